Context: an optimization exercise on an open-source flow, tuned for small area, a short achievable clock period and few clock cycles per item. The choices shown serve that exercise and are no tape-out recipe.
Where RTL was checked, it was by simulation tests only, not by an equivalence proof against the original.
Order is by start time. A run may have started before the one above it ended, and the first run may already hold edits.
The series may have gaps, and a smaller design here may also do less where the tests do not look.
For runs 3, 6 to 9, 13, 14, 19 to 22, 25 to 29 and 34 to 36, only the layout was checked, not whether the RTL still works.
Power and IR drop assume default switching activity.

[design/flow/run.sh]
#!/bin/bash
# synth_recipe.tcl (not shown) runs the flow's synth.tcl, then flattens the netlist and writes it again
# the make line also repeats each setting of config.mk as NAME=value (left out here)
make -C /OpenROAD-flow-scripts/flow DESIGN_CONFIG=/design/flow/config.mk WORK_HOME=/design/flow/orfs CLKGATE_MAP_FILE= SYNTH_SCRIPT=/design/flow/synth_recipe.tcl finish
[design/flow/config.mk]
export PLATFORM = sky130hd
export DESIGN_NAME = LASER
export DESIGN_NICKNAME = LASER
export VERILOG_FILES = /design/flow/design.v
export SDC_FILE = /design/flow/constraint.sdc
export NUM_CORES = 4
export LEC_CHECK = 0
export CAP_MARGIN = 20
export CORE_MARGIN = 2
export CORE_UTILIZATION = 40
export SLEW_MARGIN = 20
[design/flow/constraint.sdc]
create_clock -name core_clock -period 6.0 [get_ports {CLK}]
set_input_delay 1.2000 -clock core_clock [delete_from_list [all_inputs] [get_ports {CLK}]]
set_output_delay 1.2000 -clock core_clock [all_outputs]
set_load 0.01 [all_outputs]
[design/flow/design.v]
module LASER (
input CLK,
input RST,
input [3:0] X,
input [3:0] Y,
output reg [3:0] C1X,
output reg [3:0] C1Y,
output reg [3:0] C2X,
output reg [3:0] C2Y,
output reg DONE);
parameter LFSR_WIDTH = 10;
parameter [LFSR_WIDTH-1:0] threshold = 10'd150;
reg [LFSR_WIDTH-1:0] q;  
wire feedback;  
assign feedback = q[9] ^ q[6];
always @(posedge CLK) begin
    if (RST)
        q <= 10'h1;  
    else
        q <= {q[LFSR_WIDTH-2:0], feedback};  
end
wire [3:0] step;
assign step = (q[5])? 4'b0001: 4'b0010;   
reg [1:0] current_state;
reg [1:0] next_state;
parameter  INIT = 0;
parameter READ = 1;
parameter WALK = 2;
parameter OUTPUT = 3;
reg [5:0] cover_prev;  
reg [5:0] cover_current;  
reg [5:0] cover_max;  
reg [5:0] cnt;  
reg [3:0] corX [39:0];  
reg [3:0] corY [39:0];
reg [3:0] x1, y1, x2, y2;  
reg [3:0] tmpX1, tmpY1, tmpX2, tmpY2; 
reg [3:0] dx1, dy1, dx2, dy2;
reg [19:0] round;  
parameter MAX_ROUND = 20'd2000;
parameter [5:0] LAST = 6'd41;  
always @(posedge CLK) begin
  if (current_state == INIT) begin
    corX[cnt] <= X;
    corY[cnt] <= Y;
  end
  if (current_state == READ || next_state == READ) begin
    corX[cnt] <= X;
    corY[cnt] <= Y;
  end
end
always @(*) begin
  if (cnt == 6'd0 || cnt == LAST || next_state == READ || RST) begin
    dx1 = 4'd0; dy1 = 4'd0;
    dx2 = 4'd0; dy2 = 4'd0;
  end
  else if (next_state == WALK) begin
    dx1 = (tmpX1 > corX[cnt-6'd1])? tmpX1 - corX[cnt-6'd1] : corX[cnt-6'd1] - tmpX1;
    dy1 = (tmpY1 > corY[cnt-6'd1])? tmpY1 - corY[cnt-6'd1] : corY[cnt-6'd1] - tmpY1;
    dx2 = (tmpX2 > corX[cnt-6'd1])? tmpX2 - corX[cnt-6'd1] : corX[cnt-6'd1] - tmpX2;
    dy2 = (tmpY2 > corY[cnt-6'd1])? tmpY2 - corY[cnt-6'd1] : corY[cnt-6'd1] - tmpY2;
  end
  else begin
    dx1 = 4'd0; dy1 = 4'd0;
    dx2 = 4'd0; dy2 = 4'd0;
  end
end
always @(posedge CLK) begin
  if (RST)
    current_state <= INIT;
  else
    current_state <= next_state;
end
always @(*) begin
  case (current_state)
    INIT:
      next_state = (RST)? INIT: READ;
    READ:
      next_state = (cnt == 6'd39)? WALK: READ;
    WALK:  
      next_state = (round == MAX_ROUND)? OUTPUT: WALK;
    OUTPUT:
      next_state = INIT;
    default:
      next_state = INIT;
  endcase
end
always @(posedge CLK) begin
  if (RST)
    round <= 0;
  else if (current_state == OUTPUT)
    round <= 0;
  else if (current_state == WALK) begin
    if (cnt == LAST)
      round <= round + 1;
  end
end
always @(posedge CLK) begin
  if (RST) begin
    tmpX2 <= 4'd7; 
  end
  else if (current_state == OUTPUT) begin
    tmpX2 <= 4'd7;
  end
  else if (current_state == WALK && cnt == 6'd0) begin  
    if (q[5]) tmpX2 <= (x2+step < 16)? x2+step : 15; 
    else      tmpX2 <= (x2 > step) ? x2-step : 0;  
  end
end
always @(posedge CLK) begin
  if (RST) begin
    tmpY2 <= 4'd7;
  end
  else if (current_state == OUTPUT) begin
    tmpY2 <= 4'd7;
  end
  else if (current_state == WALK && cnt == 6'd0) begin  
    if (q[9]) tmpY2 <= (y2+step < 16)? y2+step : 15;
    else      tmpY2 <= (y2 > step)? y2-step : 0;  
  end
end
always @(posedge CLK) begin
  if (RST) begin
    tmpX1 <= 4'd7;
  end
  else if (current_state == OUTPUT) begin
    tmpX1 <= 4'd7;
  end
  else if (current_state == WALK && cnt == 6'd0) begin  
    if (q[0]) tmpX1 <= (x1+step < 16)? x1+step : 15;  
    else      tmpX1 <= (x1 > step)? x1-step : 0; 
  end
end
always @(posedge CLK) begin
  if (RST) begin
    tmpY1 <= 4'd7;
  end
  else if (current_state == OUTPUT) begin
    tmpY1 <= 4'd7;
  end
  else if (current_state == WALK && cnt == 6'd0) begin  
    if (q[3]) tmpY1 <= (y1+step < 16)? y1+step : 15; 
    else      tmpY1 <= (y1 > step)? y1-step : 0;  
  end
end
always @(posedge CLK) begin
  if (RST) begin
    x1 <= 4'd0; y1 <= 4'd0;
    x2 <= 4'd8; y2 <= 4'd8;
  end
  else if (current_state == OUTPUT) begin
    x1 <= 4'd0; y1 <= 4'd0;
    x2 <= 4'd8; y2 <= 4'd8;
  end
  else if (current_state == WALK) begin
    if (cnt == LAST) begin
      if(cover_current > cover_prev) begin
        x1 <= tmpX1; y1 <= tmpY1;
        x2 <= tmpX2; y2 <= tmpY2;
      end
      else begin  
        if (q < threshold) begin  
          x1 <= tmpX1; y1 <= tmpY1;
          x2 <= tmpX2; y2 <= tmpY2;
        end
      end
    end
  end
end
always @(posedge CLK) begin
  if (RST)
    cover_prev <= 6'd0;
  else if (current_state == OUTPUT)
    cover_prev <= 6'd0;
  else if (current_state == WALK) begin
    if(cnt == LAST) begin  
      if(cover_current > cover_prev)
        cover_prev <= cover_current;
      else begin  
        if (q < threshold)   
          cover_prev <= cover_current;
      end
    end
  end
end
always @(posedge CLK) begin
  if(RST)
    cover_current <= 6'd0;
  else if(next_state == OUTPUT)   
    cover_current <= 6'd0;
  else if(current_state == WALK) begin
    if(cnt > 0) begin
      if (cnt == LAST)
        cover_current <= 6'd0;
      else begin
        cover_current <= cover_current +
        ((dx1 + dy1 <= 4) || (dx1 == 3 && dy1 == 2) || (dx1 == 2 && dy1 == 3) ||
         (dx2 + dy2 <= 4) || (dx2 == 3 && dy2 == 2) || (dx2 == 2 && dy2 == 3));        
      end
    end
    else 
      cover_current <= 6'd0;
  end
  else
    cover_current <= 6'd0;
end
always @(posedge CLK) begin
  if(RST)
    cover_max <= 6'd0;
  else if(current_state == WALK) begin
    if(cnt == LAST) begin  
      if(cover_current > cover_max)
        cover_max <= cover_current;
    end
  end
  else if(current_state == OUTPUT)
    cover_max <= 0;
  else
    cover_max <= 0;
end
always @(posedge CLK) begin
  if (RST)
    cnt <= 0;
  else if (current_state == OUTPUT || next_state == OUTPUT)
    cnt <= 0;
  else if (next_state == READ)  
    cnt <= cnt + 1;
  else if (current_state == WALK) begin
      cnt <= (cnt == LAST)? 0: cnt+1;
  end
  else
    cnt <= 0;
end
always @(posedge CLK) begin
  if (RST) begin
    C1X <= 4'd7; C1Y <= 4'd7;
    C2X <= 4'd7; C2Y <= 4'd7;
  end
  else if (current_state == WALK) begin
    if(cnt == LAST) begin
      if(cover_current > cover_max) begin
        C1X <= tmpX1; C1Y <= tmpY1;
        C2X <= tmpX2; C2Y <= tmpY2;
      end
    end
  end
end
always @(posedge CLK) begin
  if(RST)
    DONE <= 1'b0;
  else if (next_state == OUTPUT)
    DONE <= 1'b1;
  else
    DONE <= 1'b0;
end
endmodule
==> results.sh, run 1 <==
export IMPL_status="timing/DRC/antenna clean"
export IMPL_worst_pin_slew_ps=1070
export IMPL_yosys_warnings=1
export IMPL_grt_pass1_wl_um=66300
export IMPL_synth_seq_cells=425
export IMPL_slowest_delay_ps=500
export IMPL_core_rowCount=80
export IMPL_power_mw=7.24
export IMPL_fin_crit_sh_pct=97.5
export IMPL_synthFlopType="edfxtp_1"
export IMPL_synth_edff_count=320
export IMPL_worstSkewPairLatency_ps=580
export IMPL_cts_root_buf="clkbuf_16"
export IMPL_hpwl_um=28200
export IMPL_worstPathArrival_ps=6310
export IMPL_seq_area_frac_synth_pct=60.6
export IMPL_reg2reg_setup_slack_ps=150
export IMPL_max_slew_margin_pct=28.4
export IMPL_crit_family="multiplexers"
export IMPL_cts_tree="built"
export IMPL_syn_area_sq_um=19300
export IMPL_grt_max_degree=49
export IMPL_core_area_sq_um=47700
export IMPL_layout_nets=1539
export IMPL_min_path_type="flip-flop to flip-flop"
export IMPL_path_buf_inv=5
export IMPL_design_die_area_sq_um=50100
export IMPL_finalSetupViolCount=0
export IMPL_maxSlewViolCount=0
export IMPL_most_common_layout_cells="edfxtp_1, nor2_1, dfxtp_1, mux4_2, nand2_1"
export IMPL_syn_num_nets=1463
export IMPL_clock_sinks=425
export IMPL_viasPerCell=5.45
export IMPL_rsz0062_at_grt="true"
export IMPL_first_iter_violations=932
export IMPL_crit_path_end_kind="flip-flop"
export IMPL_crit_type="flip-flop to flip-flop"
export IMPL_avgSynthCellArea_sq_um=14.2
export IMPL_grt_pass1_vias=11400
export IMPL_htreeDepth=2
export IMPL_die_height_um=224
export IMPL_crit_path_frequent_cell="mux2i_2"
export IMPL_grt_usage_pct=17.1
export IMPL_ir_drop_v=0.000246
export IMPL_max_cap_viol_count=0
export IMPL_wl_um=43200
export IMPL_seqCellArea_sq_um=11700
export IMPL_drc=0
export IMPL_numCtsBuffers=45
export IMPL_synth_distinct_cells=57
export IMPL_stdcell_area_sq_um=22500
export IMPL_cts_hold_buf=0
export IMPL_final_fill_count=4106
export IMPL_worstPathMaxFanout=7
export IMPL_gp_congestion=0.879
export IMPL_route_vias_total=11400
export IMPL_finClkSkew_ps=20.5
export IMPL_total_leakage_power_nw=7.87
export IMPL_slowest_stage="mux4_2"
export IMPL_grt_overflow=0
export IMPL_final_antenna_net_count=0
export IMPL_die_width_um=224
export IMPL_drive_gt1_share_pct=20.2
export IMPL_area_growth_pct=16.6
export IMPL_worst_ep_required_time_ps=6460
export IMPL_antenna_found_initial=0
export IMPL_finalHoldViolations=0
export IMPL_design_portCount=27
export IMPL_final_common_cell="edfxtp_1"
export IMPL_clock_fmax_ghz=0.171
export IMPL_wl_per_cell_um=20.7
export IMPL_portBuffers=26
export IMPL_async_flop_share_pct=0
export IMPL_post_route_min_period_ps=5850
export IMPL_start_util_pct=40.5
export IMPL_dr_pass1_iters=5
export IMPL_powerDensity_nw_per_um2=321
export IMPL_synth_cells=1363
export IMPL_critPathLaunchType="flip-flop"
export IMPL_clk_pin_slew_ps=60
export IMPL_clockBufferDepth=3
export IMPL_multi_input_area_sq_um=7400
export IMPL_placed_area_sq_um=20500
## repair_timing
action / 4_1_cts / 5_1_grt
endpoints found under the setup margin: 0 / 6
gates resized for setup: 0 / 64
setup buffers: 0 / 29
endpoints found under the hold margin: 0 / 0
## area by class of cell
type,count,share of cell area [%]
inverters,65,1.09
well taps,615,3.42
multi-input cells,810,32.9
clock buffers,54,5.24
repair buffers,92,4.08
clock inverters,28,1.32
flip-flops and latches,425,52.0
diodes,1,0.0111
## where the power goes
part / total [mW] / switching [mW] / internal (mW)
registers: 3.19 / 0.00967 / 3.18
logic: 1.25 / 0.636 / 0.612
clock network: 2.80 / 1.17 / 1.63
total: 7.24 / 1.81 / 5.43
## flip-flops by register name (all words and copies together) (netlist names), 6 cells and up
register	flops
q	10
corY	160
cnt	6
cover_current	6
cover_prev	6
corX	160
cover_max	6
round	20
## final timing paths
kind	end	depth (start not counted)	start
hold reg to reg	C1X[3]$_SDFFE_PP0P_	2	C1X[3]$_SDFFE_PP0P_
setup reg to reg	cover_current[5]$_SDFF_PP0_	27	cnt[0]$_SDFF_PP0_
hold / removal	C1X[3]$_SDFFE_PP0P_	2	C1X[3]$_SDFFE_PP0P_
setup / recovery	cover_current[5]$_SDFF_PP0_	27	cnt[0]$_SDFF_PP0_
## layer usage
metal / global-route usage [%] / vias to the layer above / share of wire (%)
met4: 5.16 / 0 / 2.2
li1: - / 5297 / -
met3: 2.77 / 61 / 4.8
met1: 23.8 / 5760 / 45
met2: 27.9 / 279 / 48
met5: 0 / - / 0
## tightest hold or removal path: cells and delay by family (launching register included)
| kind | cells | cell delay [ps] |
|---|---|---|
| AOI/OAI and AO/OA | 1 | 50 |
| DFF | 1 | 310 |
| and+or+nand+nor | 1 | 50 |
## cells in the mapped netlist (7+ instances only)
cell type | n | area [sq um]
edfxtp_1 | 320 | 9610
nor2_1 | 127 | 477
dfxtp_1 | 105 | 2100
mux4_2 | 96 | 2160
a21oi_1 | 72 | 360
ha_1 | 72 | 901
nand2_1 | 71 | 267
inv_1 | 65 | 244
o21ai_0 | 53 | 265
nand3_1 | 45 | 225
mux2i_1 | 40 | 400
clkbuf_1 | 39 | 146
nor2b_1 | 24 | 150
fa_1 | 18 | 360
xor2_1 | 17 | 149
o211ai_1 | 16 | 120
buf_2 | 15 | 75.1
a211o_1 | 13 | 114
nand2b_1 | 13 | 81.3
xnor2_1 | 13 | 114
mux2_2 | 11 | 124
and3_1 | 10 | 62.6
a21o_1 | 9 | 67.6
nand4_1 | 8 | 50.1
nor3_1 | 8 | 40.0
nand3b_1 | 7 | 52.6
or3_1 | 7 | 43.8
## kinds of logic (layout without fill, tap and decap cells)
kind of cell | after synthesis | in the layout | share of synthesized area [%]
other | 0 | 1 | 0
buffers and inverters | 128 | 239 | 2.74
flip-flops | 425 | 425 | 60.6
AND/OR/NAND/NOR | 345 | 345 | 8.61
AO/OA/AOI/OAI | 197 | 197 | 6.15
multiplexers | 147 | 147 | 13.9
XOR/XNOR | 31 | 31 | 1.44
adder cells (fa/ha/maj) | 90 | 90 | 6.53
## through the flow
step                hold WS (ps)  utilization, %  std cells  setup WS [ps]  TNS [ps]
floorplan                    430               -       1363           3.92         0
global placement             437            42.8       1975            102         0
detailed placement           450            42.8       1975           43.0         0
CTS                          461            45.9       2057           28.6         0
global route                 482            47.2       2089          -89.7      -152
finish                       457            47.2       2090            153         0
Testbench counts, summed over its fixed seeds: cycles 5,378,688, items 64.
==> run 2: changes to the inputs <==
==> design/flow/design.v (replaced) <==
module LASER (
input CLK,
input RST,
input [3:0] X,
input [3:0] Y,
output reg [3:0] C1X,
output reg [3:0] C1Y,
output reg [3:0] C2X,
output reg [3:0] C2Y,
output reg DONE);
localparam [10:0] NREAD  = 11'd40;
localparam [10:0] LASTC  = 11'd2040;    
function [9:0] lfsr_step;
  input [9:0] v;
  input integer n;
  integer k;
  begin
    lfsr_step = v;
    for (k = 0; k < n; k = k + 1)
      lfsr_step = {lfsr_step[8:0], lfsr_step[9] ^ lfsr_step[6]};
  end
endfunction
reg  [9:0]  V;
reg  [10:0] cnt;
wire        rd    = (cnt < NREAD);
wire        last  = (cnt == LASTC);
wire [9:0]  V1    = lfsr_step(V, 1);
wire [9:0]  V2    = lfsr_step(V, 2);
wire [9:0]  V42   = lfsr_step(V, 42);
wire [9:0]  VD    = lfsr_step(V, 41);      
wire [9:0]  Vn    = rd ? V1 : last ? V2 : V42;
wire        rnd_acc = (VD < 10'd150);
always @(posedge CLK) begin
  if (RST) begin
    V   <= 10'h1;
    cnt <= 11'd0;
  end else begin
    V   <= Vn;
    cnt <= last ? 11'd0 : cnt + 11'd1;
  end
end
always @(posedge CLK) begin
  if (RST) DONE <= 1'b0;
  else     DONE <= (cnt == LASTC - 11'd1);
end
reg [7:0] P [0:39];
integer i;
always @(posedge CLK) begin
  P[0] <= rd ? {X, Y} : P[39];
  for (i = 1; i < 40; i = i + 1)
    P[i] <= P[i-1];
end
reg [3:0] x1, y1, x2, y2;          
reg [3:0] t1x, t1y, t2x, t2y;      
reg [5:0] prev, best;
function [3:0] mv;
  input [3:0] b;
  input       up;
  input       s1;                  
  reg   [4:0] sum;
  begin
    if (up) begin
      sum = {1'b0, b} + (s1 ? 5'd1 : 5'd2);
      mv  = sum[4] ? 4'd15 : sum[3:0];
    end else begin
      sum = {1'b0, b} - (s1 ? 5'd1 : 5'd2);
      mv  = sum[4] ? 4'd0 : sum[3:0];
    end
  end
endfunction
function cov1;
  input [3:0] px, py, cx, cy;
  reg   [3:0] dx, dy;
  begin
    dx = (px > cx) ? px - cx : cx - px;
    dy = (py > cy) ? py - cy : cy - py;
    cov1 = ({1'b0, dx} + {1'b0, dy} <= 5'd4) || (dx == 4'd3 && dy == 4'd2) || (dx == 4'd2 && dy == 4'd3);
  end
endfunction
reg [5:0] cov;
integer j;
always @(*) begin
  cov = 6'd0;
  for (j = 0; j < 40; j = j + 1)
    cov = cov + (cov1(P[j][7:4], P[j][3:0], t1x, t1y) | cov1(P[j][7:4], P[j][3:0], t2x, t2y));
end
wire accept = (cov > prev) | rnd_acc;
wire better = (cov > best);
wire [3:0] bx1 = rd ? 4'd0 : accept ? t1x : x1;
wire [3:0] by1 = rd ? 4'd0 : accept ? t1y : y1;
wire [3:0] bx2 = rd ? 4'd8 : accept ? t2x : x2;
wire [3:0] by2 = rd ? 4'd8 : accept ? t2y : y2;
always @(posedge CLK) begin
  x1 <= bx1; y1 <= by1; x2 <= bx2; y2 <= by2;
  t1x <= mv(bx1, Vn[0], Vn[5]);
  t1y <= mv(by1, Vn[3], Vn[5]);
  t2x <= mv(bx2, Vn[5], Vn[5]);
  t2y <= mv(by2, Vn[9], Vn[5]);
  if (rd) begin
    prev <= 6'd0;
    best <= 6'd0;
  end else begin
    if (accept) prev <= cov;
    if (better) best <= cov;
  end
end
always @(posedge CLK) begin
  if (RST) begin
    C1X <= 4'd7; C1Y <= 4'd7;
    C2X <= 4'd7; C2Y <= 4'd7;
  end else if (!rd && !last && better) begin
    C1X <= t1x; C1Y <= t1y;
    C2X <= t2x; C2Y <= t2y;
  end
end
endmodule
==> results.sh, run 2 <==
export IMPL_die_height_um=400
export IMPL_slowest_stage="fa_2"
export IMPL_final_antenna_net_count=0
export IMPL_max_cap_viol_count=0
export IMPL_finalSetupTns_ps=-260970
export IMPL_clk_pin_slew_ps=70
export IMPL_syn_area_sq_um=62800
export IMPL_dr_pass1_iters=5
export IMPL_status="failed layout checks"
export IMPL_drive_gt1_share_pct=29.0
export IMPL_grt_overflow=0
export IMPL_finClkSkew_ps=40.7
export IMPL_critPathLaunchType="flip-flop"
export IMPL_cts_hold_buf=0
export IMPL_top_regs="P (320), cnt (11), V (10)"
export IMPL_finalSetupViolCount=60
export IMPL_syn_num_nets=8545
export IMPL_path_buf_inv=12
export IMPL_synth_distinct_cells=68
export IMPL_worstPathArrival_ps=11690
export IMPL_clock_sinks=402
export IMPL_grt_pass1_wl_um=321000
export IMPL_yosysMostFrequentCell="ha_1"
export IMPL_drc=0
export IMPL_synth_top_area_cell="ha_1"
export IMPL_clock_fmax_ghz=0.0902
export IMPL_numCtsBuffers=55
export IMPL_grt_max_degree=45
export IMPL_route_vias_total=56500
export IMPL_portBuffers=26
export IMPL_cts_root_buf="clkbuf_16"
export IMPL_crit_family="adder cells"
export IMPL_antenna_found_initial=5
export IMPL_yosys_warnings=2
export IMPL_wl_per_cell_um=18.5
export IMPL_worstSkewPairLatency_ps=710
export IMPL_design_portCount=27
export IMPL_avgSynthCellArea_sq_um=9.48
export IMPL_async_flop_share_pct=0
export IMPL_maxSlewViolCount=0
export IMPL_grt_pass1_vias=59900
export IMPL_synthTopCellsByArea="ha_1, fa_1, dfxtp_1"
export IMPL_core_rowCount=145
export IMPL_yosysTopAreaCellShare_pct=29.5
export IMPL_clockBufferDepth=3
export IMPL_start_util_pct=40.2
export IMPL_worstPathMaxFanout=5
export IMPL_viasPerCell=5.13
export IMPL_rsz0062_at_grt="true"
export IMPL_pre_cts_ws_ps=-5060
export IMPL_slowest_delay_ps=560
export IMPL_worst_ep_required_time_ps=6600
export IMPL_hpwl_um=165000
export IMPL_reg2reg_setup_slack_ps=-5090
export IMPL_post_route_min_period_ps=11090
export IMPL_die_width_um=400
export IMPL_synth_edff_count=0
export IMPL_ys_top_cells_by_count="ha_1, inv_1, a21oi_1, a21o_1, mux2i_1"
export IMPL_wl_um=203000
export IMPL_n_antenna_cell=0
export IMPL_final_common_cell="buf_4"
export IMPL_gp_congestion=0.927
export IMPL_area_growth_pct=37.7
export IMPL_worst_slack_ps=-5090
export IMPL_fin_crit_sh_pct=185
export IMPL_stdcell_area_sq_um=86400
export IMPL_synthFlopType="dfxtp_1"
export IMPL_crit_path_end_kind="flip-flop"
export IMPL_first_iter_violations=2645
export IMPL_worst_pin_slew_ps=1080
export IMPL_synth_cells=6624
export IMPL_finalHoldViolations=0
export IMPL_min_path_type="flip-flop to flip-flop"
export IMPL_cts_tree="built"
export IMPL_top_register="P"
export IMPL_layout_nets=10800
export IMPL_seq_area_frac_synth_pct=12.8
export IMPL_htreeDepth=2
export IMPL_most_common_layout_cells="buf_4, ha_1, inv_1, a21oi_1, a21o_1"
export IMPL_grt_usage_pct=25.3
export IMPL_largest_reg_flops=320
export IMPL_crit_type="flip-flop to flip-flop"
export IMPL_core_area_sq_um=156000
export IMPL_synth_seq_cells=402
export IMPL_max_slew_margin_pct=28.3
export IMPL_hold_slack_ps=397
export IMPL_design_die_area_sq_um=160000
export IMPL_check_faults="setup timing"
export IMPL_placed_area_sq_um=82900
## run 2: worst reg2reg max path, delay by kind of cell (launching register included)
kind / cells / cell delay (ps)
AND/OR/NAND/NOR: 5 / 840
flip-flops: 1 / 450
buffers and inverters: 12 / 1260
XOR/XNOR: 3 / 710
AO/OA/AOI/OAI: 15 / 2260
multiplexers: 2 / 410
adder cells (fa/ha/maj): 14 / 5060
## run 2: final cells by class
class	count	area (sq um)
Timing Repair Buffer	2248	18000
Tap cell	2058	2570
Inverter	1110	4220
Fill cell	13800	69600
Clock inverter	32	430
Multi-Input combinational cell	5083	51600
Sequential cell	402	8090
Clock buffer	72	1540
## run 2: stage by stage
step                      util (%)  cells
after floorplan                  -   6624
after global placement        53.2  10800
after detailed placement      53.2  10800
after CTS                     55.1  11000
after global routing          55.4  11000
final                         55.4  11000
## run 2: cells by family (layout without fill, tap and decap cells)
group,Yosys count,after routing,synth area share (%)
flip-flops,402,402,12.8
AND/OR/NAND/NOR,537,537,4.64
XOR/XNOR,526,526,7.46
adder cells (fa/ha/maj),1912,1912,43.3
buffers and inverters,1139,3462,6.91
AO/OA/AOI/OAI,1588,1588,16.6
multiplexers,520,520,8.36
## run 2: final timing paths
check                                       from                to  cells past startpoint
worst max-delay path              t1x[0]$_DFF_P_    t1y[2]$_DFF_P_                     51
worst min-delay path            P[33][6]$_DFF_P_  P[34][6]$_DFF_P_                      0
worst max register to register    t1x[0]$_DFF_P_    t1y[2]$_DFF_P_                     51
worst min register to register  P[33][6]$_DFF_P_  P[34][6]$_DFF_P_                      0
## run 2: repair_timing
action	4_1_cts	5_1_grt
setup buffers	48	22
pin swaps	61	45
setup endpoints to repair	60	60
gates resized for setup	143	80
gates cloned	2	2
endpoints found under the hold margin	0	0
## run 2: metal layers
| metal | part of all wire (%) | vias up | GRT usage [%] |
|---|---|---|---|
| li1 | - | 27700 | - |
| met3 | 4.9 | 358 | 3.39 |
| met5 | 0.0064 | - | 0 |
| met4 | 3.7 | 2 | 8.59 |
| met2 | 46 | 1068 | 42.8 |
| met1 | 45 | 27400 | 33.1 |
Testbench counts for the RTL of run 2, summed over its fixed seeds: cycles 130,624, items 64.
Power of run 2 is not shown: the default activity estimate is doubtful for this run.
==> run 3: changes to the inputs <==
==> design/flow/design.v (replaced) <==
module LASER (
input CLK,
input RST,
input [3:0] X,
input [3:0] Y,
output reg [3:0] C1X,
output reg [3:0] C1Y,
output reg [3:0] C2X,
output reg [3:0] C2Y,
output reg DONE);
localparam [12:0] NREAD  = 13'd40;
localparam [12:0] LASTC  = 13'd4040;    
function [9:0] lfsr_step;
  input [9:0] v;
  input integer n;
  integer k;
  begin
    lfsr_step = v;
    for (k = 0; k < n; k = k + 1)
      lfsr_step = {lfsr_step[8:0], lfsr_step[9] ^ lfsr_step[6]};
  end
endfunction
reg  [9:0]  V;
reg  [12:0] cnt;
wire        ph1   = cnt[0];              
wire        rd    = (cnt < NREAD);
wire        last  = (cnt == LASTC);
wire [9:0]  V1    = lfsr_step(V, 1);
wire [9:0]  V2    = lfsr_step(V, 2);
wire [9:0]  V42   = lfsr_step(V, 42);
wire [9:0]  VD    = lfsr_step(V, 41);      
wire [9:0]  Vn    = rd ? V1 : last ? V2 : ph1 ? V42 : V;
wire        rnd_acc = (VD < 10'd150);
always @(posedge CLK) begin
  if (RST) begin
    V   <= 10'h1;
    cnt <= 13'd0;
  end else begin
    V   <= Vn;
    cnt <= last ? 13'd0 : cnt + 13'd1;
  end
end
always @(posedge CLK) begin
  if (RST) DONE <= 1'b0;
  else     DONE <= (cnt == LASTC - 13'd1);
end
reg [7:0] P [0:39];
integer i;
always @(posedge CLK) begin
  P[0] <= rd ? {X, Y} : P[39];
  for (i = 1; i < 40; i = i + 1)
    P[i] <= P[i-1];
end
reg [3:0] x1, y1, x2, y2;          
reg [3:0] t1x, t1y, t2x, t2y;      
reg [5:0] prev, best;
function [3:0] mv;
  input [3:0] b;
  input       up;
  input       s1;                  
  reg   [4:0] sum;
  begin
    if (up) begin
      sum = {1'b0, b} + (s1 ? 5'd1 : 5'd2);
      mv  = sum[4] ? 4'd15 : sum[3:0];
    end else begin
      sum = {1'b0, b} - (s1 ? 5'd1 : 5'd2);
      mv  = sum[4] ? 4'd0 : sum[3:0];
    end
  end
endfunction
function [3:0] cls;
  input [3:0] p, c;
  reg [4:0] d, k;
  integer b;
  begin
    k[0] = 1'b1;
    for (b = 0; b < 4; b = b + 1) begin
      d[b]   = p[b] ^ ~c[b] ^ k[b];
      k[b+1] = (p[b] & ~c[b]) | (p[b] & k[b]) | (~c[b] & k[b]);
    end
    d[4] = ~k[4];
    cls[0] = ~|d;
    cls[1] = (~d[4] & ~d[3] & ~d[2] & ~(d[1] & d[0])) | (d[4] & d[3] & d[2] & d[1]);
    cls[2] = (~d[4] & ~d[3] & ~d[2]) | (d[4] & d[3] & d[2] & (d[1] | d[0]));
    cls[3] = (~d[4] & ~d[3] & (~d[2] | ~(d[1] | d[0]))) | (d[4] & d[3] & d[2]);
  end
endfunction
function cov1;
  input [3:0] px, py, cx, cy;
  reg [3:0] a, b;
  begin
    a = cls(px, cx);
    b = cls(py, cy);
    cov1 = (a[3] & b[0]) | (a[2] & b[1]) | (a[1] & b[2]) | (a[0] & b[3]);
  end
endfunction
reg [39:0] hit;
integer j;
always @(*)
  for (j = 0; j < 40; j = j + 1)
    hit[j] = cov1(P[j][7:4], P[j][3:0], t1x, t1y) | cov1(P[j][7:4], P[j][3:0], t2x, t2y);
wire [5:0] ca, cb;
wire cs1 = hit[0] ^ hit[1] ^ hit[2];
wire cs2 = (hit[0] & hit[1]) | (hit[0] & hit[2]) | (hit[1] & hit[2]);
wire cs3 = hit[3] ^ hit[4] ^ hit[5];
wire cs4 = (hit[3] & hit[4]) | (hit[3] & hit[5]) | (hit[4] & hit[5]);
wire cs5 = hit[6] ^ hit[7] ^ hit[8];
wire cs6 = (hit[6] & hit[7]) | (hit[6] & hit[8]) | (hit[7] & hit[8]);
wire cs7 = hit[9] ^ hit[10] ^ hit[11];
wire cs8 = (hit[9] & hit[10]) | (hit[9] & hit[11]) | (hit[10] & hit[11]);
wire cs9 = hit[12] ^ hit[13] ^ hit[14];
wire cs10 = (hit[12] & hit[13]) | (hit[12] & hit[14]) | (hit[13] & hit[14]);
wire cs11 = hit[15] ^ hit[16] ^ hit[17];
wire cs12 = (hit[15] & hit[16]) | (hit[15] & hit[17]) | (hit[16] & hit[17]);
wire cs13 = hit[18] ^ hit[19] ^ hit[20];
wire cs14 = (hit[18] & hit[19]) | (hit[18] & hit[20]) | (hit[19] & hit[20]);
wire cs15 = hit[21] ^ hit[22] ^ hit[23];
wire cs16 = (hit[21] & hit[22]) | (hit[21] & hit[23]) | (hit[22] & hit[23]);
wire cs17 = hit[24] ^ hit[25] ^ hit[26];
wire cs18 = (hit[24] & hit[25]) | (hit[24] & hit[26]) | (hit[25] & hit[26]);
wire cs19 = hit[27] ^ hit[28] ^ hit[29];
wire cs20 = (hit[27] & hit[28]) | (hit[27] & hit[29]) | (hit[28] & hit[29]);
wire cs21 = hit[30] ^ hit[31] ^ hit[32];
wire cs22 = (hit[30] & hit[31]) | (hit[30] & hit[32]) | (hit[31] & hit[32]);
wire cs23 = hit[33] ^ hit[34] ^ hit[35];
wire cs24 = (hit[33] & hit[34]) | (hit[33] & hit[35]) | (hit[34] & hit[35]);
wire cs25 = hit[36] ^ hit[37] ^ hit[38];
wire cs26 = (hit[36] & hit[37]) | (hit[36] & hit[38]) | (hit[37] & hit[38]);
wire cs27 = cs1 ^ cs3 ^ cs5;
wire cs28 = (cs1 & cs3) | (cs1 & cs5) | (cs3 & cs5);
wire cs29 = cs7 ^ cs9 ^ cs11;
wire cs30 = (cs7 & cs9) | (cs7 & cs11) | (cs9 & cs11);
wire cs31 = cs13 ^ cs15 ^ cs17;
wire cs32 = (cs13 & cs15) | (cs13 & cs17) | (cs15 & cs17);
wire cs33 = cs19 ^ cs21 ^ cs23;
wire cs34 = (cs19 & cs21) | (cs19 & cs23) | (cs21 & cs23);
wire cs35 = cs2 ^ cs4 ^ cs6;
wire cs36 = (cs2 & cs4) | (cs2 & cs6) | (cs4 & cs6);
wire cs37 = cs8 ^ cs10 ^ cs12;
wire cs38 = (cs8 & cs10) | (cs8 & cs12) | (cs10 & cs12);
wire cs39 = cs14 ^ cs16 ^ cs18;
wire cs40 = (cs14 & cs16) | (cs14 & cs18) | (cs16 & cs18);
wire cs41 = cs20 ^ cs22 ^ cs24;
wire cs42 = (cs20 & cs22) | (cs20 & cs24) | (cs22 & cs24);
wire cs43 = pr0 ^ pr1 ^ pr2;
wire cs44 = (pr0 & pr1) | (pr0 & pr2) | (pr1 & pr2);
wire cs45 = pr3 ^ pr4 ^ pr5;
wire cs46 = (pr3 & pr4) | (pr3 & pr5) | (pr4 & pr5);
wire cs47 = pr6 ^ pr7 ^ pr8;
wire cs48 = (pr6 & pr7) | (pr6 & pr8) | (pr7 & pr8);
wire cs49 = pr9 ^ pr10 ^ pr11;
wire cs50 = (pr9 & pr10) | (pr9 & pr11) | (pr10 & pr11);
wire cs51 = pr12 ^ pr13 ^ pr14;
wire cs52 = (pr12 & pr13) | (pr12 & pr14) | (pr13 & pr14);
wire cs53 = pr15 ^ pr16 ^ pr17;
wire cs54 = (pr15 & pr16) | (pr15 & pr17) | (pr16 & pr17);
wire cs55 = cs44 ^ cs46 ^ cs47;
wire cs56 = (cs44 & cs46) | (cs44 & cs47) | (cs46 & cs47);
wire cs57 = cs48 ^ cs50 ^ cs52;
wire cs58 = (cs48 & cs50) | (cs48 & cs52) | (cs50 & cs52);
wire cs59 = cs55 ^ cs49 ^ cs51;
wire cs60 = (cs55 & cs49) | (cs55 & cs51) | (cs49 & cs51);
wire cs61 = cs56 ^ cs57 ^ cs53;
wire cs62 = (cs56 & cs57) | (cs56 & cs53) | (cs57 & cs53);
wire cs63 = cs60 ^ cs61 ^ pr18;
wire cs64 = (cs60 & cs61) | (cs60 & pr18) | (cs61 & pr18);
wire cs65 = cs62 ^ cs58 ^ cs54;
wire cs66 = (cs62 & cs58) | (cs62 & cs54) | (cs58 & cs54);
reg pr0;
reg pr1;
reg pr2;
reg pr3;
reg pr4;
reg pr5;
reg pr6;
reg pr7;
reg pr8;
reg pr9;
reg pr10;
reg pr11;
reg pr12;
reg pr13;
reg pr14;
reg pr15;
reg pr16;
reg pr17;
reg pr18;
always @(posedge CLK) begin
  pr0 <= cs27;
  pr1 <= cs29;
  pr2 <= cs31;
  pr3 <= cs33;
  pr4 <= cs25;
  pr5 <= hit[39];
  pr6 <= cs28;
  pr7 <= cs30;
  pr8 <= cs32;
  pr9 <= cs34;
  pr10 <= cs35;
  pr11 <= cs37;
  pr12 <= cs39;
  pr13 <= cs41;
  pr14 <= cs26;
  pr15 <= cs36;
  pr16 <= cs38;
  pr17 <= cs40;
  pr18 <= cs42;
end
assign ca = {1'b0, cs66, cs64, cs63, cs59, cs43};
assign cb = {1'b0, 1'b0, cs65, 1'b0, 1'b0, cs45};
wire [5:0] cov = ca + cb;
function gt3;
  input [5:0] a, b, r;
  reg [5:0] s, k;
  reg [6:0] t;
  begin
    s = a ^ b ^ ~r;
    k = (a & b) | (a & ~r) | (b & ~r);
    t = {1'b0, s} + {k, 1'b0};
    gt3 = t[6];
  end
endfunction
wire accept = gt3(ca, cb, prev) | rnd_acc;
wire better = gt3(ca, cb, best);
wire [3:0] ix1 = rd ? 4'd0 : x1;
wire [3:0] iy1 = rd ? 4'd0 : y1;
wire [3:0] ix2 = rd ? 4'd8 : x2;
wire [3:0] iy2 = rd ? 4'd8 : y2;
wire [15:0] cand_x = {mv(ix1, Vn[0], Vn[5]), mv(iy1, Vn[3], Vn[5]), mv(ix2, Vn[5], Vn[5]), mv(iy2, Vn[9], Vn[5])};
wire [15:0] cand_t = {mv(t1x, Vn[0], Vn[5]), mv(t1y, Vn[3], Vn[5]), mv(t2x, Vn[5], Vn[5]), mv(t2y, Vn[9], Vn[5])};
wire        dec    = ph1 & ~rd & accept;
always @(posedge CLK) begin
  if (rd) begin
    x1 <= 4'd0; y1 <= 4'd0; x2 <= 4'd8; y2 <= 4'd8;
  end else if (dec) begin
    x1 <= t1x; y1 <= t1y; x2 <= t2x; y2 <= t2y;
  end
  if (rd || ph1)
    {t1x, t1y, t2x, t2y} <= dec ? cand_t : cand_x;
  if (rd) begin
    prev <= 6'd0;
    best <= 6'd0;
  end else if (ph1) begin
    if (accept) prev <= cov;
    if (better) best <= cov;
  end
end
always @(posedge CLK) begin
  if (RST) begin
    C1X <= 4'd7; C1Y <= 4'd7;
    C2X <= 4'd7; C2Y <= 4'd7;
  end else if (!rd && !last && ph1 && better) begin
    C1X <= t1x; C1Y <= t1y;
    C2X <= t2x; C2Y <= t2y;
  end
end
endmodule
==> results.sh, run 3 <==
export IMPL_synth_xor_area_share_pct=0.991
export IMPL_cts_hold_buf=0
export IMPL_top_regs="P (320), cnt (13), V (10)"
export IMPL_pwr_share_comb_pct=34.9
export IMPL_cp_cell_sequence="fa_1 > fa_1 > inv_1 > fa_1 > inv_1 > fa_1 > fa_1 > ha_1 > and3_1 > a221oi_1 > o21ai_0 > a22oi_2 > buf_4 > nor2_2 > o211ai_1 > a31o_1"
export IMPL_synth_top_family_by_area="adder cells"
export IMPL_total_leakage_power_nw=17.8
export IMPL_syn_area_sq_um=36900
export IMPL_final_common_cell="inv_1"
export IMPL_worstPathMaxFanout=29
export IMPL_seq_area_frac_synth_pct=23.4
export IMPL_muxShareOfSynthArea_pct=2.87
export IMPL_grt_pass1_vias=26900
export IMPL_cts_root_buf="clkbuf_16"
export IMPL_viasPerCell=5.08
export IMPL_drc=0
export IMPL_gp_congestion=0.847
export IMPL_worst_pin_slew_ps=1060
export IMPL_synthAdderAreaFrac_pct=36.2
export IMPL_pre_cts_ws_ps=749
export IMPL_finClkSkew_ps=27.8
export IMPL_max_slew_margin_pct=29.1
export IMPL_final_fill_count=8674
export IMPL_grt_overflow=0
export IMPL_portBuffers=26
export IMPL_worst_slack_ps=780
export IMPL_finalSetupTns_ps=0
export IMPL_gr_usage_met3_pct=2.13
export IMPL_hpwl_um=68100
export IMPL_status="timing/DRC/antenna clean"
export IMPL_yosysTopAreaCellShare_pct=28.8
export IMPL_crit_path_end_kind="flip-flop"
export IMPL_core_area_sq_um=91500
export IMPL_synth_cells=3988
export IMPL_syn_num_nets=4747
export IMPL_p_seq_share_pct=31.2
export IMPL_p_int_mw=6.54
export IMPL_core_rowCount=111
export IMPL_postCtsResizedCells=0
export IMPL_synth_compound_area_share_pct=11.9
export IMPL_largest_reg_flops=320
export IMPL_slowest_delay_ps=520
export IMPL_htreeDepth=2
export IMPL_synth_top_area_cell="fa_1"
export IMPL_crit_type="flip-flop to flip-flop"
export IMPL_die_width_um=308
export IMPL_clk_pin_slew_ps=60
export IMPL_slowest_stage="fa_1"
export IMPL_reg2reg_depth=16
export IMPL_yosys_warnings=2
export IMPL_sw_frac_of_total_pct=35.2
export IMPL_synth_seq_cells=423
export IMPL_die_height_um=308
export IMPL_p_switching_mw=3.56
export IMPL_grt_met1_usage_pct=27.6
export IMPL_wl_per_cell_um=17.3
export IMPL_crit_path_frequent_cell="fa_1"
export IMPL_busiest_layer="met2"
export IMPL_antenna_found_initial=0
export IMPL_synth_edff_count=16
export IMPL_synthTopCellsByArea="fa_1, dfxtp_1, inv_1"
export IMPL_most_common_layout_cells="inv_1, fa_1, dfxtp_1, o21ai_0, nor2_1"
export IMPL_max_cap_viol_count=0
export IMPL_yosysMostFrequentCell="inv_1"
export IMPL_synthFlopType="dfxtp_1"
export IMPL_powerDensity_nw_per_um2=248
export IMPL_worst_ep_required_time_ps=6380
export IMPL_clock_sinks=423
export IMPL_maxSlewViolCount=0
export IMPL_worstPathArrival_ps=5600
export IMPL_critPathLaunchType="flip-flop"
export IMPL_drive_gt1_share_pct=4.88
export IMPL_post_route_min_period_ps=5220
export IMPL_yosys_area_share_simple_pct=15.8
export IMPL_fin_crit_sh_pct=87.0
export IMPL_met2_usage_pct=34.2
export IMPL_route_vias_total=26900
export IMPL_top_register="P"
export IMPL_synth_distinct_cells=90
export IMPL_numCtsBuffers=51
export IMPL_post_cts_setup_buffers=0
export IMPL_clock_fmax_ghz=0.192
export IMPL_ir_drop_v=0.000368
export IMPL_wl_um=91700
export IMPL_start_util_pct=40.3
export IMPL_final_antenna_net_count=0
export IMPL_cts_tree="built"
export IMPL_design_portCount=27
export IMPL_area_growth_pct=10.3
export IMPL_avgSynthCellArea_sq_um=9.24
export IMPL_clockBufferDepth=3
export IMPL_first_iter_violations=1336
export IMPL_ys_top_cells_by_count="inv_1, fa_1, dfxtp_1, o21ai_0, nor2_1"
export IMPL_async_flop_share_pct=0
export IMPL_grt_usage_pct=20.0
export IMPL_dr_pass1_iters=5
export IMPL_finalSetupViolCount=0
export IMPL_rsz0062_at_grt="false"
export IMPL_whs_path_depth=0
export IMPL_design_die_area_sq_um=94600
export IMPL_clkPwrFrac_pct=33.9
export IMPL_grt_pass1_wl_um=149000
export IMPL_min_path_type="flip-flop to flip-flop"
export IMPL_grt_max_degree=49
export IMPL_finalHoldViolations=0
export IMPL_worstSkewPairLatency_ps=630
export IMPL_layout_nets=4821
-- run 3: cell count changes after synthesis, sizes merged, moves of 233 or more --
cell	delta
mux2i	-442
a21oi	-465
xor2	-233
xnor2	-251
ha	-1262
inv	-328
a21o	-558
-- run 3: worst paths after layout --
kind | end | from | slack [ps]
setup / recovery | t2y[3]$_DFFE_PP_ | pr9$_DFF_P_ | 780
hold / removal | P[18][0]$_DFF_P_ | P[17][0]$_DFF_P_ | 350
setup reg to reg | t2y[3]$_DFFE_PP_ | pr9$_DFF_P_ | 780
hold reg to reg | P[18][0]$_DFF_P_ | P[17][0]$_DFF_P_ | 350
-- run 3: worst max-delay path, delay by kind of cell (launching register included) --
kind / cells / cell delay, ps
AO/OA/AOI/OAI: 5 / 950
adder cells (fa/ha/maj): 6 / 2650
buffers and inverters: 3 / 390
flip-flops: 1 / 320
AND/OR/NAND/NOR: 2 / 670
-- run 3: cell type report --
cell class / count / area [sq um] / share of cell area [%]
clock inverters: 26 / 382 / 0.938
flip-flops and latches: 423 / 8630 / 21.2
clock buffers: 66 / 1440 / 3.53
diodes: 1 / 2.50 / 0.00615
multi-input cells: 2724 / 25000 / 61.5
inverters: 783 / 2960 / 7.28
repair buffers: 79 / 771 / 1.90
well taps: 1186 / 1480 / 3.65
-- run 3: per-layer routing --
| layer | part of all wire (%) | wire length, um |
|---|---|---|
| met5 | 0 | 0 |
| met4 | 1.7 | 1580 |
| met3 | 3.4 | 3090 |
| met2 | 48 | 43900 |
| met1 | 47 | 43200 |
-- run 3: cells by family (layout without fill, tap and decap cells) --
family | Yosys count | in the layout
XOR/XNOR | 37 | 37
buffers and inverters | 841 | 954
multiplexers | 99 | 99
other | 0 | 1
AND/OR/NAND/NOR | 1102 | 1102
adder cells (fa/ha/maj) | 749 | 749
flip-flops | 423 | 423
AO/OA/AOI/OAI | 737 | 737
-- run 3: power by group through the flow --
stage / Sequential, mW / Combinational (mW) / Clock (mW)
5_1_grt: 3.18 / 4.07 / 3.59
4_1_cts: 3.16 / 3.57 / 3.50
2_1_floorplan: 3.16 / 2.71 / 0
6_report: 3.15 / 3.53 / 3.42
3_3_place_gp: 3.22 / 3.49 / 0
3_5_place_dp: 3.22 / 3.54 / 0
-- run 3: through the flow --
step                      total power, mW  area (sq um)  hold WS (ps)  cells  util [%]
after CTS                            10.2         40700           349   5287      44.4
after global routing                 10.8         40700           354   5287      44.4
after global placement               6.71         38800           335   5195      42.4
after floorplan                      5.87         36900           331   3988         -
after detailed placement             6.76         38800           335   5195      42.4
final                                10.1         40700           348   5288      44.4
==> run 4: changes to the inputs <==
--- a/design/flow/design.v
+++ b/design/flow/design.v
@@ -143,30 +143,30 @@
 wire cs40 = (cs14 & cs16) | (cs14 & cs18) | (cs16 & cs18);
 wire cs41 = cs20 ^ cs22 ^ cs24;
 wire cs42 = (cs20 & cs22) | (cs20 & cs24) | (cs22 & cs24);
-wire cs43 = pr0 ^ pr1 ^ pr2;
-wire cs44 = (pr0 & pr1) | (pr0 & pr2) | (pr1 & pr2);
-wire cs45 = pr3 ^ pr4 ^ pr5;
-wire cs46 = (pr3 & pr4) | (pr3 & pr5) | (pr4 & pr5);
-wire cs47 = pr6 ^ pr7 ^ pr8;
-wire cs48 = (pr6 & pr7) | (pr6 & pr8) | (pr7 & pr8);
-wire cs49 = pr9 ^ pr10 ^ pr11;
-wire cs50 = (pr9 & pr10) | (pr9 & pr11) | (pr10 & pr11);
-wire cs51 = pr12 ^ pr13 ^ pr14;
-wire cs52 = (pr12 & pr13) | (pr12 & pr14) | (pr13 & pr14);
-wire cs53 = pr15 ^ pr16 ^ pr17;
-wire cs54 = (pr15 & pr16) | (pr15 & pr17) | (pr16 & pr17);
-wire cs55 = cs44 ^ cs46 ^ cs47;
-wire cs56 = (cs44 & cs46) | (cs44 & cs47) | (cs46 & cs47);
-wire cs57 = cs48 ^ cs50 ^ cs52;
-wire cs58 = (cs48 & cs50) | (cs48 & cs52) | (cs50 & cs52);
-wire cs59 = cs55 ^ cs49 ^ cs51;
-wire cs60 = (cs55 & cs49) | (cs55 & cs51) | (cs49 & cs51);
-wire cs61 = cs56 ^ cs57 ^ cs53;
-wire cs62 = (cs56 & cs57) | (cs56 & cs53) | (cs57 & cs53);
-wire cs63 = cs60 ^ cs61 ^ pr18;
-wire cs64 = (cs60 & cs61) | (cs60 & pr18) | (cs61 & pr18);
-wire cs65 = cs62 ^ cs58 ^ cs54;
-wire cs66 = (cs62 & cs58) | (cs62 & cs54) | (cs58 & cs54);
+wire cs43 = cs27 ^ cs29 ^ cs31;
+wire cs44 = (cs27 & cs29) | (cs27 & cs31) | (cs29 & cs31);
+wire cs45 = cs33 ^ cs25 ^ hit[39];
+wire cs46 = (cs33 & cs25) | (cs33 & hit[39]) | (cs25 & hit[39]);
+wire cs47 = cs28 ^ cs30 ^ cs32;
+wire cs48 = (cs28 & cs30) | (cs28 & cs32) | (cs30 & cs32);
+wire cs49 = cs34 ^ cs35 ^ cs37;
+wire cs50 = (cs34 & cs35) | (cs34 & cs37) | (cs35 & cs37);
+wire cs51 = cs39 ^ cs41 ^ cs26;
+wire cs52 = (cs39 & cs41) | (cs39 & cs26) | (cs41 & cs26);
+wire cs53 = cs36 ^ cs38 ^ cs40;
+wire cs54 = (cs36 & cs38) | (cs36 & cs40) | (cs38 & cs40);
+wire cs55 = pr2 ^ pr3 ^ pr4;
+wire cs56 = (pr2 & pr3) | (pr2 & pr4) | (pr3 & pr4);
+wire cs57 = pr7 ^ pr8 ^ pr9;
+wire cs58 = (pr7 & pr8) | (pr7 & pr9) | (pr8 & pr9);
+wire cs59 = cs55 ^ pr5 ^ pr6;
+wire cs60 = (cs55 & pr5) | (cs55 & pr6) | (pr5 & pr6);
+wire cs61 = cs56 ^ cs57 ^ pr10;
+wire cs62 = (cs56 & cs57) | (cs56 & pr10) | (cs57 & pr10);
+wire cs63 = cs60 ^ cs61 ^ pr11;
+wire cs64 = (cs60 & cs61) | (cs60 & pr11) | (cs61 & pr11);
+wire cs65 = cs62 ^ cs58 ^ pr12;
+wire cs66 = (cs62 & cs58) | (cs62 & pr12) | (cs58 & pr12);
 reg pr0;
 reg pr1;
 reg pr2;
@@ -180,35 +180,23 @@
 reg pr10;
 reg pr11;
 reg pr12;
-reg pr13;
-reg pr14;
-reg pr15;
-reg pr16;
-reg pr17;
-reg pr18;
-always @(posedge CLK) begin
-  pr0 <= cs27;
-  pr1 <= cs29;
-  pr2 <= cs31;
-  pr3 <= cs33;
-  pr4 <= cs25;
-  pr5 <= hit[39];
-  pr6 <= cs28;
-  pr7 <= cs30;
-  pr8 <= cs32;
-  pr9 <= cs34;
-  pr10 <= cs35;
-  pr11 <= cs37;
-  pr12 <= cs39;
-  pr13 <= cs41;
-  pr14 <= cs26;
-  pr15 <= cs36;
-  pr16 <= cs38;
-  pr17 <= cs40;
-  pr18 <= cs42;
-end
-assign ca = {1'b0, cs66, cs64, cs63, cs59, cs43};
-assign cb = {1'b0, 1'b0, cs65, 1'b0, 1'b0, cs45};
+always @(posedge CLK) begin
+  pr0 <= cs43;
+  pr1 <= cs45;
+  pr2 <= cs44;
+  pr3 <= cs46;
+  pr4 <= cs47;
+  pr5 <= cs49;
+  pr6 <= cs51;
+  pr7 <= cs48;
+  pr8 <= cs50;
+  pr9 <= cs52;
+  pr10 <= cs53;
+  pr11 <= cs42;
+  pr12 <= cs54;
+end
+assign ca = {1'b0, cs66, cs64, cs63, cs59, pr0};
+assign cb = {1'b0, 1'b0, cs65, 1'b0, 1'b0, pr1};
 wire [5:0] cov = ca + cb;
 function gt3;
   input [5:0] a, b, r;
==> results.sh, run 4 <==
export IMPL_synth_top_area_cell="fa_1"
export IMPL_top_regs="P (320), cnt (13), V (10)"
export IMPL_largest_reg_flops=320
export IMPL_wl_per_cell_um=17.3
export IMPL_first_iter_violations=1491
export IMPL_core_area_sq_um=91200
export IMPL_startpoint="t1x[1]$_DFFE_PP_"
export IMPL_hpwl_um=67700
export IMPL_max_slew_margin_pct=33.7
export IMPL_clock_sinks=417
export IMPL_grt_max_degree=48
export IMPL_worst_ep_required_time_ps=6490
export IMPL_avgSynthCellArea_sq_um=9.21
export IMPL_die_height_um=307
export IMPL_post_route_min_period_ps=5030
export IMPL_post_cts_setup_buffers=0
export IMPL_powerDensity_nw_per_um2=231
export IMPL_ir_drop_v=0.000215
export IMPL_clockBufferDepth=3
export IMPL_dr_pass1_iters=6
export IMPL_design_portCount=27
export IMPL_grt_usage_pct=20.0
export IMPL_synthFlopType="dfxtp_1"
export IMPL_cp_cell_sequence="inv_4 > buf_12 > fa_1 > inv_1 > fa_1 > nor4bb_1 > o21ai_0 > nand2_1 > nand2_1 > o21ai_0 > nand2_1 > o21ai_0 > fa_1 > fa_1 > fa_1"
export IMPL_crit_family="adder cells"
export IMPL_core_rowCount=111
export IMPL_r2r_start="t1x[1]$_DFFE_PP_"
export IMPL_route_vias_total=26800
export IMPL_finalSetupTns_ps=0
export IMPL_max_cap_viol_count=0
export IMPL_final_fill_count=8741
export IMPL_viasPerCell=5.07
export IMPL_synth_distinct_cells=83
export IMPL_min_path_type="flip-flop to flip-flop"
export IMPL_grt_pass1_wl_um=148000
export IMPL_worstPathArrival_ps=5520
export IMPL_fin_crit_sh_pct=83.9
export IMPL_syn_num_nets=4741
export IMPL_finClkSkew_ps=38.9
export IMPL_synth_seq_cells=417
export IMPL_r2r_end="pr0$_DFF_P_"
export IMPL_grt_pass1_vias=26900
export IMPL_synth_cells=3982
export IMPL_total_leakage_power_nw=17.8
export IMPL_worst_pin_slew_ps=984
export IMPL_clock_fmax_ghz=0.199
export IMPL_yosysMostFrequentCell="inv_1"
export IMPL_antenna_found_initial=1
export IMPL_n_antenna_cell=0
export IMPL_drc=0
export IMPL_ys_top_cells_by_count="inv_1, fa_1, dfxtp_1, nor2_1"
export IMPL_numCtsBuffers=54
export IMPL_final_common_cell="inv_1"
export IMPL_cts_root_buf="clkbuf_16"
export IMPL_reg2reg_depth=15
export IMPL_crit_path_end="pr0$_DFF_P_"
export IMPL_most_common_layout_cells="inv_1, fa_1, dfxtp_1, nor2_1"
export IMPL_critPathLaunchType="flip-flop"
export IMPL_gp_congestion=0.836
export IMPL_crit_path_end_kind="flip-flop"
export IMPL_async_flop_share_pct=0
export IMPL_grt_overflow=0
export IMPL_area_growth_pct=10.7
export IMPL_clk_pin_slew_ps=60
export IMPL_finalHoldViolations=0
export IMPL_syn_area_sq_um=36700
export IMPL_path_buf_inv=3
export IMPL_seqCellArea_sq_um=8510
export IMPL_yosysTopAreaCellShare_pct=29.0
export IMPL_synthTopCellsByArea="fa_1, dfxtp_1, inv_1"
export IMPL_synth_edff_count=16
export IMPL_wl_um=91600
export IMPL_stdcell_area_sq_um=40600
export IMPL_status="timing/DRC/antenna clean"
export IMPL_rsz0062_at_grt="false"
export IMPL_layout_nets=4824
export IMPL_worstSkewPairLatency_ps=640
export IMPL_drive_gt1_share_pct=4.94
export IMPL_worstPathMaxFanout=19
export IMPL_portBuffers=26
export IMPL_die_width_um=307
export IMPL_reg2reg_setup_slack_ps=970
export IMPL_crit_type="flip-flop to flip-flop"
export IMPL_placed_area_sq_um=38800
export IMPL_slowest_delay_ps=610
export IMPL_cts_tree="built"
export IMPL_finalSetupViolCount=0
export IMPL_design_die_area_sq_um=94100
export IMPL_yosys_warnings=2
export IMPL_multi_input_area_sq_um=24900
export IMPL_crit_path_frequent_cell="fa_1"
export IMPL_critical_path_depth=15
export IMPL_maxSlewViolCount=0
export IMPL_postCtsResizedCells=0
export IMPL_final_antenna_net_count=0
export IMPL_top_register="P"
export IMPL_slowest_stage="fa_1"
export IMPL_seq_area_frac_synth_pct=23.2
export IMPL_start_util_pct=40.2
export IMPL_cts_hold_buf=0
export IMPL_htreeDepth=2
run 4: layout make-up:
type | count | share of cell area [%]
sequential | 417 | 20.9
tap | 1186 | 3.65
clock inverter | 27 | 0.798
clock buffer | 73 | 3.73
multi-input combinational | 2702 | 61.3
inverter | 810 | 7.53
timing repair buffer | 80 | 2.09
run 4: stage by stage:
step	utilization, %	cells	worst slack [ps]	hold slack (ps)	total power, mW
final	44.5	5295	969	348	9.40
after global routing	44.5	5295	691	353	10.0
after CTS	44.5	5295	970	344	9.50
after detailed placement	42.5	5195	989	336	6.04
after global placement	42.5	5194	1070	334	5.98
after floorplan	-	3982	412	331	5.23
run 4: routing by layer:
layer	vias to the layer above	GRT usage, %	part of all wire [%]
met5	-	0	0
met4	0	5.52	2.7
met3	140	2.47	3.9
met2	486	32.7	46
met1	13000	27.9	47
li1	13200	-	-
run 4: cell families (layout without fill, tap and decap cells):
group / Yosys count / count (layout) / synth area share, %
adder cells (fa/ha/maj): 749 / 749 / 36.4
XOR/XNOR: 45 / 45 / 1.07
AO/OA/AOI/OAI: 720 / 720 / 12.0
flip-flops: 417 / 417 / 23.2
AND/OR/NAND/NOR: 1075 / 1075 / 15.1
buffers and inverters: 863 / 990 / 8.99
multiplexers: 113 / 113 / 3.21
run 4: how the worst min path moves through the flow:
| stage | cells after the start | from | endpoint | slack, ps |
|---|---|---|---|---|
| after floorplan | 0 | P[9][0]$_DFF_P_ | P[10][0]$_DFF_P_ | 330 |
| after global placement | 0 | P[30][3]$_DFF_P_ | P[31][3]$_DFF_P_ | 330 |
| after detailed placement | 0 | P[29][6]$_DFF_P_ | P[30][6]$_DFF_P_ | 340 |
| after CTS | 0 | P[38][0]$_DFF_P_ | P[39][0]$_DFF_P_ | 340 |
| after global routing | 0 | P[26][4]$_DFF_P_ | P[27][4]$_DFF_P_ | 350 |
| final | 0 | P[31][4]$_DFF_P_ | P[32][4]$_DFF_P_ | 350 |
run 4: power by group:
part           internal, mW  total (mW)  switching (mW)
Combinational          1.22        2.87            1.66
Clock                  2.03        3.40            1.37
Sequential             2.94        3.12           0.174
Total                  6.19        9.40            3.20
Testbench counts for the RTL of run 4, summed over its fixed seeds: cycles 258,624, items 64.
==> run 5: changes to the inputs <==
--- a/design/flow/config.mk
+++ b/design/flow/config.mk
@@ -8,4 +8,5 @@
 export CAP_MARGIN = 20
 export CORE_MARGIN = 2
 export CORE_UTILIZATION = 40
+export SETUP_SLACK_MARGIN = 1.5
 export SLEW_MARGIN = 20
==> results.sh, run 5 <==
export IMPL_status="timing/DRC/antenna clean"
export IMPL_finalSetupViolCount=0
export IMPL_avgSynthCellArea_sq_um=9.21
export IMPL_slowest_delay_ps=640
export IMPL_gp_congestion=0.837
export IMPL_design_die_area_sq_um=94100
export IMPL_p_switching_mw=3.21
export IMPL_worstPathMaxFanout=41
export IMPL_hpwl_um=65800
export IMPL_top_register="P"
export IMPL_core_area_sq_um=91200
export IMPL_cp_cell_sequence="clkinvlp_4 > buf_12 > fa_1 > fa_1 > inv_1 > fa_1 > inv_1 > nand3_1 > o21ai_0 > o221ai_1 > o22ai_2 > fa_1 > fa_2 > fa_2"
export IMPL_die_width_um=307
export IMPL_synthTopCellsByArea="fa_1, dfxtp_1, inv_1"
export IMPL_crit_path_end_kind="flip-flop"
export IMPL_final_common_cell="inv_1"
export IMPL_synthFlopType="dfxtp_1"
export IMPL_first_iter_violations=1703
export IMPL_hold_slack_ps=323
export IMPL_design_portCount=27
export IMPL_drive_gt1_share_pct=10.7
export IMPL_viasPerCell=5.16
export IMPL_maxSlewViolCount=0
export IMPL_clock_sinks=417
export IMPL_crit_family="adder cells"
export IMPL_htreeDepth=2
export IMPL_wl_per_cell_um=18.8
export IMPL_route_vias_total=27700
export IMPL_fin_crit_sh_pct=77.4
export IMPL_drc=0
export IMPL_layout_nets=4899
export IMPL_finalSetupTns_ps=0
export IMPL_sw_frac_of_total_pct=33.2
export IMPL_powerDensity_nw_per_um2=228
export IMPL_worst_ep_required_time_ps=6510
export IMPL_area_growth_pct=16.1
export IMPL_yosysTopAreaCellShare_pct=29.0
export IMPL_synth_seq_cells=417
export IMPL_clockBufferDepth=3
export IMPL_grt_pass1_vias=27300
export IMPL_synth_top_area_cell="fa_1"
export IMPL_die_height_um=307
export IMPL_grt_max_degree=52
export IMPL_most_common_layout_cells="inv_1, fa_1, dfxtp_1, nor2_1, ha_1"
export IMPL_min_path_type="flip-flop to flip-flop"
export IMPL_final_antenna_net_count=0
export IMPL_max_slew_margin_pct=36.2
export IMPL_grt_usage_pct=21.2
export IMPL_p_seq_share_pct=32.0
export IMPL_syn_num_nets=4741
export IMPL_seq_area_frac_synth_pct=23.2
export IMPL_grt_pass1_wl_um=155000
export IMPL_worst_pin_slew_ps=955
export IMPL_grt_overflow=0
export IMPL_core_rowCount=111
export IMPL_post_route_util_pct=46.7
export IMPL_pwr_share_comb_pct=30.9
export IMPL_path_buf_inv=4
export IMPL_slowest_stage="fa_2"
export IMPL_worstPathArrival_ps=5150
export IMPL_top_regs="P (320), cnt (13), V (10)"
export IMPL_ir_drop_v=0.000221
export IMPL_synth_cells=3982
export IMPL_largest_reg_flops=320
export IMPL_crit_path_frequent_cell="fa_1"
export IMPL_critPathLaunchType="flip-flop"
export IMPL_synth_edff_count=16
export IMPL_numCtsBuffers=53
export IMPL_clock_fmax_ghz=0.215
export IMPL_crit_type="flip-flop to flip-flop"
export IMPL_finClkSkew_ps=31.4
export IMPL_yosysMostFrequentCell="inv_1"
export IMPL_synth_distinct_cells=83
export IMPL_yosys_warnings=2
export IMPL_clk_pin_slew_ps=60
export IMPL_rsz0062_at_grt="true"
export IMPL_place_inst=5188
export IMPL_total_leakage_power_nw=18.5
export IMPL_clkPwrFrac_pct=37.1
export IMPL_syn_area_sq_um=36700
export IMPL_post_route_min_period_ps=4640
export IMPL_async_flop_share_pct=0
export IMPL_fin_cells=5371
export IMPL_worstSkewPairLatency_ps=640
export IMPL_p_int_mw=6.48
export IMPL_cts_root_buf="clkbuf_16"
export IMPL_wl_um=101000
export IMPL_dr_pass1_iters=6
export IMPL_finalHoldViolations=0
export IMPL_max_cap_viol_count=0
export IMPL_antenna_found_initial=2
export IMPL_ys_top_cells_by_count="inv_1, fa_1, dfxtp_1, nor2_1"
export IMPL_portBuffers=26
export IMPL_cts_tree="built"
export IMPL_start_util_pct=40.2
[run 5: through the flow]
step	worst slack [ps]	instance area [sq um]	power, mW
after floorplan	686	36900	5.25
after global placement	936	38900	5.92
after detailed placement	836	38900	5.97
after CTS	1360	41900	9.68
after global routing	1190	42600	10.3
final	1360	42600	9.69
[run 5: cell type report]
cell class              count  area, sq um
clock buffers              77         1570
flip-flops and latches    417         8510
well taps                1186         1480
clock inverters            21          393
diodes                      2         5.00
repair buffers            156         2030
fillers                  8592        48700
inverters                 810         3070
multi-input cells        2702        25500
[run 5: power groups by stage]
stage | logic [mW] | registers (mW) | clock network (mW)
2_1_floorplan | 2.14 | 3.11 | 0
3_3_place_gp | 2.75 | 3.17 | 0
3_5_place_dp | 2.80 | 3.17 | 0
4_1_cts | 2.91 | 3.11 | 3.66
5_1_grt | 3.36 | 3.13 | 3.77
6_report | 2.99 | 3.10 | 3.60
[run 5: metal layers]
metal | wire length [um] | up-vias | track usage [%]
li1 | - | 13400 | -
met1 | 45700 | 13700 | 29.4
met2 | 48000 | 515 | 35.9
met3 | 4520 | 131 | 2.38
met4 | 2690 | 2 | 4.58
met5 | 13 | - | 0
[run 5: cell families after synthesis]
| logic type | Yosys count | synth area share [%] |
|---|---|---|
| XOR/XNOR | 45 | 1.07 |
| multiplexers | 113 | 3.21 |
| AND/OR/NAND/NOR | 1075 | 15.1 |
| adder cells (fa/ha/maj) | 749 | 36.4 |
| flip-flops | 417 | 23.2 |
| buffers and inverters | 863 | 8.99 |
| AO/OA/AOI/OAI | 720 | 12.0 |
[run 5: repair_timing]
item	CTS	global route
endpoints found under the setup margin	15	27
resized for setup	70	83
hold buffers	0	0
pin swaps	32	42
gates cloned	11	8
buffers inserted	40	24
[run 5: worst paths after layout]
kind | start | end | slack [ps] | depth (start not counted)
worst max-delay path | t2y[1]$_DFFE_PP_ | pr0$_DFF_P_ | 1360 | 14
worst max register to register | t2y[1]$_DFFE_PP_ | pr0$_DFF_P_ | 1360 | 14
worst min-delay path | P[31][4]$_DFF_P_ | P[32][4]$_DFF_P_ | 320 | 0
worst min register to register | P[31][4]$_DFF_P_ | P[32][4]$_DFF_P_ | 320 | 0
==> run 6: changes to the inputs <==
==> design/flow/design.v (replaced) <==
module LASER (
input CLK,
input RST,
input [3:0] X,
input [3:0] Y,
output reg [3:0] C1X,
output reg [3:0] C1Y,
output reg [3:0] C2X,
output reg [3:0] C2Y,
output reg DONE);
localparam [10:0] NREAD  = 11'd40;      
localparam [10:0] LAST1  = 11'd2039;    
localparam [10:0] LASTC  = 11'd2041;    
function [9:0] lfsr_step;
  input [9:0] v;
  input integer n;
  integer k;
  begin
    lfsr_step = v;
    for (k = 0; k < n; k = k + 1)
      lfsr_step = {lfsr_step[8:0], lfsr_step[9] ^ lfsr_step[6]};
  end
endfunction
reg  [9:0]  V;
reg  [10:0] cnt;
wire        rd    = (cnt < NREAD);
wire        s1    = ~rd & (cnt <= LAST1);               
wire        s2    = (cnt > NREAD) & (cnt <= LAST1 + 11'd1);  
wire        last  = (cnt == LASTC);
wire [9:0]  V1    = lfsr_step(V, 1);
wire [9:0]  V42   = lfsr_step(V, 42);
wire [9:0]  VD    = lfsr_step(V, 41);      
always @(posedge CLK) begin
  if (RST) begin
    V   <= 10'h1;
    cnt <= 11'd0;
  end else begin
    V   <= s1 ? V42 : V1;
    cnt <= last ? 11'd0 : cnt + 11'd1;
  end
end
always @(posedge CLK) begin
  if (RST) DONE <= 1'b0;
  else     DONE <= (cnt == LASTC - 11'd1);
end
reg [7:0] P [0:39];
integer i;
always @(posedge CLK) begin
  P[0] <= rd ? {X, Y} : P[39];
  for (i = 1; i < 40; i = i + 1)
    P[i] <= P[i-1];
end
function [3:0] mv;
  input [3:0] b;
  input       up;
  input       st1;                 
  reg   [4:0] sum;
  begin
    if (up) begin
      sum = {1'b0, b} + (st1 ? 5'd1 : 5'd2);
      mv  = sum[4] ? 4'd15 : sum[3:0];
    end else begin
      sum = {1'b0, b} - (st1 ? 5'd1 : 5'd2);
      mv  = sum[4] ? 4'd0 : sum[3:0];
    end
  end
endfunction
function [15:0] mv4;
  input [15:0] b;
  input [9:0]  q;
  begin
    mv4 = {mv(b[15:12], q[0], q[5]), mv(b[11:8], q[3], q[5]),
           mv(b[7:4],   q[5], q[5]), mv(b[3:0],  q[9], q[5])};
  end
endfunction
function [3:0] cls;
  input [3:0] p, c;
  reg [4:0] d, k;
  integer b;
  begin
    k[0] = 1'b1;
    for (b = 0; b < 4; b = b + 1) begin
      d[b]   = p[b] ^ ~c[b] ^ k[b];
      k[b+1] = (p[b] & ~c[b]) | (p[b] & k[b]) | (~c[b] & k[b]);
    end
    d[4] = ~k[4];
    cls[0] = ~|d;
    cls[1] = (~d[4] & ~d[3] & ~d[2] & ~(d[1] & d[0])) | (d[4] & d[3] & d[2] & d[1]);
    cls[2] = (~d[4] & ~d[3] & ~d[2]) | (d[4] & d[3] & d[2] & (d[1] | d[0]));
    cls[3] = (~d[4] & ~d[3] & (~d[2] | ~(d[1] | d[0]))) | (d[4] & d[3] & d[2]);
  end
endfunction
function cov1;
  input [3:0] px, py, cx, cy;
  reg [3:0] a, b;
  begin
    a = cls(px, cx);
    b = cls(py, cy);
    cov1 = (a[3] & b[0]) | (a[2] & b[1]) | (a[1] & b[2]) | (a[0] & b[3]);
  end
endfunction
function cov2;
  input [7:0]  p;
  input [15:0] t;
  begin
    cov2 = cov1(p[7:4], p[3:0], t[15:12], t[11:8]) | cov1(p[7:4], p[3:0], t[7:4], t[3:0]);
  end
endfunction
localparam [15:0] INIT = {4'd0, 4'd0, 4'd8, 4'd8};
reg        dec;                
reg [15:0] Ar, Br;             
reg [15:0] T2, X2;             
reg [5:0]  prev, best;
reg        rndr;               
wire [15:0] tp  = dec ? Ar : Br;           
wire [15:0] xp  = dec ? T2 : X2;           
wire [15:0] mA1 = mv4(Ar, V);
wire [15:0] mA2 = mv4(Br, V);
wire [15:0] mB1 = mv4(T2, V);
wire [15:0] mB2 = mv4(X2, V);
wire [15:0] A   = dec ? mA1 : mA2;         
wire [15:0] B   = dec ? mB1 : mB2;         
always @(posedge CLK) begin
  if (rd) begin
    Ar <= INIT; Br <= INIT; T2 <= INIT; X2 <= INIT;
  end else begin
    Ar <= A; Br <= B; T2 <= tp; X2 <= xp;
  end
  rndr <= (VD < 10'd150);
end
reg [39:0] hitA, hitB;
integer j;
always @(*)
  for (j = 0; j < 40; j = j + 1) begin
    hitA[j] = cov2(P[j], A);
    hitB[j] = cov2(P[j], B);
  end
wire [5:0] caA, cbA, caB, cbB;
wire A_s1 = hitA[0] ^ hitA[1] ^ hitA[2];
wire A_s2 = (hitA[0] & hitA[1]) | (hitA[0] & hitA[2]) | (hitA[1] & hitA[2]);
wire A_s3 = hitA[3] ^ hitA[4] ^ hitA[5];
wire A_s4 = (hitA[3] & hitA[4]) | (hitA[3] & hitA[5]) | (hitA[4] & hitA[5]);
wire A_s5 = hitA[6] ^ hitA[7] ^ hitA[8];
wire A_s6 = (hitA[6] & hitA[7]) | (hitA[6] & hitA[8]) | (hitA[7] & hitA[8]);
wire A_s7 = hitA[9] ^ hitA[10] ^ hitA[11];
wire A_s8 = (hitA[9] & hitA[10]) | (hitA[9] & hitA[11]) | (hitA[10] & hitA[11]);
wire A_s9 = hitA[12] ^ hitA[13] ^ hitA[14];
wire A_s10 = (hitA[12] & hitA[13]) | (hitA[12] & hitA[14]) | (hitA[13] & hitA[14]);
wire A_s11 = hitA[15] ^ hitA[16] ^ hitA[17];
wire A_s12 = (hitA[15] & hitA[16]) | (hitA[15] & hitA[17]) | (hitA[16] & hitA[17]);
wire A_s13 = hitA[18] ^ hitA[19] ^ hitA[20];
wire A_s14 = (hitA[18] & hitA[19]) | (hitA[18] & hitA[20]) | (hitA[19] & hitA[20]);
wire A_s15 = hitA[21] ^ hitA[22] ^ hitA[23];
wire A_s16 = (hitA[21] & hitA[22]) | (hitA[21] & hitA[23]) | (hitA[22] & hitA[23]);
wire A_s17 = hitA[24] ^ hitA[25] ^ hitA[26];
wire A_s18 = (hitA[24] & hitA[25]) | (hitA[24] & hitA[26]) | (hitA[25] & hitA[26]);
wire A_s19 = hitA[27] ^ hitA[28] ^ hitA[29];
wire A_s20 = (hitA[27] & hitA[28]) | (hitA[27] & hitA[29]) | (hitA[28] & hitA[29]);
wire A_s21 = hitA[30] ^ hitA[31] ^ hitA[32];
wire A_s22 = (hitA[30] & hitA[31]) | (hitA[30] & hitA[32]) | (hitA[31] & hitA[32]);
wire A_s23 = hitA[33] ^ hitA[34] ^ hitA[35];
wire A_s24 = (hitA[33] & hitA[34]) | (hitA[33] & hitA[35]) | (hitA[34] & hitA[35]);
wire A_s25 = hitA[36] ^ hitA[37] ^ hitA[38];
wire A_s26 = (hitA[36] & hitA[37]) | (hitA[36] & hitA[38]) | (hitA[37] & hitA[38]);
wire A_s27 = A_s1 ^ A_s3 ^ A_s5;
wire A_s28 = (A_s1 & A_s3) | (A_s1 & A_s5) | (A_s3 & A_s5);
wire A_s29 = A_s7 ^ A_s9 ^ A_s11;
wire A_s30 = (A_s7 & A_s9) | (A_s7 & A_s11) | (A_s9 & A_s11);
wire A_s31 = A_s13 ^ A_s15 ^ A_s17;
wire A_s32 = (A_s13 & A_s15) | (A_s13 & A_s17) | (A_s15 & A_s17);
wire A_s33 = A_s19 ^ A_s21 ^ A_s23;
wire A_s34 = (A_s19 & A_s21) | (A_s19 & A_s23) | (A_s21 & A_s23);
wire A_s35 = A_s2 ^ A_s4 ^ A_s6;
wire A_s36 = (A_s2 & A_s4) | (A_s2 & A_s6) | (A_s4 & A_s6);
wire A_s37 = A_s8 ^ A_s10 ^ A_s12;
wire A_s38 = (A_s8 & A_s10) | (A_s8 & A_s12) | (A_s10 & A_s12);
wire A_s39 = A_s14 ^ A_s16 ^ A_s18;
wire A_s40 = (A_s14 & A_s16) | (A_s14 & A_s18) | (A_s16 & A_s18);
wire A_s41 = A_s20 ^ A_s22 ^ A_s24;
wire A_s42 = (A_s20 & A_s22) | (A_s20 & A_s24) | (A_s22 & A_s24);
wire A_s43 = A_s27 ^ A_s29 ^ A_s31;
wire A_s44 = (A_s27 & A_s29) | (A_s27 & A_s31) | (A_s29 & A_s31);
wire A_s45 = A_s33 ^ A_s25 ^ hitA[39];
wire A_s46 = (A_s33 & A_s25) | (A_s33 & hitA[39]) | (A_s25 & hitA[39]);
wire A_s47 = A_s28 ^ A_s30 ^ A_s32;
wire A_s48 = (A_s28 & A_s30) | (A_s28 & A_s32) | (A_s30 & A_s32);
wire A_s49 = A_s34 ^ A_s35 ^ A_s37;
wire A_s50 = (A_s34 & A_s35) | (A_s34 & A_s37) | (A_s35 & A_s37);
wire A_s51 = A_s39 ^ A_s41 ^ A_s26;
wire A_s52 = (A_s39 & A_s41) | (A_s39 & A_s26) | (A_s41 & A_s26);
wire A_s53 = A_s36 ^ A_s38 ^ A_s40;
wire A_s54 = (A_s36 & A_s38) | (A_s36 & A_s40) | (A_s38 & A_s40);
wire A_s55 = prA2 ^ prA3 ^ prA4;
wire A_s56 = (prA2 & prA3) | (prA2 & prA4) | (prA3 & prA4);
wire A_s57 = prA7 ^ prA8 ^ prA9;
wire A_s58 = (prA7 & prA8) | (prA7 & prA9) | (prA8 & prA9);
wire A_s59 = A_s55 ^ prA5 ^ prA6;
wire A_s60 = (A_s55 & prA5) | (A_s55 & prA6) | (prA5 & prA6);
wire A_s61 = A_s56 ^ A_s57 ^ prA10;
wire A_s62 = (A_s56 & A_s57) | (A_s56 & prA10) | (A_s57 & prA10);
wire A_s63 = A_s60 ^ A_s61 ^ prA11;
wire A_s64 = (A_s60 & A_s61) | (A_s60 & prA11) | (A_s61 & prA11);
wire A_s65 = A_s62 ^ A_s58 ^ prA12;
wire A_s66 = (A_s62 & A_s58) | (A_s62 & prA12) | (A_s58 & prA12);
reg prA0;
reg prA1;
reg prA2;
reg prA3;
reg prA4;
reg prA5;
reg prA6;
reg prA7;
reg prA8;
reg prA9;
reg prA10;
reg prA11;
reg prA12;
always @(posedge CLK) begin
  prA0 <= A_s43;
  prA1 <= A_s45;
  prA2 <= A_s44;
  prA3 <= A_s46;
  prA4 <= A_s47;
  prA5 <= A_s49;
  prA6 <= A_s51;
  prA7 <= A_s48;
  prA8 <= A_s50;
  prA9 <= A_s52;
  prA10 <= A_s53;
  prA11 <= A_s42;
  prA12 <= A_s54;
end
assign caA = {1'b0, A_s66, A_s64, A_s63, A_s59, prA0};
assign cbA = {1'b0, 1'b0, A_s65, 1'b0, 1'b0, prA1};
wire B_s1 = hitB[0] ^ hitB[1] ^ hitB[2];
wire B_s2 = (hitB[0] & hitB[1]) | (hitB[0] & hitB[2]) | (hitB[1] & hitB[2]);
wire B_s3 = hitB[3] ^ hitB[4] ^ hitB[5];
wire B_s4 = (hitB[3] & hitB[4]) | (hitB[3] & hitB[5]) | (hitB[4] & hitB[5]);
wire B_s5 = hitB[6] ^ hitB[7] ^ hitB[8];
wire B_s6 = (hitB[6] & hitB[7]) | (hitB[6] & hitB[8]) | (hitB[7] & hitB[8]);
wire B_s7 = hitB[9] ^ hitB[10] ^ hitB[11];
wire B_s8 = (hitB[9] & hitB[10]) | (hitB[9] & hitB[11]) | (hitB[10] & hitB[11]);
wire B_s9 = hitB[12] ^ hitB[13] ^ hitB[14];
wire B_s10 = (hitB[12] & hitB[13]) | (hitB[12] & hitB[14]) | (hitB[13] & hitB[14]);
wire B_s11 = hitB[15] ^ hitB[16] ^ hitB[17];
wire B_s12 = (hitB[15] & hitB[16]) | (hitB[15] & hitB[17]) | (hitB[16] & hitB[17]);
wire B_s13 = hitB[18] ^ hitB[19] ^ hitB[20];
wire B_s14 = (hitB[18] & hitB[19]) | (hitB[18] & hitB[20]) | (hitB[19] & hitB[20]);
wire B_s15 = hitB[21] ^ hitB[22] ^ hitB[23];
wire B_s16 = (hitB[21] & hitB[22]) | (hitB[21] & hitB[23]) | (hitB[22] & hitB[23]);
wire B_s17 = hitB[24] ^ hitB[25] ^ hitB[26];
wire B_s18 = (hitB[24] & hitB[25]) | (hitB[24] & hitB[26]) | (hitB[25] & hitB[26]);
wire B_s19 = hitB[27] ^ hitB[28] ^ hitB[29];
wire B_s20 = (hitB[27] & hitB[28]) | (hitB[27] & hitB[29]) | (hitB[28] & hitB[29]);
wire B_s21 = hitB[30] ^ hitB[31] ^ hitB[32];
wire B_s22 = (hitB[30] & hitB[31]) | (hitB[30] & hitB[32]) | (hitB[31] & hitB[32]);
wire B_s23 = hitB[33] ^ hitB[34] ^ hitB[35];
wire B_s24 = (hitB[33] & hitB[34]) | (hitB[33] & hitB[35]) | (hitB[34] & hitB[35]);
wire B_s25 = hitB[36] ^ hitB[37] ^ hitB[38];
wire B_s26 = (hitB[36] & hitB[37]) | (hitB[36] & hitB[38]) | (hitB[37] & hitB[38]);
wire B_s27 = B_s1 ^ B_s3 ^ B_s5;
wire B_s28 = (B_s1 & B_s3) | (B_s1 & B_s5) | (B_s3 & B_s5);
wire B_s29 = B_s7 ^ B_s9 ^ B_s11;
wire B_s30 = (B_s7 & B_s9) | (B_s7 & B_s11) | (B_s9 & B_s11);
wire B_s31 = B_s13 ^ B_s15 ^ B_s17;
wire B_s32 = (B_s13 & B_s15) | (B_s13 & B_s17) | (B_s15 & B_s17);
wire B_s33 = B_s19 ^ B_s21 ^ B_s23;
wire B_s34 = (B_s19 & B_s21) | (B_s19 & B_s23) | (B_s21 & B_s23);
wire B_s35 = B_s2 ^ B_s4 ^ B_s6;
wire B_s36 = (B_s2 & B_s4) | (B_s2 & B_s6) | (B_s4 & B_s6);
wire B_s37 = B_s8 ^ B_s10 ^ B_s12;
wire B_s38 = (B_s8 & B_s10) | (B_s8 & B_s12) | (B_s10 & B_s12);
wire B_s39 = B_s14 ^ B_s16 ^ B_s18;
wire B_s40 = (B_s14 & B_s16) | (B_s14 & B_s18) | (B_s16 & B_s18);
wire B_s41 = B_s20 ^ B_s22 ^ B_s24;
wire B_s42 = (B_s20 & B_s22) | (B_s20 & B_s24) | (B_s22 & B_s24);
wire B_s43 = B_s27 ^ B_s29 ^ B_s31;
wire B_s44 = (B_s27 & B_s29) | (B_s27 & B_s31) | (B_s29 & B_s31);
wire B_s45 = B_s33 ^ B_s25 ^ hitB[39];
wire B_s46 = (B_s33 & B_s25) | (B_s33 & hitB[39]) | (B_s25 & hitB[39]);
wire B_s47 = B_s28 ^ B_s30 ^ B_s32;
wire B_s48 = (B_s28 & B_s30) | (B_s28 & B_s32) | (B_s30 & B_s32);
wire B_s49 = B_s34 ^ B_s35 ^ B_s37;
wire B_s50 = (B_s34 & B_s35) | (B_s34 & B_s37) | (B_s35 & B_s37);
wire B_s51 = B_s39 ^ B_s41 ^ B_s26;
wire B_s52 = (B_s39 & B_s41) | (B_s39 & B_s26) | (B_s41 & B_s26);
wire B_s53 = B_s36 ^ B_s38 ^ B_s40;
wire B_s54 = (B_s36 & B_s38) | (B_s36 & B_s40) | (B_s38 & B_s40);
wire B_s55 = prB2 ^ prB3 ^ prB4;
wire B_s56 = (prB2 & prB3) | (prB2 & prB4) | (prB3 & prB4);
wire B_s57 = prB7 ^ prB8 ^ prB9;
wire B_s58 = (prB7 & prB8) | (prB7 & prB9) | (prB8 & prB9);
wire B_s59 = B_s55 ^ prB5 ^ prB6;
wire B_s60 = (B_s55 & prB5) | (B_s55 & prB6) | (prB5 & prB6);
wire B_s61 = B_s56 ^ B_s57 ^ prB10;
wire B_s62 = (B_s56 & B_s57) | (B_s56 & prB10) | (B_s57 & prB10);
wire B_s63 = B_s60 ^ B_s61 ^ prB11;
wire B_s64 = (B_s60 & B_s61) | (B_s60 & prB11) | (B_s61 & prB11);
wire B_s65 = B_s62 ^ B_s58 ^ prB12;
wire B_s66 = (B_s62 & B_s58) | (B_s62 & prB12) | (B_s58 & prB12);
reg prB0;
reg prB1;
reg prB2;
reg prB3;
reg prB4;
reg prB5;
reg prB6;
reg prB7;
reg prB8;
reg prB9;
reg prB10;
reg prB11;
reg prB12;
always @(posedge CLK) begin
  prB0 <= B_s43;
  prB1 <= B_s45;
  prB2 <= B_s44;
  prB3 <= B_s46;
  prB4 <= B_s47;
  prB5 <= B_s49;
  prB6 <= B_s51;
  prB7 <= B_s48;
  prB8 <= B_s50;
  prB9 <= B_s52;
  prB10 <= B_s53;
  prB11 <= B_s42;
  prB12 <= B_s54;
end
assign caB = {1'b0, B_s66, B_s64, B_s63, B_s59, prB0};
assign cbB = {1'b0, 1'b0, B_s65, 1'b0, 1'b0, prB1};
function gt3;
  input [5:0] a, b, r;
  reg [5:0] s, k;
  reg [6:0] t;
  begin
    s = a ^ b ^ ~r;
    k = (a & b) | (a & ~r) | (b & ~r);
    t = {1'b0, s} + {k, 1'b0};
    gt3 = t[6];
  end
endfunction
wire [5:0] cntA = caA + cbA;
wire [5:0] cntB = caB + cbB;
wire [5:0] cov  = dec ? cntA : cntB;
wire       acc  = (dec ? gt3(caA, cbA, prev) : gt3(caB, cbB, prev)) | rndr;
wire       bet  = dec ? gt3(caA, cbA, best) : gt3(caB, cbB, best);
wire [15:0] tr  = dec ? Ar : Br;           
always @(posedge CLK) begin
  dec <= s2 & acc;
  if (!s2) begin
    prev <= 6'd0;
    best <= 6'd0;
  end else begin
    if (acc) prev <= cov;
    if (bet) best <= cov;
  end
end
always @(posedge CLK) begin
  if (RST) begin
    C1X <= 4'd7; C1Y <= 4'd7;
    C2X <= 4'd7; C2Y <= 4'd7;
  end else if (s2 && bet) begin
    {C1X, C1Y, C2X, C2Y} <= tr;
  end
end
endmodule
--- a/design/flow/config.mk
+++ b/design/flow/config.mk
@@ -8,5 +8,4 @@
 export CAP_MARGIN = 20
 export CORE_MARGIN = 2
 export CORE_UTILIZATION = 40
-export SETUP_SLACK_MARGIN = 1.5
 export SLEW_MARGIN = 20
==> results.sh, run 6 <==
export IMPL_finalHoldViolations=0
export IMPL_worst_slack_ps=-112
export IMPL_critPathLaunchType="flip-flop"
export IMPL_portBuffers=26
export IMPL_synth_seq_cells=462
export IMPL_first_iter_violations=3587
export IMPL_numCtsBuffers=59
export IMPL_multi_input_area_sq_um=48900
export IMPL_avgSynthCellArea_sq_um=9.62
export IMPL_final_fill_count=13900
export IMPL_cts_hold_buf=0
export IMPL_clockBufferDepth=3
export IMPL_grt_pass1_vias=49500
export IMPL_clock_fmax_ghz=0.164
export IMPL_die_height_um=393
export IMPL_synth_xor_area_share_pct=0.522
export IMPL_largest_reg_flops=320
export IMPL_core_rowCount=142
export IMPL_worst_pin_slew_ps=887
export IMPL_synth_cells=6280
export IMPL_synth_top_area_cell="fa_1"
export IMPL_muxShareOfSynthArea_pct=5.70
export IMPL_core_area_sq_um=150000
export IMPL_ys_top_cells_by_count="fa_1, inv_1, dfxtp_1, nor2_1, ha_1"
export IMPL_final_common_cell="fa_1"
export IMPL_dr_pass1_iters=8
export IMPL_syn_num_nets=7773
export IMPL_wl_per_cell_um=22.3
export IMPL_grt_pass1_wl_um=297000
export IMPL_wl_um=197000
export IMPL_top_register="P"
export IMPL_synth_top_family_by_area="adder cells"
export IMPL_most_common_layout_cells="fa_1, inv_1, dfxtp_1, nor2_1, ha_1"
export IMPL_area_growth_pct=19.1
export IMPL_drc=0
export IMPL_cts_root_buf="clkbuf_16"
export IMPL_min_path_type="flip-flop to flip-flop"
export IMPL_layout_nets=8261
export IMPL_htreeDepth=2
export IMPL_hpwl_um=148000
export IMPL_synthTopCellsByArea="fa_1, dfxtp_1, ha_1"
export IMPL_post_route_min_period_ps=6110
export IMPL_crit_path_end_kind="flip-flop"
export IMPL_fin_crit_sh_pct=102
export IMPL_finClkSkew_ps=38.7
export IMPL_worstPathMaxFanout=7
export IMPL_stdcell_area_sq_um=71900
export IMPL_crit_type="flip-flop to flip-flop"
export IMPL_reg2reg_setup_slack_ps=-110
export IMPL_worst_ep_required_time_ps=6560
export IMPL_yosysMostFrequentCell="fa_1"
export IMPL_grt_overflow=0
export IMPL_synth_distinct_cells=72
export IMPL_clock_sinks=462
export IMPL_status="failed layout checks"
export IMPL_syn_area_sq_um=60400
export IMPL_viasPerCell=5.56
export IMPL_maxSlewViolCount=0
export IMPL_check_faults="setup timing"
export IMPL_max_cap_viol_count=0
export IMPL_worstSkewPairLatency_ps=710
export IMPL_grt_max_degree=55
export IMPL_design_portCount=27
export IMPL_synthAdderAreaFrac_pct=43.9
export IMPL_start_util_pct=40.3
export IMPL_async_flop_share_pct=0
export IMPL_worstPathArrival_ps=6670
export IMPL_seq_area_frac_synth_pct=15.3
export IMPL_grt_usage_pct=25.5
export IMPL_yosysTopAreaCellShare_pct=35.2
export IMPL_yosys_area_share_simple_pct=15.2
export IMPL_pre_cts_ws_ps=-320
export IMPL_clk_pin_slew_ps=60
export IMPL_final_antenna_net_count=0
export IMPL_drive_gt1_share_pct=15.8
export IMPL_finalSetupViolCount=6
export IMPL_gp_congestion=0.933
export IMPL_route_vias_total=49100
export IMPL_antenna_found_initial=3
export IMPL_max_slew_margin_pct=40.8
export IMPL_synth_edff_count=0
export IMPL_seqCellArea_sq_um=9260
export IMPL_yosys_warnings=2
export IMPL_die_width_um=393
export IMPL_rsz0062_at_grt="true"
export IMPL_placed_area_sq_um=67200
export IMPL_synth_compound_area_share_pct=12.9
export IMPL_design_die_area_sq_um=154000
export IMPL_cts_tree="built"
export IMPL_synthFlopType="dfxtp_1"
-- run 6: area by class of cell --
type,count,area share [%]
diodes,1,0.00348
clock buffers,76,2.27
clock inverters,34,0.604
inverters,964,5.05
multi-input cells,4786,68.0
flip-flops and latches,462,12.9
well taps,2016,3.51
repair buffers,495,7.67
-- run 6: cell families after synthesis --
| family | count (synthesis) |
|---|---|
| xor+xnor | 36 |
| simple gates | 1700 |
| compound gates | 1248 |
| mux | 319 |
| flops | 462 |
| fa+ha+maj | 1483 |
| buf+inv | 1032 |
-- run 6: through the flow --
stage	setup TNS, ps	utilization [%]	hold slack, ps	instances
after floorplan	-7620	-	331	6280
after global placement	-2060	44.8	333	8632
after detailed placement	-3180	44.8	336	8632
after CTS	-174	47.2	350	8803
after global routing	-2280	48.0	353	8833
final	-279	48.0	348	8834
-- run 6: critical path, cell delays in order (launching register included) --
cell      delay [ps]
dfxtp_4          350
buf_12           160
ha_4             170
fa_1             450
a31o_2           230
mux4_4           680
buf_12           200
buf_12           150
fa_1             410
fa_1             370
inv_1             80
fa_1             440
o22ai_1          220
a211oi_2         110
a22oi_1          340
fa_2             540
fa_2             540
inv_1             70
fa_1             430
-- run 6: routing by layer --
| layer | global-route usage (%) | wire length, um | share of wire (%) |
|---|---|---|---|
| met1 | 34.8 | 84200 | 43 |
| met2 | 41.2 | 89700 | 46 |
| met3 | 3.40 | 13400 | 6.8 |
| met4 | 9.90 | 9360 | 4.8 |
| met5 | 0 | 0 | 0 |
-- run 6: path summary, 6_finish.rpt --
kind | startpoint | endpoint | depth (start not counted)
setup / recovery | V[5]$_SDFF_PP0_ | prA0$_DFF_P_ | 18
hold / removal | P[25][2]$_DFF_P_ | P[26][2]$_DFF_P_ | 0
setup reg to reg | V[5]$_SDFF_PP0_ | prA0$_DFF_P_ | 18
hold reg to reg | P[25][2]$_DFF_P_ | P[26][2]$_DFF_P_ | 0
-- run 6: repair_timing --
item                       4_1_cts  5_1_grt
resized for setup              212      225
pin swaps                      101       78
setup endpoints to repair       22       22
gates cloned                     7        5
buffers inserted                57       27
Power of run 6 is not shown: the default activity estimate is doubtful for this run.
==> run 7: changes to the inputs <==
--- a/design/flow/design.v
+++ b/design/flow/design.v
@@ -178,30 +178,30 @@
 wire A_s40 = (A_s14 & A_s16) | (A_s14 & A_s18) | (A_s16 & A_s18);
 wire A_s41 = A_s20 ^ A_s22 ^ A_s24;
 wire A_s42 = (A_s20 & A_s22) | (A_s20 & A_s24) | (A_s22 & A_s24);
-wire A_s43 = A_s27 ^ A_s29 ^ A_s31;
-wire A_s44 = (A_s27 & A_s29) | (A_s27 & A_s31) | (A_s29 & A_s31);
-wire A_s45 = A_s33 ^ A_s25 ^ hitA[39];
-wire A_s46 = (A_s33 & A_s25) | (A_s33 & hitA[39]) | (A_s25 & hitA[39]);
-wire A_s47 = A_s28 ^ A_s30 ^ A_s32;
-wire A_s48 = (A_s28 & A_s30) | (A_s28 & A_s32) | (A_s30 & A_s32);
-wire A_s49 = A_s34 ^ A_s35 ^ A_s37;
-wire A_s50 = (A_s34 & A_s35) | (A_s34 & A_s37) | (A_s35 & A_s37);
-wire A_s51 = A_s39 ^ A_s41 ^ A_s26;
-wire A_s52 = (A_s39 & A_s41) | (A_s39 & A_s26) | (A_s41 & A_s26);
-wire A_s53 = A_s36 ^ A_s38 ^ A_s40;
-wire A_s54 = (A_s36 & A_s38) | (A_s36 & A_s40) | (A_s38 & A_s40);
-wire A_s55 = prA2 ^ prA3 ^ prA4;
-wire A_s56 = (prA2 & prA3) | (prA2 & prA4) | (prA3 & prA4);
-wire A_s57 = prA7 ^ prA8 ^ prA9;
-wire A_s58 = (prA7 & prA8) | (prA7 & prA9) | (prA8 & prA9);
-wire A_s59 = A_s55 ^ prA5 ^ prA6;
-wire A_s60 = (A_s55 & prA5) | (A_s55 & prA6) | (prA5 & prA6);
-wire A_s61 = A_s56 ^ A_s57 ^ prA10;
-wire A_s62 = (A_s56 & A_s57) | (A_s56 & prA10) | (A_s57 & prA10);
-wire A_s63 = A_s60 ^ A_s61 ^ prA11;
-wire A_s64 = (A_s60 & A_s61) | (A_s60 & prA11) | (A_s61 & prA11);
-wire A_s65 = A_s62 ^ A_s58 ^ prA12;
-wire A_s66 = (A_s62 & A_s58) | (A_s62 & prA12) | (A_s58 & prA12);
+wire A_s43 = prA0 ^ prA1 ^ prA2;
+wire A_s44 = (prA0 & prA1) | (prA0 & prA2) | (prA1 & prA2);
+wire A_s45 = prA3 ^ prA4 ^ prA5;
+wire A_s46 = (prA3 & prA4) | (prA3 & prA5) | (prA4 & prA5);
+wire A_s47 = prA6 ^ prA7 ^ prA8;
+wire A_s48 = (prA6 & prA7) | (prA6 & prA8) | (prA7 & prA8);
+wire A_s49 = prA9 ^ prA10 ^ prA11;
+wire A_s50 = (prA9 & prA10) | (prA9 & prA11) | (prA10 & prA11);
+wire A_s51 = prA12 ^ prA13 ^ prA14;
+wire A_s52 = (prA12 & prA13) | (prA12 & prA14) | (prA13 & prA14);
+wire A_s53 = prA15 ^ prA16 ^ prA17;
+wire A_s54 = (prA15 & prA16) | (prA15 & prA17) | (prA16 & prA17);
+wire A_s55 = A_s44 ^ A_s46 ^ A_s47;
+wire A_s56 = (A_s44 & A_s46) | (A_s44 & A_s47) | (A_s46 & A_s47);
+wire A_s57 = A_s48 ^ A_s50 ^ A_s52;
+wire A_s58 = (A_s48 & A_s50) | (A_s48 & A_s52) | (A_s50 & A_s52);
+wire A_s59 = A_s55 ^ A_s49 ^ A_s51;
+wire A_s60 = (A_s55 & A_s49) | (A_s55 & A_s51) | (A_s49 & A_s51);
+wire A_s61 = A_s56 ^ A_s57 ^ A_s53;
+wire A_s62 = (A_s56 & A_s57) | (A_s56 & A_s53) | (A_s57 & A_s53);
+wire A_s63 = A_s60 ^ A_s61 ^ prA18;
+wire A_s64 = (A_s60 & A_s61) | (A_s60 & prA18) | (A_s61 & prA18);
+wire A_s65 = A_s62 ^ A_s58 ^ A_s54;
+wire A_s66 = (A_s62 & A_s58) | (A_s62 & A_s54) | (A_s58 & A_s54);
 reg prA0;
 reg prA1;
 reg prA2;
@@ -215,23 +215,35 @@
 reg prA10;
 reg prA11;
 reg prA12;
+reg prA13;
+reg prA14;
+reg prA15;
+reg prA16;
+reg prA17;
+reg prA18;
 always @(posedge CLK) begin
-  prA0 <= A_s43;
-  prA1 <= A_s45;
-  prA2 <= A_s44;
-  prA3 <= A_s46;
-  prA4 <= A_s47;
-  prA5 <= A_s49;
-  prA6 <= A_s51;
-  prA7 <= A_s48;
-  prA8 <= A_s50;
-  prA9 <= A_s52;
-  prA10 <= A_s53;
-  prA11 <= A_s42;
-  prA12 <= A_s54;
+  prA0 <= A_s27;
+  prA1 <= A_s29;
+  prA2 <= A_s31;
+  prA3 <= A_s33;
+  prA4 <= A_s25;
+  prA5 <= hitA[39];
+  prA6 <= A_s28;
+  prA7 <= A_s30;
+  prA8 <= A_s32;
+  prA9 <= A_s34;
+  prA10 <= A_s35;
+  prA11 <= A_s37;
+  prA12 <= A_s39;
+  prA13 <= A_s41;
+  prA14 <= A_s26;
+  prA15 <= A_s36;
+  prA16 <= A_s38;
+  prA17 <= A_s40;
+  prA18 <= A_s42;
 end
-assign caA = {1'b0, A_s66, A_s64, A_s63, A_s59, prA0};
-assign cbA = {1'b0, 1'b0, A_s65, 1'b0, 1'b0, prA1};
+assign caA = {1'b0, A_s66, A_s64, A_s63, A_s59, A_s43};
+assign cbA = {1'b0, 1'b0, A_s65, 1'b0, 1'b0, A_s45};
 wire B_s1 = hitB[0] ^ hitB[1] ^ hitB[2];
 wire B_s2 = (hitB[0] & hitB[1]) | (hitB[0] & hitB[2]) | (hitB[1] & hitB[2]);
 wire B_s3 = hitB[3] ^ hitB[4] ^ hitB[5];
@@ -274,30 +286,30 @@
 wire B_s40 = (B_s14 & B_s16) | (B_s14 & B_s18) | (B_s16 & B_s18);
 wire B_s41 = B_s20 ^ B_s22 ^ B_s24;
 wire B_s42 = (B_s20 & B_s22) | (B_s20 & B_s24) | (B_s22 & B_s24);
-wire B_s43 = B_s27 ^ B_s29 ^ B_s31;
-wire B_s44 = (B_s27 & B_s29) | (B_s27 & B_s31) | (B_s29 & B_s31);
-wire B_s45 = B_s33 ^ B_s25 ^ hitB[39];
-wire B_s46 = (B_s33 & B_s25) | (B_s33 & hitB[39]) | (B_s25 & hitB[39]);
-wire B_s47 = B_s28 ^ B_s30 ^ B_s32;
-wire B_s48 = (B_s28 & B_s30) | (B_s28 & B_s32) | (B_s30 & B_s32);
-wire B_s49 = B_s34 ^ B_s35 ^ B_s37;
-wire B_s50 = (B_s34 & B_s35) | (B_s34 & B_s37) | (B_s35 & B_s37);
-wire B_s51 = B_s39 ^ B_s41 ^ B_s26;
-wire B_s52 = (B_s39 & B_s41) | (B_s39 & B_s26) | (B_s41 & B_s26);
-wire B_s53 = B_s36 ^ B_s38 ^ B_s40;
-wire B_s54 = (B_s36 & B_s38) | (B_s36 & B_s40) | (B_s38 & B_s40);
-wire B_s55 = prB2 ^ prB3 ^ prB4;
-wire B_s56 = (prB2 & prB3) | (prB2 & prB4) | (prB3 & prB4);
-wire B_s57 = prB7 ^ prB8 ^ prB9;
-wire B_s58 = (prB7 & prB8) | (prB7 & prB9) | (prB8 & prB9);
-wire B_s59 = B_s55 ^ prB5 ^ prB6;
-wire B_s60 = (B_s55 & prB5) | (B_s55 & prB6) | (prB5 & prB6);
-wire B_s61 = B_s56 ^ B_s57 ^ prB10;
-wire B_s62 = (B_s56 & B_s57) | (B_s56 & prB10) | (B_s57 & prB10);
-wire B_s63 = B_s60 ^ B_s61 ^ prB11;
-wire B_s64 = (B_s60 & B_s61) | (B_s60 & prB11) | (B_s61 & prB11);
-wire B_s65 = B_s62 ^ B_s58 ^ prB12;
-wire B_s66 = (B_s62 & B_s58) | (B_s62 & prB12) | (B_s58 & prB12);
+wire B_s43 = prB0 ^ prB1 ^ prB2;
+wire B_s44 = (prB0 & prB1) | (prB0 & prB2) | (prB1 & prB2);
+wire B_s45 = prB3 ^ prB4 ^ prB5;
+wire B_s46 = (prB3 & prB4) | (prB3 & prB5) | (prB4 & prB5);
+wire B_s47 = prB6 ^ prB7 ^ prB8;
+wire B_s48 = (prB6 & prB7) | (prB6 & prB8) | (prB7 & prB8);
+wire B_s49 = prB9 ^ prB10 ^ prB11;
+wire B_s50 = (prB9 & prB10) | (prB9 & prB11) | (prB10 & prB11);
+wire B_s51 = prB12 ^ prB13 ^ prB14;
+wire B_s52 = (prB12 & prB13) | (prB12 & prB14) | (prB13 & prB14);
+wire B_s53 = prB15 ^ prB16 ^ prB17;
+wire B_s54 = (prB15 & prB16) | (prB15 & prB17) | (prB16 & prB17);
+wire B_s55 = B_s44 ^ B_s46 ^ B_s47;
+wire B_s56 = (B_s44 & B_s46) | (B_s44 & B_s47) | (B_s46 & B_s47);
+wire B_s57 = B_s48 ^ B_s50 ^ B_s52;
+wire B_s58 = (B_s48 & B_s50) | (B_s48 & B_s52) | (B_s50 & B_s52);
+wire B_s59 = B_s55 ^ B_s49 ^ B_s51;
+wire B_s60 = (B_s55 & B_s49) | (B_s55 & B_s51) | (B_s49 & B_s51);
+wire B_s61 = B_s56 ^ B_s57 ^ B_s53;
+wire B_s62 = (B_s56 & B_s57) | (B_s56 & B_s53) | (B_s57 & B_s53);
+wire B_s63 = B_s60 ^ B_s61 ^ prB18;
+wire B_s64 = (B_s60 & B_s61) | (B_s60 & prB18) | (B_s61 & prB18);
+wire B_s65 = B_s62 ^ B_s58 ^ B_s54;
+wire B_s66 = (B_s62 & B_s58) | (B_s62 & B_s54) | (B_s58 & B_s54);
 reg prB0;
 reg prB1;
 reg prB2;
@@ -311,23 +323,35 @@
 reg prB10;
 reg prB11;
 reg prB12;
+reg prB13;
+reg prB14;
+reg prB15;
+reg prB16;
+reg prB17;
+reg prB18;
 always @(posedge CLK) begin
-  prB0 <= B_s43;
-  prB1 <= B_s45;
-  prB2 <= B_s44;
-  prB3 <= B_s46;
-  prB4 <= B_s47;
-  prB5 <= B_s49;
-  prB6 <= B_s51;
-  prB7 <= B_s48;
-  prB8 <= B_s50;
-  prB9 <= B_s52;
-  prB10 <= B_s53;
-  prB11 <= B_s42;
-  prB12 <= B_s54;
+  prB0 <= B_s27;
+  prB1 <= B_s29;
+  prB2 <= B_s31;
+  prB3 <= B_s33;
+  prB4 <= B_s25;
+  prB5 <= hitB[39];
+  prB6 <= B_s28;
+  prB7 <= B_s30;
+  prB8 <= B_s32;
+  prB9 <= B_s34;
+  prB10 <= B_s35;
+  prB11 <= B_s37;
+  prB12 <= B_s39;
+  prB13 <= B_s41;
+  prB14 <= B_s26;
+  prB15 <= B_s36;
+  prB16 <= B_s38;
+  prB17 <= B_s40;
+  prB18 <= B_s42;
 end
-assign caB = {1'b0, B_s66, B_s64, B_s63, B_s59, prB0};
-assign cbB = {1'b0, 1'b0, B_s65, 1'b0, 1'b0, prB1};
+assign caB = {1'b0, B_s66, B_s64, B_s63, B_s59, B_s43};
+assign cbB = {1'b0, 1'b0, B_s65, 1'b0, 1'b0, B_s45};
 function gt3;
   input [5:0] a, b, r;
   reg [5:0] s, k;
==> results.sh, run 7 <==
export IMPL_status="timing/DRC/antenna clean"
export IMPL_final_common_cell="fa_1"
export IMPL_grt_pass1_wl_um=283000
export IMPL_finalSetupTns_ps=0
export IMPL_finalSetupViolCount=0
export IMPL_die_height_um=393
export IMPL_most_common_layout_cells="fa_1, inv_1, dfxtp_1, nor2_1, ha_1"
export IMPL_drc=0
export IMPL_placed_area_sq_um=65000
export IMPL_crit_type="flip-flop to flip-flop"
export IMPL_max_slew_margin_pct=35.2
export IMPL_start_util_pct=40.4
export IMPL_hpwl_um=138000
export IMPL_syn_area_sq_um=60600
export IMPL_clock_sinks=474
export IMPL_place_inst=8432
export IMPL_critPathLaunchType="flip-flop"
export IMPL_cts_root_buf="clkbuf_16"
export IMPL_total_leakage_power_nw=29.1
export IMPL_htreeDepth=3
export IMPL_die_width_um=393
export IMPL_worst_pin_slew_ps=972
export IMPL_yosys_warnings=2
export IMPL_post_route_min_period_ps=5720
export IMPL_crit_family="adder cells"
export IMPL_dr_pass1_iters=6
export IMPL_route_vias_total=47200
export IMPL_slowest_stage="fa_1"
export IMPL_stdcell_area_sq_um=67300
export IMPL_first_iter_violations=3514
export IMPL_top_register="P"
export IMPL_area_growth_pct=11.2
export IMPL_path_buf_inv=5
export IMPL_async_flop_share_pct=0
export IMPL_numCtsBuffers=66
export IMPL_final_antenna_net_count=0
export IMPL_worstSkewPairLatency_ps=650
export IMPL_worstPathArrival_ps=6230
export IMPL_fin_crit_sh_pct=95.3
export IMPL_hold_start="P[4][1]$_DFF_P_"
export IMPL_portBuffers=26
export IMPL_synth_edff_count=0
export IMPL_clockBufferDepth=3
export IMPL_finClkSkew_ps=33.6
export IMPL_synthTopCellsByArea="fa_1, dfxtp_1, ha_1"
export IMPL_antenna_found_initial=3
export IMPL_design_die_area_sq_um=155000
export IMPL_crit_path_frequent_cell="fa_1"
export IMPL_clock_fmax_ghz=0.175
export IMPL_slowest_delay_ps=540
export IMPL_wl_um=186000
export IMPL_ys_top_cells_by_count="fa_1, inv_1, dfxtp_1, nor2_1, ha_1"
export IMPL_grt_pass1_vias=46900
export IMPL_worst_ep_required_time_ps=6510
export IMPL_yosysTopAreaCellShare_pct=35.1
export IMPL_cts_tree="built"
export IMPL_r2r_start="V[5]$_SDFF_PP0_"
export IMPL_post_route_util_pct=44.9
export IMPL_gp_congestion=0.925
export IMPL_cts_hold_buf=0
export IMPL_maxSlewViolCount=0
export IMPL_design_portCount=27
export IMPL_ir_drop_v=0.000819
export IMPL_avgSynthCellArea_sq_um=9.59
export IMPL_largest_reg_flops=320
export IMPL_wl_per_cell_um=21.7
export IMPL_finalHoldViolations=0
export IMPL_core_area_sq_um=150000
export IMPL_seq_area_frac_synth_pct=15.7
export IMPL_grt_usage_pct=24.3
export IMPL_rsz0062_at_grt="false"
export IMPL_grt_overflow=0
export IMPL_layout_nets=7994
export IMPL_startpoint="V[5]$_SDFF_PP0_"
export IMPL_power_mw=15.4
export IMPL_max_cap_viol_count=0
export IMPL_crit_path_end_kind="flip-flop"
export IMPL_pre_cts_ws_ps=194
export IMPL_worst_slack_ps=279
export IMPL_core_rowCount=142
export IMPL_clk_pin_slew_ps=60
export IMPL_min_path_type="flip-flop to flip-flop"
export IMPL_final_fill_count=14200
export IMPL_cp_cell_sequence="buf_4 > ha_1 > fa_1 > and3_1 > o211ai_1 > nand2_4 > buf_12 > buf_4 > ha_1 > inv_1 > fa_1 > inv_1 > fa_1 > fa_1 > nor3_1 > a21oi_1 > a211oi_1 > a22o_1 > fa_1 > fa_1"
export IMPL_synth_top_area_cell="fa_1"
export IMPL_hold_slack_ps=337
export IMPL_synthFlopType="dfxtp_1"
export IMPL_synth_distinct_cells=74
export IMPL_yosysMostFrequentCell="fa_1"
export IMPL_fin_cells=8571
export IMPL_grt_max_degree=45
export IMPL_synth_cells=6317
export IMPL_worstPathMaxFanout=16
export IMPL_drive_gt1_share_pct=6.68
export IMPL_viasPerCell=5.51
export IMPL_synth_seq_cells=474
export IMPL_powerDensity_nw_per_um2=228
export IMPL_syn_num_nets=7810
-- run 7: changes by cell type after synthesis, sizes merged, moves of 9 or more --
cell	delta
nand2	+32
o21ai	+22
a21oi	-20
nand3b	-14
dfxtp	+12
nand2b	-12
inv	+11
nand4	+11
a221oi	-10
nand3	+10
a22o	+9
mux2i	-9
o31ai	+9
-- run 7: layout make-up --
| cell class | count | area [sq um] | share of cell area [%] |
|---|---|---|---|
| Antenna cell | 2 | 5.00 | 0.00743 |
| Clock buffer | 89 | 1850 | 2.75 |
| Clock inverter | 31 | 345 | 0.513 |
| Inverter | 975 | 3660 | 5.44 |
| Multi-Input combinational cell | 4805 | 47600 | 70.6 |
| Sequential cell | 474 | 9500 | 14.1 |
| Tap cell | 2016 | 2520 | 3.75 |
| Timing Repair Buffer | 179 | 1900 | 2.81 |
-- run 7: power by group --
group,internal (mW),switching [mW],leakage (nW)
Clock,2.40,1.72,1.07
Combinational,3.35,4.28,24.1
Sequential,3.36,0.278,3.95
Total,9.11,6.28,29.1
-- run 7: path summary, 6_finish.rpt --
check / end / slack, ps / cells past startpoint
max: prA2$_DFF_P_ / 280 / 20
min: P[5][1]$_DFF_P_ / 340 / 0
max reg2reg: prA2$_DFF_P_ / 280 / 20
min reg2reg: P[5][1]$_DFF_P_ / 340 / 0
-- run 7: cells by family (layout without fill, tap and decap cells) --
family	count (synthesis)	count (layout)	share of synthesized area (%)
AO/OA/AOI/OAI	1238	1238	12.7
XOR/XNOR	36	36	0.520
adder cells (fa/ha/maj)	1483	1483	43.8
buffers and inverters	1039	1274	6.49
flip-flops	474	474	15.7
multiplexers	302	302	5.38
other	0	2	0
AND/OR/NAND/NOR	1745	1746	15.5
-- run 7: what timing repair did --
| item | in CTS | in global routing |
|---|---|---|
| gates resized for setup | 0 | 8 |
| endpoints found under the setup margin | 0 | 16 |
| setup buffers | 0 | 16 |
-- run 7: layer usage --
metal / global-route usage (%) / routed length, um
met1: 33.8 / 83100
met2: 39.4 / 85700
met3: 2.82 / 11100
met4: 7.91 / 6390
met5: 0 / 13
==> run 8: changes to the inputs <==
--- a/design/flow/design.v
+++ b/design/flow/design.v
@@ -10,7 +10,7 @@
 output reg DONE);
 localparam [10:0] NREAD  = 11'd40;      
 localparam [10:0] LAST1  = 11'd2039;    
-localparam [10:0] LASTC  = 11'd2041;    
+localparam [10:0] LASTC  = 11'd2042;    
 function [9:0] lfsr_step;
   input [9:0] v;
   input integer n;
@@ -30,12 +30,13 @@
 wire [9:0]  V1    = lfsr_step(V, 1);
 wire [9:0]  V42   = lfsr_step(V, 42);
 wire [9:0]  VD    = lfsr_step(V, 41);      
+wire [9:0]  Vn    = s1 ? V42 : last ? V : V1;    
 always @(posedge CLK) begin
   if (RST) begin
     V   <= 10'h1;
     cnt <= 11'd0;
   end else begin
-    V   <= s1 ? V42 : V1;
+    V   <= Vn;
     cnt <= last ? 11'd0 : cnt + 11'd1;
   end
 end
@@ -110,22 +111,24 @@
 reg        dec;                
 reg [15:0] Ar, Br;             
 reg [15:0] T2, X2;             
+reg [15:0] MA1, MA2, MB1, MB2;  
 reg [5:0]  prev, best;
 reg        rndr;               
 wire [15:0] tp  = dec ? Ar : Br;           
 wire [15:0] xp  = dec ? T2 : X2;           
-wire [15:0] mA1 = mv4(Ar, V);
-wire [15:0] mA2 = mv4(Br, V);
-wire [15:0] mB1 = mv4(T2, V);
-wire [15:0] mB2 = mv4(X2, V);
-wire [15:0] A   = dec ? mA1 : mA2;         
-wire [15:0] B   = dec ? mB1 : mB2;         
+wire [15:0] A   = dec ? MA1 : MA2;         
+wire [15:0] B   = dec ? MB1 : MB2;         
 always @(posedge CLK) begin
   if (rd) begin
     Ar <= INIT; Br <= INIT; T2 <= INIT; X2 <= INIT;
   end else begin
     Ar <= A; Br <= B; T2 <= tp; X2 <= xp;
   end
+  if (rd) begin
+    MA1 <= mv4(INIT, Vn); MA2 <= mv4(INIT, Vn); MB1 <= mv4(INIT, Vn); MB2 <= mv4(INIT, Vn);
+  end else begin
+    MA1 <= mv4(A, Vn); MA2 <= mv4(B, Vn); MB1 <= mv4(tp, Vn); MB2 <= mv4(xp, Vn);
+  end
   rndr <= (VD < 10'd150);
 end
 reg [39:0] hitA, hitB;
@@ -367,24 +370,31 @@
 wire [5:0] cntB = caB + cbB;
 wire [5:0] cov  = dec ? cntA : cntB;
 wire       acc  = (dec ? gt3(caA, cbA, prev) : gt3(caB, cbB, prev)) | rndr;
-wire       bet  = dec ? gt3(caA, cbA, best) : gt3(caB, cbB, best);
-wire [15:0] tr  = dec ? Ar : Br;           
+reg [5:0]  cov3;               
+reg [15:0] t3;
+reg        s3;
 always @(posedge CLK) begin
   dec <= s2 & acc;
-  if (!s2) begin
+  if (!s2)
     prev <= 6'd0;
+  else if (acc)
+    prev <= cov;
+  cov3 <= cov;
+  t3   <= dec ? Ar : Br;
+  s3   <= s2;
+end
+always @(posedge CLK) begin
+  if (rd)
     best <= 6'd0;
-  end else begin
-    if (acc) prev <= cov;
-    if (bet) best <= cov;
-  end
+  else if (s3 && cov3 > best)
+    best <= cov3;
 end
 always @(posedge CLK) begin
   if (RST) begin
     C1X <= 4'd7; C1Y <= 4'd7;
     C2X <= 4'd7; C2Y <= 4'd7;
-  end else if (s2 && bet) begin
-    {C1X, C1Y, C2X, C2Y} <= tr;
+  end else if (s3 && cov3 > best) begin
+    {C1X, C1Y, C2X, C2Y} <= t3;
   end
 end
 endmodule
==> results.sh, run 8 <==
export IMPL_status="timing/DRC/antenna clean"
export IMPL_placed_area_sq_um=68900
export IMPL_design_die_area_sq_um=165000
export IMPL_first_iter_violations=3788
export IMPL_clock_fmax_ghz=0.185
export IMPL_crit_family="adder cells"
export IMPL_grt_usage_pct=24.1
export IMPL_drive_gt1_share_pct=5.02
export IMPL_path_buf_inv=6
export IMPL_fin_cells=9494
export IMPL_stdcell_area_sq_um=71600
export IMPL_post_route_util_pct=44.6
export IMPL_grt_pass1_wl_um=301000
export IMPL_antenna_found_initial=2
export IMPL_most_common_layout_cells="inv_1, fa_1, dfxtp_1, o21ai_0, nor2_1"
export IMPL_top_register="P"
export IMPL_wl_um=195000
export IMPL_postCtsResizedCells=0
export IMPL_clk_pin_slew_ps=60
export IMPL_worstPathMaxFanout=53
export IMPL_synthFlopType="dfxtp_1"
export IMPL_async_flop_share_pct=0
export IMPL_slowest_stage="dfxtp_4"
export IMPL_slowest_delay_ps=710
export IMPL_grt_pass1_vias=50100
export IMPL_syn_num_nets=8580
export IMPL_worstSkewPairLatency_ps=710
export IMPL_synthTopCellsByArea="fa_1, dfxtp_1, inv_1"
export IMPL_worst_slack_ps=588
export IMPL_hold_slack_ps=310
export IMPL_gp_congestion=0.940
export IMPL_synth_seq_cells=561
export IMPL_worstPathArrival_ps=6010
export IMPL_cp_cell_sequence="buf_12 > mux2i_1 > clkinv_2 > buf_12 > ha_1 > inv_1 > fa_1 > fa_1 > inv_1 > fa_1 > mux2_2 > nor3_1 > a31oi_1 > fa_1 > inv_1 > fa_1"
export IMPL_crit_path_frequent_cell="fa_1"
export IMPL_yosysMostFrequentCell="inv_1"
export IMPL_fin_crit_sh_pct=90.2
export IMPL_worst_pin_slew_ps=1040
export IMPL_design_portCount=27
export IMPL_crit_path_end_kind="flip-flop"
export IMPL_final_antenna_net_count=0
export IMPL_viasPerCell=5.35
export IMPL_worst_ep_required_time_ps=6590
export IMPL_grt_max_degree=82
export IMPL_route_vias_total=50800
export IMPL_ys_top_cells_by_count="inv_1, fa_1, dfxtp_1, o21ai_0, nor2_1"
export IMPL_finalHoldViolations=0
export IMPL_htreeDepth=3
export IMPL_n_antenna_cell=0
export IMPL_synth_top_area_cell="fa_1"
export IMPL_total_leakage_power_nw=31.3
export IMPL_layout_nets=8755
export IMPL_yosys_warnings=2
export IMPL_clock_sinks=561
export IMPL_maxSlewViolCount=0
export IMPL_dr_pass1_iters=6
export IMPL_whs_path_depth=0
export IMPL_post_cts_setup_buffers=0
export IMPL_largest_reg_flops=320
export IMPL_place_inst=9353
export IMPL_finalSetupViolCount=0
export IMPL_die_width_um=406
export IMPL_finalSetupTns_ps=0
export IMPL_start_util_pct=40.2
export IMPL_critPathLaunchType="flip-flop"
export IMPL_max_cap_viol_count=0
export IMPL_cts_tree="built"
export IMPL_area_growth_pct=11.0
export IMPL_synth_cells=7096
export IMPL_cts_root_buf="clkbuf_16"
export IMPL_pre_cts_ws_ps=644
export IMPL_crit_type="flip-flop to flip-flop"
export IMPL_core_rowCount=147
export IMPL_die_height_um=406
export IMPL_finClkSkew_ps=66.4
export IMPL_clockBufferDepth=3
export IMPL_wl_per_cell_um=20.6
export IMPL_hpwl_um=144000
export IMPL_final_common_cell="inv_1"
export IMPL_powerDensity_nw_per_um2=199
export IMPL_numCtsBuffers=76
export IMPL_cts_hold_buf=0
export IMPL_grt_overflow=0
export IMPL_synth_edff_count=0
export IMPL_drc=0
export IMPL_min_path_type="flip-flop to flip-flop"
export IMPL_avgSynthCellArea_sq_um=9.09
export IMPL_post_route_min_period_ps=5410
export IMPL_ir_drop_v=0.000376
export IMPL_critical_path_depth=16
export IMPL_syn_area_sq_um=64500
export IMPL_core_area_sq_um=160000
export IMPL_power_mw=14.2
export IMPL_synth_distinct_cells=76
export IMPL_yosysTopAreaCellShare_pct=32.9
export IMPL_seq_area_frac_synth_pct=17.4
export IMPL_max_slew_margin_pct=30.2
export IMPL_rsz0062_at_grt="false"
export IMPL_final_fill_count=15300
export IMPL_portBuffers=26
export IMPL_reg2reg_depth=16
export IMPL_reg2reg_setup_slack_ps=590
## run 8: cell count changes after synthesis, moves of 104 or more
| cell | previous run | this run |
|---|---|---|
| nand2b_1 | 251 | 94 |
| nor2b_1 | 187 | 347 |
| nor3b_1 | 188 | 84 |
| inv_1 | 974 | 1417 |
| o22ai_1 | 281 | 115 |
| o21ai_0 | 302 | 503 |
## run 8: cell type report
type | instances | area (sq um) | share of cell area [%]
Multi-Input combinational cell | 5059 | 47900 | 66.9
Timing Repair Buffer | 155 | 1680 | 2.35
Tap cell | 2160 | 2700 | 3.77
Inverter | 1418 | 5360 | 7.49
Clock buffer | 94 | 2080 | 2.90
Sequential cell | 561 | 11200 | 15.7
Clock inverter | 47 | 644 | 0.900
## run 8: final timing paths
check	to	startpoint
worst min-delay path	P[38][0]$_DFF_P_	P[37][0]$_DFF_P_
worst max register to register	prB2$_DFF_P_	dec$_DFF_P_
worst min register to register	P[38][0]$_DFF_P_	P[37][0]$_DFF_P_
worst max-delay path	prB2$_DFF_P_	dec$_DFF_P_
## run 8: routing by layer
| layer | global-route usage (%) | up-vias | wire (um) |
|---|---|---|---|
| li1 | - | 23700 | - |
| met1 | 33.5 | 25200 | 86500 |
| met2 | 39.0 | 1575 | 89500 |
| met3 | 3.08 | 341 | 12200 |
| met4 | 7.77 | 4 | 7050 |
| met5 | 0 | - | 23 |
## run 8: cells by family after synthesis
group                      after synthesis  share of synthesized area [%]
AOI/OAI and AO/OA                     1327                           12.3
DFF                                    561                           17.4
xor gates and xnor gates                44                          0.597
buffers and inverters                 1476                           8.64
adders and majority gates             1474                           40.9
and+or+nand+nor                       1930                           15.6
muxes                                  284                           4.58
## run 8: where the power goes
group / internal, mW / switching (mW) / leakage (nW)
sequential: 3.96 / 0.346 / 4.66
clock: 2.84 / 2.11 / 1.30
combinational: 2.12 / 2.84 / 25.3
==> run 9: changes to the inputs <==
--- a/design/flow/design.v
+++ b/design/flow/design.v
@@ -181,30 +181,30 @@
 wire A_s40 = (A_s14 & A_s16) | (A_s14 & A_s18) | (A_s16 & A_s18);
 wire A_s41 = A_s20 ^ A_s22 ^ A_s24;
 wire A_s42 = (A_s20 & A_s22) | (A_s20 & A_s24) | (A_s22 & A_s24);
-wire A_s43 = prA0 ^ prA1 ^ prA2;
-wire A_s44 = (prA0 & prA1) | (prA0 & prA2) | (prA1 & prA2);
-wire A_s45 = prA3 ^ prA4 ^ prA5;
-wire A_s46 = (prA3 & prA4) | (prA3 & prA5) | (prA4 & prA5);
-wire A_s47 = prA6 ^ prA7 ^ prA8;
-wire A_s48 = (prA6 & prA7) | (prA6 & prA8) | (prA7 & prA8);
-wire A_s49 = prA9 ^ prA10 ^ prA11;
-wire A_s50 = (prA9 & prA10) | (prA9 & prA11) | (prA10 & prA11);
-wire A_s51 = prA12 ^ prA13 ^ prA14;
-wire A_s52 = (prA12 & prA13) | (prA12 & prA14) | (prA13 & prA14);
-wire A_s53 = prA15 ^ prA16 ^ prA17;
-wire A_s54 = (prA15 & prA16) | (prA15 & prA17) | (prA16 & prA17);
-wire A_s55 = A_s44 ^ A_s46 ^ A_s47;
-wire A_s56 = (A_s44 & A_s46) | (A_s44 & A_s47) | (A_s46 & A_s47);
-wire A_s57 = A_s48 ^ A_s50 ^ A_s52;
-wire A_s58 = (A_s48 & A_s50) | (A_s48 & A_s52) | (A_s50 & A_s52);
-wire A_s59 = A_s55 ^ A_s49 ^ A_s51;
-wire A_s60 = (A_s55 & A_s49) | (A_s55 & A_s51) | (A_s49 & A_s51);
-wire A_s61 = A_s56 ^ A_s57 ^ A_s53;
-wire A_s62 = (A_s56 & A_s57) | (A_s56 & A_s53) | (A_s57 & A_s53);
-wire A_s63 = A_s60 ^ A_s61 ^ prA18;
-wire A_s64 = (A_s60 & A_s61) | (A_s60 & prA18) | (A_s61 & prA18);
-wire A_s65 = A_s62 ^ A_s58 ^ A_s54;
-wire A_s66 = (A_s62 & A_s58) | (A_s62 & A_s54) | (A_s58 & A_s54);
+wire A_s43 = A_s27 ^ A_s29 ^ A_s31;
+wire A_s44 = (A_s27 & A_s29) | (A_s27 & A_s31) | (A_s29 & A_s31);
+wire A_s45 = A_s33 ^ A_s25 ^ hitA[39];
+wire A_s46 = (A_s33 & A_s25) | (A_s33 & hitA[39]) | (A_s25 & hitA[39]);
+wire A_s47 = A_s28 ^ A_s30 ^ A_s32;
+wire A_s48 = (A_s28 & A_s30) | (A_s28 & A_s32) | (A_s30 & A_s32);
+wire A_s49 = A_s34 ^ A_s35 ^ A_s37;
+wire A_s50 = (A_s34 & A_s35) | (A_s34 & A_s37) | (A_s35 & A_s37);
+wire A_s51 = A_s39 ^ A_s41 ^ A_s26;
+wire A_s52 = (A_s39 & A_s41) | (A_s39 & A_s26) | (A_s41 & A_s26);
+wire A_s53 = A_s36 ^ A_s38 ^ A_s40;
+wire A_s54 = (A_s36 & A_s38) | (A_s36 & A_s40) | (A_s38 & A_s40);
+wire A_s55 = prA2 ^ prA3 ^ prA4;
+wire A_s56 = (prA2 & prA3) | (prA2 & prA4) | (prA3 & prA4);
+wire A_s57 = prA7 ^ prA8 ^ prA9;
+wire A_s58 = (prA7 & prA8) | (prA7 & prA9) | (prA8 & prA9);
+wire A_s59 = A_s55 ^ prA5 ^ prA6;
+wire A_s60 = (A_s55 & prA5) | (A_s55 & prA6) | (prA5 & prA6);
+wire A_s61 = A_s56 ^ A_s57 ^ prA10;
+wire A_s62 = (A_s56 & A_s57) | (A_s56 & prA10) | (A_s57 & prA10);
+wire A_s63 = A_s60 ^ A_s61 ^ prA11;
+wire A_s64 = (A_s60 & A_s61) | (A_s60 & prA11) | (A_s61 & prA11);
+wire A_s65 = A_s62 ^ A_s58 ^ prA12;
+wire A_s66 = (A_s62 & A_s58) | (A_s62 & prA12) | (A_s58 & prA12);
 reg prA0;
 reg prA1;
 reg prA2;
@@ -218,35 +218,23 @@
 reg prA10;
 reg prA11;
 reg prA12;
-reg prA13;
-reg prA14;
-reg prA15;
-reg prA16;
-reg prA17;
-reg prA18;
 always @(posedge CLK) begin
-  prA0 <= A_s27;
-  prA1 <= A_s29;
-  prA2 <= A_s31;
-  prA3 <= A_s33;
-  prA4 <= A_s25;
-  prA5 <= hitA[39];
-  prA6 <= A_s28;
-  prA7 <= A_s30;
-  prA8 <= A_s32;
-  prA9 <= A_s34;
-  prA10 <= A_s35;
-  prA11 <= A_s37;
-  prA12 <= A_s39;
-  prA13 <= A_s41;
-  prA14 <= A_s26;
-  prA15 <= A_s36;
-  prA16 <= A_s38;
-  prA17 <= A_s40;
-  prA18 <= A_s42;
+  prA0 <= A_s43;
+  prA1 <= A_s45;
+  prA2 <= A_s44;
+  prA3 <= A_s46;
+  prA4 <= A_s47;
+  prA5 <= A_s49;
+  prA6 <= A_s51;
+  prA7 <= A_s48;
+  prA8 <= A_s50;
+  prA9 <= A_s52;
+  prA10 <= A_s53;
+  prA11 <= A_s42;
+  prA12 <= A_s54;
 end
-assign caA = {1'b0, A_s66, A_s64, A_s63, A_s59, A_s43};
-assign cbA = {1'b0, 1'b0, A_s65, 1'b0, 1'b0, A_s45};
+assign caA = {1'b0, A_s66, A_s64, A_s63, A_s59, prA0};
+assign cbA = {1'b0, 1'b0, A_s65, 1'b0, 1'b0, prA1};
 wire B_s1 = hitB[0] ^ hitB[1] ^ hitB[2];
 wire B_s2 = (hitB[0] & hitB[1]) | (hitB[0] & hitB[2]) | (hitB[1] & hitB[2]);
 wire B_s3 = hitB[3] ^ hitB[4] ^ hitB[5];
@@ -289,30 +277,30 @@
 wire B_s40 = (B_s14 & B_s16) | (B_s14 & B_s18) | (B_s16 & B_s18);
 wire B_s41 = B_s20 ^ B_s22 ^ B_s24;
 wire B_s42 = (B_s20 & B_s22) | (B_s20 & B_s24) | (B_s22 & B_s24);
-wire B_s43 = prB0 ^ prB1 ^ prB2;
-wire B_s44 = (prB0 & prB1) | (prB0 & prB2) | (prB1 & prB2);
-wire B_s45 = prB3 ^ prB4 ^ prB5;
-wire B_s46 = (prB3 & prB4) | (prB3 & prB5) | (prB4 & prB5);
-wire B_s47 = prB6 ^ prB7 ^ prB8;
-wire B_s48 = (prB6 & prB7) | (prB6 & prB8) | (prB7 & prB8);
-wire B_s49 = prB9 ^ prB10 ^ prB11;
-wire B_s50 = (prB9 & prB10) | (prB9 & prB11) | (prB10 & prB11);
-wire B_s51 = prB12 ^ prB13 ^ prB14;
-wire B_s52 = (prB12 & prB13) | (prB12 & prB14) | (prB13 & prB14);
-wire B_s53 = prB15 ^ prB16 ^ prB17;
-wire B_s54 = (prB15 & prB16) | (prB15 & prB17) | (prB16 & prB17);
-wire B_s55 = B_s44 ^ B_s46 ^ B_s47;
-wire B_s56 = (B_s44 & B_s46) | (B_s44 & B_s47) | (B_s46 & B_s47);
-wire B_s57 = B_s48 ^ B_s50 ^ B_s52;
-wire B_s58 = (B_s48 & B_s50) | (B_s48 & B_s52) | (B_s50 & B_s52);
-wire B_s59 = B_s55 ^ B_s49 ^ B_s51;
-wire B_s60 = (B_s55 & B_s49) | (B_s55 & B_s51) | (B_s49 & B_s51);
-wire B_s61 = B_s56 ^ B_s57 ^ B_s53;
-wire B_s62 = (B_s56 & B_s57) | (B_s56 & B_s53) | (B_s57 & B_s53);
-wire B_s63 = B_s60 ^ B_s61 ^ prB18;
-wire B_s64 = (B_s60 & B_s61) | (B_s60 & prB18) | (B_s61 & prB18);
-wire B_s65 = B_s62 ^ B_s58 ^ B_s54;
-wire B_s66 = (B_s62 & B_s58) | (B_s62 & B_s54) | (B_s58 & B_s54);
+wire B_s43 = B_s27 ^ B_s29 ^ B_s31;
+wire B_s44 = (B_s27 & B_s29) | (B_s27 & B_s31) | (B_s29 & B_s31);
+wire B_s45 = B_s33 ^ B_s25 ^ hitB[39];
+wire B_s46 = (B_s33 & B_s25) | (B_s33 & hitB[39]) | (B_s25 & hitB[39]);
+wire B_s47 = B_s28 ^ B_s30 ^ B_s32;
+wire B_s48 = (B_s28 & B_s30) | (B_s28 & B_s32) | (B_s30 & B_s32);
+wire B_s49 = B_s34 ^ B_s35 ^ B_s37;
+wire B_s50 = (B_s34 & B_s35) | (B_s34 & B_s37) | (B_s35 & B_s37);
+wire B_s51 = B_s39 ^ B_s41 ^ B_s26;
+wire B_s52 = (B_s39 & B_s41) | (B_s39 & B_s26) | (B_s41 & B_s26);
+wire B_s53 = B_s36 ^ B_s38 ^ B_s40;
+wire B_s54 = (B_s36 & B_s38) | (B_s36 & B_s40) | (B_s38 & B_s40);
+wire B_s55 = prB2 ^ prB3 ^ prB4;
+wire B_s56 = (prB2 & prB3) | (prB2 & prB4) | (prB3 & prB4);
+wire B_s57 = prB7 ^ prB8 ^ prB9;
+wire B_s58 = (prB7 & prB8) | (prB7 & prB9) | (prB8 & prB9);
+wire B_s59 = B_s55 ^ prB5 ^ prB6;
+wire B_s60 = (B_s55 & prB5) | (B_s55 & prB6) | (prB5 & prB6);
+wire B_s61 = B_s56 ^ B_s57 ^ prB10;
+wire B_s62 = (B_s56 & B_s57) | (B_s56 & prB10) | (B_s57 & prB10);
+wire B_s63 = B_s60 ^ B_s61 ^ prB11;
+wire B_s64 = (B_s60 & B_s61) | (B_s60 & prB11) | (B_s61 & prB11);
+wire B_s65 = B_s62 ^ B_s58 ^ prB12;
+wire B_s66 = (B_s62 & B_s58) | (B_s62 & prB12) | (B_s58 & prB12);
 reg prB0;
 reg prB1;
 reg prB2;
@@ -326,35 +314,23 @@
 reg prB10;
 reg prB11;
 reg prB12;
-reg prB13;
-reg prB14;
-reg prB15;
-reg prB16;
-reg prB17;
-reg prB18;
 always @(posedge CLK) begin
-  prB0 <= B_s27;
-  prB1 <= B_s29;
-  prB2 <= B_s31;
-  prB3 <= B_s33;
-  prB4 <= B_s25;
-  prB5 <= hitB[39];
-  prB6 <= B_s28;
-  prB7 <= B_s30;
-  prB8 <= B_s32;
-  prB9 <= B_s34;
-  prB10 <= B_s35;
-  prB11 <= B_s37;
-  prB12 <= B_s39;
-  prB13 <= B_s41;
-  prB14 <= B_s26;
-  prB15 <= B_s36;
-  prB16 <= B_s38;
-  prB17 <= B_s40;
-  prB18 <= B_s42;
+  prB0 <= B_s43;
+  prB1 <= B_s45;
+  prB2 <= B_s44;
+  prB3 <= B_s46;
+  prB4 <= B_s47;
+  prB5 <= B_s49;
+  prB6 <= B_s51;
+  prB7 <= B_s48;
+  prB8 <= B_s50;
+  prB9 <= B_s52;
+  prB10 <= B_s53;
+  prB11 <= B_s42;
+  prB12 <= B_s54;
 end
-assign caB = {1'b0, B_s66, B_s64, B_s63, B_s59, B_s43};
-assign cbB = {1'b0, 1'b0, B_s65, 1'b0, 1'b0, B_s45};
+assign caB = {1'b0, B_s66, B_s64, B_s63, B_s59, prB0};
+assign cbB = {1'b0, 1'b0, B_s65, 1'b0, 1'b0, prB1};
 function gt3;
   input [5:0] a, b, r;
   reg [5:0] s, k;
==> results.sh, run 9 <==
export IMPL_synth_distinct_cells=84
export IMPL_post_route_min_period_ps=5670
export IMPL_total_leakage_power_nw=30.9
export IMPL_grt_max_degree=57
export IMPL_final_common_cell="inv_1"
export IMPL_core_rowCount=147
export IMPL_design_portCount=27
export IMPL_hpwl_um=140000
export IMPL_top_layer_used="met4"
export IMPL_min_path_type="flip-flop to flip-flop"
export IMPL_wl_per_cell_um=20.2
export IMPL_worst_pin_slew_ps=1040
export IMPL_clock_fmax_ghz=0.176
export IMPL_most_common_layout_cells="inv_1, fa_1, dfxtp_1, nor2_1, o21ai_0"
export IMPL_synth_compound_area_share_pct=12.1
export IMPL_synth_edff_count=0
export IMPL_wl_um=189000
export IMPL_first_iter_violations=3904
export IMPL_synthTopCellsByArea="fa_1, dfxtp_1, inv_1"
export IMPL_clk_pin_slew_ps=60
export IMPL_die_width_um=405
export IMPL_largest_reg_flops=320
export IMPL_layout_nets=8710
export IMPL_top_register="P"
export IMPL_synthFlopType="dfxtp_1"
export IMPL_worstPathMaxFanout=20
export IMPL_crit_type="flip-flop to flip-flop"
export IMPL_maxSlewViolCount=0
export IMPL_max_cap_viol_count=0
export IMPL_drive_gt1_share_pct=5.60
export IMPL_muxShareOfSynthArea_pct=5.06
export IMPL_grt_pass1_vias=49700
export IMPL_grt_pass1_wl_um=293000
export IMPL_worstSkewPairLatency_ps=690
export IMPL_synth_top_family_by_area="adder cells"
export IMPL_grt_overflow=0
export IMPL_grt_usage_pct=23.4
export IMPL_dr_pass1_iters=6
export IMPL_synth_cells=7051
export IMPL_yosys_warnings=2
export IMPL_rsz0062_at_grt="false"
export IMPL_yosys_area_share_simple_pct=15.1
export IMPL_cts_tree="built"
export IMPL_viasPerCell=5.35
export IMPL_htreeDepth=3
export IMPL_start_util_pct=40.2
export IMPL_status="timing/DRC/antenna clean"
export IMPL_area_growth_pct=10.7
export IMPL_powerDensity_nw_per_um2=186
export IMPL_worstPathArrival_ps=6230
export IMPL_design_die_area_sq_um=164000
export IMPL_synth_xor_area_share_pct=0.640
export IMPL_postCtsResizedCells=0
export IMPL_stdcell_area_sq_um=71200
export IMPL_critPathLaunchType="flip-flop"
export IMPL_route_vias_total=50100
export IMPL_ir_drop_v=0.000209
export IMPL_n_antenna_cell=0
export IMPL_portBuffers=26
export IMPL_synth_top_area_cell="fa_1"
export IMPL_async_flop_share_pct=0
export IMPL_pre_cts_ws_ps=353
export IMPL_final_antenna_net_count=0
export IMPL_wl_met3_um=11000
export IMPL_gp_congestion=0.893
export IMPL_power_mw=13.2
export IMPL_seq_area_frac_synth_pct=17.1
export IMPL_placed_area_sq_um=68700
export IMPL_fin_crit_sh_pct=94.5
export IMPL_cts_root_buf="clkbuf_16"
export IMPL_die_height_um=405
export IMPL_hold_slack_ps=316
export IMPL_worst_slack_ps=331
export IMPL_clock_sinks=549
export IMPL_antenna_found_initial=2
export IMPL_post_cts_setup_buffers=0
export IMPL_syn_area_sq_um=64300
export IMPL_yosysMostFrequentCell="inv_1"
export IMPL_max_slew_margin_pct=29.2
export IMPL_synthAdderAreaFrac_pct=41.1
export IMPL_yosysTopAreaCellShare_pct=33.0
export IMPL_ys_top_cells_by_count="inv_1, fa_1, dfxtp_1, nor2_1, o21ai_0"
export IMPL_numCtsBuffers=69
export IMPL_avgSynthCellArea_sq_um=9.12
export IMPL_clockBufferDepth=3
export IMPL_finalHoldViolations=0
export IMPL_wl_met1_um=84400
export IMPL_synth_seq_cells=549
export IMPL_syn_num_nets=8535
export IMPL_crit_path_end_kind="flip-flop"
export IMPL_finalSetupTns_ps=0
export IMPL_core_area_sq_um=160000
export IMPL_worst_ep_required_time_ps=6570
export IMPL_finalSetupViolCount=0
export IMPL_dr_wl_met2_um=88200
export IMPL_cts_hold_buf=0
export IMPL_finClkSkew_ps=46.2
export IMPL_drc=0
run 9: changes by cell type after synthesis, moves of 15 or more:
cell and delta:
mux2_2 +33, a21oi_1 +43, nand3b_1 -15, nor3_1 +15, o21ai_0 -56, nor4_1 +17, inv_1 +29, nand2_1 -46
run 9: worst paths after layout:
check | startpoint | to | slack [ps] | cells past startpoint
min reg2reg | P[26][6]$_DFF_P_ | P[27][6]$_DFF_P_ | 320 | 0
max | dec$_DFF_P_ | prB0$_DFF_P_ | 330 | 15
max reg2reg | dec$_DFF_P_ | prB0$_DFF_P_ | 330 | 15
min | P[26][6]$_DFF_P_ | P[27][6]$_DFF_P_ | 320 | 0
run 9: area by class of cell:
cell class	count	area, sq um
fill	15400	88800
multi-input combinational	4995	47800
sequential	549	11000
inverter	1447	5470
tap	2086	2610
clock buffer	92	1960
timing repair buffer	164	1900
clock inverter	35	480
run 9: cell families after synthesis:
| logic type | after synthesis |
|---|---|
| AOI/OAI and AO/OA | 1296 |
| adders and majority gates | 1474 |
| and+or+nand+nor | 1866 |
| buffers and inverters | 1507 |
| xor gates and xnor gates | 47 |
| DFF | 549 |
| muxes | 312 |
run 9: worst max-delay path, cell delays in order (launching register included):
cell	delay [ps]
dfxtp_4	570
buf_4	400
mux2i_4	680
buf_12	310
fa_1	220
inv_1	50
fa_1	350
inv_1	80
fa_1	430
mux2i_1	180
nor3_1	60
a31oi_1	350
fa_1	620
fa_1	640
inv_1	100
fa_1	460
run 9: power by group:
part           total, mW  switching, mW  leakage [nW]  internal (mW)
combinational       4.51           2.58          25.2           1.92
clock               4.54           1.92          1.19           2.61
sequential          4.17          0.306          4.56           3.86
total               13.2           4.81          30.9           8.40
run 9: stage by stage:
stage / util (%) / cells
floorplan: - / 7051
global placement: 43.0 / 9241
detailed placement: 43.0 / 9241
CTS: 44.5 / 9368
global route: 44.5 / 9368
finish: 44.5 / 9368
run 9: routing by layer:
metal  global-route usage, %  vias to the layer above
met4                    6.57                        0
met1                    32.3                    24900
met3                    2.70                      281
li1                        -                    23500
met5                       0                        -
met2                    38.8                     1399
==> run 10: changes to the inputs <==
--- a/design/flow/design.v
+++ b/design/flow/design.v
@@ -108,16 +108,19 @@
   end
 endfunction
 localparam [15:0] INIT = {4'd0, 4'd0, 4'd8, 4'd8};
+localparam NG = 5;             
 reg        dec;                
+reg [NG-1:0] decg;
+reg        decm;
 reg [15:0] Ar, Br;             
 reg [15:0] T2, X2;             
 reg [15:0] MA1, MA2, MB1, MB2;  
 reg [5:0]  prev, best;
 reg        rndr;               
-wire [15:0] tp  = dec ? Ar : Br;           
-wire [15:0] xp  = dec ? T2 : X2;           
-wire [15:0] A   = dec ? MA1 : MA2;         
-wire [15:0] B   = dec ? MB1 : MB2;         
+wire [15:0] tp  = decm ? Ar : Br;          
+wire [15:0] xp  = decm ? T2 : X2;          
+wire [15:0] A   = decm ? MA1 : MA2;        
+wire [15:0] B   = decm ? MB1 : MB2;        
 always @(posedge CLK) begin
   if (rd) begin
     Ar <= INIT; Br <= INIT; T2 <= INIT; X2 <= INIT;
@@ -132,11 +135,14 @@
   rndr <= (VD < 10'd150);
 end
 reg [39:0] hitA, hitB;
+reg [15:0] Ag, Bg;
 integer j;
 always @(*)
   for (j = 0; j < 40; j = j + 1) begin
-    hitA[j] = cov2(P[j], A);
-    hitB[j] = cov2(P[j], B);
+    Ag = decg[j / 8] ? MA1 : MA2;
+    Bg = decg[j / 8] ? MB1 : MB2;
+    hitA[j] = cov2(P[j], Ag);
+    hitB[j] = cov2(P[j], Bg);
   end
 wire [5:0] caA, cbA, caB, cbB;
 wire A_s1 = hitA[0] ^ hitA[1] ^ hitA[2];
@@ -181,30 +187,30 @@
 wire A_s40 = (A_s14 & A_s16) | (A_s14 & A_s18) | (A_s16 & A_s18);
 wire A_s41 = A_s20 ^ A_s22 ^ A_s24;
 wire A_s42 = (A_s20 & A_s22) | (A_s20 & A_s24) | (A_s22 & A_s24);
-wire A_s43 = A_s27 ^ A_s29 ^ A_s31;
-wire A_s44 = (A_s27 & A_s29) | (A_s27 & A_s31) | (A_s29 & A_s31);
-wire A_s45 = A_s33 ^ A_s25 ^ hitA[39];
-wire A_s46 = (A_s33 & A_s25) | (A_s33 & hitA[39]) | (A_s25 & hitA[39]);
-wire A_s47 = A_s28 ^ A_s30 ^ A_s32;
-wire A_s48 = (A_s28 & A_s30) | (A_s28 & A_s32) | (A_s30 & A_s32);
-wire A_s49 = A_s34 ^ A_s35 ^ A_s37;
-wire A_s50 = (A_s34 & A_s35) | (A_s34 & A_s37) | (A_s35 & A_s37);
-wire A_s51 = A_s39 ^ A_s41 ^ A_s26;
-wire A_s52 = (A_s39 & A_s41) | (A_s39 & A_s26) | (A_s41 & A_s26);
-wire A_s53 = A_s36 ^ A_s38 ^ A_s40;
-wire A_s54 = (A_s36 & A_s38) | (A_s36 & A_s40) | (A_s38 & A_s40);
-wire A_s55 = prA2 ^ prA3 ^ prA4;
-wire A_s56 = (prA2 & prA3) | (prA2 & prA4) | (prA3 & prA4);
-wire A_s57 = prA7 ^ prA8 ^ prA9;
-wire A_s58 = (prA7 & prA8) | (prA7 & prA9) | (prA8 & prA9);
-wire A_s59 = A_s55 ^ prA5 ^ prA6;
-wire A_s60 = (A_s55 & prA5) | (A_s55 & prA6) | (prA5 & prA6);
-wire A_s61 = A_s56 ^ A_s57 ^ prA10;
-wire A_s62 = (A_s56 & A_s57) | (A_s56 & prA10) | (A_s57 & prA10);
-wire A_s63 = A_s60 ^ A_s61 ^ prA11;
-wire A_s64 = (A_s60 & A_s61) | (A_s60 & prA11) | (A_s61 & prA11);
-wire A_s65 = A_s62 ^ A_s58 ^ prA12;
-wire A_s66 = (A_s62 & A_s58) | (A_s62 & prA12) | (A_s58 & prA12);
+wire A_s43 = prA0 ^ prA1 ^ prA2;
+wire A_s44 = (prA0 & prA1) | (prA0 & prA2) | (prA1 & prA2);
+wire A_s45 = prA3 ^ prA4 ^ prA5;
+wire A_s46 = (prA3 & prA4) | (prA3 & prA5) | (prA4 & prA5);
+wire A_s47 = prA6 ^ prA7 ^ prA8;
+wire A_s48 = (prA6 & prA7) | (prA6 & prA8) | (prA7 & prA8);
+wire A_s49 = prA9 ^ prA10 ^ prA11;
+wire A_s50 = (prA9 & prA10) | (prA9 & prA11) | (prA10 & prA11);
+wire A_s51 = prA12 ^ prA13 ^ prA14;
+wire A_s52 = (prA12 & prA13) | (prA12 & prA14) | (prA13 & prA14);
+wire A_s53 = prA15 ^ prA16 ^ prA17;
+wire A_s54 = (prA15 & prA16) | (prA15 & prA17) | (prA16 & prA17);
+wire A_s55 = A_s44 ^ A_s46 ^ A_s47;
+wire A_s56 = (A_s44 & A_s46) | (A_s44 & A_s47) | (A_s46 & A_s47);
+wire A_s57 = A_s48 ^ A_s50 ^ A_s52;
+wire A_s58 = (A_s48 & A_s50) | (A_s48 & A_s52) | (A_s50 & A_s52);
+wire A_s59 = A_s55 ^ A_s49 ^ A_s51;
+wire A_s60 = (A_s55 & A_s49) | (A_s55 & A_s51) | (A_s49 & A_s51);
+wire A_s61 = A_s56 ^ A_s57 ^ A_s53;
+wire A_s62 = (A_s56 & A_s57) | (A_s56 & A_s53) | (A_s57 & A_s53);
+wire A_s63 = A_s60 ^ A_s61 ^ prA18;
+wire A_s64 = (A_s60 & A_s61) | (A_s60 & prA18) | (A_s61 & prA18);
+wire A_s65 = A_s62 ^ A_s58 ^ A_s54;
+wire A_s66 = (A_s62 & A_s58) | (A_s62 & A_s54) | (A_s58 & A_s54);
 reg prA0;
 reg prA1;
 reg prA2;
@@ -218,23 +224,35 @@
 reg prA10;
 reg prA11;
 reg prA12;
+reg prA13;
+reg prA14;
+reg prA15;
+reg prA16;
+reg prA17;
+reg prA18;
 always @(posedge CLK) begin
-  prA0 <= A_s43;
-  prA1 <= A_s45;
-  prA2 <= A_s44;
-  prA3 <= A_s46;
-  prA4 <= A_s47;
-  prA5 <= A_s49;
-  prA6 <= A_s51;
-  prA7 <= A_s48;
-  prA8 <= A_s50;
-  prA9 <= A_s52;
-  prA10 <= A_s53;
-  prA11 <= A_s42;
-  prA12 <= A_s54;
+  prA0 <= A_s27;
+  prA1 <= A_s29;
+  prA2 <= A_s31;
+  prA3 <= A_s33;
+  prA4 <= A_s25;
+  prA5 <= hitA[39];
+  prA6 <= A_s28;
+  prA7 <= A_s30;
+  prA8 <= A_s32;
+  prA9 <= A_s34;
+  prA10 <= A_s35;
+  prA11 <= A_s37;
+  prA12 <= A_s39;
+  prA13 <= A_s41;
+  prA14 <= A_s26;
+  prA15 <= A_s36;
+  prA16 <= A_s38;
+  prA17 <= A_s40;
+  prA18 <= A_s42;
 end
-assign caA = {1'b0, A_s66, A_s64, A_s63, A_s59, prA0};
-assign cbA = {1'b0, 1'b0, A_s65, 1'b0, 1'b0, prA1};
+assign caA = {1'b0, A_s66, A_s64, A_s63, A_s59, A_s43};
+assign cbA = {1'b0, 1'b0, A_s65, 1'b0, 1'b0, A_s45};
 wire B_s1 = hitB[0] ^ hitB[1] ^ hitB[2];
 wire B_s2 = (hitB[0] & hitB[1]) | (hitB[0] & hitB[2]) | (hitB[1] & hitB[2]);
 wire B_s3 = hitB[3] ^ hitB[4] ^ hitB[5];
@@ -277,30 +295,30 @@
 wire B_s40 = (B_s14 & B_s16) | (B_s14 & B_s18) | (B_s16 & B_s18);
 wire B_s41 = B_s20 ^ B_s22 ^ B_s24;
 wire B_s42 = (B_s20 & B_s22) | (B_s20 & B_s24) | (B_s22 & B_s24);
-wire B_s43 = B_s27 ^ B_s29 ^ B_s31;
-wire B_s44 = (B_s27 & B_s29) | (B_s27 & B_s31) | (B_s29 & B_s31);
-wire B_s45 = B_s33 ^ B_s25 ^ hitB[39];
-wire B_s46 = (B_s33 & B_s25) | (B_s33 & hitB[39]) | (B_s25 & hitB[39]);
-wire B_s47 = B_s28 ^ B_s30 ^ B_s32;
-wire B_s48 = (B_s28 & B_s30) | (B_s28 & B_s32) | (B_s30 & B_s32);
-wire B_s49 = B_s34 ^ B_s35 ^ B_s37;
-wire B_s50 = (B_s34 & B_s35) | (B_s34 & B_s37) | (B_s35 & B_s37);
-wire B_s51 = B_s39 ^ B_s41 ^ B_s26;
-wire B_s52 = (B_s39 & B_s41) | (B_s39 & B_s26) | (B_s41 & B_s26);
-wire B_s53 = B_s36 ^ B_s38 ^ B_s40;
-wire B_s54 = (B_s36 & B_s38) | (B_s36 & B_s40) | (B_s38 & B_s40);
-wire B_s55 = prB2 ^ prB3 ^ prB4;
-wire B_s56 = (prB2 & prB3) | (prB2 & prB4) | (prB3 & prB4);
-wire B_s57 = prB7 ^ prB8 ^ prB9;
-wire B_s58 = (prB7 & prB8) | (prB7 & prB9) | (prB8 & prB9);
-wire B_s59 = B_s55 ^ prB5 ^ prB6;
-wire B_s60 = (B_s55 & prB5) | (B_s55 & prB6) | (prB5 & prB6);
-wire B_s61 = B_s56 ^ B_s57 ^ prB10;
-wire B_s62 = (B_s56 & B_s57) | (B_s56 & prB10) | (B_s57 & prB10);
-wire B_s63 = B_s60 ^ B_s61 ^ prB11;
-wire B_s64 = (B_s60 & B_s61) | (B_s60 & prB11) | (B_s61 & prB11);
-wire B_s65 = B_s62 ^ B_s58 ^ prB12;
-wire B_s66 = (B_s62 & B_s58) | (B_s62 & prB12) | (B_s58 & prB12);
+wire B_s43 = prB0 ^ prB1 ^ prB2;
+wire B_s44 = (prB0 & prB1) | (prB0 & prB2) | (prB1 & prB2);
+wire B_s45 = prB3 ^ prB4 ^ prB5;
+wire B_s46 = (prB3 & prB4) | (prB3 & prB5) | (prB4 & prB5);
+wire B_s47 = prB6 ^ prB7 ^ prB8;
+wire B_s48 = (prB6 & prB7) | (prB6 & prB8) | (prB7 & prB8);
+wire B_s49 = prB9 ^ prB10 ^ prB11;
+wire B_s50 = (prB9 & prB10) | (prB9 & prB11) | (prB10 & prB11);
+wire B_s51 = prB12 ^ prB13 ^ prB14;
+wire B_s52 = (prB12 & prB13) | (prB12 & prB14) | (prB13 & prB14);
+wire B_s53 = prB15 ^ prB16 ^ prB17;
+wire B_s54 = (prB15 & prB16) | (prB15 & prB17) | (prB16 & prB17);
+wire B_s55 = B_s44 ^ B_s46 ^ B_s47;
+wire B_s56 = (B_s44 & B_s46) | (B_s44 & B_s47) | (B_s46 & B_s47);
+wire B_s57 = B_s48 ^ B_s50 ^ B_s52;
+wire B_s58 = (B_s48 & B_s50) | (B_s48 & B_s52) | (B_s50 & B_s52);
+wire B_s59 = B_s55 ^ B_s49 ^ B_s51;
+wire B_s60 = (B_s55 & B_s49) | (B_s55 & B_s51) | (B_s49 & B_s51);
+wire B_s61 = B_s56 ^ B_s57 ^ B_s53;
+wire B_s62 = (B_s56 & B_s57) | (B_s56 & B_s53) | (B_s57 & B_s53);
+wire B_s63 = B_s60 ^ B_s61 ^ prB18;
+wire B_s64 = (B_s60 & B_s61) | (B_s60 & prB18) | (B_s61 & prB18);
+wire B_s65 = B_s62 ^ B_s58 ^ B_s54;
+wire B_s66 = (B_s62 & B_s58) | (B_s62 & B_s54) | (B_s58 & B_s54);
 reg prB0;
 reg prB1;
 reg prB2;
@@ -314,23 +332,35 @@
 reg prB10;
 reg prB11;
 reg prB12;
+reg prB13;
+reg prB14;
+reg prB15;
+reg prB16;
+reg prB17;
+reg prB18;
 always @(posedge CLK) begin
-  prB0 <= B_s43;
-  prB1 <= B_s45;
-  prB2 <= B_s44;
-  prB3 <= B_s46;
-  prB4 <= B_s47;
-  prB5 <= B_s49;
-  prB6 <= B_s51;
-  prB7 <= B_s48;
-  prB8 <= B_s50;
-  prB9 <= B_s52;
-  prB10 <= B_s53;
-  prB11 <= B_s42;
-  prB12 <= B_s54;
+  prB0 <= B_s27;
+  prB1 <= B_s29;
+  prB2 <= B_s31;
+  prB3 <= B_s33;
+  prB4 <= B_s25;
+  prB5 <= hitB[39];
+  prB6 <= B_s28;
+  prB7 <= B_s30;
+  prB8 <= B_s32;
+  prB9 <= B_s34;
+  prB10 <= B_s35;
+  prB11 <= B_s37;
+  prB12 <= B_s39;
+  prB13 <= B_s41;
+  prB14 <= B_s26;
+  prB15 <= B_s36;
+  prB16 <= B_s38;
+  prB17 <= B_s40;
+  prB18 <= B_s42;
 end
-assign caB = {1'b0, B_s66, B_s64, B_s63, B_s59, prB0};
-assign cbB = {1'b0, 1'b0, B_s65, 1'b0, 1'b0, prB1};
+assign caB = {1'b0, B_s66, B_s64, B_s63, B_s59, B_s43};
+assign cbB = {1'b0, 1'b0, B_s65, 1'b0, 1'b0, B_s45};
 function gt3;
   input [5:0] a, b, r;
   reg [5:0] s, k;
@@ -345,12 +375,18 @@
 wire [5:0] cntA = caA + cbA;
 wire [5:0] cntB = caB + cbB;
 wire [5:0] cov  = dec ? cntA : cntB;
-wire       acc  = (dec ? gt3(caA, cbA, prev) : gt3(caB, cbB, prev)) | rndr;
+wire       gtA  = gt3(caA, cbA, prev);
+wire       gtB  = gt3(caB, cbB, prev);
+wire       acc  = (dec ? gtA : gtB) | rndr;
+integer g;
 reg [5:0]  cov3;               
 reg [15:0] t3;
 reg        s3;
 always @(posedge CLK) begin
-  dec <= s2 & acc;
+  dec  <= s2 & acc;
+  decm <= s2 & ((decm ? gtA : gtB) | rndr);
+  for (g = 0; g < NG; g = g + 1)
+    decg[g] <= s2 & ((decg[g] ? gtA : gtB) | rndr);
   if (!s2)
     prev <= 6'd0;
   else if (acc)
==> results.sh, run 10 <==
export IMPL_gp_congestion=0.934
export IMPL_finalSetupTns_ps=0
export IMPL_r2r_end="prA1$_DFF_P_"
export IMPL_start_util_pct=40.1
export IMPL_wl_per_cell_um=22.0
export IMPL_final_antenna_net_count=0
export IMPL_cts_tree="built"
export IMPL_async_flop_share_pct=0
export IMPL_ys_top_cells_by_count="inv_1, fa_1, dfxtp_1, o21ai_0, nor2_1"
export IMPL_die_width_um=410
export IMPL_syn_area_sq_um=65900
export IMPL_clockBufferDepth=3
export IMPL_powerDensity_nw_per_um2=216
export IMPL_viasPerCell=5.50
export IMPL_synth_cells=7090
export IMPL_first_iter_violations=3986
export IMPL_wl_um=209000
export IMPL_clk_pin_slew_ps=70
export IMPL_largest_reg_flops=320
export IMPL_max_slew_margin_pct=19.1
export IMPL_status="timing/DRC/antenna clean"
export IMPL_multi_input_area_sq_um=50000
export IMPL_synthTopCellsByArea="fa_1, dfxtp_1, ha_1"
export IMPL_yosysMostFrequentCell="inv_1"
export IMPL_postCtsResizedCells=0
export IMPL_seq_area_frac_synth_pct=17.2
export IMPL_yosys_warnings=2
export IMPL_grt_pass1_wl_um=314000
export IMPL_hpwl_um=154000
export IMPL_synth_edff_count=0
export IMPL_grt_pass1_vias=51600
export IMPL_worst_ep_required_time_ps=6570
export IMPL_clock_fmax_ghz=0.198
export IMPL_min_path_type="flip-flop to flip-flop"
export IMPL_antenna_found_initial=2
export IMPL_drc=0
export IMPL_post_route_util_pct=44.2
export IMPL_reg2reg_depth=15
export IMPL_area_growth_pct=10.2
export IMPL_avgSynthCellArea_sq_um=9.30
export IMPL_fin_cells=9494
export IMPL_route_vias_total=52200
export IMPL_synth_seq_cells=567
export IMPL_post_cts_setup_buffers=0
export IMPL_pre_cts_ws_ps=983
export IMPL_worst_pin_slew_ps=1190
export IMPL_seqCellArea_sq_um=11400
export IMPL_startpoint="decg[1]$_DFF_P_"
export IMPL_dr_pass1_iters=6
export IMPL_finalSetupViolCount=0
export IMPL_rsz0062_at_grt="false"
export IMPL_finalHoldViolations=0
export IMPL_worstPathArrival_ps=5620
export IMPL_fin_crit_sh_pct=84.2
export IMPL_place_inst=9357
export IMPL_portBuffers=26
export IMPL_max_cap_viol_count=0
export IMPL_numCtsBuffers=74
export IMPL_most_common_layout_cells="inv_1, fa_1, dfxtp_1, o21ai_0, nor2_1"
export IMPL_core_rowCount=149
export IMPL_total_leakage_power_nw=30.4
export IMPL_ir_drop_v=0.000560
export IMPL_worstPathMaxFanout=20
export IMPL_final_fill_count=15800
export IMPL_synth_top_area_cell="fa_1"
export IMPL_design_die_area_sq_um=168000
export IMPL_top_register="P"
export IMPL_stdcell_area_sq_um=72700
export IMPL_final_common_cell="inv_1"
export IMPL_whs_endpoint="P[16][0]$_DFF_P_"
export IMPL_r2r_start="decg[1]$_DFF_P_"
export IMPL_reg2reg_setup_slack_ps=950
export IMPL_grt_overflow=0
export IMPL_die_height_um=410
export IMPL_worstSkewPairLatency_ps=700
export IMPL_crit_type="flip-flop to flip-flop"
export IMPL_yosysTopAreaCellShare_pct=32.2
export IMPL_hold_start="P[15][0]$_DFF_P_"
export IMPL_cts_hold_buf=0
export IMPL_placed_area_sq_um=70000
export IMPL_design_portCount=27
export IMPL_layout_nets=8729
export IMPL_clock_sinks=567
export IMPL_maxSlewViolCount=0
export IMPL_crit_path_end_kind="flip-flop"
export IMPL_worst_slack_ps=947
export IMPL_synth_distinct_cells=78
export IMPL_finClkSkew_ps=31.0
export IMPL_core_area_sq_um=164000
export IMPL_whs_path_depth=0
export IMPL_synthFlopType="dfxtp_1"
export IMPL_drive_gt1_share_pct=7.50
export IMPL_critPathLaunchType="flip-flop"
export IMPL_syn_num_nets=8575
export IMPL_grt_max_degree=68
export IMPL_cts_root_buf="clkbuf_16"
export IMPL_grt_usage_pct=24.8
export IMPL_post_route_min_period_ps=5050
export IMPL_htreeDepth=3
run 10: changes by cell type after synthesis, moves of 14 or more:
cell      change
o21ai_0      +58
a211oi_1     +25
a31oi_1      -14
nand3b_1     +17
mux2i_1      +75
and2_1       +16
inv_1       -202
nor3_1       -18
nor2_1       -19
dfxtp_1      +18
nand3_1      +29
mux2_2       +84
a21oi_1      -31
run 10: report_power, final:
group	leakage (nW)	internal [mW]	total, mW	switching [mW]
clock network	1.28	2.96	4.93	1.97
registers	4.71	4.01	4.44	0.430
logic	24.4	2.68	6.32	3.63
total	30.4	9.65	15.7	6.04
run 10: worst max-delay path by stage:
stage                         endpoint  slack (ps)  cells after the start
after floorplan           prB3$_DFF_P_        1030                     15
after global placement    prA3$_DFF_P_        1070                     13
after detailed placement  prA3$_DFF_P_         980                     13
after CTS                 prA3$_DFF_P_         970                     13
after global routing      prA2$_DFF_P_         760                     15
final                     prA1$_DFF_P_         950                     15
run 10: through the flow:
stage,hold slack (ps),power (mW)
2_1_floorplan,331,8.88
3_3_place_gp,333,10.5
3_5_place_dp,335,10.6
4_1_cts,336,15.6
5_1_grt,348,16.6
6_report,337,15.7
run 10: cell type report:
type	count	area share [%]
multi-input cells	5201	68.8
flip-flops and latches	567	15.6
clock buffers	97	2.89
inverters	1245	6.43
clock inverters	38	0.757
well taps	2189	3.77
diodes	2	0.00689
repair buffers	155	1.71
run 10: logic make-up (layout without fill, tap and decap cells):
| logic type | Yosys count | in the layout | synth area share [%] |
|---|---|---|---|
| flops | 567 | 567 | 17.2 |
| fa+ha+maj | 1475 | 1475 | 40.1 |
| compound gates | 1326 | 1326 | 12.0 |
| simple gates | 1882 | 1882 | 15.0 |
| xor+xnor | 45 | 45 | 0.598 |
| other cells | 0 | 2 | 0 |
| mux | 473 | 473 | 7.52 |
| buf+inv | 1322 | 1535 | 7.61 |
run 10: critical path: stages (launching register included):
cell and delay [ps]:
dfxtp_2 570, buf_4 430, mux2_2 500, ha_1 230, inv_1 50, fa_1 370
fa_1 390, fa_1 510, inv_1 60, nor3b_1 200, o21ai_0 160, a21oi_1 150
a31oi_1 70, o32ai_1 220, fa_1 500, fa_1 490
run 10: routing by layer:
layer	vias to the layer above	global-route usage, %	wire length, um
met5	-	0	163
met4	2	10.3	9870
met3	495	5.26	16200
met2	1962	39.1	93400
met1	25800	33.1	89000
li1	24000	-	-
Testbench counts for the RTL of run 10, summed over its fixed seeds: cycles 130,752, items 64.
==> run 11: changes to the inputs <==
--- a/design/flow/config.mk
+++ b/design/flow/config.mk
@@ -8,4 +8,5 @@
 export CAP_MARGIN = 20
 export CORE_MARGIN = 2
 export CORE_UTILIZATION = 40
+export SETUP_SLACK_MARGIN = 1.5
 export SLEW_MARGIN = 20
==> results.sh, run 11 <==
export IMPL_largest_reg_flops=320
export IMPL_syn_num_nets=8575
export IMPL_startpoint="decg[2]$_DFF_P_"
export IMPL_drive_gt1_share_pct=8.59
export IMPL_avgSynthCellArea_sq_um=9.30
export IMPL_crit_path_end_kind="flip-flop"
export IMPL_grt_max_degree=82
export IMPL_post_route_util_pct=44.5
export IMPL_hold_start="P[14][0]$_DFF_P_"
export IMPL_design_portCount=27
export IMPL_synth_xor_area_share_pct=0.598
export IMPL_clockBufferDepth=3
export IMPL_finalHoldViolations=0
export IMPL_worstSkewPairLatency_ps=690
export IMPL_pre_cts_ws_ps=982
export IMPL_seq_area_frac_synth_pct=17.2
export IMPL_most_common_layout_cells="inv_1, fa_1, dfxtp_1, o21ai_0, nor2_1"
export IMPL_grt_pass1_wl_um=311000
export IMPL_yosysMostFrequentCell="inv_1"
export IMPL_worst_ep_required_time_ps=6540
export IMPL_hold_slack_ps=341
export IMPL_htreeDepth=3
export IMPL_first_iter_violations=4499
export IMPL_finalSetupTns_ps=0
export IMPL_ys_top_cells_by_count="inv_1, fa_1, dfxtp_1, o21ai_0, nor2_1"
export IMPL_synthFlopType="dfxtp_1"
export IMPL_wl_per_cell_um=21.7
export IMPL_top_layer_used="met5"
export IMPL_antenna_found_initial=3
export IMPL_gp_congestion=0.944
export IMPL_powerDensity_nw_per_um2=213
export IMPL_grt_pass1_vias=51000
export IMPL_dr_pass1_iters=6
export IMPL_async_flop_share_pct=0
export IMPL_drc=0
export IMPL_route_vias_total=51800
export IMPL_yosys_warnings=2
export IMPL_design_die_area_sq_um=168000
export IMPL_syn_area_sq_um=65900
export IMPL_numCtsBuffers=72
export IMPL_slowest_stage="fa_1"
export IMPL_synth_compound_area_share_pct=12.0
export IMPL_start_util_pct=40.1
export IMPL_area_growth_pct=11.1
export IMPL_clock_fmax_ghz=0.226
export IMPL_dr_wl_met2_um=93800
export IMPL_worstPathMaxFanout=13
export IMPL_synth_distinct_cells=78
export IMPL_portBuffers=26
export IMPL_wl_met3_um=14400
export IMPL_final_common_cell="inv_1"
export IMPL_top_register="P"
export IMPL_max_cap_viol_count=0
export IMPL_total_leakage_power_nw=30.6
export IMPL_grt_usage_pct=24.6
export IMPL_synth_top_area_cell="fa_1"
export IMPL_reg2reg_setup_slack_ps=1570
export IMPL_worst_slack_ps=1570
export IMPL_synth_seq_cells=567
export IMPL_hpwl_um=153000
export IMPL_core_area_sq_um=164000
export IMPL_synthAdderAreaFrac_pct=40.1
export IMPL_synth_top_family_by_area="adder cells"
export IMPL_clk_pin_slew_ps=60
export IMPL_critPathLaunchType="flip-flop"
export IMPL_die_width_um=410
export IMPL_core_rowCount=149
export IMPL_grt_overflow=0
export IMPL_max_slew_margin_pct=24.1
export IMPL_finClkSkew_ps=26.4
export IMPL_wl_um=207000
export IMPL_maxSlewViolCount=0
export IMPL_ir_drop_v=0.000504
export IMPL_synth_cells=7090
export IMPL_synthTopCellsByArea="fa_1, dfxtp_1, ha_1"
export IMPL_post_route_min_period_ps=4430
export IMPL_die_height_um=410
export IMPL_synth_edff_count=0
export IMPL_r2r_start="decg[2]$_DFF_P_"
export IMPL_layout_nets=8771
export IMPL_cts_hold_buf=0
export IMPL_yosysTopAreaCellShare_pct=32.2
export IMPL_cts_root_buf="clkbuf_16"
export IMPL_cts_tree="built"
export IMPL_fin_crit_sh_pct=73.8
export IMPL_muxShareOfSynthArea_pct=7.52
export IMPL_viasPerCell=5.44
export IMPL_min_path_type="flip-flop to flip-flop"
export IMPL_crit_path_frequent_cell="fa_1"
export IMPL_worst_pin_slew_ps=1120
export IMPL_clock_sinks=567
export IMPL_crit_type="flip-flop to flip-flop"
export IMPL_worstPathArrival_ps=4970
export IMPL_rsz0062_at_grt="true"
export IMPL_cp_cell_sequence="buf_4 > mux2i_2 > buf_4 > fa_1 > fa_1 > fa_1 > inv_1 > a22oi_1 > a21oi_1 > nor4_1 > a31oi_1 > fa_1 > inv_1 > fa_1"
export IMPL_status="timing/DRC/antenna clean"
export IMPL_yosys_area_share_simple_pct=15.0
export IMPL_finalSetupViolCount=0
export IMPL_slowest_delay_ps=630
export IMPL_final_antenna_net_count=0
export IMPL_wl_met1_um=90100
## run 11: cell counts after synthesis
No cell type changed its count.
## run 11: cells by family after synthesis
kind of cell,Yosys count
AO/OA/AOI/OAI,1326
XOR/XNOR,45
adder cells (fa/ha/maj),1475
buffers and inverters,1322
flip-flops,567
multiplexers,473
AND/OR/NAND/NOR,1882
## run 11: area by class of cell
| class | count | area [sq um] |
|---|---|---|
| antenna | 3 | 7.51 |
| clock inverter | 33 | 370 |
| sequential | 567 | 11400 |
| tap | 2189 | 2740 |
| clock buffer | 98 | 2010 |
| fill | 15800 | 91200 |
| timing repair buffer | 199 | 1700 |
| inverter | 1245 | 4680 |
| multi-input combinational | 5201 | 50300 |
## run 11: timing repair
item                       4_1_cts  5_1_grt
pin swaps                        1        2
gates resized for setup         63       43
setup endpoints to repair       46       35
setup buffers                    9       38
## run 11: report_power, final
part	internal (mW)	switching, mW
clock	2.62	1.91
combinational	2.82	3.79
sequential	4.01	0.428
total	9.45	6.13
## run 11: critical path: cells and delay by family (launching register included)
family,cells,cell delay [ps]
mux,1,80
compound gates,3,400
fa+ha+maj,5,2390
flops,1,460
buf+inv,4,640
simple gates,1,340
## run 11: layer usage
| metal | vias to the layer above | global-route usage, % |
|---|---|---|
| li1 | 24100 | - |
| met1 | 25600 | 33.4 |
| met2 | 1661 | 39.0 |
| met3 | 425 | 4.54 |
| met4 | 4 | 9.60 |
| met5 | - | 0 |
## run 11: path summary, 6_finish.rpt
kind	end	depth (start not counted)
max reg2reg	prA1$_DFF_P_	14
max	prA1$_DFF_P_	14
min reg2reg	P[15][0]$_DFF_P_	0
min	P[15][0]$_DFF_P_	0
## run 11: through the flow
step / instance area (sq um) / power, mW / std cells
2_1_floorplan: 66000 / 8.88 / 7090
3_3_place_gp: 69900 / 10.5 / 9352
3_5_place_dp: 70000 / 10.7 / 9354
4_1_cts: 72700 / 15.3 / 9494
5_1_grt: 73200 / 16.5 / 9532
6_report: 73200 / 15.6 / 9535
==> run 12: changes to the inputs <==
--- a/design/flow/config.mk
+++ b/design/flow/config.mk
@@ -8,5 +8,5 @@
 export CAP_MARGIN = 20
 export CORE_MARGIN = 2
 export CORE_UTILIZATION = 40
-export SETUP_SLACK_MARGIN = 1.5
+export SETUP_SLACK_MARGIN = 2.5
 export SLEW_MARGIN = 20
==> results.sh, run 12 <==
export IMPL_status="timing/DRC/antenna clean"
export IMPL_clock_fmax_ghz=0.233
export IMPL_die_height_um=410
export IMPL_whs_path_depth=0
export IMPL_most_common_layout_cells="inv_1, fa_1, dfxtp_1, o21ai_0, nor2_1"
export IMPL_max_cap_viol_count=0
export IMPL_numCtsBuffers=76
export IMPL_finalSetupTns_ps=0
export IMPL_synth_cells=7090
export IMPL_grt_usage_pct=25.8
export IMPL_worstSkewPairLatency_ps=710
export IMPL_grt_pass1_wl_um=327000
export IMPL_p_seq_share_pct=24.1
export IMPL_stdcell_area_sq_um=79600
export IMPL_design_die_area_sq_um=168000
export IMPL_core_rowCount=149
export IMPL_gp_congestion=0.952
export IMPL_htreeDepth=3
export IMPL_async_flop_share_pct=0
export IMPL_max_slew_margin_pct=25.5
export IMPL_post_route_util_pct=48.4
export IMPL_reg2reg_setup_slack_ps=1710
export IMPL_top_register="P"
export IMPL_design_portCount=27
export IMPL_rsz0062_at_grt="true"
export IMPL_area_growth_pct=20.8
export IMPL_first_iter_violations=4443
export IMPL_worstPathArrival_ps=4870
export IMPL_yosysTopAreaCellShare_pct=32.2
export IMPL_sw_frac_of_total_pct=40.0
export IMPL_maxSlewViolCount=0
export IMPL_synth_seq_cells=567
export IMPL_crit_path_end_kind="flip-flop"
export IMPL_route_vias_total=54000
export IMPL_start_util_pct=40.1
export IMPL_pwr_share_comb_pct=48.3
export IMPL_grt_pass1_vias=53400
export IMPL_clk_pin_slew_ps=60
export IMPL_clock_sinks=567
export IMPL_syn_num_nets=8575
export IMPL_wl_per_cell_um=22.5
export IMPL_grt_max_degree=80
export IMPL_place_inst=9328
export IMPL_crit_type="flip-flop to flip-flop"
export IMPL_worst_pin_slew_ps=1100
export IMPL_powerDensity_nw_per_um2=231
export IMPL_clkPwrFrac_pct=27.6
export IMPL_min_path_type="flip-flop to flip-flop"
export IMPL_clockBufferDepth=3
export IMPL_worst_ep_required_time_ps=6590
export IMPL_synth_edff_count=0
export IMPL_die_width_um=410
export IMPL_portBuffers=26
export IMPL_final_common_cell="inv_1"
export IMPL_antenna_found_initial=4
export IMPL_reg2reg_depth=13
export IMPL_synthFlopType="dfxtp_1"
export IMPL_ys_top_cells_by_count="inv_1, fa_1, dfxtp_1, o21ai_0, nor2_1"
export IMPL_ir_drop_v=0.000856
export IMPL_largest_reg_flops=320
export IMPL_yosys_warnings=2
export IMPL_finalSetupViolCount=0
export IMPL_final_fill_count=15100
export IMPL_viasPerCell=5.52
export IMPL_fin_cells=9788
export IMPL_seq_area_frac_synth_pct=17.2
export IMPL_p_int_mw=11.0
export IMPL_post_route_min_period_ps=4290
export IMPL_cts_root_buf="clkbuf_16"
export IMPL_wl_um=220000
export IMPL_fin_crit_sh_pct=71.4
export IMPL_finClkSkew_ps=28.5
export IMPL_final_antenna_net_count=0
export IMPL_worstPathMaxFanout=8
export IMPL_critPathLaunchType="flip-flop"
export IMPL_avgSynthCellArea_sq_um=9.30
export IMPL_hold_slack_ps=330
export IMPL_placed_area_sq_um=70700
export IMPL_synth_top_area_cell="fa_1"
export IMPL_p_switching_mw=7.36
export IMPL_drc=0
export IMPL_cts_tree="built"
export IMPL_grt_overflow=0
export IMPL_hpwl_um=155000
export IMPL_layout_nets=9018
export IMPL_synthTopCellsByArea="fa_1, dfxtp_1, ha_1"
export IMPL_core_area_sq_um=164000
export IMPL_yosysMostFrequentCell="inv_1"
export IMPL_total_leakage_power_nw=32.4
export IMPL_cts_hold_buf=0
export IMPL_syn_area_sq_um=65900
export IMPL_finalHoldViolations=0
export IMPL_dr_pass1_iters=6
export IMPL_drive_gt1_share_pct=19.7
export IMPL_synth_distinct_cells=78
==> run 12: cell counts after synthesis <==
No cell type changed its count.
==> run 12: area by class of cell <==
cell class / instances / area, sq um / area share (%)
Multi-Input combinational cell: 5203 / 53100 / 66.7
Sequential cell: 567 / 11500 / 14.5
Timing Repair Buffer: 439 / 4780 / 6.00
Inverter: 1245 / 4680 / 5.88
Tap cell: 2189 / 2740 / 3.44
Clock buffer: 99 / 2130 / 2.67
Clock inverter: 42 / 644 / 0.809
Timing Repair inverter: 1 / 7.51 / 0.00943
Antenna cell: 3 / 7.51 / 0.00943
==> run 12: metal layers <==
metal / vias up / GRT usage (%) / wire length (um)
met5: - / 0 / 0
met4: 0 / 11.4 / 11900
met3: 557 / 4.82 / 16400
met2: 1987 / 40.5 / 99100
met1: 26900 / 34.8 / 92700
li1: 24600 / - / -
==> run 12: worst paths after layout <==
path                                  startpoint                to
worst min register to register  P[14][4]$_DFF_P_  P[15][4]$_DFF_P_
worst max-delay path             decg[1]$_DFF_P_      prA1$_DFF_P_
worst min-delay path            P[14][4]$_DFF_P_  P[15][4]$_DFF_P_
worst max register to register   decg[1]$_DFF_P_      prA1$_DFF_P_
==> run 12: cell families (layout without fill, tap and decap cells) <==
group | after synthesis | in the layout | share of synthesized area (%)
buffers and inverters | 1322 | 1826 | 7.61
muxes | 473 | 473 | 7.52
xor gates and xnor gates | 45 | 45 | 0.598
adders and majority gates | 1475 | 1475 | 40.1
other | 0 | 3 | 0
AOI/OAI and AO/OA | 1326 | 1326 | 12.0
DFF | 567 | 567 | 17.2
and+or+nand+nor | 1882 | 1884 | 15.0
==> run 12: critical path, cell delays in order, from the launching register on <==
cell      delay (ps)
dfxtp_4          370
buf_6            130
buf_4            140
mux2i_4          180
buf_6            190
fa_2             380
fa_2             420
fa_1             540
nand2b_1         170
a21oi_1          140
o21ai_1          120
o32ai_4          310
fa_2             560
fa_1             490
==> run 12: power groups by stage <==
| stage | clock network (mW) | registers, mW | logic [mW] |
|---|---|---|---|
| after CTS | 5.12 | 4.42 | 7.95 |
| after global routing | 5.28 | 4.47 | 9.55 |
| final | 5.06 | 4.43 | 8.87 |
| after detailed placement | 0 | 4.50 | 6.86 |
| after global placement | 0 | 4.50 | 6.73 |
| after floorplan | 0 | 4.30 | 5.28 |
==> run 12: through the flow <==
step / setup slack [ps] / total power [mW]
CTS: 1760 / 17.5
finish: 1710 / 18.4
global route: 1590 / 19.3
global placement: 1050 / 11.2
detailed placement: 1000 / 11.4
floorplan: 2080 / 9.58
==> run 12: repair_timing <==
| action | in CTS | in global routing |
|---|---|---|
| pin swaps | 132 | 212 |
| setup buffers | 225 | 83 |
| gates cloned | 6 | 2 |
| endpoints found under the setup margin | 115 | 71 |
| gates resized for setup | 422 | 372 |
| endpoints found under the hold margin | 0 | 0 |
==> run 13: changes to the inputs <==
--- a/design/flow/design.v
+++ b/design/flow/design.v
@@ -75,20 +75,23 @@
   end
 endfunction
 function [3:0] cls;
-  input [3:0] p, c;
+  input [3:0] p, cb;
   reg [4:0] d, k;
+  reg z, o;
   integer b;
   begin
     k[0] = 1'b1;
     for (b = 0; b < 4; b = b + 1) begin
-      d[b]   = p[b] ^ ~c[b] ^ k[b];
-      k[b+1] = (p[b] & ~c[b]) | (p[b] & k[b]) | (~c[b] & k[b]);
+      d[b]   = p[b] ^ cb[b] ^ k[b];
+      k[b+1] = (p[b] & cb[b]) | (p[b] & k[b]) | (cb[b] & k[b]);
     end
     d[4] = ~k[4];
-    cls[0] = ~|d;
-    cls[1] = (~d[4] & ~d[3] & ~d[2] & ~(d[1] & d[0])) | (d[4] & d[3] & d[2] & d[1]);
-    cls[2] = (~d[4] & ~d[3] & ~d[2]) | (d[4] & d[3] & d[2] & (d[1] | d[0]));
-    cls[3] = (~d[4] & ~d[3] & (~d[2] | ~(d[1] | d[0]))) | (d[4] & d[3] & d[2]);
+    z = ~(d[4] | d[3] | d[2]);             
+    o = d[4] & d[3] & d[2];                
+    cls[0] = z & ~(d[1] | d[0]);
+    cls[1] = (z & ~(d[1] & d[0])) | (o & d[1]);
+    cls[2] = z | (o & (d[1] | d[0]));
+    cls[3] = z | o | (d[2] & ~(d[4] | d[3] | d[1] | d[0]));
   end
 endfunction
 function cov1;
@@ -102,7 +105,7 @@
 endfunction
 function cov2;
   input [7:0]  p;
-  input [15:0] t;
+  input [15:0] t;                  
   begin
     cov2 = cov1(p[7:4], p[3:0], t[15:12], t[11:8]) | cov1(p[7:4], p[3:0], t[7:4], t[3:0]);
   end
@@ -119,8 +122,8 @@
 reg        rndr;               
 wire [15:0] tp  = decm ? Ar : Br;          
 wire [15:0] xp  = decm ? T2 : X2;          
-wire [15:0] A   = decm ? MA1 : MA2;        
-wire [15:0] B   = decm ? MB1 : MB2;        
+wire [15:0] A   = ~(decm ? MA1 : MA2);     
+wire [15:0] B   = ~(decm ? MB1 : MB2);     
 always @(posedge CLK) begin
   if (rd) begin
     Ar <= INIT; Br <= INIT; T2 <= INIT; X2 <= INIT;
@@ -128,9 +131,9 @@
     Ar <= A; Br <= B; T2 <= tp; X2 <= xp;
   end
   if (rd) begin
-    MA1 <= mv4(INIT, Vn); MA2 <= mv4(INIT, Vn); MB1 <= mv4(INIT, Vn); MB2 <= mv4(INIT, Vn);
+    MA1 <= ~mv4(INIT, Vn); MA2 <= ~mv4(INIT, Vn); MB1 <= ~mv4(INIT, Vn); MB2 <= ~mv4(INIT, Vn);
   end else begin
-    MA1 <= mv4(A, Vn); MA2 <= mv4(B, Vn); MB1 <= mv4(tp, Vn); MB2 <= mv4(xp, Vn);
+    MA1 <= ~mv4(A, Vn); MA2 <= ~mv4(B, Vn); MB1 <= ~mv4(tp, Vn); MB2 <= ~mv4(xp, Vn);
   end
   rndr <= (VD < 10'd150);
 end
--- a/design/flow/config.mk
+++ b/design/flow/config.mk
@@ -8,5 +8,5 @@
 export CAP_MARGIN = 20
 export CORE_MARGIN = 2
 export CORE_UTILIZATION = 40
-export SETUP_SLACK_MARGIN = 2.5
+export SETUP_SLACK_MARGIN = 1.0
 export SLEW_MARGIN = 20
==> results.sh, run 13 <==
export IMPL_status="timing/DRC/antenna clean"
export IMPL_grt_pass1_wl_um=323000
export IMPL_dr_pass1_iters=8
export IMPL_placed_area_sq_um=69400
export IMPL_avgSynthCellArea_sq_um=9.36
export IMPL_wl_per_cell_um=23.1
export IMPL_synthTopCellsByArea="fa_1, dfxtp_1, ha_1"
export IMPL_yosysTopAreaCellShare_pct=32.4
export IMPL_syn_num_nets=8492
export IMPL_core_rowCount=148
export IMPL_hpwl_um=164000
export IMPL_synth_distinct_cells=60
export IMPL_ys_top_cells_by_count="inv_1, fa_1, nor2_1, dfxtp_1, nand2_1"
export IMPL_worst_ep_required_time_ps=6570
export IMPL_rsz0062_at_grt="true"
export IMPL_yosysMostFrequentCell="inv_1"
export IMPL_yosys_warnings=2
export IMPL_crit_type="flip-flop to flip-flop"
export IMPL_finalHoldViolations=0
export IMPL_final_fill_count=15800
export IMPL_design_die_area_sq_um=167000
export IMPL_worstPathArrival_ps=5530
export IMPL_max_slew_margin_pct=26.7
export IMPL_final_common_cell="inv_1"
export IMPL_synth_cells=6995
export IMPL_finalSetupViolCount=0
export IMPL_htreeDepth=3
export IMPL_post_route_min_period_ps=4960
export IMPL_cts_root_buf="clkbuf_16"
export IMPL_max_cap_viol_count=0
export IMPL_gp_congestion=0.969
export IMPL_synth_top_area_cell="fa_1"
export IMPL_grt_pass1_vias=51400
export IMPL_viasPerCell=5.58
export IMPL_start_util_pct=40.3
export IMPL_clock_sinks=567
export IMPL_crit_path_end_kind="flip-flop"
export IMPL_die_height_um=409
export IMPL_finalSetupTns_ps=0
export IMPL_area_growth_pct=9.99
export IMPL_drc=0
export IMPL_syn_area_sq_um=65400
export IMPL_worstSkewPairLatency_ps=720
export IMPL_worst_pin_slew_ps=1080
export IMPL_fin_crit_sh_pct=82.7
export IMPL_ir_drop_v=0.000442
export IMPL_clk_pin_slew_ps=70
export IMPL_async_flop_share_pct=0
export IMPL_p_seq_share_pct=28.7
export IMPL_worstPathMaxFanout=17
export IMPL_route_vias_total=52500
export IMPL_hold_slack_ps=346
export IMPL_power_mw=15.3
export IMPL_clock_fmax_ghz=0.201
export IMPL_min_path_type="flip-flop to flip-flop"
export IMPL_seq_area_frac_synth_pct=17.3
export IMPL_numCtsBuffers=72
export IMPL_grt_max_degree=97
export IMPL_p_switching_mw=6.03
export IMPL_die_width_um=409
export IMPL_design_portCount=27
export IMPL_portBuffers=26
export IMPL_maxSlewViolCount=0
export IMPL_sw_frac_of_total_pct=39.4
export IMPL_final_antenna_net_count=0
export IMPL_clkPwrFrac_pct=30.6
export IMPL_powerDensity_nw_per_um2=213
export IMPL_core_area_sq_um=163000
export IMPL_pwr_share_comb_pct=40.7
export IMPL_largest_reg_flops=320
export IMPL_antenna_found_initial=15
export IMPL_p_int_mw=9.28
export IMPL_cts_tree="built"
export IMPL_first_iter_violations=4223
export IMPL_synth_edff_count=0
export IMPL_top_register="P"
export IMPL_stdcell_area_sq_um=72000
export IMPL_most_common_layout_cells="inv_1, fa_1, nor2_1, dfxtp_1, nand2_1"
export IMPL_synth_seq_cells=567
export IMPL_synthFlopType="dfxtp_1"
export IMPL_wl_um=217000
export IMPL_finClkSkew_ps=40.0
export IMPL_clockBufferDepth=3
export IMPL_critPathLaunchType="flip-flop"
export IMPL_layout_nets=8649
export IMPL_grt_overflow=0
export IMPL_total_leakage_power_nw=31.4
export IMPL_grt_usage_pct=25.9
export IMPL_drive_gt1_share_pct=7.53
[run 13: kinds of logic after synthesis]
family	synth area share [%]
AO/OA/AOI/OAI	11.8
XOR/XNOR	0.482
adder cells (fa/ha/maj)	40.6
buffers and inverters	7.04
flip-flops	17.3
multiplexers	9.06
AND/OR/NAND/NOR	13.7
[run 13: routing by layer]
metal	share of wire (%)	vias to the layer above	track usage, %
li1	-	23900	-
met1	42	26000	34.0
met2	45	2048	40.2
met3	8.4	544	6.33
met4	5.1	4	12.2
met5	0.0097	-	0
[run 13: final timing paths]
check	startpoint	to	slack, ps	depth (start not counted)
worst max register to register	decg[4]$_DFF_P_	prB4$_DFF_P_	1040	9
worst min-delay path	P[23][2]$_DFF_P_	P[24][2]$_DFF_P_	350	0
worst max-delay path	decg[4]$_DFF_P_	prB4$_DFF_P_	1040	9
worst min register to register	P[23][2]$_DFF_P_	P[24][2]$_DFF_P_	350	0
[run 13: critical path, cell delays in order, from the launching register on]
cell and delay (ps):
dfxtp_4 530, buf_4 390, mux2i_1 770, inv_1 550, fa_1 650, nand2_1 60, mux2_2 260, or3_1 350
o21ai_0 690, fa_1 540
[run 13: layout make-up]
| cell class | instances | area [sq um] | area share [%] |
|---|---|---|---|
| Clock inverter | 40 | 541 | 0.751 |
| Inverter | 1140 | 4280 | 5.94 |
| Sequential cell | 567 | 11400 | 15.8 |
| Tap cell | 2175 | 2720 | 3.78 |
| Multi-Input combinational cell | 5207 | 49700 | 69.1 |
| Antenna cell | 9 | 22.5 | 0.0313 |
| Timing Repair Buffer | 164 | 1350 | 1.88 |
| Clock buffer | 93 | 1970 | 2.74 |
[run 13: power groups by stage]
| stage | Sequential, mW | Combinational (mW) | Clock [mW] |
|---|---|---|---|
| 3_5_place_dp | 4.47 | 6.07 | 0 |
| 5_1_grt | 4.41 | 6.94 | 4.90 |
| 3_3_place_gp | 4.47 | 5.93 | 0 |
| 6_report | 4.39 | 6.23 | 4.69 |
| 2_1_floorplan | 4.26 | 4.52 | 0 |
| 4_1_cts | 4.39 | 6.10 | 4.76 |
[run 13: repair_timing]
item / 4_1_cts / 5_1_grt
hold buffers: 0 / 0
hold endpoints to repair: 0 / 0
endpoints found under the setup margin: 9 / 17
gates resized for setup: 6 / 10
buffers inserted: 0 / 0
pin swaps: 0 / 0
[run 13: metrics by stage]
stage | cells | setup slack, ps | util [%]
floorplan | 6995 | 1000 | -
global placement | 9252 | 832 | 42.7
detailed placement | 9252 | 756 | 42.7
CTS | 9385 | 957 | 44.2
global route | 9386 | 944 | 44.3
finish | 9395 | 1040 | 44.3
==> run 14: changes to the inputs <==
--- a/design/flow/config.mk
+++ b/design/flow/config.mk
@@ -8,5 +8,5 @@
 export CAP_MARGIN = 20
 export CORE_MARGIN = 2
 export CORE_UTILIZATION = 40
-export SETUP_SLACK_MARGIN = 1.0
+export SETUP_SLACK_MARGIN = 1.5
 export SLEW_MARGIN = 20
==> results.sh, run 14 <==
export IMPL_yosysTopAreaCellShare_pct=32.4
export IMPL_grt_pass1_wl_um=323000
export IMPL_ir_drop_v=0.000553
export IMPL_p_seq_share_pct=26.8
export IMPL_core_rowCount=148
export IMPL_die_height_um=409
export IMPL_synth_edff_count=0
export IMPL_layout_nets=8750
export IMPL_first_iter_violations=4550
export IMPL_finalSetupTns_ps=0
export IMPL_crit_path_end_kind="flip-flop"
export IMPL_core_area_sq_um=163000
export IMPL_synth_distinct_cells=60
export IMPL_cts_root_buf="clkbuf_16"
export IMPL_post_route_min_period_ps=4550
export IMPL_muxShareOfSynthArea_pct=9.06
export IMPL_start_util_pct=40.3
export IMPL_design_die_area_sq_um=167000
export IMPL_worst_ep_required_time_ps=6570
export IMPL_async_flop_share_pct=0
export IMPL_drc=0
export IMPL_clockBufferDepth=3
export IMPL_crit_type="flip-flop to flip-flop"
export IMPL_startpoint="MA1[10]$_SDFF_PP1_"
export IMPL_drive_gt1_share_pct=10.4
export IMPL_viasPerCell=5.55
export IMPL_hpwl_um=159000
export IMPL_most_common_layout_cells="inv_1, fa_1, nor2_1, dfxtp_1, nand2_1"
export IMPL_worst_pin_slew_ps=1040
export IMPL_grt_pass1_vias=52200
export IMPL_power_mw=16.3
export IMPL_area_growth_pct=13.3
export IMPL_hold_slack_ps=307
export IMPL_clock_sinks=567
export IMPL_dr_pass1_iters=8
export IMPL_finalHoldViolations=0
export IMPL_synthTopCellsByArea="fa_1, dfxtp_1, ha_1"
export IMPL_largest_reg_flops=320
export IMPL_r2r_end="prA0$_DFF_P_"
export IMPL_wl_um=217000
export IMPL_grt_max_degree=63
export IMPL_reg2reg_setup_slack_ps=1450
export IMPL_yosys_warnings=2
export IMPL_wl_per_cell_um=22.8
export IMPL_critPathLaunchType="flip-flop"
export IMPL_synth_compound_area_share_pct=11.8
export IMPL_synth_top_area_cell="fa_1"
export IMPL_reg2reg_depth=10
export IMPL_gp_congestion=0.941
export IMPL_powerDensity_nw_per_um2=220
export IMPL_antenna_found_initial=7
export IMPL_yosysMostFrequentCell="inv_1"
export IMPL_worstPathArrival_ps=5110
export IMPL_syn_area_sq_um=65400
export IMPL_ys_top_cells_by_count="inv_1, fa_1, nor2_1, dfxtp_1, nand2_1"
export IMPL_seq_area_frac_synth_pct=17.3
export IMPL_final_common_cell="inv_1"
export IMPL_synth_top_family_by_area="adder cells"
export IMPL_placed_area_sq_um=69300
export IMPL_final_antenna_net_count=0
export IMPL_die_width_um=409
export IMPL_syn_num_nets=8492
export IMPL_p_switching_mw=6.40
export IMPL_max_slew_margin_pct=30.8
export IMPL_clock_fmax_ghz=0.220
export IMPL_numCtsBuffers=77
export IMPL_status="timing/DRC/antenna clean"
export IMPL_avgSynthCellArea_sq_um=9.36
export IMPL_sw_frac_of_total_pct=39.2
export IMPL_hold_start="P[12][5]$_DFF_P_"
export IMPL_worstSkewPairLatency_ps=740
export IMPL_synthFlopType="dfxtp_1"
export IMPL_grt_usage_pct=25.8
export IMPL_crit_path_end="prA0$_DFF_P_"
export IMPL_worstPathMaxFanout=7
export IMPL_design_portCount=27
export IMPL_rsz0062_at_grt="true"
export IMPL_yosys_area_share_simple_pct=13.7
export IMPL_top_register="P"
export IMPL_clkPwrFrac_pct=30.6
export IMPL_htreeDepth=3
export IMPL_finClkSkew_ps=58.5
export IMPL_route_vias_total=52700
export IMPL_pwr_share_comb_pct=42.6
export IMPL_synthAdderAreaFrac_pct=40.6
export IMPL_stdcell_area_sq_um=74200
export IMPL_synth_cells=6995
export IMPL_cts_tree="built"
export IMPL_finalSetupViolCount=0
export IMPL_maxSlewViolCount=0
export IMPL_fin_crit_sh_pct=75.8
export IMPL_synth_seq_cells=567
export IMPL_r2r_start="MA1[10]$_SDFF_PP1_"
export IMPL_synth_xor_area_share_pct=0.482
export IMPL_grt_overflow=0
export IMPL_cts_hold_buf=0
export IMPL_total_leakage_power_nw=32.3
export IMPL_final_fill_count=15600
export IMPL_clk_pin_slew_ps=60
export IMPL_min_path_type="flip-flop to flip-flop"
export IMPL_portBuffers=26
export IMPL_max_cap_viol_count=0
export IMPL_p_int_mw=9.92
## run 14: cell types whose count changed in the layout (fill, tap and decap cells not counted), sizes merged
| cell | delta |
|---|---|
| clkbuf | +13 |
| clkinv | -2 |
| inv | -4 |
| clkinvlp | +1 |
| bufinv | +1 |
| buf | +95 |
| and3 | +1 |
| diode | -1 |
## run 14: area by class of cell
cell class                 instances  area, sq um  share of cell area (%)
antenna                            8         20.0                  0.0270
timing repair buffer             259         2490                    3.36
inverter                        1140         4280                    5.77
sequential                       567        11400                    15.4
clock inverter                    36          543                   0.732
clock buffer                     106         2210                    2.97
tap                             2175         2720                    3.67
multi-input combinational       5208        50500                    68.1
## run 14: worst min path at each step
stage | slack, ps | cells after the start | end
after floorplan | 330 | 0 | P[10][0]$_DFF_P_
after global placement | 340 | 0 | P[14][2]$_DFF_P_
after detailed placement | 330 | 0 | P[26][5]$_DFF_P_
after CTS | 310 | 0 | P[13][5]$_DFF_P_
after global routing | 330 | 0 | P[12][4]$_DFF_P_
final | 310 | 0 | P[13][5]$_DFF_P_
## run 14: logic make-up (layout without fill, tap and decap cells)
kind of cell	count (synthesis)	count (layout)
simple gates	1899	1900
fa+ha+maj	1487	1487
buf+inv	1221	1541
compound gates	1220	1220
flops	567	567
mux	565	565
xor+xnor	36	36
other cells	0	8
## run 14: metal layers
metal	global-route usage, %	wire, um
met3	5.45	17100
met2	40.0	96700
met4	13.0	11800
met1	34.2	91300
met5	0	14
## run 14: power groups by stage
stage	logic [mW]	registers (mW)	clock network [mW]
finish	6.94	4.38	5.00
global route	7.59	4.41	5.20
CTS	6.30	4.37	5.07
detailed placement	6.03	4.45	0
global placement	5.87	4.46	0
floorplan	4.52	4.26	0
## run 14: stage by stage
| stage | cells | util, % | setup slack (ps) |
|---|---|---|---|
| floorplan | 6995 | - | 1460 |
| global placement | 9220 | 42.6 | 800 |
| detailed placement | 9222 | 42.6 | 733 |
| CTS | 9432 | 45.0 | 1460 |
| global route | 9491 | 45.6 | 1450 |
| finish | 9499 | 45.6 | 1450 |
## run 14: what timing repair did
action,CTS,global route
setup endpoints to repair,47,45
endpoints found under the hold margin,0,0
gates cloned,1,0
pin swaps,2,23
setup buffers,67,59
resized for setup,104,121
## run 14: critical path: stages, from the launching register on
cell and delay [ps]:
dfxtp_1 1000, mux2i_2 480, buf_4 340, fa_1 380
inv_1 80, fa_1 430, mux2i_1 140, a221oi_1 220
a22o_1 250, fa_1 550, fa_1 480
==> run 15: changes to the inputs <==
--- a/design/flow/design.v
+++ b/design/flow/design.v
@@ -75,23 +75,20 @@
   end
 endfunction
 function [3:0] cls;
-  input [3:0] p, cb;
+  input [3:0] p, c;
   reg [4:0] d, k;
-  reg z, o;
   integer b;
   begin
     k[0] = 1'b1;
     for (b = 0; b < 4; b = b + 1) begin
-      d[b]   = p[b] ^ cb[b] ^ k[b];
-      k[b+1] = (p[b] & cb[b]) | (p[b] & k[b]) | (cb[b] & k[b]);
+      d[b]   = p[b] ^ ~c[b] ^ k[b];
+      k[b+1] = (p[b] & ~c[b]) | (p[b] & k[b]) | (~c[b] & k[b]);
     end
     d[4] = ~k[4];
-    z = ~(d[4] | d[3] | d[2]);             
-    o = d[4] & d[3] & d[2];                
-    cls[0] = z & ~(d[1] | d[0]);
-    cls[1] = (z & ~(d[1] & d[0])) | (o & d[1]);
-    cls[2] = z | (o & (d[1] | d[0]));
-    cls[3] = z | o | (d[2] & ~(d[4] | d[3] | d[1] | d[0]));
+    cls[0] = ~|d;
+    cls[1] = (~d[4] & ~d[3] & ~d[2] & ~(d[1] & d[0])) | (d[4] & d[3] & d[2] & d[1]);
+    cls[2] = (~d[4] & ~d[3] & ~d[2]) | (d[4] & d[3] & d[2] & (d[1] | d[0]));
+    cls[3] = (~d[4] & ~d[3] & (~d[2] | ~(d[1] | d[0]))) | (d[4] & d[3] & d[2]);
   end
 endfunction
 function cov1;
@@ -105,7 +102,7 @@
 endfunction
 function cov2;
   input [7:0]  p;
-  input [15:0] t;                  
+  input [15:0] t;
   begin
     cov2 = cov1(p[7:4], p[3:0], t[15:12], t[11:8]) | cov1(p[7:4], p[3:0], t[7:4], t[3:0]);
   end
@@ -122,8 +119,8 @@
 reg        rndr;               
 wire [15:0] tp  = decm ? Ar : Br;          
 wire [15:0] xp  = decm ? T2 : X2;          
-wire [15:0] A   = ~(decm ? MA1 : MA2);     
-wire [15:0] B   = ~(decm ? MB1 : MB2);     
+wire [15:0] A   = decm ? MA1 : MA2;        
+wire [15:0] B   = decm ? MB1 : MB2;        
 always @(posedge CLK) begin
   if (rd) begin
     Ar <= INIT; Br <= INIT; T2 <= INIT; X2 <= INIT;
@@ -131,9 +128,9 @@
     Ar <= A; Br <= B; T2 <= tp; X2 <= xp;
   end
   if (rd) begin
-    MA1 <= ~mv4(INIT, Vn); MA2 <= ~mv4(INIT, Vn); MB1 <= ~mv4(INIT, Vn); MB2 <= ~mv4(INIT, Vn);
+    MA1 <= mv4(INIT, Vn); MA2 <= mv4(INIT, Vn); MB1 <= mv4(INIT, Vn); MB2 <= mv4(INIT, Vn);
   end else begin
-    MA1 <= ~mv4(A, Vn); MA2 <= ~mv4(B, Vn); MB1 <= ~mv4(tp, Vn); MB2 <= ~mv4(xp, Vn);
+    MA1 <= mv4(A, Vn); MA2 <= mv4(B, Vn); MB1 <= mv4(tp, Vn); MB2 <= mv4(xp, Vn);
   end
   rndr <= (VD < 10'd150);
 end
--- a/design/flow/config.mk
+++ b/design/flow/config.mk
@@ -7,6 +7,7 @@
 export LEC_CHECK = 0
 export CAP_MARGIN = 20
 export CORE_MARGIN = 2
-export CORE_UTILIZATION = 40
+export CORE_UTILIZATION = 60
+export PLACE_DENSITY = 0.75
 export SETUP_SLACK_MARGIN = 1.5
 export SLEW_MARGIN = 20
==> results.sh, run 15 <==
export IMPL_design_die_area_sq_um=113000
export IMPL_r2r_end="prB1$_DFF_P_"
export IMPL_synth_xor_area_share_pct=0.598
export IMPL_synthAdderAreaFrac_pct=40.1
export IMPL_cts_hold_buf=0
export IMPL_synth_edff_count=0
export IMPL_finalSetupViolCount=0
export IMPL_design_portCount=27
export IMPL_place_inst=8572
export IMPL_synth_top_family_by_area="adder cells"
export IMPL_total_leakage_power_nw=30.7
export IMPL_most_common_layout_cells="inv_1, fa_1, dfxtp_1, o21ai_0, nor2_1"
export IMPL_multi_input_area_sq_um=50400
export IMPL_core_area_sq_um=109000
export IMPL_whs_path_depth=0
export IMPL_die_width_um=336
export IMPL_avgSynthCellArea_sq_um=9.30
export IMPL_hpwl_um=155000
export IMPL_crit_path_end_kind="flip-flop"
export IMPL_seqCellArea_sq_um=11400
export IMPL_slowest_delay_ps=610
export IMPL_crit_path_frequent_cell="fa_1"
export IMPL_syn_num_nets=8575
export IMPL_worst_pin_slew_ps=1170
export IMPL_clockBufferDepth=3
export IMPL_final_common_cell="inv_1"
export IMPL_synth_compound_area_share_pct=12.0
export IMPL_rsz0062_at_grt="true"
export IMPL_hold_start="P[20][0]$_DFF_P_"
export IMPL_synthTopCellsByArea="fa_1, dfxtp_1, ha_1"
export IMPL_yosys_area_share_simple_pct=15.0
export IMPL_largest_reg_flops=320
export IMPL_grt_usage_pct=37.4
export IMPL_dr_pass1_iters=6
export IMPL_synth_distinct_cells=78
export IMPL_fin_crit_sh_pct=74.1
export IMPL_grt_pass1_wl_um=316000
export IMPL_critPathLaunchType="flip-flop"
export IMPL_pre_cts_ws_ps=902
export IMPL_r2r_start="MB2[9]$_DFF_P_"
export IMPL_status="timing/DRC/antenna clean"
export IMPL_htreeDepth=3
export IMPL_max_slew_margin_pct=20.5
export IMPL_powerDensity_nw_per_um2=219
export IMPL_crit_type="flip-flop to flip-flop"
export IMPL_worst_ep_required_time_ps=6540
export IMPL_grt_overflow=0
export IMPL_fin_cells=8762
export IMPL_muxShareOfSynthArea_pct=7.52
export IMPL_area_growth_pct=10.0
export IMPL_async_flop_share_pct=0
export IMPL_synthFlopType="dfxtp_1"
export IMPL_reg2reg_setup_slack_ps=1550
export IMPL_wl_per_cell_um=23.8
export IMPL_drive_gt1_share_pct=8.93
export IMPL_syn_area_sq_um=65900
export IMPL_worstPathMaxFanout=8
export IMPL_min_path_type="flip-flop to flip-flop"
export IMPL_grt_max_degree=87
export IMPL_finClkSkew_ps=50.0
export IMPL_grt_pass1_vias=53900
export IMPL_post_route_min_period_ps=4450
export IMPL_clock_sinks=567
export IMPL_ir_drop_v=0.000413
export IMPL_drc=0
export IMPL_route_vias_total=54100
export IMPL_viasPerCell=6.17
export IMPL_yosysTopAreaCellShare_pct=32.2
export IMPL_core_rowCount=121
export IMPL_worst_slack_ps=1550
export IMPL_worstSkewPairLatency_ps=690
export IMPL_die_height_um=336
export IMPL_portBuffers=26
export IMPL_clock_fmax_ghz=0.225
export IMPL_synth_seq_cells=567
export IMPL_final_fill_count=8603
export IMPL_layout_nets=8773
export IMPL_gp_congestion=1.00
export IMPL_cts_root_buf="clkbuf_16"
export IMPL_worstPathArrival_ps=4990
export IMPL_yosysMostFrequentCell="inv_1"
export IMPL_hold_slack_ps=346
export IMPL_antenna_found_initial=3
export IMPL_start_util_pct=60.5
export IMPL_yosys_warnings=2
export IMPL_max_cap_viol_count=0
export IMPL_first_iter_violations=5524
export IMPL_final_antenna_net_count=0
export IMPL_finalHoldViolations=0
export IMPL_finalSetupTns_ps=0
export IMPL_synth_top_area_cell="fa_1"
export IMPL_whs_endpoint="P[21][0]$_DFF_P_"
export IMPL_cp_cell_sequence="buf_4 > mux2i_2 > fa_1 > fa_1 > fa_1 > nand2_1 > mux2_2 > nor4_2 > a31oi_1 > fa_1 > inv_1 > fa_1"
export IMPL_reg2reg_depth=12
export IMPL_cts_tree="built"
export IMPL_seq_area_frac_synth_pct=17.2
export IMPL_numCtsBuffers=72
export IMPL_clk_pin_slew_ps=70
export IMPL_top_register="P"
export IMPL_slowest_stage="fa_1"
export IMPL_maxSlewViolCount=0
export IMPL_ys_top_cells_by_count="inv_1, fa_1, dfxtp_1, o21ai_0, nor2_1"
export IMPL_wl_um=208000
export IMPL_synth_cells=7090
## run 15: changes by cell type in the layout (fill, tap and decap cells not counted), moves of 57 or more
| cell | previous run | this run |
|---|---|---|
| o21ai_0 | 302 | 495 |
| nor2b_1 | 136 | 326 |
| nor2_1 | 599 | 441 |
| nand2_1 | 478 | 340 |
| inv_1 | 1136 | 1243 |
| nor3b_1 | 1 | 94 |
| a32oi_1 | 87 | 9 |
| mux2i_1 | 283 | 208 |
| mux2_2 | 201 | 129 |
| a21o_1 | 82 | 11 |
| a22oi_1 | 150 | 83 |
| nor3_1 | 190 | 133 |
## run 15: cell families after synthesis
family,count (synthesis)
compound gates,1326
xor+xnor,45
fa+ha+maj,1475
buf+inv,1322
flops,567
mux,473
simple gates,1882
## run 15: stage by stage
step                      utilization [%]  cell area [sq um]  total power [mW]
after floorplan                         -              66000              8.88
after global placement               63.3              68900              10.5
after detailed placement             63.3              69000              10.6
after CTS                            66.0              71900              15.4
after global routing                 66.5              72500              16.8
final                                66.5              72500              15.9
## run 15: how the worst max path moves through the flow
stage / start / to / slack (ps) / cells after the start
after floorplan: decg[4]$_DFF_P_ / prB3$_DFF_P_ / 1430 / 15
after global placement: decg[0]$_DFF_P_ / prA0$_DFF_P_ / 1000 / 12
after detailed placement: decg[0]$_DFF_P_ / prA0$_DFF_P_ / 900 / 12
after CTS: decg[0]$_DFF_P_ / prA0$_DFF_P_ / 1480 / 12
after global routing: MB1[1]$_DFF_P_ / prB1$_DFF_P_ / 1460 / 12
final: MB2[9]$_DFF_P_ / prB1$_DFF_P_ / 1550 / 12
## run 15: worst max-delay path: cells and delay by family (launching register included)
family,cells,cell delay (ps)
flip-flops,1,540
adder cells (fa/ha/maj),5,2450
multiplexers,2,550
AND/OR/NAND/NOR,2,380
AO/OA/AOI/OAI,1,120
buffers and inverters,2,270
## run 15: layout make-up
| type | instances | share of cell area [%] |
|---|---|---|
| repair buffers | 201 | 2.40 |
| inverters | 1245 | 6.44 |
| flip-flops and latches | 567 | 15.8 |
| clock inverters | 41 | 0.702 |
| well taps | 1414 | 2.44 |
| diodes | 2 | 0.00690 |
| clock buffers | 91 | 2.82 |
| multi-input cells | 5201 | 69.4 |
## run 15: report_power, final
part | leakage [nW] | switching [mW] | internal, mW
Combinational | 24.7 | 3.84 | 2.88
Sequential | 4.72 | 0.402 | 4.00
Clock | 1.23 | 1.98 | 2.75
Total | 30.7 | 6.22 | 9.64
## run 15: metal layers
layer / vias to the layer above / GRT usage [%] / part of all wire (%)
li1: 24100 / - / -
met1: 26500 / 48.8 / 39
met2: 2709 / 57.2 / 44
met3: 742 / 9.09 / 10
met4: 4 / 21.4 / 6.4
met5: - / 0 / 0.031
## run 15: repair_timing
| action | CTS | global route |
|---|---|---|
| gates resized for setup | 73 | 61 |
| setup endpoints to repair | 40 | 40 |
| hold endpoints to repair | 0 | 0 |
| pin swaps | 1 | 6 |
| setup buffers | 10 | 46 |
Testbench counts for the RTL of run 15, summed over its fixed seeds: cycles 130,752, items 64.
==> run 16: changes to the inputs <==
--- a/design/flow/config.mk
+++ b/design/flow/config.mk
@@ -9,5 +9,5 @@
 export CORE_MARGIN = 2
 export CORE_UTILIZATION = 60
 export PLACE_DENSITY = 0.75
-export SETUP_SLACK_MARGIN = 1.5
+export SETUP_SLACK_MARGIN = 2.0
 export SLEW_MARGIN = 20
==> results.sh, run 16 <==
export IMPL_die_height_um=336
export IMPL_critPathLaunchType="flip-flop"
export IMPL_gp_congestion=1.00
export IMPL_place_inst=8564
export IMPL_viasPerCell=6.24
export IMPL_largest_reg_flops=320
export IMPL_antenna_found_initial=6
export IMPL_ir_drop_v=0.000636
export IMPL_yosys_warnings=2
export IMPL_reg2reg_setup_slack_ps=1650
export IMPL_avgSynthCellArea_sq_um=9.30
export IMPL_htreeDepth=3
export IMPL_worstPathMaxFanout=8
export IMPL_synth_top_area_cell="fa_1"
export IMPL_synthTopCellsByArea="fa_1, dfxtp_1, ha_1"
export IMPL_grt_max_degree=82
export IMPL_yosysTopAreaCellShare_pct=32.2
export IMPL_clk_pin_slew_ps=70
export IMPL_finalSetupViolCount=0
export IMPL_placed_area_sq_um=69200
export IMPL_finClkSkew_ps=40.5
export IMPL_async_flop_share_pct=0
export IMPL_grt_pass1_vias=55600
export IMPL_powerDensity_nw_per_um2=232
export IMPL_crit_type="flip-flop to flip-flop"
export IMPL_worst_pin_slew_ps=1060
export IMPL_rsz0062_at_grt="true"
export IMPL_multi_input_area_sq_um=52800
export IMPL_total_leakage_power_nw=31.9
export IMPL_clock_sinks=567
export IMPL_grt_usage_pct=37.6
export IMPL_maxSlewViolCount=0
export IMPL_most_common_layout_cells="inv_1, fa_1, dfxtp_1, o21ai_0, nor2_1"
export IMPL_max_cap_viol_count=0
export IMPL_layout_nets=8975
export IMPL_drc=0
export IMPL_fin_crit_sh_pct=72.5
export IMPL_whs_endpoint="P[5][0]$_DFF_P_"
export IMPL_core_area_sq_um=109000
export IMPL_worstPathArrival_ps=4880
export IMPL_worstSkewPairLatency_ps=680
export IMPL_final_fill_count=7866
export IMPL_area_growth_pct=17.1
export IMPL_core_rowCount=121
export IMPL_hpwl_um=149000
export IMPL_grt_pass1_wl_um=320000
export IMPL_r2r_end="prA0$_DFF_P_"
export IMPL_syn_num_nets=8575
export IMPL_r2r_start="MA1[12]$_DFF_P_"
export IMPL_start_util_pct=60.5
export IMPL_seq_area_frac_synth_pct=17.2
export IMPL_max_slew_margin_pct=27.7
export IMPL_synth_edff_count=0
export IMPL_power_mw=17.9
export IMPL_finalSetupTns_ps=0
export IMPL_seqCellArea_sq_um=11500
export IMPL_worst_slack_ps=1650
export IMPL_grt_overflow=0
export IMPL_whs_path_depth=0
export IMPL_die_width_um=336
export IMPL_status="timing/DRC/antenna clean"
export IMPL_post_route_min_period_ps=4350
export IMPL_drive_gt1_share_pct=18.2
export IMPL_synthFlopType="dfxtp_1"
export IMPL_cts_tree="built"
export IMPL_finalHoldViolations=0
export IMPL_portBuffers=26
export IMPL_worst_ep_required_time_ps=6530
export IMPL_first_iter_violations=5660
export IMPL_syn_area_sq_um=65900
export IMPL_synth_distinct_cells=78
export IMPL_stdcell_area_sq_um=77200
export IMPL_synth_cells=7090
export IMPL_clock_fmax_ghz=0.230
export IMPL_final_antenna_net_count=0
export IMPL_design_die_area_sq_um=113000
export IMPL_route_vias_total=56000
export IMPL_post_route_util_pct=70.8
export IMPL_reg2reg_depth=16
export IMPL_wl_per_cell_um=24.1
export IMPL_cts_root_buf="clkbuf_16"
export IMPL_wl_um=216000
export IMPL_hold_start="P[4][0]$_DFF_P_"
export IMPL_numCtsBuffers=69
export IMPL_synth_seq_cells=567
export IMPL_pre_cts_ws_ps=1060
export IMPL_min_path_type="flip-flop to flip-flop"
export IMPL_top_register="P"
export IMPL_fin_cells=8962
export IMPL_design_portCount=27
export IMPL_final_common_cell="inv_1"
export IMPL_crit_path_end_kind="flip-flop"
export IMPL_yosysMostFrequentCell="inv_1"
export IMPL_dr_pass1_iters=7
export IMPL_clockBufferDepth=3
export IMPL_hold_slack_ps=340
export IMPL_ys_top_cells_by_count="inv_1, fa_1, dfxtp_1, o21ai_0, nor2_1"
## run 16: repair_timing
item | in CTS | in global routing
setup endpoints to repair | 65 | 65
buffers inserted | 196 | 68
resized for setup | 464 | 390
pin swaps | 128 | 242
gates cloned | 3 | 1
hold buffers | 0 | 0
## run 16: logic make-up (layout without fill, tap and decap cells)
family / after synthesis / after routing / synth area share [%]
other: 0 / 4 / 0
buffers and inverters: 1322 / 1775 / 7.61
DFF: 567 / 567 / 17.2
and+or+nand+nor: 1882 / 1883 / 15.0
adders and majority gates: 1475 / 1475 / 40.1
muxes: 473 / 473 / 7.52
xor gates and xnor gates: 45 / 45 / 0.598
AOI/OAI and AO/OA: 1326 / 1326 / 12.0
## run 16: how the worst max path moves through the flow
| stage | startpoint | endpoint | slack (ps) |
|---|---|---|---|
| 2_1_floorplan | decg[4]$_DFF_P_ | prB3$_DFF_P_ | 1960 |
| 3_3_place_gp | decg[3]$_DFF_P_ | prA3$_DFF_P_ | 1140 |
| 3_5_place_dp | decg[3]$_DFF_P_ | prA3$_DFF_P_ | 1060 |
| 4_1_cts | decg[3]$_DFF_P_ | prB3$_DFF_P_ | 1800 |
| 5_1_grt | MA1[12]$_DFF_P_ | prA0$_DFF_P_ | 1590 |
| 6_report | MA1[12]$_DFF_P_ | prA0$_DFF_P_ | 1650 |
## run 16: final cells by class
class / instances / area share [%]
Antenna cell: 4 / 0.0130
Clock buffer: 85 / 2.46
Clock inverter: 40 / 0.626
Inverter: 1245 / 6.05
Multi-Input combinational cell: 5202 / 68.4
Sequential cell: 567 / 14.9
Tap cell: 1414 / 2.29
Timing Repair Buffer: 405 / 5.28
## run 16: layer usage
metal / global-route usage, % / up-vias / part of all wire [%]
li1: - / 24500 / -
met1: 47.3 / 27400 / 37
met2: 59.0 / 3052 / 45
met3: 9.00 / 948 / 10
met4: 22.5 / 2 / 7.3
met5: 0 / - / 0.0046
## run 16: worst max-delay path, cell delays in order (launching register included)
cell     delay (ps)
dfxtp_1         540
mux2_4          430
buf_6           150
ha_4            110
inv_1            40
fa_1            350
inv_1            80
fa_1            160
inv_1            50
fa_1            470
inv_1            60
nor3_2          160
a21oi_1          70
or3_1           320
o22ai_2         210
fa_2            540
fa_1            480
## run 16: power by group
part,leakage [nW],internal (mW),switching (mW)
Combinational,26.0,4.16,4.75
Clock,1.16,2.65,1.92
Sequential,4.72,4.02,0.439
Total,31.9,10.8,7.11
==> run 17: changes to the inputs <==
==> design/flow/design.v (replaced) <==
module LASER (
input CLK,
input RST,
input [3:0] X,
input [3:0] Y,
output reg [3:0] C1X,
output reg [3:0] C1Y,
output reg [3:0] C2X,
output reg [3:0] C2Y,
output reg DONE);
localparam [5:0]  NREAD  = 6'd40;       
localparam [10:0] NROUND = 11'd2000;
localparam [15:0] INIT   = {4'd0, 4'd0, 4'd8, 4'd8};
localparam NG = 5;                      
function [9:0] lfsr_step;
  input [9:0] v;
  input integer n;
  integer k;
  begin
    lfsr_step = v;
    for (k = 0; k < n; k = k + 1)
      lfsr_step = {lfsr_step[8:0], lfsr_step[9] ^ lfsr_step[6]};
  end
endfunction
function [3:0] mv;
  input [3:0] b;
  input       up;
  input       st1;                 
  reg   [4:0] sum;
  begin
    if (up) begin
      sum = {1'b0, b} + (st1 ? 5'd1 : 5'd2);
      mv  = sum[4] ? 4'd15 : sum[3:0];
    end else begin
      sum = {1'b0, b} - (st1 ? 5'd1 : 5'd2);
      mv  = sum[4] ? 4'd0 : sum[3:0];
    end
  end
endfunction
function [15:0] mv4;
  input [15:0] b;
  input [9:0]  q;
  begin
    mv4 = {mv(b[15:12], q[0], q[5]), mv(b[11:8], q[3], q[5]),
           mv(b[7:4],   q[5], q[5]), mv(b[3:0],  q[9], q[5])};
  end
endfunction
function [3:0] cls;
  input [3:0] p, c;
  reg [4:0] d, k;
  integer b;
  begin
    k[0] = 1'b1;
    for (b = 0; b < 4; b = b + 1) begin
      d[b]   = p[b] ^ ~c[b] ^ k[b];
      k[b+1] = (p[b] & ~c[b]) | (p[b] & k[b]) | (~c[b] & k[b]);
    end
    d[4] = ~k[4];
    cls[0] = ~|d;
    cls[1] = (~d[4] & ~d[3] & ~d[2] & ~(d[1] & d[0])) | (d[4] & d[3] & d[2] & d[1]);
    cls[2] = (~d[4] & ~d[3] & ~d[2]) | (d[4] & d[3] & d[2] & (d[1] | d[0]));
    cls[3] = (~d[4] & ~d[3] & (~d[2] | ~(d[1] | d[0]))) | (d[4] & d[3] & d[2]);
  end
endfunction
function cov1;
  input [3:0] px, py, cx, cy;
  reg [3:0] a, b;
  begin
    a = cls(px, cx);
    b = cls(py, cy);
    cov1 = (a[3] & b[0]) | (a[2] & b[1]) | (a[1] & b[2]) | (a[0] & b[3]);
  end
endfunction
function cov2;
  input [7:0]  p;
  input [15:0] t;
  begin
    cov2 = cov1(p[7:4], p[3:0], t[15:12], t[11:8]) | cov1(p[7:4], p[3:0], t[7:4], t[3:0]);
  end
endfunction
function gt3;
  input [5:0] a, b, r;
  reg [5:0] s, k;
  reg [6:0] t;
  begin
    s = a ^ b ^ ~r;
    k = (a & b) | (a & ~r) | (b & ~r);
    t = {1'b0, s} + {k, 1'b0};
    gt3 = t[6];
  end
endfunction
reg  [5:0]  cnt;                        
reg  [10:0] rc;                         
reg  [9:0]  V;
reg         s1d;                        
reg         fin2, fin3;                 
wire        rd    = (cnt < NREAD);
wire        s1    = ~rd & ~DONE & (rc < NROUND);    
wire [9:0]  V1    = lfsr_step(V, 1);
wire [9:0]  V42   = lfsr_step(V, 42);
wire        rndS  = (lfsr_step(V, 41) < 10'd150);  
reg [NG-1:0] redo;
reg          redom;
reg          rnd2;                      
wire         s2v = s1d & ~redom;        
wire         gt;                        
wire         mp  = s2v & ~rnd2 & gt & s1;
always @(posedge CLK) begin
  if (RST) begin
    cnt  <= 6'd0;
    s1d  <= 1'b0;
    fin2 <= 1'b0;
    fin3 <= 1'b0;
    DONE <= 1'b0;
  end else begin
    cnt  <= DONE ? 6'd0 : rd ? cnt + 6'd1 : cnt;
    s1d  <= s1;
    fin2 <= s1 & ~mp & (rc == NROUND - 11'd1);
    fin3 <= fin2;
    DONE <= fin3;
  end
end
integer g;
always @(posedge CLK) begin
  if (RST | rd) begin
    redom <= 1'b0;
    redo  <= {NG{1'b0}};
  end else begin
    redom <= s1d & ~redom & ~rnd2 & gt & s1;
    for (g = 0; g < NG; g = g + 1)
      redo[g] <= s1d & ~redo[g] & ~rnd2 & gt & s1;
  end
  rnd2 <= rndS;
end
always @(posedge CLK) begin
  if (RST)
    V <= 10'h1;
  else if (rd | fin2 | fin3)
    V <= V1;
  else if (s1 & ~mp)
    V <= V42;
end
always @(posedge CLK) begin
  if (rd)
    rc <= 11'd0;
  else if (s1 & ~mp)
    rc <= rc + 11'd1;
end
reg [7:0] P [0:39];
integer i;
always @(posedge CLK) begin
  P[0] <= rd ? {X, Y} : P[39];
  for (i = 1; i < 40; i = i + 1)
    P[i] <= P[i-1];
end
reg  [15:0] PA;                         
reg  [15:0] PQ;                         
reg  [15:0] T1;                         
reg  [15:0] Xc;                         
wire [15:0] K = redom ? PA : PQ;        
always @(posedge CLK) begin
  PA <= mv4(T1, V);
  if (rd)
    PQ <= mv4(INIT, V1);
  else if (rndS)
    PQ <= mv4(K, V42);
  else if (s2v & rnd2)
    PQ <= mv4(T1, V42);
  else
    PQ <= mv4(Xc, V42);
  if (s1 & ~mp)
    T1 <= K;
  if (rd)
    Xc <= INIT;
  else if (s1 & (mp | (s2v & rnd2)))
    Xc <= T1;
end
reg [39:0] hit;
reg [15:0] Kg;
integer j;
always @(*)
  for (j = 0; j < 40; j = j + 1) begin
    Kg = redo[j / 8] ? PA : PQ;
    hit[j] = cov2(P[j], Kg);
  end
wire [5:0] ca, cb;
wire cs1 = hit[0] ^ hit[1] ^ hit[2];
wire cs2 = (hit[0] & hit[1]) | (hit[0] & hit[2]) | (hit[1] & hit[2]);
wire cs3 = hit[3] ^ hit[4] ^ hit[5];
wire cs4 = (hit[3] & hit[4]) | (hit[3] & hit[5]) | (hit[4] & hit[5]);
wire cs5 = hit[6] ^ hit[7] ^ hit[8];
wire cs6 = (hit[6] & hit[7]) | (hit[6] & hit[8]) | (hit[7] & hit[8]);
wire cs7 = hit[9] ^ hit[10] ^ hit[11];
wire cs8 = (hit[9] & hit[10]) | (hit[9] & hit[11]) | (hit[10] & hit[11]);
wire cs9 = hit[12] ^ hit[13] ^ hit[14];
wire cs10 = (hit[12] & hit[13]) | (hit[12] & hit[14]) | (hit[13] & hit[14]);
wire cs11 = hit[15] ^ hit[16] ^ hit[17];
wire cs12 = (hit[15] & hit[16]) | (hit[15] & hit[17]) | (hit[16] & hit[17]);
wire cs13 = hit[18] ^ hit[19] ^ hit[20];
wire cs14 = (hit[18] & hit[19]) | (hit[18] & hit[20]) | (hit[19] & hit[20]);
wire cs15 = hit[21] ^ hit[22] ^ hit[23];
wire cs16 = (hit[21] & hit[22]) | (hit[21] & hit[23]) | (hit[22] & hit[23]);
wire cs17 = hit[24] ^ hit[25] ^ hit[26];
wire cs18 = (hit[24] & hit[25]) | (hit[24] & hit[26]) | (hit[25] & hit[26]);
wire cs19 = hit[27] ^ hit[28] ^ hit[29];
wire cs20 = (hit[27] & hit[28]) | (hit[27] & hit[29]) | (hit[28] & hit[29]);
wire cs21 = hit[30] ^ hit[31] ^ hit[32];
wire cs22 = (hit[30] & hit[31]) | (hit[30] & hit[32]) | (hit[31] & hit[32]);
wire cs23 = hit[33] ^ hit[34] ^ hit[35];
wire cs24 = (hit[33] & hit[34]) | (hit[33] & hit[35]) | (hit[34] & hit[35]);
wire cs25 = hit[36] ^ hit[37] ^ hit[38];
wire cs26 = (hit[36] & hit[37]) | (hit[36] & hit[38]) | (hit[37] & hit[38]);
wire cs27 = cs1 ^ cs3 ^ cs5;
wire cs28 = (cs1 & cs3) | (cs1 & cs5) | (cs3 & cs5);
wire cs29 = cs7 ^ cs9 ^ cs11;
wire cs30 = (cs7 & cs9) | (cs7 & cs11) | (cs9 & cs11);
wire cs31 = cs13 ^ cs15 ^ cs17;
wire cs32 = (cs13 & cs15) | (cs13 & cs17) | (cs15 & cs17);
wire cs33 = cs19 ^ cs21 ^ cs23;
wire cs34 = (cs19 & cs21) | (cs19 & cs23) | (cs21 & cs23);
wire cs35 = cs2 ^ cs4 ^ cs6;
wire cs36 = (cs2 & cs4) | (cs2 & cs6) | (cs4 & cs6);
wire cs37 = cs8 ^ cs10 ^ cs12;
wire cs38 = (cs8 & cs10) | (cs8 & cs12) | (cs10 & cs12);
wire cs39 = cs14 ^ cs16 ^ cs18;
wire cs40 = (cs14 & cs16) | (cs14 & cs18) | (cs16 & cs18);
wire cs41 = cs20 ^ cs22 ^ cs24;
wire cs42 = (cs20 & cs22) | (cs20 & cs24) | (cs22 & cs24);
wire cs43 = pr0 ^ pr1 ^ pr2;
wire cs44 = (pr0 & pr1) | (pr0 & pr2) | (pr1 & pr2);
wire cs45 = pr3 ^ pr4 ^ pr5;
wire cs46 = (pr3 & pr4) | (pr3 & pr5) | (pr4 & pr5);
wire cs47 = pr6 ^ pr7 ^ pr8;
wire cs48 = (pr6 & pr7) | (pr6 & pr8) | (pr7 & pr8);
wire cs49 = pr9 ^ pr10 ^ pr11;
wire cs50 = (pr9 & pr10) | (pr9 & pr11) | (pr10 & pr11);
wire cs51 = pr12 ^ pr13 ^ pr14;
wire cs52 = (pr12 & pr13) | (pr12 & pr14) | (pr13 & pr14);
wire cs53 = pr15 ^ pr16 ^ pr17;
wire cs54 = (pr15 & pr16) | (pr15 & pr17) | (pr16 & pr17);
wire cs55 = cs44 ^ cs46 ^ cs47;
wire cs56 = (cs44 & cs46) | (cs44 & cs47) | (cs46 & cs47);
wire cs57 = cs48 ^ cs50 ^ cs52;
wire cs58 = (cs48 & cs50) | (cs48 & cs52) | (cs50 & cs52);
wire cs59 = cs55 ^ cs49 ^ cs51;
wire cs60 = (cs55 & cs49) | (cs55 & cs51) | (cs49 & cs51);
wire cs61 = cs56 ^ cs57 ^ cs53;
wire cs62 = (cs56 & cs57) | (cs56 & cs53) | (cs57 & cs53);
wire cs63 = cs60 ^ cs61 ^ pr18;
wire cs64 = (cs60 & cs61) | (cs60 & pr18) | (cs61 & pr18);
wire cs65 = cs62 ^ cs58 ^ cs54;
wire cs66 = (cs62 & cs58) | (cs62 & cs54) | (cs58 & cs54);
reg pr0;
reg pr1;
reg pr2;
reg pr3;
reg pr4;
reg pr5;
reg pr6;
reg pr7;
reg pr8;
reg pr9;
reg pr10;
reg pr11;
reg pr12;
reg pr13;
reg pr14;
reg pr15;
reg pr16;
reg pr17;
reg pr18;
always @(posedge CLK) begin
  pr0 <= cs27;
  pr1 <= cs29;
  pr2 <= cs31;
  pr3 <= cs33;
  pr4 <= cs25;
  pr5 <= hit[39];
  pr6 <= cs28;
  pr7 <= cs30;
  pr8 <= cs32;
  pr9 <= cs34;
  pr10 <= cs35;
  pr11 <= cs37;
  pr12 <= cs39;
  pr13 <= cs41;
  pr14 <= cs26;
  pr15 <= cs36;
  pr16 <= cs38;
  pr17 <= cs40;
  pr18 <= cs42;
end
assign ca = {1'b0, cs66, cs64, cs63, cs59, cs43};
assign cb = {1'b0, 1'b0, cs65, 1'b0, 1'b0, cs45};
reg  [5:0] prev, best;
wire [5:0] cov = ca + cb;
assign     gt  = gt3(ca, cb, prev);
wire       dec = rnd2 | gt;
reg  [5:0]  cov3;                       
reg  [15:0] t3;
reg         s3;
always @(posedge CLK) begin
  if (rd)
    prev <= 6'd0;
  else if (s2v & dec)
    prev <= cov;
  cov3 <= cov;
  t3   <= T1;
  s3   <= s2v & ~rd;
end
always @(posedge CLK) begin
  if (rd)
    best <= 6'd0;
  else if (s3 && cov3 > best)
    best <= cov3;
end
always @(posedge CLK) begin
  if (RST) begin
    C1X <= 4'd7; C1Y <= 4'd7;
    C2X <= 4'd7; C2Y <= 4'd7;
  end else if (s3 && cov3 > best) begin
    {C1X, C1Y, C2X, C2Y} <= t3;
  end
end
endmodule
--- a/design/flow/config.mk
+++ b/design/flow/config.mk
@@ -7,7 +7,6 @@
 export LEC_CHECK = 0
 export CAP_MARGIN = 20
 export CORE_MARGIN = 2
-export CORE_UTILIZATION = 60
-export PLACE_DENSITY = 0.75
+export CORE_UTILIZATION = 40
 export SETUP_SLACK_MARGIN = 2.0
 export SLEW_MARGIN = 20
==> results.sh, run 17 <==
export IMPL_final_fill_count=9232
export IMPL_dr_pass1_iters=6
export IMPL_path_buf_inv=3
export IMPL_gr_usage_met3_pct=2.75
export IMPL_avgSynthCellArea_sq_um=9.48
export IMPL_crit_path_frequent_cell="fa_1"
export IMPL_critical_path_depth=15
export IMPL_viasPerCell=5.23
export IMPL_drc=0
export IMPL_ir_drop_v=0.000676
export IMPL_yosysMostFrequentCell="inv_1"
export IMPL_powerDensity_nw_per_um2=255
export IMPL_synth_edff_count=16
export IMPL_die_width_um=322
export IMPL_hold_start="P[22][6]$_DFF_P_"
export IMPL_grt_overflow=0
export IMPL_async_flop_share_pct=0
export IMPL_finalSetupTns_ps=0
export IMPL_seq_area_frac_synth_pct=24.8
export IMPL_core_rowCount=116
export IMPL_fin_cells=5828
export IMPL_crit_type="flip-flop to flip-flop"
export IMPL_synthFlopType="dfxtp_1"
export IMPL_grt_pass1_vias=30000
export IMPL_hpwl_um=79200
export IMPL_reg2reg_depth=15
export IMPL_reg2reg_setup_slack_ps=1640
export IMPL_worst_ep_required_time_ps=6620
export IMPL_clock_fmax_ghz=0.230
export IMPL_clock_sinks=492
export IMPL_final_antenna_net_count=0
export IMPL_min_path_type="flip-flop to flip-flop"
export IMPL_slowest_stage="fa_1"
export IMPL_grt_usage_pct=21.3
export IMPL_drive_gt1_share_pct=15.9
export IMPL_layout_nets=5279
export IMPL_final_common_cell="inv_1"
export IMPL_grt_met1_usage_pct=29.6
export IMPL_synth_seq_cells=492
export IMPL_worst_pin_slew_ps=1140
export IMPL_clockBufferDepth=3
export IMPL_grt_max_degree=45
export IMPL_synth_top_area_cell="fa_1"
export IMPL_max_slew_margin_pct=23.8
export IMPL_syn_area_sq_um=40400
export IMPL_clk_pin_slew_ps=60
export IMPL_wl_per_cell_um=18.8
export IMPL_ys_top_cells_by_count="inv_1, fa_1, dfxtp_1, o21ai_0, nor2_1"
export IMPL_finalHoldViolations=0
export IMPL_worstPathArrival_ps=4980
export IMPL_yosysTopAreaCellShare_pct=27.0
export IMPL_syn_num_nets=5058
export IMPL_route_vias_total=30500
export IMPL_total_leakage_power_nw=19.8
export IMPL_design_portCount=27
export IMPL_most_common_layout_cells="inv_1, fa_1, dfxtp_1, nor2_1, o21ai_0"
export IMPL_place_inst=5566
export IMPL_finClkSkew_ps=38.8
export IMPL_gp_congestion=0.881
export IMPL_design_die_area_sq_um=104000
export IMPL_wl_um=109000
export IMPL_r2r_start="pr6$_DFF_P_"
export IMPL_synth_cells=4261
export IMPL_status="timing/DRC/antenna clean"
export IMPL_htreeDepth=2
export IMPL_whs_path_depth=0
export IMPL_portBuffers=26
export IMPL_top_register="P"
export IMPL_numCtsBuffers=60
export IMPL_worstSkewPairLatency_ps=700
export IMPL_maxSlewViolCount=0
export IMPL_startpoint="pr6$_DFF_P_"
export IMPL_post_route_min_period_ps=4360
export IMPL_n_antenna_cell=0
export IMPL_core_area_sq_um=100000
export IMPL_first_iter_violations=2103
export IMPL_met2_usage_pct=34.4
export IMPL_synthTopCellsByArea="fa_1, dfxtp_1, ha_1"
export IMPL_synth_distinct_cells=73
export IMPL_crit_path_end_kind="flip-flop"
export IMPL_rsz0062_at_grt="true"
export IMPL_die_height_um=322
export IMPL_area_growth_pct=19.3
export IMPL_cts_root_buf="clkbuf_16"
export IMPL_worstPathMaxFanout=6
export IMPL_max_cap_viol_count=0
export IMPL_critPathLaunchType="flip-flop"
export IMPL_start_util_pct=40.3
export IMPL_yosys_warnings=2
export IMPL_busiest_layer="met2"
export IMPL_fin_crit_sh_pct=72.6
export IMPL_largest_reg_flops=320
export IMPL_slowest_delay_ps=530
export IMPL_crit_family="adder cells"
export IMPL_finalSetupViolCount=0
export IMPL_antenna_found_initial=0
export IMPL_grt_pass1_wl_um=172000
export IMPL_cts_tree="built"
export IMPL_cp_cell_sequence="inv_2 > fa_1 > inv_1 > fa_1 > fa_2 > fa_2 > fa_1 > ha_1 > o21a_1 > o21a_1 > a21oi_4 > o21ai_4 > buf_6 > or4_1 > a21oi_1"
-- run 17: per-stage QoR --
stage                     area [sq um]  hold slack [ps]  worst slack, ps  power [mW]  utilization [%]
after floorplan                  41100              331             1780        6.30                -
after global placement           43000              336             1260        6.90             42.9
after detailed placement         43000              338             1240        6.95             42.9
after CTS                        47300              346             1640        12.0             47.3
after global routing             48200              353             1470        13.0             48.1
final                            48200              346             1640        12.3             48.1
-- run 17: what timing repair did --
action	in CTS	in global routing
pin swaps	88	74
setup endpoints to repair	98	86
gates cloned	2	1
hold buffers	0	0
gates resized for setup	250	140
setup buffers	114	34
-- run 17: worst reg2reg max path, cell delays in order, from the launching register on --
cell and delay [ps]:
dfxtp_2 320, inv_2 30, fa_1 530, inv_1 50, fa_1 450, fa_2 390, fa_2 390, fa_1 460
ha_1 280, o21a_1 170, o21a_1 210, a21oi_4 180, o21ai_4 120, buf_6 170, or4_1 400, a21oi_1 130
-- run 17: worst paths after layout --
| path | endpoint |
|---|---|
| worst max register to register | rc[6]$_SDFFE_PP0P_ |
| worst min register to register | P[23][6]$_DFF_P_ |
| worst max-delay path | rc[6]$_SDFFE_PP0P_ |
| worst min-delay path | P[23][6]$_DFF_P_ |
-- run 17: kinds of logic (layout without fill, tap and decap cells) --
logic type / after synthesis / count (layout) / synth area share [%]
muxes: 212 / 212 / 5.49
buffers and inverters: 795 / 1064 / 7.47
DFF: 492 / 492 / 24.8
xor gates and xnor gates: 52 / 52 / 1.21
adders and majority gates: 787 / 787 / 34.5
AOI/OAI and AO/OA: 809 / 809 / 12.2
and+or+nand+nor: 1114 / 1114 / 14.4
-- run 17: layout make-up --
cell class	instances	area, sq um	share of cell area, %
multi-input cells	2974	29100	60.4
flip-flops and latches	492	10100	20.9
clock inverters	36	638	1.32
repair buffers	236	2350	4.87
repair inverters	1	7.51	0.0156
inverters	717	2700	5.60
clock buffers	74	1670	3.46
well taps	1298	1620	3.37
-- run 17: report_power, final --
part | internal, mW | total, mW | switching [mW] | leakage [nW]
Sequential | 3.47 | 3.68 | 0.208 | 4.13
Combinational | 2.06 | 4.40 | 2.34 | 14.6
Clock | 2.59 | 4.21 | 1.62 | 1.11
-- run 17: per-layer routing --
metal  vias to the layer above  wire length (um)
li1                      14700                 -
met5                         -                 0
met1                     14900             50100
met3                       198              4800
met4                         0              3360
met2                       675             51200
Testbench counts for the RTL of run 17, summed over its fixed seeds: cycles 151,005, items 64.
==> run 18: changes to the inputs <==
--- a/design/flow/config.mk
+++ b/design/flow/config.mk
@@ -8,5 +8,5 @@
 export CAP_MARGIN = 20
 export CORE_MARGIN = 2
 export CORE_UTILIZATION = 40
-export SETUP_SLACK_MARGIN = 2.0
+export SETUP_SLACK_MARGIN = 1.5
 export SLEW_MARGIN = 20
==> results.sh, run 18 <==
export IMPL_largest_reg_flops=320
export IMPL_ys_top_cells_by_count="inv_1, fa_1, dfxtp_1, o21ai_0, nor2_1"
export IMPL_min_path_type="flip-flop to flip-flop"
export IMPL_reg2reg_setup_slack_ps=1570
export IMPL_design_die_area_sq_um=104000
export IMPL_grt_max_degree=42
export IMPL_pre_cts_ws_ps=1190
export IMPL_yosys_warnings=2
export IMPL_worstPathArrival_ps=5040
export IMPL_worst_ep_required_time_ps=6610
export IMPL_clock_sinks=492
export IMPL_max_slew_margin_pct=26.7
export IMPL_drc=0
export IMPL_portBuffers=26
export IMPL_viasPerCell=5.23
export IMPL_worst_pin_slew_ps=1080
export IMPL_yosysTopAreaCellShare_pct=27.0
export IMPL_area_growth_pct=12.4
export IMPL_wl_um=106000
export IMPL_yosysMostFrequentCell="inv_1"
export IMPL_grt_overflow=0
export IMPL_r2r_start="pr9$_DFF_P_"
export IMPL_synth_top_area_cell="fa_1"
export IMPL_synth_distinct_cells=73
export IMPL_cts_tree="built"
export IMPL_max_cap_viol_count=0
export IMPL_crit_type="flip-flop to flip-flop"
export IMPL_syn_num_nets=5058
export IMPL_layout_nets=5150
export IMPL_numCtsBuffers=58
export IMPL_clockBufferDepth=3
export IMPL_wl_met1_um=49700
export IMPL_seq_area_frac_synth_pct=24.8
export IMPL_clock_fmax_ghz=0.226
export IMPL_worst_slack_ps=1570
export IMPL_die_width_um=322
export IMPL_r2r_end="rc[6]$_SDFFE_PP0P_"
export IMPL_cts_root_buf="clkbuf_16"
export IMPL_cts_hold_buf=0
export IMPL_seqCellArea_sq_um=10000
export IMPL_final_common_cell="inv_1"
export IMPL_total_leakage_power_nw=18.9
export IMPL_whs_endpoint="P[38][4]$_DFF_P_"
export IMPL_crit_path_end_kind="flip-flop"
export IMPL_worstPathMaxFanout=5
export IMPL_start_util_pct=40.3
export IMPL_synth_edff_count=16
export IMPL_clk_pin_slew_ps=70
export IMPL_status="timing/DRC/antenna clean"
export IMPL_core_rowCount=116
export IMPL_critPathLaunchType="flip-flop"
export IMPL_fin_crit_sh_pct=73.9
export IMPL_first_iter_violations=2018
export IMPL_hpwl_um=80300
export IMPL_top_layer_used="met5"
export IMPL_ir_drop_v=0.000426
export IMPL_htreeDepth=2
export IMPL_synth_seq_cells=492
export IMPL_synth_cells=4261
export IMPL_final_fill_count=9505
export IMPL_hold_start="P[37][4]$_DFF_P_"
export IMPL_route_vias_total=29800
export IMPL_reg2reg_depth=15
export IMPL_top_register="P"
export IMPL_n_antenna_cell=0
export IMPL_async_flop_share_pct=0
export IMPL_whs_path_depth=0
export IMPL_syn_area_sq_um=40400
export IMPL_final_antenna_net_count=0
export IMPL_finalSetupTns_ps=0
export IMPL_powerDensity_nw_per_um2=250
export IMPL_finClkSkew_ps=47.4
export IMPL_finalSetupViolCount=0
export IMPL_grt_pass1_wl_um=167000
export IMPL_core_area_sq_um=100000
export IMPL_drive_gt1_share_pct=8.29
export IMPL_synthTopCellsByArea="fa_1, dfxtp_1, ha_1"
export IMPL_grt_usage_pct=20.8
export IMPL_dr_wl_met2_um=48400
export IMPL_synthFlopType="dfxtp_1"
export IMPL_worstSkewPairLatency_ps=680
export IMPL_dr_pass1_iters=6
export IMPL_multi_input_area_sq_um=27800
export IMPL_gp_congestion=0.850
export IMPL_die_height_um=322
export IMPL_post_route_min_period_ps=4430
export IMPL_grt_pass1_vias=29400
export IMPL_maxSlewViolCount=0
export IMPL_design_portCount=27
export IMPL_antenna_found_initial=1
export IMPL_avgSynthCellArea_sq_um=9.48
export IMPL_finalHoldViolations=0
export IMPL_wl_met3_um=5120
export IMPL_rsz0062_at_grt="true"
export IMPL_most_common_layout_cells="inv_1, fa_1, dfxtp_1, nor2_1, o21ai_0"
export IMPL_wl_per_cell_um=18.6
==> run 18: timing repair <==
item,CTS,global route
setup buffers,4,4
endpoints found under the setup margin,63,62
pin swaps,2,10
resized for setup,27,53
gates cloned,0,2
==> run 18: routing by layer <==
layer,GRT usage (%),vias up
li1,-,14400
met1,29.5,14500
met2,33.2,727
met3,2.70,169
met4,6.14,2
met5,0,-
==> run 18: per-stage QoR <==
| step | cells | instance area [sq um] | power (mW) | util [%] | hold WS (ps) |
|---|---|---|---|---|---|
| 3_5_place_dp | 5579 | 42800 | 6.92 | 42.7 | 336 |
| 2_1_floorplan | 4261 | 40500 | 5.97 | - | 331 |
| 6_report | 5701 | 45400 | 11.3 | 45.3 | 335 |
| 5_1_grt | 5701 | 45400 | 12.0 | 45.3 | 341 |
| 4_1_cts | 5693 | 45200 | 11.3 | 45.1 | 326 |
| 3_3_place_gp | 5578 | 42700 | 6.87 | 42.7 | 335 |
==> run 18: logic make-up after synthesis <==
group,count (synthesis),share of synthesized area (%)
AOI/OAI and AO/OA,809,12.2
xor gates and xnor gates,52,1.21
adders and majority gates,787,34.5
buffers and inverters,795,7.47
DFF,492,24.8
muxes,212,5.49
and+or+nand+nor,1114,14.4
==> run 18: how the worst max path moves through the flow <==
stage | start | endpoint | cells past startpoint
6_report | pr9$_DFF_P_ | rc[6]$_SDFFE_PP0P_ | 15
5_1_grt | pr11$_DFF_P_ | rc[6]$_SDFFE_PP0P_ | 15
2_1_floorplan | V[5]$_SDFFE_PP0P_ | PQ[15]$_SDFF_PP0_ | 12
3_5_place_dp | pr6$_DFF_P_ | rc[9]$_SDFFE_PP0P_ | 15
3_3_place_gp | pr9$_DFF_P_ | rc[9]$_SDFFE_PP0P_ | 15
4_1_cts | PQ[12]$_DFF_P_ | pr6$_DFF_P_ | 13
==> run 18: cell type report <==
cell class	count	share of cell area (%)
clock buffer	71	3.63
clock inverter	39	1.34
inverter	717	5.94
multi-input combinational	2974	61.3
sequential	492	22.1
tap	1298	3.58
timing repair buffer	109	2.04
timing repair inverter	1	0.0110
==> run 18: critical path: stages, from the launching register on <==
cell	delay [ps]
dfxtp_1	320
fa_2	400
fa_1	530
inv_2	40
fa_1	370
inv_1	70
fa_1	450
fa_1	470
ha_1	280
o21a_1	170
o21a_1	220
a21oi_4	190
o21ai_4	100
buf_6	150
or4_4	500
a21oi_2	120
==> run 18: report_power, final <==
group / switching (mW) / leakage (nW) / total (mW) / internal (mW)
registers: 0.202 / 4.12 / 3.68 / 3.48
clock network: 1.60 / 1.07 / 4.13 / 2.53
logic: 2.04 / 13.7 / 3.54 / 1.49
==> run 19: changes to the inputs <==
--- a/design/flow/design.v
+++ b/design/flow/design.v
@@ -91,60 +91,59 @@
 endfunction
 reg  [5:0]  cnt;                        
 reg  [10:0] rc;                         
-reg  [9:0]  V;
-reg         s1d;                        
-reg         fin2, fin3;                 
+reg  [10:0] cr;                         
+reg  [9:0]  V;                          
+reg         fin4;                       
 wire        rd    = (cnt < NREAD);
 wire        s1    = ~rd & ~DONE & (rc < NROUND);    
 wire [9:0]  V1    = lfsr_step(V, 1);
 wire [9:0]  V42   = lfsr_step(V, 42);
 wire        rndS  = (lfsr_step(V, 41) < 10'd150);  
-reg [NG-1:0] redo;
-reg          redom;
-reg          rnd2;                      
-wire         s2v = s1d & ~redom;        
-wire         gt;                        
-wire         mp  = s2v & ~rnd2 & gt & s1;
+reg  [15:0] T2, T3;
+reg         r2, r3, v2, v3;
+reg  [9:0]  V2;
+wire        gt;                         
+wire        fin3 = v3 & (cr == NROUND - 11'd1);     
+wire        mp   = v3 & ~r3 & gt & ~fin3;           
 always @(posedge CLK) begin
   if (RST) begin
     cnt  <= 6'd0;
-    s1d  <= 1'b0;
-    fin2 <= 1'b0;
-    fin3 <= 1'b0;
+    fin4 <= 1'b0;
     DONE <= 1'b0;
   end else begin
     cnt  <= DONE ? 6'd0 : rd ? cnt + 6'd1 : cnt;
-    s1d  <= s1;
-    fin2 <= s1 & ~mp & (rc == NROUND - 11'd1);
-    fin3 <= fin2;
-    DONE <= fin3;
+    fin4 <= fin3;
+    DONE <= fin4;
   end
 end
-integer g;
-always @(posedge CLK) begin
-  if (RST | rd) begin
-    redom <= 1'b0;
-    redo  <= {NG{1'b0}};
-  end else begin
-    redom <= s1d & ~redom & ~rnd2 & gt & s1;
-    for (g = 0; g < NG; g = g + 1)
-      redo[g] <= s1d & ~redo[g] & ~rnd2 & gt & s1;
-  end
-  rnd2 <= rndS;
-end
 always @(posedge CLK) begin
   if (RST)
     V <= 10'h1;
-  else if (rd | fin2 | fin3)
+  else if (rd | fin3 | fin4)
     V <= V1;
-  else if (s1 & ~mp)
+  else if (mp)
+    V <= V2;
+  else if (s1)
     V <= V42;
 end
 always @(posedge CLK) begin
-  if (rd)
+  if (rd) begin
     rc <= 11'd0;
-  else if (s1 & ~mp)
-    rc <= rc + 11'd1;
+    cr <= 11'd0;
+    v2 <= 1'b0;
+    v3 <= 1'b0;
+  end else begin
+    if (mp)
+      rc <= cr + 11'd1;
+    else if (s1)
+      rc <= rc + 11'd1;
+    if (v3)
+      cr <= cr + 11'd1;
+    v2 <= s1 & ~mp;
+    v3 <= v2 & ~mp;
+  end
+  T2 <= Km; r2 <= rndS; V2 <= V;
+  T3 <= T2; r3 <= r2;
 end
 reg [7:0] P [0:39];
 integer i;
@@ -153,36 +152,33 @@
   for (i = 1; i < 40; i = i + 1)
     P[i] <= P[i-1];
 end
-reg  [15:0] PA;                         
-reg  [15:0] PQ;                         
-reg  [15:0] T1;                         
-reg  [15:0] Xc;                         
-wire [15:0] K = redom ? PA : PQ;        
+reg  [15:0] Km;
+reg  [15:0] Kg [0:NG-1];
+reg  [15:0] XP;                         
+wire [15:0] Kfl = mv4(T3, V2);          
+wire [15:0] Kxp = mv4(XP, V42);         
+wire [15:0] Ki  = mv4(INIT, V1);
+integer g;
 always @(posedge CLK) begin
-  PA <= mv4(T1, V);
-  if (rd)
-    PQ <= mv4(INIT, V1);
-  else if (rndS)
-    PQ <= mv4(K, V42);
-  else if (s2v & rnd2)
-    PQ <= mv4(T1, V42);
-  else
-    PQ <= mv4(Xc, V42);
-  if (s1 & ~mp)
-    T1 <= K;
-  if (rd)
-    Xc <= INIT;
-  else if (s1 & (mp | (s2v & rnd2)))
-    Xc <= T1;
+  if (rd) begin
+    Km <= Ki;
+    for (g = 0; g < NG; g = g + 1) Kg[g] <= Ki;
+    XP <= INIT;
+  end else if (mp) begin
+    Km <= Kfl;
+    for (g = 0; g < NG; g = g + 1) Kg[g] <= Kfl;
+    XP <= T3;
+  end else if (s1) begin
+    Km <= rndS ? mv4(Km, V42) : Kxp;
+    for (g = 0; g < NG; g = g + 1) Kg[g] <= rndS ? mv4(Kg[g], V42) : Kxp;
+    if (rndS) XP <= Km;
+  end
 end
 reg [39:0] hit;
-reg [15:0] Kg;
 integer j;
-always @(*)
-  for (j = 0; j < 40; j = j + 1) begin
-    Kg = redo[j / 8] ? PA : PQ;
-    hit[j] = cov2(P[j], Kg);
-  end
+always @(posedge CLK)
+  for (j = 0; j < 40; j = j + 1)
+    hit[j] <= cov2(P[j], Kg[j / 8]);
 wire [5:0] ca, cb;
 wire cs1 = hit[0] ^ hit[1] ^ hit[2];
 wire cs2 = (hit[0] & hit[1]) | (hit[0] & hit[2]) | (hit[1] & hit[2]);
@@ -226,30 +222,30 @@
 wire cs40 = (cs14 & cs16) | (cs14 & cs18) | (cs16 & cs18);
 wire cs41 = cs20 ^ cs22 ^ cs24;
 wire cs42 = (cs20 & cs22) | (cs20 & cs24) | (cs22 & cs24);
-wire cs43 = pr0 ^ pr1 ^ pr2;
-wire cs44 = (pr0 & pr1) | (pr0 & pr2) | (pr1 & pr2);
-wire cs45 = pr3 ^ pr4 ^ pr5;
-wire cs46 = (pr3 & pr4) | (pr3 & pr5) | (pr4 & pr5);
-wire cs47 = pr6 ^ pr7 ^ pr8;
-wire cs48 = (pr6 & pr7) | (pr6 & pr8) | (pr7 & pr8);
-wire cs49 = pr9 ^ pr10 ^ pr11;
-wire cs50 = (pr9 & pr10) | (pr9 & pr11) | (pr10 & pr11);
-wire cs51 = pr12 ^ pr13 ^ pr14;
-wire cs52 = (pr12 & pr13) | (pr12 & pr14) | (pr13 & pr14);
-wire cs53 = pr15 ^ pr16 ^ pr17;
-wire cs54 = (pr15 & pr16) | (pr15 & pr17) | (pr16 & pr17);
+wire cs43 = cs27 ^ cs29 ^ cs31;
+wire cs44 = (cs27 & cs29) | (cs27 & cs31) | (cs29 & cs31);
+wire cs45 = cs33 ^ cs25 ^ hit[39];
+wire cs46 = (cs33 & cs25) | (cs33 & hit[39]) | (cs25 & hit[39]);
+wire cs47 = cs28 ^ cs30 ^ cs32;
+wire cs48 = (cs28 & cs30) | (cs28 & cs32) | (cs30 & cs32);
+wire cs49 = cs34 ^ cs35 ^ cs37;
+wire cs50 = (cs34 & cs35) | (cs34 & cs37) | (cs35 & cs37);
+wire cs51 = cs39 ^ cs41 ^ cs26;
+wire cs52 = (cs39 & cs41) | (cs39 & cs26) | (cs41 & cs26);
+wire cs53 = cs36 ^ cs38 ^ cs40;
+wire cs54 = (cs36 & cs38) | (cs36 & cs40) | (cs38 & cs40);
 wire cs55 = cs44 ^ cs46 ^ cs47;
 wire cs56 = (cs44 & cs46) | (cs44 & cs47) | (cs46 & cs47);
 wire cs57 = cs48 ^ cs50 ^ cs52;
 wire cs58 = (cs48 & cs50) | (cs48 & cs52) | (cs50 & cs52);
-wire cs59 = cs55 ^ cs49 ^ cs51;
-wire cs60 = (cs55 & cs49) | (cs55 & cs51) | (cs49 & cs51);
-wire cs61 = cs56 ^ cs57 ^ cs53;
-wire cs62 = (cs56 & cs57) | (cs56 & cs53) | (cs57 & cs53);
-wire cs63 = cs60 ^ cs61 ^ pr18;
-wire cs64 = (cs60 & cs61) | (cs60 & pr18) | (cs61 & pr18);
-wire cs65 = cs62 ^ cs58 ^ cs54;
-wire cs66 = (cs62 & cs58) | (cs62 & cs54) | (cs58 & cs54);
+wire cs59 = pr2 ^ pr3 ^ pr4;
+wire cs60 = (pr2 & pr3) | (pr2 & pr4) | (pr3 & pr4);
+wire cs61 = pr5 ^ pr6 ^ pr7;
+wire cs62 = (pr5 & pr6) | (pr5 & pr7) | (pr6 & pr7);
+wire cs63 = cs60 ^ cs61 ^ pr8;
+wire cs64 = (cs60 & cs61) | (cs60 & pr8) | (cs61 & pr8);
+wire cs65 = cs62 ^ pr9 ^ pr10;
+wire cs66 = (cs62 & pr9) | (cs62 & pr10) | (pr9 & pr10);
 reg pr0;
 reg pr1;
 reg pr2;
@@ -261,65 +257,49 @@
 reg pr8;
 reg pr9;
 reg pr10;
-reg pr11;
-reg pr12;
-reg pr13;
-reg pr14;
-reg pr15;
-reg pr16;
-reg pr17;
-reg pr18;
-always @(posedge CLK) begin
-  pr0 <= cs27;
-  pr1 <= cs29;
-  pr2 <= cs31;
-  pr3 <= cs33;
-  pr4 <= cs25;
-  pr5 <= hit[39];
-  pr6 <= cs28;
-  pr7 <= cs30;
-  pr8 <= cs32;
-  pr9 <= cs34;
-  pr10 <= cs35;
-  pr11 <= cs37;
-  pr12 <= cs39;
-  pr13 <= cs41;
-  pr14 <= cs26;
-  pr15 <= cs36;
-  pr16 <= cs38;
-  pr17 <= cs40;
-  pr18 <= cs42;
+always @(posedge CLK) begin
+  pr0 <= cs43;
+  pr1 <= cs45;
+  pr2 <= cs55;
+  pr3 <= cs49;
+  pr4 <= cs51;
+  pr5 <= cs56;
+  pr6 <= cs57;
+  pr7 <= cs53;
+  pr8 <= cs42;
+  pr9 <= cs58;
+  pr10 <= cs54;
 end
-assign ca = {1'b0, cs66, cs64, cs63, cs59, cs43};
-assign cb = {1'b0, 1'b0, cs65, 1'b0, 1'b0, cs45};
+assign ca = {1'b0, cs66, cs64, cs63, cs59, pr0};
+assign cb = {1'b0, 1'b0, cs65, 1'b0, 1'b0, pr1};
 reg  [5:0] prev, best;
 wire [5:0] cov = ca + cb;
 assign     gt  = gt3(ca, cb, prev);
-wire       dec = rnd2 | gt;
-reg  [5:0]  cov3;                       
-reg  [15:0] t3;
-reg         s3;
+wire       dec = r3 | gt;
+reg  [5:0]  cov4;                       
+reg  [15:0] t4;
+reg         v4;
 always @(posedge CLK) begin
   if (rd)
     prev <= 6'd0;
-  else if (s2v & dec)
+  else if (v3 & dec)
     prev <= cov;
-  cov3 <= cov;
-  t3   <= T1;
-  s3   <= s2v & ~rd;
+  cov4 <= cov;
+  t4   <= T3;
+  v4   <= v3 & ~rd;
 end
 always @(posedge CLK) begin
   if (rd)
     best <= 6'd0;
-  else if (s3 && cov3 > best)
-    best <= cov3;
+  else if (v4 && cov4 > best)
+    best <= cov4;
 end
 always @(posedge CLK) begin
   if (RST) begin
     C1X <= 4'd7; C1Y <= 4'd7;
     C2X <= 4'd7; C2Y <= 4'd7;
-  end else if (s3 && cov3 > best) begin
-    {C1X, C1Y, C2X, C2Y} <= t3;
+  end else if (v4 && cov4 > best) begin
+    {C1X, C1Y, C2X, C2Y} <= t4;
   end
 end
 endmodule
--- a/design/flow/config.mk
+++ b/design/flow/config.mk
@@ -8,5 +8,5 @@
 export CAP_MARGIN = 20
 export CORE_MARGIN = 2
 export CORE_UTILIZATION = 40
-export SETUP_SLACK_MARGIN = 1.5
+export SETUP_SLACK_MARGIN = 2.5
 export SLEW_MARGIN = 20
==> results.sh, run 19 <==
export IMPL_synth_distinct_cells=78
export IMPL_powerDensity_nw_per_um2=233
export IMPL_syn_area_sq_um=47800
export IMPL_cts_root_buf="clkbuf_16"
export IMPL_finalSetupTns_ps=0
export IMPL_grt_max_degree=65
export IMPL_worstSkewPairLatency_ps=660
export IMPL_most_common_layout_cells="inv_1, fa_1, dfxtp_1, o21ai_0, nor2_1"
export IMPL_drive_gt1_share_pct=7.17
export IMPL_design_portCount=27
export IMPL_design_die_area_sq_um=122000
export IMPL_syn_num_nets=5951
export IMPL_yosys_warnings=3
export IMPL_post_route_min_period_ps=3800
export IMPL_clk_pin_slew_ps=60
export IMPL_yosysTopAreaCellShare_pct=24.0
export IMPL_max_cap_viol_count=0
export IMPL_grt_usage_pct=21.8
export IMPL_worstPathArrival_ps=4210
export IMPL_fin_crit_sh_pct=63.4
export IMPL_grt_overflow=0
export IMPL_numCtsBuffers=77
export IMPL_maxSlewViolCount=0
export IMPL_reg2reg_setup_slack_ps=2200
export IMPL_crit_type="flip-flop to flip-flop"
export IMPL_core_rowCount=126
export IMPL_cts_tree="built"
export IMPL_worst_slack_ps=2200
export IMPL_multi_input_area_sq_um=31500
export IMPL_final_common_cell="inv_1"
export IMPL_synth_seq_cells=620
export IMPL_area_growth_pct=14.2
export IMPL_worst_ep_required_time_ps=6410
export IMPL_drc=0
export IMPL_cts_hold_buf=0
export IMPL_largest_reg_flops=320
export IMPL_die_width_um=350
export IMPL_synth_cells=5072
export IMPL_antenna_found_initial=3
export IMPL_synthTopCellsByArea="fa_1, dfxtp_1, ha_1"
export IMPL_hpwl_um=92500
export IMPL_ir_drop_v=0.000323
export IMPL_layout_nets=6088
export IMPL_core_area_sq_um=118000
export IMPL_synth_edff_count=96
export IMPL_die_height_um=350
export IMPL_critPathLaunchType="flip-flop"
export IMPL_max_slew_margin_pct=22.4
export IMPL_first_iter_violations=2671
export IMPL_reg2reg_depth=15
export IMPL_startpoint="pr7$_DFF_P_"
export IMPL_dr_pass1_iters=5
export IMPL_avgSynthCellArea_sq_um=9.42
export IMPL_finalSetupViolCount=0
export IMPL_final_antenna_net_count=0
export IMPL_top_regs="P (320), Kg (80), hit (40)"
export IMPL_grt_pass1_vias=35600
export IMPL_clock_fmax_ghz=0.263
export IMPL_clock_sinks=620
export IMPL_min_path_type="flip-flop to flip-flop"
export IMPL_crit_path_end="Kg[2][12]$_DFFE_PP_"
export IMPL_worst_pin_slew_ps=1160
export IMPL_async_flop_share_pct=0
export IMPL_power_mw=12.7
export IMPL_r2r_end="Kg[2][12]$_DFFE_PP_"
export IMPL_final_fill_count=11100
export IMPL_crit_path_end_kind="flip-flop"
export IMPL_hold_slack_ps=323
export IMPL_finalHoldViolations=0
export IMPL_gp_congestion=0.858
export IMPL_portBuffers=26
export IMPL_r2r_start="pr7$_DFF_P_"
export IMPL_top_register="P"
export IMPL_pre_cts_ws_ps=1360
export IMPL_wl_per_cell_um=19.5
export IMPL_grt_pass1_wl_um=206000
export IMPL_wl_um=133000
export IMPL_yosysMostFrequentCell="inv_1"
export IMPL_route_vias_total=36200
export IMPL_total_leakage_power_nw=23.2
export IMPL_worstPathMaxFanout=24
export IMPL_clockBufferDepth=3
export IMPL_status="timing/DRC/antenna clean"
export IMPL_synthFlopType="dfxtp_1"
export IMPL_seqCellArea_sq_um=13400
export IMPL_viasPerCell=5.32
export IMPL_finClkSkew_ps=27.6
export IMPL_synth_top_area_cell="fa_1"
export IMPL_seq_area_frac_synth_pct=28.0
export IMPL_rsz0062_at_grt="true"
export IMPL_htreeDepth=3
export IMPL_ys_top_cells_by_count="inv_1, fa_1, dfxtp_1, o21ai_0, nor2_1"
export IMPL_start_util_pct=40.4
export IMPL_n_antenna_cell=0
==> run 19: cell families after synthesis <==
logic type | count (synthesis) | share of synthesized area, %
buf+inv | 1004 | 8.03
mux | 117 | 2.57
simple gates | 1331 | 14.4
compound gates | 1061 | 13.7
fa+ha+maj | 869 | 31.8
flops | 620 | 28.0
xor+xnor | 70 | 1.52
==> run 19: area by class of cell <==
type / instances / share of cell area [%]
clock buffer: 107 / 4.27
clock inverter: 33 / 0.879
inverter: 918 / 6.36
multi-input combinational: 3463 / 57.7
sequential: 620 / 24.5
tap: 1536 / 3.52
timing repair buffer: 129 / 2.74
==> run 19: through the flow <==
stage	util, %	instances	instance area, sq um
6_report	46.1	6806	54500
3_5_place_dp	42.3	6582	50000
3_3_place_gp	42.3	6582	50000
2_1_floorplan	-	5072	47900
5_1_grt	46.1	6806	54500
4_1_cts	45.4	6766	53700
==> run 19: worst min-delay path by stage <==
stage                         from              to  slack [ps]  cells past startpoint
global placement     T2[7]$_DFF_P_   T3[7]$_DFF_P_         310                      0
global route         T2[4]$_DFF_P_   T3[4]$_DFF_P_         320                      0
CTS                  T2[4]$_DFF_P_   T3[4]$_DFF_P_         320                      0
detailed placement  T2[12]$_DFF_P_  T3[12]$_DFF_P_         310                      0
finish               T2[0]$_DFF_P_   T3[0]$_DFF_P_         320                      0
floorplan            T2[0]$_DFF_P_   T3[0]$_DFF_P_         310                      0
==> run 19: metal layers <==
| layer | vias up | part of all wire [%] | track usage [%] |
|---|---|---|---|
| met3 | 183 | 5.6 | 2.96 |
| met2 | 956 | 47 | 35.8 |
| met1 | 17800 | 45 | 30.1 |
| met4 | 0 | 2.4 | 5.96 |
| met5 | - | 0 | 0 |
| li1 | 17300 | - | - |
==> run 19: worst max-delay path: stages, from the launching register on <==
cell	delay (ps)
dfxtp_2	330
fa_2	380
inv_2	60
fa_1	410
inv_2	80
fa_1	410
ha_1	290
nor2_1	40
o21a_1	220
a31oi_4	250
buf_6	140
nand2b_4	100
buf_12	170
nand2_4	280
a21oi_1	60
or2_2	310
==> run 19: what timing repair did <==
action / CTS / global route
setup buffers: 32 / 29
resized for setup: 102 / 91
gates cloned: 12 / 9
endpoints found under the setup margin: 231 / 234
pin swaps: 25 / 25
==> run 19: power breakdown <==
part / switching [mW] / internal, mW
combinational: 1.70 / 1.25
clock: 2.01 / 3.12
sequential: 0.220 / 4.44
==> run 20: changes to the inputs <==
--- a/design/flow/config.mk
+++ b/design/flow/config.mk
@@ -8,5 +8,5 @@
 export CAP_MARGIN = 20
 export CORE_MARGIN = 2
 export CORE_UTILIZATION = 40
-export SETUP_SLACK_MARGIN = 2.5
+export SETUP_SLACK_MARGIN = 3.0
 export SLEW_MARGIN = 20
==> results.sh, run 20 <==
export IMPL_crit_path_end_kind="flip-flop"
export IMPL_maxSlewViolCount=0
export IMPL_synthTopCellsByArea="fa_1, dfxtp_1, ha_1"
export IMPL_largest_reg_flops=320
export IMPL_sw_frac_of_total_pct=31.3
export IMPL_htreeDepth=3
export IMPL_top_register="P"
export IMPL_rsz0062_at_grt="true"
export IMPL_final_fill_count=10900
export IMPL_r2r_start="pr5$_DFF_P_"
export IMPL_yosysMostFrequentCell="inv_1"
export IMPL_wl_met3_um=8430
export IMPL_p_switching_mw=4.08
export IMPL_cp_cell_sequence="fa_2 > inv_2 > fa_1 > inv_2 > fa_1 > ha_1 > nor2_1 > o21a_1 > a31oi_4 > nor2b_4 > buf_12 > buf_12 > buf_6 > o211ai_1 > o21ai_1 > a21oi_1"
export IMPL_first_iter_violations=2666
export IMPL_die_height_um=350
export IMPL_post_route_min_period_ps=3800
export IMPL_total_leakage_power_nw=24.0
export IMPL_finalSetupTns_ps=0
export IMPL_grt_pass1_vias=36600
export IMPL_worstPathMaxFanout=6
export IMPL_die_width_um=350
export IMPL_grt_overflow=0
export IMPL_design_portCount=27
export IMPL_numCtsBuffers=77
export IMPL_startpoint="pr5$_DFF_P_"
export IMPL_worstPathArrival_ps=4210
export IMPL_powerDensity_nw_per_um2=230
export IMPL_hold_slack_ps=311
export IMPL_clkPwrFrac_pct=39.3
export IMPL_clock_sinks=620
export IMPL_dr_pass1_iters=7
export IMPL_r2r_end="Kg[2][2]$_DFFE_PP_"
export IMPL_reg2reg_setup_slack_ps=2200
export IMPL_worst_ep_required_time_ps=6410
export IMPL_slowest_stage="fa_1"
export IMPL_status="timing/DRC/antenna clean"
export IMPL_worstSkewPairLatency_ps=680
export IMPL_final_common_cell="inv_1"
export IMPL_portBuffers=26
export IMPL_cts_tree="built"
export IMPL_max_slew_margin_pct=27.3
export IMPL_grt_usage_pct=22.3
export IMPL_finalHoldViolations=0
export IMPL_min_path_type="flip-flop to flip-flop"
export IMPL_ys_top_cells_by_count="inv_1, fa_1, dfxtp_1, o21ai_0, nor2_1"
export IMPL_avgSynthCellArea_sq_um=9.42
export IMPL_crit_path_end="Kg[2][2]$_DFFE_PP_"
export IMPL_async_flop_share_pct=0
export IMPL_wl_met1_um=58800
export IMPL_grt_max_degree=65
export IMPL_cts_root_buf="clkbuf_16"
export IMPL_clk_pin_slew_ps=70
export IMPL_finClkSkew_ps=46.7
export IMPL_synth_cells=5072
export IMPL_clock_fmax_ghz=0.263
export IMPL_critPathLaunchType="flip-flop"
export IMPL_worst_pin_slew_ps=1090
export IMPL_layout_nets=6215
export IMPL_crit_type="flip-flop to flip-flop"
export IMPL_drive_gt1_share_pct=10.6
export IMPL_most_common_layout_cells="inv_1, fa_1, dfxtp_1, o21ai_0, nor2_1"
export IMPL_top_regs="P (320), Kg (80), hit (40)"
export IMPL_synth_top_area_cell="fa_1"
export IMPL_slowest_delay_ps=410
export IMPL_ir_drop_v=0.000226
export IMPL_synth_distinct_cells=78
export IMPL_max_cap_viol_count=0
export IMPL_cts_hold_buf=0
export IMPL_wl_um=136000
export IMPL_synthFlopType="dfxtp_1"
export IMPL_finalSetupViolCount=0
export IMPL_viasPerCell=5.36
export IMPL_yosys_warnings=3
export IMPL_core_rowCount=126
export IMPL_dr_wl_met2_um=63900
export IMPL_clockBufferDepth=3
export IMPL_grt_pass1_wl_um=210000
export IMPL_gp_congestion=0.877
export IMPL_reg2reg_depth=16
export IMPL_start_util_pct=40.4
export IMPL_yosysTopAreaCellShare_pct=24.0
export IMPL_design_die_area_sq_um=122000
export IMPL_area_growth_pct=18.4
export IMPL_route_vias_total=37200
export IMPL_p_int_mw=8.94
export IMPL_syn_num_nets=5951
export IMPL_wl_per_cell_um=19.7
export IMPL_core_area_sq_um=118000
export IMPL_antenna_found_initial=5
export IMPL_top_layer_used="met4"
export IMPL_seq_area_frac_synth_pct=28.0
export IMPL_synth_edff_count=96
export IMPL_fin_crit_sh_pct=63.3
export IMPL_hpwl_um=93500
export IMPL_final_antenna_net_count=0
export IMPL_drc=0
export IMPL_synth_seq_cells=620
export IMPL_pwr_share_comb_pct=25.0
export IMPL_p_seq_share_pct=35.7
export IMPL_syn_area_sq_um=47800
## run 20: power groups by stage
stage	logic (mW)	clock network [mW]	registers [mW]
finish	3.26	5.11	4.65
global placement	2.57	0	4.75
global route	3.62	5.36	4.68
floorplan	1.94	0	4.66
detailed placement	2.61	0	4.75
CTS	3.08	5.20	4.66
## run 20: layout make-up
class / count / area, sq um / share of cell area [%]
Clock buffer: 99 / 2140 / 3.79
Sequential cell: 620 / 13400 / 23.7
Timing Repair Buffer: 250 / 3110 / 5.50
Multi-Input combinational cell: 3469 / 31800 / 56.3
Antenna cell: 1 / 2.50 / 0.00443
Tap cell: 1536 / 1920 / 3.40
Clock inverter: 44 / 627 / 1.11
Inverter: 918 / 3540 / 6.26
## run 20: worst min path at each step
| stage | from | to | slack, ps | cells after the start |
|---|---|---|---|---|
| finish | T2[9]$_DFF_P_ | T3[9]$_DFF_P_ | 310 | 0 |
| CTS | T2[9]$_DFF_P_ | T3[9]$_DFF_P_ | 320 | 0 |
| floorplan | T2[0]$_DFF_P_ | T3[0]$_DFF_P_ | 310 | 0 |
| global route | T2[9]$_DFF_P_ | T3[9]$_DFF_P_ | 330 | 0 |
| global placement | T2[14]$_DFF_P_ | T3[14]$_DFF_P_ | 310 | 0 |
| detailed placement | T2[13]$_DFF_P_ | T3[13]$_DFF_P_ | 310 | 0 |
## run 20: stage by stage
step / utilization (%) / area (sq um) / setup WS [ps] / instances / power (mW)
global route: 47.8 / 56500 / 2100 / 6936 / 13.7
finish: 47.8 / 56500 / 2200 / 6937 / 13.0
detailed placement: 42.4 / 50100 / 1660 / 6581 / 7.36
CTS: 46.8 / 55400 / 2320 / 6879 / 12.9
global placement: 42.4 / 50100 / 1710 / 6581 / 7.31
floorplan: - / 48100 / 2500 / 5072 / 6.60
## run 20: timing repair
| item | CTS | global route |
|---|---|---|
| pin swaps | 29 | 32 |
| resized for setup | 168 | 101 |
| setup endpoints to repair | 269 | 256 |
| buffers inserted | 132 | 46 |
| cloned | 23 | 7 |
## run 20: cell families (layout without fill, tap and decap cells)
logic type	Yosys count	in the layout	synth area share [%]
buffers and inverters	1004	1311	8.03
and+or+nand+nor	1331	1349	14.4
DFF	620	620	28.0
adders and majority gates	869	869	31.8
xor gates and xnor gates	70	72	1.52
AOI/OAI and AO/OA	1061	1062	13.7
muxes	117	117	2.57
other	0	1	0
## run 20: critical path, delay by kind of cell (launching register included)
family / cells / cell delay, ps
compound gates: 5 / 940
fa+ha+maj: 4 / 1480
buf+inv: 5 / 510
flops: 1 / 330
simple gates: 2 / 280
## run 20: metal layers
metal  vias to the layer above  GRT usage (%)
li1                      17600              -
met1                     18200           29.9
met2                      1134           36.8
met3                       272           2.92
met4                         0           8.15
met5                         -              0
==> run 21: changes to the inputs <==
--- a/design/flow/design.v
+++ b/design/flow/design.v
@@ -90,21 +90,29 @@
   end
 endfunction
 reg  [5:0]  cnt;                        
-reg  [10:0] rc;                         
+reg  [10:0] rcQ;                        
 reg  [10:0] cr;                         
-reg  [9:0]  V;                          
+reg  [9:0]  VQ, VF;                     
 reg         fin4;                       
+reg  [NG-1:0] flq;                      
+reg         flqm;                       
+wire [10:0] rc    = flqm ? cr : rcQ;
+wire [9:0]  V     = flqm ? VF : VQ;
 wire        rd    = (cnt < NREAD);
 wire        s1    = ~rd & ~DONE & (rc < NROUND);    
 wire [9:0]  V1    = lfsr_step(V, 1);
 wire [9:0]  V42   = lfsr_step(V, 42);
 wire        rndS  = (lfsr_step(V, 41) < 10'd150);  
 reg  [15:0] T2, T3;
-reg         r2, r3, v2, v3;
+reg         r2, r3, v2d, v3d;
 reg  [9:0]  V2;
+wire        v2   = v2d & ~flqm;
+wire        v3   = v3d & ~flqm;
 wire        gt;                         
-wire        fin3 = v3 & (cr == NROUND - 11'd1);     
-wire        mp   = v3 & ~r3 & gt & ~fin3;           
+wire        last = (cr == NROUND - 11'd1);
+wire        fin3 = v3 & last;           
+wire        mp   = v3 & ~r3 & gt & ~last;   
+integer g;
 always @(posedge CLK) begin
   if (RST) begin
     cnt  <= 6'd0;
@@ -115,32 +123,38 @@
     fin4 <= fin3;
     DONE <= fin4;
   end
+  if (RST | rd) begin
+    flqm <= 1'b0;
+    flq  <= {NG{1'b0}};
+  end else begin
+    flqm <= v3d & ~flqm & ~r3 & gt & ~last;
+    for (g = 0; g < NG; g = g + 1)
+      flq[g] <= v3d & ~flq[g] & ~r3 & gt & ~last;
+  end
 end
 always @(posedge CLK) begin
   if (RST)
-    V <= 10'h1;
+    VQ <= 10'h1;
   else if (rd | fin3 | fin4)
-    V <= V1;
-  else if (mp)
-    V <= V2;
+    VQ <= V1;
   else if (s1)
-    V <= V42;
+    VQ <= V42;
+  else
+    VQ <= V;
+  VF <= V2;
 end
 always @(posedge CLK) begin
   if (rd) begin
-    rc <= 11'd0;
-    cr <= 11'd0;
-    v2 <= 1'b0;
-    v3 <= 1'b0;
+    rcQ <= 11'd0;
+    cr  <= 11'd0;
+    v2d <= 1'b0;
+    v3d <= 1'b0;
   end else begin
-    if (mp)
-      rc <= cr + 11'd1;
-    else if (s1)
-      rc <= rc + 11'd1;
+    rcQ <= s1 ? rc + 11'd1 : rc;
     if (v3)
       cr <= cr + 11'd1;
-    v2 <= s1 & ~mp;
-    v3 <= v2 & ~mp;
+    v2d <= s1;
+    v3d <= v2;
   end
   T2 <= Km; r2 <= rndS; V2 <= V;
   T3 <= T2; r3 <= r2;
@@ -152,26 +166,33 @@
   for (i = 1; i < 40; i = i + 1)
     P[i] <= P[i-1];
 end
-reg  [15:0] Km;
-reg  [15:0] Kg [0:NG-1];
-reg  [15:0] XP;                         
-wire [15:0] Kfl = mv4(T3, V2);          
+reg  [15:0] KQm, KF;
+reg  [15:0] KQg [0:NG-1];
+reg  [15:0] XQ, XF;                     
+wire [15:0] Km  = flqm ? KF : KQm;
+wire [15:0] XP  = flqm ? XF : XQ;
 wire [15:0] Kxp = mv4(XP, V42);         
 wire [15:0] Ki  = mv4(INIT, V1);
-integer g;
+reg  [15:0] Kg [0:NG-1];
+integer h;
+always @(*)
+  for (h = 0; h < NG; h = h + 1)
+    Kg[h] = flq[h] ? KF : KQg[h];
 always @(posedge CLK) begin
+  KF <= mv4(T3, V2);                    
+  XF <= T3;
   if (rd) begin
-    Km <= Ki;
-    for (g = 0; g < NG; g = g + 1) Kg[g] <= Ki;
-    XP <= INIT;
-  end else if (mp) begin
-    Km <= Kfl;
-    for (g = 0; g < NG; g = g + 1) Kg[g] <= Kfl;
-    XP <= T3;
+    KQm <= Ki;
+    for (g = 0; g < NG; g = g + 1) KQg[g] <= Ki;
+    XQ <= INIT;
   end else if (s1) begin
-    Km <= rndS ? mv4(Km, V42) : Kxp;
-    for (g = 0; g < NG; g = g + 1) Kg[g] <= rndS ? mv4(Kg[g], V42) : Kxp;
-    if (rndS) XP <= Km;
+    KQm <= rndS ? mv4(Km, V42) : Kxp;
+    for (g = 0; g < NG; g = g + 1) KQg[g] <= rndS ? mv4(Kg[g], V42) : Kxp;
+    XQ <= rndS ? Km : XP;
+  end else begin
+    KQm <= Km;
+    for (g = 0; g < NG; g = g + 1) KQg[g] <= Kg[g];
+    XQ <= XP;
   end
 end
 reg [39:0] hit;
--- a/design/flow/config.mk
+++ b/design/flow/config.mk
@@ -8,5 +8,5 @@
 export CAP_MARGIN = 20
 export CORE_MARGIN = 2
 export CORE_UTILIZATION = 40
-export SETUP_SLACK_MARGIN = 3.0
+export SETUP_SLACK_MARGIN = 2.5
 export SLEW_MARGIN = 20
==> results.sh, run 21 <==
export IMPL_core_area_sq_um=122000
export IMPL_placed_area_sq_um=51500
export IMPL_max_cap_viol_count=0
export IMPL_htreeDepth=3
export IMPL_synth_top_area_cell="dfxtp_1"
export IMPL_min_path_type="flip-flop to flip-flop"
export IMPL_synth_seq_cells=652
export IMPL_design_portCount=27
export IMPL_hpwl_um=96900
export IMPL_worstPathArrival_ps=3970
export IMPL_core_rowCount=128
export IMPL_fin_cells=7170
export IMPL_async_flop_share_pct=0
export IMPL_grt_pass1_wl_um=212000
export IMPL_drc=0
export IMPL_viasPerCell=5.26
export IMPL_antenna_found_initial=1
export IMPL_final_common_cell="inv_1"
export IMPL_max_slew_margin_pct=32.1
export IMPL_portBuffers=26
export IMPL_grt_overflow=0
export IMPL_cts_tree="built"
export IMPL_crit_type="flip-flop to flip-flop"
export IMPL_numCtsBuffers=82
export IMPL_cts_root_buf="clkbuf_16"
export IMPL_rsz0062_at_grt="true"
export IMPL_crit_path_end_kind="flip-flop"
export IMPL_yosys_warnings=4
export IMPL_clockBufferDepth=3
export IMPL_clk_pin_slew_ps=60
export IMPL_grt_max_degree=58
export IMPL_final_antenna_net_count=0
export IMPL_cts_hold_buf=0
export IMPL_first_iter_violations=2635
export IMPL_finalHoldViolations=0
export IMPL_area_growth_pct=14.8
export IMPL_ir_drop_v=0.000224
export IMPL_synth_edff_count=0
export IMPL_synth_cells=5306
export IMPL_synthTopCellsByArea="dfxtp_1, fa_1, ha_1"
export IMPL_status="timing/DRC/antenna clean"
export IMPL_design_die_area_sq_um=125000
export IMPL_synthFlopType="dfxtp_1"
export IMPL_dr_pass1_iters=5
export IMPL_finClkSkew_ps=45.0
export IMPL_syn_area_sq_um=49000
export IMPL_worst_pin_slew_ps=998
export IMPL_drive_gt1_share_pct=9.45
export IMPL_wl_per_cell_um=18.6
export IMPL_worstSkewPairLatency_ps=670
export IMPL_power_mw=12.7
export IMPL_top_register="P"
export IMPL_largest_reg_flops=320
export IMPL_layout_nets=6354
export IMPL_reg2reg_depth=14
export IMPL_syn_num_nets=6185
export IMPL_grt_usage_pct=21.5
export IMPL_finalSetupViolCount=0
export IMPL_die_width_um=354
export IMPL_critPathLaunchType="flip-flop"
export IMPL_slowest_delay_ps=420
export IMPL_ys_top_cells_by_count="inv_1, dfxtp_1, fa_1, nor2_1, o21ai_0"
export IMPL_slowest_stage="fa_1"
export IMPL_grt_pass1_vias=37300
export IMPL_r2r_end="KQg[4][4]$_DFF_P_"
export IMPL_crit_path_frequent_cell="o21ai_0"
export IMPL_yosysTopAreaCellShare_pct=26.6
export IMPL_wl_um=134000
export IMPL_hold_start="T2[3]$_DFF_P_"
export IMPL_whs_endpoint="T3[3]$_DFF_P_"
export IMPL_post_route_min_period_ps=3390
export IMPL_start_util_pct=40.3
export IMPL_yosysMostFrequentCell="inv_1"
export IMPL_fin_crit_sh_pct=56.5
export IMPL_r2r_start="VF[3]$_DFF_P_"
export IMPL_place_inst=6894
export IMPL_worstPathMaxFanout=26
export IMPL_maxSlewViolCount=0
export IMPL_die_height_um=354
export IMPL_avgSynthCellArea_sq_um=9.24
export IMPL_stdcell_area_sq_um=56300
export IMPL_worst_ep_required_time_ps=6590
export IMPL_cp_cell_sequence="xnor2_1 > mux2i_4 > xnor2_4 > buf_4 > buf_12 > ha_1 > inv_1 > fa_1 > or3_1 > nand2_1 > o21ai_0 > o21ai_0 > nand3_2 > o211ai_1"
export IMPL_most_common_layout_cells="inv_1, dfxtp_1, fa_1, nor2_1, o21ai_0"
export IMPL_seq_area_frac_synth_pct=26.6
export IMPL_finalSetupTns_ps=0
export IMPL_reg2reg_setup_slack_ps=2610
export IMPL_top_regs="P (320), KQg (80), hit (40)"
export IMPL_hold_slack_ps=322
export IMPL_route_vias_total=37700
export IMPL_clock_fmax_ghz=0.295
export IMPL_whs_path_depth=0
export IMPL_powerDensity_nw_per_um2=225
export IMPL_gp_congestion=0.877
export IMPL_clock_sinks=652
export IMPL_total_leakage_power_nw=23.6
export IMPL_synth_distinct_cells=82
## run 21: changes by cell type after synthesis, moves of 19 or more
cell,delta
a21o_1,-19
a21oi_1,+53
clkbuf_1,+27
dfxtp_1,+128
edfxtp_1,-96
inv_1,+22
mux2_2,+39
mux2i_1,+69
nand2_1,-37
nand3_1,+42
nor2_1,+27
o21ai_0,-73
o311ai_1,+22
or3_1,+21
## run 21: how the worst max path moves through the flow
stage | start | end | slack [ps]
floorplan | flqm$_SDFF_PP0_ | KQg[4][15]$_SDFF_PP0_ | 2440
finish | VF[3]$_DFF_P_ | KQg[4][4]$_DFF_P_ | 2610
global route | flq[4]$_SDFF_PP0_ | hit[32]$_DFF_P_ | 2450
global placement | flqm$_SDFF_PP0_ | KQg[4][5]$_DFF_P_ | 1450
CTS | flq[4]$_SDFF_PP0_ | hit[32]$_DFF_P_ | 2500
detailed placement | flqm$_SDFF_PP0_ | KQg[2][5]$_DFF_P_ | 1390
## run 21: per-stage QoR
step	setup WS, ps	util (%)
6_report	2610	46.2
4_1_cts	2500	45.6
3_3_place_gp	1450	42.3
3_5_place_dp	1390	42.3
5_1_grt	2450	46.2
2_1_floorplan	2440	-
## run 21: routing by layer
| metal | global-route usage (%) | vias up | part of all wire, % | wire [um] |
|---|---|---|---|---|
| met5 | 0 | - | 0 | 0 |
| met4 | 7.02 | 0 | 3.0 | 4070 |
| met3 | 2.56 | 216 | 5.0 | 6640 |
| met2 | 35.2 | 858 | 47 | 62200 |
| met1 | 29.6 | 18400 | 45 | 60800 |
| li1 | - | 18200 | - | - |
## run 21: layout make-up
| class | count | area (sq um) |
|---|---|---|
| Fill cell | 11500 | 65400 |
| Multi-Input combinational cell | 3590 | 32600 |
| Sequential cell | 652 | 13100 |
| Inverter | 947 | 3660 |
| Clock buffer | 107 | 2310 |
| Tap cell | 1625 | 2030 |
| Timing Repair Buffer | 201 | 2000 |
| Clock inverter | 46 | 616 |
| Timing Repair inverter | 1 | 7.51 |
| Antenna cell | 1 | 2.50 |
## run 21: kinds of logic (layout without fill, tap and decap cells)
group,count (synthesis),in the layout,share of synthesized area (%)
buffers and inverters,1065,1302,8.28
AND/OR/NAND/NOR,1332,1332,13.9
AO/OA/AOI/OAI,1101,1101,14.2
multiplexers,228,228,4.87
XOR/XNOR,59,60,1.16
other,0,1,0
adder cells (fa/ha/maj),869,869,31.0
flip-flops,652,652,26.6
## run 21: worst max-delay path, delay by kind of cell, from the launching register on
family	cells	cell delay [ps]
muxes	1	150
DFF	1	410
xor gates and xnor gates	2	540
and+or+nand+nor	3	710
adders and majority gates	2	620
AOI/OAI and AO/OA	3	430
buffers and inverters	3	440
## run 21: report_power, final
group	switching [mW]	internal [mW]
combinational	1.50	1.08
sequential	0.211	4.55
clock	2.08	3.25
## run 21: repair_timing
item,in CTS,in global routing
setup buffers,67,51
gates resized for setup,92,71
cloned,3,1
pin swaps,4,5
endpoints found under the setup margin,160,149
==> run 22: changes to the inputs <==
--- a/design/flow/config.mk
+++ b/design/flow/config.mk
@@ -8,5 +8,5 @@
 export CAP_MARGIN = 20
 export CORE_MARGIN = 2
 export CORE_UTILIZATION = 40
-export SETUP_SLACK_MARGIN = 2.5
+export SETUP_SLACK_MARGIN = 3.0
 export SLEW_MARGIN = 20
==> results.sh, run 22 <==
export IMPL_yosysMostFrequentCell="inv_1"
export IMPL_pwr_share_comb_pct=24.7
export IMPL_wl_per_cell_um=20.4
export IMPL_syn_area_sq_um=49000
export IMPL_clk_pin_slew_ps=60
export IMPL_cp_cell_sequence="buf_6 > mux2i_4 > xnor2_4 > buf_6 > buf_6 > buf_8 > ha_4 > inv_2 > fa_2 > or3_4 > nand2_2 > o21ai_2 > o21ai_2 > nand3_4 > o211ai_1"
export IMPL_synthTopCellsByArea="dfxtp_1, fa_1, ha_1"
export IMPL_powerDensity_nw_per_um2=204
export IMPL_seq_area_frac_synth_pct=26.6
export IMPL_yosys_warnings=4
export IMPL_sw_frac_of_total_pct=31.9
export IMPL_most_common_layout_cells="inv_1, dfxtp_1, fa_1, nor2_1, buf_4"
export IMPL_hpwl_um=97500
export IMPL_fin_crit_sh_pct=53.5
export IMPL_clkPwrFrac_pct=38.3
export IMPL_crit_path_frequent_cell="buf_6"
export IMPL_crit_path_end_kind="flip-flop"
export IMPL_cts_tree="built"
export IMPL_start_util_pct=40.3
export IMPL_core_rowCount=128
export IMPL_finalSetupViolCount=0
export IMPL_synth_distinct_cells=82
export IMPL_critPathLaunchType="flip-flop"
export IMPL_worstPathArrival_ps=3780
export IMPL_rsz0062_at_grt="true"
export IMPL_crit_type="flip-flop to flip-flop"
export IMPL_maxSlewViolCount=0
export IMPL_core_area_sq_um=122000
export IMPL_worst_pin_slew_ps=1400
export IMPL_area_growth_pct=28.9
export IMPL_worstSkewPairLatency_ps=680
export IMPL_slowest_stage="dfxtp_4"
export IMPL_total_leakage_power_nw=25.6
export IMPL_clockBufferDepth=3
export IMPL_finalHoldViolations=0
export IMPL_first_iter_violations=3264
export IMPL_drc=0
export IMPL_async_flop_share_pct=0
export IMPL_power_mw=12.9
export IMPL_layout_nets=6675
export IMPL_path_buf_inv=5
export IMPL_yosysTopAreaCellShare_pct=26.6
export IMPL_slowest_delay_ps=400
export IMPL_clock_sinks=652
export IMPL_largest_reg_flops=320
export IMPL_antenna_found_initial=8
export IMPL_htreeDepth=3
export IMPL_syn_num_nets=6185
export IMPL_route_vias_total=40400
export IMPL_synthFlopType="dfxtp_1"
export IMPL_ir_drop_v=0.000217
export IMPL_grt_usage_pct=23.1
export IMPL_top_regs="P (320), KQg (80), hit (40)"
export IMPL_viasPerCell=5.40
export IMPL_avgSynthCellArea_sq_um=9.24
export IMPL_max_slew_margin_pct=6.85
export IMPL_grt_max_degree=78
export IMPL_synth_edff_count=0
export IMPL_status="timing/DRC/antenna clean"
export IMPL_wl_um=153000
export IMPL_ys_top_cells_by_count="inv_1, dfxtp_1, fa_1, nor2_1, o21ai_0"
export IMPL_max_cap_viol_count=0
export IMPL_p_int_mw=8.79
export IMPL_worstPathMaxFanout=6
export IMPL_final_antenna_net_count=0
export IMPL_gp_congestion=0.892
export IMPL_worst_ep_required_time_ps=6570
export IMPL_synth_cells=5306
export IMPL_hold_slack_ps=316
export IMPL_design_portCount=27
export IMPL_die_height_um=354
export IMPL_cts_root_buf="clkbuf_16"
export IMPL_grt_pass1_wl_um=225000
export IMPL_grt_overflow=0
export IMPL_grt_pass1_vias=38800
export IMPL_finClkSkew_ps=44.2
export IMPL_post_route_min_period_ps=3210
export IMPL_min_path_type="flip-flop to flip-flop"
export IMPL_dr_pass1_iters=8
export IMPL_portBuffers=26
export IMPL_numCtsBuffers=79
export IMPL_design_die_area_sq_um=125000
export IMPL_p_seq_share_pct=37.0
export IMPL_synth_top_area_cell="dfxtp_1"
export IMPL_drive_gt1_share_pct=27.3
export IMPL_final_fill_count=10600
export IMPL_crit_family="simple AND/OR/NAND/NOR gates"
export IMPL_p_switching_mw=4.11
export IMPL_clock_fmax_ghz=0.312
export IMPL_top_register="P"
export IMPL_finalSetupTns_ps=0
export IMPL_die_width_um=354
export IMPL_final_common_cell="inv_1"
export IMPL_synth_seq_cells=652
[run 22: kinds of logic after synthesis]
group	synth area share [%]
flops	26.6
mux	4.87
simple gates	13.9
buf+inv	8.28
compound gates	14.2
xor+xnor	1.16
fa+ha+maj	31.0
[run 22: power groups by stage]
stage / clock network, mW / registers [mW] / logic (mW)
floorplan: 0 / 4.78 / 1.86
global placement: 0 / 4.87 / 2.45
detailed placement: 0 / 4.87 / 2.51
CTS: 5.02 / 4.78 / 2.88
global route: 5.19 / 4.81 / 3.51
finish: 4.94 / 4.78 / 3.18
[run 22: what timing repair did]
| action | in CTS | in global routing |
|---|---|---|
| endpoints found under the hold margin | 0 | 0 |
| pin swaps | 183 | 341 |
| resized for setup | 522 | 731 |
| endpoints found under the setup margin | 184 | 165 |
| hold buffers | 0 | 0 |
| cloned | 14 | 10 |
| setup buffers | 263 | 163 |
[run 22: through the flow]
step	util (%)	setup WS, ps	std cells	area (sq um)
after global routing	51.9	2680	7482	63200
after detailed placement	42.6	1720	6889	51800
final	51.9	2790	7483	63200
after CTS	48.7	2880	7308	59300
after global placement	42.6	1790	6888	51800
after floorplan	-	2440	5306	49800
[run 22: per-layer routing]
layer	GRT usage, %	part of all wire, %	vias up	wire length [um]
li1	-	-	18800	-
met1	31.1	43	19700	65200
met2	37.0	46	1392	69700
met3	4.27	7.3	418	11200
met4	8.45	4.5	12	6810
met5	0	0.059	-	90
[run 22: final timing paths]
check | cells after the start | from | slack (ps) | endpoint
hold reg to reg | 0 | V2[6]$_DFF_P_ | 320 | VF[6]$_DFF_P_
setup reg to reg | 15 | flqm$_SDFF_PP0_ | 2790 | KQg[1][4]$_DFF_P_
setup / recovery | 15 | flqm$_SDFF_PP0_ | 2790 | KQg[1][4]$_DFF_P_
hold / removal | 0 | V2[6]$_DFF_P_ | 320 | VF[6]$_DFF_P_
[run 22: final cells by class]
| cell class | count | area (sq um) | share of cell area, % |
|---|---|---|---|
| multi-input combinational | 3591 | 35800 | 56.7 |
| clock inverter | 45 | 514 | 0.814 |
| sequential | 652 | 13100 | 20.8 |
| antenna | 1 | 2.50 | 0.00396 |
| inverter | 947 | 3740 | 5.92 |
| timing repair buffer | 522 | 5750 | 9.10 |
| tap | 1625 | 2030 | 3.22 |
| timing repair inverter | 3 | 31.3 | 0.0495 |
| clock buffer | 97 | 2160 | 3.41 |
==> run 23: changes to the inputs <==
==> design/flow/design.v: back to that of run 17 <==
--- a/design/flow/config.mk
+++ b/design/flow/config.mk
@@ -5,8 +5,9 @@
 export SDC_FILE = /design/flow/constraint.sdc
 export NUM_CORES = 4
 export LEC_CHECK = 0
+export ABC_AREA = 1
 export CAP_MARGIN = 20
 export CORE_MARGIN = 2
 export CORE_UTILIZATION = 40
-export SETUP_SLACK_MARGIN = 3.0
+export SETUP_SLACK_MARGIN = 1.5
 export SLEW_MARGIN = 20
==> results.sh, run 23 <==
export IMPL_status="timing/DRC/antenna clean"
export IMPL_max_cap_viol_count=0
export IMPL_yosys_warnings=2
export IMPL_worstPathArrival_ps=5070
export IMPL_total_leakage_power_nw=21.0
export IMPL_crit_path_end_kind="flip-flop"
export IMPL_slowest_delay_ps=570
export IMPL_max_slew_margin_pct=32.3
export IMPL_critPathLaunchType="flip-flop"
export IMPL_worstSkewPairLatency_ps=660
export IMPL_synth_top_area_cell="fa_1"
export IMPL_fin_cells=6319
export IMPL_finClkSkew_ps=18.1
export IMPL_start_util_pct=40.3
export IMPL_drive_gt1_share_pct=9.38
export IMPL_yosysMostFrequentCell="inv_1"
export IMPL_htreeDepth=2
export IMPL_placed_area_sq_um=42700
export IMPL_crit_type="flip-flop to flip-flop"
export IMPL_grt_pass1_wl_um=172000
export IMPL_fin_crit_sh_pct=74.7
export IMPL_area_growth_pct=13.7
export IMPL_clock_fmax_ghz=0.223
export IMPL_gp_congestion=0.898
export IMPL_cts_tree="built"
export IMPL_ir_drop_v=0.000423
export IMPL_worst_pin_slew_ps=1010
export IMPL_grt_overflow=0
export IMPL_syn_area_sq_um=40300
export IMPL_cts_hold_buf=0
export IMPL_reg2reg_setup_slack_ps=1520
export IMPL_antenna_found_initial=1
export IMPL_hold_start="P[6][6]$_DFF_P_"
export IMPL_grt_max_degree=56
export IMPL_largest_reg_flops=320
export IMPL_design_die_area_sq_um=103000
export IMPL_clock_sinks=492
export IMPL_powerDensity_nw_per_um2=234
export IMPL_yosysTopAreaCellShare_pct=27.1
export IMPL_finalSetupViolCount=0
export IMPL_slowest_stage="fa_2"
export IMPL_synth_edff_count=16
export IMPL_min_path_type="flip-flop to flip-flop"
export IMPL_finalHoldViolations=0
export IMPL_die_height_um=321
export IMPL_power_mw=10.7
export IMPL_avgSynthCellArea_sq_um=8.38
export IMPL_r2r_start="PQ[0]$_DFF_P_"
export IMPL_pre_cts_ws_ps=880
export IMPL_synth_seq_cells=492
export IMPL_layout_nets=5770
export IMPL_clk_pin_slew_ps=60
export IMPL_ys_top_cells_by_count="inv_1, nand2_1, fa_1, o21ai_0, dfxtp_1"
export IMPL_cp_cell_sequence="clkinvlp_4 > buf_4 > buf_4 > o21ai_2 > buf_6 > ha_1 > inv_1 > fa_2 > fa_2 > fa_1 > a21oi_1 > a221o_1 > nor2_1 > nand2_1 > o31ai_4 > fa_2 > fa_2"
export IMPL_worst_slack_ps=1520
export IMPL_die_width_um=321
export IMPL_dr_pass1_iters=7
export IMPL_design_portCount=27
export IMPL_r2r_end="pr3$_DFF_P_"
export IMPL_numCtsBuffers=58
export IMPL_wl_um=109000
export IMPL_synthFlopType="dfxtp_1"
export IMPL_route_vias_total=31900
export IMPL_async_flop_share_pct=0
export IMPL_core_rowCount=116
export IMPL_core_area_sq_um=100000
export IMPL_worst_ep_required_time_ps=6590
export IMPL_clockBufferDepth=3
export IMPL_viasPerCell=5.05
export IMPL_final_antenna_net_count=0
export IMPL_stdcell_area_sq_um=45800
export IMPL_grt_pass1_vias=31800
export IMPL_grt_usage_pct=21.3
export IMPL_wl_per_cell_um=17.2
export IMPL_crit_path_frequent_cell="fa_2"
export IMPL_rsz0062_at_grt="true"
export IMPL_whs_endpoint="P[7][6]$_DFF_P_"
export IMPL_cts_root_buf="clkbuf_16"
export IMPL_first_iter_violations=2157
export IMPL_synth_distinct_cells=63
export IMPL_portBuffers=26
export IMPL_n_antenna_cell=0
export IMPL_worstPathMaxFanout=8
export IMPL_syn_num_nets=5607
export IMPL_post_route_min_period_ps=4480
export IMPL_finalSetupTns_ps=0
export IMPL_hpwl_um=82700
export IMPL_synthTopCellsByArea="fa_1, dfxtp_1, inv_1"
export IMPL_synth_cells=4809
export IMPL_final_common_cell="inv_1"
export IMPL_seq_area_frac_synth_pct=24.8
export IMPL_drc=0
export IMPL_place_inst=6168
export IMPL_most_common_layout_cells="inv_1, nand2_1, fa_1, dfxtp_1, o21ai_0"
export IMPL_maxSlewViolCount=0
export IMPL_whs_path_depth=0
export IMPL_reg2reg_depth=17
export IMPL_top_register="P"
## run 23: cell types whose count changed after synthesis, sizes merged, moves of 54 or more
| cell | previous run | this run |
|---|---|---|
| nor2b | 212 | 0 |
| nand3b | 78 | 8 |
| o21ai | 349 | 523 |
| nor2 | 341 | 215 |
| mux2 | 63 | 0 |
| or2 | 0 | 86 |
| a31oi | 71 | 14 |
| dfxtp | 652 | 476 |
| inv | 942 | 1051 |
| mux2i | 165 | 3 |
| ha | 296 | 242 |
| nand2 | 252 | 734 |
| nand3 | 143 | 199 |
## run 23: cells by family (layout without fill, tap and decap cells)
group | Yosys count | count (layout) | synth area share (%)
simple gates | 1342 | 1342 | 14.3
buf+inv | 1120 | 1332 | 10.6
compound gates | 1034 | 1034 | 14.9
fa+ha+maj | 788 | 788 | 34.6
flops | 492 | 492 | 24.8
xor+xnor | 30 | 30 | 0.723
mux | 3 | 3 | 0.0745
## run 23: worst max-delay path by stage
stage / startpoint / endpoint / slack, ps / depth (start not counted)
after floorplan: redo[1]$_SDFF_PP0_ / pr1$_DFF_P_ / 1480 / 12
after global placement: redo[1]$_SDFF_PP0_ / pr1$_DFF_P_ / 900 / 14
after detailed placement: redo[0]$_SDFF_PP0_ / pr0$_DFF_P_ / 880 / 15
after CTS: PQ[0]$_DFF_P_ / pr9$_DFF_P_ / 1480 / 16
after global routing: PQ[0]$_DFF_P_ / pr1$_DFF_P_ / 1380 / 15
final: PQ[0]$_DFF_P_ / pr3$_DFF_P_ / 1520 / 17
## run 23: area by class of cell
| cell class | count | area, sq um |
|---|---|---|
| repair buffers | 168 | 1500 |
| clock buffers | 77 | 1690 |
| fillers | 9583 | 54200 |
| repair inverters | 1 | 7.51 |
| well taps | 1298 | 1620 |
| clock inverters | 32 | 434 |
| multi-input cells | 3197 | 26600 |
| flip-flops and latches | 492 | 10000 |
| inverters | 1054 | 3970 |
## run 23: metrics by stage
step	hold WS, ps	util, %
3_3_place_gp	336	42.7
6_report	343	45.8
5_1_grt	349	45.8
3_5_place_dp	336	42.7
2_1_floorplan	331	-
4_1_cts	345	45.0
## run 23: repair_timing
item	in CTS	in global routing
cloned	1	1
gates resized for setup	44	133
setup endpoints to repair	72	66
setup buffers	8	32
endpoints found under the hold margin	0	0
pin swaps	5	43
## run 23: critical path: cells and delay by family, from the launching register on
| family | cells | cell delay, ps |
|---|---|---|
| and+or+nand+nor | 2 | 190 |
| DFF | 1 | 350 |
| buffers and inverters | 5 | 620 |
| AOI/OAI and AO/OA | 4 | 780 |
| adders and majority gates | 6 | 2460 |
## run 23: power by group
part	switching [mW]	internal (mW)	total (mW)
sequential	0.206	3.49	3.70
combinational	1.79	1.33	3.12
clock	1.54	2.36	3.91
total	3.53	7.19	10.7
## run 23: layer usage
metal	GRT usage, %	share of wire [%]	vias to the layer above
met5	0	0	-
met4	7.62	3.4	0
met3	2.68	5.2	195
met2	35.2	47	796
met1	28.6	45	15100
li1	-	-	15800
Testbench counts for the RTL of run 23, summed over its fixed seeds: cycles 151,005, items 64.
==> run 24: changes to the inputs <==
==> design/flow/config.mk (replaced) <==
export PLATFORM = sky130hd
export DESIGN_NAME = LASER
export DESIGN_NICKNAME = LASER
export VERILOG_FILES = /design/flow/design.v
export SDC_FILE = /design/flow/constraint.sdc
export NUM_CORES = 4
export LEC_CHECK = 0
export CAP_MARGIN = 20
export CORE_MARGIN = 2
export CORE_UTILIZATION = 40
export SETUP_SLACK_MARGIN = 1.0
export SLEW_MARGIN = 20
==> results.sh, run 24 <==
export IMPL_layout_nets=5138
export IMPL_finClkSkew_ps=30.7
export IMPL_route_vias_total=29500
export IMPL_min_path_type="flip-flop to flip-flop"
export IMPL_core_area_sq_um=100000
export IMPL_status="timing/DRC/antenna clean"
export IMPL_synthTopCellsByArea="fa_1, dfxtp_1, ha_1"
export IMPL_portBuffers=26
export IMPL_synth_distinct_cells=73
export IMPL_worstPathArrival_ps=5320
export IMPL_clockBufferDepth=3
export IMPL_cts_tree="built"
export IMPL_first_iter_violations=1873
export IMPL_design_die_area_sq_um=104000
export IMPL_clock_fmax_ghz=0.208
export IMPL_worstPathMaxFanout=6
export IMPL_grt_usage_pct=20.8
export IMPL_hold_slack_ps=345
export IMPL_synth_edff_count=16
export IMPL_crit_path_end_kind="flip-flop"
export IMPL_postCtsResizedCells=1
export IMPL_max_cap_viol_count=0
export IMPL_worst_ep_required_time_ps=6510
export IMPL_synth_top_area_cell="fa_1"
export IMPL_start_util_pct=40.3
export IMPL_design_portCount=27
export IMPL_async_flop_share_pct=0
export IMPL_cts_hold_buf=0
export IMPL_largest_reg_flops=320
export IMPL_total_leakage_power_nw=18.7
export IMPL_n_antenna_cell=0
export IMPL_post_route_min_period_ps=4810
export IMPL_avgSynthCellArea_sq_um=9.48
export IMPL_grt_pass1_vias=29500
export IMPL_clock_sinks=492
export IMPL_gp_congestion=0.874
export IMPL_clk_pin_slew_ps=60
export IMPL_core_rowCount=116
export IMPL_grt_pass1_wl_um=167000
export IMPL_max_slew_margin_pct=27.5
export IMPL_ys_top_cells_by_count="inv_1, fa_1, dfxtp_1, o21ai_0, nor2_1"
export IMPL_finalSetupTns_ps=0
export IMPL_wl_um=106000
export IMPL_yosys_warnings=2
export IMPL_top_register="P"
export IMPL_drive_gt1_share_pct=6.68
export IMPL_antenna_found_initial=1
export IMPL_grt_max_degree=74
export IMPL_most_common_layout_cells="inv_1, fa_1, dfxtp_1, o21ai_0, nor2_1"
export IMPL_pre_cts_ws_ps=953
export IMPL_finalSetupViolCount=0
export IMPL_synth_cells=4261
export IMPL_synthFlopType="dfxtp_1"
export IMPL_wl_per_cell_um=18.6
export IMPL_post_route_util_pct=44.7
export IMPL_powerDensity_nw_per_um2=231
export IMPL_seq_area_frac_synth_pct=24.8
export IMPL_numCtsBuffers=59
export IMPL_synth_seq_cells=492
export IMPL_grt_overflow=0
export IMPL_viasPerCell=5.20
export IMPL_hpwl_um=79000
export IMPL_syn_area_sq_um=40400
export IMPL_area_growth_pct=10.7
export IMPL_htreeDepth=2
export IMPL_finalHoldViolations=0
export IMPL_worstSkewPairLatency_ps=660
export IMPL_syn_num_nets=5058
export IMPL_maxSlewViolCount=0
export IMPL_die_height_um=322
export IMPL_cts_root_buf="clkbuf_16"
export IMPL_crit_type="flip-flop to flip-flop"
export IMPL_critPathLaunchType="flip-flop"
export IMPL_dr_pass1_iters=6
export IMPL_post_cts_setup_buffers=0
export IMPL_worst_slack_ps=1190
export IMPL_fin_crit_sh_pct=80.2
export IMPL_final_common_cell="inv_1"
export IMPL_drc=0
export IMPL_worst_pin_slew_ps=1060
export IMPL_ir_drop_v=0.000554
export IMPL_final_antenna_net_count=0
export IMPL_yosysMostFrequentCell="inv_1"
export IMPL_yosysTopAreaCellShare_pct=27.0
export IMPL_die_width_um=322
export IMPL_rsz0062_at_grt="false"
run 24: per-layer routing:
metal	up-vias	global-route usage (%)	wire [um]
met5	-	0	0
met4	0	5.96	3000
met3	158	2.85	4710
met2	566	34.2	48900
met1	14400	28.7	49000
li1	14400	-	-
run 24: through the flow:
step / std cells / instance area [sq um] / total power [mW]
finish: 5684 / 44700 / 10.4
detailed placement: 5578 / 42700 / 6.72
CTS: 5684 / 44700 / 10.4
global route: 5684 / 44700 / 11.0
floorplan: 4261 / 40400 / 5.96
global placement: 5578 / 42700 / 6.71
run 24: layout make-up:
type	instances	area (sq um)
clock buffer	82	1700
sequential	492	10000
tap	1298	1620
clock inverter	24	273
timing repair buffer	97	793
multi-input combinational	2974	27600
inverter	717	2700
fill	9599	55400
run 24: final timing paths:
| check | end | from | cells past startpoint | slack (ps) |
|---|---|---|---|---|
| setup / recovery | pr2$_DFF_P_ | PQ[1]$_DFF_P_ | 11 | 1190 |
| hold / removal | P[27][0]$_DFF_P_ | P[26][0]$_DFF_P_ | 0 | 350 |
| setup reg to reg | pr2$_DFF_P_ | PQ[1]$_DFF_P_ | 11 | 1190 |
| hold reg to reg | P[27][0]$_DFF_P_ | P[26][0]$_DFF_P_ | 0 | 350 |
run 24: power by group:
group / switching [mW] / total, mW / internal, mW
Clock: 1.54 / 3.65 / 2.11
Combinational: 1.76 / 3.02 / 1.27
Sequential: 0.196 / 3.68 / 3.48
Total: 3.50 / 10.4 / 6.85
run 24: logic make-up after synthesis:
| family | count (synthesis) | synth area share (%) |
|---|---|---|
| mux | 212 | 5.49 |
| fa+ha+maj | 787 | 34.5 |
| buf+inv | 795 | 7.47 |
| xor+xnor | 52 | 1.21 |
| simple gates | 1114 | 14.4 |
| compound gates | 809 | 12.2 |
| flops | 492 | 24.8 |
run 24: critical path, cell delays in order, from the launching register on:
cell      delay, ps
dfxtp_1         790
mux2i_1         550
buf_4           350
fa_1            410
fa_1            390
fa_1            490
nand2b_1        170
a221oi_1        280
nand3_1         110
nand2_1         110
fa_1            490
fa_1            520
==> run 25: changes to the inputs <==
--- a/design/flow/design.v
+++ b/design/flow/design.v
@@ -90,34 +90,36 @@
   end
 endfunction
 reg  [5:0]  cnt;                        
-reg  [10:0] rc;                         
-reg  [9:0]  V;
+reg  [10:0] rcQ, rcO;                   
+reg  [9:0]  VQ, VO;                     
 reg         s1d;                        
-reg         fin2, fin3;                 
+reg         fin2q, fin3;                
 wire        rd    = (cnt < NREAD);
+reg [NG-1:0] redo;
+reg          redom;
+reg          rnd2;                      
+wire [10:0] rc    = redom ? rcO : rcQ;
+wire [9:0]  V     = redom ? VO : VQ;
+wire        fin2  = fin2q & ~redom;
 wire        s1    = ~rd & ~DONE & (rc < NROUND);    
 wire [9:0]  V1    = lfsr_step(V, 1);
 wire [9:0]  V42   = lfsr_step(V, 42);
 wire        rndS  = (lfsr_step(V, 41) < 10'd150);  
-reg [NG-1:0] redo;
-reg          redom;
-reg          rnd2;                      
 wire         s2v = s1d & ~redom;        
 wire         gt;                        
-wire         mp  = s2v & ~rnd2 & gt & s1;
 always @(posedge CLK) begin
   if (RST) begin
-    cnt  <= 6'd0;
-    s1d  <= 1'b0;
-    fin2 <= 1'b0;
-    fin3 <= 1'b0;
-    DONE <= 1'b0;
+    cnt   <= 6'd0;
+    s1d   <= 1'b0;
+    fin2q <= 1'b0;
+    fin3  <= 1'b0;
+    DONE  <= 1'b0;
   end else begin
-    cnt  <= DONE ? 6'd0 : rd ? cnt + 6'd1 : cnt;
-    s1d  <= s1;
-    fin2 <= s1 & ~mp & (rc == NROUND - 11'd1);
-    fin3 <= fin2;
-    DONE <= fin3;
+    cnt   <= DONE ? 6'd0 : rd ? cnt + 6'd1 : cnt;
+    s1d   <= s1;
+    fin2q <= s1 & (rc == NROUND - 11'd1);
+    fin3  <= fin2;
+    DONE  <= fin3;
   end
 end
 integer g;
@@ -134,17 +136,23 @@
 end
 always @(posedge CLK) begin
   if (RST)
-    V <= 10'h1;
+    VQ <= 10'h1;
   else if (rd | fin2 | fin3)
-    V <= V1;
-  else if (s1 & ~mp)
-    V <= V42;
+    VQ <= V1;
+  else if (s1)
+    VQ <= V42;
+  else
+    VQ <= V;
+  VO <= V;
 end
 always @(posedge CLK) begin
   if (rd)
-    rc <= 11'd0;
-  else if (s1 & ~mp)
-    rc <= rc + 11'd1;
+    rcQ <= 11'd0;
+  else if (s1)
+    rcQ <= rc + 11'd1;
+  else
+    rcQ <= rc;
+  rcO <= rc;
 end
 reg [7:0] P [0:39];
 integer i;
@@ -155,25 +163,22 @@
 end
 reg  [15:0] PA;                         
 reg  [15:0] PQ;                         
-reg  [15:0] T1;                         
-reg  [15:0] Xc;                         
-wire [15:0] K = redom ? PA : PQ;        
+reg  [15:0] T1Q, XQ, TO;
+wire [15:0] T1 = redom ? TO : T1Q;      
+wire [15:0] Xc = redom ? TO : XQ;       
+wire [15:0] K  = redom ? PA : PQ;       
+wire [15:0] Pb = rd ? INIT : rndS ? K : (s2v & rnd2) ? T1 : Xc;
 always @(posedge CLK) begin
   PA <= mv4(T1, V);
+  PQ <= mv4(Pb, rd ? V1 : V42);
+  T1Q <= s1 ? K : T1;
+  TO  <= T1;
   if (rd)
-    PQ <= mv4(INIT, V1);
-  else if (rndS)
-    PQ <= mv4(K, V42);
-  else if (s2v & rnd2)
-    PQ <= mv4(T1, V42);
+    XQ <= INIT;
+  else if (s1 & s2v & rnd2)
+    XQ <= T1;
   else
-    PQ <= mv4(Xc, V42);
-  if (s1 & ~mp)
-    T1 <= K;
-  if (rd)
-    Xc <= INIT;
-  else if (s1 & (mp | (s2v & rnd2)))
-    Xc <= T1;
+    XQ <= Xc;
 end
 reg [39:0] hit;
 reg [15:0] Kg;
--- a/design/flow/config.mk
+++ b/design/flow/config.mk
@@ -8,5 +8,5 @@
 export CAP_MARGIN = 20
 export CORE_MARGIN = 2
 export CORE_UTILIZATION = 40
-export SETUP_SLACK_MARGIN = 1.0
+export SETUP_SLACK_MARGIN = 1.5
 export SLEW_MARGIN = 20
==> results.sh, run 25 <==
export IMPL_p_int_mw=7.43
export IMPL_synthTopCellsByArea="fa_1, dfxtp_1, inv_1"
export IMPL_sw_frac_of_total_pct=33.1
export IMPL_numCtsBuffers=59
export IMPL_maxSlewViolCount=0
export IMPL_worst_ep_required_time_ps=6510
export IMPL_worst_pin_slew_ps=1100
export IMPL_final_antenna_net_count=0
export IMPL_design_portCount=27
export IMPL_start_util_pct=40.2
export IMPL_min_path_type="flip-flop to flip-flop"
export IMPL_top_register="P"
export IMPL_crit_path_end_kind="flip-flop"
export IMPL_placed_area_sq_um=42500
export IMPL_core_rowCount=116
export IMPL_reg2reg_depth=14
export IMPL_seq_area_frac_synth_pct=25.6
export IMPL_p_seq_share_pct=36.0
export IMPL_most_common_layout_cells="inv_1, fa_1, dfxtp_1, nor2_1, o21ai_0"
export IMPL_largest_reg_flops=320
export IMPL_first_iter_violations=1991
export IMPL_grt_pass1_wl_um=168000
export IMPL_crit_type="flip-flop to flip-flop"
export IMPL_finalSetupViolCount=0
export IMPL_portBuffers=26
export IMPL_n_antenna_cell=0
export IMPL_htreeDepth=2
export IMPL_hold_slack_ps=337
export IMPL_syn_area_sq_um=40100
export IMPL_wl_um=106000
export IMPL_syn_num_nets=4979
export IMPL_async_flop_share_pct=0
export IMPL_final_common_cell="inv_1"
export IMPL_synthFlopType="dfxtp_1"
export IMPL_grt_max_degree=58
export IMPL_core_area_sq_um=99700
export IMPL_synth_seq_cells=513
export IMPL_clock_fmax_ghz=0.225
export IMPL_finalSetupTns_ps=0
export IMPL_final_fill_count=9432
export IMPL_total_leakage_power_nw=19.1
export IMPL_layout_nets=5107
export IMPL_yosys_warnings=2
export IMPL_seqCellArea_sq_um=10300
export IMPL_drc=0
export IMPL_fin_crit_sh_pct=74.0
export IMPL_pwr_share_comb_pct=29.4
export IMPL_reg2reg_setup_slack_ps=1560
export IMPL_worstSkewPairLatency_ps=660
export IMPL_whs_path_depth=0
export IMPL_hpwl_um=79900
export IMPL_die_height_um=320
export IMPL_wl_per_cell_um=18.6
export IMPL_grt_usage_pct=21.0
export IMPL_grt_overflow=0
export IMPL_clk_pin_slew_ps=60
export IMPL_post_route_min_period_ps=4440
export IMPL_yosysMostFrequentCell="inv_1"
export IMPL_cts_root_buf="clkbuf_16"
export IMPL_worstPathMaxFanout=6
export IMPL_die_width_um=320
export IMPL_rsz0062_at_grt="true"
export IMPL_status="timing/DRC/antenna clean"
export IMPL_clock_sinks=513
export IMPL_cts_hold_buf=0
export IMPL_synth_edff_count=0
export IMPL_max_slew_margin_pct=25.3
export IMPL_worstPathArrival_ps=4950
export IMPL_drive_gt1_share_pct=8.22
export IMPL_finalHoldViolations=0
export IMPL_clkPwrFrac_pct=34.6
export IMPL_dr_pass1_iters=5
export IMPL_max_cap_viol_count=0
export IMPL_gp_congestion=0.874
export IMPL_p_switching_mw=3.67
export IMPL_area_growth_pct=12.2
export IMPL_finClkSkew_ps=32.1
export IMPL_design_die_area_sq_um=103000
export IMPL_powerDensity_nw_per_um2=247
export IMPL_route_vias_total=29400
export IMPL_avgSynthCellArea_sq_um=9.47
export IMPL_yosysTopAreaCellShare_pct=26.5
export IMPL_ys_top_cells_by_count="inv_1, fa_1, dfxtp_1, nor2_1, o21ai_0"
export IMPL_viasPerCell=5.17
export IMPL_antenna_found_initial=0
export IMPL_stdcell_area_sq_um=45000
export IMPL_grt_pass1_vias=29500
export IMPL_ir_drop_v=0.000375
export IMPL_synth_distinct_cells=78
export IMPL_multi_input_area_sq_um=27200
export IMPL_cts_tree="built"
export IMPL_synth_cells=4229
export IMPL_clockBufferDepth=3
export IMPL_synth_top_area_cell="fa_1"
export IMPL_critPathLaunchType="flip-flop"
==> run 25: timing repair <==
item                       in CTS  in global routing
setup endpoints to repair      23                 31
pin swaps                       1                  5
setup buffers                   2                 26
gates cloned                    0                  0
resized for setup              22                 40
==> run 25: metal layers <==
layer,vias up,track usage (%),routed length (um)
met1,14400,28.6,48400
li1,14300,-,-
met5,-,0,0
met2,612,34.8,49800
met3,155,3.25,5040
met4,0,5.43,2880
==> run 25: worst max-delay path, stage by stage, from the launching register on <==
cell	delay, ps
dfxtp_2	500
mux2_4	280
ha_1	160
inv_1	50
fa_1	370
fa_1	390
fa_1	490
and3b_1	200
o21ai_0	240
o211ai_1	140
nand4b_1	110
o21ai_0	100
a32o_1	270
fa_1	500
fa_1	470
==> run 25: stage by stage <==
stage	std cells	worst slack (ps)	utilization [%]	power (mW)
2_1_floorplan	4229	1430	-	6.20
3_3_place_gp	5565	1140	42.6	6.99
3_5_place_dp	5566	1030	42.6	7.05
4_1_cts	5674	1450	44.8	11.0
5_1_grt	5700	1410	45.1	11.8
6_report	5700	1560	45.1	11.1
==> run 25: power by group through the flow <==
stage	logic (mW)	registers, mW	clock network [mW]
after global placement	2.92	4.07	0
after floorplan	2.31	3.89	0
final	3.26	4.00	3.84
after global routing	3.74	4.03	4.04
after CTS	3.04	3.99	3.92
after detailed placement	2.98	4.06	0
==> run 25: cell families after synthesis <==
kind of cell,count (synthesis),share of synthesized area [%]
xor+xnor,54,1.37
fa+ha+maj,740,33.0
flops,513,25.6
mux,221,5.90
simple gates,1137,14.8
compound gates,769,11.7
buf+inv,795,7.53
==> run 25: path summary, 6_finish.rpt <==
check,start,end
worst max register to register,PQ[8]$_DFF_P_,pr0$_DFF_P_
worst max-delay path,PQ[8]$_DFF_P_,pr0$_DFF_P_
worst min-delay path,P[26][4]$_DFF_P_,P[27][4]$_DFF_P_
worst min register to register,P[26][4]$_DFF_P_,P[27][4]$_DFF_P_
==> run 25: cell type report <==
class | instances | area share, %
multi-input cells | 2921 | 60.4
clock inverters | 28 | 0.862
flip-flops and latches | 513 | 22.9
inverters | 733 | 6.12
clock buffers | 78 | 3.69
repair buffers | 129 | 2.39
well taps | 1298 | 3.61
==> run 26: changes to the inputs <==
--- a/design/flow/design.v
+++ b/design/flow/design.v
@@ -215,34 +215,34 @@
 wire cs24 = (hit[33] & hit[34]) | (hit[33] & hit[35]) | (hit[34] & hit[35]);
 wire cs25 = hit[36] ^ hit[37] ^ hit[38];
 wire cs26 = (hit[36] & hit[37]) | (hit[36] & hit[38]) | (hit[37] & hit[38]);
-wire cs27 = cs1 ^ cs3 ^ cs5;
-wire cs28 = (cs1 & cs3) | (cs1 & cs5) | (cs3 & cs5);
-wire cs29 = cs7 ^ cs9 ^ cs11;
-wire cs30 = (cs7 & cs9) | (cs7 & cs11) | (cs9 & cs11);
-wire cs31 = cs13 ^ cs15 ^ cs17;
-wire cs32 = (cs13 & cs15) | (cs13 & cs17) | (cs15 & cs17);
-wire cs33 = cs19 ^ cs21 ^ cs23;
-wire cs34 = (cs19 & cs21) | (cs19 & cs23) | (cs21 & cs23);
-wire cs35 = cs2 ^ cs4 ^ cs6;
-wire cs36 = (cs2 & cs4) | (cs2 & cs6) | (cs4 & cs6);
-wire cs37 = cs8 ^ cs10 ^ cs12;
-wire cs38 = (cs8 & cs10) | (cs8 & cs12) | (cs10 & cs12);
-wire cs39 = cs14 ^ cs16 ^ cs18;
-wire cs40 = (cs14 & cs16) | (cs14 & cs18) | (cs16 & cs18);
-wire cs41 = cs20 ^ cs22 ^ cs24;
-wire cs42 = (cs20 & cs22) | (cs20 & cs24) | (cs22 & cs24);
-wire cs43 = pr0 ^ pr1 ^ pr2;
-wire cs44 = (pr0 & pr1) | (pr0 & pr2) | (pr1 & pr2);
-wire cs45 = pr3 ^ pr4 ^ pr5;
-wire cs46 = (pr3 & pr4) | (pr3 & pr5) | (pr4 & pr5);
-wire cs47 = pr6 ^ pr7 ^ pr8;
-wire cs48 = (pr6 & pr7) | (pr6 & pr8) | (pr7 & pr8);
-wire cs49 = pr9 ^ pr10 ^ pr11;
-wire cs50 = (pr9 & pr10) | (pr9 & pr11) | (pr10 & pr11);
-wire cs51 = pr12 ^ pr13 ^ pr14;
-wire cs52 = (pr12 & pr13) | (pr12 & pr14) | (pr13 & pr14);
-wire cs53 = pr15 ^ pr16 ^ pr17;
-wire cs54 = (pr15 & pr16) | (pr15 & pr17) | (pr16 & pr17);
+wire cs27 = pr0 ^ pr1 ^ pr2;
+wire cs28 = (pr0 & pr1) | (pr0 & pr2) | (pr1 & pr2);
+wire cs29 = pr3 ^ pr4 ^ pr5;
+wire cs30 = (pr3 & pr4) | (pr3 & pr5) | (pr4 & pr5);
+wire cs31 = pr6 ^ pr7 ^ pr8;
+wire cs32 = (pr6 & pr7) | (pr6 & pr8) | (pr7 & pr8);
+wire cs33 = pr9 ^ pr10 ^ pr11;
+wire cs34 = (pr9 & pr10) | (pr9 & pr11) | (pr10 & pr11);
+wire cs35 = pr14 ^ pr15 ^ pr16;
+wire cs36 = (pr14 & pr15) | (pr14 & pr16) | (pr15 & pr16);
+wire cs37 = pr17 ^ pr18 ^ pr19;
+wire cs38 = (pr17 & pr18) | (pr17 & pr19) | (pr18 & pr19);
+wire cs39 = pr20 ^ pr21 ^ pr22;
+wire cs40 = (pr20 & pr21) | (pr20 & pr22) | (pr21 & pr22);
+wire cs41 = pr23 ^ pr24 ^ pr25;
+wire cs42 = (pr23 & pr24) | (pr23 & pr25) | (pr24 & pr25);
+wire cs43 = cs27 ^ cs29 ^ cs31;
+wire cs44 = (cs27 & cs29) | (cs27 & cs31) | (cs29 & cs31);
+wire cs45 = cs33 ^ pr12 ^ pr13;
+wire cs46 = (cs33 & pr12) | (cs33 & pr13) | (pr12 & pr13);
+wire cs47 = cs28 ^ cs30 ^ cs32;
+wire cs48 = (cs28 & cs30) | (cs28 & cs32) | (cs30 & cs32);
+wire cs49 = cs34 ^ cs35 ^ cs37;
+wire cs50 = (cs34 & cs35) | (cs34 & cs37) | (cs35 & cs37);
+wire cs51 = cs39 ^ cs41 ^ pr26;
+wire cs52 = (cs39 & cs41) | (cs39 & pr26) | (cs41 & pr26);
+wire cs53 = cs36 ^ cs38 ^ cs40;
+wire cs54 = (cs36 & cs38) | (cs36 & cs40) | (cs38 & cs40);
 wire cs55 = cs44 ^ cs46 ^ cs47;
 wire cs56 = (cs44 & cs46) | (cs44 & cs47) | (cs46 & cs47);
 wire cs57 = cs48 ^ cs50 ^ cs52;
@@ -251,8 +251,8 @@
 wire cs60 = (cs55 & cs49) | (cs55 & cs51) | (cs49 & cs51);
 wire cs61 = cs56 ^ cs57 ^ cs53;
 wire cs62 = (cs56 & cs57) | (cs56 & cs53) | (cs57 & cs53);
-wire cs63 = cs60 ^ cs61 ^ pr18;
-wire cs64 = (cs60 & cs61) | (cs60 & pr18) | (cs61 & pr18);
+wire cs63 = cs60 ^ cs61 ^ cs42;
+wire cs64 = (cs60 & cs61) | (cs60 & cs42) | (cs61 & cs42);
 wire cs65 = cs62 ^ cs58 ^ cs54;
 wire cs66 = (cs62 & cs58) | (cs62 & cs54) | (cs58 & cs54);
 reg pr0;
@@ -274,26 +274,42 @@
 reg pr16;
 reg pr17;
 reg pr18;
+reg pr19;
+reg pr20;
+reg pr21;
+reg pr22;
+reg pr23;
+reg pr24;
+reg pr25;
+reg pr26;
 always @(posedge CLK) begin
-  pr0 <= cs27;
-  pr1 <= cs29;
-  pr2 <= cs31;
-  pr3 <= cs33;
-  pr4 <= cs25;
-  pr5 <= hit[39];
-  pr6 <= cs28;
-  pr7 <= cs30;
-  pr8 <= cs32;
-  pr9 <= cs34;
-  pr10 <= cs35;
-  pr11 <= cs37;
-  pr12 <= cs39;
-  pr13 <= cs41;
-  pr14 <= cs26;
-  pr15 <= cs36;
-  pr16 <= cs38;
-  pr17 <= cs40;
-  pr18 <= cs42;
+  pr0 <= cs1;
+  pr1 <= cs3;
+  pr2 <= cs5;
+  pr3 <= cs7;
+  pr4 <= cs9;
+  pr5 <= cs11;
+  pr6 <= cs13;
+  pr7 <= cs15;
+  pr8 <= cs17;
+  pr9 <= cs19;
+  pr10 <= cs21;
+  pr11 <= cs23;
+  pr12 <= cs25;
+  pr13 <= hit[39];
+  pr14 <= cs2;
+  pr15 <= cs4;
+  pr16 <= cs6;
+  pr17 <= cs8;
+  pr18 <= cs10;
+  pr19 <= cs12;
+  pr20 <= cs14;
+  pr21 <= cs16;
+  pr22 <= cs18;
+  pr23 <= cs20;
+  pr24 <= cs22;
+  pr25 <= cs24;
+  pr26 <= cs26;
 end
 assign ca = {1'b0, cs66, cs64, cs63, cs59, cs43};
 assign cb = {1'b0, 1'b0, cs65, 1'b0, 1'b0, cs45};
==> results.sh, run 26 <==
export IMPL_status="timing/DRC/antenna clean"
export IMPL_r2r_start="pr19$_DFF_P_"
export IMPL_die_height_um=321
export IMPL_synthTopCellsByArea="fa_1, dfxtp_1, inv_1"
export IMPL_synth_top_area_cell="fa_1"
export IMPL_drc=0
export IMPL_synth_distinct_cells=74
export IMPL_finalHoldViolations=0
export IMPL_crit_path_end_kind="flip-flop"
export IMPL_first_iter_violations=1974
export IMPL_stdcell_area_sq_um=44900
export IMPL_min_path_type="flip-flop to flip-flop"
export IMPL_worstPathMaxFanout=7
export IMPL_synth_seq_cells=521
export IMPL_placed_area_sq_um=42500
export IMPL_final_fill_count=9354
export IMPL_powerDensity_nw_per_um2=287
export IMPL_portBuffers=26
export IMPL_grt_max_degree=69
export IMPL_die_width_um=321
export IMPL_wl_um=103000
export IMPL_dr_pass1_iters=6
export IMPL_slowest_stage="fa_1"
export IMPL_hold_start="P[36][4]$_DFF_P_"
export IMPL_finalSetupViolCount=0
export IMPL_ir_drop_v=0.000729
export IMPL_worstPathArrival_ps=5130
export IMPL_grt_pass1_vias=29200
export IMPL_yosys_warnings=2
export IMPL_maxSlewViolCount=0
export IMPL_gp_congestion=0.874
export IMPL_whs_endpoint="P[37][4]$_DFF_P_"
export IMPL_cp_cell_sequence="fa_1 > fa_2 > fa_1 > inv_2 > fa_2 > fa_1 > inv_2 > ha_4 > ha_4 > o211a_1 > o21a_1 > o21a_1 > o21a_1 > o31ai_4 > buf_12 > mux2i_1 > nor2_1"
export IMPL_top_register="P"
export IMPL_slowest_delay_ps=530
export IMPL_hpwl_um=77800
export IMPL_fin_cells=5691
export IMPL_final_antenna_net_count=0
export IMPL_syn_area_sq_um=40100
export IMPL_cts_hold_buf=0
export IMPL_final_common_cell="inv_1"
export IMPL_async_flop_share_pct=0
export IMPL_worstSkewPairLatency_ps=640
export IMPL_core_rowCount=116
export IMPL_critPathLaunchType="flip-flop"
export IMPL_place_inst=5562
export IMPL_htreeDepth=3
export IMPL_hold_slack_ps=345
export IMPL_synth_cells=4229
export IMPL_cts_root_buf="clkbuf_16"
export IMPL_clockBufferDepth=3
export IMPL_worst_pin_slew_ps=1160
export IMPL_drive_gt1_share_pct=7.76
export IMPL_ys_top_cells_by_count="inv_1, fa_1, dfxtp_1, nor2_1, o21ai_0"
export IMPL_clock_sinks=521
export IMPL_route_vias_total=29300
export IMPL_wl_per_cell_um=18.2
export IMPL_rsz0062_at_grt="true"
export IMPL_synthFlopType="dfxtp_1"
export IMPL_crit_type="flip-flop to flip-flop"
export IMPL_max_cap_viol_count=0
export IMPL_reg2reg_depth=17
export IMPL_viasPerCell=5.15
export IMPL_max_slew_margin_pct=21.3
export IMPL_n_antenna_cell=0
export IMPL_area_growth_pct=12.1
export IMPL_grt_usage_pct=20.5
export IMPL_finalSetupTns_ps=0
export IMPL_reg2reg_setup_slack_ps=1340
export IMPL_total_leakage_power_nw=19.1
export IMPL_whs_path_depth=0
export IMPL_seq_area_frac_synth_pct=26.0
export IMPL_start_util_pct=40.2
export IMPL_post_route_min_period_ps=4660
export IMPL_worst_ep_required_time_ps=6470
export IMPL_seqCellArea_sq_um=10400
export IMPL_finClkSkew_ps=32.9
export IMPL_cts_tree="built"
export IMPL_yosysTopAreaCellShare_pct=26.5
export IMPL_core_area_sq_um=99700
export IMPL_syn_num_nets=4979
export IMPL_fin_crit_sh_pct=77.7
export IMPL_largest_reg_flops=320
export IMPL_synth_edff_count=0
export IMPL_avgSynthCellArea_sq_um=9.48
export IMPL_clk_pin_slew_ps=60
export IMPL_multi_input_area_sq_um=27000
export IMPL_antenna_found_initial=0
export IMPL_yosysMostFrequentCell="inv_1"
export IMPL_numCtsBuffers=66
export IMPL_layout_nets=5090
export IMPL_grt_overflow=0
export IMPL_design_die_area_sq_um=103000
export IMPL_grt_pass1_wl_um=164000
export IMPL_design_portCount=27
export IMPL_r2r_end="prev[0]$_SDFFE_PP0P_"
export IMPL_most_common_layout_cells="inv_1, fa_1, dfxtp_1, nor2_1, o21ai_0"
export IMPL_clock_fmax_ghz=0.215
export IMPL_power_mw=12.9
==> run 26: critical path: cells and delay by family (launching register included) <==
kind,cells,cell delay (ps)
buf+inv,3,300
compound gates,5,860
mux,1,180
flops,1,320
fa+ha+maj,7,2790
simple gates,1,60
==> run 26: cell families (layout without fill, tap and decap cells) <==
| group | Yosys count | in the layout | share of synthesized area (%) |
|---|---|---|---|
| adders and majority gates | 740 | 740 | 33.0 |
| xor gates and xnor gates | 54 | 54 | 1.35 |
| DFF | 521 | 521 | 26.0 |
| buffers and inverters | 775 | 939 | 7.31 |
| and+or+nand+nor | 1127 | 1127 | 14.6 |
| AOI/OAI and AO/OA | 773 | 773 | 11.5 |
| muxes | 239 | 239 | 6.24 |
==> run 26: routing by layer <==
layer	vias up	global-route usage, %	wire (um)
met5	-	0	0
met4	0	6.92	3270
met3	170	2.88	5250
met2	679	33.1	47400
met1	14200	28.3	47500
li1	14300	-	-
==> run 26: metrics by stage <==
step                      utilization, %  worst slack [ps]
final                               45.1              1340
after global routing                45.1              1180
after CTS                           45.0              1330
after detailed placement            42.6              1140
after global placement              42.6              1200
after floorplan                        -              1400
==> run 26: power breakdown <==
part | leakage [nW] | internal, mW | switching [mW]
logic | 13.7 | 2.12 | 2.50
registers | 4.35 | 3.74 | 0.312
clock network | 1.13 | 2.51 | 1.71
total | 19.1 | 8.37 | 4.52
==> run 26: cell type report <==
| type | count | share of cell area [%] |
|---|---|---|
| Inverter | 716 | 5.99 |
| Tap cell | 1298 | 3.61 |
| Sequential cell | 521 | 23.2 |
| Timing Repair Buffer | 102 | 1.93 |
| Multi-Input combinational cell | 2933 | 60.1 |
| Clock buffer | 78 | 3.89 |
| Clock inverter | 43 | 1.23 |
==> run 26: what timing repair did <==
action	4_1_cts	5_1_grt
setup buffers	5	2
cloned	0	0
pin swaps	6	1
setup endpoints to repair	14	28
resized for setup	0	18
==> run 26: worst max path at each step <==
| stage | from | cells past startpoint | endpoint |
|---|---|---|---|
| CTS | pr25$_DFF_P_ | 17 | prev[0]$_SDFFE_PP0P_ |
| floorplan | pr25$_DFF_P_ | 16 | prev[0]$_SDFFE_PP0P_ |
| detailed placement | pr3$_DFF_P_ | 18 | prev[0]$_SDFFE_PP0P_ |
| finish | pr19$_DFF_P_ | 17 | prev[0]$_SDFFE_PP0P_ |
| global placement | pr3$_DFF_P_ | 18 | prev[0]$_SDFFE_PP0P_ |
| global route | pr25$_DFF_P_ | 17 | prev[4]$_SDFFE_PP0P_ |
==> run 27: changes to the inputs <==
==> design/flow/design.v: back to that of run 25 <==
--- a/design/flow/config.mk
+++ b/design/flow/config.mk
@@ -5,6 +5,7 @@
 export SDC_FILE = /design/flow/constraint.sdc
 export NUM_CORES = 4
 export LEC_CHECK = 0
+export ABC_CLOCK_PERIOD_IN_PS = 3500
 export CAP_MARGIN = 20
 export CORE_MARGIN = 2
 export CORE_UTILIZATION = 40
==> results.sh, run 27 <==
export IMPL_antenna_found_initial=0
export IMPL_drive_gt1_share_pct=8.22
export IMPL_max_slew_margin_pct=25.3
export IMPL_slowest_stage="dfxtp_2"
export IMPL_finalSetupViolCount=0
export IMPL_yosys_warnings=2
export IMPL_start_util_pct=40.2
export IMPL_grt_max_degree=58
export IMPL_wl_um=106000
export IMPL_cts_tree="built"
export IMPL_whs_path_depth=0
export IMPL_maxSlewViolCount=0
export IMPL_hold_slack_ps=337
export IMPL_grt_pass1_vias=29500
export IMPL_grt_overflow=0
export IMPL_largest_reg_flops=320
export IMPL_synth_top_area_cell="fa_1"
export IMPL_first_iter_violations=1991
export IMPL_reg2reg_setup_slack_ps=1560
export IMPL_crit_path_frequent_cell="fa_1"
export IMPL_worst_ep_required_time_ps=6510
export IMPL_design_portCount=27
export IMPL_finClkSkew_ps=32.1
export IMPL_yosysMostFrequentCell="inv_1"
export IMPL_final_fill_count=9432
export IMPL_clock_sinks=513
export IMPL_crit_path_end_kind="flip-flop"
export IMPL_synth_cells=4229
export IMPL_fin_crit_sh_pct=74.0
export IMPL_crit_path_end="pr0$_DFF_P_"
export IMPL_synth_edff_count=0
export IMPL_worstSkewPairLatency_ps=660
export IMPL_startpoint="PQ[8]$_DFF_P_"
export IMPL_viasPerCell=5.17
export IMPL_slowest_delay_ps=500
export IMPL_cts_root_buf="clkbuf_16"
export IMPL_design_die_area_sq_um=103000
export IMPL_min_path_type="flip-flop to flip-flop"
export IMPL_seqCellArea_sq_um=10300
export IMPL_most_common_layout_cells="inv_1, fa_1, dfxtp_1, nor2_1, o21ai_0"
export IMPL_numCtsBuffers=59
export IMPL_wl_per_cell_um=18.6
export IMPL_post_route_min_period_ps=4440
export IMPL_layout_nets=5107
export IMPL_r2r_end="pr0$_DFF_P_"
export IMPL_top_register="P"
export IMPL_hpwl_um=79900
export IMPL_ir_drop_v=0.000375
export IMPL_syn_area_sq_um=40100
export IMPL_synthFlopType="dfxtp_1"
export IMPL_finalSetupTns_ps=0
export IMPL_die_width_um=320
export IMPL_grt_usage_pct=21.0
export IMPL_worst_pin_slew_ps=1100
export IMPL_core_rowCount=116
export IMPL_r2r_start="PQ[8]$_DFF_P_"
export IMPL_async_flop_share_pct=0
export IMPL_finalHoldViolations=0
export IMPL_seq_area_frac_synth_pct=25.6
export IMPL_drc=0
export IMPL_core_area_sq_um=99700
export IMPL_powerDensity_nw_per_um2=247
export IMPL_synth_seq_cells=513
export IMPL_gp_congestion=0.874
export IMPL_area_growth_pct=12.2
export IMPL_crit_type="flip-flop to flip-flop"
export IMPL_synth_distinct_cells=78
export IMPL_cts_hold_buf=0
export IMPL_syn_num_nets=4979
export IMPL_worstPathArrival_ps=4950
export IMPL_reg2reg_depth=14
export IMPL_clk_pin_slew_ps=60
export IMPL_final_antenna_net_count=0
export IMPL_ys_top_cells_by_count="inv_1, fa_1, dfxtp_1, nor2_1, o21ai_0"
export IMPL_rsz0062_at_grt="true"
export IMPL_status="timing/DRC/antenna clean"
export IMPL_die_height_um=320
export IMPL_synthTopCellsByArea="fa_1, dfxtp_1, inv_1"
export IMPL_max_cap_viol_count=0
export IMPL_total_leakage_power_nw=19.1
export IMPL_critPathLaunchType="flip-flop"
export IMPL_route_vias_total=29400
export IMPL_htreeDepth=2
export IMPL_clockBufferDepth=3
export IMPL_grt_pass1_wl_um=168000
export IMPL_avgSynthCellArea_sq_um=9.47
export IMPL_clock_fmax_ghz=0.225
export IMPL_portBuffers=26
export IMPL_cp_cell_sequence="mux2_4 > ha_1 > inv_1 > fa_1 > fa_1 > fa_1 > and3b_1 > o21ai_0 > o211ai_1 > nand4b_1 > o21ai_0 > a32o_1 > fa_1 > fa_1"
export IMPL_final_common_cell="inv_1"
export IMPL_dr_pass1_iters=5
export IMPL_n_antenna_cell=0
export IMPL_yosysTopAreaCellShare_pct=26.5
export IMPL_worstPathMaxFanout=6
export IMPL_multi_input_area_sq_um=27200
## run 27: critical path: cells and delay by family (launching register included)
kind	cells	cell delay [ps]
buffers and inverters	1	50
AND/OR/NAND/NOR	2	310
multiplexers	1	280
AO/OA/AOI/OAI	4	750
flip-flops	1	500
adder cells (fa/ha/maj)	6	2380
## run 27: stage by stage
step                setup WS, ps  total power, mW  utilization, %  cell area, sq um  instances
finish                      1560             11.1            45.1             45000       5700
detailed placement          1030             7.05            42.6             42500       5566
CTS                         1450             11.0            44.8             44600       5674
floorplan                   1430             6.20               -             40100       4229
global placement            1140             6.99            42.6             42500       5565
global route                1410             11.8            45.1             45000       5700
## run 27: worst min-delay path by stage
stage                                 from               end
after floorplan            P[9][0]$_DFF_P_  P[10][0]$_DFF_P_
after global placement     P[5][4]$_DFF_P_   P[6][4]$_DFF_P_
after detailed placement  P[20][6]$_DFF_P_  P[21][6]$_DFF_P_
after CTS                 P[20][6]$_DFF_P_  P[21][6]$_DFF_P_
after global routing      P[20][6]$_DFF_P_  P[21][6]$_DFF_P_
final                     P[26][4]$_DFF_P_  P[27][4]$_DFF_P_
## run 27: cell type report
type	count	share of cell area [%]
clock buffers	78	3.69
clock inverters	28	0.862
inverters	733	6.12
multi-input cells	2921	60.4
flip-flops and latches	513	22.9
well taps	1298	3.61
repair buffers	129	2.39
## run 27: per-layer routing
| metal | routed length, um | vias up | part of all wire (%) | track usage, % |
|---|---|---|---|---|
| met5 | 0 | - | 0 | 0 |
| met4 | 2880 | 0 | 2.7 | 5.43 |
| met3 | 5040 | 155 | 4.7 | 3.25 |
| met2 | 49800 | 612 | 47 | 34.8 |
| met1 | 48400 | 14400 | 46 | 28.6 |
| li1 | - | 14300 | - | - |
## run 27: cells by family after synthesis
| logic type | after synthesis | share of synthesized area [%] |
|---|---|---|
| simple gates | 1137 | 14.8 |
| buf+inv | 795 | 7.53 |
| compound gates | 769 | 11.7 |
| fa+ha+maj | 740 | 33.0 |
| flops | 513 | 25.6 |
| mux | 221 | 5.90 |
| xor+xnor | 54 | 1.37 |
## run 27: what timing repair did
item / in CTS / in global routing
gates resized for setup: 22 / 40
pin swaps: 1 / 5
endpoints found under the setup margin: 23 / 31
buffers inserted: 2 / 26
## run 27: where the power goes
part	leakage [nW]	internal, mW	switching [mW]
Combinational	13.8	1.49	1.77
Sequential	4.29	3.66	0.338
Clock	1.00	2.28	1.56
Total	19.1	7.43	3.67
==> run 28: changes to the inputs <==
--- a/design/flow/config.mk
+++ b/design/flow/config.mk
@@ -5,7 +5,7 @@
 export SDC_FILE = /design/flow/constraint.sdc
 export NUM_CORES = 4
 export LEC_CHECK = 0
-export ABC_CLOCK_PERIOD_IN_PS = 3500
+export ABC_CLOCK_PERIOD_IN_PS = 2500
 export CAP_MARGIN = 20
 export CORE_MARGIN = 2
 export CORE_UTILIZATION = 40
==> results.sh, run 28 <==
export IMPL_crit_family="adder cells"
export IMPL_portBuffers=26
export IMPL_final_fill_count=9432
export IMPL_synth_top_area_cell="fa_1"
export IMPL_n_antenna_cell=0
export IMPL_crit_path_end_kind="flip-flop"
export IMPL_syn_area_sq_um=40100
export IMPL_design_die_area_sq_um=103000
export IMPL_wl_um=106000
export IMPL_clockBufferDepth=3
export IMPL_max_cap_viol_count=0
export IMPL_synth_edff_count=0
export IMPL_max_slew_margin_pct=25.3
export IMPL_synth_cells=4229
export IMPL_yosysTopAreaCellShare_pct=26.5
export IMPL_yosysMostFrequentCell="inv_1"
export IMPL_maxSlewViolCount=0
export IMPL_post_route_min_period_ps=4440
export IMPL_crit_path_frequent_cell="fa_1"
export IMPL_synthFlopType="dfxtp_1"
export IMPL_avgSynthCellArea_sq_um=9.47
export IMPL_powerDensity_nw_per_um2=247
export IMPL_total_leakage_power_nw=19.1
export IMPL_top_register="P"
export IMPL_layout_nets=5107
export IMPL_core_rowCount=116
export IMPL_worst_ep_required_time_ps=6510
export IMPL_route_vias_total=29400
export IMPL_area_growth_pct=12.2
export IMPL_critPathLaunchType="flip-flop"
export IMPL_finalSetupViolCount=0
export IMPL_clk_pin_slew_ps=60
export IMPL_seq_area_frac_synth_pct=25.6
export IMPL_placed_area_sq_um=42500
export IMPL_cp_cell_sequence="mux2_4 > ha_1 > inv_1 > fa_1 > fa_1 > fa_1 > and3b_1 > o21ai_0 > o211ai_1 > nand4b_1 > o21ai_0 > a32o_1 > fa_1 > fa_1"
export IMPL_grt_overflow=0
export IMPL_slowest_stage="dfxtp_2"
export IMPL_crit_type="flip-flop to flip-flop"
export IMPL_hpwl_um=79900
export IMPL_grt_pass1_wl_um=168000
export IMPL_gp_congestion=0.874
export IMPL_clock_fmax_ghz=0.225
export IMPL_viasPerCell=5.17
export IMPL_ys_top_cells_by_count="inv_1, fa_1, dfxtp_1, nor2_1, o21ai_0"
export IMPL_worstPathArrival_ps=4950
export IMPL_drive_gt1_share_pct=8.22
export IMPL_async_flop_share_pct=0
export IMPL_worst_pin_slew_ps=1100
export IMPL_finalHoldViolations=0
export IMPL_syn_num_nets=4979
export IMPL_finalSetupTns_ps=0
export IMPL_pre_cts_ws_ps=1030
export IMPL_numCtsBuffers=59
export IMPL_start_util_pct=40.2
export IMPL_final_common_cell="inv_1"
export IMPL_antenna_found_initial=0
export IMPL_first_iter_violations=1991
export IMPL_yosys_warnings=2
export IMPL_worst_slack_ps=1560
export IMPL_dr_pass1_iters=5
export IMPL_cts_tree="built"
export IMPL_grt_pass1_vias=29500
export IMPL_synth_seq_cells=513
export IMPL_cts_hold_buf=0
export IMPL_fin_crit_sh_pct=74.0
export IMPL_die_width_um=320
export IMPL_hold_slack_ps=337
export IMPL_final_antenna_net_count=0
export IMPL_core_area_sq_um=99700
export IMPL_drc=0
export IMPL_largest_reg_flops=320
export IMPL_ir_drop_v=0.000375
export IMPL_stdcell_area_sq_um=45000
export IMPL_most_common_layout_cells="inv_1, fa_1, dfxtp_1, nor2_1, o21ai_0"
export IMPL_synth_distinct_cells=78
export IMPL_htreeDepth=2
export IMPL_cts_root_buf="clkbuf_16"
export IMPL_grt_usage_pct=21.0
export IMPL_clock_sinks=513
export IMPL_finClkSkew_ps=32.1
export IMPL_min_path_type="flip-flop to flip-flop"
export IMPL_synthTopCellsByArea="fa_1, dfxtp_1, inv_1"
export IMPL_grt_max_degree=58
export IMPL_design_portCount=27
export IMPL_status="timing/DRC/antenna clean"
export IMPL_rsz0062_at_grt="true"
export IMPL_wl_per_cell_um=18.6
export IMPL_worstSkewPairLatency_ps=660
export IMPL_worstPathMaxFanout=6
export IMPL_slowest_delay_ps=500
export IMPL_path_buf_inv=1
export IMPL_die_height_um=320
## run 28: cell counts in the layout (fill, tap and decap cells not counted)
Identical to the previous run, type by type.
## run 28: metrics by stage
| step | total power, mW | cells | utilization [%] |
|---|---|---|---|
| 5_1_grt | 11.8 | 5700 | 45.1 |
| 2_1_floorplan | 6.20 | 4229 | - |
| 4_1_cts | 11.0 | 5674 | 44.8 |
| 3_3_place_gp | 6.99 | 5565 | 42.6 |
| 6_report | 11.1 | 5700 | 45.1 |
| 3_5_place_dp | 7.05 | 5566 | 42.6 |
## run 28: report_power, final
part	total, mW	leakage, nW	switching [mW]	internal, mW
sequential	4.00	4.29	0.338	3.66
combinational	3.26	13.8	1.77	1.49
clock	3.84	1.00	1.56	2.28
## run 28: per-layer routing
metal	vias up	global-route usage [%]	part of all wire (%)
li1	14300	-	-
met4	0	5.43	2.7
met2	612	34.8	47
met5	-	0	0
met1	14400	28.6	46
met3	155	3.25	4.7
## run 28: repair_timing
item | 4_1_cts | 5_1_grt
setup buffers | 2 | 26
endpoints found under the setup margin | 23 | 31
gates resized for setup | 22 | 40
pin swaps | 1 | 5
endpoints found under the hold margin | 0 | 0
## run 28: layout make-up
type | count | area [sq um] | share of cell area, %
Multi-Input combinational cell | 2921 | 27200 | 60.4
Sequential cell | 513 | 10300 | 22.9
Inverter | 733 | 2750 | 6.12
Clock buffer | 78 | 1660 | 3.69
Tap cell | 1298 | 1620 | 3.61
Timing Repair Buffer | 129 | 1070 | 2.39
Clock inverter | 28 | 388 | 0.862
## run 28: cells by family after synthesis
logic type               after synthesis  share of synthesized area, %
adder cells (fa/ha/maj)              740                          33.0
AO/OA/AOI/OAI                        769                          11.7
buffers and inverters                795                          7.53
XOR/XNOR                              54                          1.37
multiplexers                         221                          5.90
AND/OR/NAND/NOR                     1137                          14.8
flip-flops                           513                          25.6
## run 28: worst reg2reg max path: cells and delay by family, from the launching register on
kind / cells / cell delay [ps]
adders and majority gates: 6 / 2390
AOI/OAI and AO/OA: 4 / 750
DFF: 1 / 500
muxes: 1 / 280
and+or+nand+nor: 2 / 310
buffers and inverters: 1 / 50
## run 28: path summary, 6_finish.rpt
| check | start | end | slack [ps] | depth (start not counted) |
|---|---|---|---|---|
| worst max register to register | PQ[8]$_DFF_P_ | pr0$_DFF_P_ | 1560 | 14 |
| worst min-delay path | P[26][4]$_DFF_P_ | P[27][4]$_DFF_P_ | 340 | 0 |
| worst min register to register | P[26][4]$_DFF_P_ | P[27][4]$_DFF_P_ | 340 | 0 |
| worst max-delay path | PQ[8]$_DFF_P_ | pr0$_DFF_P_ | 1560 | 14 |
==> run 29: changes to the inputs <==
--- a/design/flow/design.v
+++ b/design/flow/design.v
@@ -11,7 +11,7 @@
 localparam [5:0]  NREAD  = 6'd40;       
 localparam [10:0] NROUND = 11'd2000;
 localparam [15:0] INIT   = {4'd0, 4'd0, 4'd8, 4'd8};
-localparam NG = 5;                      
+localparam NG = 8;                      
 function [9:0] lfsr_step;
   input [9:0] v;
   input integer n;
@@ -185,7 +185,7 @@
 integer j;
 always @(*)
   for (j = 0; j < 40; j = j + 1) begin
-    Kg = redo[j / 8] ? PA : PQ;
+    Kg = redo[j * NG / 40] ? PA : PQ;
     hit[j] = cov2(P[j], Kg);
   end
 wire [5:0] ca, cb;
--- a/design/flow/config.mk
+++ b/design/flow/config.mk
@@ -5,7 +5,6 @@
 export SDC_FILE = /design/flow/constraint.sdc
 export NUM_CORES = 4
 export LEC_CHECK = 0
-export ABC_CLOCK_PERIOD_IN_PS = 2500
 export CAP_MARGIN = 20
 export CORE_MARGIN = 2
 export CORE_UTILIZATION = 40
==> results.sh, run 29 <==
export IMPL_status="timing/DRC/antenna clean"
export IMPL_worstSkewPairLatency_ps=690
export IMPL_rsz0062_at_grt="true"
export IMPL_post_route_min_period_ps=4350
export IMPL_design_die_area_sq_um=104000
export IMPL_clock_sinks=516
export IMPL_layout_nets=5124
export IMPL_crit_path_frequent_cell="fa_1"
export IMPL_gp_congestion=0.889
export IMPL_synthFlopType="dfxtp_1"
export IMPL_async_flop_share_pct=0
export IMPL_yosysMostFrequentCell="inv_1"
export IMPL_core_area_sq_um=101000
export IMPL_p_switching_mw=3.85
export IMPL_wl_um=107000
export IMPL_die_height_um=323
export IMPL_finalHoldViolations=0
export IMPL_total_leakage_power_nw=19.1
export IMPL_min_path_type="flip-flop to flip-flop"
export IMPL_slowest_stage="dfxtp_1"
export IMPL_design_portCount=27
export IMPL_final_common_cell="inv_1"
export IMPL_most_common_layout_cells="inv_1, fa_1, dfxtp_1, nor2_1, o21ai_0"
export IMPL_critPathLaunchType="flip-flop"
export IMPL_top_layer_used="met4"
export IMPL_synth_edff_count=0
export IMPL_dr_pass1_iters=5
export IMPL_p_seq_share_pct=35.1
export IMPL_drc=0
export IMPL_powerDensity_nw_per_um2=251
export IMPL_largest_reg_flops=320
export IMPL_crit_path_end_kind="flip-flop"
export IMPL_wl_met3_um=4980
export IMPL_synth_top_area_cell="fa_1"
export IMPL_hold_slack_ps=319
export IMPL_ys_top_cells_by_count="inv_1, fa_1, dfxtp_1, nor2_1, o21ai_0"
export IMPL_route_vias_total=29800
export IMPL_portBuffers=26
export IMPL_synth_distinct_cells=86
export IMPL_maxSlewViolCount=0
export IMPL_syn_num_nets=5033
export IMPL_worst_slack_ps=1650
export IMPL_grt_usage_pct=20.9
export IMPL_synthTopCellsByArea="fa_1, dfxtp_1, inv_1"
export IMPL_grt_max_degree=57
export IMPL_cts_hold_buf=0
export IMPL_final_antenna_net_count=0
export IMPL_worstPathMaxFanout=9
export IMPL_antenna_found_initial=1
export IMPL_sw_frac_of_total_pct=33.5
export IMPL_max_cap_viol_count=0
export IMPL_post_route_util_pct=45.0
export IMPL_slowest_delay_ps=1000
export IMPL_grt_pass1_vias=29600
export IMPL_grt_pass1_wl_um=169000
export IMPL_pre_cts_ws_ps=1080
export IMPL_worst_ep_required_time_ps=6530
export IMPL_synth_seq_cells=516
export IMPL_grt_overflow=0
export IMPL_yosysTopAreaCellShare_pct=26.0
export IMPL_viasPerCell=5.14
export IMPL_pwr_share_comb_pct=28.6
export IMPL_cts_root_buf="clkbuf_16"
export IMPL_worstPathArrival_ps=4880
export IMPL_max_slew_margin_pct=24.7
export IMPL_die_width_um=323
export IMPL_area_growth_pct=12.0
export IMPL_htreeDepth=2
export IMPL_avgSynthCellArea_sq_um=9.52
export IMPL_cp_cell_sequence="mux2i_1 > fa_1 > nand2_1 > mux2i_1 > o21ai_0 > a31oi_1 > o311ai_0 > o31ai_2 > fa_1 > fa_1"
export IMPL_start_util_pct=40.2
export IMPL_dr_wl_met2_um=49000
export IMPL_yosys_warnings=2
export IMPL_first_iter_violations=2246
export IMPL_ir_drop_v=0.000420
export IMPL_finalSetupTns_ps=0
export IMPL_wl_per_cell_um=18.5
export IMPL_syn_area_sq_um=40800
export IMPL_finalSetupViolCount=0
export IMPL_finClkSkew_ps=41.9
export IMPL_drive_gt1_share_pct=8.61
export IMPL_worst_pin_slew_ps=1100
export IMPL_crit_type="flip-flop to flip-flop"
export IMPL_seq_area_frac_synth_pct=25.3
export IMPL_wl_met1_um=50000
export IMPL_p_int_mw=7.63
export IMPL_cts_tree="built"
export IMPL_n_antenna_cell=0
export IMPL_clock_fmax_ghz=0.230
export IMPL_power_mw=11.5
export IMPL_hpwl_um=82200
export IMPL_fin_crit_sh_pct=72.5
export IMPL_synth_cells=4283
export IMPL_top_register="P"
export IMPL_clk_pin_slew_ps=70
export IMPL_clockBufferDepth=3
export IMPL_clkPwrFrac_pct=36.3
export IMPL_numCtsBuffers=61
export IMPL_core_rowCount=117
[run 29: changes by cell type in the layout (fill, tap and decap cells not counted), moves of 12 or more]
cell / change
a21oi_1: +14
dfxtp_4: +15
inv_1: -20
mux2_2: +42
mux2i_1: +64
mux2i_2: -19
nand2_1: +15
nor2_1: -42
o211ai_1: +12
[run 29: final cells by class]
class,instances,area (sq um)
multi-input combinational,2963,27600
sequential,516,10400
clock inverter,27,447
tap,1368,1710
inverter,712,2680
clock buffer,88,1820
timing repair buffer,120,981
fill,9635,55800
[run 29: worst max-delay path: cells and delay by family, from the launching register on]
family                   cells  cell delay [ps]
AO/OA/AOI/OAI                4              610
adder cells (fa/ha/maj)      3             1770
flip-flops                   1             1000
multiplexers                 2              740
AND/OR/NAND/NOR              1               60
[run 29: cells by family (layout without fill, tap and decap cells)]
group	count (synthesis)	count (layout)	share of synthesized area (%)
AOI/OAI and AO/OA	766	766	11.4
xor gates and xnor gates	51	51	1.25
adders and majority gates	740	740	32.5
buffers and inverters	804	947	7.50
DFF	516	516	25.3
muxes	287	287	7.43
and+or+nand+nor	1119	1119	14.6
[run 29: worst paths after layout]
| path | from | endpoint | slack (ps) | cells past startpoint |
|---|---|---|---|---|
| worst max-delay path | PA[3]$_DFF_P_ | pr0$_DFF_P_ | 1650 | 10 |
| worst min-delay path | P[1][6]$_DFF_P_ | P[2][6]$_DFF_P_ | 320 | 0 |
| worst max register to register | PA[3]$_DFF_P_ | pr0$_DFF_P_ | 1650 | 10 |
| worst min register to register | P[1][6]$_DFF_P_ | P[2][6]$_DFF_P_ | 320 | 0 |
[run 29: per-layer routing]
| metal | GRT usage (%) | up-vias |
|---|---|---|
| met4 | 6.71 | 0 |
| met1 | 29.2 | 14600 |
| li1 | - | 14400 |
| met2 | 33.7 | 635 |
| met5 | 0 | - |
| met3 | 2.64 | 162 |
[run 29: power groups by stage]
stage	logic (mW)	clock network (mW)	registers, mW
floorplan	2.40	0	3.89
global placement	3.07	0	4.09
detailed placement	3.15	0	4.09
CTS	3.18	4.25	4.03
global route	3.71	4.39	4.06
finish	3.28	4.17	4.03
[run 29: stage by stage]
stage / instances / area [sq um]
floorplan: 4283 / 40800
global placement: 5670 / 43000
detailed placement: 5670 / 43100
CTS: 5787 / 45400
global route: 5794 / 45600
finish: 5794 / 45600
[run 29: repair_timing]
item | in CTS | in global routing
endpoints found under the setup margin | 44 | 39
buffers inserted | 2 | 7
resized for setup | 27 | 56
pin swaps | 0 | 5
==> run 30: changes to the inputs <==
--- a/design/flow/design.v
+++ b/design/flow/design.v
@@ -11,7 +11,7 @@
 localparam [5:0]  NREAD  = 6'd40;       
 localparam [10:0] NROUND = 11'd2000;
 localparam [15:0] INIT   = {4'd0, 4'd0, 4'd8, 4'd8};
-localparam NG = 8;                      
+localparam NG = 3;                      
 function [9:0] lfsr_step;
   input [9:0] v;
   input integer n;
==> results.sh, run 30 <==
export IMPL_status="timing/DRC/antenna clean"
export IMPL_finalSetupTns_ps=0
export IMPL_r2r_end="pr3$_DFF_P_"
export IMPL_ir_drop_v=0.000241
export IMPL_critPathLaunchType="flip-flop"
export IMPL_path_buf_inv=2
export IMPL_slowest_stage="fa_1"
export IMPL_placed_area_sq_um=42000
export IMPL_pre_cts_ws_ps=1180
export IMPL_crit_type="flip-flop to flip-flop"
export IMPL_place_inst=5500
export IMPL_cts_root_buf="clkbuf_16"
export IMPL_finClkSkew_ps=47.6
export IMPL_clock_sinks=511
export IMPL_avgSynthCellArea_sq_um=9.44
export IMPL_synthFlopType="dfxtp_1"
export IMPL_fin_crit_sh_pct=73.4
export IMPL_yosysMostFrequentCell="inv_1"
export IMPL_grt_max_degree=40
export IMPL_top_register="P"
export IMPL_finalSetupViolCount=0
export IMPL_drc=0
export IMPL_crit_path_end_kind="flip-flop"
export IMPL_hpwl_um=74900
export IMPL_die_width_um=318
export IMPL_top_layer_used="met4"
export IMPL_worst_pin_slew_ps=1030
export IMPL_wl_um=102000
export IMPL_wl_met3_um=4320
export IMPL_worstPathMaxFanout=6
export IMPL_core_area_sq_um=98100
export IMPL_reg2reg_setup_slack_ps=1600
export IMPL_numCtsBuffers=60
export IMPL_grt_overflow=0
export IMPL_yosysTopAreaCellShare_pct=26.9
export IMPL_clk_pin_slew_ps=70
export IMPL_worstPathArrival_ps=4960
export IMPL_wl_per_cell_um=17.9
export IMPL_cts_tree="built"
export IMPL_clock_fmax_ghz=0.227
export IMPL_synth_seq_cells=511
export IMPL_synth_cells=4184
export IMPL_first_iter_violations=2029
export IMPL_stdcell_area_sq_um=45000
export IMPL_slowest_delay_ps=540
export IMPL_worst_ep_required_time_ps=6560
export IMPL_synth_distinct_cells=80
export IMPL_synth_edff_count=0
export IMPL_post_route_min_period_ps=4400
export IMPL_yosys_warnings=2
export IMPL_htreeDepth=2
export IMPL_start_util_pct=40.3
export IMPL_crit_path_end="pr3$_DFF_P_"
export IMPL_powerDensity_nw_per_um2=244
export IMPL_post_route_util_pct=45.9
export IMPL_die_height_um=318
export IMPL_synth_top_area_cell="fa_1"
export IMPL_most_common_layout_cells="inv_1, fa_1, dfxtp_1, nor2_1, o21ai_0"
export IMPL_viasPerCell=5.09
export IMPL_ys_top_cells_by_count="inv_1, fa_1, dfxtp_1, nor2_1, o21ai_0"
export IMPL_portBuffers=26
export IMPL_async_flop_share_pct=0
export IMPL_hold_slack_ps=327
export IMPL_final_common_cell="inv_1"
export IMPL_synthTopCellsByArea="fa_1, dfxtp_1, inv_1"
export IMPL_min_path_type="flip-flop to flip-flop"
export IMPL_grt_pass1_wl_um=160000
export IMPL_final_antenna_net_count=0
export IMPL_syn_area_sq_um=39500
export IMPL_critical_path_depth=13
export IMPL_total_leakage_power_nw=19.1
export IMPL_n_antenna_cell=0
export IMPL_wl_met1_um=48300
export IMPL_crit_family="adder cells"
export IMPL_reg2reg_depth=13
export IMPL_grt_usage_pct=19.9
export IMPL_area_growth_pct=13.9
export IMPL_gp_congestion=0.818
export IMPL_grt_pass1_vias=28600
export IMPL_clockBufferDepth=3
export IMPL_max_slew_margin_pct=30.1
export IMPL_drive_gt1_share_pct=8.12
export IMPL_startpoint="PQ[8]$_DFF_P_"
export IMPL_syn_num_nets=4934
export IMPL_power_mw=11.0
export IMPL_rsz0062_at_grt="true"
export IMPL_design_portCount=27
export IMPL_seq_area_frac_synth_pct=25.9
export IMPL_antenna_found_initial=2
export IMPL_maxSlewViolCount=0
export IMPL_finalHoldViolations=0
export IMPL_cp_cell_sequence="mux2_4 > buf_4 > ha_1 > inv_1 > fa_1 > fa_1 > fa_1 > nand2_1 > mux2i_1 > nand3_1 > o21ai_0 > fa_1 > fa_1"
export IMPL_worstSkewPairLatency_ps=690
export IMPL_largest_reg_flops=320
export IMPL_design_die_area_sq_um=101000
export IMPL_crit_path_frequent_cell="fa_1"
export IMPL_max_cap_viol_count=0
export IMPL_r2r_start="PQ[8]$_DFF_P_"
export IMPL_dr_pass1_iters=8
export IMPL_fin_cells=5685
export IMPL_worst_slack_ps=1600
export IMPL_core_rowCount=115
export IMPL_layout_nets=5097
export IMPL_route_vias_total=28900
export IMPL_dr_wl_met2_um=46500
[run 30: cell count changes in the layout (fill, tap and decap cells not counted), moves of 17 or more]
cell,previous run,this run
mux2_2,91,46
nor2b_1,200,171
nand3b_1,74,99
buf_12,0,17
mux2i_2,22,3
mux2i_1,165,113
inv_1,708,736
nand2b_1,52,71
dfxtp_4,19,1
nor2_1,284,307
a21oi_1,200,228
mux2i_4,4,32
[run 30: where the power goes]
| part | switching, mW | total (mW) | internal [mW] | leakage [nW] |
|---|---|---|---|---|
| registers | 0.292 | 3.94 | 3.64 | 4.27 |
| clock network | 1.64 | 3.86 | 2.22 | 0.989 |
| logic | 1.75 | 3.20 | 1.45 | 13.9 |
[run 30: cell families (layout without fill, tap and decap cells)]
family / count (synthesis) / in the layout / share of synthesized area (%)
multiplexers: 202 / 207 / 5.45
flip-flops: 511 / 511 / 25.9
adder cells (fa/ha/maj): 740 / 740 / 33.5
buffers and inverters: 794 / 1003 / 7.60
AO/OA/AOI/OAI: 773 / 773 / 11.7
AND/OR/NAND/NOR: 1115 / 1115 / 14.5
XOR/XNOR: 49 / 49 / 1.29
[run 30: timing repair]
action | 4_1_cts | 5_1_grt
resized for setup | 19 | 23
pin swaps | 1 | 5
hold endpoints to repair | 0 | 0
gates cloned | 0 | 5
setup endpoints to repair | 21 | 38
setup buffers | 8 | 58
hold buffers | 0 | 0
[run 30: cell type report]
type / instances / area [sq um]
clock buffers: 79 / 1650
clock inverters: 34 / 429
fillers: 9393 / 53100
inverters: 740 / 2780
multi-input cells: 2884 / 26800
flip-flops and latches: 511 / 10200
well taps: 1287 / 1610
repair buffers: 150 / 1480
[run 30: worst min-delay path by stage]
stage	cells after the start	start	slack (ps)	end
after floorplan	0	P[9][0]$_DFF_P_	330	P[10][0]$_DFF_P_
after global placement	0	P[11][0]$_DFF_P_	330	P[12][0]$_DFF_P_
after detailed placement	0	P[17][6]$_DFF_P_	340	P[18][6]$_DFF_P_
after CTS	0	P[33][0]$_DFF_P_	330	P[34][0]$_DFF_P_
after global routing	0	P[33][0]$_DFF_P_	340	P[34][0]$_DFF_P_
final	0	P[33][0]$_DFF_P_	330	P[34][0]$_DFF_P_
[run 30: routing by layer]
layer  vias up  track usage (%)
met3       127             2.65
met2       545             32.5
met4         0             5.12
met1     14100             28.0
met5         -                0
li1      14200                -
[run 30: worst reg2reg max path: stages, from the launching register on]
cell and delay (ps):
dfxtp_2 530, mux2_4 340, buf_4 220, ha_1 160
inv_1 50, fa_1 410, fa_1 430, fa_1 540
nand2_1 60, mux2i_1 170, nand3_1 90, o21ai_0 260
fa_1 530, fa_1 490
Testbench counts for the RTL of run 30, summed over its fixed seeds: cycles 151,005, items 64.
==> run 31: changes to the inputs <==
--- a/design/flow/config.mk
+++ b/design/flow/config.mk
@@ -8,5 +8,7 @@
 export CAP_MARGIN = 20
 export CORE_MARGIN = 2
 export CORE_UTILIZATION = 40
+export CTS_BUF_LIST = sky130_fd_sc_hd__clkbuf_8
+export CTS_CLUSTER_SIZE = 20
 export SETUP_SLACK_MARGIN = 1.5
 export SLEW_MARGIN = 20
==> results.sh, run 31 <==
export IMPL_status="timing/DRC/antenna clean"
export IMPL_crit_path_end_kind="flip-flop"
export IMPL_numCtsBuffers=95
export IMPL_rsz0062_at_grt="false"
export IMPL_post_route_min_period_ps=4440
export IMPL_worstPathArrival_ps=5070
export IMPL_yosys_warnings=2
export IMPL_grt_overflow=0
export IMPL_sw_frac_of_total_pct=34.3
export IMPL_synthTopCellsByArea="fa_1, dfxtp_1, inv_1"
export IMPL_fin_crit_sh_pct=74.1
export IMPL_wl_per_cell_um=17.8
export IMPL_ir_drop_v=0.000337
export IMPL_layout_nets=5131
export IMPL_finalHoldViolations=0
export IMPL_grt_max_degree=40
export IMPL_synth_seq_cells=511
export IMPL_min_path_type="flip-flop to flip-flop"
export IMPL_reg2reg_setup_slack_ps=1560
export IMPL_final_fill_count=9389
export IMPL_worst_pin_slew_ps=963
export IMPL_drc=0
export IMPL_grt_pass1_vias=29000
export IMPL_syn_num_nets=4934
export IMPL_core_area_sq_um=98100
export IMPL_largest_reg_flops=320
export IMPL_avgSynthCellArea_sq_um=9.44
export IMPL_most_common_layout_cells="inv_1, fa_1, dfxtp_1, nor2_1, o21ai_0"
export IMPL_worstPathMaxFanout=18
export IMPL_async_flop_share_pct=0
export IMPL_portBuffers=26
export IMPL_clock_sinks=511
export IMPL_grt_pass1_wl_um=161000
export IMPL_die_height_um=318
export IMPL_clk_pin_slew_ps=60
export IMPL_yosysTopAreaCellShare_pct=26.9
export IMPL_place_inst=5500
export IMPL_crit_type="flip-flop to flip-flop"
export IMPL_p_seq_share_pct=36.1
export IMPL_dr_pass1_iters=5
export IMPL_stdcell_area_sq_um=45000
export IMPL_cts_hold_buf=0
export IMPL_top_register="P"
export IMPL_worst_ep_required_time_ps=6620
export IMPL_clkPwrFrac_pct=34.6
export IMPL_final_common_cell="inv_1"
export IMPL_syn_area_sq_um=39500
export IMPL_drive_gt1_share_pct=9.08
export IMPL_synthFlopType="dfxtp_1"
export IMPL_cts_root_buf="clkbuf_8"
export IMPL_antenna_found_initial=1
export IMPL_total_leakage_power_nw=19.3
export IMPL_gr_usage_met3_pct=2.82
export IMPL_ys_top_cells_by_count="inv_1, fa_1, dfxtp_1, nor2_1, o21ai_0"
export IMPL_route_vias_total=29200
export IMPL_start_util_pct=40.3
export IMPL_finClkSkew_ps=58.1
export IMPL_hpwl_um=74900
export IMPL_synth_distinct_cells=80
export IMPL_max_cap_viol_count=0
export IMPL_synth_cells=4184
export IMPL_die_width_um=318
export IMPL_pwr_share_comb_pct=29.3
export IMPL_powerDensity_nw_per_um2=242
export IMPL_grt_usage_pct=20.1
export IMPL_placed_area_sq_um=42000
export IMPL_core_rowCount=115
export IMPL_finalSetupViolCount=0
export IMPL_htreeDepth=3
export IMPL_wl_um=102000
export IMPL_maxSlewViolCount=0
export IMPL_finalSetupTns_ps=0
export IMPL_clockBufferDepth=3
export IMPL_worst_slack_ps=1560
export IMPL_yosysMostFrequentCell="inv_1"
export IMPL_design_portCount=27
export IMPL_p_int_mw=7.15
export IMPL_clock_fmax_ghz=0.225
export IMPL_synth_top_area_cell="fa_1"
export IMPL_grt_met1_usage_pct=28.0
export IMPL_final_antenna_net_count=0
export IMPL_gp_congestion=0.818
export IMPL_critPathLaunchType="flip-flop"
export IMPL_met2_usage_pct=32.6
export IMPL_area_growth_pct=13.9
export IMPL_design_die_area_sq_um=101000
export IMPL_first_iter_violations=1971
export IMPL_viasPerCell=5.07
export IMPL_seq_area_frac_synth_pct=25.9
export IMPL_busiest_layer="met2"
export IMPL_pre_cts_ws_ps=1180
export IMPL_p_switching_mw=3.74
export IMPL_synth_edff_count=0
export IMPL_worstSkewPairLatency_ps=790
export IMPL_fin_cells=5750
export IMPL_cts_tree="built"
export IMPL_max_slew_margin_pct=34.5
==> run 31: cell counts after synthesis <==
Identical to the previous run, type by type.
==> run 31: final cells by class <==
| class | instances | area [sq um] | area share [%] |
|---|---|---|---|
| timing repair buffer | 150 | 1450 | 3.22 |
| antenna | 4 | 10.0 | 0.0222 |
| multi-input combinational | 2883 | 26800 | 59.5 |
| sequential | 511 | 10200 | 22.8 |
| clock buffer | 118 | 1620 | 3.61 |
| tap | 1287 | 1610 | 3.58 |
| inverter | 740 | 2780 | 6.19 |
| clock inverter | 57 | 490 | 1.09 |
==> run 31: kinds of logic after synthesis <==
family	Yosys count	synth area share, %
simple gates	1115	14.5
buf+inv	794	7.60
mux	202	5.45
compound gates	773	11.7
fa+ha+maj	740	33.5
xor+xnor	49	1.29
flops	511	25.9
==> run 31: power groups by stage <==
stage | Combinational [mW] | Sequential, mW | Clock [mW]
2_1_floorplan | 2.26 | 3.87 | 0
3_3_place_gp | 2.83 | 4.01 | 0
3_5_place_dp | 2.93 | 4.01 | 0
4_1_cts | 3.01 | 3.94 | 3.86
5_1_grt | 3.65 | 3.97 | 4.01
6_report | 3.19 | 3.94 | 3.77
==> run 31: what timing repair did <==
action	CTS	global route
hold endpoints to repair	0	0
buffers inserted	8	57
pin swaps	1	5
gates resized for setup	19	22
cloned	0	4
endpoints found under the setup margin	21	38
==> run 31: path summary, 6_finish.rpt <==
check             cells past startpoint          startpoint          endpoint
hold / removal                        0    P[18][4]$_DFF_P_  P[19][4]$_DFF_P_
hold reg to reg                       0    P[18][4]$_DFF_P_  P[19][4]$_DFF_P_
setup / recovery                     16  redo[0]$_SDFF_PP0_       pr7$_DFF_P_
setup reg to reg                     16  redo[0]$_SDFF_PP0_       pr7$_DFF_P_
==> run 31: stage by stage <==
stage	hold slack (ps)	util, %	total power [mW]
final	342	45.9	10.9
after global placement	334	42.7	6.84
after floorplan	331	-	6.13
after detailed placement	336	42.8	6.93
after CTS	340	45.1	10.8
after global routing	353	45.9	11.6
==> run 31: per-layer routing <==
layer  vias up  share of wire, %
met5         -                 0
met4         0               2.8
met3       157               4.3
met2       563                46
met1     14200                47
li1      14300                 -
==> run 31: worst max-delay path, cell delays in order, from the launching register on <==
cell,delay (ps)
dfxtp_1,390
buf_12,250
mux2_4,350
ha_1,190
inv_1,40
fa_1,370
fa_1,390
fa_1,550
nand3b_1,90
o21ai_0,130
nand2_1,110
nand2_1,80
nand2_1,50
o22ai_1,170
a21o_1,220
fa_1,450
fa_1,460
==> run 32: changes to the inputs <==
--- a/design/flow/config.mk
+++ b/design/flow/config.mk
@@ -8,7 +8,5 @@
 export CAP_MARGIN = 20
 export CORE_MARGIN = 2
 export CORE_UTILIZATION = 40
-export CTS_BUF_LIST = sky130_fd_sc_hd__clkbuf_8
-export CTS_CLUSTER_SIZE = 20
-export SETUP_SLACK_MARGIN = 1.5
+export SETUP_SLACK_MARGIN = 1.75
 export SLEW_MARGIN = 20
==> results.sh, run 32 <==
export IMPL_finalHoldViolations=0
export IMPL_worstPathArrival_ps=4820
export IMPL_fin_cells=5715
export IMPL_yosysTopAreaCellShare_pct=26.9
export IMPL_most_common_layout_cells="inv_1, fa_1, dfxtp_1, nor2_1, o21ai_0"
export IMPL_worst_ep_required_time_ps=6530
export IMPL_clock_sinks=511
export IMPL_wl_per_cell_um=17.9
export IMPL_cts_root_buf="clkbuf_16"
export IMPL_design_die_area_sq_um=101000
export IMPL_synth_edff_count=0
export IMPL_viasPerCell=5.13
export IMPL_synth_top_area_cell="fa_1"
export IMPL_avgSynthCellArea_sq_um=9.44
export IMPL_drc=0
export IMPL_synthTopCellsByArea="fa_1, dfxtp_1, inv_1"
export IMPL_seq_area_frac_synth_pct=25.9
export IMPL_die_height_um=318
export IMPL_worst_slack_ps=1710
export IMPL_critPathLaunchType="flip-flop"
export IMPL_cts_tree="built"
export IMPL_syn_num_nets=4934
export IMPL_largest_reg_flops=320
export IMPL_post_route_min_period_ps=4290
export IMPL_async_flop_share_pct=0
export IMPL_finalSetupViolCount=0
export IMPL_die_width_um=318
export IMPL_core_area_sq_um=98100
export IMPL_area_growth_pct=16.3
export IMPL_worst_pin_slew_ps=1090
export IMPL_grt_pass1_wl_um=162000
export IMPL_hold_slack_ps=347
export IMPL_grt_pass1_vias=29400
export IMPL_n_antenna_cell=0
export IMPL_clockBufferDepth=3
export IMPL_finalSetupTns_ps=0
export IMPL_start_util_pct=40.3
export IMPL_synthFlopType="dfxtp_1"
export IMPL_worstSkewPairLatency_ps=670
export IMPL_grt_max_degree=46
export IMPL_wl_um=102000
export IMPL_final_common_cell="inv_1"
export IMPL_post_route_util_pct=46.8
export IMPL_dr_pass1_iters=5
export IMPL_max_cap_viol_count=0
export IMPL_fin_crit_sh_pct=71.5
export IMPL_ys_top_cells_by_count="inv_1, fa_1, dfxtp_1, nor2_1, o21ai_0"
export IMPL_worstPathMaxFanout=6
export IMPL_final_fill_count=9257
export IMPL_top_register="P"
export IMPL_crit_type="flip-flop to flip-flop"
export IMPL_clk_pin_slew_ps=70
export IMPL_placed_area_sq_um=41900
export IMPL_design_portCount=27
export IMPL_grt_overflow=0
export IMPL_syn_area_sq_um=39500
export IMPL_grt_usage_pct=20.2
export IMPL_crit_path_end_kind="flip-flop"
export IMPL_status="timing/DRC/antenna clean"
export IMPL_final_antenna_net_count=0
export IMPL_numCtsBuffers=61
export IMPL_stdcell_area_sq_um=46000
export IMPL_maxSlewViolCount=0
export IMPL_synth_seq_cells=511
export IMPL_yosysMostFrequentCell="inv_1"
export IMPL_htreeDepth=2
export IMPL_total_leakage_power_nw=19.4
export IMPL_gp_congestion=0.846
export IMPL_min_path_type="flip-flop to flip-flop"
export IMPL_cp_cell_sequence="inv_2 > fa_2 > inv_2 > fa_2 > fa_2 > fa_1 > inv_2 > fa_1 > inv_2 > ha_4 > a21oi_2 > o21bai_1 > a21oi_2 > a21oi_4 > buf_12 > mux2i_2 > nor2_1"
export IMPL_clock_fmax_ghz=0.233
export IMPL_core_rowCount=115
export IMPL_slowest_stage="fa_1"
export IMPL_hpwl_um=74300
export IMPL_drive_gt1_share_pct=11.0
export IMPL_crit_path_frequent_cell="inv_2"
export IMPL_powerDensity_nw_per_um2=249
export IMPL_rsz0062_at_grt="true"
export IMPL_portBuffers=26
export IMPL_antenna_found_initial=1
export IMPL_slowest_delay_ps=600
export IMPL_max_slew_margin_pct=25.9
export IMPL_finClkSkew_ps=16.1
export IMPL_cts_hold_buf=0
export IMPL_power_mw=11.5
export IMPL_yosys_warnings=2
export IMPL_place_inst=5493
export IMPL_route_vias_total=29300
export IMPL_pre_cts_ws_ps=1120
export IMPL_synth_cells=4184
export IMPL_first_iter_violations=1817
export IMPL_layout_nets=5127
export IMPL_ir_drop_v=0.000333
export IMPL_synth_distinct_cells=80
[run 32: cell families (layout without fill, tap and decap cells)]
| family | Yosys count | after routing | synth area share (%) |
|---|---|---|---|
| AO/OA/AOI/OAI | 773 | 773 | 11.7 |
| XOR/XNOR | 49 | 49 | 1.29 |
| adder cells (fa/ha/maj) | 740 | 740 | 33.5 |
| buffers and inverters | 794 | 1036 | 7.60 |
| flip-flops | 511 | 511 | 25.9 |
| multiplexers | 202 | 204 | 5.45 |
| AND/OR/NAND/NOR | 1115 | 1115 | 14.5 |
[run 32: where the power goes]
part / switching (mW) / internal (mW) / total [mW]
logic: 1.89 / 1.59 / 3.48
clock network: 1.62 / 2.40 / 4.01
registers: 0.311 / 3.65 / 3.96
total: 3.82 / 7.64 / 11.5
[run 32: critical path, delay by kind of cell (launching register included)]
family / cells / cell delay (ps)
multiplexers: 1 / 200
flip-flops: 1 / 320
AND/OR/NAND/NOR: 1 / 60
buffers and inverters: 5 / 330
adder cells (fa/ha/maj): 6 / 2710
AO/OA/AOI/OAI: 4 / 520
[run 32: per-layer routing]
metal  global-route usage [%]  vias up  routed length [um]
li1                         -    14200                   -
met1                     27.9    14300               47000
met2                     33.4      576               48300
met3                     2.64      157                4460
met4                     5.83        0                2750
met5                        0        -                   0
[run 32: worst paths after layout]
check	from	endpoint	slack [ps]	cells past startpoint
setup reg to reg	pr6$_DFF_P_	prev[2]$_SDFFE_PP0P_	1710	17
setup / recovery	pr6$_DFF_P_	prev[2]$_SDFFE_PP0P_	1710	17
hold / removal	P[21][6]$_DFF_P_	P[22][6]$_DFF_P_	350	0
hold reg to reg	P[21][6]$_DFF_P_	P[22][6]$_DFF_P_	350	0
[run 32: area by class of cell]
class                      count  area (sq um)  area share (%)
multi-input combinational   2881         27200            59.1
sequential                   511         10300            22.4
inverter                     740          2780            6.05
timing repair buffer         182          1950            4.24
clock buffer                  80          1710            3.72
tap                         1287          1610            3.50
clock inverter                34           457           0.994
[run 32: repair_timing]
item                                    4_1_cts  5_1_grt
setup buffers                                48       57
gates resized for setup                      54      132
endpoints found under the setup margin       44       28
cloned                                        0        3
pin swaps                                    10       57
endpoints found under the hold margin         0        0
==> run 33: changes to the inputs <==
--- a/design/flow/config.mk
+++ b/design/flow/config.mk
@@ -8,5 +8,5 @@
 export CAP_MARGIN = 20
 export CORE_MARGIN = 2
 export CORE_UTILIZATION = 40
-export SETUP_SLACK_MARGIN = 1.75
+export SETUP_SLACK_MARGIN = 2.0
 export SLEW_MARGIN = 20
==> results.sh, run 33 <==
export IMPL_finalSetupViolCount=0
export IMPL_status="timing/DRC/antenna clean"
export IMPL_async_flop_share_pct=0
export IMPL_grt_pass1_wl_um=166000
export IMPL_wl_um=103000
export IMPL_design_portCount=27
export IMPL_route_vias_total=29300
export IMPL_gp_congestion=0.840
export IMPL_first_iter_violations=1644
export IMPL_reg2reg_setup_slack_ps=1600
export IMPL_seq_area_frac_synth_pct=25.9
export IMPL_critPathLaunchType="flip-flop"
export IMPL_worst_ep_required_time_ps=6580
export IMPL_clock_sinks=511
export IMPL_r2r_start="redo[1]$_SDFF_PP0_"
export IMPL_core_rowCount=115
export IMPL_yosysMostFrequentCell="inv_1"
export IMPL_synthTopCellsByArea="fa_1, dfxtp_1, inv_1"
export IMPL_cts_tree="built"
export IMPL_clk_pin_slew_ps=60
export IMPL_crit_type="flip-flop to flip-flop"
export IMPL_synth_cells=4184
export IMPL_post_route_min_period_ps=4400
export IMPL_finalHoldViolations=0
export IMPL_worstSkewPairLatency_ps=710
export IMPL_fin_crit_sh_pct=73.4
export IMPL_final_antenna_net_count=0
export IMPL_yosysTopAreaCellShare_pct=26.9
export IMPL_top_register="P"
export IMPL_design_die_area_sq_um=101000
export IMPL_grt_pass1_vias=30000
export IMPL_cts_root_buf="clkbuf_16"
export IMPL_synthFlopType="dfxtp_1"
export IMPL_largest_reg_flops=320
export IMPL_n_antenna_cell=0
export IMPL_min_path_type="flip-flop to flip-flop"
export IMPL_drive_gt1_share_pct=14.5
export IMPL_startpoint="redo[1]$_SDFF_PP0_"
export IMPL_synth_seq_cells=511
export IMPL_antenna_found_initial=0
export IMPL_grt_usage_pct=20.6
export IMPL_worstPathMaxFanout=6
export IMPL_reg2reg_depth=17
export IMPL_pre_cts_ws_ps=1300
export IMPL_crit_path_end_kind="flip-flop"
export IMPL_total_leakage_power_nw=19.8
export IMPL_worstPathArrival_ps=4980
export IMPL_viasPerCell=5.10
export IMPL_rsz0062_at_grt="true"
export IMPL_area_growth_pct=19.6
export IMPL_worst_slack_ps=1600
export IMPL_maxSlewViolCount=0
export IMPL_ys_top_cells_by_count="inv_1, fa_1, dfxtp_1, nor2_1, o21ai_0"
export IMPL_die_width_um=318
export IMPL_avgSynthCellArea_sq_um=9.44
export IMPL_finalSetupTns_ps=0
export IMPL_numCtsBuffers=61
export IMPL_cts_hold_buf=0
export IMPL_die_height_um=318
export IMPL_worst_pin_slew_ps=994
export IMPL_max_slew_margin_pct=32.3
export IMPL_synth_top_area_cell="fa_1"
export IMPL_syn_area_sq_um=39500
export IMPL_grt_max_degree=51
export IMPL_max_cap_viol_count=0
export IMPL_layout_nets=5162
export IMPL_placed_area_sq_um=42000
export IMPL_core_area_sq_um=98100
export IMPL_syn_num_nets=4934
export IMPL_htreeDepth=2
export IMPL_crit_path_end="pr2$_DFF_P_"
export IMPL_fin_cells=5748
export IMPL_clockBufferDepth=3
export IMPL_portBuffers=26
export IMPL_synth_edff_count=0
export IMPL_drc=0
export IMPL_final_common_cell="inv_1"
export IMPL_dr_pass1_iters=5
export IMPL_hpwl_um=74000
export IMPL_synth_distinct_cells=80
export IMPL_most_common_layout_cells="inv_1, dfxtp_1, fa_1, nor2_1, o21ai_0"
export IMPL_place_inst=5489
export IMPL_powerDensity_nw_per_um2=250
export IMPL_clock_fmax_ghz=0.227
export IMPL_wl_per_cell_um=17.9
export IMPL_grt_overflow=0
export IMPL_r2r_end="pr2$_DFF_P_"
export IMPL_yosys_warnings=2
export IMPL_ir_drop_v=0.000398
export IMPL_finClkSkew_ps=77.4
export IMPL_start_util_pct=40.3
export IMPL_stdcell_area_sq_um=47200
[run 33: cell counts after synthesis]
Identical to the previous run, type by type.
[run 33: worst min path at each step]
stage	from	to	slack (ps)	cells after the start
6_report	P[34][0]$_DFF_P_	P[35][0]$_DFF_P_	340	0
4_1_cts	P[14][4]$_DFF_P_	P[15][4]$_DFF_P_	330	0
2_1_floorplan	P[9][0]$_DFF_P_	P[10][0]$_DFF_P_	330	0
5_1_grt	P[14][4]$_DFF_P_	P[15][4]$_DFF_P_	340	0
3_3_place_gp	P[8][4]$_DFF_P_	P[9][4]$_DFF_P_	340	0
3_5_place_dp	P[8][4]$_DFF_P_	P[9][4]$_DFF_P_	330	0
[run 33: kinds of logic after synthesis]
logic type	synth area share [%]
simple gates	14.5
buf+inv	7.60
compound gates	11.7
fa+ha+maj	33.5
flops	25.9
mux	5.45
xor+xnor	1.29
[run 33: critical path: stages, from the launching register on]
cell,delay [ps]
dfxtp_4,350
buf_12,130
mux2_4,230
buf_6,120
buf_12,100
buf_12,100
ha_4,120
inv_2,40
fa_2,360
fa_2,370
fa_1,560
nand2_1,50
mux2_4,280
nor3_4,190
a31oi_4,110
fa_2,550
inv_2,40
fa_2,550
[run 33: cell type report]
type	count	area (sq um)
Tap cell	1287	1610
Clock buffer	84	1750
Clock inverter	28	531
Inverter	740	2780
Timing Repair Buffer	217	2460
Sequential cell	511	10300
Fill cell	9058	50900
Multi-Input combinational cell	2881	27800
[run 33: report_power, final]
group	switching [mW]	leakage [nW]	total, mW	internal (mW)
Sequential	0.275	4.27	3.92	3.65
Combinational	1.96	14.4	3.69	1.73
Clock	1.62	1.11	4.18	2.56
[run 33: per-layer routing]
| metal | up-vias | global-route usage (%) | share of wire, % |
|---|---|---|---|
| met5 | - | 0 | 0 |
| met4 | 0 | 5.93 | 2.9 |
| met3 | 162 | 2.24 | 3.8 |
| met2 | 537 | 34.7 | 48 |
| met1 | 14400 | 27.9 | 45 |
| li1 | 14300 | - | - |
[run 33: repair_timing]
action	4_1_cts	5_1_grt
pin swaps	104	103
gates cloned	6	0
gates resized for setup	211	140
setup buffers	106	35
endpoints found under the setup margin	43	42
[run 33: per-stage QoR]
stage	hold WS (ps)	total power [mW]	utilization [%]
after global placement	336	6.91	42.7
final	342	11.8	48.1
after global routing	342	12.5	48.1
after CTS	329	11.6	47.3
after floorplan	331	6.17	-
after detailed placement	335	6.98	42.8
==> run 34: changes to the inputs <==
--- a/design/flow/design.v
+++ b/design/flow/design.v
@@ -48,6 +48,7 @@
 function [3:0] cls;
   input [3:0] p, c;
   reg [4:0] d, k;
+  reg z, o;
   integer b;
   begin
     k[0] = 1'b1;
@@ -56,10 +57,12 @@
       k[b+1] = (p[b] & ~c[b]) | (p[b] & k[b]) | (~c[b] & k[b]);
     end
     d[4] = ~k[4];
-    cls[0] = ~|d;
-    cls[1] = (~d[4] & ~d[3] & ~d[2] & ~(d[1] & d[0])) | (d[4] & d[3] & d[2] & d[1]);
-    cls[2] = (~d[4] & ~d[3] & ~d[2]) | (d[4] & d[3] & d[2] & (d[1] | d[0]));
-    cls[3] = (~d[4] & ~d[3] & (~d[2] | ~(d[1] | d[0]))) | (d[4] & d[3] & d[2]);
+    z = ~(d[4] | d[3] | d[2]);             
+    o = d[4] & d[3] & d[2];                
+    cls[0] = z & ~(d[1] | d[0]);
+    cls[1] = (z & ~(d[1] & d[0])) | (o & d[1]);
+    cls[2] = z | (o & (d[1] | d[0]));
+    cls[3] = z | o | (d[2] & ~(d[4] | d[3] | d[1] | d[0]));
   end
 endfunction
 function cov1;
--- a/design/flow/config.mk
+++ b/design/flow/config.mk
@@ -8,5 +8,5 @@
 export CAP_MARGIN = 20
 export CORE_MARGIN = 2
 export CORE_UTILIZATION = 40
-export SETUP_SLACK_MARGIN = 2.0
+export SETUP_SLACK_MARGIN = 1.75
 export SLEW_MARGIN = 20
==> results.sh, run 34 <==
export IMPL_worst_pin_slew_ps=934
export IMPL_crit_path_frequent_cell="fa_1"
export IMPL_post_route_min_period_ps=4310
export IMPL_worstSkewPairLatency_ps=710
export IMPL_pwr_share_comb_pct=34.0
export IMPL_hpwl_um=75500
export IMPL_design_portCount=27
export IMPL_area_growth_pct=16.8
export IMPL_clock_sinks=511
export IMPL_layout_nets=5115
export IMPL_sw_frac_of_total_pct=34.2
export IMPL_synth_compound_area_share_pct=12.1
export IMPL_cts_root_buf="clkbuf_16"
export IMPL_finalSetupViolCount=0
export IMPL_synth_top_family_by_area="adder cells"
export IMPL_cts_hold_buf=0
export IMPL_viasPerCell=5.23
export IMPL_route_vias_total=29800
export IMPL_gr_usage_met3_pct=2.74
export IMPL_ir_drop_v=0.000432
export IMPL_powerDensity_nw_per_um2=266
export IMPL_portBuffers=26
export IMPL_status="timing/DRC/antenna clean"
export IMPL_final_antenna_net_count=0
export IMPL_design_die_area_sq_um=101000
export IMPL_hold_start="P[9][7]$_DFF_P_"
export IMPL_p_seq_share_pct=32.3
export IMPL_clk_pin_slew_ps=70
export IMPL_cp_cell_sequence="buf_12 > mux2_4 > buf_12 > buf_4 > ha_1 > inv_1 > fa_1 > inv_1 > fa_1 > fa_1 > nor3b_1 > o21ai_0 > o31ai_2 > fa_2 > fa_2"
export IMPL_antenna_found_initial=0
export IMPL_first_iter_violations=1948
export IMPL_die_height_um=317
export IMPL_avgSynthCellArea_sq_um=9.46
export IMPL_synthAdderAreaFrac_pct=33.7
export IMPL_gp_congestion=0.870
export IMPL_synth_distinct_cells=77
export IMPL_most_common_layout_cells="inv_1, fa_1, dfxtp_1, nor2_1, a21oi_1"
export IMPL_worst_ep_required_time_ps=6610
export IMPL_seqCellArea_sq_um=10300
export IMPL_worstPathMaxFanout=7
export IMPL_finalSetupTns_ps=0
export IMPL_grt_usage_pct=21.1
export IMPL_synth_cells=4153
export IMPL_multi_input_area_sq_um=27000
export IMPL_muxShareOfSynthArea_pct=6.59
export IMPL_clock_fmax_ghz=0.232
export IMPL_synth_top_area_cell="fa_1"
export IMPL_largest_reg_flops=320
export IMPL_max_cap_viol_count=0
export IMPL_min_path_type="flip-flop to flip-flop"
export IMPL_n_antenna_cell=0
export IMPL_place_inst=5442
export IMPL_total_leakage_power_nw=20.3
export IMPL_grt_pass1_vias=29700
export IMPL_fin_cells=5691
export IMPL_crit_family="adder cells"
export IMPL_drive_gt1_share_pct=13.0
export IMPL_die_width_um=317
export IMPL_reg2reg_setup_slack_ps=1690
export IMPL_rsz0062_at_grt="true"
export IMPL_async_flop_share_pct=0
export IMPL_yosysTopAreaCellShare_pct=27.0
export IMPL_slowest_delay_ps=540
export IMPL_wl_per_cell_um=18.8
export IMPL_synthTopCellsByArea="fa_1, dfxtp_1, inv_1"
export IMPL_met2_usage_pct=34.7
export IMPL_whs_endpoint="P[10][7]$_DFF_P_"
export IMPL_numCtsBuffers=60
export IMPL_final_common_cell="inv_1"
export IMPL_reg2reg_depth=15
export IMPL_r2r_end="pr0$_DFF_P_"
export IMPL_syn_num_nets=4903
export IMPL_grt_overflow=0
export IMPL_cts_tree="built"
export IMPL_p_int_mw=8.05
export IMPL_busiest_layer="met2"
export IMPL_grt_max_degree=59
export IMPL_critPathLaunchType="flip-flop"
export IMPL_fin_crit_sh_pct=71.8
export IMPL_ys_top_cells_by_count="inv_1, fa_1, dfxtp_1, nor2_1, a21oi_1"
export IMPL_synth_seq_cells=511
export IMPL_placed_area_sq_um=41500
export IMPL_worstPathArrival_ps=4920
export IMPL_slowest_stage="fa_2"
export IMPL_finClkSkew_ps=81.7
export IMPL_top_register="P"
export IMPL_synth_xor_area_share_pct=1.07
export IMPL_finalHoldViolations=0
export IMPL_stdcell_area_sq_um=45900
export IMPL_start_util_pct=40.5
export IMPL_grt_pass1_wl_um=167000
export IMPL_crit_type="flip-flop to flip-flop"
export IMPL_yosys_area_share_simple_pct=12.7
export IMPL_syn_area_sq_um=39300
export IMPL_core_rowCount=114
export IMPL_yosys_warnings=2
export IMPL_yosysMostFrequentCell="inv_1"
export IMPL_dr_pass1_iters=5
export IMPL_grt_met1_usage_pct=29.2
export IMPL_final_fill_count=9092
export IMPL_p_switching_mw=4.18
export IMPL_synthFlopType="dfxtp_1"
export IMPL_clkPwrFrac_pct=33.8
export IMPL_maxSlewViolCount=0
export IMPL_htreeDepth=2
export IMPL_path_buf_inv=5
export IMPL_max_slew_margin_pct=36.0
export IMPL_crit_path_end_kind="flip-flop"
export IMPL_clockBufferDepth=3
export IMPL_seq_area_frac_synth_pct=26.0
export IMPL_core_area_sq_um=97000
export IMPL_whs_path_depth=0
export IMPL_wl_um=107000
export IMPL_drc=0
export IMPL_synth_edff_count=0
export IMPL_r2r_start="redo[0]$_SDFF_PP0_"
==> run 34: cell types whose count changed in the layout (fill, tap and decap cells not counted), sizes merged, moves of 20 or more <==
cell	delta
nor3	+41
a32oi	+57
nand2b	-54
a22oi	+37
inv	+26
nand3b	-80
a31oi	-22
nand3	-20
a21oi	+21
nor2b	-44
o31ai	+30
o21ai	-122
mux2	+35
nor2	+80
==> run 34: area by class of cell <==
| class | instances | share of cell area (%) |
|---|---|---|
| clock inverter | 37 | 1.32 |
| multi-input combinational | 2824 | 58.8 |
| sequential | 511 | 22.4 |
| timing repair buffer | 200 | 4.05 |
| clock buffer | 75 | 3.59 |
| tap | 1276 | 3.48 |
| inverter | 768 | 6.31 |
==> run 34: how the worst max path moves through the flow <==
| stage | startpoint | to | slack [ps] | cells after the start |
|---|---|---|---|---|
| after floorplan | redo[0]$_SDFF_PP0_ | pr1$_DFF_P_ | 1740 | 13 |
| after global placement | redo[2]$_SDFF_PP0_ | pr3$_DFF_P_ | 1150 | 11 |
| after detailed placement | redo[1]$_SDFF_PP0_ | pr2$_DFF_P_ | 1060 | 13 |
| after CTS | redo[1]$_SDFF_PP0_ | pr2$_DFF_P_ | 1730 | 16 |
| after global routing | redo[0]$_SDFF_PP0_ | pr0$_DFF_P_ | 1580 | 15 |
| final | redo[0]$_SDFF_PP0_ | pr0$_DFF_P_ | 1690 | 15 |
==> run 34: layer usage <==
metal,up-vias,part of all wire [%]
met4,0,2.6
met1,14700,46
met3,172,5.1
met2,715,47
met5,-,0
li1,14200,-
==> run 34: what timing repair did <==
item                                    4_1_cts  5_1_grt
cloned                                        3        2
buffers inserted                            102       30
endpoints found under the setup margin       43       34
pin swaps                                    25       59
resized for setup                           107      128
==> run 34: logic make-up (layout without fill, tap and decap cells) <==
| kind of cell | after synthesis | in the layout |
|---|---|---|
| AO/OA/AOI/OAI | 751 | 751 |
| adder cells (fa/ha/maj) | 740 | 740 |
| XOR/XNOR | 45 | 45 |
| flip-flops | 511 | 511 |
| AND/OR/NAND/NOR | 1044 | 1044 |
| multiplexers | 240 | 244 |
| buffers and inverters | 822 | 1080 |
==> run 34: metrics by stage <==
stage | power, mW | util (%) | hold WS, ps | setup WS [ps]
finish | 12.2 | 47.3 | 327 | 1690
floorplan | 6.46 | - | 331 | 1740
CTS | 11.7 | 46.5 | 322 | 1730
global route | 12.9 | 47.3 | 328 | 1580
global placement | 7.33 | 42.8 | 334 | 1150
detailed placement | 7.41 | 42.8 | 336 | 1060
==> run 34: power groups by stage <==
stage	combinational [mW]	sequential [mW]	clock, mW
detailed placement	3.41	4.00	0
global route	4.63	3.97	4.35
floorplan	2.62	3.85	0
CTS	3.57	3.94	4.21
global placement	3.33	4.01	0
finish	4.15	3.95	4.13
==> run 35: changes to the inputs <==
--- a/design/flow/design.v
+++ b/design/flow/design.v
@@ -11,7 +11,7 @@
 localparam [5:0]  NREAD  = 6'd40;       
 localparam [10:0] NROUND = 11'd2000;
 localparam [15:0] INIT   = {4'd0, 4'd0, 4'd8, 4'd8};
-localparam NG = 3;                      
+localparam NG = 1;                      
 function [9:0] lfsr_step;
   input [9:0] v;
   input integer n;
@@ -48,7 +48,6 @@
 function [3:0] cls;
   input [3:0] p, c;
   reg [4:0] d, k;
-  reg z, o;
   integer b;
   begin
     k[0] = 1'b1;
@@ -57,12 +56,10 @@
       k[b+1] = (p[b] & ~c[b]) | (p[b] & k[b]) | (~c[b] & k[b]);
     end
     d[4] = ~k[4];
-    z = ~(d[4] | d[3] | d[2]);             
-    o = d[4] & d[3] & d[2];                
-    cls[0] = z & ~(d[1] | d[0]);
-    cls[1] = (z & ~(d[1] & d[0])) | (o & d[1]);
-    cls[2] = z | (o & (d[1] | d[0]));
-    cls[3] = z | o | (d[2] & ~(d[4] | d[3] | d[1] | d[0]));
+    cls[0] = ~|d;
+    cls[1] = (~d[4] & ~d[3] & ~d[2] & ~(d[1] & d[0])) | (d[4] & d[3] & d[2] & d[1]);
+    cls[2] = (~d[4] & ~d[3] & ~d[2]) | (d[4] & d[3] & d[2] & (d[1] | d[0]));
+    cls[3] = (~d[4] & ~d[3] & (~d[2] | ~(d[1] | d[0]))) | (d[4] & d[3] & d[2]);
   end
 endfunction
 function cov1;
==> results.sh, run 35 <==
export IMPL_grt_pass1_wl_um=166000
export IMPL_grt_overflow=0
export IMPL_synth_cells=4210
export IMPL_design_die_area_sq_um=102000
export IMPL_die_width_um=319
export IMPL_cts_tree="built"
export IMPL_drive_gt1_share_pct=12.5
export IMPL_synthFlopType="dfxtp_1"
export IMPL_max_slew_margin_pct=40.0
export IMPL_route_vias_total=29200
export IMPL_ys_top_cells_by_count="inv_1, fa_1, dfxtp_1, nor2_1, o21ai_0"
export IMPL_clockBufferDepth=3
export IMPL_worst_ep_required_time_ps=6590
export IMPL_startpoint="redo$_SDFF_PP0_"
export IMPL_cts_root_buf="clkbuf_16"
export IMPL_worstSkewPairLatency_ps=660
export IMPL_die_height_um=319
export IMPL_viasPerCell=5.11
export IMPL_syn_num_nets=4960
export IMPL_powerDensity_nw_per_um2=254
export IMPL_worstPathMaxFanout=5
export IMPL_crit_path_frequent_cell="fa_2"
export IMPL_synth_top_family_by_area="adder cells"
export IMPL_fin_cells=5709
export IMPL_slowest_stage="fa_2"
export IMPL_antenna_found_initial=0
export IMPL_largest_reg_flops=320
export IMPL_synthAdderAreaFrac_pct=33.4
export IMPL_status="timing/DRC/antenna clean"
export IMPL_muxShareOfSynthArea_pct=4.37
export IMPL_grt_usage_pct=20.7
export IMPL_finClkSkew_ps=38.3
export IMPL_portBuffers=26
export IMPL_critPathLaunchType="flip-flop"
export IMPL_async_flop_share_pct=0
export IMPL_dr_pass1_iters=6
export IMPL_avgSynthCellArea_sq_um=9.41
export IMPL_grt_max_degree=63
export IMPL_top_register="P"
export IMPL_wl_per_cell_um=18.4
export IMPL_worstPathArrival_ps=5000
export IMPL_final_fill_count=9143
export IMPL_final_antenna_net_count=0
export IMPL_synth_xor_area_share_pct=1.36
export IMPL_yosysTopAreaCellShare_pct=26.8
export IMPL_final_common_cell="inv_1"
export IMPL_htreeDepth=2
export IMPL_numCtsBuffers=60
export IMPL_crit_type="flip-flop to flip-flop"
export IMPL_first_iter_violations=1866
export IMPL_crit_path_end="pr3$_DFF_P_"
export IMPL_design_portCount=27
export IMPL_finalHoldViolations=0
export IMPL_n_antenna_cell=0
export IMPL_yosys_warnings=2
export IMPL_core_area_sq_um=98300
export IMPL_synth_edff_count=0
export IMPL_yosys_area_share_simple_pct=15.0
export IMPL_r2r_end="pr3$_DFF_P_"
export IMPL_clock_fmax_ghz=0.227
export IMPL_synth_compound_area_share_pct=12.0
export IMPL_reg2reg_depth=16
export IMPL_yosysMostFrequentCell="inv_1"
export IMPL_gp_congestion=0.818
export IMPL_drc=0
export IMPL_maxSlewViolCount=0
export IMPL_post_route_util_pct=47.0
export IMPL_slowest_delay_ps=560
export IMPL_clock_sinks=509
export IMPL_place_inst=5522
export IMPL_post_route_min_period_ps=4410
export IMPL_reg2reg_setup_slack_ps=1590
export IMPL_area_growth_pct=16.5
export IMPL_synth_seq_cells=509
export IMPL_seq_area_frac_synth_pct=25.7
export IMPL_total_leakage_power_nw=19.4
export IMPL_fin_crit_sh_pct=73.5
export IMPL_most_common_layout_cells="inv_1, dfxtp_1, fa_1, nor2_1, o21ai_0"
export IMPL_min_path_type="flip-flop to flip-flop"
export IMPL_ir_drop_v=0.000409
export IMPL_clk_pin_slew_ps=60
export IMPL_worst_pin_slew_ps=881
export IMPL_hpwl_um=70100
export IMPL_rsz0062_at_grt="true"
export IMPL_r2r_start="redo$_SDFF_PP0_"
export IMPL_synthTopCellsByArea="fa_1, dfxtp_1, inv_1"
export IMPL_syn_area_sq_um=39600
export IMPL_grt_pass1_vias=29400
export IMPL_finalSetupViolCount=0
export IMPL_layout_nets=5123
export IMPL_finalSetupTns_ps=0
export IMPL_crit_path_end_kind="flip-flop"
export IMPL_max_cap_viol_count=0
export IMPL_synth_distinct_cells=82
export IMPL_core_rowCount=115
export IMPL_wl_um=105000
export IMPL_synth_top_area_cell="fa_1"
export IMPL_start_util_pct=40.3
export IMPL_cp_cell_sequence="buf_8 > buf_12 > mux2i_4 > buf_6 > buf_12 > clkbuf_16 > fa_2 > fa_2 > fa_1 > nand2_1 > mux2_4 > nor3_4 > a31oi_2 > fa_2 > inv_2 > fa_2"
[run 35: changes by cell type after synthesis, moves of 37 or more]
| cell | delta |
|---|---|
| mux2i_1 | -37 |
| nor2_1 | -82 |
| nand3b_1 | +58 |
| a21oi_1 | -59 |
| nor2b_1 | +65 |
| o21ai_0 | +145 |
| a32oi_1 | -56 |
| nor3_1 | -48 |
| mux2_2 | -44 |
[run 35: per-stage QoR]
stage	instance area (sq um)	hold slack, ps	power, mW	worst slack [ps]
4_1_cts	45400	350	11.4	1620
5_1_grt	46200	359	12.4	1460
6_report	46200	348	11.7	1590
3_5_place_dp	42000	338	6.95	819
3_3_place_gp	42000	335	6.90	914
2_1_floorplan	39800	331	6.16	1240
[run 35: what timing repair did]
| action | CTS | global route |
|---|---|---|
| pin swaps | 61 | 63 |
| gates cloned | 12 | 3 |
| setup endpoints to repair | 42 | 30 |
| hold buffers | 0 | 0 |
| gates resized for setup | 146 | 146 |
| setup buffers | 38 | 23 |
[run 35: kinds of logic after synthesis]
kind of cell	after synthesis
xor+xnor	56
mux	159
buf+inv	842
compound gates	778
flops	509
simple gates	1126
fa+ha+maj	740
[run 35: worst min-delay path by stage]
| stage | start | slack (ps) | endpoint | cells past startpoint |
|---|---|---|---|---|
| floorplan | P[9][0]$_DFF_P_ | 330 | P[10][0]$_DFF_P_ | 0 |
| global placement | P[19][4]$_DFF_P_ | 340 | P[20][4]$_DFF_P_ | 0 |
| detailed placement | P[19][4]$_DFF_P_ | 340 | P[20][4]$_DFF_P_ | 0 |
| CTS | P[21][6]$_DFF_P_ | 350 | P[22][6]$_DFF_P_ | 0 |
| global route | P[21][0]$_DFF_P_ | 360 | P[22][0]$_DFF_P_ | 0 |
| finish | P[30][0]$_DFF_P_ | 350 | P[31][0]$_DFF_P_ | 0 |
[run 35: where the power goes]
part / switching, mW / internal [mW] / total [mW]
clock: 1.59 / 2.38 / 3.97
sequential: 0.251 / 3.63 / 3.88
combinational: 2.04 / 1.82 / 3.85
[run 35: final cells by class]
cell class | instances | area, sq um | share of cell area, %
inverters | 790 | 2980 | 6.45
clock buffers | 78 | 1700 | 3.69
repair buffers | 153 | 2000 | 4.33
multi-input cells | 2859 | 27200 | 59.0
clock inverters | 33 | 420 | 0.911
flip-flops and latches | 509 | 10200 | 22.1
well taps | 1287 | 1610 | 3.49
[run 35: worst max-delay path: cells and delay by family, from the launching register on]
| kind | cells | cell delay, ps |
|---|---|---|
| adders and majority gates | 5 | 2300 |
| buffers and inverters | 6 | 780 |
| DFF | 1 | 370 |
| and+or+nand+nor | 2 | 230 |
| AOI/OAI and AO/OA | 1 | 130 |
| muxes | 2 | 530 |
[run 35: metal layers]
metal	wire [um]	vias to the layer above	global-route usage, %
met1	48100	14300	28.4
met4	2360	0	4.51
met2	50300	484	35.1
met5	0	-	0
li1	-	14200	-
met3	4040	135	2.31
==> run 36: changes to the inputs <==
--- a/design/flow/design.v
+++ b/design/flow/design.v
@@ -11,7 +11,7 @@
 localparam [5:0]  NREAD  = 6'd40;       
 localparam [10:0] NROUND = 11'd2000;
 localparam [15:0] INIT   = {4'd0, 4'd0, 4'd8, 4'd8};
-localparam NG = 1;                      
+localparam NG = 2;                      
 function [9:0] lfsr_step;
   input [9:0] v;
   input integer n;
==> results.sh, run 36 <==
export IMPL_cts_root_buf="clkbuf_16"
export IMPL_area_growth_pct=17.5
export IMPL_pwr_share_comb_pct=31.4
export IMPL_powerDensity_nw_per_um2=246
export IMPL_slowest_stage="fa_1"
export IMPL_final_common_cell="inv_1"
export IMPL_critPathLaunchType="flip-flop"
export IMPL_hpwl_um=73900
export IMPL_crit_path_end_kind="flip-flop"
export IMPL_synth_distinct_cells=78
export IMPL_n_antenna_cell=0
export IMPL_design_die_area_sq_um=101000
export IMPL_synth_seq_cells=510
export IMPL_clkPwrFrac_pct=34.2
export IMPL_post_route_min_period_ps=4290
export IMPL_grt_pass1_wl_um=164000
export IMPL_slowest_delay_ps=590
export IMPL_htreeDepth=2
export IMPL_sw_frac_of_total_pct=33.5
export IMPL_worstPathArrival_ps=4820
export IMPL_yosys_warnings=2
export IMPL_cts_tree="built"
export IMPL_fin_cells=5734
export IMPL_clock_sinks=510
export IMPL_status="timing/DRC/antenna clean"
export IMPL_finalSetupViolCount=0
export IMPL_synthTopCellsByArea="fa_1, dfxtp_1, inv_1"
export IMPL_path_buf_inv=4
export IMPL_stdcell_area_sq_um=46400
export IMPL_max_slew_margin_pct=27.9
export IMPL_min_path_type="flip-flop to flip-flop"
export IMPL_layout_nets=5148
export IMPL_p_switching_mw=3.82
export IMPL_yosysTopAreaCellShare_pct=26.9
export IMPL_p_int_mw=7.58
export IMPL_drc=0
export IMPL_avgSynthCellArea_sq_um=9.46
export IMPL_syn_num_nets=4922
export IMPL_portBuffers=26
export IMPL_largest_reg_flops=320
export IMPL_synth_top_area_cell="fa_1"
export IMPL_core_rowCount=115
export IMPL_p_seq_share_pct=34.4
export IMPL_final_antenna_net_count=0
export IMPL_seq_area_frac_synth_pct=25.9
export IMPL_pre_cts_ws_ps=950
export IMPL_maxSlewViolCount=0
export IMPL_crit_family="adder cells"
export IMPL_start_util_pct=40.2
export IMPL_drive_gt1_share_pct=13.5
export IMPL_fin_crit_sh_pct=71.4
export IMPL_post_route_util_pct=47.2
export IMPL_core_area_sq_um=98100
export IMPL_synthFlopType="dfxtp_1"
export IMPL_ir_drop_v=0.000428
export IMPL_cts_hold_buf=0
export IMPL_cp_cell_sequence="mux2_4 > buf_12 > buf_6 > ha_4 > inv_2 > fa_2 > fa_2 > fa_1 > nand2_1 > mux2_4 > nor4_4 > a31oi_2 > fa_1 > inv_2 > fa_1"
export IMPL_finalHoldViolations=0
export IMPL_synth_cells=4172
export IMPL_rsz0062_at_grt="true"
export IMPL_worst_pin_slew_ps=1080
export IMPL_placed_area_sq_um=41900
export IMPL_grt_pass1_vias=29200
export IMPL_clockBufferDepth=3
export IMPL_hold_slack_ps=350
export IMPL_power_mw=11.4
export IMPL_finClkSkew_ps=28.5
export IMPL_worstSkewPairLatency_ps=680
export IMPL_ys_top_cells_by_count="inv_1, fa_1, dfxtp_1, nor2_1, o21ai_0"
export IMPL_gp_congestion=0.854
export IMPL_first_iter_violations=1901
export IMPL_crit_type="flip-flop to flip-flop"
export IMPL_syn_area_sq_um=39500
export IMPL_worstPathMaxFanout=7
export IMPL_finalSetupTns_ps=0
export IMPL_synth_edff_count=0
export IMPL_design_portCount=27
export IMPL_most_common_layout_cells="inv_1, dfxtp_1, fa_1, nor2_1, o21ai_0"
export IMPL_worst_ep_required_time_ps=6540
export IMPL_place_inst=5488
export IMPL_crit_path_frequent_cell="fa_1"
export IMPL_wl_per_cell_um=18.2
export IMPL_viasPerCell=5.10
export IMPL_route_vias_total=29200
export IMPL_antenna_found_initial=1
export IMPL_numCtsBuffers=61
export IMPL_grt_usage_pct=20.5
export IMPL_yosysMostFrequentCell="inv_1"
export IMPL_worst_slack_ps=1710
export IMPL_top_register="P"
export IMPL_clk_pin_slew_ps=60
export IMPL_async_flop_share_pct=0
export IMPL_max_cap_viol_count=0
export IMPL_grt_max_degree=69
export IMPL_wl_um=104000
export IMPL_dr_pass1_iters=5
export IMPL_die_height_um=318
export IMPL_total_leakage_power_nw=19.5
export IMPL_clock_fmax_ghz=0.233
export IMPL_grt_overflow=0
export IMPL_die_width_um=318
## run 36: changes by cell type after synthesis, moves of 13 or more
cell      delta
inv_1       -53
nor2_1      -32
mux2i_1     +25
a21oi_1     +28
nand3b_1    +13
o21ai_0     -24
## run 36: power by group through the flow
stage,clock network (mW),registers (mW),logic [mW]
floorplan,0,3.86,2.28
global placement,0,3.99,2.93
detailed placement,0,3.99,2.97
CTS,3.99,3.92,3.21
global route,4.12,3.95,4.03
finish,3.90,3.92,3.58
## run 36: cells by family after synthesis
family	Yosys count	synth area share [%]
flops	510	25.9
mux	194	5.25
compound gates	775	11.8
fa+ha+maj	740	33.6
buf+inv	793	7.65
xor+xnor	56	1.35
simple gates	1104	14.5
## run 36: worst register-to-register path, stage by stage, from the launching register on
cell and delay (ps):
dfxtp_4 390, mux2_4 270, buf_12 130, buf_6 100, ha_4 110, inv_2 30
fa_2 330, fa_2 350, fa_1 580, nand2_1 70, mux2_4 290, nor4_4 300
a31oi_2 90, fa_1 590, inv_2 50, fa_1 460
## run 36: area by class of cell
class,instances,area [sq um]
clock buffer,83,1690
inverter,737,2770
multi-input combinational,2874,27400
timing repair buffer,214,2250
fill,9213,51800
tap,1287,1610
clock inverter,29,388
sequential,510,10200
## run 36: final timing paths
path,startpoint,to,slack [ps],cells after the start
max,redo[1]$_SDFF_PP0_,pr3$_DFF_P_,1710,15
min,P[12][0]$_DFF_P_,P[13][0]$_DFF_P_,350,0
max reg2reg,redo[1]$_SDFF_PP0_,pr3$_DFF_P_,1710,15
min reg2reg,P[12][0]$_DFF_P_,P[13][0]$_DFF_P_,350,0
## run 36: per-layer routing
metal	GRT usage (%)	up-vias	wire length (um)	part of all wire [%]
li1	-	14300	-	-
met1	29.6	14300	50200	48
met4	4.72	0	2170	2.1
met5	0	-	0	0
met3	2.15	124	4230	4.1
met2	33.2	537	47700	46
## run 36: repair_timing
| item | CTS | global route |
|---|---|---|
| pin swaps | 19 | 113 |
| gates resized for setup | 69 | 234 |
| endpoints found under the hold margin | 0 | 0 |
| setup endpoints to repair | 40 | 34 |
| cloned | 4 | 3 |
| buffers inserted | 68 | 58 |

re-timing with driven ports:
No port has a modelled driver above. Below, the same layouts with a new extraction and two added sets of constraints. Step 1 sets driving cells, clkbuf_16 on the clock port and buf_2 on the other inputs (assumed; they add their load-dependent delay and slew). Step 2 adds t to the input delays and takes it off the output delays; t is the mean of the earliest and latest rising clock arrival at the registers after step 1. Input paths then give back, and output paths get back, about the clock's delay inside the block. Three values: no drivers, after step 1, after step 2; two values: the first two.
| run | t, ns | setup slack, ns | hold WS [ns] | worst setup path at the end | pins driven straight from the clock port |
|---|---|---|---|---|---|
| run 1 | 0.627 | 0.153 / 0.153 / 0.153 | 0.457 / 0.457 / 0.457 | register to register | 1 |
| run 2 | 0.780 | -5.090 / -5.090 / -5.090 | 0.397 / 0.397 / 0.397 | register to register | 1 |
| run 3 | 0.675 | 0.780 / 0.780 / 0.780 | 0.348 / 0.348 / 0.348 | register to register | 1 |
| run 4 | 0.674 | 0.969 / 0.969 / 0.969 | 0.348 / 0.348 / 0.348 | register to register | 1 |
| run 5 | 0.694 | 1.358 / 1.358 / 1.358 | 0.323 / 0.323 / 0.323 | register to register | 1 |
| run 6 | 0.772 | -0.112 / -0.112 / -0.112 | 0.348 / 0.348 / 0.348 | register to register | 1 |
| run 7 | 0.722 | 0.279 / 0.279 / 0.279 | 0.337 / 0.337 / 0.337 | register to register | 1 |
| run 8 | 0.778 | 0.588 / 0.588 / 0.588 | 0.310 / 0.310 / 0.310 | register to register | 1 |
| run 9 | 0.753 | 0.331 / 0.331 / 0.331 | 0.316 / 0.316 / 0.316 | register to register | 1 |
| run 10 | 0.766 | 0.947 / 0.947 / 0.947 | 0.337 / 0.337 / 0.337 | register to register | 1 |
| run 11 | 0.756 | 1.572 / 1.572 / 1.572 | 0.341 / 0.341 / 0.341 | register to register | 1 |
| run 12 | 0.786 | 1.714 / 1.714 / 1.714 | 0.330 / 0.330 / 0.330 | register to register | 1 |
| run 13 | 0.783 | 1.036 / 1.036 / 1.036 | 0.346 / 0.346 / 0.346 | register to register | 1 |
| run 14 | 0.785 | 1.455 / 1.455 / 1.455 | 0.307 / 0.307 / 0.307 | register to register | 1 |
| run 15 | 0.730 | 1.552 / 1.552 / 1.552 | 0.346 / 0.346 / 0.346 | register to register | 1 |
| run 16 | 0.730 | 1.650 / 1.650 / 1.650 | 0.340 / 0.340 / 0.340 | register to register | 1 |
| run 17 | 0.744 | 1.643 / 1.643 / 1.643 | 0.346 / 0.346 / 0.346 | register to register | 1 |
| run 18 | 0.728 | 1.568 / 1.568 / 1.568 | 0.335 / 0.335 / 0.335 | register to register | 1 |
| run 19 | 0.730 | 2.196 / 2.196 / 2.196 | 0.323 / 0.323 / 0.323 | register to register | 1 |
| run 20 | 0.736 | 2.200 / 2.200 / 2.200 | 0.311 / 0.311 / 0.311 | register to register | 1 |
| run 21 | 0.728 | 2.612 / 2.612 / 2.612 | 0.322 / 0.322 / 0.322 | register to register | 1 |
| run 22 | 0.730 | 2.790 / 2.790 / 2.790 | 0.316 / 0.316 / 0.316 | register to register | 1 |
| run 23 | 0.714 | 1.519 / 1.519 / 1.519 | 0.343 / 0.343 / 0.343 | register to register | 1 |
| run 24 | 0.710 | 1.191 / 1.191 / 1.191 | 0.345 / 0.345 / 0.345 | register to register | 1 |
| run 25 | 0.705 | 1.561 / 1.561 / 1.561 | 0.337 / 0.337 / 0.337 | register to register | 1 |
| run 26 | 0.683 | 1.339 / 1.339 / 1.339 | 0.345 / 0.345 / 0.345 | register to register | 1 |
| run 27 | 0.705 | 1.561 / 1.561 / 1.561 | 0.337 / 0.337 / 0.337 | register to register | 1 |
| run 28 | 0.705 | 1.561 / 1.561 / 1.561 | 0.337 / 0.337 / 0.337 | register to register | 1 |
| run 29 | 0.734 | 1.649 / 1.649 / 1.649 | 0.319 / 0.319 / 0.319 | register to register | 1 |
| run 30 | 0.740 | 1.598 / 1.598 / 1.598 | 0.327 / 0.327 / 0.327 | register to register | 1 |
| run 31 | 0.819 | 1.556 / 1.556 / 1.556 | 0.342 / 0.342 / 0.342 | register to register | 1 |
| run 32 | 0.730 | 1.712 / 1.712 / 1.712 | 0.347 / 0.347 / 0.347 | register to register | 1 |
| run 33 | 0.733 | 1.598 / 1.598 / 1.598 | 0.342 / 0.342 / 0.342 | register to register | 1 |
| run 34 | 0.732 | 1.690 / 1.690 / 1.690 | 0.327 / 0.327 / 0.327 | register to register | 1 |
| run 35 | 0.711 | 1.592 / 1.592 / 1.592 | 0.348 / 0.348 / 0.348 | register to register | 1 |
| run 36 | 0.724 | 1.713 / 1.713 / 1.713 | 0.350 / 0.350 / 0.350 | register to register | 1 |
